From an optimization exercise on the open Yosys and OpenROAD flow, aimed at small area and a short achievable clock period; shortcuts taken in it are not production practice.
At most, simulation tests tie the RTL to the original design; equivalence was not proved.
Order is by start time. A run may have started before the one above it ended, and the first run may already hold edits.
Some runs may be left out. An edit can pass the tests and still lose a function that they never use.
Function not checked in runs 6 to 12, 15, 16, 30, 34, 35 and 40: the RTL went through the layout flow alone.

File: design/flow/config.mk
export PLATFORM = sky130hd
export DESIGN_NAME = TIMER_TOP
export DESIGN_NICKNAME = TIMER_TOP
export VERILOG_FILES = /design/flow/design.v
export SDC_FILE = /design/flow/constraint.sdc
export NUM_CORES = 4
export LEC_CHECK = 0
export CAP_MARGIN = 20
export CORE_MARGIN = 2
export CORE_UTILIZATION = 40
export SLEW_MARGIN = 20
File: design/flow/constraint.sdc
create_clock -name core_clock -period 5.5 [get_ports {sys_clk}]
set_input_delay 1.1000 -clock core_clock [delete_from_list [all_inputs] [get_ports {sys_clk}]]
set_output_delay 1.1000 -clock core_clock [all_outputs]
set_load 0.01 [all_outputs]
File: design/flow/design.v
module THCSR_REG (
	input wire clk,
	input wire rst_n,
	input wire [11:0] addr,
	input wire wr_en,
	input wire [31:0] wr_data,
	input wire dbg_mode,
	output wire [31:0] rd_data	
);
	localparam THCSR_ADDR = 12'h1C;
	wire next_halt_req_mux_sel;
	wire next_halt_req_mux_out;
	wire halt_ack;
	reg halt_req;
	always @(posedge clk or negedge rst_n) begin
		if(~rst_n) begin
			halt_req <= 1'b0;
		end else begin
			halt_req <= next_halt_req_mux_out;
		end
	end
	assign halt_ack = halt_req && dbg_mode;
	assign next_halt_req_mux_sel = wr_en & (addr == THCSR_ADDR);
	assign next_halt_req_mux_out = next_halt_req_mux_sel ? wr_data[0] : halt_req;
	assign rd_data = {30'h0,halt_ack,halt_req};
endmodule
module TISR_REG (
	input wire clk,
	input wire rst_n,
	input wire [31:0] wr_data,
    input wire wr_en,
	input wire [11:0] addr,
	input wire cmp,	
	input wire int_en,
	output wire [31:0] rd_data
);
	localparam TISR_ADDR = 12'h18;
	wire int_mux_sel;
	wire clear_mux_sel;
	wire int_mux_out;
	wire clear_mux_out;
	reg int_st;
	always @(posedge clk or negedge rst_n) begin
		if(~rst_n) begin
			int_st <= 1'b0;	
		end else begin
			int_st <= clear_mux_out;
		end
	end
	assign clear_mux_out = clear_mux_sel ? 1'b0 : int_mux_out;
	assign int_mux_out = int_mux_sel ? 1'b1 : int_st;
	assign int_mux_sel = int_en && cmp;
	assign clear_mux_sel = wr_en & wr_data[0] & (addr == TISR_ADDR); 
	assign rd_data = {31'b0,int_st};
endmodule
module TIER_REG (
	input wire clk,
	input wire rst_n,	
	input wire [31:0] wr_data,
	input wire [11:0] addr,
	input wire wr_en,
	output wire [31:0] rd_data
);
	localparam TIER_ADDR = 12'h14;
	wire next_int_en_mux_sel;
	wire next_int_en;
	reg int_en;
	always @(posedge clk or negedge rst_n) begin
		if(~rst_n) begin
			int_en <= 1'b0;	
		end else begin
			int_en <= next_int_en;
		end
	end
	assign next_int_en = next_int_en_mux_sel ? wr_data[0] : int_en; 
	assign next_int_en_mux_sel = (addr == TIER_ADDR) & wr_en;
	assign rd_data = {31'h0,int_en};
endmodule
module TCR_REG (
	input wire  clk             ,
	input wire  rst_n           ,
	input wire  wr_en           ,
	input wire  [11:0] addr     ,
	input wire  [31:0] wr_data  ,
	output wire [31:0] rd_data  ,
	output wire        p_error  
);
	localparam TCR_ADDR = 12'h0;
	reg       timer_en ;
	reg       div_en   ;
	reg [3:0] div_val  ;
	wire       less_9           ;
	wire       addr_en          ;
	wire       timer_en_mux_sel ;
	wire       div_en_mux_sel   ;
	wire       div_val_mux_sel  ;
	wire       next_timer_en    ;
	wire       next_div_en      ;
	wire [3:0] next_div_val     ;
	wire       more_9_error     ;
	wire       write_error      ;
	always @(posedge clk or negedge rst_n) begin
		if(~rst_n) begin
			timer_en <= 1'b0;
		end else if (p_error) begin
			timer_en <= timer_en;
		end else begin
			timer_en <= next_timer_en;
		end
	end
	always @(posedge clk or negedge rst_n) begin
		if(~rst_n) begin
			div_en <= 1'b0;
		end else if (p_error) begin
			div_en <= div_en;
		end else begin
			div_en <= next_div_en;
		end
	end
	always @(posedge clk or negedge rst_n) begin
		if(~rst_n) begin
			div_val <= 4'b0001;
		end else if (p_error) begin
			div_val <= div_val;
		end else begin
			div_val <= next_div_val;
		end
	end
	assign p_error = write_error || more_9_error;
	assign write_error = timer_en_mux_sel && (wr_data[0] || timer_en) && ({wr_data[11:8],wr_data[1]} != {div_val,div_en});
	assign more_9_error = ~less_9 && div_en_mux_sel; 
	assign next_timer_en = timer_en_mux_sel ? wr_data[0] : timer_en;                   
	assign next_div_en = div_en_mux_sel ? wr_data[1] : div_en;
	assign next_div_val = div_val_mux_sel ? wr_data[11:8] : div_val;
	assign div_val_mux_sel = less_9 & div_en_mux_sel;
	assign div_en_mux_sel = (~(wr_data[0] || timer_en)) && timer_en_mux_sel;
	assign timer_en_mux_sel = addr_en & wr_en;
	assign addr_en = (addr == TCR_ADDR);
	assign less_9 = (~(|wr_data[10:8])) | (~wr_data[11]);
	assign rd_data = {20'h0,div_val,6'b0,div_en,timer_en};
endmodule
module TCMP0_REG (
	input wire clk,
	input wire rst_n,
	input wire [11:0] addr,
	input wire [31:0] wr_data,
	input wire wr_en,
	output wire [31:0] rd_data
);
	localparam TCMP0_ADDR = 12'h0c;
	reg [31:0] tcmp0_reg;
	wire next_tcmp0_mux_sel;
	wire [31:0] next_tcmp0;
	always @(posedge clk or negedge rst_n) begin
		if(~rst_n) begin
			tcmp0_reg <= 32'hFFFF_FFFF;
		end else begin
			tcmp0_reg <= next_tcmp0;
		end
	end
	assign next_tcmp0 = next_tcmp0_mux_sel ? wr_data : tcmp0_reg;
	assign next_tcmp0_mux_sel = wr_en & (addr == TCMP0_ADDR);
	assign rd_data = tcmp0_reg;
endmodule 
module TCMP1_REG (
	input wire clk,
	input wire rst_n,
	input wire [11:0] addr,
	input wire [31:0] wr_data,
	input wire wr_en,
	output wire [31:0] rd_data
);
	localparam TCMP1_ADDR = 12'h10;
	reg [31:0] tcmp1_reg;
	wire next_tcmp1_mux_sel;
	wire [31:0] next_tcmp1;
	always @(posedge clk or negedge rst_n) begin
		if(~rst_n) begin
			tcmp1_reg <= 32'hFFFF_FFFF;
		end else begin
			tcmp1_reg <= next_tcmp1;
		end
	end
	assign next_tcmp1 = next_tcmp1_mux_sel ? wr_data : tcmp1_reg;
	assign next_tcmp1_mux_sel = wr_en & (addr == TCMP1_ADDR);
	assign rd_data = tcmp1_reg;
endmodule 
module TDR0_REG (
	input wire wr_en,
	input wire [11:0] addr,
	input wire [31:0] wr_data,
	input wire [31:0] lsb_count,
	output wire [31:0] rd_data,
	output wire [31:0] wr_count,
	output wire tdr0_wr_en
);
	localparam TDR0_ADDR = 12'h4;
	wire addr_en;
	assign wr_count = wr_data;
	assign tdr0_wr_en = addr_en && wr_en;
	assign addr_en = (addr == TDR0_ADDR);
	assign rd_data = lsb_count;
endmodule
module TDR1_REG (
	input wire wr_en,
	input wire [11:0] addr,
	input wire [31:0] wr_data,
	input wire [31:0] msb_count,
	output wire [31:0] rd_data,
	output wire [31:0] wr_count,
	output wire tdr1_wr_en
);
	localparam TDR1_ADDR = 12'h8;
	wire addr_en;
	assign wr_count = wr_data;
	assign tdr1_wr_en = addr_en && wr_en;
	assign addr_en = (addr == TDR1_ADDR);
	assign rd_data = msb_count;
endmodule
module REGISTER (
	input wire clk            ,
	input wire rst_n          ,
	input wire [11:0] addr    ,
	input wire [31:0] wr_data ,
	input wire wr_en          ,
	input wire rd_en          ,
	input wire [63:0] counter ,
	input wire dbg_mode       ,
	output reg [31:0] rd_data,
	output wire interrupt     ,
	output wire div_en        ,
	output wire [3:0] div_val ,
	output wire halt_req      ,
	output wire timer_en      ,
	output wire tdr0_wr_en    ,
	output wire tdr1_wr_en    ,
	output wire [31:0] wr_count
);
	wire [31:0] rd_data_tcr;
	wire [31:0] rd_data_tdr0;
	wire [31:0] rd_data_tdr1;
	wire [31:0] rd_data_tcmp0;
	wire [31:0] rd_data_tcmp1;
	wire [31:0] rd_data_tier;
	wire [31:0] rd_data_tisr;
	wire [31:0] rd_data_thcsr; 
	wire        cmp;
	assign div_val  = rd_data_tcr[11:8];
	assign div_en   = rd_data_tcr[1];
	assign halt_req = rd_data_thcsr[1];
	assign timer_en = rd_data_tcr[0];
	always @(*) begin
		if(rd_en) begin
			case(addr)
				12'h00:
					rd_data = rd_data_tcr;
				12'h04:
					rd_data = rd_data_tdr0;
				12'h08:
					rd_data = rd_data_tdr1;
				12'h0c:
					rd_data = rd_data_tcmp0;
				12'h10:
					rd_data = rd_data_tcmp1;
				12'h14:
					rd_data = rd_data_tier;
				12'h18:
					rd_data = rd_data_tisr;
				12'h1c:
					rd_data = rd_data_thcsr;
				default:
					rd_data = 32'h0;
			endcase
		end else begin
			rd_data = 32'h0;
		end
	end 
	assign cmp = ({rd_data_tcmp1,rd_data_tcmp0} == counter);
	assign interrupt = rd_data_tisr[0] & rd_data_tier[0];
	TCR_REG M_TCR_REG (            
		.clk     (clk     ),
		.rst_n   (rst_n),
		.addr    (addr),
		.wr_data (wr_data),
		.wr_en   (wr_en),
		.rd_data (rd_data_tcr)
	);
	THCSR_REG M_THCSR_REG (      
		.clk(clk),
		.rst_n(rst_n),
		.addr(addr),
		.wr_data(wr_data),
		.rd_data(rd_data_thcsr),
		.wr_en(wr_en),
		.dbg_mode(dbg_mode)
	);
	TISR_REG M_TISR_REG (      
		.clk(clk),
		.rst_n(rst_n),
		.addr(addr),
		.wr_data(wr_data),
		.rd_data(rd_data_tisr),
		.wr_en(wr_en),
		.cmp(cmp),
		.int_en(rd_data_tier[0])
	);
	TIER_REG M_TIER_REG (     
		.clk(clk),
		.rst_n(rst_n),
		.addr(addr),
		.wr_data(wr_data),
		.wr_en(wr_en),
		.rd_data(rd_data_tier)
	);
	TCMP0_REG M_TCMP0_REG (    
		.clk(clk),
		.rst_n(rst_n),
		.addr(addr),
		.wr_data(wr_data),
		.wr_en(wr_en),
		.rd_data(rd_data_tcmp0)
	);
	TCMP1_REG M_TCMP1_REG (    
		.clk(clk),
		.rst_n(rst_n),
		.addr(addr),
		.wr_data(wr_data),
		.wr_en(wr_en),
		.rd_data(rd_data_tcmp1) 
	);
	TDR0_REG M_TDR0_REG (    
		.wr_en(wr_en),
		.addr(addr),
		.wr_data(wr_data),
		.lsb_count(counter[31:0]),
		.rd_data(rd_data_tdr0),
		.wr_count(wr_count),
		.tdr0_wr_en(tdr0_wr_en)
	);
	TDR1_REG M_TDR1_REG (     
		.wr_en(wr_en),
		.addr(addr),
		.wr_data(wr_data),
		.msb_count(counter[63:32]),
		.rd_data(rd_data_tdr1),
		.wr_count(),
		.tdr1_wr_en(tdr1_wr_en)
	);
endmodule
module rom (
	input  wire [3:0] div_val,
	output reg [7:0] val_overflow
);
	always @(*) begin
		case(div_val) 
			4'b0001:
				val_overflow = 8'b1        ;
			4'b0010:
				val_overflow = 8'b11       ;
			4'b0011:
				val_overflow = 8'b111      ;
			4'b0100:
				val_overflow = 8'b1111     ;
			4'b0101:
				val_overflow = 8'b1_1111   ;
			4'b0110:
				val_overflow = 8'b11_1111  ;
			4'b0111:
				val_overflow = 8'b111_1111 ;
			4'b1000:
				val_overflow = 8'b1111_1111;
			default:
				val_overflow = 8'b0;
		endcase
	end
endmodule 
module COUNTER (
	input wire clk	          ,
	input wire rst_n          ,
	input wire [3:0] div_val  ,   
	input wire div_en         ,	  
	input wire halt_req       ,   
	input wire timer_en       ,   
	input wire [31:0] wr_data ,
	input wire tdr1_wr_en     ,
	input wire tdr0_wr_en     ,
	output wire [63:0] counter
);
	reg        timer_en_reg_neg;
	wire        timer_en_neg;
	always @(posedge clk or negedge rst_n) begin
		if(~rst_n) begin
			timer_en_reg_neg <= 1'b0;
		end else begin
			timer_en_reg_neg <= timer_en;
		end
	end
	assign timer_en_neg = timer_en_reg_neg && (~timer_en);
	reg [7:0] counter_in;
	wire rst_counter_in_mux_sel;
	wire [7:0] next_counter_in;
	wire rst_counter_in;
	wire [7:0] halt_req_mux_out;
	always @(posedge clk or negedge rst_n) begin
		if(~rst_n) begin
			counter_in <= 8'b0;
		end else if (timer_en_neg) begin
			counter_in <= 8'h0;
		end else begin
			counter_in <= next_counter_in;
		end
	end
	assign halt_req_mux_out = halt_req ? counter_in : counter_in + 1'b1;
	assign next_counter_in = rst_counter_in_mux_sel ? 8'h0 : halt_req_mux_out;
	assign rst_counter_in_mux_sel = (~timer_en) | (rst_counter_in && ~halt_req);
	wire counter_en;
	wire counter_en_mux_sel;
	wire [7:0] val_overflow;
	rom ROM (
	.div_val(div_val),
	.val_overflow(val_overflow)
	);
	assign counter_en = halt_req ? 1'b0 : ~timer_en ? 1'b0 : counter_en_mux_sel ? 1'b1 : rst_counter_in;
	assign rst_counter_in = counter_in == val_overflow;
	assign counter_en_mux_sel = (~div_en) | ((div_val == 4'b0000) & div_en);
	wire [63:0] counter_plus;
	wire [31:0] next_counter_lsb;
	wire [31:0] next_counter_msb;
	reg [31:0] counter_lsb;
	reg [31:0] counter_msb;
	always @(posedge clk or negedge rst_n) begin
		if(~rst_n) begin
			counter_lsb <= 32'b0;
			counter_msb <= 32'b0;
		end else if(timer_en_neg) begin
			counter_lsb <= 32'b0;
			counter_msb <= 32'b0;
		end else begin
			counter_lsb <= next_counter_lsb;
			counter_msb <= next_counter_msb;
		end
	end
	assign counter_plus = {counter_msb,counter_lsb} + 1'b1; 
	assign next_counter_lsb = tdr0_wr_en ? wr_data : counter_en ? counter_plus[31: 0] : counter_lsb;
	assign next_counter_msb = tdr1_wr_en ? wr_data : counter_en ? counter_plus[63:32] : counter_msb;
	assign counter = {counter_msb, counter_lsb};
endmodule
module APB_SLAVE (  
	input wire clk,
	input wire rst_n,
	input wire psel,
	input wire penable,
	input wire pwrite,
	input wire [ 3:0] pstrb,
	input wire [31:0] apb_wr_data,
	output wire [31:0] reg_wr_data,
	output reg pready,
	output wire wr_en,
	output wire rd_en
);
	localparam IDLE     = 2'b00;
	localparam SETUP    = 2'b01;
	localparam ACCESS   = 2'b10;
	reg [31:0] data_strb ;
	reg [ 1:0] p_state   ;
	reg [ 1:0] n_state   ;
	reg [ 1:0] p_state_ff;
	always @(posedge clk or negedge rst_n) begin
		if(~rst_n) begin
			p_state_ff <= IDLE;
		end else begin
			p_state_ff <= p_state;
		end
	end
	always @(*) begin
		pready = (p_state_ff == SETUP) && (p_state == ACCESS);
	end
	assign wr_en = pready &&  pwrite;
	assign rd_en = pready && ~pwrite;
	always @(posedge clk or negedge rst_n) begin
		if(~rst_n) begin
			p_state <= IDLE    ;
		end else begin
			p_state <= n_state ;
		end
	end
	always @(*) begin
		case(p_state)
			IDLE: begin
				if(psel) begin
					n_state = SETUP;
				end else begin
					n_state = IDLE;
				end
			end
			SETUP: begin
				if(psel && penable) begin
					n_state = ACCESS;
				end else begin
					n_state = SETUP;
				end
			end
			ACCESS: begin
				if(psel && penable) begin
					n_state = ACCESS;
				end else if (psel && ~penable) begin
					n_state = SETUP;
				end else if (~psel && ~penable) begin
					n_state = IDLE;
				end else begin
					n_state = IDLE;
				end
			end
			default:
				n_state = IDLE;
		endcase
	end
	assign reg_wr_data = apb_wr_data & { {8{pstrb[3]}}, {8{pstrb[2]}}, {8{pstrb[1]}}, {8{pstrb[0]}} };
endmodule
module TIMER_TOP (
	input wire        sys_clk,
	input wire        sys_rst_n,
	input wire        tim_psel,
	input wire        tim_write,
	input wire        tim_penable,
	input wire [11:0] tim_paddr,
	input wire [31:0] tim_pwdata,
	output wire [31:0] tim_prdata,
	input  wire [3:0] tim_pstrb,
	output wire tim_pready,
	output wire tim_int,
	input wire dbg_mode 
);
	wire [31:0] reg_wr_data; 
	wire        wr_en, rd_en;
	wire div_en;
	wire [3:0] div_val;
	wire timer_en;
	wire tdr0_wr_en;
	wire tdr1_wr_en;
	wire [31:0] wr_count;
	wire [63:0] counter;
	wire halt_req;
	APB_SLAVE M_APB_SLAVE (
		.clk(sys_clk),
		.rst_n(sys_rst_n),
		.psel(tim_psel),
		.penable(tim_penable),
		.pwrite(tim_write),
		.pstrb(tim_pstrb),
		.apb_wr_data(tim_pwdata),
		.reg_wr_data(reg_wr_data),
		.pready(tim_pready),
		.wr_en(wr_en),
		.rd_en(rd_en)
	);
	REGISTER M_REGISTER (
		.clk     (sys_clk)     ,
		.rst_n   (sys_rst_n)   ,
		.addr    (tim_paddr)   ,
		.wr_data (reg_wr_data) ,
		.wr_en   (wr_en),
		.rd_en   (rd_en),
		.counter (counter),
		.dbg_mode (dbg_mode)    ,
		.rd_data (tim_prdata),
		.interrupt   (tim_int)  ,
		.div_en      (div_en)  ,
		.div_val (div_val),
		.halt_req   (halt_req)   ,
		.timer_en    (timer_en)  ,
		.tdr0_wr_en    (tdr0_wr_en),
		.tdr1_wr_en    (tdr1_wr_en),
		.wr_count	(wr_count)
	);
	COUNTER M_COUNTER (
		.clk  (sys_clk)	          ,
		.rst_n       (sys_rst_n)   ,
		.div_val  (div_val),   
		.div_en      (div_en)   ,	  
		.halt_req     (halt_req)  ,   
		.timer_en      (timer_en) ,   
		.wr_data (wr_count),
		.tdr1_wr_en     (tdr1_wr_en),
		.tdr0_wr_en   (tdr0_wr_en)  ,
		.counter(counter)
	);
endmodule
File: design/flow/run.sh
#!/bin/bash
# synth_recipe.tcl (not shown) runs the flow's synth.tcl, then flattens the netlist and writes it again
# the make line also repeats each setting of config.mk as NAME=value (left out here)
make -C /OpenROAD-flow-scripts/flow DESIGN_CONFIG=/design/flow/config.mk WORK_HOME=/design/flow/orfs CLKGATE_MAP_FILE= SYNTH_SCRIPT=/design/flow/synth_recipe.tcl finish
==> results of run 1 <==
final timing paths:
check / start / to / slack (ns)
max: tim_paddr[9] / tim_prdata[6] / 0.39
min reg2reg: M_APB_SLAVE.p_state[1]$_DFF_PN0_ / M_APB_SLAVE.p_state_ff[1]$_DFF_PN0_ / 0.47
max in group asynchronous: sys_rst_n / M_COUNTER.counter_lsb[18]$_DFFE_PN0P_ / 3.74
min in group asynchronous: sys_rst_n / M_COUNTER.counter_in[3]$_DFFE_PN0P_ / 0.67
min: M_APB_SLAVE.p_state[1]$_DFF_PN0_ / M_APB_SLAVE.p_state_ff[1]$_DFF_PN0_ / 0.47
max reg2reg: M_REGISTER.M_TCR_REG.div_val[0]$_DFFE_PN1P_ / M_COUNTER.counter_lsb[7]$_DFFE_PN0P_ / 1.63
Yosys cell counts, types with 5 or more instances:
cell	n
and2_1	11
o2bb2ai_1	5
nand2_1	136
nor2b_1	6
nand3_1	36
and4_1	6
buf_1	7
o21ai_0	95
o22ai_1	9
nor4_2	10
a211oi_1	27
mux2i_1	8
nor3_1	46
mux4_2	5
a21boi_0	24
nand4_1	31
dfrtp_1	85
a22oi_1	57
inv_1	31
a21oi_1	85
buf_2	7
nor4_1	19
a221oi_1	8
or2_2	5
and3_1	23
clkbuf_1	79
xnor2_1	83
xor2_1	19
dfstp_2	65
or3_1	10
nand2b_1	5
nor2_1	23
final cells by class:
| cell class | instances | area [um2] | share of cell area (%) |
|---|---|---|---|
| Inverter | 31 | 116.4 | 1.012 |
| Clock inverter | 12 | 126.4 | 1.099 |
| Tap cell | 324 | 405.4 | 3.527 |
| Timing Repair Buffer | 109 | 1062 | 9.242 |
| Clock buffer | 20 | 456.7 | 3.973 |
| Multi-Input combinational cell | 854 | 5492 | 47.78 |
| Sequential cell | 150 | 3835 | 33.37 |
metrics by stage:
step | setup slack, ns | util [%] | std cells
after global placement | 0.4133 | 45.22 | 1468
after detailed placement | 0.3953 | 45.26 | 1468
final | 0.3912 | 47.68 | 1500
after CTS | 0.3904 | 47.68 | 1500
after global routing | 0.2348 | 47.68 | 1500
after floorplan | 1.074 | - | 1130
per-layer routing:
layer	routed length [um]	share of wire, %	up-vias
li1	-	-	4203
met1	15150	44	4388
met2	15350	45	395
met3	2757	8.1	48
met4	899	2.6	0
met5	0	0	-
critical path: cells and delay by family:
kind	cells	cell delay (ns)
AO/OA/AOI/OAI	2	0.38
buffers and inverters	4	1.57
AND/OR/NAND/NOR	3	0.94
cells by family after synthesis:
group,after synthesis
simple gates,392
compound gates,342
flops,150
buf+inv,126
xor+xnor,102
mux,16
fa+ha+maj,2
==> results.json, run 1 <==
{
  "worst_path_max_delay_cell": "clkdlybuf4s50_1",
  "place_area_mm2": 0.01091,
  "synth_top_cell_by_area": "dfrtp_1",
  "start_util_pct": 40.44,
  "muxShareOfSynthArea_pct": 2.323,
  "worst_ep_arrival_time_ns": 4.01,
  "dominantRegCellSynth": "dfrtp_1",
  "cts_resized": 0,
  "cts_max_path_buffers": 2,
  "overflow": 0,
  "ctsHoldBuffers": 0,
  "dp_hpwl_mm": 23.50,
  "slowest_delay_ns": 0.58,
  "vias": 9034,
  "status": "timing/DRC/antenna clean",
  "post-route-min-period_ns": 5.109,
  "synth_edf_count": 0,
  "syn_nets": 1186,
  "avgViaCountPerCell": 6.023,
  "areaGrowthSynthToFinish_pct": 17.91,
  "syn-cell-area_mm2": 0.009748,
  "synth_compound_area_share_pct": 22.12,
  "cts_buffers": 17,
  "wl_mm": 34.16,
  "fmax_ghz": 0.1957,
  "die_y_um": 160.1,
  "slew_headroom_pct": 36.10,
  "antennaDiodeCount": 0,
  "clock_skew_ns": 0.01421,
  "synth.top_cells.by_area": "dfrtp_1 (22%), dfstp_2 (18%), xnor2_1 (7.5%)",
  "busiest_layer": "met2",
  "cts.clk_slew.worst_paths_ns": 0.06,
  "cts_sinks": 150,
  "wl_per_cell_um": 22.77,
  "whs_ns": 0.4681,
  "yosysSeqAreaShare_pct": 39.34,
  "critPathKind": "in -> out",
  "final_cell_mix": "nand2_1 (133), o21ai_0 (95), clkdlybuf4s50_1 (86)",
  "cts_setup_buffers": 0,
  "whs_path_depth": 0,
  "yosysUniqueCellTypes": 67,
  "fillers": 2396,
  "cp-start-kind": "input port",
  "worstMarginPinSlew_ns": 0.9505,
  "gr-usage-met1_pct": 37.53,
  "path_cells": "clkdlybuf4s50_1 -> or4_1 -> nor4_2 -> buf_4 -> and2_1 -> buf_4 -> a22oi_1 -> a21oi_1 -> clkdlybuf4s50_1",
  "die_w_um": 160.1,
  "drive_gt1_share_pct": 13.78,
  "period_share_pct": 92.89,
  "synth_top_area_share_pct": 21.82,
  "num-nets-final": 1219,
  "grt.met2_usage_pct": 41.11,
  "numPortBuffers": 87,
  "crit_fanout": 26,
  "rsz0062_at_grt": "no",
  "yosys.area_share.adder_pct": 0.2567,
  "gp_congestion": 0.9357,
  "synthCells": 1130,
  "antenna_found_initial": 0,
  "setup_viol": 0,
  "grt_max_degree": 74,
  "hold_viol": 0,
  "syn_area_per_cell_um2": 8.627,
  "maxCapViolations": 0,
  "maxSlewViolCount": 0,
  "clk-insertion-delay-late_ns": 0.43,
  "first_iter_violations": 860,
  "rr_worst_depth": 8,
  "async_flop_share_pct": 100.0,
  "cp-end-kind": "output pin",
  "cts_tree": "built",
  "track_usage_pct": 26.77,
  "synth-simple-area-share_pct": 21.78,
  "core_area_mm2": 0.02411,
  "yosys_warnings": 10,
  "die_area_mm2": 0.02564,
  "layout_commonest_cell": "nand2_1",
  "final_cell_area_mm2": 0.01149,
  "hp-class": "reg -> reg",
  "drtAntennaViolNets": 0,
  "grt_pass1_vias": 8801,
  "clock-root-buffer": "clkbuf_16",
  "io-pin-count": 88,
  "grt_use_met3_pct": 5.766,
  "synth_top_family_by_area": "compound AO/OA/AOI/OAI gates",
  "grt_pass1_wl_mm": 53.21,
  "rows": 57,
  "synth-seq-cells": 150,
  "dr.pass1.iters": 5,
  "drc": 0,
  "critPathRequiredTime_ns": 4.40,
  "synth_xor_area_share_pct": 9.164,
  "finalSetupTns_ns": 0,
  "cts_max_level": 4
}
Power of run 1 is not shown: the default activity estimate is doubtful for this run.
==> inputs of run 2 (changes only) <==
==> design/flow/design.v (replaced) <==
module TIMER_TOP (
	input  wire        sys_clk,
	input  wire        sys_rst_n,
	input  wire        tim_psel,
	input  wire        tim_write,
	input  wire        tim_penable,
	input  wire [11:0] tim_paddr,
	input  wire [31:0] tim_pwdata,
	output wire [31:0] tim_prdata,
	input  wire [3:0]  tim_pstrb,
	output wire        tim_pready,
	output wire        tim_int,
	input  wire        dbg_mode
);
	reg apb_wait;    
	reg rdy_rd;      
	reg rdy_wr;      
	always @(posedge sys_clk or negedge sys_rst_n) begin
		if (~sys_rst_n) begin
			apb_wait <= 1'b0;
			rdy_rd   <= 1'b0;
			rdy_wr   <= 1'b0;
		end else begin
			apb_wait <= tim_psel & ~tim_penable;
			rdy_rd   <= apb_wait & ~tim_write;
			rdy_wr   <= apb_wait &  tim_write;
		end
	end
	assign tim_pready = rdy_rd | rdy_wr;
	reg sel_tcr, sel_tdr0, sel_tdr1, sel_tcmp0, sel_tcmp1, sel_tier, sel_tisr, sel_thcsr;
	wire addr_hi0 = (tim_paddr[11:5] == 7'd0) & (tim_paddr[1:0] == 2'd0);
	always @(posedge sys_clk) begin
		sel_tcr   <= addr_hi0 & (tim_paddr[4:2] == 3'd0);
		sel_tdr0  <= addr_hi0 & (tim_paddr[4:2] == 3'd1);
		sel_tdr1  <= addr_hi0 & (tim_paddr[4:2] == 3'd2);
		sel_tcmp0 <= addr_hi0 & (tim_paddr[4:2] == 3'd3);
		sel_tcmp1 <= addr_hi0 & (tim_paddr[4:2] == 3'd4);
		sel_tier  <= addr_hi0 & (tim_paddr[4:2] == 3'd5);
		sel_tisr  <= addr_hi0 & (tim_paddr[4:2] == 3'd6);
		sel_thcsr <= addr_hi0 & (tim_paddr[4:2] == 3'd7);
	end
	wire [31:0] wdata = tim_pwdata & {{8{tim_pstrb[3]}}, {8{tim_pstrb[2]}}, {8{tim_pstrb[1]}}, {8{tim_pstrb[0]}}};
	wire we_tcr   = rdy_wr & sel_tcr;
	wire we_tdr0  = rdy_wr & sel_tdr0;
	wire we_tdr1  = rdy_wr & sel_tdr1;
	wire we_tcmp0 = rdy_wr & sel_tcmp0;
	wire we_tcmp1 = rdy_wr & sel_tcmp1;
	wire we_tier  = rdy_wr & sel_tier;
	wire we_tisr  = rdy_wr & sel_tisr;
	wire we_thcsr = rdy_wr & sel_thcsr;
	reg       timer_en;
	reg       div_en;
	reg [3:0] div_val;
	wire tcr_run  = wdata[0] | timer_en;
	wire tcr_diff = {wdata[11:8], wdata[1]} != {div_val, div_en};
	wire tcr_gt8  = wdata[11] & (|wdata[10:8]);
	wire tcr_ok   = tcr_run ? ~tcr_diff : ~tcr_gt8;
	always @(posedge sys_clk or negedge sys_rst_n) begin
		if (~sys_rst_n) begin
			timer_en <= 1'b0;
			div_en   <= 1'b0;
			div_val  <= 4'd1;
		end else if (we_tcr & tcr_ok) begin
			timer_en <= wdata[0];
			div_en   <= wdata[1];
			div_val  <= wdata[11:8];
		end
	end
	reg int_en, int_st, halt_req;
	wire halt_ack = halt_req & dbg_mode;
	always @(posedge sys_clk or negedge sys_rst_n) begin
		if (~sys_rst_n) begin
			int_en   <= 1'b0;
			halt_req <= 1'b0;
		end else begin
			if (we_tier)  int_en   <= wdata[0];
			if (we_thcsr) halt_req <= wdata[0];
		end
	end
	assign tim_int = int_st & int_en;
	reg [7:0] p;
	wire [7:0] p_ones;
	assign p_ones[0] = p[0];
	genvar gi;
	generate
		for (gi = 1; gi < 8; gi = gi + 1) begin : g_pones
			assign p_ones[gi] = p_ones[gi-1] & p[gi];
		end
	endgenerate
	reg p_tc;
	always @(*) begin
		case (div_val)
			4'd1: p_tc = p_ones[0];
			4'd2: p_tc = p_ones[1];
			4'd3: p_tc = p_ones[2];
			4'd4: p_tc = p_ones[3];
			4'd5: p_tc = p_ones[4];
			4'd6: p_tc = p_ones[5];
			4'd7: p_tc = p_ones[6];
			4'd8: p_tc = p_ones[7];
			default: p_tc = 1'b1;
		endcase
	end
	always @(posedge sys_clk or negedge sys_rst_n) begin
		if (~sys_rst_n) begin
			p <= 8'd0;
		end else if (~timer_en) begin
			p <= 8'd0;
		end else if (~halt_ack) begin
			p <= p_tc ? 8'd0 : p + 8'd1;
		end
	end
	wire cnt_en = timer_en & ~halt_ack & (~div_en | p_tc);
	reg timer_en_d;
	reg [31:0] cnt_lo, cnt_hi;
	wire clr = timer_en_d & ~timer_en;
	wire lo_ones = &cnt_lo;
	always @(posedge sys_clk or negedge sys_rst_n) begin
		if (~sys_rst_n) begin
			timer_en_d <= 1'b0;
		end else begin
			timer_en_d <= timer_en;
		end
	end
	always @(posedge sys_clk or negedge sys_rst_n) begin
		if (~sys_rst_n) begin
			cnt_lo <= 32'd0;
			cnt_hi <= 32'd0;
		end else if (clr) begin
			cnt_lo <= 32'd0;
			cnt_hi <= 32'd0;
		end else begin
			if (we_tdr0)
				cnt_lo <= wdata;
			else if (cnt_en)
				cnt_lo <= cnt_lo + 32'd1;
			if (we_tdr1)
				cnt_hi <= wdata;
			else if (cnt_en & lo_ones)
				cnt_hi <= cnt_hi + 32'd1;
		end
	end
	reg [31:0] tcmp0, tcmp1;
	always @(posedge sys_clk or negedge sys_rst_n) begin
		if (~sys_rst_n) begin
			tcmp0 <= 32'hFFFF_FFFF;
			tcmp1 <= 32'hFFFF_FFFF;
		end else begin
			if (we_tcmp0) tcmp0 <= wdata;
			if (we_tcmp1) tcmp1 <= wdata;
		end
	end
	wire cmp = ({tcmp1, tcmp0} == {cnt_hi, cnt_lo});
	always @(posedge sys_clk or negedge sys_rst_n) begin
		if (~sys_rst_n) begin
			int_st <= 1'b0;
		end else if (we_tisr & wdata[0]) begin
			int_st <= 1'b0;
		end else if (int_en & cmp) begin
			int_st <= 1'b1;
		end
	end
	assign tim_prdata =
		  ({32{sel_tcr}}   & {20'd0, div_val, 6'd0, div_en, timer_en})
		| ({32{sel_tdr0}}  & cnt_lo)
		| ({32{sel_tdr1}}  & cnt_hi)
		| ({32{sel_tcmp0}} & tcmp0)
		| ({32{sel_tcmp1}} & tcmp1)
		| ({32{sel_tier}}  & {31'd0, int_en})
		| ({32{sel_tisr}}  & {31'd0, int_st})
		| ({32{sel_thcsr}} & {30'd0, halt_ack, halt_req});
endmodule
==> results.json, run 2 <==
{
  "rows": 57,
  "worst_path_max_delay_cell": "dfxtp_1",
  "register_area_mm2": 0.003971,
  "synth-seq-cells": 157,
  "synth.top_cells.by_area": "dfrtp_1 (21%), dfstp_2 (17%), nand2_1 (9.5%)",
  "post-route-util_pct": 47.18,
  "cts_buffers": 17,
  "dp_hpwl_mm": 23.11,
  "die_w_um": 160.5,
  "hold_viol": 0,
  "synth_top_area_share_pct": 21.45,
  "hp-class": "reg -> reg",
  "numPortBuffers": 87,
  "io-pin-count": 88,
  "cts.clk_slew.worst_paths_ns": 0.07,
  "avgViaCountPerCell": 5.974,
  "syn_nets": 1214,
  "cp-start-kind": "flip-flop",
  "dr.pass1.iters": 5,
  "grt_pass1_wl_mm": 51.12,
  "status": "timing/DRC/antenna clean",
  "crit_fanout": 18,
  "yosysSeqAreaShare_pct": 40.52,
  "cts_setup_buffers": 0,
  "areaGrowthSynthToFinish_pct": 16.41,
  "maxCapViolations": 0,
  "critPathRequiredTime_ns": 4.40,
  "yosys_warnings": 1,
  "fillers": 2343,
  "muxShareOfSynthArea_pct": 0.8556,
  "overflow": 0,
  "dominantRegCellSynth": "dfrtp_1",
  "yosys.area_share.adder_pct": 0.5108,
  "path_delay_family": "flip-flops",
  "num-nets-final": 1241,
  "die_area_mm2": 0.02576,
  "start_util_pct": 40.53,
  "first_iter_violations": 917,
  "antenna_found_initial": 0,
  "yosysMostFrequentCell": "nand2_1",
  "ctsHoldBuffers": 0,
  "fmax_ghz": 0.2587,
  "cts_sinks": 157,
  "clk-insertion-delay-late_ns": 0.44,
  "drtAntennaViolNets": 0,
  "cts_tree": "built",
  "setup_viol": 0,
  "antennaDiodeCount": 0,
  "drive_gt1_share_pct": 12.12,
  "gp_congestion": 0.9383,
  "vias": 9080,
  "async_flop_share_pct": 94.90,
  "post-route-min-period_ns": 3.865,
  "path_cells": "buf_4 -> a22oi_1 -> nand2_1 -> clkdlybuf4s50_1",
  "slew_headroom_pct": 24.55,
  "grt_pass1_vias": 8705,
  "finalSetupTns_ns": 0,
  "final_cell_mix": "nand2_1 (247), clkdlybuf4s50_1 (86), dfrtp_1 (84)",
  "synth_xor_area_share_pct": 8.224,
  "rsz0062_at_grt": "no",
  "synth_top_family_by_area": "compound AO/OA/AOI/OAI gates",
  "grt_max_degree": 76,
  "clock_skew_ns": 0.008376,
  "clock-root-buffer": "clkbuf_16",
  "layout_commonest_cell": "nand2_1",
  "synth_compound_area_share_pct": 22.49,
  "worstMarginPinSlew_ns": 1.132,
  "syn_area_per_cell_um2": 8.476,
  "synth_top_cell_by_area": "dfrtp_1",
  "wl_mm": 33.22,
  "multiInputGateArea_mm2": 0.005318,
  "critPathBufInv": 2,
  "wl_per_cell_um": 21.86,
  "cts_max_level": 4,
  "synth_commonest_cells": "nand2_1 (249), dfrtp_1 (84), o21ai_0 (78)",
  "cp-end-kind": "output pin",
  "critPathKind": "reg -> out",
  "cts_resized": 0,
  "drc": 0,
  "core_area_mm2": 0.02418,
  "maxSlewViolCount": 0,
  "cts_max_path_buffers": 2,
  "yosysUniqueCellTypes": 71,
  "die_y_um": 160.5,
  "synth_edf_count": 0,
  "period_share_pct": 70.27,
  "slowest_delay_ns": 1.00,
  "synth-simple-area-share_pct": 21.93,
  "synthCells": 1156,
  "worst_ep_arrival_time_ns": 2.77,
  "syn-cell-area_mm2": 0.009798,
  "track_usage_pct": 25.82
}
-- run 2: cell types whose count changed after synthesis, moves of 11 or more --
| cell | change |
|---|---|
| a21boi_0 | -22 |
| nor3_1 | -28 |
| o21ai_0 | -17 |
| a21oi_1 | -22 |
| nand2_1 | +113 |
| xnor2_1 | -11 |
-- run 2: logic make-up after synthesis --
| family | after synthesis |
|---|---|
| buffers and inverters | 125 |
| AND/OR/NAND/NOR | 451 |
| flip-flops | 157 |
| adder cells (fa/ha/maj) | 4 |
| AO/OA/AOI/OAI | 319 |
| XOR/XNOR | 92 |
| multiplexers | 8 |
-- run 2: metal layers --
metal | vias up | global-route usage [%] | routed length [um]
li1 | 4196 | - | -
met1 | 4396 | 35.43 | 14400
met2 | 418 | 39.03 | 14830
met3 | 70 | 5.888 | 2770
met4 | 0 | 11.47 | 1226
met5 | - | 0 | 0
-- run 2: stage by stage --
stage	hold WS, ns	cell area (um2)	cells	setup WS, ns
final	0.4756	11410	1520	1.635
after global routing	0.5037	11410	1520	1.624
after CTS	0.4800	11410	1520	1.682
after detailed placement	0.4612	10810	1488	1.652
after global placement	0.4557	10810	1488	1.666
after floorplan	0.4448	9798	1156	2.584
-- run 2: worst paths after layout --
kind / start / to / slack, ns / depth (start not counted)
worst min register to register: apb_wait$_DFF_PN0_ / rdy_wr$_DFF_PN0_ / 0.48 / 1
worst min-delay path: apb_wait$_DFF_PN0_ / rdy_wr$_DFF_PN0_ / 0.48 / 1
worst max register to register: cnt_lo[1]$_DFFE_PN0P_ / cnt_hi[8]$_DFFE_PN0P_ / 2.21 / 7
max in group asynchronous: sys_rst_n / cnt_hi[27]$_DFFE_PN0P_ / 3.71 / 2
worst max-delay path: sel_tcmp0$_DFF_P_ / tim_prdata[3] / 1.63 / 4
min in group asynchronous: sys_rst_n / p[6]$_DFFE_PN0P_ / 0.72 / 1
-- run 2: final cells by class --
type	count	share of cell area, %
multi-input cells	874	46.62
flip-flops and latches	157	34.82
repair buffers	105	8.831
clock buffers	18	3.850
well taps	324	3.554
clock inverters	14	1.404
inverters	28	0.9215
Power of run 2 is not shown: the default activity estimate is doubtful for this run.
==> inputs of run 3 (changes only) <==
==> design/flow/flow/run.sh (new file) <==
#!/bin/bash
set -euo pipefail
export BUFFER_PORTS_ARGS="-buffer_cell sky130_fd_sc_hd__buf_1"
bash standard.sh "BUFFER_PORTS_ARGS=$BUFFER_PORTS_ARGS" finish > standard_flow.log 2>&1
==> design/flow/standard.sh (new file) <==
#!/bin/bash
# synth_recipe.tcl (not shown) runs the flow's synth.tcl, then flattens the netlist and writes it again
# the make line also repeats each setting of config.mk as NAME=value (left out here)
make -C /OpenROAD-flow-scripts/flow DESIGN_CONFIG=/design/flow/config.mk WORK_HOME=/design/flow/orfs CLKGATE_MAP_FILE= SYNTH_SCRIPT=/design/flow/synth_recipe.tcl "${@:-finish}"
removed: design/flow/run.sh
==> results.json, run 3 <==
{
  "dominantRegCellSynth": "dfrtp_1",
  "num-nets-final": 1241,
  "antennaDiodeCount": 0,
  "slowest_delay_ns": 0.89,
  "wl_mm": 32.90,
  "final_cell_mix": "nand2_1 (247), buf_1 (86), dfrtp_1 (84)",
  "syn_area_per_cell_um2": 8.476,
  "clk-insertion-delay-late_ns": 0.44,
  "hold_end": "rdy_wr$_DFF_PN0_",
  "path_cells": "ha_1 -> ha_1 -> a21boi_0 -> o221ai_1 -> a2bb2oi_4 -> a21oi_1 -> and4_1 -> o31a_1",
  "cts_buffers": 17,
  "dr_wl_met3_mm": 2.492,
  "crit_top_cell": "ha_1",
  "worst_ep_arrival_time_ns": 3.86,
  "maxCapViolations": 0,
  "finalSetupTns_ns": 0,
  "grt_pass1_vias": 8622,
  "critPathKind": "reg -> reg",
  "yosys_warnings": 1,
  "cts.clk_slew.worst_paths_ns": 0.07,
  "rsz0062_at_grt": "no",
  "hold_viol": 0,
  "dp_hpwl_mm": 22.77,
  "r2r_start": "p[0]$_DFFE_PN0P_",
  "avgViaCountPerCell": 5.942,
  "path_delay_family": "compound AO/OA/AOI/OAI gates",
  "die_area_mm2": 0.02576,
  "syn_nets": 1214,
  "numPortBuffers": 87,
  "antenna_found_initial": 0,
  "syn-cell-area_mm2": 0.009798,
  "yosysMostFrequentCell": "nand2_1",
  "layout_commonest_cell": "nand2_1",
  "synth_edf_count": 0,
  "whs_path_depth": 1,
  "drc": 0,
  "cts_resized": 0,
  "setup_viol": 0,
  "top_layer_used": "met4",
  "maxSlewViolCount": 0,
  "cts_setup_buffers": 0,
  "synthCells": 1156,
  "critPathRequiredTime_ns": 5.82,
  "slew_headroom_pct": 26.74,
  "die_y_um": 160.5,
  "cp-end-kind": "flip-flop",
  "clock_skew_ns": 0.01817,
  "hp-class": "reg -> reg",
  "critPathBufInv": 0,
  "yosysSeqAreaShare_pct": 40.52,
  "cts_max_level": 4,
  "overflow": 0,
  "rr_worst_depth": 8,
  "synth_top_area_share_pct": 21.45,
  "dr.pass1.iters": 5,
  "synth-seq-cells": 157,
  "reg2reg_to": "cnt_lo[31]$_DFFE_PN0P_",
  "grt_max_degree": 67,
  "grt_pass1_wl_mm": 51.71,
  "die_w_um": 160.5,
  "areaGrowthSynthToFinish_pct": 10.71,
  "wl_per_cell_um": 21.64,
  "yosysUniqueCellTypes": 71,
  "cts_tree": "built",
  "synth_commonest_cells": "nand2_1 (249), dfrtp_1 (84), o21ai_0 (78)",
  "synth.top_cells.by_area": "dfrtp_1 (21%), dfstp_2 (17%), nand2_1 (9.5%)",
  "vias": 9032,
  "post-route-min-period_ns": 3.537,
  "start_util_pct": 40.53,
  "io-pin-count": 88,
  "cp-start-kind": "flip-flop",
  "synth_top_cell_by_area": "dfrtp_1",
  "gp_congestion": 0.9949,
  "async_flop_share_pct": 94.90,
  "status": "timing/DRC/antenna clean",
  "worstMarginPinSlew_ns": 1.099,
  "fmax_ghz": 0.2827,
  "reg2reg_setup_slack_ns": 1.96,
  "worst_path_max_delay_cell": "a2bb2oi_4",
  "cts_max_path_buffers": 2,
  "core_area_mm2": 0.02418,
  "track_usage_pct": 25.99,
  "drive_gt1_share_pct": 11.87,
  "hold_start": "apb_wait$_DFF_PN0_",
  "rows": 57,
  "first_iter_violations": 1038,
  "ctsHoldBuffers": 0,
  "crit_fanout": 27,
  "drtAntennaViolNets": 0,
  "route.met2.wl_mm": 15.22,
  "clock-root-buffer": "clkbuf_16",
  "period_share_pct": 64.31,
  "cts_sinks": 157,
  "m1WireLength_mm": 14.68
}
==> run 3: cell families after synthesis <==
logic type	synth area share, %
AO/OA/AOI/OAI	22.49
adder cells (fa/ha/maj)	0.5108
buffers and inverters	5.478
XOR/XNOR	8.224
AND/OR/NAND/NOR	21.93
multiplexers	0.8556
flip-flops	40.52
==> run 3: layer usage <==
metal  track usage (%)  vias up
li1                  -     4196
met1             36.91     4414
met2             41.58      383
met3             4.623       39
met4             5.733        0
met5                 0        -
==> run 3: cell type report <==
cell class	count	area (um2)
clock buffers	20	446.7
clock inverters	12	137.6
fillers	2414	13330
inverters	28	105.1
multi-input cells	874	5318
flip-flops and latches	157	3970
well taps	324	405.4
repair buffers	105	465.4
==> run 3: stage by stage <==
| step | area [um2] | util, % | hold slack (ns) | setup WS [ns] | instances |
|---|---|---|---|---|---|
| 6_report | 10850 | 44.87 | 0.4803 | 1.963 | 1520 |
| 5_1_grt | 10850 | 44.87 | 0.4916 | 1.819 | 1520 |
| 4_1_cts | 10850 | 44.87 | 0.4849 | 2.000 | 1520 |
| 3_5_place_dp | 10260 | 42.45 | 0.4676 | 2.034 | 1488 |
| 3_3_place_gp | 10260 | 42.45 | 0.4580 | 2.092 | 1488 |
| 2_1_floorplan | 9798 | - | 0.4448 | 2.584 | 1156 |
==> run 3: worst max-delay path by stage <==
stage,cells past startpoint,to,startpoint,slack (ns)
5_1_grt,8,cnt_lo[29]$_DFFE_PN0P_,p[0]$_DFFE_PN0P_,1.82
6_report,8,cnt_lo[31]$_DFFE_PN0P_,p[0]$_DFFE_PN0P_,1.96
3_5_place_dp,8,cnt_lo[27]$_DFFE_PN0P_,p[0]$_DFFE_PN0P_,2.03
4_1_cts,8,cnt_lo[29]$_DFFE_PN0P_,p[0]$_DFFE_PN0P_,2.00
3_3_place_gp,8,cnt_hi[19]$_DFFE_PN0P_,dbg_mode,2.09
2_1_floorplan,6,div_en$_DFFE_PN0P_,tim_pstrb[0],2.58
Power of run 3 is not shown: the default activity estimate is doubtful for this run.
==> inputs of run 4 (changes only) <==
--- a/design/flow/config.mk
+++ b/design/flow/config.mk
@@ -9,3 +9,4 @@
 export CORE_MARGIN = 2
 export CORE_UTILIZATION = 40
+export SETUP_SLACK_MARGIN = 2.9
 export SLEW_MARGIN = 20
==> results.json, run 4 <==
{
  "yosysSeqAreaShare_pct": 40.52,
  "worstMarginPinSlew_ns": 0.8660,
  "yosysMostFrequentCell": "nand2_1",
  "start_util_pct": 40.53,
  "clk-insertion-delay-late_ns": 0.45,
  "path_cells": "buf_2 -> nand3_1 -> nand3_1 -> buf_2",
  "cts_max_level": 4,
  "areaGrowthSynthToFinish_pct": 20.90,
  "setup_viol": 0,
  "critical_path_depth": 4,
  "crit_fanout": 4,
  "overflow": 0,
  "die_y_um": 160.5,
  "gp_congestion": 0.9267,
  "cts_buffers": 17,
  "async_flop_share_pct": 94.90,
  "synthCells": 1156,
  "rows": 57,
  "layout_commonest_cell": "nand2_1",
  "syn_area_per_cell_um2": 8.476,
  "synth_commonest_cells": "nand2_1 (249), dfrtp_1 (84), o21ai_0 (78)",
  "critPathBufInv": 2,
  "clock-root-buffer": "clkbuf_16",
  "cts.clk_slew.worst_paths_ns": 0.06,
  "synth.top_cells.by_area": "dfrtp_1 (21%), dfstp_2 (17%), nand2_1 (9.5%)",
  "synth-seq-cells": 157,
  "synth_edf_count": 0,
  "num-nets-final": 1275,
  "cp-start-kind": "input port",
  "cp-end-kind": "output pin",
  "yosysUniqueCellTypes": 71,
  "avgViaCountPerCell": 6.077,
  "reg2reg_to": "cnt_lo[7]$_DFFE_PN0P_",
  "grt_pass1_wl_mm": 54.69,
  "clock_skew_ns": 0.01503,
  "dominantRegCellSynth": "dfrtp_1",
  "numPortBuffers": 87,
  "syn_nets": 1214,
  "worst_path_max_delay_cell": "buf_2",
  "critPathLaunch": "dbg_mode",
  "critPathRequiredTime_ns": 4.40,
  "hp-class": "reg -> reg",
  "critPathKind": "in -> out",
  "cts_sinks": 157,
  "drive_gt1_share_pct": 23.09,
  "period_share_pct": 48.79,
  "slew_headroom_pct": 42.26,
  "finalSetupTns_ns": 0,
  "dp_hpwl_mm": 22.67,
  "maxCapViolations": 0,
  "hold_viol": 0,
  "grt_max_degree": 92,
  "drtAntennaViolNets": 0,
  "syn-cell-area_mm2": 0.009798,
  "synth_top_cell_by_area": "dfrtp_1",
  "fin_ws_ns": 2.816,
  "die_w_um": 160.5,
  "yosys_warnings": 1,
  "ctsHoldBuffers": 0,
  "place_ws_ns": 1.844,
  "io-pin-count": 88,
  "post-route-min-period_ns": 2.684,
  "status": "timing/DRC/antenna clean",
  "final_cell_mix": "nand2_1 (245), o21ai_0 (78), dfrtp_1 (77)",
  "slowest_delay_ns": 0.14,
  "die_area_mm2": 0.02576,
  "setup.worst_path.end": "tim_prdata[1]",
  "reg2reg_setup_slack_ns": 2.94,
  "first_iter_violations": 985,
  "grt_pass1_vias": 9030,
  "dr.pass1.iters": 9,
  "synth_top_area_share_pct": 21.45,
  "r2r_start": "p[1]$_DFFE_PN0P_",
  "antenna_found_initial": 0,
  "path_delay_family": "buffers and inverters",
  "cts_tree": "built",
  "cts_max_path_buffers": 2,
  "antennaDiodeCount": 0,
  "worst_ep_arrival_time_ns": 1.58,
  "wl_per_cell_um": 22.99,
  "drc": 0,
  "rsz0062_at_grt": "yes",
  "maxSlewViolCount": 0,
  "fmax_ghz": 0.3726,
  "rr_worst_depth": 10,
  "track_usage_pct": 27.77,
  "core_area_mm2": 0.02418,
  "vias": 9443,
  "wl_mm": 35.72
}
run 4: cell types whose count changed in the layout (fill, tap and decap cells not counted), moves of 4 or more:
cell | before | now
a22oi_1 | 62 | 17
buf_1 | 86 | 56
buf_12 | 0 | 11
buf_6 | 0 | 4
dfrtp_1 | 84 | 77
a22oi_2 | 0 | 45
buf_4 | 18 | 29
clkbuf_2 | 0 | 11
buf_2 | 0 | 20
dfrtp_2 | 0 | 7
run 4: layer usage:
metal	part of all wire [%]	track usage, %
met1	41	38.04
met2	45	42.46
met3	9.4	5.940
met4	4.5	12.16
met5	0	0
run 4: metrics by stage:
step           std cells  hold slack, ns  util [%]  cell area, um2
2_1_floorplan       1156          0.4448         -            9823
5_1_grt             1554          0.5156     49.00           11850
4_1_cts             1551          0.4932     47.96           11600
3_3_place_gp        1487          0.4520     42.56           10290
3_5_place_dp        1487          0.4819     42.56           10290
6_report            1554          0.4927     49.00           11850
run 4: cell families after synthesis:
logic type | Yosys count | synth area share, %
AOI/OAI and AO/OA | 319 | 22.49
xor gates and xnor gates | 92 | 8.224
adders and majority gates | 4 | 0.5108
buffers and inverters | 125 | 5.478
DFF | 157 | 40.52
muxes | 8 | 0.8556
and+or+nand+nor | 451 | 21.93
run 4: layout make-up:
class | instances | area, um2
repair buffers | 138 | 1011
fillers | 2299 | 12330
clock inverters | 11 | 107.6
well taps | 324 | 405.4
clock buffers | 21 | 483.0
inverters | 28 | 105.1
flip-flops and latches | 157 | 3990
multi-input cells | 875 | 5744
run 4: what timing repair did:
item / in CTS / in global routing
endpoints found under the setup margin: 105 / 80
pin swaps: 31 / 19
gates resized for setup: 92 / 57
gates cloned: 5 / 1
setup buffers: 27 / 2
run 4: worst min-delay path by stage:
stage / startpoint / to / cells after the start
after floorplan: apb_wait$_DFF_PN0_ / rdy_wr$_DFF_PN0_ / 1
after global placement: apb_wait$_DFF_PN0_ / rdy_wr$_DFF_PN0_ / 1
after detailed placement: apb_wait$_DFF_PN0_ / rdy_rd$_DFF_PN0_ / 1
after CTS: tcmp0[27]$_DFFE_PN1P_ / tcmp0[27]$_DFFE_PN1P_ / 2
after global routing: tcmp0[24]$_DFFE_PN1P_ / tcmp0[24]$_DFFE_PN1P_ / 2
final: apb_wait$_DFF_PN0_ / rdy_rd$_DFF_PN0_ / 1
Power of run 4 is not shown: the default activity estimate is doubtful for this run.
==> inputs of run 5 (changes only) <==
--- a/design/flow/config.mk
+++ b/design/flow/config.mk
@@ -9,4 +9,4 @@
 export CORE_MARGIN = 2
 export CORE_UTILIZATION = 40
-export SETUP_SLACK_MARGIN = 2.9
+export SETUP_SLACK_MARGIN = 2.5
 export SLEW_MARGIN = 20
==> results.json, run 5 <==
{
  "maxSlewViolCount": 0,
  "period_share_pct": 52.74,
  "die_y_um": 160.5,
  "reg2reg_setup_slack_ns": 2.60,
  "cts_max_path_buffers": 2,
  "slew_headroom_pct": 30.74,
  "dr.pass1.iters": 5,
  "hold_start": "apb_wait$_DFF_PN0_",
  "rows": 57,
  "synth.top_cells.by_area": "dfrtp_1 (21%), dfstp_2 (17%), nand2_1 (9.5%)",
  "vias": 9042,
  "io-pin-count": 88,
  "overflow": 0,
  "synth-seq-cells": 157,
  "avgViaCountPerCell": 5.929,
  "layout_commonest_cell": "nand2_1",
  "synthCells": 1156,
  "hold_end": "rdy_wr$_DFF_PN0_",
  "antennaDiodeCount": 0,
  "antenna_found_initial": 0,
  "ctsHoldBuffers": 0,
  "yosysMostFrequentCell": "nand2_1",
  "fin_cells": 1525,
  "critPathKind": "reg -> reg",
  "dpl.cell_count": 1488,
  "cts_buffers": 17,
  "grt_pass1_wl_mm": 52.47,
  "grt_max_degree": 67,
  "syn_area_per_cell_um2": 8.476,
  "syn_nets": 1214,
  "clock-root-buffer": "clkbuf_16",
  "maxCapViolations": 0,
  "dominantRegCellSynth": "dfrtp_1",
  "gp_congestion": 0.9949,
  "yosys_warnings": 1,
  "yosysSeqAreaShare_pct": 40.52,
  "start_util_pct": 40.53,
  "cts.clk_slew.worst_paths_ns": 0.07,
  "die_w_um": 160.5,
  "cts_tree": "built",
  "hold_viol": 0,
  "rr_worst_depth": 7,
  "first_iter_violations": 1109,
  "syn-cell-area_mm2": 0.009798,
  "cts_sinks": 157,
  "hp-class": "reg -> reg",
  "clock_skew_ns": 0.01568,
  "drc": 0,
  "cp-start-kind": "flip-flop",
  "drive_gt1_share_pct": 12.74,
  "synth_edf_count": 0,
  "dp_hpwl_mm": 22.77,
  "track_usage_pct": 26.49,
  "numPortBuffers": 87,
  "async_flop_share_pct": 94.90,
  "synth_top_area_share_pct": 21.45,
  "areaGrowthSynthToFinish_pct": 11.75,
  "critPathRequiredTime_ns": 5.80,
  "whs_path_depth": 1,
  "r2r_start": "cnt_lo[1]$_DFFE_PN0P_",
  "worst_ep_arrival_time_ns": 3.20,
  "post-route-min-period_ns": 2.900,
  "rsz0062_at_grt": "no",
  "setup_viol": 0,
  "wl_mm": 33.72,
  "worstMarginPinSlew_ns": 1.036,
  "clk-insertion-delay-late_ns": 0.44,
  "fmax_ghz": 0.3448,
  "wl_per_cell_um": 22.11,
  "synth_top_cell_by_area": "dfrtp_1",
  "yosysUniqueCellTypes": 71,
  "reg2reg_to": "cnt_hi[19]$_DFFE_PN0P_",
  "num-nets-final": 1246,
  "crit_fanout": 21,
  "cp-end-kind": "flip-flop",
  "core_area_mm2": 0.02418,
  "synth_commonest_cells": "nand2_1 (249), dfrtp_1 (84), o21ai_0 (78)",
  "status": "timing/DRC/antenna clean",
  "final_cell_mix": "nand2_1 (247), dfrtp_1 (84), buf_1 (84)",
  "finalSetupTns_ns": 0,
  "die_area_mm2": 0.02576,
  "grt_pass1_vias": 8702,
  "cts_max_level": 4,
  "drtAntennaViolNets": 0
}
run 5: cell counts after synthesis:
Identical to the previous run, type by type.
run 5: worst max path at each step:
stage / from / to / slack, ns / cells after the start
6_report: cnt_lo[1]$_DFFE_PN0P_ / cnt_hi[19]$_DFFE_PN0P_ / 2.60 / 7
2_1_floorplan: tim_pstrb[0] / div_en$_DFFE_PN0P_ / 2.58 / 6
3_3_place_gp: dbg_mode / cnt_hi[19]$_DFFE_PN0P_ / 2.09 / 8
3_5_place_dp: p[0]$_DFFE_PN0P_ / cnt_lo[27]$_DFFE_PN0P_ / 2.03 / 8
4_1_cts: sel_tcmp1$_DFF_P_ / tim_prdata[5] / 2.51 / 4
5_1_grt: div_val[2]$_DFFE_PN0P_ / cnt_hi[24]$_DFFE_PN0P_ / 2.50 / 8
run 5: area by class of cell:
class	count	area, um2
clock buffers	20	446.7
clock inverters	12	137.6
fillers	2407	13230
inverters	28	105.1
multi-input cells	875	5370
flip-flops and latches	157	3974
well taps	324	405.4
repair buffers	109	510.5
run 5: per-stage QoR:
| stage | util (%) | cell area, um2 | worst slack, ns | hold WS, ns |
|---|---|---|---|---|
| CTS | 45.17 | 10920 | 2.513 | 0.4849 |
| detailed placement | 42.45 | 10260 | 2.034 | 0.4676 |
| global placement | 42.45 | 10260 | 2.092 | 0.4580 |
| floorplan | - | 9798 | 2.584 | 0.4448 |
| finish | 45.29 | 10950 | 2.600 | 0.4805 |
| global route | 45.29 | 10950 | 2.496 | 0.4916 |
run 5: what timing repair did:
item,4_1_cts,5_1_grt
setup endpoints to repair,76,54
gates resized for setup,4,6
gates cloned,1,0
pin swaps,1,0
setup buffers,4,0
run 5: worst max-delay path, cell delays in order (launching register included):
cell and delay [ns]:
dfrtp_1 0.51, ha_1 0.37, nand3_1 0.16, nor4_4 0.45, nand4_4 0.49, a2111oi_2 0.52
xnor2_1 0.16, a21oi_1 0.08
run 5: layer usage:
| layer | share of wire (%) | global-route usage [%] | wire, um | up-vias |
|---|---|---|---|---|
| met1 | 44 | 37.44 | 14950 | 4400 |
| met2 | 46 | 42.36 | 15380 | 386 |
| met3 | 8.0 | 4.778 | 2714 | 50 |
| li1 | - | - | - | 4206 |
| met5 | 0 | 0 | 0 | - |
| met4 | 2.0 | 6.265 | 675 | 0 |
run 5: kinds of logic (layout without fill, tap and decap cells):
| family | after synthesis | after routing | share of synthesized area, % |
|---|---|---|---|
| AO/OA/AOI/OAI | 319 | 320 | 22.49 |
| XOR/XNOR | 92 | 92 | 8.224 |
| adder cells (fa/ha/maj) | 4 | 4 | 0.5108 |
| buffers and inverters | 125 | 169 | 5.478 |
| flip-flops | 157 | 157 | 40.52 |
| multiplexers | 8 | 8 | 0.8556 |
| AND/OR/NAND/NOR | 451 | 451 | 21.93 |
Power of run 5 is not shown: the default activity estimate is doubtful for this run.
==> inputs of run 6 (changes only) <==
--- a/design/flow/design.v
+++ b/design/flow/design.v
@@ -123,4 +123,22 @@
 		end
 	end
+	wire [63:0] cnt = {cnt_hi, cnt_lo};
+	wire [63:0] ones_below;    
+	wire [7:0]  blk_ones;      
+	genvar bi, bk;
+	generate
+		for (bi = 0; bi < 8; bi = bi + 1) begin : g_blk
+			assign blk_ones[bi] = &cnt[8*bi+7:8*bi];
+			for (bk = 0; bk < 8; bk = bk + 1) begin : g_bit
+				if (bi == 0 && bk == 0)
+					assign ones_below[0] = 1'b1;
+				else if (bk == 0)
+					assign ones_below[8*bi] = &blk_ones[bi-1:0];
+				else
+					assign ones_below[8*bi+bk] = ones_below[8*bi] & (&cnt[8*bi+bk-1:8*bi]);
+			end
+		end
+	endgenerate
+	wire [63:0] cnt_inc = cnt ^ ({64{cnt_en}} & ones_below);
 	always @(posedge sys_clk or negedge sys_rst_n) begin
 		if (~sys_rst_n) begin
@@ -131,24 +149,19 @@
 			cnt_hi <= 32'd0;
 		end else begin
-			if (we_tdr0)
-				cnt_lo <= wdata;
-			else if (cnt_en)
-				cnt_lo <= cnt_lo + 32'd1;
-			if (we_tdr1)
-				cnt_hi <= wdata;
-			else if (cnt_en & lo_ones)
-				cnt_hi <= cnt_hi + 32'd1;
+			cnt_lo <= we_tdr0 ? wdata : cnt_inc[31:0];
+			cnt_hi <= we_tdr1 ? wdata : cnt_inc[63:32];
 		end
 	end
-	reg [31:0] tcmp0, tcmp1;
+	reg [31:0] tcmp0_n, tcmp1_n;
 	always @(posedge sys_clk or negedge sys_rst_n) begin
 		if (~sys_rst_n) begin
-			tcmp0 <= 32'hFFFF_FFFF;
-			tcmp1 <= 32'hFFFF_FFFF;
+			tcmp0_n <= 32'h0;
+			tcmp1_n <= 32'h0;
 		end else begin
-			if (we_tcmp0) tcmp0 <= wdata;
-			if (we_tcmp1) tcmp1 <= wdata;
+			if (we_tcmp0) tcmp0_n <= ~wdata;
+			if (we_tcmp1) tcmp1_n <= ~wdata;
 		end
 	end
+	wire [31:0] tcmp0 = ~tcmp0_n, tcmp1 = ~tcmp1_n;
 	wire cmp = ({tcmp1, tcmp0} == {cnt_hi, cnt_lo});
 	always @(posedge sys_clk or negedge sys_rst_n) begin
--- a/design/flow/config.mk
+++ b/design/flow/config.mk
@@ -9,4 +9,4 @@
 export CORE_MARGIN = 2
 export CORE_UTILIZATION = 40
-export SETUP_SLACK_MARGIN = 2.5
+export SETUP_SLACK_MARGIN = 2.7
 export SLEW_MARGIN = 20
==> results.json, run 6 <==
{
  "synth.top_cells.by_area": "dfrtp_1 (41%), xnor2_1 (6.0%), a21oi_1 (4.3%)",
  "async_flop_share_pct": 94.90,
  "hp-class": "reg -> reg",
  "die_y_um": 154.2,
  "whs_ns": 0.4552,
  "yosysUniqueCellTypes": 64,
  "setup_viol": 0,
  "grt.met2_usage_pct": 40.08,
  "yosysSeqAreaShare_pct": 43.12,
  "worst_path_max_delay_cell": "or4_1",
  "ctsHoldBuffers": 0,
  "clock_skew_ns": 0.008989,
  "syn_nets": 1059,
  "layout_commonest_cell": "dfrtp_1",
  "cts_tree": "built",
  "start_util_pct": 41.08,
  "cts.clk_slew.worst_paths_ns": 0.06,
  "worstMarginPinSlew_ns": 1.070,
  "path_cells": "ha_4 -> ha_4 -> mux2i_1 -> mux2_4 -> o32ai_4 -> o2111ai_4 -> or4_1 -> a311oi_1",
  "areaGrowthSynthToFinish_pct": 17.97,
  "numPortBuffers": 87,
  "yosys_warnings": 1,
  "clock-root-buffer": "clkbuf_16",
  "maxSlewViolCount": 0,
  "period_share_pct": 51.05,
  "vias": 8502,
  "avgViaCountPerCell": 6.256,
  "antenna_found_initial": 0,
  "dp_hpwl_mm": 19.54,
  "critPathBufInv": 0,
  "antennaDiodeCount": 0,
  "gr-usage-met1_pct": 36.78,
  "io-pin-count": 88,
  "synth-seq-cells": 157,
  "worst_ep_arrival_time_ns": 3.15,
  "rows": 54,
  "overflow": 0,
  "cp-end-kind": "flip-flop",
  "drc": 0,
  "synth_commonest_cells": "dfrtp_1 (148), nor2_1 (93), a21oi_1 (78)",
  "grt_max_degree": 150,
  "synth_top_area_share_pct": 41.05,
  "critPathKind": "reg -> reg",
  "final_cell_area_mm2": 0.01064,
  "clk-insertion-delay-late_ns": 0.43,
  "crit_fanout": 8,
  "syn_area_per_cell_um2": 9.003,
  "hold_viol": 0,
  "grt_pass1_vias": 7927,
  "final_cell_mix": "dfrtp_1 (143), nor2_1 (93), buf_1 (81)",
  "post-route-min-period_ns": 2.808,
  "slowest_delay_ns": 0.59,
  "cts_sinks": 157,
  "place_area_mm2": 0.009477,
  "wl_mm": 30.59,
  "rsz0062_at_grt": "yes",
  "syn-cell-area_mm2": 0.009021,
  "first_iter_violations": 1016,
  "path_delay_family": "compound AO/OA/AOI/OAI gates",
  "critPathRequiredTime_ns": 5.84,
  "wl_per_cell_um": 22.51,
  "finalSetupTns_ns": 0,
  "drive_gt1_share_pct": 13.16,
  "status": "timing/DRC/antenna clean",
  "num-nets-final": 1123,
  "slew_headroom_pct": 28.45,
  "cts_max_level": 4,
  "crit_top_cell": "ha_4",
  "drtAntennaViolNets": 0,
  "die_area_mm2": 0.02377,
  "yosysMostFrequentCell": "dfrtp_1",
  "maxCapViolations": 0,
  "synthCells": 1002,
  "track_usage_pct": 25.87,
  "synth_top_cell_by_area": "dfrtp_1",
  "synth_edf_count": 0,
  "fmax_ghz": 0.3562,
  "grt_use_met3_pct": 4.567,
  "dr.pass1.iters": 6,
  "busiest_layer": "met2",
  "grt_pass1_wl_mm": 47.66,
  "cts_buffers": 17,
  "core_area_mm2": 0.02196,
  "gp_congestion": 0.9013,
  "die_w_um": 154.2,
  "dominantRegCellSynth": "dfrtp_1",
  "cts_max_path_buffers": 2,
  "cp-start-kind": "flip-flop"
}
-- run 6: path summary, 6_finish.rpt --
path / start / to / slack, ns / cells after the start
worst max-delay path: p[1]$_DFFE_PN0P_ / cnt_hi[3]$_DFF_PN0_ / 2.69 / 8
max in group asynchronous: sys_rst_n / div_val[3]$_DFFE_PN0P_ / 4.01 / 2
worst min-delay path: sel_tisr$_DFF_P_ / int_st$_DFFE_PN0P_ / 0.46 / 1
min in group asynchronous: sys_rst_n / rdy_rd$_DFF_PN0_ / 0.84 / 2
worst min register to register: sel_tisr$_DFF_P_ / int_st$_DFFE_PN0P_ / 0.46 / 1
worst max register to register: p[1]$_DFFE_PN0P_ / cnt_hi[3]$_DFF_PN0_ / 2.69 / 8
-- run 6: layer usage --
metal / vias to the layer above / wire length [um]
li1: 3868 / -
met1: 4191 / 13470
met2: 389 / 14010
met3: 54 / 2296
met4: 0 / 808
met5: - / 0
-- run 6: final cells by class --
type | instances | area [um2]
fill | 2065 | 11320
inverter | 21 | 85.08
sequential | 157 | 3901
tap | 280 | 350.3
clock inverter | 8 | 95.09
multi-input combinational | 738 | 4980
clock buffer | 24 | 461.7
timing repair buffer | 131 | 769.5
-- run 6: worst reg2reg max path, cell delays in order, from the launching register on --
cell and delay, ns:
dfrtp_1 0.42, ha_4 0.17, ha_4 0.13, mux2i_1 0.06, mux2_4 0.29, o32ai_4 0.53
o2111ai_4 0.26, or4_1 0.59, a311oi_1 0.27
-- run 6: what timing repair did --
action	4_1_cts	5_1_grt
resized for setup	30	39
cloned	1	1
setup buffers	11	20
pin swaps	5	14
endpoints found under the setup margin	79	73
-- run 6: per-stage QoR --
step	utilization, %	worst slack (ns)	cells
finish	48.47	2.693	1359
global route	48.47	2.606	1359
CTS	46.92	2.577	1338
detailed placement	43.16	2.051	1294
global placement	43.16	2.051	1294
floorplan	-	2.830	1002
-- run 6: cell families after synthesis --
family	after synthesis	synth area share [%]
AOI/OAI and AO/OA	329	25.26
xor gates and xnor gates	88	8.544
adders and majority gates	3	0.4161
buffers and inverters	107	4.591
DFF	157	43.12
muxes	10	1.207
and+or+nand+nor	308	16.87
Power of run 6 is not shown: the default activity estimate is doubtful for this run.
==> inputs of run 7 (changes only) <==
--- a/design/flow/config.mk
+++ b/design/flow/config.mk
@@ -9,4 +9,4 @@
 export CORE_MARGIN = 2
 export CORE_UTILIZATION = 40
-export SETUP_SLACK_MARGIN = 2.7
+export SETUP_SLACK_MARGIN = 0
 export SLEW_MARGIN = 20
==> results.json, run 7 <==
{
  "cts.clk_slew.worst_paths_ns": 0.06,
  "vias": 8296,
  "yosysMostFrequentCell": "dfrtp_1",
  "dominantRegCellSynth": "dfrtp_1",
  "ctsHoldBuffers": 0,
  "drive_gt1_share_pct": 6.979,
  "track_usage_pct": 25.26,
  "die_y_um": 154.2,
  "grt_pass1_vias": 7803,
  "syn_area_per_cell_um2": 9.003,
  "cts_sinks": 157,
  "fmax_ghz": 0.3070,
  "grt_pass1_wl_mm": 46.59,
  "status": "timing/DRC/antenna clean",
  "cts_buffers": 17,
  "post-route-min-period_ns": 3.258,
  "overflow": 0,
  "syn-cell-area_mm2": 0.009021,
  "wl_per_cell_um": 22.28,
  "cts_resized": 0,
  "yosysSeqAreaShare_pct": 43.12,
  "wl_mm": 29.55,
  "critPathKind": "reg -> out",
  "clk-insertion-delay-late_ns": 0.44,
  "cp-end-kind": "output pin",
  "syn_nets": 1059,
  "final_cell_mix": "dfrtp_1 (148), nor2_1 (93), buf_1 (86)",
  "antennaDiodeCount": 0,
  "io-pin-count": 88,
  "worstMarginPinSlew_ns": 1.074,
  "period_share_pct": 59.23,
  "critPathRequiredTime_ns": 4.40,
  "synth_top_cell_by_area": "dfrtp_1",
  "worst_ep_arrival_time_ns": 2.16,
  "synth-seq-cells": 157,
  "avgViaCountPerCell": 6.256,
  "reg2reg_to": "cnt_hi[23]$_DFF_PN0_",
  "cts_max_level": 4,
  "synth.top_cells.by_area": "dfrtp_1 (41%), xnor2_1 (6.0%), a21oi_1 (4.3%)",
  "drtAntennaViolNets": 0,
  "num-nets-final": 1090,
  "setup_viol": 0,
  "antenna_found_initial": 0,
  "synth_edf_count": 0,
  "whs_path_depth": 1,
  "dp_hpwl_mm": 19.54,
  "clock_skew_ns": 0.01126,
  "rr_worst_depth": 9,
  "cts_max_path_buffers": 2,
  "synth_top_area_share_pct": 41.05,
  "rows": 54,
  "first_iter_violations": 956,
  "die_w_um": 154.2,
  "crit_fanout": 22,
  "hp-class": "reg -> reg",
  "grt_max_degree": 150,
  "r2r_start": "p[0]$_DFFE_PN0P_",
  "yosysUniqueCellTypes": 64,
  "dr.pass1.iters": 6,
  "hold_viol": 0,
  "clock-root-buffer": "clkbuf_16",
  "start_util_pct": 41.08,
  "numPortBuffers": 87,
  "cts_setup_buffers": 0,
  "cts_tree": "built",
  "rsz0062_at_grt": "no",
  "areaGrowthSynthToFinish_pct": 11.34,
  "yosys_warnings": 1,
  "hold_start": "sel_tisr$_DFF_P_",
  "drc": 0,
  "finalSetupTns_ns": 0,
  "core_area_mm2": 0.02196,
  "gp_congestion": 0.9013,
  "reg2reg_setup_slack_ns": 2.27,
  "async_flop_share_pct": 94.90,
  "maxCapViolations": 0,
  "cp-start-kind": "flip-flop",
  "synth_commonest_cells": "dfrtp_1 (148), nor2_1 (93), a21oi_1 (78)",
  "hold_end": "int_st$_DFFE_PN0P_",
  "maxSlewViolCount": 0,
  "layout_commonest_cell": "dfrtp_1",
  "synthCells": 1002,
  "slew_headroom_pct": 28.16,
  "die_area_mm2": 0.02377
}
run 7: cell counts after synthesis:
No cell type changed its count.
run 7: worst max path at each step:
stage	start	to	depth (start not counted)
6_report	sel_tcmp0$_DFF_P_	tim_prdata[10]	5
5_1_grt	cnt_lo[25]$_DFF_PN0_	cnt_hi[23]$_DFF_PN0_	7
4_1_cts	p[0]$_DFFE_PN0P_	cnt_hi[23]$_DFF_PN0_	9
3_5_place_dp	tim_pstrb[1]	div_val[2]$_DFFE_PN0P_	7
3_3_place_gp	tim_pstrb[1]	div_val[1]$_DFFE_PN0P_	7
2_1_floorplan	dbg_mode	cnt_hi[30]$_DFF_PN0_	8
run 7: logic make-up (layout without fill, tap and decap cells):
| logic type | after synthesis | count (layout) | share of synthesized area [%] |
|---|---|---|---|
| AOI/OAI and AO/OA | 329 | 329 | 25.26 |
| xor gates and xnor gates | 88 | 88 | 8.544 |
| adders and majority gates | 3 | 3 | 0.4161 |
| buffers and inverters | 107 | 151 | 4.591 |
| DFF | 157 | 157 | 43.12 |
| muxes | 10 | 10 | 1.207 |
| and+or+nand+nor | 308 | 308 | 16.87 |
run 7: per-layer routing:
metal	global-route usage, %	vias to the layer above	routed length [um]
met4	7.566	0	712
met3	4.287	51	1867
li1	-	3800	-
met1	36.39	4117	13390
met5	0	-	0
met2	39.14	328	13570
run 7: worst max-delay path, stage by stage (launching register included):
cell     delay [ns]
dfxtp_1        0.33
inv_1          0.32
buf_4          0.42
o22ai_1        0.20
a211o_1        0.32
buf_1          0.13
run 7: layout make-up:
cell class              instances  area, um2
fillers                      2140      11910
flip-flops and latches        157       3890
multi-input cells             738       4743
inverters                      21      78.83
clock inverters                 8      95.09
repair buffers                 98      425.4
well taps                     280      350.3
clock buffers                  24      461.7
run 7: metrics by stage:
step / worst slack (ns) / hold WS, ns / util, % / std cells / cell area, um2
3_5_place_dp: 2.051 / 0.4478 / 43.16 / 1294 / 9477
5_1_grt: 1.990 / 0.4620 / 45.74 / 1326 / 10040
6_report: 2.242 / 0.4548 / 45.74 / 1326 / 10040
3_3_place_gp: 2.051 / 0.4457 / 43.16 / 1294 / 9477
2_1_floorplan: 2.830 / 0.4208 / - / 1002 / 9021
4_1_cts: 2.296 / 0.4561 / 45.69 / 1326 / 10030
Power of run 7 is not shown: the default activity estimate is doubtful for this run.
==> inputs of run 8 (changes only) <==
--- a/design/flow/design.v
+++ b/design/flow/design.v
@@ -52,15 +52,20 @@
 	reg       div_en;
 	reg [3:0] div_val;
-	wire tcr_run  = wdata[0] | timer_en;
-	wire tcr_diff = {wdata[11:8], wdata[1]} != {div_val, div_en};
-	wire tcr_gt8  = wdata[11] & (|wdata[10:8]);
-	wire tcr_ok   = tcr_run ? ~tcr_diff : ~tcr_gt8;
+	wire tcr_same   = {wdata[11:8], wdata[1]} == {div_val, div_en};
+	wire tcr_gt8    = wdata[11] & (|wdata[10:8]);
+	wire tcr_en_we  = we_tcr & tcr_same;
+	wire tcr_div_we = we_tcr & ~wdata[0] & ~timer_en & ~tcr_gt8;
 	always @(posedge sys_clk or negedge sys_rst_n) begin
 		if (~sys_rst_n) begin
 			timer_en <= 1'b0;
+		end else if (tcr_en_we) begin
+			timer_en <= wdata[0];
+		end
+	end
+	always @(posedge sys_clk or negedge sys_rst_n) begin
+		if (~sys_rst_n) begin
 			div_en   <= 1'b0;
 			div_val  <= 4'd1;
-		end else if (we_tcr & tcr_ok) begin
-			timer_en <= wdata[0];
+		end else if (tcr_div_we) begin
 			div_en   <= wdata[1];
 			div_val  <= wdata[11:8];
@@ -80,33 +85,35 @@
 	assign tim_int = int_st & int_en;
 	reg [7:0] p;
-	wire [7:0] p_ones;
-	assign p_ones[0] = p[0];
+	reg       p_tc;
+	wire [7:1] p_ones;    
+	assign p_ones[1] = p[1];
 	genvar gi;
 	generate
-		for (gi = 1; gi < 8; gi = gi + 1) begin : g_pones
+		for (gi = 2; gi < 8; gi = gi + 1) begin : g_pones
 			assign p_ones[gi] = p_ones[gi-1] & p[gi];
 		end
 	endgenerate
-	reg p_tc;
+	reg p_before_tc;      
 	always @(*) begin
 		case (div_val)
-			4'd1: p_tc = p_ones[0];
-			4'd2: p_tc = p_ones[1];
-			4'd3: p_tc = p_ones[2];
-			4'd4: p_tc = p_ones[3];
-			4'd5: p_tc = p_ones[4];
-			4'd6: p_tc = p_ones[5];
-			4'd7: p_tc = p_ones[6];
-			4'd8: p_tc = p_ones[7];
-			default: p_tc = 1'b1;
+			4'd1: p_before_tc = ~p[0];
+			4'd2: p_before_tc = ~p[0] & p_ones[1];
+			4'd3: p_before_tc = ~p[0] & p_ones[2];
+			4'd4: p_before_tc = ~p[0] & p_ones[3];
+			4'd5: p_before_tc = ~p[0] & p_ones[4];
+			4'd6: p_before_tc = ~p[0] & p_ones[5];
+			4'd7: p_before_tc = ~p[0] & p_ones[6];
+			4'd8: p_before_tc = ~p[0] & p_ones[7];
+			default: p_before_tc = 1'b0;
 		endcase
 	end
-	always @(posedge sys_clk or negedge sys_rst_n) begin
-		if (~sys_rst_n) begin
-			p <= 8'd0;
-		end else if (~timer_en) begin
-			p <= 8'd0;
+	wire div_zero = (div_val == 4'd0);
+	always @(posedge sys_clk) begin
+		if (~timer_en) begin
+			p    <= 8'd0;
+			p_tc <= div_zero;
 		end else if (~halt_ack) begin
-			p <= p_tc ? 8'd0 : p + 8'd1;
+			p    <= p_tc ? 8'd0 : p + 8'd1;
+			p_tc <= p_tc ? div_zero : p_before_tc;
 		end
 	end
@@ -116,10 +123,6 @@
 	wire clr = timer_en_d & ~timer_en;
 	wire lo_ones = &cnt_lo;
-	always @(posedge sys_clk or negedge sys_rst_n) begin
-		if (~sys_rst_n) begin
-			timer_en_d <= 1'b0;
-		end else begin
-			timer_en_d <= timer_en;
-		end
+	always @(posedge sys_clk) begin
+		timer_en_d <= timer_en;
 	end
 	wire [63:0] cnt = {cnt_hi, cnt_lo};
==> results.json, run 8 <==
{
  "rsz0062_at_grt": "no",
  "dr.pass1.iters": 7,
  "multiInputGateArea_mm2": 0.004743,
  "finalSetupTns_ns": 0,
  "core_area_mm2": 0.02196,
  "syn_nets": 1048,
  "avgViaCountPerCell": 6.066,
  "yosys.area_share.adder_pct": 0.2775,
  "path_cells": "buf_4 -> a22oi_1 -> o221ai_1 -> buf_1",
  "yosysUniqueCellTypes": 57,
  "rows": 54,
  "critPathRequiredTime_ns": 4.40,
  "wl_per_cell_um": 21.88,
  "die_y_um": 154.1,
  "overflow": 0,
  "worstMarginPinSlew_ns": 0.9949,
  "first_iter_violations": 836,
  "synth_compound_area_share_pct": 22.58,
  "synthCells": 992,
  "maxCapViolations": 0,
  "cts_max_level": 4,
  "numPortBuffers": 87,
  "synth_top_family_by_area": "compound AO/OA/AOI/OAI gates",
  "dominantRegCellSynth": "dfrtp_1",
  "register_area_mm2": 0.003876,
  "die_area_mm2": 0.02376,
  "status": "timing/DRC/antenna clean",
  "slowest_delay_ns": 0.76,
  "grt_max_degree": 75,
  "async_flop_share_pct": 88.61,
  "antennaDiodeCount": 0,
  "synth_edf_count": 1,
  "antenna_found_initial": 0,
  "yosysMostFrequentCell": "dfrtp_1",
  "fillers": 2121,
  "route.met2.wl_mm": 13.17,
  "synth_commonest_cells": "dfrtp_1 (139), nor2_1 (83), a21oi_1 (76)",
  "whs_ns": 0.4746,
  "final_cell_mix": "dfrtp_1 (139), buf_1 (86), nor2_1 (83)",
  "cts_buffers": 17,
  "cp-start-kind": "flip-flop",
  "slew_headroom_pct": 33.67,
  "fmax_ghz": 0.3056,
  "crit_fanout": 22,
  "clk-insertion-delay-late_ns": 0.44,
  "ctsHoldBuffers": 0,
  "drive_gt1_share_pct": 7.239,
  "areaGrowthSynthToFinish_pct": 11.20,
  "cts.clk_slew.worst_paths_ns": 0.07,
  "num-nets-final": 1079,
  "clock_skew_ns": 0.01161,
  "hp-class": "reg -> reg",
  "io-pin-count": 88,
  "cp-end-kind": "output pin",
  "synth_top_cell_by_area": "dfrtp_1",
  "dr_wl_met3_mm": 1.869,
  "setup_viol": 0,
  "path_delay_family": "flip-flops",
  "drtAntennaViolNets": 0,
  "hold_viol": 0,
  "worst_ep_arrival_time_ns": 2.17,
  "dp_hpwl_mm": 19.73,
  "cts_sinks": 158,
  "synth-seq-cells": 158,
  "synth-simple-area-share_pct": 17.57,
  "die_w_um": 154.1,
  "critPathKind": "reg -> out",
  "yosysSeqAreaShare_pct": 42.97,
  "worst_path_max_delay_cell": "dfxtp_1",
  "track_usage_pct": 24.88,
  "m1WireLength_mm": 13.36,
  "syn-cell-area_mm2": 0.009017,
  "yosys_warnings": 1,
  "cts_setup_buffers": 0,
  "muxShareOfSynthArea_pct": 0.7493,
  "synth_top_area_share_pct": 38.57,
  "drc": 0,
  "vias": 7983,
  "maxSlewViolCount": 0,
  "top_layer_used": "met4",
  "gp_congestion": 0.9235,
  "grt_pass1_vias": 7616,
  "synth_xor_area_share_pct": 11.27,
  "cts_tree": "built",
  "post-route-min-period_ns": 3.272,
  "layout_commonest_cell": "dfrtp_1",
  "cts_resized": 0,
  "period_share_pct": 59.49,
  "synth.top_cells.by_area": "dfrtp_1 (39%), xnor2_1 (6.6%), xor2_1 (4.7%)",
  "syn_area_per_cell_um2": 9.090,
  "grt_pass1_wl_mm": 46.29,
  "critPathBufInv": 2,
  "cts_max_path_buffers": 2,
  "wl_mm": 28.80,
  "start_util_pct": 41.07,
  "clock-root-buffer": "clkbuf_16"
}
run 8: cell types whose count changed after synthesis, sizes merged, moves of 7 or more:
cell / delta
xor2: +22
a211oi: +20
nor2: -10
dfrtp: -9
dfxtp: +9
buf: +8
inv: -8
nor4: +8
a311oi: -7
nand3: -7
run 8: cell type report:
type,count,area share [%]
well taps,280,3.494
inverters,13,0.4866
multi-input cells,732,47.30
clock inverters,15,1.348
repair buffers,101,4.467
flip-flops and latches,158,38.66
clock buffers,17,4.243
run 8: path summary, 6_finish.rpt:
check                                startpoint  slack [ns]  cells past startpoint                     end
setup / recovery               sel_tdr0$_DFF_P_        2.23                      4          tim_prdata[31]
hold / removal               apb_wait$_DFF_PN0_        0.47                      1        rdy_wr$_DFF_PN0_
setup reg to reg           timer_en$_DFFE_PN0P_        2.68                      6    cnt_hi[11]$_DFF_PN0_
hold reg to reg              apb_wait$_DFF_PN0_        0.47                      1        rdy_wr$_DFF_PN0_
max in group asynchronous             sys_rst_n        3.64                      2  div_val[0]$_DFFE_PN1P_
min in group asynchronous             sys_rst_n        0.84                      1  tcmp0_n[6]$_DFFE_PN0P_
run 8: cell families after synthesis:
logic type               Yosys count
buffers and inverters            102
flip-flops                       158
adder cells (fa/ha/maj)            2
AO/OA/AOI/OAI                    306
XOR/XNOR                         116
AND/OR/NAND/NOR                  302
multiplexers                       6
run 8: layer usage:
metal  vias to the layer above  global-route usage (%)
li1                       3733                       -
met1                      3927                   36.40
met2                       294                   38.27
met4                         0                   5.429
met3                        29                   4.791
met5                         -                       0
run 8: per-stage QoR:
step	instances	util, %	setup WS, ns	area [um2]
after floorplan	992	-	2.281	9017
after global placement	1284	43.11	2.118	9467
after detailed placement	1284	43.11	2.081	9467
after CTS	1316	45.66	2.183	10030
after global routing	1316	45.66	2.064	10030
final	1316	45.66	2.228	10030
Power of run 8 is not shown: the default activity estimate is doubtful for this run.
==> inputs of run 9 (changes only) <==
--- a/design/flow/config.mk
+++ b/design/flow/config.mk
@@ -9,4 +9,4 @@
 export CORE_MARGIN = 2
 export CORE_UTILIZATION = 40
-export SETUP_SLACK_MARGIN = 0
+export SETUP_SLACK_MARGIN = 2.8
 export SLEW_MARGIN = 20
==> results.json, run 9 <==
{
  "synth_top_cell_by_area": "dfrtp_1",
  "clock-root-buffer": "clkbuf_16",
  "first_iter_violations": 870,
  "synth-seq-cells": 158,
  "synth.top_cells.by_area": "dfrtp_1 (39%), xnor2_1 (6.6%), xor2_1 (4.7%)",
  "synthCells": 992,
  "yosys_warnings": 1,
  "final_cell_mix": "dfrtp_1 (138), nor2_1 (83), a21oi_1 (76)",
  "cts_tree": "built",
  "setup_viol": 0,
  "post-route-min-period_ns": 2.956,
  "finalSetupTns_ns": 0,
  "clk-insertion-delay-late_ns": 0.45,
  "hold_viol": 0,
  "worst_ep_arrival_time_ns": 1.86,
  "cts_max_path_buffers": 2,
  "die_area_mm2": 0.02376,
  "rows": 54,
  "num-nets-final": 1109,
  "slew_headroom_pct": 46.56,
  "layout_commonest_cell": "dfrtp_1",
  "vias": 8363,
  "cts.clk_slew.worst_paths_ns": 0.06,
  "overflow": 0,
  "syn_nets": 1048,
  "cp-end-kind": "output pin",
  "gp_congestion": 0.8883,
  "period_share_pct": 53.75,
  "track_usage_pct": 25.62,
  "numPortBuffers": 87,
  "clock_skew_ns": 0.01496,
  "place_area_mm2": 0.009547,
  "grt_max_degree": 96,
  "hp-class": "reg -> reg",
  "die_w_um": 154.1,
  "fillers": 2078,
  "cts_max_level": 4,
  "cp-start-kind": "input port",
  "async_flop_share_pct": 88.61,
  "synth_edf_count": 1,
  "io-pin-count": 88,
  "drtAntennaViolNets": 0,
  "yosysSeqAreaShare_pct": 42.97,
  "rsz0062_at_grt": "yes",
  "dominantRegCellSynth": "dfrtp_1",
  "areaGrowthSynthToFinish_pct": 20.04,
  "cts_sinks": 158,
  "fmax_ghz": 0.3383,
  "start_util_pct": 41.07,
  "grt_pass1_vias": 7852,
  "maxCapViolations": 0,
  "wl_mm": 30.60,
  "die_y_um": 154.1,
  "dp_hpwl_mm": 19.37,
  "final_cell_area_mm2": 0.01082,
  "worstMarginPinSlew_ns": 0.7994,
  "critPathRequiredTime_ns": 4.40,
  "drive_gt1_share_pct": 14.82,
  "cts_buffers": 17,
  "antenna_found_initial": 0,
  "wl_per_cell_um": 22.73,
  "avgViaCountPerCell": 6.213,
  "dr.pass1.iters": 5,
  "status": "timing/DRC/antenna clean",
  "yosysUniqueCellTypes": 57,
  "antennaDiodeCount": 0,
  "crit_fanout": 3,
  "syn_area_per_cell_um2": 9.090,
  "grt_pass1_wl_mm": 46.75,
  "yosysMostFrequentCell": "dfrtp_1",
  "drc": 0,
  "syn-cell-area_mm2": 0.009017,
  "core_area_mm2": 0.02196,
  "maxSlewViolCount": 0,
  "synth_commonest_cells": "dfrtp_1 (139), nor2_1 (83), a21oi_1 (76)",
  "critPathKind": "in -> out",
  "synth_top_area_share_pct": 38.57
}
run 9: logic make-up (layout without fill, tap and decap cells):
logic type,Yosys count,in the layout,synth area share (%)
compound gates,306,306,22.58
buf+inv,102,173,4.593
xor+xnor,116,116,11.27
fa+ha+maj,2,2,0.2775
mux,6,6,0.7492
flops,158,158,42.97
simple gates,302,305,17.57
run 9: critical path, cell delays in order:
cell and delay [ns]:
buf_6 0.09, and2_4 0.13, a222oi_1 0.23, nand2_1 0.13, buf_2 0.16
run 9: metrics by stage:
stage	hold slack [ns]	instances	setup slack, ns	utilization [%]
6_report	0.4765	1346	2.544	49.29
3_3_place_gp	0.4524	1284	2.152	43.48
2_1_floorplan	0.4448	992	2.423	-
4_1_cts	0.4798	1332	2.544	47.87
5_1_grt	0.5149	1346	2.496	49.29
3_5_place_dp	0.4657	1284	2.134	43.48
run 9: layout make-up:
class	instances	area, um2	share of cell area (%)
well taps	280	350.3	3.237
multi-input cells	735	5080	46.93
clock buffers	21	483.0	4.462
inverters	13	58.81	0.5433
clock inverters	11	83.83	0.7745
flip-flops and latches	158	3891	35.95
repair buffers	128	877.1	8.103
run 9: metal layers:
| layer | part of all wire (%) | wire length (um) | track usage, % |
|---|---|---|---|
| met1 | 42 | 13000 | 34.54 |
| met2 | 46 | 14070 | 39.80 |
| met3 | 7.9 | 2429 | 6.201 |
| met4 | 3.6 | 1102 | 10.10 |
| met5 | 0 | 0 | 0 |
run 9: final timing paths:
check	slack [ns]	start	depth (start not counted)	end
setup reg to reg	2.87	cnt_lo[24]$_DFF_PN0_	6	cnt_hi[13]$_DFF_PN0_
min in group asynchronous	0.71	sys_rst_n	1	cnt_lo[5]$_DFF_PN0_
max in group asynchronous	3.81	sys_rst_n	2	cnt_lo[9]$_DFF_PN0_
hold reg to reg	0.48	apb_wait$_DFF_PN0_	1	rdy_wr$_DFF_PN0_
setup / recovery	2.54	dbg_mode	5	tim_prdata[1]
hold / removal	0.48	apb_wait$_DFF_PN0_	1	rdy_wr$_DFF_PN0_
run 9: timing repair:
action | 4_1_cts | 5_1_grt
gates resized for setup | 48 | 39
endpoints found under the setup margin | 54 | 65
setup buffers | 11 | 8
hold buffers | 0 | 0
pin swaps | 9 | 18
cloned | 5 | 6
Power of run 9 is not shown: the default activity estimate is doubtful for this run.
==> inputs of run 10 (changes only) <==
--- a/design/flow/config.mk
+++ b/design/flow/config.mk
@@ -9,4 +9,4 @@
 export CORE_MARGIN = 2
 export CORE_UTILIZATION = 40
-export SETUP_SLACK_MARGIN = 2.8
+export CTS_BUF_LIST = sky130_fd_sc_hd__clkbuf_8
 export SLEW_MARGIN = 20
==> results.json, run 10 <==
{
  "start_util_pct": 41.07,
  "synth.top_cells.by_area": "dfrtp_1 (39%), xnor2_1 (6.6%), xor2_1 (4.7%)",
  "setup_viol": 0,
  "cts_resized": 0,
  "dp_hpwl_mm": 19.73,
  "critPathKind": "reg -> out",
  "async_flop_share_pct": 88.61,
  "antennaDiodeCount": 0,
  "r2r_start": "timer_en$_DFFE_PN0P_",
  "worst_path_max_delay_cell": "buf_4",
  "multiInputGateArea_mm2": 0.004743,
  "synth_top_family_by_area": "compound AO/OA/AOI/OAI gates",
  "yosys.area_share.adder_pct": 0.2775,
  "die_w_um": 154.1,
  "path_cells": "inv_1 -> buf_4 -> o21ai_0 -> a221oi_1 -> nand2_1 -> buf_1",
  "clock-root-buffer": "clkbuf_8",
  "wl_per_cell_um": 21.80,
  "gp_congestion": 0.9235,
  "worst_ep_arrival_time_ns": 2.22,
  "cts_tree": "built",
  "track_usage_pct": 24.80,
  "grt_max_degree": 75,
  "drive_gt1_share_pct": 7.239,
  "slowest_delay_ns": 0.39,
  "overflow": 0,
  "num-nets-final": 1079,
  "synth_commonest_cells": "dfrtp_1 (139), nor2_1 (83), a21oi_1 (76)",
  "vias": 7941,
  "synth_xor_area_share_pct": 11.27,
  "period_share_pct": 60.37,
  "worstMarginPinSlew_ns": 0.9963,
  "register_area_mm2": 0.003876,
  "critPathLaunch": "sel_tcmp0$_DFF_P_",
  "antenna_found_initial": 0,
  "clock_skew_ns": 0.01423,
  "ctsHoldBuffers": 0,
  "drc": 0,
  "hold_start": "apb_wait$_DFF_PN0_",
  "die_y_um": 154.1,
  "synth_compound_area_share_pct": 22.58,
  "grt_pass1_vias": 7582,
  "syn-cell-area_mm2": 0.009017,
  "synth-simple-area-share_pct": 17.57,
  "cts.clk_slew.worst_paths_ns": 0.10,
  "hold_viol": 0,
  "finalSetupTns_ns": 0,
  "rows": 54,
  "synthCells": 992,
  "yosysSeqAreaShare_pct": 42.97,
  "synth-seq-cells": 158,
  "maxCapViolations": 0,
  "cts_max_level": 4,
  "dr.pass1.iters": 5,
  "syn_nets": 1048,
  "fmax_ghz": 0.3011,
  "critPathRequiredTime_ns": 4.40,
  "avgViaCountPerCell": 6.034,
  "wl_mm": 28.68,
  "numPortBuffers": 87,
  "yosys_warnings": 1,
  "layout_commonest_cell": "dfrtp_1",
  "yosysMostFrequentCell": "dfrtp_1",
  "cts_sinks": 158,
  "grt_pass1_wl_mm": 45.86,
  "syn_area_per_cell_um2": 9.090,
  "synth_top_area_share_pct": 38.57,
  "cts_setup_buffers": 0,
  "synth_edf_count": 1,
  "dominantRegCellSynth": "dfrtp_1",
  "die_area_mm2": 0.02376,
  "yosysUniqueCellTypes": 57,
  "final_cell_mix": "dfrtp_1 (139), buf_1 (86), nor2_1 (83)",
  "rsz0062_at_grt": "no",
  "muxShareOfSynthArea_pct": 0.7493,
  "cp-start-kind": "flip-flop",
  "cp-end-kind": "output pin",
  "cts_buffers": 17,
  "hp-class": "reg -> reg",
  "io-pin-count": 88,
  "maxSlewViolCount": 0,
  "post-route-min-period_ns": 3.321,
  "fillers": 2145,
  "areaGrowthSynthToFinish_pct": 9.074,
  "status": "timing/DRC/antenna clean",
  "clk-insertion-delay-late_ns": 0.47,
  "crit_fanout": 21,
  "drtAntennaViolNets": 0,
  "core_area_mm2": 0.02196,
  "slew_headroom_pct": 33.58,
  "first_iter_violations": 780,
  "cts_max_path_buffers": 2,
  "synth_top_cell_by_area": "dfrtp_1"
}
-- run 10: changes by cell type in the layout (fill, tap and decap cells not counted), sizes merged, moves of 3 or more --
cell / previous run / this run
inv: 14 / 18
or3: 10 / 7
clkbuf: 27 / 18
clkinv: 3 / 7
clkinvlp: 7 / 2
bufbuf: 3 / 0
buf: 119 / 100
-- run 10: layer usage --
layer,track usage (%),part of all wire [%],vias to the layer above
met5,0,0,-
met4,6.943,2.2,0
met3,5.158,6.5,36
met2,37.11,45,275
met1,36.27,46,3898
li1,-,-,3732
-- run 10: logic make-up after synthesis --
logic type / after synthesis
buffers and inverters: 102
multiplexers: 6
AO/OA/AOI/OAI: 306
flip-flops: 158
AND/OR/NAND/NOR: 302
adder cells (fa/ha/maj): 2
XOR/XNOR: 116
-- run 10: layout make-up --
cell class / count / share of cell area, %
Multi-Input combinational cell: 732 / 48.23
Sequential cell: 158 / 39.41
Timing Repair Buffer: 101 / 4.554
Tap cell: 280 / 3.562
Clock buffer: 17 / 2.379
Clock inverter: 15 / 1.374
Inverter: 13 / 0.4961
-- run 10: critical path: cells and delay by family, from the launching register on --
kind                   cells  cell delay, ns
and+or+nand+nor            1            0.11
buffers and inverters      3            0.90
AOI/OAI and AO/OA          2            0.37
DFF                        1            0.36
-- run 10: final timing paths --
check / end / slack, ns / cells after the start
min in group asynchronous: tcmp0_n[6]$_DFFE_PN0P_ / 0.80 / 1
worst max-delay path: tim_prdata[0] / 2.18 / 6
max in group asynchronous: div_val[0]$_DFFE_PN1P_ / 3.71 / 2
worst min register to register: rdy_wr$_DFF_PN0_ / 0.48 / 1
worst min-delay path: rdy_wr$_DFF_PN0_ / 0.48 / 1
worst max register to register: cnt_hi[11]$_DFF_PN0_ / 2.65 / 6
-- run 10: per-stage QoR --
stage	util [%]	setup slack, ns	std cells	hold slack [ns]	area (um2)
after floorplan	-	2.281	992	0.4448	9017
after global placement	43.11	2.118	1284	0.4540	9467
after detailed placement	43.11	2.081	1284	0.4588	9467
after CTS	44.79	2.128	1316	0.4831	9836
after global routing	44.79	2.006	1316	0.4922	9836
final	44.79	2.179	1316	0.4812	9836
Power of run 10 is not shown: the default activity estimate is doubtful for this run.
==> inputs of run 11 (changes only) <==
--- a/design/flow/design.v
+++ b/design/flow/design.v
@@ -177,12 +177,34 @@
 		end
 	end
-	assign tim_prdata =
-		  ({32{sel_tcr}}   & {20'd0, div_val, 6'd0, div_en, timer_en})
-		| ({32{sel_tdr0}}  & cnt_lo)
-		| ({32{sel_tdr1}}  & cnt_hi)
-		| ({32{sel_tcmp0}} & tcmp0)
-		| ({32{sel_tcmp1}} & tcmp1)
-		| ({32{sel_tier}}  & {31'd0, int_en})
-		| ({32{sel_tisr}}  & {31'd0, int_st})
-		| ({32{sel_thcsr}} & {30'd0, halt_ack, halt_req});
+	wire [3:0] addr_sel_d;    
+	assign addr_sel_d[0] = addr_hi0 & (tim_paddr[4:2] == 3'd0);
+	assign addr_sel_d[1] = addr_hi0 & (tim_paddr[4:2] == 3'd1);
+	assign addr_sel_d[2] = addr_hi0 & (tim_paddr[4:2] == 3'd2);
+	assign addr_sel_d[3] = addr_hi0 & (tim_paddr[4:2] == 3'd7);
+	wire sel_tcmp0_d = addr_hi0 & (tim_paddr[4:2] == 3'd3);
+	wire sel_tcmp1_d = addr_hi0 & (tim_paddr[4:2] == 3'd4);
+	wire cnt1_nw  = ~clr & cnt_inc[1];
+	wire cnt33_nw = ~clr & cnt_inc[33];
+	reg rd1_q, rd1_halt_q;
+	always @(posedge sys_clk) begin
+		rd1_q <= (addr_sel_d[0] & div_en) | (addr_sel_d[1] & cnt1_nw) | (addr_sel_d[2] & cnt33_nw)
+		       | (sel_tcmp0_d & ~tcmp0_n[1]) | (sel_tcmp1_d & ~tcmp1_n[1]);
+		rd1_halt_q <= addr_sel_d[3] & halt_req;
+	end
+	assign tim_prdata[31:2] =
+		  ({30{sel_tcr}}   & {20'd0, div_val, 6'd0})
+		| ({30{sel_tdr0}}  & cnt_lo[31:2])
+		| ({30{sel_tdr1}}  & cnt_hi[31:2])
+		| ({30{sel_tcmp0}} & tcmp0[31:2])
+		| ({30{sel_tcmp1}} & tcmp1[31:2]);
+	assign tim_prdata[1] = rd1_q | (rd1_halt_q & dbg_mode);
+	assign tim_prdata[0] =
+		  (sel_tcr   & timer_en)
+		| (sel_tdr0  & cnt_lo[0])
+		| (sel_tdr1  & cnt_hi[0])
+		| (sel_tcmp0 & tcmp0[0])
+		| (sel_tcmp1 & tcmp1[0])
+		| (sel_tier  & int_en)
+		| (sel_tisr  & int_st)
+		| (sel_thcsr & halt_req);
 endmodule
--- a/design/flow/config.mk
+++ b/design/flow/config.mk
@@ -10,3 +10,4 @@
 export CORE_UTILIZATION = 40
 export CTS_BUF_LIST = sky130_fd_sc_hd__clkbuf_8
+export SETUP_SLACK_MARGIN = 0
 export SLEW_MARGIN = 20
==> results.json, run 11 <==
{
  "cts_max_level": 4,
  "cts_sinks": 160,
  "cts_resized": 0,
  "die_w_um": 154.7,
  "overflow": 0,
  "post-route-min-period_ns": 3.480,
  "drc": 0,
  "grt_max_degree": 66,
  "avgViaCountPerCell": 6.011,
  "track_usage_pct": 25.13,
  "synth_top_cell_by_area": "dfrtp_1",
  "clock_skew_ns": 0.01858,
  "grt_pass1_wl_mm": 46.28,
  "core_area_mm2": 0.02243,
  "die_y_um": 154.7,
  "die_area_mm2": 0.02393,
  "clock-root-buffer": "clkbuf_8",
  "syn_nets": 1067,
  "synth_commonest_cells": "dfrtp_1 (139), nor2_1 (95), a21oi_1 (80)",
  "wl_per_cell_um": 21.83,
  "io-pin-count": 88,
  "rows": 55,
  "yosysUniqueCellTypes": 63,
  "antenna_found_initial": 0,
  "clk-insertion-delay-late_ns": 0.48,
  "cts_tree": "built",
  "dominantRegCellSynth": "dfrtp_1",
  "cp-end-kind": "output pin",
  "drtAntennaViolNets": 0,
  "hold_viol": 0,
  "layout_commonest_cell": "dfrtp_1",
  "cts_max_path_buffers": 2,
  "antennaDiodeCount": 0,
  "yosys_warnings": 1,
  "synthCells": 1011,
  "hp-class": "reg -> reg",
  "gp_congestion": 0.9576,
  "finalSetupTns_ns": 0,
  "cts_buffers": 17,
  "async_flop_share_pct": 87.50,
  "drive_gt1_share_pct": 6.723,
  "synth.top_cells.by_area": "dfrtp_1 (38%), xnor2_1 (6.8%), a21oi_1 (4.4%)",
  "grt_pass1_vias": 7882,
  "yosysMostFrequentCell": "dfrtp_1",
  "syn_area_per_cell_um2": 8.985,
  "synth_edf_count": 1,
  "start_util_pct": 40.49,
  "maxCapViolations": 0,
  "period_share_pct": 63.28,
  "cts_setup_buffers": 0,
  "synth-seq-cells": 160,
  "critPathRequiredTime_ns": 4.40,
  "maxSlewViolCount": 0,
  "fmax_ghz": 0.2873,
  "slew_headroom_pct": 38.11,
  "crit_fanout": 16,
  "dr.pass1.iters": 5,
  "whs_path_depth": 1,
  "dp_hpwl_mm": 20.25,
  "yosysSeqAreaShare_pct": 43.10,
  "status": "timing/DRC/antenna clean",
  "synth_top_area_share_pct": 38.29,
  "ctsHoldBuffers": 0,
  "rsz0062_at_grt": "no",
  "numPortBuffers": 87,
  "areaGrowthSynthToFinish_pct": 9.311,
  "first_iter_violations": 629,
  "worst_ep_arrival_time_ns": 2.38,
  "critPathKind": "reg -> out",
  "cp-start-kind": "flip-flop",
  "wl_mm": 29.27,
  "worstMarginPinSlew_ns": 0.9284,
  "vias": 8061,
  "setup_viol": 0,
  "num-nets-final": 1099,
  "cts.clk_slew.worst_paths_ns": 0.09,
  "rr_worst_depth": 7,
  "final_cell_mix": "dfrtp_1 (139), nor2_1 (95), buf_1 (86)",
  "syn-cell-area_mm2": 0.009084
}
==> run 11: changes by cell type after synthesis, moves of 5 or more <==
cell / change
nor2_1: +12
clkbuf_1: -9
inv_1: +8
buf_2: +6
nor4_1: +6
xor2_1: -6
nand4_1: -5
==> run 11: cells by family (layout without fill, tap and decap cells) <==
kind of cell	after synthesis	after routing	synth area share [%]
AOI/OAI and AO/OA	310	310	22.51
and+or+nand+nor	310	310	17.56
DFF	160	160	43.10
xor gates and xnor gates	113	113	10.90
buffers and inverters	109	154	4.807
muxes	7	7	0.8539
adders and majority gates	2	2	0.2754
==> run 11: critical path: stages (launching register included) <==
cell and delay, ns:
dfxtp_1 0.34, inv_1 0.54, buf_4 0.38, o22ai_1 0.15
a211o_1 0.34, buf_1 0.14
==> run 11: path summary, 6_finish.rpt <==
path / start / to / slack, ns
max: sel_tcmp0$_DFF_P_ / tim_prdata[10] / 2.02
min: apb_wait$_DFF_PN0_ / rdy_wr$_DFF_PN0_ / 0.49
max reg2reg: cnt_lo[2]$_DFF_PN0_ / cnt_hi[25]$_DFF_PN0_ / 2.57
min reg2reg: apb_wait$_DFF_PN0_ / rdy_wr$_DFF_PN0_ / 0.49
max in group asynchronous: sys_rst_n / tcmp0_n[2]$_DFFE_PN0P_ / 3.57
min in group asynchronous: sys_rst_n / tcmp0_n[5]$_DFFE_PN0P_ / 0.77
==> run 11: final cells by class <==
type / instances / area [um2]
Clock buffer: 18 / 247.7
Clock inverter: 14 / 135.1
Fill cell: 2260 / 12500
Inverter: 21 / 78.83
Multi-Input combinational cell: 742 / 4747
Sequential cell: 160 / 3918
Tap cell: 285 / 356.6
Timing Repair Buffer: 101 / 446.7
==> run 11: layer usage <==
| layer | routed length, um | up-vias | global-route usage (%) |
|---|---|---|---|
| li1 | - | 3785 | - |
| met1 | 13010 | 3946 | 34.23 |
| met2 | 13440 | 284 | 39.60 |
| met3 | 2047 | 46 | 5.912 |
| met4 | 782 | 0 | 8.289 |
| met5 | 0 | - | 0 |
==> run 11: metrics by stage <==
step / hold WS, ns / util [%] / std cells / cell area, um2 / setup slack [ns]
final: 0.4871 / 44.26 / 1341 / 9930 / 2.020
after global routing: 0.4966 / 44.26 / 1341 / 9930 / 1.942
after CTS: 0.4934 / 44.19 / 1340 / 9915 / 2.020
after detailed placement: 0.4740 / 42.49 / 1308 / 9532 / 2.102
after global placement: 0.4603 / 42.44 / 1307 / 9520 / 1.765
after floorplan: 0.4448 / - / 1011 / 9084 / 2.883
Power of run 11 is not shown: the default activity estimate is doubtful for this run.
==> inputs of run 12 (changes only) <==
--- a/design/flow/config.mk
+++ b/design/flow/config.mk
@@ -10,4 +10,4 @@
 export CORE_UTILIZATION = 40
 export CTS_BUF_LIST = sky130_fd_sc_hd__clkbuf_8
-export SETUP_SLACK_MARGIN = 0
+export SETUP_SLACK_MARGIN = 2.9
 export SLEW_MARGIN = 20
==> results.json, run 12 <==
{
  "reg2reg_setup_slack_ns": 2.94,
  "dominantRegCellSynth": "dfrtp_1",
  "cp-start-kind": "flip-flop",
  "clock_skew_ns": 0.02468,
  "synth-simple-area-share_pct": 17.56,
  "setup_viol": 0,
  "top_layer_used": "met4",
  "crit_fanout": 7,
  "core_area_mm2": 0.02243,
  "syn-cell-area_mm2": 0.009084,
  "hold_viol": 0,
  "cts.clk_slew.worst_paths_ns": 0.09,
  "overflow": 0,
  "yosysSeqAreaShare_pct": 43.10,
  "synth_top_cell_by_area": "dfrtp_1",
  "grt_pass1_wl_mm": 49.50,
  "grt_pass1_vias": 8082,
  "vias": 8601,
  "cts_sinks": 160,
  "drc": 0,
  "drtAntennaViolNets": 0,
  "yosysMostFrequentCell": "dfrtp_1",
  "hold_start": "apb_wait$_DFF_PN0_",
  "syn_nets": 1067,
  "synth-seq-cells": 160,
  "wl_per_cell_um": 23.07,
  "first_iter_violations": 780,
  "layout_commonest_cell": "dfrtp_1",
  "antennaDiodeCount": 0,
  "io-pin-count": 88,
  "areaGrowthSynthToFinish_pct": 22.96,
  "rows": 55,
  "finalSetupTns_ns": 0,
  "syn_area_per_cell_um2": 8.985,
  "die_area_mm2": 0.02393,
  "synth_top_area_share_pct": 38.29,
  "slew_headroom_pct": 41.90,
  "die_y_um": 154.7,
  "synth_xor_area_share_pct": 10.90,
  "crit_top_cell": "buf_12",
  "cts_tree": "built",
  "whs_path_depth": 1,
  "track_usage_pct": 27.04,
  "final_cell_mix": "dfrtp_1 (130), nor2_1 (95), a21oi_1 (80)",
  "hp-class": "reg -> reg",
  "synth_commonest_cells": "dfrtp_1 (139), nor2_1 (95), a21oi_1 (80)",
  "worst_path_max_delay_cell": "dfxtp_2",
  "antenna_found_initial": 0,
  "numPortBuffers": 87,
  "num-nets-final": 1141,
  "worstMarginPinSlew_ns": 0.8716,
  "path_cells": "clkinvlp_4 -> buf_12 -> buf_12 -> buf_12 -> o22ai_2 -> a211o_1 -> buf_2",
  "synth_compound_area_share_pct": 22.51,
  "clock-root-buffer": "clkbuf_8",
  "yosys_warnings": 1,
  "r2r_start": "cnt_lo[16]$_DFF_PN0_",
  "cp-end-kind": "output pin",
  "period_share_pct": 52.61,
  "avgViaCountPerCell": 6.219,
  "maxSlewViolCount": 0,
  "die_w_um": 154.7,
  "rr_worst_depth": 6,
  "worst_ep_arrival_time_ns": 1.79,
  "cts_buffers": 17,
  "m1WireLength_mm": 13.84,
  "cts_max_level": 4,
  "fin_cells": 1383,
  "place_area_mm2": 0.009535,
  "slowest_delay_ns": 0.37,
  "synthCells": 1011,
  "wl_mm": 31.91,
  "dpl.cell_count": 1308,
  "dr_wl_met3_mm": 2.398,
  "critPathRequiredTime_ns": 4.40,
  "reg2reg_to": "cnt_hi[18]$_DFF_PN0_",
  "post-route-min-period_ns": 2.893,
  "critPathKind": "reg -> out",
  "clk-insertion-delay-late_ns": 0.48,
  "synth.top_cells.by_area": "dfrtp_1 (38%), xnor2_1 (6.8%), a21oi_1 (4.4%)",
  "maxCapViolations": 0,
  "synth_top_family_by_area": "compound AO/OA/AOI/OAI gates",
  "dr.pass1.iters": 6,
  "status": "timing/DRC/antenna clean",
  "async_flop_share_pct": 87.50,
  "drive_gt1_share_pct": 20.13,
  "final_cell_area_mm2": 0.01117,
  "route.met2.wl_mm": 14.94,
  "fmax_ghz": 0.3456,
  "grt_max_degree": 63,
  "dp_hpwl_mm": 20.62,
  "ctsHoldBuffers": 0,
  "muxShareOfSynthArea_pct": 0.8540,
  "yosys.area_share.adder_pct": 0.2755,
  "rsz0062_at_grt": "yes",
  "cts_max_path_buffers": 2,
  "hold_end": "rdy_wr$_DFF_PN0_",
  "synth_edf_count": 1,
  "start_util_pct": 40.49,
  "yosysUniqueCellTypes": 63,
  "gp_congestion": 0.9535
}
## run 12: metal layers
| layer | track usage [%] | vias to the layer above |
|---|---|---|
| li1 | - | 3899 |
| met3 | 4.819 | 46 |
| met2 | 43.05 | 416 |
| met5 | 0 | - |
| met4 | 8.377 | 0 |
| met1 | 37.66 | 4240 |
## run 12: final cells by class
class                      count  area (um2)
timing repair buffer         143        1162
clock inverter                12       122.6
sequential                   160        3936
inverter                      21       85.08
tap                          285       356.6
multi-input combinational    742        5231
clock buffer                  20       275.3
fill                        2089       11260
## run 12: worst max-delay path: cells and delay by family, from the launching register on
family	cells	cell delay, ns
compound gates	2	0.28
buf+inv	5	0.66
flops	1	0.37
## run 12: repair_timing
item	CTS	global route
pin swaps	30	18
resized for setup	112	51
cloned	5	0
buffers inserted	35	3
endpoints found under the setup margin	61	61
## run 12: metrics by stage
step	setup WS (ns)	hold slack [ns]	util [%]
global placement	1.760	0.4596	42.44
global route	2.581	0.5106	49.79
detailed placement	2.006	0.4679	42.50
floorplan	2.935	0.4448	-
CTS	2.618	0.4881	48.39
finish	2.607	0.4923	49.79
## run 12: logic make-up after synthesis
group,after synthesis
buffers and inverters,109
AOI/OAI and AO/OA,310
DFF,160
adders and majority gates,2
muxes,7
xor gates and xnor gates,113
and+or+nand+nor,310
## run 12: worst max path at each step
stage	from	end	slack, ns	depth (start not counted)
floorplan	dbg_mode	cnt_lo[8]$_DFF_PN0_	2.93	7
global placement	dbg_mode	cnt_hi[4]$_DFF_PN0_	1.76	7
detailed placement	dbg_mode	cnt_hi[23]$_DFF_PN0_	2.01	8
CTS	sel_tcmp0$_DFF_P_	tim_prdata[8]	2.62	6
global route	sel_tcmp0$_DFF_P_	tim_prdata[9]	2.58	7
finish	sel_tcmp0$_DFF_P_	tim_prdata[9]	2.61	7
Power of run 12 is not shown: the default activity estimate is doubtful for this run.
==> inputs of run 13 (changes only) <==
--- a/design/flow/design.v
+++ b/design/flow/design.v
@@ -30,14 +30,4 @@
 	reg sel_tcr, sel_tdr0, sel_tdr1, sel_tcmp0, sel_tcmp1, sel_tier, sel_tisr, sel_thcsr;
 	wire addr_hi0 = (tim_paddr[11:5] == 7'd0) & (tim_paddr[1:0] == 2'd0);
-	always @(posedge sys_clk) begin
-		sel_tcr   <= addr_hi0 & (tim_paddr[4:2] == 3'd0);
-		sel_tdr0  <= addr_hi0 & (tim_paddr[4:2] == 3'd1);
-		sel_tdr1  <= addr_hi0 & (tim_paddr[4:2] == 3'd2);
-		sel_tcmp0 <= addr_hi0 & (tim_paddr[4:2] == 3'd3);
-		sel_tcmp1 <= addr_hi0 & (tim_paddr[4:2] == 3'd4);
-		sel_tier  <= addr_hi0 & (tim_paddr[4:2] == 3'd5);
-		sel_tisr  <= addr_hi0 & (tim_paddr[4:2] == 3'd6);
-		sel_thcsr <= addr_hi0 & (tim_paddr[4:2] == 3'd7);
-	end
 	wire [31:0] wdata = tim_pwdata & {{8{tim_pstrb[3]}}, {8{tim_pstrb[2]}}, {8{tim_pstrb[1]}}, {8{tim_pstrb[0]}}};
 	wire we_tcr   = rdy_wr & sel_tcr;
@@ -119,4 +109,14 @@
 	end
 	wire cnt_en = timer_en & ~halt_ack & (~div_en | p_tc);
+	always @(posedge sys_clk) begin
+		sel_tcr   <= sel_tcr_d;
+		sel_tdr0  <= sel_tdr0_d;
+		sel_tdr1  <= sel_tdr1_d;
+		sel_tcmp0 <= sel_tcmp0_d;
+		sel_tcmp1 <= sel_tcmp1_d;
+		sel_tier  <= sel_tier_d;
+		sel_tisr  <= sel_tisr_d;
+		sel_thcsr <= sel_thcsr_d;
+	end
 	reg timer_en_d;
 	reg [31:0] cnt_lo, cnt_hi;
@@ -177,34 +177,27 @@
 		end
 	end
-	wire [3:0] addr_sel_d;    
-	assign addr_sel_d[0] = addr_hi0 & (tim_paddr[4:2] == 3'd0);
-	assign addr_sel_d[1] = addr_hi0 & (tim_paddr[4:2] == 3'd1);
-	assign addr_sel_d[2] = addr_hi0 & (tim_paddr[4:2] == 3'd2);
-	assign addr_sel_d[3] = addr_hi0 & (tim_paddr[4:2] == 3'd7);
+	wire sel_tcr_d   = addr_hi0 & (tim_paddr[4:2] == 3'd0);
+	wire sel_tdr0_d  = addr_hi0 & (tim_paddr[4:2] == 3'd1);
+	wire sel_tdr1_d  = addr_hi0 & (tim_paddr[4:2] == 3'd2);
 	wire sel_tcmp0_d = addr_hi0 & (tim_paddr[4:2] == 3'd3);
 	wire sel_tcmp1_d = addr_hi0 & (tim_paddr[4:2] == 3'd4);
-	wire cnt1_nw  = ~clr & cnt_inc[1];
-	wire cnt33_nw = ~clr & cnt_inc[33];
-	reg rd1_q, rd1_halt_q;
-	always @(posedge sys_clk) begin
-		rd1_q <= (addr_sel_d[0] & div_en) | (addr_sel_d[1] & cnt1_nw) | (addr_sel_d[2] & cnt33_nw)
-		       | (sel_tcmp0_d & ~tcmp0_n[1]) | (sel_tcmp1_d & ~tcmp1_n[1]);
-		rd1_halt_q <= addr_sel_d[3] & halt_req;
-	end
-	assign tim_prdata[31:2] =
-		  ({30{sel_tcr}}   & {20'd0, div_val, 6'd0})
-		| ({30{sel_tdr0}}  & cnt_lo[31:2])
-		| ({30{sel_tdr1}}  & cnt_hi[31:2])
-		| ({30{sel_tcmp0}} & tcmp0[31:2])
-		| ({30{sel_tcmp1}} & tcmp1[31:2]);
-	assign tim_prdata[1] = rd1_q | (rd1_halt_q & dbg_mode);
-	assign tim_prdata[0] =
-		  (sel_tcr   & timer_en)
-		| (sel_tdr0  & cnt_lo[0])
-		| (sel_tdr1  & cnt_hi[0])
-		| (sel_tcmp0 & tcmp0[0])
-		| (sel_tcmp1 & tcmp1[0])
-		| (sel_tier  & int_en)
-		| (sel_tisr  & int_st)
-		| (sel_thcsr & halt_req);
+	wire sel_tier_d  = addr_hi0 & (tim_paddr[4:2] == 3'd5);
+	wire sel_tisr_d  = addr_hi0 & (tim_paddr[4:2] == 3'd6);
+	wire sel_thcsr_d = addr_hi0 & (tim_paddr[4:2] == 3'd7);
+	wire int_st_nw   = int_st | (int_en & cmp);
+	reg [31:0] rd_q;
+	reg        rd_halt_q;
+	always @(posedge sys_clk) begin
+		rd_q <=
+			  ({32{sel_tcr_d}}   & {20'd0, div_val, 6'd0, div_en, timer_en})
+			| ({32{sel_tdr0_d}}  & cnt_inc[31:0])
+			| ({32{sel_tdr1_d}}  & cnt_inc[63:32])
+			| ({32{sel_tcmp0_d}} & ~tcmp0_n)
+			| ({32{sel_tcmp1_d}} & ~tcmp1_n)
+			| ({32{sel_tier_d}}  & {31'd0, int_en})
+			| ({32{sel_tisr_d}}  & {31'd0, int_st_nw})
+			| ({32{sel_thcsr_d}} & {31'd0, halt_req});
+		rd_halt_q <= sel_thcsr_d & halt_req;
+	end
+	assign tim_prdata = {rd_q[31:2], rd_q[1] | (rd_halt_q & dbg_mode), rd_q[0]};
 endmodule
--- a/design/flow/config.mk
+++ b/design/flow/config.mk
@@ -10,4 +10,4 @@
 export CORE_UTILIZATION = 40
 export CTS_BUF_LIST = sky130_fd_sc_hd__clkbuf_8
-export SETUP_SLACK_MARGIN = 2.9
+export SETUP_SLACK_MARGIN = 0
 export SLEW_MARGIN = 20
==> results.json, run 13 <==
{
  "status": "timing/DRC/antenna clean",
  "grt_pass1_vias": 8059,
  "grt_pass1_wl_mm": 47.83,
  "drc": 0,
  "worst_path_max_delay_cell": "or4b_1",
  "numPortBuffers": 87,
  "worstMarginPinSlew_ns": 0.9750,
  "cts_tree": "built",
  "synthCells": 1094,
  "synth_edf_count": 1,
  "rows": 58,
  "maxCapViolations": 0,
  "die_w_um": 162.8,
  "hp-class": "reg -> reg",
  "rsz0062_at_grt": "no",
  "syn-cell-area_mm2": 0.01008,
  "cts_sinks": 191,
  "clk-insertion-delay-late_ns": 0.49,
  "antennaDiodeCount": 0,
  "cts_setup_buffers": 0,
  "synth_top_cell_by_area": "dfrtp_1",
  "cts_max_level": 4,
  "reg2reg_setup_slack_ns": 2.53,
  "cp-end-kind": "flip-flop",
  "drtAntennaViolNets": 0,
  "final_cell_mix": "dfrtp_1 (139), nor2_1 (95), buf_1 (86)",
  "whs_path_depth": 1,
  "ctsHoldBuffers": 0,
  "synth_top_area_share_pct": 34.50,
  "final_cell_area_mm2": 0.01083,
  "avgViaCountPerCell": 5.965,
  "whs_ns": 0.4909,
  "critPathRequiredTime_ns": 5.89,
  "cp-start-kind": "input port",
  "cts_max_path_buffers": 2,
  "slew_headroom_pct": 35.00,
  "areaGrowthSynthToFinish_pct": 7.410,
  "gp_congestion": 0.8954,
  "synth.top_cells.by_area": "dfrtp_1 (35%), dfxtp_1 (9.9%), xor2_1 (6.2%)",
  "fmax_ghz": 0.3193,
  "path_cells": "buf_1 -> nand2_2 -> nand4_1 -> or4b_1 -> nor4_1 -> xnor2_1 -> a211oi_1",
  "track_usage_pct": 23.62,
  "syn_area_per_cell_um2": 9.215,
  "period_share_pct": 56.94,
  "yosys_warnings": 1,
  "antenna_found_initial": 0,
  "fillers": 2500,
  "layout_commonest_cell": "dfrtp_1",
  "yosysMostFrequentCell": "dfrtp_1",
  "grt_max_degree": 78,
  "die_y_um": 162.8,
  "slowest_delay_ns": 0.93,
  "clock-root-buffer": "clkbuf_8",
  "post-route-min-period_ns": 3.132,
  "dominantRegCellSynth": "dfrtp_1",
  "finalSetupTns_ns": 0,
  "synth-seq-cells": 191,
  "yosysSeqAreaShare_pct": 44.99,
  "cts.clk_slew.worst_paths_ns": 0.10,
  "setup_viol": 0,
  "clock_skew_ns": 0.02022,
  "crit_fanout": 13,
  "dr.pass1.iters": 5,
  "overflow": 0,
  "cts_buffers": 17,
  "hold_viol": 0,
  "place_ws_ns": 1.963,
  "maxSlewViolCount": 0,
  "num-nets-final": 1158,
  "yosysUniqueCellTypes": 67,
  "die_area_mm2": 0.02649,
  "cts_resized": 0,
  "core_area_mm2": 0.02496,
  "worst_ep_arrival_time_ns": 3.52,
  "io-pin-count": 88,
  "async_flop_share_pct": 73.30,
  "fin_ws_ns": 2.368,
  "start_util_pct": 40.38,
  "rr_worst_depth": 5,
  "vias": 8619,
  "dp_hpwl_mm": 21.08,
  "synth_commonest_cells": "dfrtp_1 (139), nor2_1 (95), a21oi_1 (76)",
  "syn_nets": 1150,
  "place_area_mm2": 0.01039,
  "wl_per_cell_um": 21.55,
  "first_iter_violations": 916,
  "wl_mm": 31.14,
  "drive_gt1_share_pct": 6.637,
  "critPathKind": "in -> reg"
}
run 13: cell count changes after synthesis, moves of 8 or more:
cell | previous run | this run
buf_4 | 3 | 31
nor4_1 | 26 | 16
xnor2_1 | 71 | 51
and3_1 | 10 | 20
nand4_1 | 23 | 41
dfxtp_1 | 19 | 50
o22a_1 | 1 | 13
buf_1 | 15 | 7
o22ai_1 | 5 | 21
nand2_1 | 53 | 69
a22oi_1 | 31 | 3
xor2_1 | 42 | 71
run 13: layout make-up:
| type | count | area (um2) | area share [%] |
|---|---|---|---|
| inverters | 17 | 63.81 | 0.5893 |
| flip-flops and latches | 191 | 4536 | 41.89 |
| well taps | 330 | 412.9 | 3.813 |
| clock buffers | 17 | 234.0 | 2.161 |
| multi-input cells | 773 | 4921 | 45.45 |
| repair buffers | 102 | 455.4 | 4.206 |
| clock inverters | 15 | 205.2 | 1.895 |
run 13: path summary, 6_finish.rpt:
| check | startpoint | to |
|---|---|---|
| setup / recovery | dbg_mode | cnt_hi[26]$_DFF_PN0_ |
| max in group asynchronous | sys_rst_n | cnt_lo[11]$_DFF_PN0_ |
| hold reg to reg | apb_wait$_DFF_PN0_ | rdy_wr$_DFF_PN0_ |
| min in group asynchronous | sys_rst_n | tcmp0_n[27]$_DFFE_PN0P_ |
| hold / removal | apb_wait$_DFF_PN0_ | rdy_wr$_DFF_PN0_ |
| setup reg to reg | timer_en$_DFFE_PN0P_ | cnt_hi[26]$_DFF_PN0_ |
run 13: through the flow:
stage | cells | util, %
after floorplan | 1094 | -
after global placement | 1413 | 41.61
after detailed placement | 1413 | 41.61
after CTS | 1445 | 43.37
after global routing | 1445 | 43.37
final | 1445 | 43.37
run 13: worst max-delay path, delay by kind of cell:
family / cells / cell delay, ns
and+or+nand+nor: 4 / 1.89
buffers and inverters: 1 / 0.10
xor gates and xnor gates: 1 / 0.15
AOI/OAI and AO/OA: 1 / 0.26
run 13: metal layers:
metal | track usage (%) | routed length (um)
met4 | 6.637 | 606
met5 | 0 | 0
met3 | 4.762 | 2292
met2 | 35.42 | 13600
met1 | 34.61 | 14640
run 13: cells by family after synthesis:
kind of cell    Yosys count  synth area share [%]
simple gates            345                 17.79
buf+inv                 130                 6.466
fa+ha+maj                 2                0.2482
flops                   191                 44.99
xor+xnor                122                 10.60
compound gates          300                 19.46
mux                       4                0.4468
Power of run 13 is not shown: the default activity estimate is doubtful for this run.
==> inputs of run 14 (changes only) <==
--- a/design/flow/config.mk
+++ b/design/flow/config.mk
@@ -10,4 +10,4 @@
 export CORE_UTILIZATION = 40
 export CTS_BUF_LIST = sky130_fd_sc_hd__clkbuf_8
-export SETUP_SLACK_MARGIN = 0
+export SETUP_SLACK_MARGIN = 2.9
 export SLEW_MARGIN = 20
==> results.json, run 14 <==
{
  "status": "timing/DRC/antenna clean",
  "track_usage_pct": 24.45,
  "cts_max_level": 4,
  "fmax_ghz": 0.3844,
  "ctsHoldBuffers": 0,
  "critPathBufInv": 0,
  "yosysMostFrequentCell": "dfrtp_1",
  "clock_skew_ns": 0.02798,
  "worstMarginPinSlew_ns": 0.9871,
  "synth_top_area_share_pct": 34.50,
  "numPortBuffers": 87,
  "avgViaCountPerCell": 5.961,
  "synthCells": 1094,
  "synth-seq-cells": 191,
  "synth_commonest_cells": "dfrtp_1 (139), nor2_1 (95), a21oi_1 (76)",
  "crit_fanout": 6,
  "cp-start-kind": "flip-flop",
  "muxShareOfSynthArea_pct": 0.4468,
  "period_share_pct": 47.30,
  "setup_viol": 0,
  "slew_headroom_pct": 33.59,
  "areaGrowthSynthToFinish_pct": 10.28,
  "place_ws_ns": 1.936,
  "synth_edf_count": 1,
  "overflow": 0,
  "cts_buffers": 17,
  "register_area_mm2": 0.004548,
  "reg2reg_setup_slack_ns": 2.90,
  "die_y_um": 162.8,
  "async_flop_share_pct": 73.30,
  "antennaDiodeCount": 0,
  "grt_max_degree": 66,
  "yosys.area_share.adder_pct": 0.2482,
  "clk-insertion-delay-late_ns": 0.49,
  "vias": 8739,
  "cts_tree": "built",
  "drive_gt1_share_pct": 10.92,
  "dp_hpwl_mm": 22.01,
  "hold_viol": 0,
  "cts.clk_slew.worst_paths_ns": 0.10,
  "slowest_delay_ns": 0.64,
  "drtAntennaViolNets": 0,
  "fin_ws_ns": 2.899,
  "synth_xor_area_share_pct": 10.60,
  "yosys_warnings": 1,
  "hp-class": "reg -> reg",
  "grt_pass1_vias": 8081,
  "synth-simple-area-share_pct": 17.79,
  "gp_congestion": 0.8797,
  "critPathKind": "reg -> reg",
  "core_area_mm2": 0.02496,
  "layout_commonest_cell": "dfrtp_1",
  "synth.top_cells.by_area": "dfrtp_1 (35%), dfxtp_1 (9.9%), xor2_1 (6.2%)",
  "final_cell_mix": "dfrtp_1 (129), nor2_1 (95), buf_1 (83)",
  "syn_nets": 1150,
  "wl_mm": 32.10,
  "path_delay_family": "simple AND/OR/NAND/NOR gates",
  "cp-end-kind": "flip-flop",
  "wl_per_cell_um": 21.90,
  "num-nets-final": 1179,
  "maxSlewViolCount": 0,
  "final_cell_area_mm2": 0.01112,
  "multiInputGateArea_mm2": 0.005059,
  "synth_top_cell_by_area": "dfrtp_1",
  "crit_top_cell": "or4_4",
  "critPathRequiredTime_ns": 5.88,
  "dr.pass1.iters": 5,
  "drc": 0,
  "place_area_mm2": 0.01043,
  "yosysSeqAreaShare_pct": 44.99,
  "io-pin-count": 88,
  "post-route-min-period_ns": 2.601,
  "antenna_found_initial": 0,
  "syn_area_per_cell_um2": 9.215,
  "dominantRegCellSynth": "dfrtp_1",
  "cts_sinks": 191,
  "first_iter_violations": 1103,
  "die_w_um": 162.8,
  "path_cells": "nand4_1 -> or4_4 -> or4_4 -> xor2_1 -> nor2_1 -> a2111o_1",
  "worst_ep_arrival_time_ns": 2.98,
  "maxCapViolations": 0,
  "synth_top_family_by_area": "compound AO/OA/AOI/OAI gates",
  "syn-cell-area_mm2": 0.01008,
  "start_util_pct": 40.38,
  "fillers": 2488,
  "yosysUniqueCellTypes": 67,
  "rows": 58,
  "finalSetupTns_ns": 0,
  "worst_path_max_delay_cell": "or4_4",
  "synth_compound_area_share_pct": 19.46,
  "rsz0062_at_grt": "yes",
  "grt_pass1_wl_mm": 49.54,
  "clock-root-buffer": "clkbuf_8",
  "die_area_mm2": 0.02649,
  "cts_max_path_buffers": 2
}
==> run 14: final timing paths <==
kind                                           end                 start  cells after the start
min                               rdy_wr$_DFF_PN0_    apb_wait$_DFF_PN0_                      1
min reg2reg                       rdy_wr$_DFF_PN0_    apb_wait$_DFF_PN0_                      1
max reg2reg                        rd_q[0]$_DFF_P_  cnt_lo[14]$_DFF_PN0_                      6
max                                rd_q[0]$_DFF_P_  cnt_lo[14]$_DFF_PN0_                      6
min in group asynchronous  tcmp1_n[29]$_DFFE_PN0P_             sys_rst_n                      1
max in group asynchronous     cnt_lo[11]$_DFF_PN0_             sys_rst_n                      2
==> run 14: logic make-up (layout without fill, tap and decap cells) <==
logic type	Yosys count	count (layout)
buffers and inverters	130	172
AND/OR/NAND/NOR	345	345
AO/OA/AOI/OAI	300	300
XOR/XNOR	122	122
adder cells (fa/ha/maj)	2	2
multiplexers	4	4
flip-flops	191	191
==> run 14: worst reg2reg max path: stages (launching register included) <==
cell and delay [ns]:
dfrtp_1 0.43, nand4_1 0.21, or4_4 0.50, or4_4 0.64, xor2_1 0.25, nor2_1 0.08, a2111o_1 0.39
==> run 14: routing by layer <==
metal  track usage (%)  vias to the layer above  share of wire, %
met4             6.074                        0               2.1
met5                 0                        -                 0
met3             4.813                       50               8.7
met2             36.27                      417                44
li1                  -                     4016                 -
met1             36.53                     4256                46
==> run 14: layout make-up <==
class	instances	share of cell area [%]
inverter	17	0.6078
timing repair buffer	123	5.639
clock buffer	22	2.724
sequential	191	40.91
tap	330	3.714
clock inverter	10	0.9004
multi-input combinational	773	45.50
==> run 14: timing repair <==
item | in CTS | in global routing
pin swaps | 6 | 4
endpoints found under the setup margin | 75 | 41
setup buffers | 13 | 8
gates resized for setup | 18 | 14
==> run 14: metrics by stage <==
stage,hold slack [ns],instances,utilization [%]
floorplan,0.4306,1094,-
global placement,0.4497,1413,41.79
detailed placement,0.4581,1413,41.79
CTS,0.4845,1458,44.06
global route,0.5030,1466,44.53
finish,0.4800,1466,44.53
Power of run 14 is not shown: the default activity estimate is doubtful for this run.
==> inputs of run 15 (changes only) <==
--- a/design/flow/design.v
+++ b/design/flow/design.v
@@ -28,15 +28,22 @@
 	end
 	assign tim_pready = rdy_rd | rdy_wr;
-	reg sel_tcr, sel_tdr0, sel_tdr1, sel_tcmp0, sel_tcmp1, sel_tier, sel_tisr, sel_thcsr;
 	wire addr_hi0 = (tim_paddr[11:5] == 7'd0) & (tim_paddr[1:0] == 2'd0);
+	wire sel_tcr_d   = addr_hi0 & (tim_paddr[4:2] == 3'd0);
+	wire sel_tdr0_d  = addr_hi0 & (tim_paddr[4:2] == 3'd1);
+	wire sel_tdr1_d  = addr_hi0 & (tim_paddr[4:2] == 3'd2);
+	wire sel_tcmp0_d = addr_hi0 & (tim_paddr[4:2] == 3'd3);
+	wire sel_tcmp1_d = addr_hi0 & (tim_paddr[4:2] == 3'd4);
+	wire sel_tier_d  = addr_hi0 & (tim_paddr[4:2] == 3'd5);
+	wire sel_tisr_d  = addr_hi0 & (tim_paddr[4:2] == 3'd6);
+	wire sel_thcsr_d = addr_hi0 & (tim_paddr[4:2] == 3'd7);
 	wire [31:0] wdata = tim_pwdata & {{8{tim_pstrb[3]}}, {8{tim_pstrb[2]}}, {8{tim_pstrb[1]}}, {8{tim_pstrb[0]}}};
-	wire we_tcr   = rdy_wr & sel_tcr;
-	wire we_tdr0  = rdy_wr & sel_tdr0;
-	wire we_tdr1  = rdy_wr & sel_tdr1;
-	wire we_tcmp0 = rdy_wr & sel_tcmp0;
-	wire we_tcmp1 = rdy_wr & sel_tcmp1;
-	wire we_tier  = rdy_wr & sel_tier;
-	wire we_tisr  = rdy_wr & sel_tisr;
-	wire we_thcsr = rdy_wr & sel_thcsr;
+	wire we_tcr   = rdy_wr & sel_tcr_d;
+	wire we_tdr0  = rdy_wr & sel_tdr0_d;
+	wire we_tdr1  = rdy_wr & sel_tdr1_d;
+	wire we_tcmp0 = rdy_wr & sel_tcmp0_d;
+	wire we_tcmp1 = rdy_wr & sel_tcmp1_d;
+	wire we_tier  = rdy_wr & sel_tier_d;
+	wire we_tisr  = rdy_wr & sel_tisr_d;
+	wire we_thcsr = rdy_wr & sel_thcsr_d;
 	reg       timer_en;
 	reg       div_en;
@@ -109,14 +116,4 @@
 	end
 	wire cnt_en = timer_en & ~halt_ack & (~div_en | p_tc);
-	always @(posedge sys_clk) begin
-		sel_tcr   <= sel_tcr_d;
-		sel_tdr0  <= sel_tdr0_d;
-		sel_tdr1  <= sel_tdr1_d;
-		sel_tcmp0 <= sel_tcmp0_d;
-		sel_tcmp1 <= sel_tcmp1_d;
-		sel_tier  <= sel_tier_d;
-		sel_tisr  <= sel_tisr_d;
-		sel_thcsr <= sel_thcsr_d;
-	end
 	reg timer_en_d;
 	reg [31:0] cnt_lo, cnt_hi;
@@ -177,12 +174,4 @@
 		end
 	end
-	wire sel_tcr_d   = addr_hi0 & (tim_paddr[4:2] == 3'd0);
-	wire sel_tdr0_d  = addr_hi0 & (tim_paddr[4:2] == 3'd1);
-	wire sel_tdr1_d  = addr_hi0 & (tim_paddr[4:2] == 3'd2);
-	wire sel_tcmp0_d = addr_hi0 & (tim_paddr[4:2] == 3'd3);
-	wire sel_tcmp1_d = addr_hi0 & (tim_paddr[4:2] == 3'd4);
-	wire sel_tier_d  = addr_hi0 & (tim_paddr[4:2] == 3'd5);
-	wire sel_tisr_d  = addr_hi0 & (tim_paddr[4:2] == 3'd6);
-	wire sel_thcsr_d = addr_hi0 & (tim_paddr[4:2] == 3'd7);
 	wire int_st_nw   = int_st | (int_en & cmp);
 	reg [31:0] rd_q;
--- a/design/flow/config.mk
+++ b/design/flow/config.mk
@@ -10,4 +10,4 @@
 export CORE_UTILIZATION = 40
 export CTS_BUF_LIST = sky130_fd_sc_hd__clkbuf_8
-export SETUP_SLACK_MARGIN = 2.9
+export SETUP_SLACK_MARGIN = 3.0
 export SLEW_MARGIN = 20
==> results.json, run 15 <==
{
  "layout_commonest_cell": "dfrtp_1",
  "grt_pass1_vias": 8238,
  "io-pin-count": 88,
  "clock_skew_ns": 0.01267,
  "cts_max_path_buffers": 2,
  "core_area_mm2": 0.02432,
  "yosysSeqAreaShare_pct": 44.17,
  "numPortBuffers": 87,
  "wl_per_cell_um": 22.80,
  "dp_hpwl_mm": 20.16,
  "first_iter_violations": 979,
  "hold_end": "rdy_wr$_DFF_PN0_",
  "start_util_pct": 40.73,
  "syn-cell-area_mm2": 0.009906,
  "die_w_um": 161.4,
  "cp-start-kind": "input port",
  "final_cell_mix": "dfrtp_1 (137), nand2_1 (109), xnor2_1 (91)",
  "synth_commonest_cells": "dfrtp_1 (139), nand2_1 (113), o21ai_0 (109)",
  "overflow": 0,
  "cts_sinks": 183,
  "wl_mm": 34.11,
  "worst_path_max_delay_cell": "or4_4",
  "rsz0062_at_grt": "yes",
  "cts_max_level": 4,
  "avgViaCountPerCell": 5.936,
  "yosysUniqueCellTypes": 65,
  "critPathKind": "in -> reg",
  "yosys_warnings": 1,
  "drc": 0,
  "maxSlewViolCount": 0,
  "areaGrowthSynthToFinish_pct": 19.20,
  "critPathRequiredTime_ns": 5.90,
  "synthCells": 1093,
  "period_share_pct": 49.34,
  "rows": 57,
  "antennaDiodeCount": 0,
  "cts_tree": "built",
  "r2r_start": "cnt_hi[29]$_DFF_PN0_",
  "antenna_found_initial": 0,
  "finalSetupTns_ns": 0,
  "drive_gt1_share_pct": 16.89,
  "fillers": 2305,
  "yosysMostFrequentCell": "dfrtp_1",
  "cp-end-kind": "flip-flop",
  "num-nets-final": 1215,
  "cts_buffers": 17,
  "fmax_ghz": 0.3685,
  "hold_start": "apb_wait$_DFF_PN0_",
  "async_flop_share_pct": 76.50,
  "dominantRegCellSynth": "dfrtp_1",
  "synth-seq-cells": 183,
  "slew_headroom_pct": 35.19,
  "synth_top_area_share_pct": 35.11,
  "die_y_um": 161.4,
  "hold_viol": 0,
  "syn_area_per_cell_um2": 9.063,
  "clock-root-buffer": "clkbuf_8",
  "hp-class": "reg -> reg",
  "dr.pass1.iters": 8,
  "die_area_mm2": 0.02604,
  "path_cells": "buf_1 -> or4_4 -> or3_4 -> nor4_4 -> buf_6 -> and2_4 -> nor2_1 -> nor3_1",
  "post-route-min-period_ns": 2.714,
  "track_usage_pct": 24.21,
  "whs_path_depth": 1,
  "status": "timing/DRC/antenna clean",
  "cts.clk_slew.worst_paths_ns": 0.10,
  "synth.top_cells.by_area": "dfrtp_1 (35%), dfxtp_1 (8.5%), xnor2_1 (8.0%)",
  "synth_edf_count": 1,
  "critPathLaunch": "tim_paddr[0]",
  "worst_ep_arrival_time_ns": 3.11,
  "reg2reg_to": "int_st$_DFFE_PN0P_",
  "crit_fanout": 6,
  "synth_top_cell_by_area": "dfrtp_1",
  "worstMarginPinSlew_ns": 0.9702,
  "syn_nets": 1149,
  "gp_congestion": 0.8854,
  "vias": 8881,
  "grt_max_degree": 141,
  "slowest_delay_ns": 0.55,
  "grt_pass1_wl_mm": 48.12,
  "drtAntennaViolNets": 0,
  "clk-insertion-delay-late_ns": 0.48,
  "setup_viol": 0,
  "rr_worst_depth": 6,
  "maxCapViolations": 0,
  "reg2reg_setup_slack_ns": 2.96
}
-- run 15: worst max-delay path by stage --
stage	endpoint	slack (ns)	depth (start not counted)
final	cnt_lo[28]$_DFF_PN0_	2.79	8
after global routing	cnt_lo[0]$_DFF_PN0_	2.74	8
after CTS	cnt_lo[28]$_DFF_PN0_	2.77	8
after detailed placement	rd_q[5]$_DFF_P_	1.49	8
after global placement	rd_q[5]$_DFF_P_	1.50	8
after floorplan	div_en$_DFFE_PN0P_	2.55	6
-- run 15: per-layer routing --
layer | global-route usage (%) | vias up | part of all wire [%] | routed length (um)
li1 | - | 4027 | - | -
met1 | 34.01 | 4287 | 42 | 14470
met2 | 37.47 | 483 | 45 | 15250
met3 | 4.648 | 84 | 9.2 | 3126
met4 | 8.442 | 0 | 3.7 | 1258
met5 | 0 | - | 0 | 0
-- run 15: logic make-up after synthesis --
| kind of cell | after synthesis | synth area share (%) |
|---|---|---|
| muxes | 11 | 1.213 |
| AOI/OAI and AO/OA | 262 | 16.55 |
| xor gates and xnor gates | 124 | 10.96 |
| and+or+nand+nor | 394 | 21.02 |
| buffers and inverters | 117 | 5.835 |
| adders and majority gates | 2 | 0.2526 |
| DFF | 183 | 44.17 |
-- run 15: critical path: cells and delay by family --
kind	cells	cell delay (ns)
buffers and inverters	2	0.31
AND/OR/NAND/NOR	6	1.69
-- run 15: stage by stage --
step / hold slack (ns) / cells / utilization (%) / area [um2] / worst slack [ns]
2_1_floorplan: 0.3422 / 1093 / - / 10160 / 2.552
3_5_place_dp: 0.4613 / 1416 / 42.49 / 10330 / 1.491
5_1_grt: 0.5316 / 1496 / 48.55 / 11810 / 2.739
6_report: 0.4903 / 1496 / 48.55 / 11810 / 2.786
4_1_cts: 0.4942 / 1465 / 45.24 / 11000 / 2.769
3_3_place_gp: 0.4590 / 1416 / 42.49 / 10330 / 1.498
-- run 15: area by class of cell --
cell class                 count  area, um2  area share, %
multi-input combinational    800       5578          47.24
timing repair buffer         139      998.5          8.456
sequential                   183       4380          37.10
clock inverter                14      126.4          1.070
tap                          324      405.4          3.433
clock buffer                  18      247.7          2.098
inverter                      18      71.32         0.6040
-- run 15: repair_timing --
item / 4_1_cts / 5_1_grt
hold buffers: 0 / 0
pin swaps: 17 / 44
resized for setup: 40 / 103
endpoints found under the setup margin: 168 / 167
cloned: 4 / 12
setup buffers: 13 / 19
Power of run 15 is not shown: the default activity estimate is doubtful for this run.
==> inputs of run 16 (changes only) <==
--- a/design/flow/config.mk
+++ b/design/flow/config.mk
@@ -10,4 +10,4 @@
 export CORE_UTILIZATION = 40
 export CTS_BUF_LIST = sky130_fd_sc_hd__clkbuf_8
-export SETUP_SLACK_MARGIN = 3.0
+export SETUP_SLACK_MARGIN = 2.9
 export SLEW_MARGIN = 20
==> results.json, run 16 <==
{
  "maxSlewViolCount": 0,
  "start_util_pct": 40.73,
  "yosysUniqueCellTypes": 65,
  "rows": 57,
  "worstMarginPinSlew_ns": 1.031,
  "dp_hpwl_mm": 20.31,
  "period_share_pct": 49.79,
  "cts_max_level": 4,
  "hp-class": "reg -> reg",
  "fillers": 2282,
  "track_usage_pct": 25.07,
  "synth.top_cells.by_area": "dfrtp_1 (35%), dfxtp_1 (8.5%), xnor2_1 (8.0%)",
  "layout_commonest_cell": "dfrtp_1",
  "synthCells": 1093,
  "cts_buffers": 17,
  "first_iter_violations": 1068,
  "worst_ep_arrival_time_ns": 3.10,
  "antenna_found_initial": 0,
  "grt_max_degree": 141,
  "synth_top_cell_by_area": "dfrtp_1",
  "grt_pass1_vias": 8235,
  "setup_viol": 0,
  "synth-seq-cells": 183,
  "avgViaCountPerCell": 6.040,
  "syn-cell-area_mm2": 0.009906,
  "antennaDiodeCount": 0,
  "fmax_ghz": 0.3652,
  "grt_pass1_wl_mm": 49.34,
  "yosysMostFrequentCell": "dfrtp_1",
  "hold_viol": 0,
  "synth_commonest_cells": "dfrtp_1 (139), nand2_1 (113), o21ai_0 (109)",
  "async_flop_share_pct": 76.50,
  "dpl.cell_count": 1416,
  "die_area_mm2": 0.02604,
  "cts_tree": "built",
  "post-route-min-period_ns": 2.738,
  "io-pin-count": 88,
  "maxCapViolations": 0,
  "drtAntennaViolNets": 0,
  "num-nets-final": 1211,
  "die_y_um": 161.4,
  "clock_skew_ns": 0.01700,
  "wl_mm": 35.49,
  "cp-end-kind": "flip-flop",
  "syn_area_per_cell_um2": 9.063,
  "areaGrowthSynthToFinish_pct": 18.09,
  "fin_cells": 1492,
  "clk-insertion-delay-late_ns": 0.49,
  "critPathKind": "in -> reg",
  "clock-root-buffer": "clkbuf_8",
  "slew_headroom_pct": 31.26,
  "numPortBuffers": 87,
  "final_cell_mix": "dfrtp_1 (136), nand2_1 (97), xnor2_1 (91)",
  "die_w_um": 161.4,
  "synth_top_area_share_pct": 35.11,
  "dominantRegCellSynth": "dfrtp_1",
  "cts_max_path_buffers": 2,
  "cp-start-kind": "input port",
  "status": "timing/DRC/antenna clean",
  "cts_sinks": 183,
  "dr.pass1.iters": 7,
  "yosys_warnings": 1,
  "critPathRequiredTime_ns": 5.87,
  "rsz0062_at_grt": "yes",
  "crit_fanout": 8,
  "drive_gt1_share_pct": 17.55,
  "finalSetupTns_ns": 0,
  "synth_edf_count": 1,
  "vias": 9012,
  "ctsHoldBuffers": 0,
  "yosysSeqAreaShare_pct": 44.17,
  "cts.clk_slew.worst_paths_ns": 0.09,
  "wl_per_cell_um": 23.78,
  "core_area_mm2": 0.02432,
  "overflow": 0,
  "gp_congestion": 0.8937,
  "syn_nets": 1149,
  "drc": 0
}
==> run 16: cell counts after synthesis <==
No cell type changed its count.
==> run 16: worst paths after layout <==
check / start / endpoint / slack (ns) / cells after the start
max in group asynchronous: sys_rst_n / cnt_lo[24]$_DFF_PN0_ / 3.95 / 2
worst min register to register: apb_wait$_DFF_PN0_ / rdy_wr$_DFF_PN0_ / 0.48 / 1
worst min-delay path: apb_wait$_DFF_PN0_ / rdy_wr$_DFF_PN0_ / 0.48 / 1
worst max-delay path: tim_paddr[0] / tcmp1_n[20]$_DFFE_PN0P_ / 2.76 / 10
min in group asynchronous: sys_rst_n / tcmp1_n[12]$_DFFE_PN0P_ / 0.64 / 2
worst max register to register: cnt_lo[8]$_DFF_PN0_ / rd_q[2]$_DFF_P_ / 2.92 / 6
==> run 16: critical path: stages <==
cell and delay [ns]:
buf_1 0.07, or4_4 0.56, or3_4 0.46, buf_6 0.15, nor3_4 0.13, nand2_2 0.12
buf_12 0.19, clkbuf_16 0.19, nand2_1 0.07, o21ai_1 0.06
==> run 16: layer usage <==
metal	up-vias	wire, um	global-route usage (%)
li1	4017	-	-
met2	523	15630	38.03
met3	105	3907	6.805
met1	4367	14620	34.75
met4	0	1332	8.360
met5	-	0	0
==> run 16: through the flow <==
step	util (%)	hold WS (ns)	worst slack, ns	area [um2]
global route	48.10	0.5257	2.725	11700
global placement	42.49	0.4589	1.514	10330
finish	48.10	0.4823	2.762	11700
floorplan	-	0.3422	2.552	10160
detailed placement	42.49	0.4618	1.545	10330
CTS	45.22	0.4869	2.778	11000
==> run 16: final cells by class <==
cell class / instances / area (um2) / area share [%]
multi-input combinational: 799 / 5494 / 46.97
sequential: 183 / 4382 / 37.46
timing repair buffer: 136 / 980.9 / 8.386
tap: 324 / 405.4 / 3.466
clock buffer: 17 / 234.0 / 2.000
clock inverter: 15 / 130.1 / 1.112
inverter: 18 / 71.32 / 0.6097
==> run 16: what timing repair did <==
item | in CTS | in global routing
pin swaps | 14 | 29
gates cloned | 6 | 12
resized for setup | 30 | 125
setup buffers | 12 | 14
setup endpoints to repair | 135 | 162
==> run 16: cell families after synthesis <==
group	Yosys count	share of synthesized area, %
compound gates	262	16.55
xor+xnor	124	10.96
fa+ha+maj	2	0.2526
buf+inv	117	5.835
flops	183	44.17
mux	11	1.213
simple gates	394	21.02
Power of run 16 is not shown: the default activity estimate is doubtful for this run.
==> inputs of run 17 (changes only) <==
--- a/design/flow/design.v
+++ b/design/flow/design.v
@@ -28,22 +28,15 @@
 	end
 	assign tim_pready = rdy_rd | rdy_wr;
+	reg sel_tcr, sel_tdr0, sel_tdr1, sel_tcmp0, sel_tcmp1, sel_tier, sel_tisr, sel_thcsr;
 	wire addr_hi0 = (tim_paddr[11:5] == 7'd0) & (tim_paddr[1:0] == 2'd0);
-	wire sel_tcr_d   = addr_hi0 & (tim_paddr[4:2] == 3'd0);
-	wire sel_tdr0_d  = addr_hi0 & (tim_paddr[4:2] == 3'd1);
-	wire sel_tdr1_d  = addr_hi0 & (tim_paddr[4:2] == 3'd2);
-	wire sel_tcmp0_d = addr_hi0 & (tim_paddr[4:2] == 3'd3);
-	wire sel_tcmp1_d = addr_hi0 & (tim_paddr[4:2] == 3'd4);
-	wire sel_tier_d  = addr_hi0 & (tim_paddr[4:2] == 3'd5);
-	wire sel_tisr_d  = addr_hi0 & (tim_paddr[4:2] == 3'd6);
-	wire sel_thcsr_d = addr_hi0 & (tim_paddr[4:2] == 3'd7);
 	wire [31:0] wdata = tim_pwdata & {{8{tim_pstrb[3]}}, {8{tim_pstrb[2]}}, {8{tim_pstrb[1]}}, {8{tim_pstrb[0]}}};
-	wire we_tcr   = rdy_wr & sel_tcr_d;
-	wire we_tdr0  = rdy_wr & sel_tdr0_d;
-	wire we_tdr1  = rdy_wr & sel_tdr1_d;
-	wire we_tcmp0 = rdy_wr & sel_tcmp0_d;
-	wire we_tcmp1 = rdy_wr & sel_tcmp1_d;
-	wire we_tier  = rdy_wr & sel_tier_d;
-	wire we_tisr  = rdy_wr & sel_tisr_d;
-	wire we_thcsr = rdy_wr & sel_thcsr_d;
+	wire we_tcr   = rdy_wr & sel_tcr;
+	wire we_tdr0  = rdy_wr & sel_tdr0;
+	wire we_tdr1  = rdy_wr & sel_tdr1;
+	wire we_tcmp0 = rdy_wr & sel_tcmp0;
+	wire we_tcmp1 = rdy_wr & sel_tcmp1;
+	wire we_tier  = rdy_wr & sel_tier;
+	wire we_tisr  = rdy_wr & sel_tisr;
+	wire we_thcsr = rdy_wr & sel_thcsr;
 	reg       timer_en;
 	reg       div_en;
@@ -116,4 +109,14 @@
 	end
 	wire cnt_en = timer_en & ~halt_ack & (~div_en | p_tc);
+	always @(posedge sys_clk) begin
+		sel_tcr   <= sel_tcr_d;
+		sel_tdr0  <= sel_tdr0_d;
+		sel_tdr1  <= sel_tdr1_d;
+		sel_tcmp0 <= sel_tcmp0_d;
+		sel_tcmp1 <= sel_tcmp1_d;
+		sel_tier  <= sel_tier_d;
+		sel_tisr  <= sel_tisr_d;
+		sel_thcsr <= sel_thcsr_d;
+	end
 	reg timer_en_d;
 	reg [31:0] cnt_lo, cnt_hi;
@@ -174,4 +177,12 @@
 		end
 	end
+	wire sel_tcr_d   = addr_hi0 & (tim_paddr[4:2] == 3'd0);
+	wire sel_tdr0_d  = addr_hi0 & (tim_paddr[4:2] == 3'd1);
+	wire sel_tdr1_d  = addr_hi0 & (tim_paddr[4:2] == 3'd2);
+	wire sel_tcmp0_d = addr_hi0 & (tim_paddr[4:2] == 3'd3);
+	wire sel_tcmp1_d = addr_hi0 & (tim_paddr[4:2] == 3'd4);
+	wire sel_tier_d  = addr_hi0 & (tim_paddr[4:2] == 3'd5);
+	wire sel_tisr_d  = addr_hi0 & (tim_paddr[4:2] == 3'd6);
+	wire sel_thcsr_d = addr_hi0 & (tim_paddr[4:2] == 3'd7);
 	wire int_st_nw   = int_st | (int_en & cmp);
 	reg [31:0] rd_q;
==> design/flow/flow/run.sh (replaced) <==
#!/bin/bash
set -euo pipefail
WD=$PWD
export BUFFER_PORTS_ARGS="-buffer_cell sky130_fd_sc_hd__buf_1"
if [[ -f flow/abc.script ]]; then
  rm -rf "$WD/scripts_abc"
  cp -r "$FLOW_HOME/scripts" "$WD/scripts_abc"
  cp flow/abc.script "$WD/scripts_abc/abc_speed.script"
  bash standard.sh "SCRIPTS_DIR=$WD/scripts_abc" synth > synth_flow.log 2>&1
fi
bash standard.sh "BUFFER_PORTS_ARGS=$BUFFER_PORTS_ARGS" finish > standard_flow.log 2>&1
==> design/flow/flow/abc.script (new file) <==
strash
dch
amap
topo
==> results.json, run 17 <==
{
  "gr-usage-met1_pct": 36.47,
  "overflow": 0,
  "layout_commonest_cell": "o22ai_1",
  "synthCells": 1021,
  "track_usage_pct": 28.55,
  "grt_max_degree": 64,
  "cts_sinks": 191,
  "clock-root-buffer": "clkbuf_8",
  "cts.clk_slew.worst_paths_ns": 0.09,
  "maxSlewViolCount": 0,
  "drtAntennaViolNets": 0,
  "drive_gt1_share_pct": 23.73,
  "clk-insertion-delay-late_ns": 0.48,
  "post-route-min-period_ns": 3.446,
  "synth_top_family_by_area": "compound AO/OA/AOI/OAI gates",
  "synth_xor_area_share_pct": 0.09643,
  "ctsHoldBuffers": 0,
  "cts_max_path_buffers": 2,
  "fmax_ghz": 0.2902,
  "status": "timing/DRC/antenna clean",
  "worst_ep_arrival_time_ns": 3.81,
  "areaGrowthSynthToFinish_pct": 28.65,
  "core_area_mm2": 0.02243,
  "critPathKind": "in -> reg",
  "yosysSeqAreaShare_pct": 49.94,
  "io-pin-count": 88,
  "synth_top_area_share_pct": 38.30,
  "start_util_pct": 40.49,
  "drc": 0,
  "critPathRequiredTime_ns": 5.87,
  "cp-start-kind": "input port",
  "hp-class": "reg -> reg",
  "grt_use_met3_pct": 7.425,
  "cts_max_level": 4,
  "dp_hpwl_mm": 22.21,
  "numPortBuffers": 87,
  "yosysUniqueCellTypes": 43,
  "dpl.cell_count": 1375,
  "synth_compound_area_share_pct": 26.26,
  "cts_buffers": 17,
  "wl_mm": 34.39,
  "synth_top_cell_by_area": "dfrtp_1",
  "busiest_layer": "met2",
  "syn_area_per_cell_um2": 8.896,
  "antennaDiodeCount": 0,
  "synth_commonest_cells": "clkinv_1 (148), o22ai_1 (148), dfrtp_1 (139)",
  "synth-seq-cells": 191,
  "die_area_mm2": 0.02393,
  "first_iter_violations": 1043,
  "die_y_um": 154.7,
  "async_flop_share_pct": 73.30,
  "slew_headroom_pct": 38.62,
  "syn-cell-area_mm2": 0.009082,
  "finalSetupTns_ns": 0,
  "cp-end-kind": "flip-flop",
  "synth.top_cells.by_area": "dfrtp_1 (38%), dfxtp_1 (11%), o22ai_1 (10%)",
  "maxCapViolations": 0,
  "wl_per_cell_um": 23.14,
  "final_cell_mix": "o22ai_1 (138), dfrtp_1 (137), clkinv_1 (119)",
  "vias": 9278,
  "grt_pass1_vias": 8868,
  "antenna_found_initial": 0,
  "fin_cells": 1486,
  "num-nets-final": 1244,
  "rsz0062_at_grt": "yes",
  "post-route-util_pct": 52.09,
  "avgViaCountPerCell": 6.244,
  "worstMarginPinSlew_ns": 0.8975,
  "syn_nets": 1077,
  "crit_fanout": 2,
  "dominantRegCellSynth": "dfrtp_1",
  "cts_tree": "built",
  "dr.pass1.iters": 8,
  "period_share_pct": 62.66,
  "gp_congestion": 1.005,
  "hold_viol": 0,
  "yosys.area_share.adder_pct": 0.2755,
  "setup_viol": 0,
  "muxShareOfSynthArea_pct": 0,
  "synth_edf_count": 1,
  "die_w_um": 154.7,
  "grt.met2_usage_pct": 45.81,
  "yosys_warnings": 1,
  "clock_skew_ns": 0.01176,
  "synth-simple-area-share_pct": 14.75,
  "rows": 55,
  "grt_pass1_wl_mm": 51.49
}
[run 17: cell count changes after synthesis, moves of 25 or more]
cell,previous run,this run
clkbuf_1,52,0
clkinv_1,1,148
a221oi_1,2,27
and2_1,37,0
o22ai_1,6,148
o21ai_0,109,53
nand2_1,113,56
nor2_1,60,128
xor2_1,33,0
xnor2_1,91,1
[run 17: path summary, 6_finish.rpt]
kind,start,end,slack [ns],cells past startpoint
worst max-delay path,dbg_mode,rd_q[21]$_DFF_P_,2.05,23
worst min-delay path,sel_tisr$_DFF_P_,int_st$_DFFE_PN0P_,0.41,1
worst max register to register,cnt_lo[9]$_DFF_PN0_,rd_q[21]$_DFF_P_,2.10,21
worst min register to register,sel_tisr$_DFF_P_,int_st$_DFFE_PN0P_,0.41,1
max in group asynchronous,sys_rst_n,tcmp0_n[11]$_DFFE_PN0P_,3.66,2
min in group asynchronous,sys_rst_n,cnt_hi[25]$_DFF_PN0_,0.69,1
[run 17: worst max-delay path, stage by stage]
cell and delay, ns:
buf_12 0.12, clkinv_16 0.04, nor2_4 0.03, nor3_4 0.21
nand3_2 0.16, buf_6 0.15, buf_6 0.10, buf_6 0.10
buf_6 0.10, buf_6 0.11, buf_6 0.10, buf_6 0.10
buf_6 0.11, nor2_4 0.14, nand2_4 0.09, nor2_4 0.14
nand2_2 0.11, nor2_4 0.14, nand2_2 0.09, nor2_4 0.12
buf_6 0.11, a21oi_2 0.03, a221o_1 0.31
[run 17: per-layer routing]
metal  wire length [um]  up-vias  share of wire (%)
met1              13670     4492                 40
li1                   -     4127                  -
met3               3108      117                9.0
met4               1617        0                4.7
met5                  0        -                  0
met2              16000      542                 47
[run 17: repair_timing]
action                                  CTS  global route
resized for setup                       126           112
pin swaps                                46            56
endpoints found under the setup margin  101            87
setup buffers                            51            28
[run 17: logic make-up (layout without fill, tap and decap cells)]
kind of cell             Yosys count  count (layout)
AO/OA/AOI/OAI                    356             356
flip-flops                       191             191
XOR/XNOR                           1               1
AND/OR/NAND/NOR                  292             292
buffers and inverters            179             359
adder cells (fa/ha/maj)            2               2
[run 17: cell type report]
class                      instances  area, um2
multi-input combinational        651       4586
timing repair buffer             179       1197
fill                            2105      10750
sequential                       191       4538
clock inverter                    12      98.84
inverter                         148      633.1
tap                              285      356.6
clock buffer                      20      275.3
[run 17: through the flow]
stage	hold slack, ns	worst slack [ns]	cell area, um2
2_1_floorplan	0.3908	1.724	9303
3_3_place_gp	0.3957	1.091	9854
3_5_place_dp	0.4027	0.9514	9854
4_1_cts	0.4153	2.148	11040
5_1_grt	0.4297	1.984	11690
6_report	0.4139	2.054	11690
Power of run 17 is not shown: the default activity estimate is doubtful for this run.
==> inputs of run 18 (changes only) <==
==> design/flow/flow/abc.script (replaced) <==
&get -n
&st
&dch
&nf
&put
==> results.json, run 18 <==
{
  "dr.pass1.iters": 5,
  "die_area_mm2": 0.02477,
  "slew_headroom_pct": 30.19,
  "worstMarginPinSlew_ns": 1.038,
  "areaGrowthSynthToFinish_pct": 13.69,
  "hp-class": "reg -> reg",
  "final_cell_area_mm2": 0.01070,
  "cts_max_level": 4,
  "rows": 56,
  "worst_ep_arrival_time_ns": 1.48,
  "avgViaCountPerCell": 5.827,
  "synth-seq-cells": 191,
  "fillers": 2346,
  "yosysMostFrequentCell": "dfrtp_1",
  "antennaDiodeCount": 0,
  "path_delay_family": "buffers and inverters",
  "start_util_pct": 40.46,
  "yosysUniqueCellTypes": 44,
  "dr_wl_met3_mm": 1.581,
  "first_iter_violations": 606,
  "critPathBufInv": 2,
  "drive_gt1_share_pct": 8.056,
  "top_layer_used": "met5",
  "path_cells": "buf_6 -> a21o_1 -> buf_2",
  "synth_edf_count": 1,
  "cts_sinks": 191,
  "core_area_mm2": 0.02326,
  "async_flop_share_pct": 73.30,
  "cts_tree": "built",
  "wl_mm": 30.20,
  "rsz0062_at_grt": "yes",
  "drtAntennaViolNets": 0,
  "fmax_ghz": 0.3878,
  "yosys_warnings": 1,
  "io-pin-count": 88,
  "die_y_um": 157.4,
  "synth.top_cells.by_area": "dfrtp_1 (37%), dfxtp_1 (11%), a21oi_1 (6.0%)",
  "numPortBuffers": 87,
  "syn-cell-area_mm2": 0.009413,
  "synthCells": 1027,
  "maxCapViolations": 0,
  "crit_fanout": 4,
  "dpl.cell_count": 1415,
  "clock_skew_ns": 0.02548,
  "critPathRequiredTime_ns": 4.40,
  "syn_nets": 1083,
  "cp-start-kind": "input port",
  "track_usage_pct": 24.95,
  "fin_cells": 1461,
  "dp_hpwl_mm": 19.92,
  "gp_congestion": 0.8891,
  "layout_commonest_cell": "dfrtp_1",
  "critPathKind": "in -> out",
  "overflow": 0,
  "clock-root-buffer": "clkbuf_8",
  "drc": 0,
  "finalSetupTns_ns": 0,
  "post-route-min-period_ns": 2.579,
  "num-nets-final": 1185,
  "m1WireLength_mm": 13.58,
  "cts_buffers": 17,
  "synth_top_cell_by_area": "dfrtp_1",
  "synth_commonest_cells": "dfrtp_1 (139), nor2_1 (137), a21oi_1 (112)",
  "antenna_found_initial": 1,
  "worst_path_max_delay_cell": "a21o_1",
  "place_area_mm2": 0.01008,
  "place_ws_ns": 2.263,
  "die_w_um": 157.4,
  "period_share_pct": 46.89,
  "clk-insertion-delay-late_ns": 0.48,
  "hold_viol": 0,
  "multiInputGateArea_mm2": 0.004792,
  "maxSlewViolCount": 0,
  "register_area_mm2": 0.004538,
  "slowest_delay_ns": 0.14,
  "yosysSeqAreaShare_pct": 48.19,
  "grt_pass1_wl_mm": 47.33,
  "vias": 8513,
  "cts.clk_slew.worst_paths_ns": 0.10,
  "route.met2.wl_mm": 14.07,
  "final_cell_mix": "dfrtp_1 (137), nor2_1 (136), a21oi_1 (112)",
  "grt_pass1_vias": 8320,
  "status": "timing/DRC/antenna clean",
  "syn_area_per_cell_um2": 9.165,
  "grt_max_degree": 67,
  "dominantRegCellSynth": "dfrtp_1",
  "cp-end-kind": "output pin",
  "wl_per_cell_um": 20.67,
  "synth_top_area_share_pct": 36.95,
  "fin_ws_ns": 2.921,
  "setup_viol": 0,
  "cts_max_path_buffers": 2
}
-- run 18: final cells by class --
cell class	count	share of cell area [%]
Clock buffer	19	2.444
Clock inverter	13	0.8418
Inverter	15	0.6898
Multi-Input combinational cell	791	44.78
Sequential cell	191	42.41
Tap cell	319	3.730
Timing Repair Buffer	113	5.109
-- run 18: routing by layer --
layer / track usage [%] / up-vias
met1: 33.40 / 4154
met4: 9.610 / 2
met3: 4.460 / 61
li1: - / 4012
met2: 40.24 / 284
met5: 0 / -
-- run 18: final timing paths --
path / from / end / slack [ns] / cells after the start
hold reg to reg: sel_tisr$_DFF_P_ / int_st$_DFFE_PN0P_ / 0.43 / 1
max in group asynchronous: sys_rst_n / cnt_lo[10]$_DFF_PN0_ / 3.96 / 2
setup / recovery: dbg_mode / tim_prdata[1] / 2.92 / 3
setup reg to reg: cnt_lo[1]$_DFF_PN0_ / rd_q[11]$_DFF_P_ / 2.95 / 7
min in group asynchronous: sys_rst_n / tcmp0_n[16]$_DFFE_PN0P_ / 0.60 / 1
hold / removal: sel_tisr$_DFF_P_ / int_st$_DFFE_PN0P_ / 0.43 / 1
-- run 18: timing repair --
action | 4_1_cts | 5_1_grt
buffers inserted | 4 | 8
endpoints found under the setup margin | 52 | 35
gates cloned | 1 | 0
hold buffers | 0 | 0
gates resized for setup | 16 | 12
pin swaps | 3 | 9
-- run 18: through the flow --
| stage | utilization, % | hold WS [ns] |
|---|---|---|
| after CTS | 45.37 | 0.4296 |
| after floorplan | - | 0.4018 |
| after global routing | 46.00 | 0.4567 |
| final | 46.00 | 0.4270 |
| after global placement | 43.35 | 0.4164 |
| after detailed placement | 43.35 | 0.4155 |
-- run 18: cells by family (layout without fill, tap and decap cells) --
family          after synthesis  after routing  synth area share [%]
fa+ha+maj                     2              2                0.2658
compound gates              347            347                 22.25
buf+inv                      46            160                 3.071
flops                       191            191                 48.19
xor+xnor                     91             91                 8.467
mux                           2              2                0.2392
simple gates                348            349                 17.52
Power of run 18 is not shown: the default activity estimate is doubtful for this run.
==> inputs of run 19 (changes only) <==
==> design/flow/flow/run.sh (replaced) <==
#!/bin/bash
set -euo pipefail
WD=$PWD
CLUSTER=$(cat flow/cts_cluster_size 2>/dev/null || echo 30)
export BUFFER_PORTS_ARGS="-buffer_cell sky130_fd_sc_hd__buf_1"
export CTS_ARGS="-sink_clustering_enable -repair_clock_nets -buf_list sky130_fd_sc_hd__clkbuf_8 -dont_use_dummy_load -sink_clustering_size $CLUSTER"
if [[ -f flow/abc.script ]]; then
  rm -rf "$WD/scripts_abc"
  cp -r "$FLOW_HOME/scripts" "$WD/scripts_abc"
  cp flow/abc.script "$WD/scripts_abc/abc_speed.script"
  bash standard.sh "SCRIPTS_DIR=$WD/scripts_abc" synth > synth_flow.log 2>&1
fi
bash standard.sh "BUFFER_PORTS_ARGS=$BUFFER_PORTS_ARGS" "CTS_ARGS=$CTS_ARGS" finish > standard_flow.log 2>&1
==> design/flow/flow/cts_cluster_size (new file) <==
45
--- a/design/flow/config.mk
+++ b/design/flow/config.mk
@@ -9,5 +9,4 @@
 export CORE_MARGIN = 2
 export CORE_UTILIZATION = 40
-export CTS_BUF_LIST = sky130_fd_sc_hd__clkbuf_8
 export SETUP_SLACK_MARGIN = 2.9
 export SLEW_MARGIN = 20
==> results.json, run 19 <==
{
  "grt_pass1_wl_mm": 47.15,
  "path_cells": "buf_6 -> a21o_1 -> buf_2",
  "areaGrowthSynthToFinish_pct": 12.77,
  "vias": 8409,
  "grt_max_degree": 67,
  "period_share_pct": 46.89,
  "ctsHoldBuffers": 0,
  "worst_ep_arrival_time_ns": 1.48,
  "synth_top_cell_by_area": "dfrtp_1",
  "place_area_mm2": 0.01008,
  "dr.pass1.iters": 6,
  "clock_skew_ns": 0.03879,
  "yosysMostFrequentCell": "dfrtp_1",
  "antennaDiodeCount": 0,
  "status": "timing/DRC/antenna clean",
  "cp-start-kind": "input port",
  "num-nets-final": 1185,
  "yosysUniqueCellTypes": 44,
  "critPathBufInv": 2,
  "critPathRequiredTime_ns": 4.40,
  "gp_congestion": 0.8891,
  "hp-class": "reg -> reg",
  "first_iter_violations": 717,
  "track_usage_pct": 24.90,
  "antenna_found_initial": 1,
  "syn_area_per_cell_um2": 9.165,
  "rr_worst_depth": 8,
  "final_cell_mix": "nor2_1 (136), dfrtp_1 (136), a21oi_1 (112)",
  "whs_ns": 0.4305,
  "path_delay_family": "buffers and inverters",
  "post-route-util_pct": 45.63,
  "cts_sinks": 191,
  "slowest_delay_ns": 0.14,
  "overflow": 0,
  "avgViaCountPerCell": 5.815,
  "die_y_um": 157.4,
  "worst_path_max_delay_cell": "a21o_1",
  "fmax_ghz": 0.3878,
  "slew_headroom_pct": 30.46,
  "numPortBuffers": 87,
  "reg2reg_to": "cnt_hi[21]$_DFF_PN0_",
  "yosys_warnings": 1,
  "cp-end-kind": "output pin",
  "syn_nets": 1083,
  "synth_edf_count": 1,
  "synth.top_cells.by_area": "dfrtp_1 (37%), dfxtp_1 (11%), a21oi_1 (6.0%)",
  "start_util_pct": 40.46,
  "die_area_mm2": 0.02477,
  "yosysSeqAreaShare_pct": 48.19,
  "clock-root-buffer": "clkbuf_8",
  "post-route-min-period_ns": 2.579,
  "reg2reg_setup_slack_ns": 3.01,
  "setup.worst_path.end": "tim_prdata[1]",
  "dp_hpwl_mm": 19.92,
  "wl_mm": 30.11,
  "drtAntennaViolNets": 0,
  "grt_pass1_vias": 8288,
  "synth-seq-cells": 191,
  "synthCells": 1027,
  "critPathKind": "in -> out",
  "maxSlewViolCount": 0,
  "finalSetupTns_ns": 0,
  "drive_gt1_share_pct": 7.098,
  "core_area_mm2": 0.02326,
  "die_w_um": 157.4,
  "async_flop_share_pct": 73.30,
  "synth_commonest_cells": "dfrtp_1 (139), nor2_1 (137), a21oi_1 (112)",
  "setup_viol": 0,
  "critPathLaunch": "dbg_mode",
  "crit_fanout": 4,
  "r2r_start": "cnt_lo[1]$_DFF_PN0_",
  "cts_buffers": 17,
  "cts_max_level": 4,
  "cts_tree": "built",
  "maxCapViolations": 0,
  "final_cell_area_mm2": 0.01062,
  "wl_per_cell_um": 20.82,
  "clk-insertion-delay-late_ns": 0.48,
  "synth_top_area_share_pct": 36.95,
  "critical_path_depth": 3,
  "dominantRegCellSynth": "dfrtp_1",
  "syn-cell-area_mm2": 0.009413,
  "rows": 56,
  "cts_max_path_buffers": 2,
  "rsz0062_at_grt": "yes",
  "drc": 0,
  "cts.clk_slew.worst_paths_ns": 0.09,
  "io-pin-count": 88,
  "hold_viol": 0,
  "worstMarginPinSlew_ns": 1.034
}
[run 19: cell counts after synthesis]
No cell type changed its count.
[run 19: per-layer routing]
layer	part of all wire [%]	wire [um]	vias to the layer above	global-route usage [%]
li1	-	-	3992	-
met5	0.043	13	-	0
met4	3.1	940	2	9.134
met2	47	14100	333	40.42
met3	6.3	1890	57	4.598
met1	44	13170	4025	33.19
[run 19: area by class of cell]
class                   instances  area (um2)
multi-input cells             791        4822
flip-flops and latches        191        4539
repair buffers                113       546.8
fillers                      2352       12650
well taps                     319       399.1
clock buffers                  17       234.0
inverters                      15       73.82
[run 19: cells by family after synthesis]
kind of cell	Yosys count	share of synthesized area, %
muxes	2	0.2392
xor gates and xnor gates	91	8.467
and+or+nand+nor	348	17.52
adders and majority gates	2	0.2658
buffers and inverters	46	3.071
DFF	191	48.19
AOI/OAI and AO/OA	347	22.25
[run 19: worst min path at each step]
stage,cells after the start,endpoint,start
global route,1,int_st$_DFFE_PN0P_,sel_tisr$_DFF_P_
CTS,1,int_st$_DFFE_PN0P_,sel_tisr$_DFF_P_
finish,1,int_st$_DFFE_PN0P_,sel_tisr$_DFF_P_
detailed placement,1,int_st$_DFFE_PN0P_,sel_tisr$_DFF_P_
global placement,1,int_st$_DFFE_PN0P_,sel_tisr$_DFF_P_
floorplan,1,int_st$_DFFE_PN0P_,sel_tisr$_DFF_P_
[run 19: timing repair]
action | 4_1_cts | 5_1_grt
gates resized for setup | 16 | 17
endpoints found under the setup margin | 56 | 38
pin swaps | 3 | 10
cloned | 1 | 0
setup buffers | 4 | 8
[run 19: stage by stage]
stage | setup WS (ns) | cells
2_1_floorplan | 2.901 | 1027
3_3_place_gp | 2.285 | 1415
3_5_place_dp | 2.263 | 1415
4_1_cts | 2.891 | 1437
5_1_grt | 2.804 | 1446
6_report | 2.921 | 1446
Power of run 19 is not shown: the default activity estimate is doubtful for this run.
==> inputs of run 20 (changes only) <==
==> design/flow/flow/cts_cluster_size (replaced) <==
30
==> results.json, run 20 <==
{
  "antenna_found_initial": 1,
  "critPathKind": "in -> out",
  "wl_per_cell_um": 20.82,
  "syn_nets": 1083,
  "rows": 56,
  "drive_gt1_share_pct": 7.098,
  "r2r_start": "cnt_lo[1]$_DFF_PN0_",
  "overflow": 0,
  "cts_sinks": 191,
  "dominantRegCellSynth": "dfrtp_1",
  "io-pin-count": 88,
  "cp-end-kind": "output pin",
  "first_iter_violations": 717,
  "die_w_um": 157.4,
  "start_util_pct": 40.46,
  "setup_viol": 0,
  "yosysSeqAreaShare_pct": 48.19,
  "status": "timing/DRC/antenna clean",
  "hold_viol": 0,
  "grt_max_degree": 67,
  "synth_top_area_share_pct": 36.95,
  "avgViaCountPerCell": 5.815,
  "clk-insertion-delay-late_ns": 0.48,
  "dp_hpwl_mm": 19.92,
  "yosysMostFrequentCell": "dfrtp_1",
  "path_cells": "buf_6 -> a21o_1 -> buf_2",
  "worstMarginPinSlew_ns": 1.034,
  "die_area_mm2": 0.02477,
  "cts_buffers": 17,
  "antennaDiodeCount": 0,
  "numPortBuffers": 87,
  "core_area_mm2": 0.02326,
  "syn_area_per_cell_um2": 9.165,
  "critPathRequiredTime_ns": 4.40,
  "post-route-min-period_ns": 2.579,
  "clock_skew_ns": 0.03879,
  "slowest_delay_ns": 0.14,
  "ctsHoldBuffers": 0,
  "drc": 0,
  "finalSetupTns_ns": 0,
  "cts_tree": "built",
  "worst_ep_arrival_time_ns": 1.48,
  "track_usage_pct": 24.90,
  "grt_pass1_wl_mm": 47.15,
  "async_flop_share_pct": 73.30,
  "hp-class": "reg -> reg",
  "cts_max_level": 4,
  "worst_path_max_delay_cell": "a21o_1",
  "hold_start": "sel_tisr$_DFF_P_",
  "synth.top_cells.by_area": "dfrtp_1 (37%), dfxtp_1 (11%), a21oi_1 (6.0%)",
  "critPathLaunch": "dbg_mode",
  "final_cell_mix": "nor2_1 (136), dfrtp_1 (136), a21oi_1 (112)",
  "synth_commonest_cells": "dfrtp_1 (139), nor2_1 (137), a21oi_1 (112)",
  "gp_congestion": 0.8891,
  "period_share_pct": 46.89,
  "synthCells": 1027,
  "clock-root-buffer": "clkbuf_8",
  "num-nets-final": 1185,
  "yosysUniqueCellTypes": 44,
  "maxSlewViolCount": 0,
  "drtAntennaViolNets": 0,
  "slew_headroom_pct": 30.46,
  "fmax_ghz": 0.3878,
  "synth_top_cell_by_area": "dfrtp_1",
  "synth_edf_count": 1,
  "areaGrowthSynthToFinish_pct": 12.77,
  "syn-cell-area_mm2": 0.009413,
  "maxCapViolations": 0,
  "crit_fanout": 4,
  "cts_max_path_buffers": 2,
  "vias": 8409,
  "cp-start-kind": "input port",
  "yosys_warnings": 1,
  "synth-seq-cells": 191,
  "dr.pass1.iters": 6,
  "die_y_um": 157.4,
  "wl_mm": 30.11,
  "rsz0062_at_grt": "yes",
  "grt_pass1_vias": 8288,
  "cts.clk_slew.worst_paths_ns": 0.09
}
-- run 20: cell families (layout without fill, tap and decap cells) --
family,Yosys count,after routing,share of synthesized area (%)
buffers and inverters,46,145,3.071
xor gates and xnor gates,91,91,8.467
and+or+nand+nor,348,349,17.52
DFF,191,191,48.19
AOI/OAI and AO/OA,347,347,22.25
muxes,2,2,0.2392
adders and majority gates,2,2,0.2658
-- run 20: stage by stage --
| stage | setup slack [ns] | hold slack [ns] | utilization, % | area, um2 | cells |
|---|---|---|---|---|---|
| 5_1_grt | 2.804 | 0.4559 | 45.63 | 10620 | 1446 |
| 2_1_floorplan | 2.901 | 0.4018 | - | 9482 | 1027 |
| 4_1_cts | 2.891 | 0.4291 | 44.87 | 10440 | 1437 |
| 3_3_place_gp | 2.285 | 0.4164 | 43.35 | 10080 | 1415 |
| 6_report | 2.921 | 0.4305 | 45.63 | 10620 | 1446 |
| 3_5_place_dp | 2.263 | 0.4155 | 43.35 | 10080 | 1415 |
-- run 20: final timing paths --
| check | slack [ns] | endpoint | cells after the start |
|---|---|---|---|
| setup / recovery | 2.92 | tim_prdata[1] | 3 |
| hold / removal | 0.43 | int_st$_DFFE_PN0P_ | 1 |
| setup reg to reg | 3.01 | cnt_hi[21]$_DFF_PN0_ | 8 |
| hold reg to reg | 0.43 | int_st$_DFFE_PN0P_ | 1 |
| max in group asynchronous | 3.94 | cnt_lo[10]$_DFF_PN0_ | 2 |
| min in group asynchronous | 0.61 | tcmp0_n[16]$_DFFE_PN0P_ | 1 |
-- run 20: final cells by class --
class,count,area (um2)
fillers,2352,12650
multi-input cells,791,4822
flip-flops and latches,191,4539
repair buffers,113,546.8
well taps,319,399.1
clock buffers,17,234.0
inverters,15,73.82
-- run 20: worst max-delay path, delay by kind of cell --
family          cells  cell delay, ns
compound gates      1            0.14
buf+inv             2            0.23
-- run 20: timing repair --
item                                    4_1_cts  5_1_grt
setup buffers                                 4        8
resized for setup                            16       17
endpoints found under the setup margin       56       38
hold endpoints to repair                      0        0
gates cloned                                  1        0
pin swaps                                     3       10
-- run 20: routing by layer --
| layer | track usage [%] | vias up | part of all wire, % |
|---|---|---|---|
| met5 | 0 | - | 0.043 |
| met4 | 9.134 | 2 | 3.1 |
| met3 | 4.598 | 57 | 6.3 |
| met2 | 40.42 | 333 | 47 |
| met1 | 33.19 | 4025 | 44 |
| li1 | - | 3992 | - |
Power of run 20 is not shown: the default activity estimate is doubtful for this run.
==> inputs of run 21 (changes only) <==
--- a/design/flow/flow/run.sh
+++ b/design/flow/flow/run.sh
@@ -3,6 +3,7 @@
 WD=$PWD
 CLUSTER=$(cat flow/cts_cluster_size 2>/dev/null || echo 30)
+CTS_EXTRA=$(cat flow/cts_extra 2>/dev/null || true)
 export BUFFER_PORTS_ARGS="-buffer_cell sky130_fd_sc_hd__buf_1"
-export CTS_ARGS="-sink_clustering_enable -repair_clock_nets -buf_list sky130_fd_sc_hd__clkbuf_8 -dont_use_dummy_load -sink_clustering_size $CLUSTER"
+export CTS_ARGS="-sink_clustering_enable -repair_clock_nets -buf_list sky130_fd_sc_hd__clkbuf_8 -dont_use_dummy_load -sink_clustering_size $CLUSTER $CTS_EXTRA"
 if [[ -f flow/abc.script ]]; then
   rm -rf "$WD/scripts_abc"
==> design/flow/flow/cts_extra (new file) <==
-sink_buffer_max_cap_derate 0.2
==> results.json, run 21 <==
{
  "status": "timing/DRC/antenna clean",
  "register_area_mm2": 0.004539,
  "vias": 8409,
  "async_flop_share_pct": 73.30,
  "track_usage_pct": 24.90,
  "fmax_ghz": 0.3878,
  "cts_sinks": 191,
  "period_share_pct": 46.89,
  "cts_buffers": 17,
  "maxCapViolations": 0,
  "slowest_delay_ns": 0.14,
  "areaGrowthSynthToFinish_pct": 12.77,
  "post-route-min-period_ns": 2.579,
  "whs_path_depth": 1,
  "dp_hpwl_mm": 19.92,
  "hp-class": "reg -> reg",
  "place_ws_ns": 2.263,
  "worst_path_max_delay_cell": "a21o_1",
  "whs_ns": 0.4305,
  "ctsHoldBuffers": 0,
  "grt_pass1_vias": 8288,
  "drive_gt1_share_pct": 7.098,
  "synth_top_area_share_pct": 36.95,
  "die_w_um": 157.4,
  "syn_nets": 1083,
  "numPortBuffers": 87,
  "start_util_pct": 40.46,
  "grt_pass1_wl_mm": 47.15,
  "grt_max_degree": 67,
  "cts_tree": "built",
  "drc": 0,
  "clock-root-buffer": "clkbuf_8",
  "cts.clk_slew.worst_paths_ns": 0.09,
  "cts_max_level": 4,
  "avgViaCountPerCell": 5.815,
  "synth_commonest_cells": "dfrtp_1 (139), nor2_1 (137), a21oi_1 (112)",
  "r2r_start": "cnt_lo[1]$_DFF_PN0_",
  "crit_fanout": 4,
  "finalSetupTns_ns": 0,
  "wl_mm": 30.11,
  "critPathRequiredTime_ns": 4.40,
  "core_area_mm2": 0.02326,
  "worstMarginPinSlew_ns": 1.034,
  "dominantRegCellSynth": "dfrtp_1",
  "path_cells": "buf_6 -> a21o_1 -> buf_2",
  "gp_congestion": 0.8891,
  "yosysUniqueCellTypes": 44,
  "multiInputGateArea_mm2": 0.004822,
  "rsz0062_at_grt": "yes",
  "post-route-util_pct": 45.63,
  "rr_worst_depth": 8,
  "yosys_warnings": 1,
  "drtAntennaViolNets": 0,
  "fin_ws_ns": 2.921,
  "setup_viol": 0,
  "clk-insertion-delay-late_ns": 0.48,
  "fillers": 2352,
  "overflow": 0,
  "yosysMostFrequentCell": "dfrtp_1",
  "syn-cell-area_mm2": 0.009413,
  "clock_skew_ns": 0.03879,
  "slew_headroom_pct": 30.46,
  "synth_top_cell_by_area": "dfrtp_1",
  "wl_per_cell_um": 20.82,
  "first_iter_violations": 717,
  "cp-end-kind": "output pin",
  "num-nets-final": 1185,
  "antenna_found_initial": 1,
  "io-pin-count": 88,
  "yosysSeqAreaShare_pct": 48.19,
  "rows": 56,
  "maxSlewViolCount": 0,
  "antennaDiodeCount": 0,
  "reg2reg_to": "cnt_hi[21]$_DFF_PN0_",
  "die_area_mm2": 0.02477,
  "synth_edf_count": 1,
  "worst_ep_arrival_time_ns": 1.48,
  "cts_max_path_buffers": 2,
  "reg2reg_setup_slack_ns": 3.01,
  "critPathKind": "in -> out",
  "cp-start-kind": "input port",
  "dr.pass1.iters": 6,
  "die_y_um": 157.4,
  "critPathLaunch": "dbg_mode",
  "synth-seq-cells": 191,
  "synthCells": 1027,
  "final_cell_mix": "nor2_1 (136), dfrtp_1 (136), a21oi_1 (112)",
  "syn_area_per_cell_um2": 9.165,
  "synth.top_cells.by_area": "dfrtp_1 (37%), dfxtp_1 (11%), a21oi_1 (6.0%)",
  "setup.worst_path.end": "tim_prdata[1]",
  "hold_viol": 0
}
## run 21: cells by family (layout without fill, tap and decap cells)
logic type | Yosys count | in the layout | share of synthesized area (%)
AND/OR/NAND/NOR | 348 | 349 | 17.52
AO/OA/AOI/OAI | 347 | 347 | 22.25
flip-flops | 191 | 191 | 48.19
XOR/XNOR | 91 | 91 | 8.467
buffers and inverters | 46 | 145 | 3.071
adder cells (fa/ha/maj) | 2 | 2 | 0.2658
multiplexers | 2 | 2 | 0.2392
## run 21: stage by stage
| step | instances | cell area (um2) |
|---|---|---|
| 4_1_cts | 1437 | 10440 |
| 3_3_place_gp | 1415 | 10080 |
| 2_1_floorplan | 1027 | 9482 |
| 5_1_grt | 1446 | 10620 |
| 6_report | 1446 | 10620 |
| 3_5_place_dp | 1415 | 10080 |
## run 21: cell type report
cell class | instances | share of cell area, %
Timing Repair Buffer | 113 | 5.151
Clock buffer | 17 | 2.204
Multi-Input combinational cell | 791 | 45.43
Inverter | 15 | 0.6954
Tap cell | 319 | 3.760
Sequential cell | 191 | 42.76
## run 21: metal layers
metal  global-route usage [%]  vias up  wire [um]
met3                    4.598       57       1890
li1                         -     3992          -
met1                    33.19     4025      13170
met2                    40.42      333      14100
met4                    9.134        2        940
met5                        0        -         13
## run 21: repair_timing
action                     in CTS  in global routing
setup buffers                   4                  8
gates cloned                    1                  0
pin swaps                       3                 10
resized for setup              16                 17
setup endpoints to repair      56                 38
## run 21: worst max-delay path: cells and delay by family
kind / cells / cell delay, ns
buffers and inverters: 2 / 0.23
AOI/OAI and AO/OA: 1 / 0.14
## run 21: worst min path at each step
stage / slack, ns / endpoint / startpoint
6_report: 0.43 / int_st$_DFFE_PN0P_ / sel_tisr$_DFF_P_
5_1_grt: 0.46 / int_st$_DFFE_PN0P_ / sel_tisr$_DFF_P_
4_1_cts: 0.43 / int_st$_DFFE_PN0P_ / sel_tisr$_DFF_P_
3_5_place_dp: 0.42 / int_st$_DFFE_PN0P_ / sel_tisr$_DFF_P_
3_3_place_gp: 0.42 / int_st$_DFFE_PN0P_ / sel_tisr$_DFF_P_
2_1_floorplan: 0.40 / int_st$_DFFE_PN0P_ / sel_tisr$_DFF_P_
Power of run 21 is not shown: the default activity estimate is doubtful for this run.
==> inputs of run 22 (changes only) <==
==> design/flow/flow/cts_extra (replaced) <==
-sink_buffer_max_cap_derate 0.05
==> results.json, run 22 <==
{
  "status": "timing/DRC/antenna clean",
  "dominantRegCellSynth": "dfrtp_1",
  "drtAntennaViolNets": 0,
  "dr.pass1.iters": 6,
  "place_area_mm2": 0.01008,
  "syn-cell-area_mm2": 0.009413,
  "cts.clk_slew.worst_paths_ns": 0.09,
  "crit_fanout": 4,
  "drc": 0,
  "synth-seq-cells": 191,
  "cp-end-kind": "output pin",
  "start_util_pct": 40.46,
  "track_usage_pct": 24.90,
  "critPathKind": "in -> out",
  "fillers": 2352,
  "die_y_um": 157.4,
  "critPathRequiredTime_ns": 4.40,
  "die_w_um": 157.4,
  "avgViaCountPerCell": 5.815,
  "async_flop_share_pct": 73.30,
  "busiest_layer": "met2",
  "vias": 8409,
  "gr-usage-met1_pct": 33.19,
  "rsz0062_at_grt": "yes",
  "maxSlewViolCount": 0,
  "core_area_mm2": 0.02326,
  "overflow": 0,
  "grt_max_degree": 67,
  "rows": 56,
  "synth_top_area_share_pct": 36.95,
  "num-nets-final": 1185,
  "register_area_mm2": 0.004539,
  "reg2reg_setup_slack_ns": 3.01,
  "areaGrowthSynthToFinish_pct": 12.77,
  "fin_cells": 1446,
  "cts_buffers": 17,
  "antenna_found_initial": 1,
  "syn_area_per_cell_um2": 9.165,
  "yosys_warnings": 1,
  "post-route-min-period_ns": 2.579,
  "synth_edf_count": 1,
  "yosysMostFrequentCell": "dfrtp_1",
  "gp_congestion": 0.8891,
  "yosysUniqueCellTypes": 44,
  "cts_tree": "built",
  "grt_pass1_vias": 8288,
  "critPathBufInv": 2,
  "first_iter_violations": 717,
  "clock_skew_ns": 0.03879,
  "period_share_pct": 46.89,
  "setup_viol": 0,
  "io-pin-count": 88,
  "slew_headroom_pct": 30.46,
  "finalSetupTns_ns": 0,
  "maxCapViolations": 0,
  "worst_path_max_delay_cell": "a21o_1",
  "clock-root-buffer": "clkbuf_8",
  "final_cell_area_mm2": 0.01062,
  "cp-start-kind": "input port",
  "cts_max_level": 4,
  "synth.top_cells.by_area": "dfrtp_1 (37%), dfxtp_1 (11%), a21oi_1 (6.0%)",
  "cts_max_path_buffers": 2,
  "hp-class": "reg -> reg",
  "worst_ep_arrival_time_ns": 1.48,
  "dp_hpwl_mm": 19.92,
  "path_cells": "buf_6 -> a21o_1 -> buf_2",
  "grt_pass1_wl_mm": 47.15,
  "path_delay_family": "buffers and inverters",
  "yosysSeqAreaShare_pct": 48.19,
  "wl_mm": 30.11,
  "synth_commonest_cells": "dfrtp_1 (139), nor2_1 (137), a21oi_1 (112)",
  "clk-insertion-delay-late_ns": 0.48,
  "synth_top_cell_by_area": "dfrtp_1",
  "hold_viol": 0,
  "numPortBuffers": 87,
  "dpl.cell_count": 1415,
  "antennaDiodeCount": 0,
  "drive_gt1_share_pct": 7.098,
  "multiInputGateArea_mm2": 0.004822,
  "syn_nets": 1083,
  "grt.met2_usage_pct": 40.42,
  "slowest_delay_ns": 0.14,
  "synthCells": 1027,
  "grt_use_met3_pct": 4.598,
  "final_cell_mix": "nor2_1 (136), dfrtp_1 (136), a21oi_1 (112)",
  "worstMarginPinSlew_ns": 1.034,
  "fmax_ghz": 0.3878,
  "die_area_mm2": 0.02477,
  "wl_per_cell_um": 20.82,
  "cts_sinks": 191
}
-- run 22: worst reg2reg max path, delay by kind of cell, from the launching register on --
| family | cells | cell delay, ns |
|---|---|---|
| AO/OA/AOI/OAI | 1 | 0.12 |
| XOR/XNOR | 1 | 0.26 |
| buffers and inverters | 1 | 0.26 |
| flip-flops | 1 | 0.48 |
| AND/OR/NAND/NOR | 5 | 1.31 |
-- run 22: what timing repair did --
item	in CTS	in global routing
gates resized for setup	16	17
cloned	1	0
hold endpoints to repair	0	0
buffers inserted	4	8
hold buffers	0	0
pin swaps	3	10
setup endpoints to repair	56	38
-- run 22: final cells by class --
| cell class | count | area share (%) |
|---|---|---|
| Multi-Input combinational cell | 791 | 45.43 |
| Sequential cell | 191 | 42.76 |
| Timing Repair Buffer | 113 | 5.151 |
| Tap cell | 319 | 3.760 |
| Clock buffer | 17 | 2.204 |
| Inverter | 15 | 0.6954 |
-- run 22: path summary, 6_finish.rpt --
path                       depth (start not counted)                       to                 from
max                                                3            tim_prdata[1]             dbg_mode
min                                                1       int_st$_DFFE_PN0P_     sel_tisr$_DFF_P_
max reg2reg                                        8     cnt_hi[21]$_DFF_PN0_  cnt_lo[1]$_DFF_PN0_
min reg2reg                                        1       int_st$_DFFE_PN0P_     sel_tisr$_DFF_P_
max in group asynchronous                          2     cnt_lo[10]$_DFF_PN0_            sys_rst_n
min in group asynchronous                          1  tcmp0_n[16]$_DFFE_PN0P_            sys_rst_n
-- run 22: through the flow --
step,hold WS (ns),worst slack (ns),utilization [%]
2_1_floorplan,0.4018,2.901,-
3_3_place_gp,0.4164,2.285,43.35
3_5_place_dp,0.4155,2.263,43.35
4_1_cts,0.4291,2.891,44.87
5_1_grt,0.4559,2.804,45.63
6_report,0.4305,2.921,45.63
-- run 22: cell families (layout without fill, tap and decap cells) --
group	count (synthesis)	after routing	synth area share, %
AND/OR/NAND/NOR	348	349	17.52
multiplexers	2	2	0.2392
flip-flops	191	191	48.19
AO/OA/AOI/OAI	347	347	22.25
XOR/XNOR	91	91	8.467
adder cells (fa/ha/maj)	2	2	0.2658
buffers and inverters	46	145	3.071
-- run 22: layer usage --
metal / vias up / routed length, um
met5: - / 13
met4: 2 / 940
met3: 57 / 1890
met2: 333 / 14100
met1: 4025 / 13170
li1: 3992 / -
Power of run 22 is not shown: the default activity estimate is doubtful for this run.
==> inputs of run 23 (changes only) <==
removed: design/flow/flow/cts_cluster_size
removed: design/flow/flow/cts_extra
==> results.json, run 23 <==
{
  "status": "timing/DRC/antenna clean",
  "cts_max_level": 4,
  "dp_hpwl_mm": 19.92,
  "yosysUniqueCellTypes": 44,
  "rows": 56,
  "period_share_pct": 46.89,
  "clock_skew_ns": 0.03879,
  "synth_top_cell_by_area": "dfrtp_1",
  "m1WireLength_mm": 13.17,
  "route.met2.wl_mm": 14.10,
  "yosysSeqAreaShare_pct": 48.19,
  "hp-class": "reg -> reg",
  "die_area_mm2": 0.02477,
  "worst_ep_arrival_time_ns": 1.48,
  "rsz0062_at_grt": "yes",
  "fin_ws_ns": 2.921,
  "critPathBufInv": 2,
  "start_util_pct": 40.46,
  "cts_sinks": 191,
  "avgViaCountPerCell": 5.815,
  "dr_wl_met3_mm": 1.890,
  "drc": 0,
  "slowest_delay_ns": 0.14,
  "clk-insertion-delay-late_ns": 0.48,
  "final_cell_mix": "nor2_1 (136), dfrtp_1 (136), a21oi_1 (112)",
  "post-route-min-period_ns": 2.579,
  "wl_per_cell_um": 20.82,
  "gp_congestion": 0.8891,
  "critPathRequiredTime_ns": 4.40,
  "io-pin-count": 88,
  "antennaDiodeCount": 0,
  "cts_max_path_buffers": 2,
  "path_delay_family": "buffers and inverters",
  "path_cells": "buf_6 -> a21o_1 -> buf_2",
  "place_ws_ns": 2.263,
  "track_usage_pct": 24.90,
  "cts_buffers": 17,
  "synth-seq-cells": 191,
  "synthCells": 1027,
  "num-nets-final": 1185,
  "yosys_warnings": 1,
  "wl_mm": 30.11,
  "antenna_found_initial": 1,
  "cts.clk_slew.worst_paths_ns": 0.09,
  "cp-start-kind": "input port",
  "yosysMostFrequentCell": "dfrtp_1",
  "syn_nets": 1083,
  "top_layer_used": "met5",
  "overflow": 0,
  "worstMarginPinSlew_ns": 1.034,
  "first_iter_violations": 717,
  "fmax_ghz": 0.3878,
  "slew_headroom_pct": 30.46,
  "grt_pass1_wl_mm": 47.15,
  "setup_viol": 0,
  "numPortBuffers": 87,
  "dominantRegCellSynth": "dfrtp_1",
  "async_flop_share_pct": 73.30,
  "synth_commonest_cells": "dfrtp_1 (139), nor2_1 (137), a21oi_1 (112)",
  "syn-cell-area_mm2": 0.009413,
  "maxSlewViolCount": 0,
  "grt_pass1_vias": 8288,
  "drtAntennaViolNets": 0,
  "grt_max_degree": 67,
  "drive_gt1_share_pct": 7.098,
  "vias": 8409,
  "die_w_um": 157.4,
  "cts_tree": "built",
  "worst_path_max_delay_cell": "a21o_1",
  "critPathKind": "in -> out",
  "core_area_mm2": 0.02326,
  "hold_viol": 0,
  "synth.top_cells.by_area": "dfrtp_1 (37%), dfxtp_1 (11%), a21oi_1 (6.0%)",
  "cp-end-kind": "output pin",
  "areaGrowthSynthToFinish_pct": 12.77,
  "synth_top_area_share_pct": 36.95,
  "finalSetupTns_ns": 0,
  "dr.pass1.iters": 6,
  "die_y_um": 157.4,
  "synth_edf_count": 1,
  "syn_area_per_cell_um2": 9.165,
  "crit_fanout": 4,
  "clock-root-buffer": "clkbuf_8",
  "maxCapViolations": 0
}
run 23: cell families (layout without fill, tap and decap cells):
logic type      after synthesis  in the layout  synth area share, %
xor+xnor                     91             91                8.467
buf+inv                      46            145                3.071
compound gates              347            347                22.25
simple gates                348            349                17.52
mux                           2              2               0.2392
fa+ha+maj                     2              2               0.2658
flops                       191            191                48.19
run 23: per-layer routing:
layer | GRT usage (%) | up-vias
met5 | 0 | -
met4 | 9.134 | 2
met3 | 4.598 | 57
met2 | 40.42 | 333
met1 | 33.19 | 4025
li1 | - | 3992
run 23: cell type report:
type	count	area, um2
Fill cell	2352	12650
Clock buffer	17	234.0
Tap cell	319	399.1
Multi-Input combinational cell	791	4822
Sequential cell	191	4539
Inverter	15	73.82
Timing Repair Buffer	113	546.8
run 23: timing repair:
item	4_1_cts	5_1_grt
endpoints found under the setup margin	56	38
hold buffers	0	0
resized for setup	16	17
cloned	1	0
pin swaps	3	10
buffers inserted	4	8
run 23: worst paths after layout:
kind | cells after the start | slack, ns | start | to
worst max-delay path | 3 | 2.92 | dbg_mode | tim_prdata[1]
worst max register to register | 8 | 3.01 | cnt_lo[1]$_DFF_PN0_ | cnt_hi[21]$_DFF_PN0_
worst min-delay path | 1 | 0.43 | sel_tisr$_DFF_P_ | int_st$_DFFE_PN0P_
max in group asynchronous | 2 | 3.94 | sys_rst_n | cnt_lo[10]$_DFF_PN0_
worst min register to register | 1 | 0.43 | sel_tisr$_DFF_P_ | int_st$_DFFE_PN0P_
min in group asynchronous | 1 | 0.61 | sys_rst_n | tcmp0_n[16]$_DFFE_PN0P_
run 23: per-stage QoR:
stage / util [%] / hold WS [ns] / std cells / instance area (um2)
finish: 45.63 / 0.4305 / 1446 / 10620
global route: 45.63 / 0.4559 / 1446 / 10620
CTS: 44.87 / 0.4291 / 1437 / 10440
detailed placement: 43.35 / 0.4155 / 1415 / 10080
global placement: 43.35 / 0.4164 / 1415 / 10080
floorplan: - / 0.4018 / 1027 / 9482
run 23: worst register-to-register path: stages (launching register included):
cell,delay [ns]
dfrtp_1,0.48
nand4_1,0.29
nor4_4,0.43
buf_4,0.26
nand4_1,0.18
nor4_1,0.29
xor2_1,0.26
o21ai_0,0.12
nor2_1,0.12
Power of run 23 is not shown: the default activity estimate is doubtful for this run.
==> inputs of run 24 (changes only) <==
==> design/flow/flow/abc.script (replaced) <==
&get -n
&st
&syn2
&dch
&nf
&put
==> results.json, run 24 <==
{
  "dominantRegCellSynth": "dfrtp_1",
  "vias": 7868,
  "cp-end-kind": "output pin",
  "drive_gt1_share_pct": 8.278,
  "slew_headroom_pct": 47.01,
  "overflow": 0,
  "maxSlewViolCount": 0,
  "start_util_pct": 40.90,
  "yosys_warnings": 1,
  "rsz0062_at_grt": "yes",
  "hold_viol": 0,
  "syn_area_per_cell_um2": 9.857,
  "io-pin-count": 88,
  "setup_viol": 0,
  "grt_pass1_vias": 7500,
  "synth_top_cell_by_area": "dfrtp_1",
  "clock_skew_ns": 0.03183,
  "path_delay_family": "buffers and inverters",
  "grt_pass1_wl_mm": 43.73,
  "worstMarginPinSlew_ns": 0.7949,
  "synth.top_cells.by_area": "dfrtp_1 (37%), dfxtp_1 (11%), xnor2_1 (6.8%)",
  "critPathRequiredTime_ns": 4.40,
  "ctsHoldBuffers": 0,
  "numPortBuffers": 87,
  "cts_max_level": 4,
  "syn_nets": 1001,
  "fmax_ghz": 0.3837,
  "dr.pass1.iters": 5,
  "maxCapViolations": 0,
  "worst_path_max_delay_cell": "a21o_1",
  "cts_max_path_buffers": 2,
  "async_flop_share_pct": 73.30,
  "syn-cell-area_mm2": 0.009315,
  "crit_fanout": 4,
  "dp_hpwl_mm": 17.92,
  "slowest_delay_ns": 0.16,
  "cts_sinks": 191,
  "layout_commonest_cell": "dfrtp_1",
  "critPathBufInv": 2,
  "synth-seq-cells": 191,
  "cts.clk_slew.worst_paths_ns": 0.10,
  "synth_top_area_share_pct": 37.34,
  "yosysUniqueCellTypes": 39,
  "status": "timing/DRC/antenna clean",
  "clock-root-buffer": "clkbuf_8",
  "gp_congestion": 0.8394,
  "track_usage_pct": 23.51,
  "avgViaCountPerCell": 5.768,
  "num-nets-final": 1109,
  "grt_max_degree": 141,
  "first_iter_violations": 613,
  "finalSetupTns_ns": 0,
  "die_w_um": 156.6,
  "die_area_mm2": 0.02453,
  "cts_tree": "built",
  "die_y_um": 156.6,
  "cts_buffers": 17,
  "synth_edf_count": 1,
  "wl_per_cell_um": 21.03,
  "path_cells": "buf_8 -> a21o_1 -> buf_2",
  "antenna_found_initial": 0,
  "drc": 0,
  "wl_mm": 28.68,
  "areaGrowthSynthToFinish_pct": 13.34,
  "period_share_pct": 47.39,
  "antennaDiodeCount": 0,
  "final_cell_mix": "dfrtp_1 (136), nor2_1 (92), a21oi_1 (90)",
  "yosysMostFrequentCell": "dfrtp_1",
  "synthCells": 945,
  "core_area_mm2": 0.02278,
  "yosysSeqAreaShare_pct": 48.69,
  "clk-insertion-delay-late_ns": 0.48,
  "fillers": 2224,
  "synth_commonest_cells": "dfrtp_1 (139), nor2_1 (94), a21oi_1 (90)",
  "cp-start-kind": "input port",
  "hp-class": "reg -> reg",
  "worst_ep_arrival_time_ns": 1.51,
  "post-route-min-period_ns": 2.606,
  "rows": 55,
  "critPathKind": "in -> out",
  "drtAntennaViolNets": 0
}
[run 24: worst paths after layout]
| kind | from | end | slack [ns] | cells past startpoint |
|---|---|---|---|---|
| hold reg to reg | sel_tier$_DFF_P_ | int_en$_DFFE_PN0P_ | 0.44 | 1 |
| setup / recovery | dbg_mode | tim_prdata[1] | 2.89 | 3 |
| setup reg to reg | cnt_hi[9]$_DFF_PN0_ | rd_q[29]$_DFF_P_ | 3.06 | 8 |
| min in group asynchronous | sys_rst_n | cnt_hi[31]$_DFF_PN0_ | 0.76 | 2 |
| max in group asynchronous | sys_rst_n | rdy_wr$_DFF_PN0_ | 4.05 | 2 |
| hold / removal | sel_tier$_DFF_P_ | int_en$_DFFE_PN0P_ | 0.44 | 1 |
[run 24: what timing repair did]
action,CTS,global route
cloned,1,2
setup buffers,7,13
setup endpoints to repair,68,52
pin swaps,5,10
resized for setup,21,18
[run 24: through the flow]
step           utilization (%)  setup slack [ns]  hold WS [ns]  area (um2)  std cells
2_1_floorplan                -             2.768        0.4002        9389        945
3_3_place_gp             43.82             2.140        0.4173        9981       1324
3_5_place_dp             43.82             2.095        0.4222        9981       1324
4_1_cts                  45.46             2.867        0.4453       10350       1349
5_1_grt                  46.35             2.870        0.4789       10560       1364
6_report                 46.35             2.894        0.4441       10560       1364
[run 24: cell type report]
class / count / area [um2] / share of cell area [%]
clock buffers: 17 / 234.0 / 2.216
repair buffers: 117 / 615.6 / 5.831
flip-flops and latches: 191 / 4539 / 43.00
multi-input cells: 708 / 4710 / 44.61
inverters: 18 / 67.56 / 0.6400
well taps: 313 / 391.6 / 3.709
[run 24: worst reg2reg max path, cell delays in order, from the launching register on]
cell and delay [ns]:
dfrtp_1 0.45, nand4_1 0.28, nor3_1 0.39, nand4_1 0.31, nor4_4 0.31, buf_4 0.17
nand2_1 0.05, xor2_1 0.19, o221ai_1 0.15
[run 24: per-layer routing]
layer / track usage, % / share of wire [%]
met1: 32.16 / 45
met2: 38.26 / 48
met3: 3.988 / 5.8
met4: 7.121 / 1.6
met5: 0 / 0
[run 24: logic make-up (layout without fill, tap and decap cells)]
kind of cell / Yosys count / after routing / share of synthesized area (%)
compound gates: 300 / 300 / 21.16
simple gates: 270 / 273 / 14.08
flops: 191 / 191 / 48.69
xor+xnor: 130 / 130 / 12.22
buf+inv: 49 / 152 / 3.224
mux: 3 / 3 / 0.3626
fa+ha+maj: 2 / 2 / 0.2686
Power of run 24 is not shown: the default activity estimate is doubtful for this run.
==> inputs of run 25 (changes only) <==
==> design/flow/flow/abc.script (replaced) <==
&get -n
&st
&dch
&nf -R 1000
&put
==> results.json, run 25 <==
{
  "synth_compound_area_share_pct": 23.90,
  "first_iter_violations": 752,
  "hold_viol": 0,
  "rr_worst_depth": 10,
  "yosys.area_share.adder_pct": 0.2711,
  "wl_per_cell_um": 21.69,
  "grt_pass1_wl_mm": 48.15,
  "slew_headroom_pct": 34.75,
  "die_w_um": 155.9,
  "fmax_ghz": 0.3611,
  "dp_hpwl_mm": 20.49,
  "syn_area_per_cell_um2": 9.113,
  "cts.clk_slew.worst_paths_ns": 0.09,
  "worstMarginPinSlew_ns": 0.9788,
  "synth_commonest_cells": "nor2_1 (148), dfrtp_1 (139), a21oi_1 (109)",
  "final_cell_mix": "nor2_1 (139), dfrtp_1 (135), a21oi_1 (107)",
  "period_share_pct": 50.35,
  "yosysSeqAreaShare_pct": 49.13,
  "areaGrowthSynthToFinish_pct": 16.05,
  "yosysUniqueCellTypes": 45,
  "maxCapViolations": 0,
  "clk-insertion-delay-late_ns": 0.48,
  "grt_use_met3_pct": 4.528,
  "worst_ep_arrival_time_ns": 3.10,
  "post-route-min-period_ns": 2.769,
  "syn-cell-area_mm2": 0.009231,
  "dominantRegCellSynth": "dfrtp_1",
  "synth_xor_area_share_pct": 6.452,
  "crit_fanout": 4,
  "maxSlewViolCount": 0,
  "cts_buffers": 17,
  "busiest_layer": "met2",
  "grt.met2_usage_pct": 41.15,
  "rsz0062_at_grt": "yes",
  "rows": 55,
  "yosys_warnings": 1,
  "dr.pass1.iters": 5,
  "status": "timing/DRC/antenna clean",
  "overflow": 0,
  "vias": 8550,
  "cp-start-kind": "input port",
  "syn_nets": 1069,
  "synth.top_cells.by_area": "dfrtp_1 (38%), dfxtp_1 (11%), nor2_1 (6.0%)",
  "r2r_start": "cnt_lo[7]$_DFF_PN0_",
  "setup_viol": 0,
  "drc": 0,
  "synth_top_family_by_area": "compound AO/OA/AOI/OAI gates",
  "synthCells": 1013,
  "reg2reg_setup_slack_ns": 2.90,
  "synth-seq-cells": 191,
  "yosysMostFrequentCell": "nor2_1",
  "muxShareOfSynthArea_pct": 0,
  "async_flop_share_pct": 73.30,
  "hold_start": "sel_tisr$_DFF_P_",
  "clock_skew_ns": 0.04039,
  "antenna_found_initial": 0,
  "cts_max_path_buffers": 2,
  "cts_tree": "built",
  "worst_path_max_delay_cell": "a221o_1",
  "gp_congestion": 0.9467,
  "cts_max_level": 4,
  "reg2reg_to": "rd_q[22]$_DFF_P_",
  "path_cells": "buf_8 -> nand2_8 -> nand2_4 -> a21oi_4 -> buf_4 -> buf_6 -> and2_4 -> and3_4 -> and2_4 -> nor2b_4 -> and2_4 -> nand2_2 -> xnor2_2 -> a221o_1",
  "numPortBuffers": 87,
  "drtAntennaViolNets": 0,
  "die_y_um": 155.9,
  "track_usage_pct": 25.82,
  "core_area_mm2": 0.02264,
  "cts_sinks": 191,
  "whs_path_depth": 1,
  "layout_commonest_cell": "nor2_1",
  "synth_edf_count": 1,
  "hp-class": "reg -> reg",
  "antennaDiodeCount": 0,
  "grt_pass1_vias": 8222,
  "grt_max_degree": 73,
  "avgViaCountPerCell": 6.038,
  "gr-usage-met1_pct": 36.47,
  "start_util_pct": 40.77,
  "io-pin-count": 88,
  "die_area_mm2": 0.02431,
  "synth-simple-area-share_pct": 17.20,
  "slowest_delay_ns": 0.33,
  "synth_top_cell_by_area": "dfrtp_1",
  "finalSetupTns_ns": 0,
  "synth_top_area_share_pct": 37.68,
  "cp-end-kind": "flip-flop",
  "num-nets-final": 1189,
  "crit_top_cell": "and2_4",
  "clock-root-buffer": "clkbuf_8",
  "critPathKind": "in -> reg",
  "critPathRequiredTime_ns": 5.83,
  "wl_mm": 30.71,
  "hold_end": "int_st$_DFFE_PN0P_",
  "drive_gt1_share_pct": 12.47
}
[run 25: cell count changes after synthesis, moves of 19 or more]
cell and delta:
a211oi_1 -27, o21ai_0 +45, xnor2_1 -47, o221ai_1 -19
o22ai_1 +31, o22a_1 -22, a21oi_1 +19, nand2_1 +26
nor2_1 +54
[run 25: how the worst max path moves through the flow]
stage / start / to / slack [ns]
after global routing: dbg_mode / cnt_hi[31]$_DFF_PN0_ / 2.69
after global placement: dbg_mode / cnt_hi[31]$_DFF_PN0_ / 1.95
after detailed placement: dbg_mode / cnt_hi[31]$_DFF_PN0_ / 1.89
final: dbg_mode / rd_q[22]$_DFF_P_ / 2.73
after CTS: dbg_mode / rd_q[22]$_DFF_P_ / 2.85
after floorplan: dbg_mode / cnt_hi[31]$_DFF_PN0_ / 2.49
[run 25: per-stage QoR]
stage / instances / area (um2) / utilization [%] / hold slack [ns] / setup slack [ns]
final: 1416 / 10710 / 47.32 / 0.4415 / 2.731
after global routing: 1416 / 10710 / 47.32 / 0.4583 / 2.688
after CTS: 1404 / 10370 / 45.81 / 0.4377 / 2.854
after detailed placement: 1367 / 9906 / 43.75 / 0.4235 / 1.892
after global placement: 1367 / 9906 / 43.75 / 0.4208 / 1.946
after floorplan: 1013 / 9334 / - / 0.4002 / 2.494
[run 25: kinds of logic after synthesis]
group | count (synthesis)
compound gates | 363
simple gates | 345
flops | 191
xor+xnor | 68
buf+inv | 44
fa+ha+maj | 2
[run 25: layer usage]
layer	wire length, um	up-vias
met5	0	-
met4	569	0
met3	2117	37
met2	14400	352
met1	13620	4190
li1	-	3971
[run 25: repair_timing]
action,in CTS,in global routing
gates resized for setup,24,53
setup endpoints to repair,54,59
setup buffers,20,12
hold buffers,0,0
pin swaps,14,19
[run 25: cell type report]
type                            count  area, um2
Multi-Input combinational cell    778       4806
Sequential cell                   191       4541
Clock buffer                       17      234.0
Tap cell                          285      356.6
Fill cell                        2209      11930
Inverter                           13      55.05
Timing Repair Buffer              132      720.7
[run 25: critical path, delay by kind of cell]
kind,cells,cell delay [ns]
buffers and inverters,3,0.36
AND/OR/NAND/NOR,8,0.94
AO/OA/AOI/OAI,2,0.53
XOR/XNOR,1,0.16
Power of run 25 is not shown: the default activity estimate is doubtful for this run.
==> inputs of run 26 (changes only) <==
==> design/flow/flow/abc.script (replaced) <==
&get -n
&st
&dch
&nf
&put
--- a/design/flow/config.mk
+++ b/design/flow/config.mk
@@ -8,5 +8,6 @@
 export CAP_MARGIN = 20
 export CORE_MARGIN = 2
-export CORE_UTILIZATION = 40
+export CORE_UTILIZATION = 70
+export PLACE_DENSITY = 0.85
 export SETUP_SLACK_MARGIN = 2.9
 export SLEW_MARGIN = 20
==> results.json, run 26 <==
{
  "synth_top_area_share_pct": 36.95,
  "gp_congestion": 0.9870,
  "hold_viol": 0,
  "numPortBuffers": 87,
  "wl_per_cell_um": 21.06,
  "yosysUniqueCellTypes": 44,
  "syn-cell-area_mm2": 0.009413,
  "synth_top_cell_by_area": "dfrtp_1",
  "cts_buffers": 17,
  "synth.top_cells.by_area": "dfrtp_1 (37%), dfxtp_1 (11%), a21oi_1 (6.0%)",
  "cp-start-kind": "input port",
  "maxCapViolations": 0,
  "yosysSeqAreaShare_pct": 48.19,
  "start_util_pct": 71.36,
  "die_area_mm2": 0.01439,
  "critPathRequiredTime_ns": 4.40,
  "wl_mm": 27.36,
  "post-route-min-period_ns": 2.582,
  "dp_hpwl_mm": 17.75,
  "period_share_pct": 46.95,
  "grt_pass1_wl_mm": 43.13,
  "cts_tree": "built",
  "synthCells": 1027,
  "dominantRegCellSynth": "dfrtp_1",
  "setup_viol": 0,
  "maxSlewViolCount": 0,
  "core_area_mm2": 0.01319,
  "grt_max_degree": 65,
  "die_y_um": 120.0,
  "crit_fanout": 4,
  "synth-seq-cells": 191,
  "final_cell_mix": "nor2_1 (137), dfrtp_1 (137), a21oi_1 (112)",
  "yosys_warnings": 1,
  "whs_ns": 0.4516,
  "yosysMostFrequentCell": "dfrtp_1",
  "fillers": 961,
  "syn_nets": 1083,
  "cts_max_path_buffers": 2,
  "drive_gt1_share_pct": 6.679,
  "clock-root-buffer": "clkbuf_8",
  "avgViaCountPerCell": 6.894,
  "overflow": 0,
  "track_usage_pct": 38.57,
  "areaGrowthSynthToFinish_pct": 9.929,
  "grt_pass1_vias": 8246,
  "dr.pass1.iters": 9,
  "cts_sinks": 191,
  "ctsHoldBuffers": 0,
  "critPathKind": "in -> out",
  "clock_skew_ns": 0.02823,
  "drtAntennaViolNets": 0,
  "rsz0062_at_grt": "no",
  "vias": 8955,
  "fmax_ghz": 0.3873,
  "cts_max_level": 4,
  "antenna_found_initial": 0,
  "io-pin-count": 88,
  "slew_headroom_pct": 39.99,
  "synth_edf_count": 1,
  "hp-class": "reg -> reg",
  "clk-insertion-delay-late_ns": 0.48,
  "worstMarginPinSlew_ns": 0.8933,
  "drc": 0,
  "async_flop_share_pct": 73.30,
  "die_w_um": 120.0,
  "worst_ep_arrival_time_ns": 1.48,
  "finalSetupTns_ns": 0,
  "cp-end-kind": "output pin",
  "first_iter_violations": 1333,
  "synth_commonest_cells": "dfrtp_1 (139), nor2_1 (137), a21oi_1 (112)",
  "syn_area_per_cell_um2": 9.165,
  "rows": 42,
  "cts.clk_slew.worst_paths_ns": 0.09,
  "num-nets-final": 1181,
  "status": "timing/DRC/antenna clean",
  "antennaDiodeCount": 0
}
## run 26: critical path, cell delays in order
cell and delay [ns]:
buf_8 0.11, a21o_1 0.14, buf_2 0.13
## run 26: path summary, 6_finish.rpt
kind	startpoint	end	slack, ns	cells past startpoint
max	dbg_mode	tim_prdata[1]	2.92	3
min	sel_tier$_DFF_P_	int_en$_DFFE_PN0P_	0.45	1
max reg2reg	cnt_lo[14]$_DFF_PN0_	cnt_hi[19]$_DFF_PN0_	2.97	8
min reg2reg	sel_tier$_DFF_P_	int_en$_DFFE_PN0P_	0.45	1
max in group asynchronous	sys_rst_n	cnt_lo[4]$_DFF_PN0_	3.68	2
min in group asynchronous	sys_rst_n	cnt_hi[19]$_DFF_PN0_	0.75	1
## run 26: cells by family after synthesis
family	Yosys count	synth area share (%)
and+or+nand+nor	348	17.52
AOI/OAI and AO/OA	347	22.25
DFF	191	48.19
xor gates and xnor gates	91	8.467
buffers and inverters	46	3.071
muxes	2	0.2392
adders and majority gates	2	0.2658
## run 26: area by class of cell
class                   count  area [um2]  share of cell area [%]
inverters                  15       63.81                  0.6167
multi-input cells         791        4771                   46.11
flip-flops and latches    191        4538                   43.86
repair buffers            109       520.5                   5.030
clock buffers              17       234.0                   2.261
well taps                 176       220.2                   2.128
## run 26: timing repair
item | CTS | global route
pin swaps | 3 | 7
resized for setup | 13 | 11
gates cloned | 0 | 1
setup buffers | 3 | 7
endpoints found under the setup margin | 50 | 51
## run 26: stage by stage
step	area (um2)	cells	util, %	setup slack, ns
floorplan	9482	1027	-	2.901
global placement	9889	1270	74.98	2.476
detailed placement	9889	1270	74.98	2.346
CTS	10210	1290	77.41	2.894
global route	10350	1299	78.45	2.895
finish	10350	1299	78.45	2.918
## run 26: per-layer routing
layer  vias to the layer above  global-route usage (%)  share of wire [%]
met5                         -                       0                  0
met4                         0                   19.49                5.1
met3                       129                   8.603                 11
met2                       622                   60.01                 46
met1                      4210                   51.05                 38
li1                       3994                       -                  -
Power of run 26 is not shown: the default activity estimate is doubtful for this run.
==> inputs of run 27 (changes only) <==
--- a/design/flow/config.mk
+++ b/design/flow/config.mk
@@ -8,6 +8,6 @@
 export CAP_MARGIN = 20
 export CORE_MARGIN = 2
-export CORE_UTILIZATION = 70
-export PLACE_DENSITY = 0.85
+export CORE_UTILIZATION = 55
+export PLACE_DENSITY = 0.7
 export SETUP_SLACK_MARGIN = 2.9
 export SLEW_MARGIN = 20
==> results.json, run 27 <==
{
  "grt_max_degree": 65,
  "synth_top_area_share_pct": 36.95,
  "dp_hpwl_mm": 18.48,
  "synth_edf_count": 1,
  "syn_area_per_cell_um2": 9.165,
  "die_y_um": 134.8,
  "maxSlewViolCount": 0,
  "first_iter_violations": 1039,
  "cts_buffers": 17,
  "critPathKind": "in -> out",
  "hold_viol": 0,
  "grt_pass1_wl_mm": 44.27,
  "cp-start-kind": "input port",
  "fillers": 1491,
  "yosysUniqueCellTypes": 44,
  "clk-insertion-delay-late_ns": 0.47,
  "rows": 47,
  "layout_commonest_cell": "dfrtp_1",
  "finalSetupTns_ns": 0,
  "period_share_pct": 47.06,
  "rsz0062_at_grt": "yes",
  "cts.clk_slew.worst_paths_ns": 0.09,
  "cp-end-kind": "output pin",
  "avgViaCountPerCell": 6.447,
  "ctsHoldBuffers": 0,
  "cts_tree": "built",
  "maxCapViolations": 0,
  "drtAntennaViolNets": 0,
  "setup_viol": 0,
  "overflow": 0,
  "async_flop_share_pct": 73.30,
  "reg2reg_setup_slack_ns": 3.01,
  "slew_headroom_pct": 40.54,
  "die_area_mm2": 0.01818,
  "num-nets-final": 1186,
  "critPathRequiredTime_ns": 4.40,
  "syn-cell-area_mm2": 0.009413,
  "io-pin-count": 88,
  "dominantRegCellSynth": "dfrtp_1",
  "wl_per_cell_um": 20.92,
  "final_cell_mix": "dfrtp_1 (138), nor2_1 (137), a21oi_1 (112)",
  "synth.top_cells.by_area": "dfrtp_1 (37%), dfxtp_1 (11%), a21oi_1 (6.0%)",
  "drive_gt1_share_pct": 6.915,
  "dr.pass1.iters": 6,
  "worstMarginPinSlew_ns": 0.8851,
  "status": "timing/DRC/antenna clean",
  "synth_top_cell_by_area": "dfrtp_1",
  "core_area_mm2": 0.01664,
  "track_usage_pct": 31.54,
  "post-route-util_pct": 62.75,
  "die_w_um": 134.8,
  "drc": 0,
  "yosysSeqAreaShare_pct": 48.19,
  "antenna_found_initial": 0,
  "cts_max_path_buffers": 2,
  "synth_commonest_cells": "dfrtp_1 (139), nor2_1 (137), a21oi_1 (112)",
  "crit_fanout": 3,
  "synth-seq-cells": 191,
  "vias": 8691,
  "cts_max_level": 4,
  "worst_ep_arrival_time_ns": 1.49,
  "yosysMostFrequentCell": "dfrtp_1",
  "numPortBuffers": 87,
  "clock-root-buffer": "clkbuf_8",
  "synthCells": 1027,
  "grt_pass1_vias": 8223,
  "clock_skew_ns": 0.02665,
  "cts_sinks": 191,
  "yosys_warnings": 1,
  "areaGrowthSynthToFinish_pct": 10.94,
  "wl_mm": 28.20,
  "start_util_pct": 56.56,
  "post-route-min-period_ns": 2.588,
  "syn_nets": 1083,
  "gp_congestion": 1.011,
  "antennaDiodeCount": 0,
  "hp-class": "reg -> reg",
  "fmax_ghz": 0.3863
}
[run 27: cell families (layout without fill, tap and decap cells)]
kind of cell    Yosys count  after routing  share of synthesized area (%)
simple gates            348            349                          17.52
compound gates          347            347                          22.25
fa+ha+maj                 2              2                         0.2658
buf+inv                  46            146                          3.071
xor+xnor                 91             91                          8.467
mux                       2              2                         0.2392
flops                   191            191                          48.19
[run 27: final timing paths]
check	from	endpoint	cells past startpoint
max in group asynchronous	sys_rst_n	cnt_hi[15]$_DFF_PN0_	2
min in group asynchronous	sys_rst_n	tcmp0_n[13]$_DFFE_PN0P_	1
worst max-delay path	dbg_mode	tim_prdata[1]	3
worst min register to register	sel_tisr$_DFF_P_	int_st$_DFFE_PN0P_	1
worst min-delay path	sel_tisr$_DFF_P_	int_st$_DFFE_PN0P_	1
worst max register to register	cnt_hi[8]$_DFF_PN0_	cnt_hi[31]$_DFF_PN0_	7
[run 27: through the flow]
step	worst slack, ns	instance area (um2)	instances	hold WS [ns]
4_1_cts	2.866	10260	1335	0.4251
2_1_floorplan	2.901	9482	1027	0.4018
6_report	2.912	10440	1348	0.4215
3_5_place_dp	2.333	9947	1314	0.4122
5_1_grt	2.774	10440	1348	0.4464
3_3_place_gp	2.452	9945	1314	0.4088
[run 27: timing repair]
action,in CTS,in global routing
setup buffers,4,11
cloned,0,1
setup endpoints to repair,43,55
pin swaps,3,7
resized for setup,10,11
[run 27: critical path, stage by stage]
cell and delay (ns):
buf_8 0.10, a21o_1 0.15, buf_2 0.13
[run 27: area by class of cell]
type | instances | area [um2] | share of cell area, %
flip-flops and latches | 191 | 4537 | 43.45
inverters | 15 | 63.81 | 0.6111
well taps | 220 | 275.3 | 2.636
multi-input cells | 791 | 4767 | 45.65
clock buffers | 17 | 234.0 | 2.241
repair buffers | 114 | 565.5 | 5.416
[run 27: per-layer routing]
layer	vias up	GRT usage [%]	part of all wire [%]
li1	4003	-	-
met1	4204	43.25	43
met2	406	49.32	47
met3	78	6.719	7.4
met4	0	12.11	3.2
met5	-	0	0
Power of run 27 is not shown: the default activity estimate is doubtful for this run.
==> inputs of run 28 (changes only) <==
--- a/design/flow/design.v
+++ b/design/flow/design.v
@@ -119,8 +119,14 @@
 		sel_thcsr <= sel_thcsr_d;
 	end
+	reg out_of_reset;
+	always @(posedge sys_clk or negedge sys_rst_n) begin
+		if (~sys_rst_n)
+			out_of_reset <= 1'b0;
+		else
+			out_of_reset <= 1'b1;
+	end
 	reg timer_en_d;
 	reg [31:0] cnt_lo, cnt_hi;
-	wire clr = timer_en_d & ~timer_en;
-	wire lo_ones = &cnt_lo;
+	wire clr = (timer_en_d & ~timer_en) | ~out_of_reset;
 	always @(posedge sys_clk) begin
 		timer_en_d <= timer_en;
@@ -144,11 +150,8 @@
 	endgenerate
 	wire [63:0] cnt_inc = cnt ^ ({64{cnt_en}} & ones_below);
-	always @(posedge sys_clk or negedge sys_rst_n) begin
-		if (~sys_rst_n) begin
+	always @(posedge sys_clk) begin
+		if (clr) begin
 			cnt_lo <= 32'd0;
 			cnt_hi <= 32'd0;
-		end else if (clr) begin
-			cnt_lo <= 32'd0;
-			cnt_hi <= 32'd0;
 		end else begin
 			cnt_lo <= we_tdr0 ? wdata : cnt_inc[31:0];
@@ -157,6 +160,6 @@
 	end
 	reg [31:0] tcmp0_n, tcmp1_n;
-	always @(posedge sys_clk or negedge sys_rst_n) begin
-		if (~sys_rst_n) begin
+	always @(posedge sys_clk) begin
+		if (~out_of_reset) begin
 			tcmp0_n <= 32'h0;
 			tcmp1_n <= 32'h0;
--- a/design/flow/config.mk
+++ b/design/flow/config.mk
@@ -8,6 +8,6 @@
 export CAP_MARGIN = 20
 export CORE_MARGIN = 2
-export CORE_UTILIZATION = 55
-export PLACE_DENSITY = 0.7
+export CORE_UTILIZATION = 70
+export PLACE_DENSITY = 0.85
 export SETUP_SLACK_MARGIN = 2.9
 export SLEW_MARGIN = 20
==> results.json, run 28 <==
{
  "die_w_um": 116.2,
  "synthCells": 1000,
  "io-pin-count": 88,
  "hold_viol": 0,
  "hp-class": "reg -> reg",
  "antennaDiodeCount": 0,
  "ctsHoldBuffers": 0,
  "synth-simple-area-share_pct": 15.59,
  "yosysMostFrequentCell": "dfxtp_1",
  "reg2reg_to": "rd_q[13]$_DFF_P_",
  "cts.clk_slew.worst_paths_ns": 0.08,
  "synth_top_cell_by_area": "dfxtp_1",
  "final_cell_mix": "dfxtp_1 (172), a21oi_1 (144), o21ai_0 (140)",
  "clk-insertion-delay-late_ns": 0.47,
  "numPortBuffers": 87,
  "maxSlewViolCount": 0,
  "status": "timing/DRC/antenna clean",
  "cts_sinks": 192,
  "synth_edf_count": 1,
  "reg2reg_setup_slack_ns": 2.97,
  "dominantRegCellSynth": "dfxtp_1",
  "clock_skew_ns": 0.01807,
  "yosys_warnings": 1,
  "slew_headroom_pct": 46.04,
  "setup_viol": 0,
  "whs_path_depth": 1,
  "cts_max_path_buffers": 2,
  "worst_ep_arrival_time_ns": 1.51,
  "cp-end-kind": "output pin",
  "muxShareOfSynthArea_pct": 0.3689,
  "first_iter_violations": 1203,
  "finalSetupTns_ns": 0,
  "drc": 0,
  "cp-start-kind": "input port",
  "wl_mm": 28.37,
  "synth_compound_area_share_pct": 28.48,
  "synth-seq-cells": 192,
  "fillers": 906,
  "syn_nets": 1056,
  "synth_commonest_cells": "dfxtp_1 (178), a21oi_1 (144), o21ai_0 (140)",
  "dr.pass1.iters": 6,
  "antenna_found_initial": 0,
  "yosysUniqueCellTypes": 53,
  "worstMarginPinSlew_ns": 0.8094,
  "rsz0062_at_grt": "yes",
  "synth_xor_area_share_pct": 7.250,
  "async_flop_share_pct": 6.771,
  "areaGrowthSynthToFinish_pct": 11.12,
  "cts_buffers": 17,
  "start_util_pct": 70.74,
  "die_y_um": 116.2,
  "track_usage_pct": 41.70,
  "post-route-min-period_ns": 2.615,
  "grt_max_degree": 66,
  "synth_top_family_by_area": "compound AO/OA/AOI/OAI gates",
  "crit_fanout": 3,
  "yosysSeqAreaShare_pct": 44.45,
  "syn-cell-area_mm2": 0.008818,
  "drive_gt1_share_pct": 7.208,
  "hold_start": "sel_tisr$_DFF_P_",
  "cts_max_level": 4,
  "dp_hpwl_mm": 18.17,
  "period_share_pct": 47.55,
  "gp_congestion": 1.016,
  "cts_tree": "built",
  "rr_worst_depth": 8,
  "wl_per_cell_um": 22.37,
  "die_area_mm2": 0.01351,
  "overflow": 0,
  "avgViaCountPerCell": 6.958,
  "rows": 41,
  "critPathKind": "in -> out",
  "grt_pass1_vias": 7916,
  "grt_pass1_wl_mm": 43.15,
  "synth.top_cells.by_area": "dfxtp_1 (40%), a21oi_1 (8.2%), o21ai_0 (7.9%)",
  "fmax_ghz": 0.3824,
  "num-nets-final": 1154,
  "maxCapViolations": 0,
  "syn_area_per_cell_um2": 8.818,
  "hold_end": "int_st$_DFFE_PN0P_",
  "vias": 8823,
  "synth_top_area_share_pct": 40.41,
  "core_area_mm2": 0.01247,
  "r2r_start": "cnt_lo[17]$_SDFF_PP0_",
  "layout_commonest_cell": "dfxtp_1",
  "clock-root-buffer": "clkbuf_8",
  "drtAntennaViolNets": 0,
  "critPathRequiredTime_ns": 4.40,
  "yosys.area_share.adder_pct": 0.2838
}
run 28: timing repair:
| action | 4_1_cts | 5_1_grt |
|---|---|---|
| setup buffers | 10 | 3 |
| gates resized for setup | 16 | 21 |
| cloned | 1 | 0 |
| pin swaps | 6 | 6 |
| setup endpoints to repair | 63 | 51 |
| hold endpoints to repair | 0 | 0 |
run 28: final cells by class:
class                           instances  area (um2)  share of cell area [%]
Tap cell                              172       215.2                   2.196
Sequential cell                       192        3929                   40.09
Timing Repair Buffer                  109       510.5                   5.209
Multi-Input combinational cell        757        4820                   49.18
Clock buffer                           17       234.0                   2.388
Inverter                               21       91.34                  0.9321
run 28: kinds of logic (layout without fill, tap and decap cells):
logic type / count (synthesis) / count (layout)
multiplexers: 3 / 3
other: 1 / 1
buffers and inverters: 52 / 147
AO/OA/AOI/OAI: 417 / 417
AND/OR/NAND/NOR: 260 / 261
flip-flops: 192 / 192
adder cells (fa/ha/maj): 2 / 2
XOR/XNOR: 73 / 73
run 28: worst max path at each step:
stage	startpoint	end	cells past startpoint
final	dbg_mode	tim_prdata[1]	3
after global routing	dbg_mode	rd_q[13]$_DFF_P_	9
after global placement	tim_paddr[11]	rd_q[8]$_DFF_P_	7
after floorplan	tim_paddr[11]	rd_q[0]$_DFF_P_	7
after CTS	dbg_mode	tim_prdata[1]	3
after detailed placement	dbg_mode	rd_q[23]$_DFF_P_	9
run 28: per-stage QoR:
step | instance area, um2 | setup WS, ns | hold slack [ns] | cells | util, %
after floorplan | 8891 | 2.688 | 0.4017 | 1000 | -
after global placement | 9283 | 2.283 | 0.4102 | 1237 | 74.47
after detailed placement | 9283 | 2.205 | 0.4163 | 1237 | 74.47
after CTS | 9687 | 2.884 | 0.4210 | 1265 | 77.71
after global routing | 9799 | 2.860 | 0.4335 | 1268 | 78.61
final | 9799 | 2.885 | 0.4177 | 1268 | 78.61
run 28: per-layer routing:
layer | global-route usage, % | up-vias | routed length, um
li1 | - | 3952 | -
met1 | 58.50 | 4103 | 11500
met2 | 62.60 | 653 | 12450
met3 | 9.081 | 115 | 3205
met4 | 17.30 | 0 | 1212
met5 | 0 | - | 0
run 28: critical path, stage by stage:
cell and delay (ns):
buf_8 0.10, a21o_1 0.18, buf_6 0.13
Power of run 28 is not shown: the default activity estimate is doubtful for this run.
==> inputs of run 29 (changes only) <==
--- a/design/flow/config.mk
+++ b/design/flow/config.mk
@@ -8,6 +8,5 @@
 export CAP_MARGIN = 20
 export CORE_MARGIN = 2
-export CORE_UTILIZATION = 70
-export PLACE_DENSITY = 0.85
+export CORE_UTILIZATION = 40
 export SETUP_SLACK_MARGIN = 2.9
 export SLEW_MARGIN = 20
==> results.json, run 29 <==
{
  "drc": 0,
  "r2r_start": "cnt_lo[16]$_SDFF_PP0_",
  "yosysSeqAreaShare_pct": 44.45,
  "maxSlewViolCount": 0,
  "critPathKind": "in -> out",
  "critPathRequiredTime_ns": 4.40,
  "numPortBuffers": 87,
  "hold_start": "sel_tisr$_DFF_P_",
  "fmax_ghz": 0.3843,
  "areaGrowthSynthToFinish_pct": 12.90,
  "die_area_mm2": 0.02325,
  "hold_viol": 0,
  "synthCells": 1000,
  "synth_top_cell_by_area": "dfxtp_1",
  "synth.top_cells.by_area": "dfxtp_1 (40%), a21oi_1 (8.2%), o21ai_0 (7.9%)",
  "cts.clk_slew.worst_paths_ns": 0.09,
  "syn-cell-area_mm2": 0.008818,
  "crit_fanout": 3,
  "dominantRegCellSynth": "dfxtp_1",
  "synth_commonest_cells": "dfxtp_1 (178), a21oi_1 (144), o21ai_0 (140)",
  "cts_max_level": 4,
  "avgViaCountPerCell": 6.119,
  "slew_headroom_pct": 42.58,
  "cp-start-kind": "input port",
  "async_flop_share_pct": 6.771,
  "dp_hpwl_mm": 20.28,
  "cts_max_path_buffers": 2,
  "drtAntennaViolNets": 0,
  "yosys_warnings": 1,
  "post-route-min-period_ns": 2.602,
  "wl_mm": 29.88,
  "num-nets-final": 1156,
  "whs_path_depth": 1,
  "antenna_found_initial": 1,
  "clock-root-buffer": "clkbuf_8",
  "dr.pass1.iters": 5,
  "drive_gt1_share_pct": 7.559,
  "period_share_pct": 47.31,
  "synth-seq-cells": 192,
  "rr_worst_depth": 8,
  "synth_edf_count": 1,
  "track_usage_pct": 25.60,
  "cp-end-kind": "output pin",
  "hp-class": "reg -> reg",
  "io-pin-count": 88,
  "rows": 54,
  "wl_per_cell_um": 21.69,
  "whs_ns": 0.4405,
  "grt_max_degree": 66,
  "reg2reg_setup_slack_ns": 2.98,
  "synth_top_area_share_pct": 40.41,
  "antennaDiodeCount": 0,
  "setup_viol": 0,
  "rsz0062_at_grt": "yes",
  "overflow": 0,
  "vias": 8432,
  "clock_skew_ns": 0.02305,
  "die_y_um": 152.5,
  "grt_pass1_wl_mm": 47.15,
  "worst_ep_arrival_time_ns": 1.50,
  "syn_nets": 1056,
  "status": "timing/DRC/antenna clean",
  "start_util_pct": 40.53,
  "final_cell_mix": "dfxtp_1 (171), a21oi_1 (144), o21ai_0 (140)",
  "first_iter_violations": 804,
  "gp_congestion": 0.9636,
  "cts_buffers": 17,
  "cts_tree": "built",
  "syn_area_per_cell_um2": 8.818,
  "hold_end": "int_st$_DFFE_PN0P_",
  "maxCapViolations": 0,
  "yosysUniqueCellTypes": 53,
  "cts_sinks": 192,
  "yosysMostFrequentCell": "dfxtp_1",
  "clk-insertion-delay-late_ns": 0.47,
  "core_area_mm2": 0.02176,
  "die_w_um": 152.5,
  "reg2reg_to": "rd_q[19]$_DFF_P_",
  "layout_commonest_cell": "dfxtp_1",
  "worstMarginPinSlew_ns": 0.8613,
  "finalSetupTns_ns": 0,
  "grt_pass1_vias": 8098
}
-- run 29: cell counts after synthesis --
Identical to the previous run, type by type.
-- run 29: worst max path at each step --
stage	start	to	cells after the start
global placement	tim_paddr[11]	rd_q[2]$_DFF_P_	8
detailed placement	tim_paddr[11]	rd_q[9]$_DFF_P_	7
finish	dbg_mode	tim_prdata[1]	3
floorplan	tim_paddr[11]	rd_q[0]$_DFF_P_	7
CTS	dbg_mode	tim_prdata[1]	3
global route	cnt_lo[16]$_SDFF_PP0_	rd_q[19]$_DFF_P_	8
-- run 29: area by class of cell --
type | count | area [um2]
Fill cell | 2210 | 11800
Sequential cell | 192 | 3930
Inverter | 21 | 91.34
Tap cell | 280 | 350.3
Timing Repair Buffer | 111 | 523.0
Clock buffer | 17 | 234.0
Multi-Input combinational cell | 757 | 4827
-- run 29: timing repair --
item,CTS,global route
gates cloned,1,0
pin swaps,6,6
gates resized for setup,18,19
hold endpoints to repair,0,0
setup buffers,10,5
setup endpoints to repair,64,32
hold buffers,0,0
-- run 29: per-layer routing --
metal | up-vias | track usage, % | wire length, um
met5 | - | 0 | 0
met4 | 0 | 8.818 | 806
met3 | 58 | 5.148 | 2341
met2 | 374 | 38.22 | 12810
met1 | 4037 | 36.94 | 13920
li1 | 3963 | - | -
-- run 29: kinds of logic (layout without fill, tap and decap cells) --
kind of cell | Yosys count | after routing | share of synthesized area (%)
mux | 3 | 3 | 0.3689
flops | 192 | 192 | 44.45
buf+inv | 52 | 149 | 3.533
other cells | 1 | 1 | 0.04252
simple gates | 260 | 261 | 15.59
fa+ha+maj | 2 | 2 | 0.2837
xor+xnor | 73 | 73 | 7.250
compound gates | 417 | 417 | 28.48
-- run 29: worst max-delay path, cell delays in order --
cell    delay [ns]
buf_8         0.10
a21o_1        0.16
buf_2         0.14
-- run 29: stage by stage --
| step | instances | setup slack [ns] | area (um2) | utilization, % |
|---|---|---|---|---|
| final | 1378 | 2.898 | 9956 | 45.76 |
| after CTS | 1373 | 2.876 | 9848 | 45.27 |
| after floorplan | 1000 | 2.688 | 8891 | - |
| after global routing | 1378 | 2.841 | 9956 | 45.76 |
| after detailed placement | 1345 | 2.173 | 9430 | 43.35 |
| after global placement | 1344 | 2.002 | 9418 | 43.29 |
Power of run 29 is not shown: the default activity estimate is doubtful for this run.
==> inputs of run 30 (changes only) <==
--- a/design/flow/design.v
+++ b/design/flow/design.v
@@ -28,15 +28,23 @@
 	end
 	assign tim_pready = rdy_rd | rdy_wr;
-	reg sel_tcr, sel_tdr0, sel_tdr1, sel_tcmp0, sel_tcmp1, sel_tier, sel_tisr, sel_thcsr;
 	wire addr_hi0 = (tim_paddr[11:5] == 7'd0) & (tim_paddr[1:0] == 2'd0);
+	wire sel_tcr_d   = addr_hi0 & (tim_paddr[4:2] == 3'd0);
+	wire sel_tdr0_d  = addr_hi0 & (tim_paddr[4:2] == 3'd1);
+	wire sel_tdr1_d  = addr_hi0 & (tim_paddr[4:2] == 3'd2);
+	wire sel_tcmp0_d = addr_hi0 & (tim_paddr[4:2] == 3'd3);
+	wire sel_tcmp1_d = addr_hi0 & (tim_paddr[4:2] == 3'd4);
+	wire sel_tier_d  = addr_hi0 & (tim_paddr[4:2] == 3'd5);
+	wire sel_tisr_d  = addr_hi0 & (tim_paddr[4:2] == 3'd6);
+	wire sel_thcsr_d = addr_hi0 & (tim_paddr[4:2] == 3'd7);
+	reg [31:0] rd_q;
 	wire [31:0] wdata = tim_pwdata & {{8{tim_pstrb[3]}}, {8{tim_pstrb[2]}}, {8{tim_pstrb[1]}}, {8{tim_pstrb[0]}}};
-	wire we_tcr   = rdy_wr & sel_tcr;
-	wire we_tdr0  = rdy_wr & sel_tdr0;
-	wire we_tdr1  = rdy_wr & sel_tdr1;
-	wire we_tcmp0 = rdy_wr & sel_tcmp0;
-	wire we_tcmp1 = rdy_wr & sel_tcmp1;
-	wire we_tier  = rdy_wr & sel_tier;
-	wire we_tisr  = rdy_wr & sel_tisr;
-	wire we_thcsr = rdy_wr & sel_thcsr;
+	wire we_tcr   = rdy_wr & rd_q[0];
+	wire we_tdr0  = rdy_wr & rd_q[1];
+	wire we_tdr1  = rdy_wr & rd_q[2];
+	wire we_tcmp0 = rdy_wr & rd_q[3];
+	wire we_tcmp1 = rdy_wr & rd_q[4];
+	wire we_tier  = rdy_wr & rd_q[5];
+	wire we_tisr  = rdy_wr & rd_q[6];
+	wire we_thcsr = rdy_wr & rd_q[7];
 	reg       timer_en;
 	reg       div_en;
@@ -109,14 +117,4 @@
 	end
 	wire cnt_en = timer_en & ~halt_ack & (~div_en | p_tc);
-	always @(posedge sys_clk) begin
-		sel_tcr   <= sel_tcr_d;
-		sel_tdr0  <= sel_tdr0_d;
-		sel_tdr1  <= sel_tdr1_d;
-		sel_tcmp0 <= sel_tcmp0_d;
-		sel_tcmp1 <= sel_tcmp1_d;
-		sel_tier  <= sel_tier_d;
-		sel_tisr  <= sel_tisr_d;
-		sel_thcsr <= sel_thcsr_d;
-	end
 	reg out_of_reset;
 	always @(posedge sys_clk or negedge sys_rst_n) begin
@@ -180,17 +178,6 @@
 		end
 	end
-	wire sel_tcr_d   = addr_hi0 & (tim_paddr[4:2] == 3'd0);
-	wire sel_tdr0_d  = addr_hi0 & (tim_paddr[4:2] == 3'd1);
-	wire sel_tdr1_d  = addr_hi0 & (tim_paddr[4:2] == 3'd2);
-	wire sel_tcmp0_d = addr_hi0 & (tim_paddr[4:2] == 3'd3);
-	wire sel_tcmp1_d = addr_hi0 & (tim_paddr[4:2] == 3'd4);
-	wire sel_tier_d  = addr_hi0 & (tim_paddr[4:2] == 3'd5);
-	wire sel_tisr_d  = addr_hi0 & (tim_paddr[4:2] == 3'd6);
-	wire sel_thcsr_d = addr_hi0 & (tim_paddr[4:2] == 3'd7);
 	wire int_st_nw   = int_st | (int_en & cmp);
-	reg [31:0] rd_q;
-	reg        rd_halt_q;
-	always @(posedge sys_clk) begin
-		rd_q <=
+	wire [31:0] rd_d =
 			  ({32{sel_tcr_d}}   & {20'd0, div_val, 6'd0, div_en, timer_en})
 			| ({32{sel_tdr0_d}}  & cnt_inc[31:0])
@@ -201,4 +188,9 @@
 			| ({32{sel_tisr_d}}  & {31'd0, int_st_nw})
 			| ({32{sel_thcsr_d}} & {31'd0, halt_req});
+	wire [7:0] wr_sel_d = {sel_thcsr_d, sel_tisr_d, sel_tier_d, sel_tcmp1_d,
+	                       sel_tcmp0_d, sel_tdr1_d, sel_tdr0_d, sel_tcr_d};
+	reg rd_halt_q;
+	always @(posedge sys_clk) begin
+		rd_q <= {rd_d[31:8], tim_write ? wr_sel_d : rd_d[7:0]};
 		rd_halt_q <= sel_thcsr_d & halt_req;
 	end
==> results.json, run 30 <==
{
  "yosysSeqAreaShare_pct": 43.26,
  "status": "timing/DRC/antenna clean",
  "synth_xor_area_share_pct": 7.356,
  "start_util_pct": 41.09,
  "reg2reg_setup_slack_ns": 2.95,
  "syn_nets": 1048,
  "cts.clk_slew.worst_paths_ns": 0.10,
  "core_area_mm2": 0.02115,
  "yosysMostFrequentCell": "dfxtp_1",
  "reg2reg_to": "rd_q[24]$_DFF_P_",
  "cts_max_path_buffers": 2,
  "critPathRequiredTime_ns": 5.87,
  "cts_buffers": 17,
  "finalSetupTns_ns": 0,
  "maxSlewViolCount": 0,
  "wl_per_cell_um": 21.75,
  "busiest_layer": "met2",
  "synth_top_family_by_area": "compound AO/OA/AOI/OAI gates",
  "yosys_warnings": 1,
  "rsz0062_at_grt": "yes",
  "muxShareOfSynthArea_pct": 0.6334,
  "die_y_um": 151.4,
  "hold_start": "p[4]$_SDFFE_PN0N_",
  "wl_mm": 29.75,
  "grt_max_degree": 66,
  "synth_top_area_share_pct": 39.15,
  "clock-root-buffer": "clkbuf_8",
  "gp_congestion": 0.9794,
  "hold_end": "p[4]$_SDFFE_PN0N_",
  "slew_headroom_pct": 45.17,
  "synth_commonest_cells": "dfxtp_1 (170), o21ai_0 (138), a21oi_1 (135)",
  "worst_ep_arrival_time_ns": 3.02,
  "clk-insertion-delay-late_ns": 0.48,
  "ctsHoldBuffers": 0,
  "period_share_pct": 48.29,
  "overflow": 0,
  "cp-end-kind": "flip-flop",
  "rr_worst_depth": 8,
  "drc": 0,
  "drive_gt1_share_pct": 9.332,
  "worstMarginPinSlew_ns": 0.8224,
  "rows": 53,
  "dr.pass1.iters": 6,
  "synth.top_cells.by_area": "dfxtp_1 (39%), o21ai_0 (7.9%), a21oi_1 (7.8%)",
  "antennaDiodeCount": 0,
  "critPathKind": "in -> reg",
  "clock_skew_ns": 0.03111,
  "layout_commonest_cell": "dfxtp_1",
  "hp-class": "reg -> reg",
  "synth_edf_count": 1,
  "grt.met2_usage_pct": 39.25,
  "avgViaCountPerCell": 6.180,
  "fmax_ghz": 0.3765,
  "die_w_um": 151.4,
  "maxCapViolations": 0,
  "yosysUniqueCellTypes": 54,
  "cts_tree": "built",
  "drtAntennaViolNets": 0,
  "num-nets-final": 1151,
  "final_cell_mix": "dfxtp_1 (151), o21ai_0 (136), a21oi_1 (135)",
  "cp-start-kind": "input port",
  "grt_pass1_vias": 7865,
  "synth-simple-area-share_pct": 16.31,
  "grt_pass1_wl_mm": 46.09,
  "setup_viol": 0,
  "vias": 8454,
  "first_iter_violations": 702,
  "synth_top_cell_by_area": "dfxtp_1",
  "cts_sinks": 184,
  "hold_viol": 0,
  "areaGrowthSynthToFinish_pct": 14.25,
  "syn-cell-area_mm2": 0.008692,
  "async_flop_share_pct": 7.065,
  "synth_compound_area_share_pct": 29.01,
  "grt_use_met3_pct": 5.151,
  "yosys.area_share.adder_pct": 0.2879,
  "dominantRegCellSynth": "dfxtp_1",
  "dp_hpwl_mm": 20.02,
  "r2r_start": "cnt_lo[2]$_SDFF_PP0_",
  "gr-usage-met1_pct": 37.88,
  "die_area_mm2": 0.02293,
  "track_usage_pct": 26.31,
  "crit_fanout": 16,
  "whs_path_depth": 2,
  "io-pin-count": 88,
  "syn_area_per_cell_um2": 8.762,
  "synthCells": 992,
  "antenna_found_initial": 0,
  "cts_max_level": 4,
  "synth-seq-cells": 184,
  "numPortBuffers": 87,
  "post-route-min-period_ns": 2.656
}
## run 30: what timing repair did
item / CTS / global route
gates resized for setup: 23 / 33
pin swaps: 5 / 15
endpoints found under the setup margin: 63 / 47
gates cloned: 0 / 1
setup buffers: 8 / 13
## run 30: through the flow
stage	area (um2)	instances	util, %	worst slack (ns)	hold slack, ns
floorplan	8828	992	-	2.643	0.4256
global placement	9319	1328	44.05	2.092	0.4558
detailed placement	9339	1329	44.15	2.053	0.4623
CTS	9707	1354	45.89	2.879	0.4751
global route	9931	1368	46.95	2.810	0.5103
finish	9931	1368	46.95	2.844	0.4753
## run 30: worst max-delay path by stage
stage,slack [ns],depth (start not counted),from,endpoint
after floorplan,2.64,7,dbg_mode,rd_q[7]$_DFF_P_
after global placement,2.09,8,dbg_mode,rd_q[13]$_DFF_P_
after detailed placement,2.05,8,dbg_mode,rd_q[7]$_DFF_P_
after CTS,2.88,3,dbg_mode,tim_prdata[1]
after global routing,2.81,6,tim_paddr[11],rd_q[13]$_DFF_P_
final,2.84,6,tim_paddr[11],rd_q[13]$_DFF_P_
## run 30: cell type report
type,count,area (um2)
multi-input combinational,768,4935
clock buffer,17,234.0
inverter,10,37.54
timing repair buffer,114,568.0
fill,2071,11220
sequential,184,3812
tap,275,344.1
## run 30: logic make-up (layout without fill, tap and decap cells)
family / after synthesis / count (layout)
xor+xnor: 73 / 73
flops: 184 / 184
other cells: 1 / 1
mux: 5 / 5
compound gates: 415 / 415
simple gates: 271 / 272
fa+ha+maj: 2 / 2
buf+inv: 41 / 141
## run 30: worst max-delay path, stage by stage
cell and delay (ns):
buf_1 0.08, nor4_2 0.28, and3_1 0.48, nand3_2 0.57, o22a_1 0.44, o221ai_1 0.07
## run 30: metal layers
| layer | up-vias | wire length [um] |
|---|---|---|
| met2 | 398 | 12930 |
| li1 | 3963 | - |
| met4 | 0 | 795 |
| met5 | - | 0 |
| met1 | 4042 | 13570 |
| met3 | 51 | 2456 |
Power of run 30 is not shown: the default activity estimate is doubtful for this run.
==> inputs of run 31 (changes only) <==
==> design/flow/design.v: back to that of run 28 <==
--- a/design/flow/flow/run.sh
+++ b/design/flow/flow/run.sh
@@ -5,5 +5,5 @@
 CTS_EXTRA=$(cat flow/cts_extra 2>/dev/null || true)
 export BUFFER_PORTS_ARGS="-buffer_cell sky130_fd_sc_hd__buf_1"
-export CTS_ARGS="-sink_clustering_enable -repair_clock_nets -buf_list sky130_fd_sc_hd__clkbuf_8 -dont_use_dummy_load -sink_clustering_size $CLUSTER $CTS_EXTRA"
+export CTS_ARGS="-sink_clustering_enable -repair_clock_nets -buf_list $(cat flow/cts_bufs 2>/dev/null || echo sky130_fd_sc_hd__clkbuf_8) -dont_use_dummy_load -sink_clustering_size $CLUSTER $CTS_EXTRA"
 if [[ -f flow/abc.script ]]; then
   rm -rf "$WD/scripts_abc"
==> design/flow/flow/cts_bufs (new file) <==
sky130_fd_sc_hd__clkbuf_4 sky130_fd_sc_hd__clkbuf_8
==> results.json, run 31 <==
{
  "synthCells": 1000,
  "syn-cell-area_mm2": 0.008818,
  "numPortBuffers": 87,
  "dp_hpwl_mm": 20.28,
  "gp_congestion": 0.9636,
  "die_y_um": 152.5,
  "io-pin-count": 88,
  "yosys_warnings": 1,
  "yosysSeqAreaShare_pct": 44.45,
  "syn_nets": 1056,
  "synth_commonest_cells": "dfxtp_1 (178), a21oi_1 (144), o21ai_0 (140)",
  "yosysUniqueCellTypes": 53,
  "status": "did not finish",
  "synth.top_cells.by_area": "dfxtp_1 (40%), a21oi_1 (8.2%), o21ai_0 (7.9%)",
  "dominantRegCellSynth": "dfxtp_1",
  "yosysMostFrequentCell": "dfxtp_1",
  "synth_edf_count": 1,
  "rows": 54,
  "start_util_pct": 40.53,
  "syn_area_per_cell_um2": 8.818,
  "synth-seq-cells": 192,
  "synth_top_area_share_pct": 40.41,
  "async_flop_share_pct": 6.771,
  "synth_top_cell_by_area": "dfxtp_1",
  "lastStage": "4_1_cts",
  "error_line": "[ERROR STA-0564] clock_tree_synthesis positional arguments not supported.",
  "die_w_um": 152.5
}
## run 31: cell count changes after synthesis, sizes merged, moves of 9 or more
cell and delta:
a21oi +9, nor4 +11, o2bb2ai -11, nor2 -10
clkinv +11
## run 31: cell families after synthesis
logic type	after synthesis	synth area share, %
simple gates	260	15.59
buf+inv	52	3.533
fa+ha+maj	2	0.2837
other cells	1	0.04252
compound gates	417	28.48
xor+xnor	73	7.250
flops	192	44.45
mux	3	0.3689
## run 31: worst max path at each step
stage	slack [ns]	depth (start not counted)	from	to
3_5_place_dp	2.17	7	tim_paddr[11]	rd_q[9]$_DFF_P_
3_3_place_gp	2.00	8	tim_paddr[11]	rd_q[2]$_DFF_P_
2_1_floorplan	2.69	7	tim_paddr[11]	rd_q[0]$_DFF_P_
## run 31: stage by stage
| step | hold WS [ns] | setup slack, ns | cell area [um2] | cells |
|---|---|---|---|---|
| floorplan | 0.4017 | 2.688 | 8891 | 1000 |
| global placement | 0.4101 | 2.002 | 9418 | 1344 |
| detailed placement | 0.4236 | 2.173 | 9430 | 1345 |
==> inputs of run 32 (changes only) <==
==> design/flow/flow/cts_bufs (replaced) <==
{sky130_fd_sc_hd__clkbuf_2 sky130_fd_sc_hd__clkbuf_4 sky130_fd_sc_hd__clkbuf_8 sky130_fd_sc_hd__clkbuf_16}
==> results.json, run 32 <==
{
  "busiest_layer": "met2",
  "worstMarginPinSlew_ns": 0.8362,
  "synth_commonest_cells": "dfxtp_1 (178), a21oi_1 (144), o21ai_0 (140)",
  "yosysMostFrequentCell": "dfxtp_1",
  "drtAntennaViolNets": 0,
  "antenna_found_initial": 1,
  "fillers": 2169,
  "die_area_mm2": 0.02325,
  "critPathKind": "in -> out",
  "cts.clk_slew.worst_paths_ns": 0.07,
  "gr-usage-met1_pct": 37.51,
  "cts_max_path_buffers": 2,
  "synth_edf_count": 1,
  "wl_per_cell_um": 21.59,
  "final_cell_mix": "dfxtp_1 (171), a21oi_1 (144), o21ai_0 (140)",
  "fmax_ghz": 0.3843,
  "yosysUniqueCellTypes": 53,
  "cts_tree": "built",
  "dominantRegCellSynth": "dfxtp_1",
  "cts_buffers": 17,
  "track_usage_pct": 25.66,
  "maxCapViolations": 0,
  "core_area_mm2": 0.02176,
  "areaGrowthSynthToFinish_pct": 15.73,
  "cts_max_level": 4,
  "die_y_um": 152.5,
  "clock_skew_ns": 0.01731,
  "avgViaCountPerCell": 6.079,
  "cp-end-kind": "output pin",
  "maxSlewViolCount": 0,
  "rsz0062_at_grt": "yes",
  "antennaDiodeCount": 0,
  "layout_commonest_cell": "dfxtp_1",
  "critPathRequiredTime_ns": 4.40,
  "synth_top_area_share_pct": 40.41,
  "syn_area_per_cell_um2": 8.818,
  "synth.top_cells.by_area": "dfxtp_1 (40%), a21oi_1 (8.2%), o21ai_0 (7.9%)",
  "die_w_um": 152.5,
  "synth_top_cell_by_area": "dfxtp_1",
  "io-pin-count": 88,
  "num-nets-final": 1165,
  "drive_gt1_share_pct": 8.130,
  "setup_viol": 0,
  "finalSetupTns_ns": 0,
  "first_iter_violations": 785,
  "clock-root-buffer": "clkbuf_16",
  "grt_use_met3_pct": 4.238,
  "grt_pass1_vias": 8145,
  "cts_sinks": 192,
  "syn_nets": 1056,
  "ctsHoldBuffers": 0,
  "crit_fanout": 3,
  "numPortBuffers": 87,
  "slew_headroom_pct": 44.25,
  "vias": 8431,
  "worst_ep_arrival_time_ns": 1.50,
  "start_util_pct": 40.53,
  "hold_viol": 0,
  "yosysSeqAreaShare_pct": 44.45,
  "hp-class": "reg -> reg",
  "grt.met2_usage_pct": 38.42,
  "grt_max_degree": 66,
  "syn-cell-area_mm2": 0.008818,
  "status": "timing/DRC/antenna clean",
  "gp_congestion": 0.9636,
  "clk-insertion-delay-late_ns": 0.43,
  "dp_hpwl_mm": 20.28,
  "synthCells": 1000,
  "overflow": 0,
  "period_share_pct": 47.31,
  "wl_mm": 29.94,
  "synth-seq-cells": 192,
  "grt_pass1_wl_mm": 47.35,
  "drc": 0,
  "dr.pass1.iters": 5,
  "post-route-min-period_ns": 2.602,
  "cp-start-kind": "input port",
  "rows": 54,
  "yosys_warnings": 1,
  "async_flop_share_pct": 6.771
}
==> run 32: repair_timing <==
action	CTS	global route
endpoints found under the setup margin	64	42
setup buffers	14	10
gates resized for setup	17	18
gates cloned	1	0
pin swaps	7	8
hold endpoints to repair	0	0
==> run 32: layout make-up <==
cell class	count	area, um2	area share (%)
Clock buffer	17	425.4	4.168
Tap cell	280	350.3	3.433
Sequential cell	192	3929	38.49
Multi-Input combinational cell	757	4816	47.19
Inverter	21	91.34	0.8949
Timing Repair Buffer	120	594.3	5.823
==> run 32: final timing paths <==
| check | from | end | slack, ns | cells past startpoint |
|---|---|---|---|---|
| hold / removal | sel_tisr$_DFF_P_ | int_st$_DFFE_PN0P_ | 0.43 | 1 |
| setup reg to reg | cnt_lo[16]$_SDFF_PP0_ | rd_q[21]$_DFF_P_ | 2.95 | 8 |
| hold reg to reg | sel_tisr$_DFF_P_ | int_st$_DFFE_PN0P_ | 0.43 | 1 |
| min in group asynchronous | sys_rst_n | timer_en$_DFFE_PN0P_ | 0.74 | 1 |
| max in group asynchronous | sys_rst_n | div_val[2]$_DFFE_PN0P_ | 4.24 | 1 |
| setup / recovery | dbg_mode | tim_prdata[1] | 2.90 | 3 |
==> run 32: cell families (layout without fill, tap and decap cells) <==
group                    Yosys count  count (layout)  synth area share [%]
multiplexers                       3               3                0.3689
AND/OR/NAND/NOR                  260             261                 15.59
other                              1               1               0.04252
AO/OA/AOI/OAI                    417             417                 28.48
XOR/XNOR                          73              73                 7.250
flip-flops                       192             192                 44.45
buffers and inverters             52             158                 3.533
adder cells (fa/ha/maj)            2               2                0.2837
==> run 32: layer usage <==
layer  part of all wire [%]  vias up
met1                     47     4035
li1                       -     3993
met3                    6.8       48
met2                     44      355
met5                      0        -
met4                    2.5        0
==> run 32: worst max-delay path: stages <==
cell and delay [ns]:
buf_8 0.10, a21o_1 0.16, buf_2 0.14
==> run 32: per-stage QoR <==
step	area (um2)	util, %	setup slack (ns)	cells	hold slack (ns)
global route	10210	46.91	2.830	1387	0.4603
CTS	10060	46.26	2.876	1377	0.4328
global placement	9418	43.29	2.002	1344	0.4101
detailed placement	9430	43.35	2.173	1345	0.4236
floorplan	8891	-	2.688	1000	0.4017
finish	10210	46.91	2.898	1387	0.4295
Power of run 32 is not shown: the default activity estimate is doubtful for this run.
==> inputs of run 33 (changes only) <==
==> design/flow/flow/cts_bufs (replaced) <==
{sky130_fd_sc_hd__clkbuf_4 sky130_fd_sc_hd__clkbuf_8}
==> results.json, run 33 <==
{
  "first_iter_violations": 804,
  "dp_hpwl_mm": 20.28,
  "grt_max_degree": 66,
  "grt.met2_usage_pct": 38.22,
  "post-route-min-period_ns": 2.602,
  "cts_max_path_buffers": 2,
  "overflow": 0,
  "synth_top_area_share_pct": 40.41,
  "setup_viol": 0,
  "gr-usage-met1_pct": 36.94,
  "syn_nets": 1056,
  "rows": 54,
  "cts_buffers": 17,
  "antennaDiodeCount": 0,
  "areaGrowthSynthToFinish_pct": 12.90,
  "yosysUniqueCellTypes": 53,
  "syn-cell-area_mm2": 0.008818,
  "slew_headroom_pct": 42.58,
  "synth_edf_count": 1,
  "synth_commonest_cells": "dfxtp_1 (178), a21oi_1 (144), o21ai_0 (140)",
  "die_w_um": 152.5,
  "yosysSeqAreaShare_pct": 44.45,
  "num-nets-final": 1156,
  "antenna_found_initial": 1,
  "whs_path_depth": 1,
  "dominantRegCellSynth": "dfxtp_1",
  "die_y_um": 152.5,
  "drive_gt1_share_pct": 7.559,
  "cts_sinks": 192,
  "maxSlewViolCount": 0,
  "numPortBuffers": 87,
  "wl_mm": 29.88,
  "hold_viol": 0,
  "gp_congestion": 0.9636,
  "yosys_warnings": 1,
  "fin_ws_ns": 2.898,
  "grt_pass1_vias": 8098,
  "grt_pass1_wl_mm": 47.15,
  "worst_ep_arrival_time_ns": 1.50,
  "drc": 0,
  "clock-root-buffer": "clkbuf_8",
  "synth-seq-cells": 192,
  "core_area_mm2": 0.02176,
  "rsz0062_at_grt": "yes",
  "clk-insertion-delay-late_ns": 0.47,
  "synth_top_cell_by_area": "dfxtp_1",
  "wl_per_cell_um": 21.69,
  "fmax_ghz": 0.3843,
  "period_share_pct": 47.31,
  "busiest_layer": "met2",
  "final_cell_mix": "dfxtp_1 (171), a21oi_1 (144), o21ai_0 (140)",
  "yosysMostFrequentCell": "dfxtp_1",
  "avgViaCountPerCell": 6.119,
  "cts_max_level": 4,
  "worstMarginPinSlew_ns": 0.8613,
  "die_area_mm2": 0.02325,
  "cts_tree": "built",
  "clock_skew_ns": 0.02305,
  "critPathRequiredTime_ns": 4.40,
  "maxCapViolations": 0,
  "drtAntennaViolNets": 0,
  "io-pin-count": 88,
  "hp-class": "reg -> reg",
  "grt_use_met3_pct": 5.148,
  "syn_area_per_cell_um2": 8.818,
  "dr.pass1.iters": 5,
  "layout_commonest_cell": "dfxtp_1",
  "track_usage_pct": 25.60,
  "vias": 8432,
  "async_flop_share_pct": 6.771,
  "cts.clk_slew.worst_paths_ns": 0.09,
  "rr_worst_depth": 8,
  "ctsHoldBuffers": 0,
  "cp-start-kind": "input port",
  "crit_fanout": 3,
  "status": "timing/DRC/antenna clean",
  "cp-end-kind": "output pin",
  "synth.top_cells.by_area": "dfxtp_1 (40%), a21oi_1 (8.2%), o21ai_0 (7.9%)",
  "synthCells": 1000,
  "critPathKind": "in -> out",
  "finalSetupTns_ns": 0,
  "start_util_pct": 40.53,
  "place_ws_ns": 2.173
}
==> run 33: cell types whose count changed in the layout (fill, tap and decap cells not counted), sizes merged <==
cell,before,now
buf,120,111
==> run 33: critical path: stages <==
cell and delay [ns]:
buf_8 0.10, a21o_1 0.16, buf_2 0.14
==> run 33: logic make-up (layout without fill, tap and decap cells) <==
group	count (synthesis)	in the layout	synth area share (%)
buf+inv	52	149	3.533
mux	3	3	0.3689
other cells	1	1	0.04252
simple gates	260	261	15.59
compound gates	417	417	28.48
fa+ha+maj	2	2	0.2837
flops	192	192	44.45
xor+xnor	73	73	7.250
==> run 33: timing repair <==
action | 4_1_cts | 5_1_grt
cloned | 1 | 0
gates resized for setup | 18 | 19
buffers inserted | 10 | 5
setup endpoints to repair | 64 | 32
pin swaps | 6 | 6
==> run 33: final timing paths <==
check	endpoint	start	slack, ns
worst max-delay path	tim_prdata[1]	dbg_mode	2.90
worst min-delay path	int_st$_DFFE_PN0P_	sel_tisr$_DFF_P_	0.44
worst max register to register	rd_q[19]$_DFF_P_	cnt_lo[16]$_SDFF_PP0_	2.98
worst min register to register	int_st$_DFFE_PN0P_	sel_tisr$_DFF_P_	0.44
max in group asynchronous	rdy_wr$_DFF_PN0_	sys_rst_n	4.21
min in group asynchronous	halt_req$_DFFE_PN0P_	sys_rst_n	0.71
==> run 33: final cells by class <==
type,instances,area (um2)
fillers,2210,11800
multi-input cells,757,4827
flip-flops and latches,192,3930
repair buffers,111,523.0
well taps,280,350.3
clock buffers,17,234.0
inverters,21,91.34
==> run 33: stage by stage <==
stage	hold slack, ns	utilization, %	area (um2)	cells
final	0.4405	45.76	9956	1378
after global routing	0.4529	45.76	9956	1378
after CTS	0.4366	45.27	9848	1373
after detailed placement	0.4236	43.35	9430	1345
after global placement	0.4101	43.29	9418	1344
after floorplan	0.4017	-	8891	1000
==> run 33: per-layer routing <==
layer	wire length, um	part of all wire [%]
met5	0	0
met4	806	2.7
met3	2341	7.8
met2	12810	43
met1	13920	47
Power of run 33 is not shown: the default activity estimate is doubtful for this run.
==> inputs of run 34 (changes only) <==
--- a/design/flow/design.v
+++ b/design/flow/design.v
@@ -30,4 +30,12 @@
 	reg sel_tcr, sel_tdr0, sel_tdr1, sel_tcmp0, sel_tcmp1, sel_tier, sel_tisr, sel_thcsr;
 	wire addr_hi0 = (tim_paddr[11:5] == 7'd0) & (tim_paddr[1:0] == 2'd0);
+	wire sel_tcr_d   = addr_hi0 & (tim_paddr[4:2] == 3'd0);
+	wire sel_tdr0_d  = addr_hi0 & (tim_paddr[4:2] == 3'd1);
+	wire sel_tdr1_d  = addr_hi0 & (tim_paddr[4:2] == 3'd2);
+	wire sel_tcmp0_d = addr_hi0 & (tim_paddr[4:2] == 3'd3);
+	wire sel_tcmp1_d = addr_hi0 & (tim_paddr[4:2] == 3'd4);
+	wire sel_tier_d  = addr_hi0 & (tim_paddr[4:2] == 3'd5);
+	wire sel_tisr_d  = addr_hi0 & (tim_paddr[4:2] == 3'd6);
+	wire sel_thcsr_d = addr_hi0 & (tim_paddr[4:2] == 3'd7);
 	wire [31:0] wdata = tim_pwdata & {{8{tim_pstrb[3]}}, {8{tim_pstrb[2]}}, {8{tim_pstrb[1]}}, {8{tim_pstrb[0]}}};
 	wire we_tcr   = rdy_wr & sel_tcr;
@@ -180,27 +188,25 @@
 		end
 	end
-	wire sel_tcr_d   = addr_hi0 & (tim_paddr[4:2] == 3'd0);
-	wire sel_tdr0_d  = addr_hi0 & (tim_paddr[4:2] == 3'd1);
-	wire sel_tdr1_d  = addr_hi0 & (tim_paddr[4:2] == 3'd2);
-	wire sel_tcmp0_d = addr_hi0 & (tim_paddr[4:2] == 3'd3);
-	wire sel_tcmp1_d = addr_hi0 & (tim_paddr[4:2] == 3'd4);
-	wire sel_tier_d  = addr_hi0 & (tim_paddr[4:2] == 3'd5);
-	wire sel_tisr_d  = addr_hi0 & (tim_paddr[4:2] == 3'd6);
-	wire sel_thcsr_d = addr_hi0 & (tim_paddr[4:2] == 3'd7);
-	wire int_st_nw   = int_st | (int_en & cmp);
-	reg [31:0] rd_q;
-	reg        rd_halt_q;
-	always @(posedge sys_clk) begin
-		rd_q <=
-			  ({32{sel_tcr_d}}   & {20'd0, div_val, 6'd0, div_en, timer_en})
-			| ({32{sel_tdr0_d}}  & cnt_inc[31:0])
-			| ({32{sel_tdr1_d}}  & cnt_inc[63:32])
-			| ({32{sel_tcmp0_d}} & ~tcmp0_n)
-			| ({32{sel_tcmp1_d}} & ~tcmp1_n)
-			| ({32{sel_tier_d}}  & {31'd0, int_en})
-			| ({32{sel_tisr_d}}  & {31'd0, int_st_nw})
-			| ({32{sel_thcsr_d}} & {31'd0, halt_req});
-		rd_halt_q <= sel_thcsr_d & halt_req;
-	end
-	assign tim_prdata = {rd_q[31:2], rd_q[1] | (rd_halt_q & dbg_mode), rd_q[0]};
+	reg rd1_q, rd1_halt_q;
+	always @(posedge sys_clk) begin
+		rd1_q <= (sel_tcr_d & div_en) | (sel_tdr0_d & cnt_inc[1]) | (sel_tdr1_d & cnt_inc[33])
+		       | (sel_tcmp0_d & ~tcmp0_n[1]) | (sel_tcmp1_d & ~tcmp1_n[1]);
+		rd1_halt_q <= sel_thcsr_d & halt_req;
+	end
+	assign tim_prdata[31:2] =
+		  ({30{sel_tcr}}   & {20'd0, div_val, 6'd0})
+		| ({30{sel_tdr0}}  & cnt_lo[31:2])
+		| ({30{sel_tdr1}}  & cnt_hi[31:2])
+		| ({30{sel_tcmp0}} & tcmp0[31:2])
+		| ({30{sel_tcmp1}} & tcmp1[31:2]);
+	assign tim_prdata[1] = rd1_q | (rd1_halt_q & dbg_mode);
+	assign tim_prdata[0] =
+		  (sel_tcr   & timer_en)
+		| (sel_tdr0  & cnt_lo[0])
+		| (sel_tdr1  & cnt_hi[0])
+		| (sel_tcmp0 & tcmp0[0])
+		| (sel_tcmp1 & tcmp1[0])
+		| (sel_tier  & int_en)
+		| (sel_tisr  & int_st)
+		| (sel_thcsr & halt_req);
 endmodule
--- a/design/flow/flow/run.sh
+++ b/design/flow/flow/run.sh
@@ -5,5 +5,5 @@
 CTS_EXTRA=$(cat flow/cts_extra 2>/dev/null || true)
 export BUFFER_PORTS_ARGS="-buffer_cell sky130_fd_sc_hd__buf_1"
-export CTS_ARGS="-sink_clustering_enable -repair_clock_nets -buf_list $(cat flow/cts_bufs 2>/dev/null || echo sky130_fd_sc_hd__clkbuf_8) -dont_use_dummy_load -sink_clustering_size $CLUSTER $CTS_EXTRA"
+export CTS_ARGS="-sink_clustering_enable -repair_clock_nets -buf_list sky130_fd_sc_hd__clkbuf_8 -dont_use_dummy_load -sink_clustering_size $CLUSTER $CTS_EXTRA"
 if [[ -f flow/abc.script ]]; then
   rm -rf "$WD/scripts_abc"
removed: design/flow/flow/cts_bufs
==> results.json, run 34 <==
{
  "hold_viol": 0,
  "numPortBuffers": 87,
  "post-route-util_pct": 48.51,
  "yosysSeqAreaShare_pct": 41.33,
  "place_area_mm2": 0.008800,
  "antenna_found_initial": 0,
  "num-nets-final": 1112,
  "rows": 51,
  "cts_max_level": 4,
  "synth_top_cell_by_area": "dfxtp_1",
  "die_w_um": 145.3,
  "slowest_delay_ns": 0.35,
  "synth.top_cells.by_area": "dfxtp_1 (37%), o21ai_0 (7.0%), xnor2_1 (6.0%)",
  "drc": 0,
  "clock_skew_ns": 0.02839,
  "status": "timing/DRC/antenna clean",
  "yosys_warnings": 1,
  "synth_edf_count": 1,
  "path_delay_family": "compound AO/OA/AOI/OAI gates",
  "critPathKind": "reg -> out",
  "final_cell_mix": "dfxtp_1 (144), o21ai_0 (102), a21oi_1 (84)",
  "synth_top_area_share_pct": 36.86,
  "cts.clk_slew.worst_paths_ns": 0.07,
  "crit_fanout": 5,
  "finalSetupTns_ns": 0,
  "grt_pass1_wl_mm": 41.65,
  "cts_tree": "built",
  "areaGrowthSynthToFinish_pct": 18.65,
  "post-route-min-period_ns": 3.026,
  "die_y_um": 145.3,
  "path_cells": "buf_12 -> a222oi_1 -> o221ai_1 -> a221oi_1 -> nand2_1 -> buf_2",
  "cts_buffers": 17,
  "synth-seq-cells": 161,
  "grt_max_degree": 66,
  "final_cell_area_mm2": 0.009473,
  "critPathRequiredTime_ns": 4.40,
  "hp-class": "reg -> reg",
  "grt_pass1_vias": 7418,
  "start_util_pct": 40.89,
  "maxSlewViolCount": 0,
  "layout_commonest_cell": "dfxtp_1",
  "slew_headroom_pct": 29.52,
  "period_share_pct": 55.01,
  "clock-root-buffer": "clkbuf_8",
  "rsz0062_at_grt": "yes",
  "synth_commonest_cells": "dfxtp_1 (147), o21ai_0 (112), a21oi_1 (84)",
  "core_area_mm2": 0.01953,
  "cts_sinks": 161,
  "syn-cell-area_mm2": 0.007984,
  "fin_ws_ns": 2.474,
  "synthCells": 928,
  "maxCapViolations": 0,
  "first_iter_violations": 539,
  "drive_gt1_share_pct": 11.57,
  "worst_ep_arrival_time_ns": 1.93,
  "critPathBufInv": 2,
  "yosysUniqueCellTypes": 49,
  "syn_area_per_cell_um2": 8.603,
  "dr.pass1.iters": 5,
  "dp_hpwl_mm": 17.06,
  "gp_congestion": 0.8793,
  "place_ws_ns": 2.134,
  "die_area_mm2": 0.02111,
  "drtAntennaViolNets": 0,
  "cp-start-kind": "flip-flop",
  "async_flop_share_pct": 8.075,
  "worst_path_max_delay_cell": "dfxtp_4",
  "yosysMostFrequentCell": "dfxtp_1",
  "cp-end-kind": "output pin",
  "setup_viol": 0,
  "fmax_ghz": 0.3305,
  "syn_nets": 984,
  "wl_mm": 26.14,
  "dominantRegCellSynth": "dfxtp_1",
  "clk-insertion-delay-late_ns": 0.47,
  "antennaDiodeCount": 0,
  "io-pin-count": 88,
  "wl_per_cell_um": 19.82,
  "track_usage_pct": 24.59,
  "vias": 7992,
  "worstMarginPinSlew_ns": 1.057,
  "avgViaCountPerCell": 6.059,
  "overflow": 0,
  "cts_max_path_buffers": 2
}
[run 34: changes by cell type after synthesis, sizes merged, moves of 14 or more]
| cell | delta |
|---|---|
| a211oi | +36 |
| a21oi | -60 |
| a22oi | +23 |
| a31oi | +52 |
| and2 | -23 |
| buf | -31 |
| dfxtp | -31 |
| o21ai | -28 |
| o22a | -27 |
| o22ai | -16 |
| xor2 | +14 |
[run 34: worst paths after layout]
kind / from / endpoint / slack [ns] / cells after the start
min in group asynchronous: sys_rst_n / rdy_rd$_DFF_PN0_ / 0.68 / 1
min: sel_tisr$_DFF_P_ / int_st$_DFFE_PN0P_ / 0.47 / 1
max: sel_tdr0$_DFF_P_ / tim_prdata[0] / 2.47 / 6
max in group asynchronous: sys_rst_n / rdy_wr$_DFF_PN0_ / 4.28 / 1
max reg2reg: cnt_lo[17]$_SDFF_PP0_ / cnt_hi[14]$_SDFF_PP0_ / 3.01 / 7
min reg2reg: sel_tisr$_DFF_P_ / int_st$_DFFE_PN0P_ / 0.47 / 1
[run 34: cell families after synthesis]
logic type      count (synthesis)  synth area share, %
fa+ha+maj                       2               0.3134
buf+inv                        26                1.222
flops                         161                41.33
other cells                     1              0.04697
simple gates                  256                16.36
compound gates                388                30.32
xor+xnor                       91                9.983
mux                             3               0.4231
[run 34: timing repair]
action / 4_1_cts / 5_1_grt
buffers inserted: 8 / 2
pin swaps: 11 / 12
endpoints found under the setup margin: 46 / 37
resized for setup: 69 / 32
gates cloned: 3 / 0
hold buffers: 0 / 0
[run 34: area by class of cell]
class	count	area, um2
tap	265	331.6
sequential	161	3316
timing repair inverter	1	8.758
fill	1964	10050
clock buffer	17	234.0
timing repair buffer	108	609.3
multi-input combinational	741	4845
inverter	26	128.9
[run 34: per-layer routing]
layer  wire length (um)  vias to the layer above  global-route usage [%]
met5                  0                        -                       0
met4                671                        0                   8.431
met3               1483                       41                   4.654
met2              12420                      266                   39.69
met1              11560                     3799                   33.01
li1                   -                     3886                       -
[run 34: through the flow]
step | hold slack (ns) | std cells
floorplan | 0.4204 | 928
global placement | 0.4590 | 1289
detailed placement | 0.4621 | 1289
CTS | 0.4735 | 1317
global route | 0.4994 | 1319
finish | 0.4690 | 1319
Power of run 34 is not shown: the default activity estimate is doubtful for this run.
==> inputs of run 35 (changes only) <==
--- a/design/flow/config.mk
+++ b/design/flow/config.mk
@@ -9,4 +9,4 @@
 export CORE_MARGIN = 2
 export CORE_UTILIZATION = 40
-export SETUP_SLACK_MARGIN = 2.9
+export SETUP_SLACK_MARGIN = 2.8
 export SLEW_MARGIN = 20
==> results.json, run 35 <==
{
  "status": "timing/DRC/antenna clean",
  "avgViaCountPerCell": 6.032,
  "die_area_mm2": 0.02111,
  "hold_end": "int_st$_DFFE_PN0P_",
  "fin_ws_ns": 2.491,
  "reg2reg_to": "cnt_hi[29]$_SDFF_PP0_",
  "finalSetupTns_ns": 0,
  "clock_skew_ns": 0.02943,
  "syn_area_per_cell_um2": 8.603,
  "hp-class": "reg -> reg",
  "yosysMostFrequentCell": "dfxtp_1",
  "overflow": 0,
  "worstMarginPinSlew_ns": 0.9879,
  "numPortBuffers": 87,
  "vias": 7962,
  "slowest_delay_ns": 0.36,
  "cts.clk_slew.worst_paths_ns": 0.09,
  "register_area_mm2": 0.003316,
  "crit_fanout": 3,
  "critPathRequiredTime_ns": 4.40,
  "critPathKind": "reg -> out",
  "fmax_ghz": 0.3323,
  "path_cells": "buf_12 -> a222oi_1 -> o221ai_1 -> a221oi_1 -> nand2_1 -> buf_2",
  "rows": 51,
  "core_area_mm2": 0.01953,
  "die_y_um": 145.3,
  "cts_max_level": 4,
  "yosysUniqueCellTypes": 49,
  "drc": 0,
  "cts_buffers": 17,
  "synthCells": 928,
  "multiInputGateArea_mm2": 0.004871,
  "cp-start-kind": "flip-flop",
  "first_iter_violations": 585,
  "syn-cell-area_mm2": 0.007984,
  "layout_commonest_cell": "dfxtp_1",
  "reg2reg_setup_slack_ns": 3.01,
  "slew_headroom_pct": 34.10,
  "synth_top_area_share_pct": 36.86,
  "synth-seq-cells": 161,
  "grt_pass1_wl_mm": 41.29,
  "clk-insertion-delay-late_ns": 0.46,
  "cp-end-kind": "output pin",
  "async_flop_share_pct": 8.075,
  "wl_mm": 25.93,
  "track_usage_pct": 24.20,
  "worst_ep_arrival_time_ns": 1.91,
  "dpl.cell_count": 1287,
  "dr.pass1.iters": 8,
  "grt_pass1_vias": 7340,
  "yosysSeqAreaShare_pct": 41.33,
  "period_share_pct": 54.72,
  "cts_tree": "built",
  "final_cell_mix": "dfxtp_1 (144), o21ai_0 (102), a21oi_1 (84)",
  "maxCapViolations": 0,
  "worst_path_max_delay_cell": "dfxtp_4",
  "maxSlewViolCount": 0,
  "synth_edf_count": 1,
  "synth_commonest_cells": "dfxtp_1 (147), o21ai_0 (112), a21oi_1 (84)",
  "whs_path_depth": 1,
  "fin_cells": 1320,
  "gp_congestion": 0.8252,
  "place_ws_ns": 2.118,
  "antennaDiodeCount": 0,
  "hold_viol": 0,
  "hold_start": "sel_tisr$_DFF_P_",
  "rsz0062_at_grt": "yes",
  "start_util_pct": 40.89,
  "synth_top_cell_by_area": "dfxtp_1",
  "dominantRegCellSynth": "dfxtp_1",
  "areaGrowthSynthToFinish_pct": 19.04,
  "yosys_warnings": 1,
  "drtAntennaViolNets": 0,
  "fillers": 1981,
  "die_w_um": 145.3,
  "path_delay_family": "compound AO/OA/AOI/OAI gates",
  "rr_worst_depth": 8,
  "syn_nets": 984,
  "post-route-min-period_ns": 3.009,
  "dp_hpwl_mm": 16.84,
  "drive_gt1_share_pct": 12.32,
  "num-nets-final": 1113,
  "wl_per_cell_um": 19.65,
  "grt_max_degree": 67,
  "r2r_start": "cnt_lo[16]$_SDFF_PP0_",
  "clock-root-buffer": "clkbuf_8",
  "critPathBufInv": 2,
  "setup_viol": 0,
  "cts_max_path_buffers": 2,
  "io-pin-count": 88,
  "place_area_mm2": 0.008752,
  "final_cell_area_mm2": 0.009504,
  "synth.top_cells.by_area": "dfxtp_1 (37%), o21ai_0 (7.0%), xnor2_1 (6.0%)",
  "cts_sinks": 161,
  "antenna_found_initial": 0
}
run 35: worst max path at each step:
stage / endpoint / from / slack, ns / cells past startpoint
finish: tim_prdata[0] / sel_tdr0$_DFF_P_ / 2.49 / 6
global route: tim_prdata[0] / sel_tdr0$_DFF_P_ / 2.35 / 6
CTS: tim_prdata[0] / sel_tdr0$_DFF_P_ / 2.45 / 6
detailed placement: tim_prdata[0] / sel_tcmp0$_DFF_P_ / 2.12 / 5
global placement: tim_prdata[0] / sel_tcmp0$_DFF_P_ / 2.17 / 5
floorplan: cnt_hi[18]$_SDFF_PP0_ / dbg_mode / 2.79 / 8
run 35: per-stage QoR:
step | utilization (%) | hold slack (ns)
4_1_cts | 47.86 | 0.4591
2_1_floorplan | - | 0.4204
3_5_place_dp | 44.82 | 0.4487
6_report | 48.67 | 0.4619
5_1_grt | 48.67 | 0.5044
3_3_place_gp | 44.82 | 0.4455
run 35: final cells by class:
cell class | count | share of cell area, %
sequential | 161 | 34.89
timing repair inverter | 1 | 0.09215
tap | 265 | 3.489
inverter | 26 | 1.316
multi-input combinational | 741 | 51.25
timing repair buffer | 109 | 6.503
clock buffer | 17 | 2.462
run 35: timing repair:
action | in CTS | in global routing
gates cloned | 3 | 0
endpoints found under the setup margin | 56 | 50
setup buffers | 9 | 4
endpoints found under the hold margin | 0 | 0
hold buffers | 0 | 0
resized for setup | 79 | 32
pin swaps | 10 | 10
run 35: cell families (layout without fill, tap and decap cells):
group	after synthesis	in the layout	share of synthesized area, %
flops	161	161	41.33
simple gates	256	256	16.36
compound gates	388	388	30.32
mux	3	3	0.4231
xor+xnor	91	91	9.983
fa+ha+maj	2	2	0.3134
buf+inv	26	153	1.222
other cells	1	1	0.04697
run 35: per-layer routing:
metal  track usage (%)  up-vias  wire length [um]
met2             38.98      263             12230
met4             7.157        0               443
met1             32.71     3773             11720
met3             5.063       29              1545
met5                 0        -                 0
li1                  -     3897                 -
run 35: worst reg2reg max path, stage by stage, from the launching register on:
cell      delay, ns
dfxtp_1        0.46
nand3_1        0.23
nor3_2         0.40
nand4_1        0.31
nor4_4         0.32
buf_4          0.20
nand3_1        0.11
xor2_1         0.17
a211oi_1       0.23
Power of run 35 is not shown: the default activity estimate is doubtful for this run.
==> inputs of run 36 (changes only) <==
==> design/flow/design.v: back to that of run 28 <==
--- a/design/flow/config.mk
+++ b/design/flow/config.mk
@@ -9,4 +9,4 @@
 export CORE_MARGIN = 2
 export CORE_UTILIZATION = 40
-export SETUP_SLACK_MARGIN = 2.8
+export SETUP_SLACK_MARGIN = 2.95
 export SLEW_MARGIN = 20
==> results.json, run 36 <==
{
  "status": "timing/DRC/antenna clean",
  "numPortBuffers": 87,
  "dpl.cell_count": 1345,
  "grt_pass1_wl_mm": 46.51,
  "fin_ws_ns": 2.921,
  "crit_fanout": 2,
  "synth_top_cell_by_area": "dfxtp_1",
  "yosysMostFrequentCell": "dfxtp_1",
  "finalSetupTns_ns": 0,
  "yosysSeqAreaShare_pct": 44.45,
  "track_usage_pct": 25.46,
  "rsz0062_at_grt": "yes",
  "avgViaCountPerCell": 6.128,
  "post-route-min-period_ns": 2.579,
  "cts_tree": "built",
  "synth_top_area_share_pct": 40.41,
  "wl_per_cell_um": 22.01,
  "die_w_um": 152.5,
  "worst_path_max_delay_cell": "a21o_1",
  "wl_mm": 30.53,
  "whs_path_depth": 1,
  "die_area_mm2": 0.02325,
  "hold_end": "int_st$_DFFE_PN0P_",
  "dr.pass1.iters": 6,
  "synth_xor_area_share_pct": 7.250,
  "multiInputGateArea_mm2": 0.004865,
  "io-pin-count": 88,
  "num-nets-final": 1165,
  "clock_skew_ns": 0.04228,
  "core_area_mm2": 0.02176,
  "post-route-util_pct": 46.47,
  "synth.top_cells.by_area": "dfxtp_1 (40%), a21oi_1 (8.2%), o21ai_0 (7.9%)",
  "hp-class": "reg -> reg",
  "dominantRegCellSynth": "dfxtp_1",
  "cts_sinks": 192,
  "drtAntennaViolNets": 0,
  "cts.clk_slew.worst_paths_ns": 0.10,
  "syn_nets": 1056,
  "slowest_delay_ns": 0.16,
  "ctsHoldBuffers": 0,
  "synth-simple-area-share_pct": 15.59,
  "maxCapViolations": 0,
  "hold_start": "sel_tisr$_DFF_P_",
  "synth_top_family_by_area": "compound AO/OA/AOI/OAI gates",
  "drc": 0,
  "maxSlewViolCount": 0,
  "fin_cells": 1387,
  "r2r_start": "cnt_lo[5]$_SDFF_PP0_",
  "first_iter_violations": 995,
  "cts_buffers": 17,
  "synthCells": 1000,
  "cts_max_path_buffers": 2,
  "drive_gt1_share_pct": 9.214,
  "critPathRequiredTime_ns": 4.40,
  "synth_commonest_cells": "dfxtp_1 (178), a21oi_1 (144), o21ai_0 (140)",
  "synth-seq-cells": 192,
  "path_cells": "buf_8 -> a21o_1 -> buf_6",
  "register_area_mm2": 0.003934,
  "critPathKind": "in -> out",
  "syn-cell-area_mm2": 0.008818,
  "gp_congestion": 0.9632,
  "place_ws_ns": 2.183,
  "yosysUniqueCellTypes": 53,
  "rr_worst_depth": 8,
  "areaGrowthSynthToFinish_pct": 14.64,
  "antenna_found_initial": 1,
  "final_cell_mix": "dfxtp_1 (168), a21oi_1 (144), o21ai_0 (139)",
  "hold_viol": 0,
  "clk-insertion-delay-late_ns": 0.49,
  "setup_viol": 0,
  "antennaDiodeCount": 0,
  "clock-root-buffer": "clkbuf_8",
  "cts_max_level": 4,
  "period_share_pct": 46.89,
  "overflow": 0,
  "fmax_ghz": 0.3877,
  "die_y_um": 152.5,
  "reg2reg_to": "rd_q[12]$_DFF_P_",
  "syn_area_per_cell_um2": 8.818,
  "rows": 54,
  "cp-start-kind": "input port",
  "layout_commonest_cell": "dfxtp_1",
  "yosys_warnings": 1,
  "async_flop_share_pct": 6.771,
  "grt_pass1_vias": 7954,
  "reg2reg_setup_slack_ns": 2.97,
  "yosys.area_share.adder_pct": 0.2838,
  "muxShareOfSynthArea_pct": 0.3689,
  "slew_headroom_pct": 46.23,
  "worst_ep_arrival_time_ns": 1.48,
  "worstMarginPinSlew_ns": 0.8065,
  "grt_max_degree": 66,
  "vias": 8500,
  "cp-end-kind": "output pin",
  "dp_hpwl_mm": 20.03,
  "fillers": 2189,
  "synth_edf_count": 1,
  "start_util_pct": 40.53,
  "synth_compound_area_share_pct": 28.48
}
[run 36: cell count changes after synthesis, sizes merged, moves of 16 or more]
cell	before	now
buf	0	31
a211oi	44	8
o22ai	2	18
a31oi	60	8
a22oi	24	1
and2	16	39
dfxtp	147	178
o21ai	112	140
o22a	0	27
a21oi	84	144
[run 36: what timing repair did]
action,4_1_cts,5_1_grt
cloned,1,1
pin swaps,8,12
endpoints found under the setup margin,66,55
setup buffers,13,10
gates resized for setup,23,30
[run 36: cells by family (layout without fill, tap and decap cells)]
| logic type | count (synthesis) | after routing |
|---|---|---|
| mux | 3 | 3 |
| buf+inv | 52 | 157 |
| other cells | 1 | 1 |
| fa+ha+maj | 2 | 2 |
| simple gates | 260 | 262 |
| flops | 192 | 192 |
| xor+xnor | 73 | 73 |
| compound gates | 417 | 417 |
[run 36: critical path: cells and delay by family]
kind,cells,cell delay [ns]
buffers and inverters,2,0.22
AOI/OAI and AO/OA,1,0.16
[run 36: final cells by class]
type	count	area share, %
sequential	192	38.91
clock buffer	17	2.314
tap	280	3.465
inverter	21	0.9035
multi-input combinational	758	48.12
timing repair buffer	119	6.287
[run 36: through the flow]
stage / instance area (um2) / hold WS [ns]
after floorplan: 8899 / 0.4017
after global placement: 9433 / 0.4169
after detailed placement: 9433 / 0.4139
after CTS: 9901 / 0.4288
after global routing: 10110 / 0.4481
final: 10110 / 0.4285
[run 36: worst max path at each step]
| stage | cells past startpoint | end | start | slack, ns |
|---|---|---|---|---|
| finish | 3 | tim_prdata[1] | dbg_mode | 2.92 |
| global route | 6 | rd_q[6]$_DFF_P_ | tim_paddr[11] | 2.88 |
| floorplan | 7 | rd_q[0]$_DFF_P_ | tim_paddr[11] | 2.69 |
| CTS | 3 | tim_prdata[1] | dbg_mode | 2.90 |
| global placement | 7 | rd_q[11]$_DFF_P_ | tim_paddr[11] | 2.24 |
| detailed placement | 7 | rd_q[9]$_DFF_P_ | tim_paddr[11] | 2.18 |
[run 36: per-layer routing]
layer	vias up	wire length (um)	global-route usage [%]	part of all wire, %
met4	0	721	7.584	2.4
met3	53	2712	4.608	8.9
met5	-	0	0	0
met2	435	13100	38.31	43
li1	3979	-	-	-
met1	4033	13990	37.28	46
Power of run 36 is not shown: the default activity estimate is doubtful for this run.
==> inputs of run 37 (changes only) <==
==> design/flow/flow/abc.script (replaced) <==
&get -n
&st
&syn2
&dch
&nf
&put
--- a/design/flow/config.mk
+++ b/design/flow/config.mk
@@ -9,4 +9,4 @@
 export CORE_MARGIN = 2
 export CORE_UTILIZATION = 40
-export SETUP_SLACK_MARGIN = 2.95
+export SETUP_SLACK_MARGIN = 2.9
 export SLEW_MARGIN = 20
==> results.json, run 37 <==
{
  "fin_ws_ns": 2.736,
  "cts.clk_slew.worst_paths_ns": 0.10,
  "maxCapViolations": 0,
  "drc": 0,
  "worst_ep_arrival_time_ns": 3.18,
  "synth_top_area_share_pct": 39.73,
  "cts_tree": "built",
  "async_flop_share_pct": 6.771,
  "cts_max_level": 4,
  "synth_top_cell_by_area": "dfxtp_1",
  "place_ws_ns": 2.154,
  "m1WireLength_mm": 13.14,
  "rows": 54,
  "critPathKind": "reg -> reg",
  "synth_commonest_cells": "dfxtp_1 (178), nor2_1 (150), o21ai_0 (137)",
  "clock-root-buffer": "clkbuf_8",
  "syn-cell-area_mm2": 0.008970,
  "cts_buffers": 17,
  "cp-end-kind": "flip-flop",
  "core_area_mm2": 0.02189,
  "synth_edf_count": 1,
  "gp_congestion": 0.8720,
  "hp-class": "reg -> reg",
  "synthCells": 1052,
  "die_area_mm2": 0.02364,
  "clock_skew_ns": 0.02702,
  "post-route-min-period_ns": 2.764,
  "die_w_um": 153.8,
  "yosysUniqueCellTypes": 47,
  "maxSlewViolCount": 0,
  "slew_headroom_pct": 38.50,
  "post-route-util_pct": 47.27,
  "fmax_ghz": 0.3618,
  "register_area_mm2": 0.003951,
  "top_layer_used": "met4",
  "fillers": 2152,
  "worstMarginPinSlew_ns": 0.9225,
  "yosys_warnings": 1,
  "critPathRequiredTime_ns": 5.91,
  "synth-seq-cells": 192,
  "synth.top_cells.by_area": "dfxtp_1 (40%), o21ai_0 (7.6%), xor2_1 (6.6%)",
  "antenna_found_initial": 0,
  "syn_area_per_cell_um2": 8.526,
  "overflow": 0,
  "setup_viol": 0,
  "final_cell_mix": "dfxtp_1 (162), nor2_1 (145), o21ai_0 (136)",
  "syn_nets": 1108,
  "wl_mm": 27.85,
  "drtAntennaViolNets": 0,
  "route.met2.wl_mm": 12.87,
  "drive_gt1_share_pct": 10.53,
  "hold_viol": 0,
  "wl_per_cell_um": 19.36,
  "rsz0062_at_grt": "yes",
  "multiInputGateArea_mm2": 0.005165,
  "yosysSeqAreaShare_pct": 43.70,
  "grt_max_degree": 66,
  "ctsHoldBuffers": 0,
  "areaGrowthSynthToFinish_pct": 15.37,
  "die_y_um": 153.8,
  "cts_max_path_buffers": 2,
  "first_iter_violations": 544,
  "period_share_pct": 50.25,
  "status": "timing/DRC/antenna clean",
  "vias": 8078,
  "num-nets-final": 1217,
  "cts_sinks": 192,
  "layout_commonest_cell": "dfxtp_1",
  "dominantRegCellSynth": "dfxtp_1",
  "finalSetupTns_ns": 0,
  "clk-insertion-delay-late_ns": 0.49,
  "dr.pass1.iters": 5,
  "dp_hpwl_mm": 18.40,
  "avgViaCountPerCell": 5.614,
  "numPortBuffers": 87,
  "yosysMostFrequentCell": "dfxtp_1",
  "start_util_pct": 40.98,
  "antennaDiodeCount": 0,
  "track_usage_pct": 23.51,
  "dr_wl_met3_mm": 1.318,
  "grt_pass1_wl_mm": 43.51,
  "crit_fanout": 6,
  "cp-start-kind": "flip-flop",
  "grt_pass1_vias": 7738,
  "io-pin-count": 88
}
## run 37: changes by cell type after synthesis, moves of 7 or more
cell and delta:
a211oi_1 -7, a21oi_1 -68, clkinv_1 -12, nand2_1 +25, nor2_1 +112, o22ai_1 -15, xor2_1 +46
## run 37: worst paths after layout
kind,start,end,slack [ns],cells after the start
max,cnt_lo[8]$_SDFF_PP0_,rd_q[10]$_DFF_P_,2.74,9
min,sel_thcsr$_DFF_P_,halt_req$_DFFE_PN0P_,0.45,1
max reg2reg,cnt_lo[8]$_SDFF_PP0_,rd_q[10]$_DFF_P_,2.74,9
min reg2reg,sel_thcsr$_DFF_P_,halt_req$_DFFE_PN0P_,0.45,1
max in group asynchronous,sys_rst_n,rdy_wr$_DFF_PN0_,4.34,1
min in group asynchronous,sys_rst_n,rdy_rd$_DFF_PN0_,0.65,1
## run 37: cell type report
class	count	area share [%]
multi-input cells	820	49.91
flip-flops and latches	192	38.18
repair buffers	121	5.936
well taps	280	3.385
clock buffers	17	2.261
inverters	9	0.3264
## run 37: kinds of logic (layout without fill, tap and decap cells)
family,after synthesis,count (layout),share of synthesized area [%]
fa+ha+maj,2,2,0.2789
simple gates,386,386,20.11
other cells,1,1,0.04181
flops,192,192,43.70
mux,1,1,0.1116
buf+inv,40,147,2.971
compound gates,305,305,20.58
xor+xnor,125,125,12.21
## run 37: critical path, cell delays in order (launching register included)
cell,delay (ns)
dfxtp_2,0.40
nand4_1,0.17
or4_4,0.57
or4_4,0.59
buf_6,0.15
nor3_4,0.21
buf_6,0.15
nand3_4,0.09
xor2_4,0.21
o221ai_2,0.16
## run 37: metrics by stage
step,hold slack (ns),cells,cell area (um2)
floorplan,0.4204,1052,9086
global route,0.4703,1439,10350
global placement,0.4285,1396,9608
CTS,0.4443,1430,10080
detailed placement,0.4321,1396,9608
finish,0.4537,1439,10350
## run 37: repair_timing
| action | in CTS | in global routing |
|---|---|---|
| pin swaps | 14 | 14 |
| resized for setup | 32 | 40 |
| hold endpoints to repair | 0 | 0 |
| buffers inserted | 17 | 9 |
| setup endpoints to repair | 62 | 60 |
## run 37: layer usage
metal | GRT usage [%] | vias to the layer above
met3 | 4.087 | 39
met2 | 38.10 | 223
met4 | 6.422 | 0
li1 | - | 3958
met5 | 0 | -
met1 | 32.44 | 3858
Power of run 37 is not shown: the default activity estimate is doubtful for this run.
==> inputs of run 38 (changes only) <==
==> design/flow/flow/abc.script (replaced) <==
&get -n
&st
&dch
&nf
&put
--- a/design/flow/config.mk
+++ b/design/flow/config.mk
@@ -9,4 +9,4 @@
 export CORE_MARGIN = 2
 export CORE_UTILIZATION = 40
-export SETUP_SLACK_MARGIN = 2.9
+export SETUP_SLACK_MARGIN = 2.8
 export SLEW_MARGIN = 20
==> results.json, run 38 <==
{
  "final_cell_mix": "dfxtp_1 (174), a21oi_1 (144), o21ai_0 (140)",
  "syn-cell-area_mm2": 0.008818,
  "cts_max_level": 4,
  "ctsHoldBuffers": 0,
  "grt_pass1_wl_mm": 45.53,
  "grt_max_degree": 66,
  "cts_sinks": 192,
  "synthCells": 1000,
  "vias": 8284,
  "antennaDiodeCount": 0,
  "core_area_mm2": 0.02176,
  "drive_gt1_share_pct": 6.044,
  "dr.pass1.iters": 7,
  "clock_skew_ns": 0.03806,
  "synth_top_cell_by_area": "dfxtp_1",
  "wl_mm": 29.16,
  "maxSlewViolCount": 0,
  "cts_max_path_buffers": 2,
  "cp-end-kind": "flip-flop",
  "avgViaCountPerCell": 6.038,
  "syn_nets": 1056,
  "cp-start-kind": "input port",
  "slowest_delay_ns": 0.49,
  "worstMarginPinSlew_ns": 0.7719,
  "worst_ep_arrival_time_ns": 2.97,
  "gp_congestion": 0.9394,
  "start_util_pct": 40.53,
  "cts_tree": "built",
  "path_cells": "clkbuf_2 -> a21boi_4 -> nand2_8 -> inv_8 -> nand4_1 -> nor4_4 -> nand4_1 -> xor2_1 -> o221ai_1",
  "rows": 54,
  "whs_path_depth": 1,
  "maxCapViolations": 0,
  "status": "timing/DRC/antenna clean",
  "synth_top_area_share_pct": 40.41,
  "yosysSeqAreaShare_pct": 44.45,
  "layout_commonest_cell": "dfxtp_1",
  "setup_viol": 0,
  "rsz0062_at_grt": "no",
  "async_flop_share_pct": 6.771,
  "grt_pass1_vias": 7649,
  "die_area_mm2": 0.02325,
  "yosysUniqueCellTypes": 53,
  "num-nets-final": 1150,
  "critPathRequiredTime_ns": 5.83,
  "hold_viol": 0,
  "worst_path_max_delay_cell": "nor4_4",
  "die_w_um": 152.5,
  "slew_headroom_pct": 48.54,
  "die_y_um": 152.5,
  "drc": 0,
  "clk-insertion-delay-late_ns": 0.48,
  "finalSetupTns_ns": 0,
  "rr_worst_depth": 8,
  "cts_buffers": 17,
  "hold_start": "sel_tisr$_DFF_P_",
  "critPathKind": "in -> reg",
  "dominantRegCellSynth": "dfxtp_1",
  "crit_fanout": 15,
  "synth_edf_count": 1,
  "syn_area_per_cell_um2": 8.818,
  "synth.top_cells.by_area": "dfxtp_1 (40%), a21oi_1 (8.2%), o21ai_0 (7.9%)",
  "clock-root-buffer": "clkbuf_8",
  "antenna_found_initial": 1,
  "yosys_warnings": 1,
  "cts.clk_slew.worst_paths_ns": 0.09,
  "first_iter_violations": 962,
  "areaGrowthSynthToFinish_pct": 11.58,
  "drtAntennaViolNets": 0,
  "hp-class": "reg -> reg",
  "dp_hpwl_mm": 19.71,
  "wl_per_cell_um": 21.25,
  "reg2reg_to": "rd_q[21]$_DFF_P_",
  "r2r_start": "cnt_lo[17]$_SDFF_PP0_",
  "numPortBuffers": 87,
  "yosysMostFrequentCell": "dfxtp_1",
  "period_share_pct": 48.04,
  "post-route-min-period_ns": 2.642,
  "crit_top_cell": "nand4_1",
  "overflow": 0,
  "synth-seq-cells": 192,
  "fmax_ghz": 0.3785,
  "io-pin-count": 88,
  "synth_commonest_cells": "dfxtp_1 (178), a21oi_1 (144), o21ai_0 (140)",
  "hold_end": "int_st$_DFFE_PN0P_",
  "track_usage_pct": 24.60,
  "reg2reg_setup_slack_ns": 2.90
}
==> run 38: cell types whose count changed after synthesis, moves of 12 or more <==
cell      previous run  this run
a21oi_1             76       144
clkinv_1             9        21
nand2_1             82        57
nor2_1             150        38
o22ai_1              3        18
xor2_1              68        22
==> run 38: through the flow <==
step                      cells  util, %  worst slack [ns]  hold slack (ns)  instance area [um2]
after floorplan            1000        -             2.686           0.4017                 8899
after global placement     1345    43.33             2.179           0.4151                 9427
after detailed placement   1345    43.33             2.092           0.4195                 9427
after CTS                  1365    44.67             2.799           0.4325                 9718
after global routing       1372    45.23             2.746           0.4486                 9839
final                      1372    45.23             2.858           0.4332                 9839
==> run 38: cell families (layout without fill, tap and decap cells) <==
kind of cell,count (synthesis),count (layout),synth area share (%)
flops,192,192,44.45
compound gates,417,417,28.48
xor+xnor,73,73,7.250
simple gates,260,261,15.59
other cells,1,1,0.04252
buf+inv,52,143,3.533
fa+ha+maj,2,2,0.2837
mux,3,3,0.3689
==> run 38: worst max-delay path, delay by kind of cell <==
family	cells	cell delay, ns
AOI/OAI and AO/OA	2	0.44
xor gates and xnor gates	1	0.20
buffers and inverters	2	0.26
and+or+nand+nor	4	0.98
==> run 38: what timing repair did <==
action,in CTS,in global routing
gates cloned,0,1
endpoints found under the setup margin,59,48
pin swaps,2,5
setup buffers,3,6
gates resized for setup,5,16
hold endpoints to repair,0,0
==> run 38: cell type report <==
| class | instances | area (um2) |
|---|---|---|
| flip-flops and latches | 192 | 3925 |
| inverters | 21 | 86.33 |
| multi-input cells | 757 | 4781 |
| fillers | 2212 | 11920 |
| well taps | 280 | 350.3 |
| repair buffers | 105 | 462.9 |
| clock buffers | 17 | 234.0 |
==> run 38: per-layer routing <==
layer | wire [um] | part of all wire (%) | GRT usage (%)
met5 | 0 | 0 | 0
met4 | 566 | 1.9 | 6.393
met3 | 2191 | 7.5 | 4.266
met2 | 12780 | 44 | 37.24
met1 | 13620 | 47 | 36.31
==> run 38: worst max path at each step <==
stage               cells after the start                   from               end  slack (ns)
detailed placement                      9          tim_paddr[11]   rd_q[0]$_DFF_P_        2.09
global route                            8  cnt_lo[21]$_SDFF_PP0_  rd_q[22]$_DFF_P_        2.75
floorplan                               7          tim_paddr[11]   rd_q[0]$_DFF_P_        2.69
CTS                                     7   cnt_hi[5]$_SDFF_PP0_  rd_q[31]$_DFF_P_        2.80
finish                                  9               dbg_mode  rd_q[23]$_DFF_P_        2.86
global placement                        9          tim_paddr[11]   rd_q[0]$_DFF_P_        2.18
Power of run 38 is not shown: the default activity estimate is doubtful for this run.
==> inputs of run 39 (changes only) <==
--- a/design/flow/config.mk
+++ b/design/flow/config.mk
@@ -9,4 +9,4 @@
 export CORE_MARGIN = 2
 export CORE_UTILIZATION = 40
-export SETUP_SLACK_MARGIN = 2.8
+export SETUP_SLACK_MARGIN = 2.85
 export SLEW_MARGIN = 20
==> results.json, run 39 <==
{
  "slew_headroom_pct": 44.76,
  "slowest_delay_ns": 0.31,
  "cts_buffers": 17,
  "cts_max_level": 4,
  "final_cell_mix": "dfxtp_1 (174), a21oi_1 (144), o21ai_0 (140)",
  "gp_congestion": 0.9644,
  "path_cells": "buf_2 -> a21boi_4 -> nand2_8 -> clkinv_8 -> and3_1 -> and4_1 -> nand4_1 -> xor2_1 -> o221ai_1",
  "fin_cells": 1377,
  "reg2reg_setup_slack_ns": 2.92,
  "post-route-min-period_ns": 2.647,
  "synth_commonest_cells": "dfxtp_1 (178), a21oi_1 (144), o21ai_0 (140)",
  "cp-end-kind": "flip-flop",
  "whs_ns": 0.4411,
  "status": "timing/DRC/antenna clean",
  "synth.top_cells.by_area": "dfxtp_1 (40%), a21oi_1 (8.2%), o21ai_0 (7.9%)",
  "crit_fanout": 15,
  "async_flop_share_pct": 6.771,
  "drive_gt1_share_pct": 6.472,
  "synthCells": 1000,
  "die_y_um": 152.5,
  "critPathBufInv": 2,
  "path_delay_family": "simple AND/OR/NAND/NOR gates",
  "setup_viol": 0,
  "grt_max_degree": 66,
  "yosysUniqueCellTypes": 53,
  "die_w_um": 152.5,
  "yosys_warnings": 1,
  "cts_max_path_buffers": 2,
  "clock_skew_ns": 0.03933,
  "drtAntennaViolNets": 0,
  "dominantRegCellSynth": "dfxtp_1",
  "worst_path_max_delay_cell": "a21boi_4",
  "post-route-util_pct": 45.51,
  "synth-seq-cells": 192,
  "cts_sinks": 192,
  "grt_pass1_vias": 7670,
  "start_util_pct": 40.53,
  "io-pin-count": 88,
  "antenna_found_initial": 1,
  "period_share_pct": 48.13,
  "maxCapViolations": 0,
  "avgViaCountPerCell": 6.007,
  "cp-start-kind": "input port",
  "cts_tree": "built",
  "wl_per_cell_um": 21.34,
  "dp_hpwl_mm": 19.90,
  "synth_edf_count": 1,
  "vias": 8271,
  "track_usage_pct": 24.80,
  "yosysSeqAreaShare_pct": 44.45,
  "clk-insertion-delay-late_ns": 0.48,
  "rows": 54,
  "syn_area_per_cell_um2": 8.818,
  "synth_top_area_share_pct": 40.41,
  "core_area_mm2": 0.02176,
  "areaGrowthSynthToFinish_pct": 12.27,
  "layout_commonest_cell": "dfxtp_1",
  "drc": 0,
  "synth_top_cell_by_area": "dfxtp_1",
  "clock-root-buffer": "clkbuf_8",
  "rsz0062_at_grt": "yes",
  "hp-class": "reg -> reg",
  "cts.clk_slew.worst_paths_ns": 0.09,
  "numPortBuffers": 87,
  "critPathRequiredTime_ns": 5.82,
  "fmax_ghz": 0.3778,
  "hold_viol": 0,
  "wl_mm": 29.39,
  "num-nets-final": 1155,
  "syn-cell-area_mm2": 0.008818,
  "grt_pass1_wl_mm": 45.47,
  "antennaDiodeCount": 0,
  "overflow": 0,
  "worst_ep_arrival_time_ns": 2.96,
  "syn_nets": 1056,
  "first_iter_violations": 784,
  "yosysMostFrequentCell": "dfxtp_1",
  "worstMarginPinSlew_ns": 0.8285,
  "dr.pass1.iters": 5,
  "dpl.cell_count": 1345,
  "critPathKind": "in -> reg",
  "finalSetupTns_ns": 0,
  "die_area_mm2": 0.02325,
  "maxSlewViolCount": 0
}
## run 39: cell counts after synthesis
Identical to the previous run, type by type.
## run 39: worst paths after layout
check                                           from                endpoint  cells after the start
worst max-delay path                        dbg_mode        rd_q[29]$_DFF_P_                      9
max in group asynchronous                  sys_rst_n        rdy_wr$_DFF_PN0_                      1
worst min-delay path                sel_tisr$_DFF_P_      int_st$_DFFE_PN0P_                      1
min in group asynchronous                  sys_rst_n  out_of_reset$_DFF_PN0_                      1
worst max register to register  cnt_lo[1]$_SDFF_PP0_        rd_q[22]$_DFF_P_                      8
worst min register to register      sel_tisr$_DFF_P_      int_st$_DFFE_PN0P_                      1
## run 39: kinds of logic (layout without fill, tap and decap cells)
logic type / count (synthesis) / count (layout) / share of synthesized area, %
compound gates: 417 / 417 / 28.48
xor+xnor: 73 / 73 / 7.250
fa+ha+maj: 2 / 2 / 0.2837
buf+inv: 52 / 148 / 3.533
flops: 192 / 192 / 44.45
mux: 3 / 3 / 0.3689
other cells: 1 / 1 / 0.04252
simple gates: 260 / 261 / 15.59
## run 39: layout make-up
cell class / instances / area, um2
fill: 2208 / 11860
multi-input combinational: 757 / 4791
sequential: 192 / 3926
clock buffer: 17 / 234.0
tap: 280 / 350.3
inverter: 21 / 91.34
timing repair buffer: 110 / 508.0
## run 39: repair_timing
action	CTS	global route
buffers inserted	9	5
setup endpoints to repair	61	33
hold buffers	0	0
pin swaps	3	3
cloned	0	1
gates resized for setup	9	14
## run 39: routing by layer
layer	part of all wire, %	up-vias	global-route usage, %	routed length, um
met2	44	349	38.03	12790
met3	7.5	45	5.262	2205
met1	47	3920	35.59	13730
met5	0.048	-	0	14
met4	2.2	2	6.481	656
li1	-	3955	-	-
## run 39: per-stage QoR
step	setup slack [ns]	cell area, um2
finish	2.853	9901
global route	2.808	9901
CTS	2.888	9801
detailed placement	2.120	9440
global placement	1.990	9425
floorplan	2.688	8899
Power of run 39 is not shown: the default activity estimate is doubtful for this run.
==> inputs of run 40 (changes only) <==
--- a/design/flow/design.v
+++ b/design/flow/design.v
@@ -132,4 +132,5 @@
 		timer_en_d <= timer_en;
 	end
+	reg lo_full_q;    
 	wire [63:0] cnt = {cnt_hi, cnt_lo};
 	wire [63:0] ones_below;    
@@ -142,4 +143,8 @@
 				if (bi == 0 && bk == 0)
 					assign ones_below[0] = 1'b1;
+				else if (bk == 0 && bi == 4)
+					assign ones_below[32] = lo_full_q;
+				else if (bk == 0 && bi > 4)
+					assign ones_below[8*bi] = lo_full_q & (&blk_ones[bi-1:4]);
 				else if (bk == 0)
 					assign ones_below[8*bi] = &blk_ones[bi-1:0];
@@ -149,4 +154,12 @@
 		end
 	endgenerate
+	always @(posedge sys_clk) begin
+		if (clr)
+			lo_full_q <= 1'b0;
+		else if (we_tdr0)
+			lo_full_q <= &wdata;
+		else if (cnt_en)
+			lo_full_q <= ~cnt_lo[0] & (&cnt_lo[31:1]);
+	end
 	wire [63:0] cnt_inc = cnt ^ ({64{cnt_en}} & ones_below);
 	always @(posedge sys_clk) begin
--- a/design/flow/config.mk
+++ b/design/flow/config.mk
@@ -9,4 +9,4 @@
 export CORE_MARGIN = 2
 export CORE_UTILIZATION = 40
-export SETUP_SLACK_MARGIN = 2.85
+export SETUP_SLACK_MARGIN = 2.9
 export SLEW_MARGIN = 20
==> results.json, run 40 <==
{
  "cp-end-kind": "flip-flop",
  "syn_area_per_cell_um2": 9.006,
  "async_flop_share_pct": 6.736,
  "grt_pass1_wl_mm": 41.89,
  "num-nets-final": 1137,
  "overflow": 0,
  "drtAntennaViolNets": 0,
  "worstMarginPinSlew_ns": 0.7699,
  "place_ws_ns": 2.189,
  "die_y_um": 153.0,
  "synth_edf_count": 1,
  "drc": 0,
  "drive_gt1_share_pct": 7.414,
  "yosysSeqAreaShare_pct": 44.37,
  "post-route-min-period_ns": 2.644,
  "cts_tree": "built",
  "critPathKind": "in -> reg",
  "die_area_mm2": 0.02341,
  "wl_mm": 26.46,
  "clock_skew_ns": 0.02927,
  "track_usage_pct": 22.50,
  "die_w_um": 153.0,
  "finalSetupTns_ns": 0,
  "avgViaCountPerCell": 5.799,
  "worst_path_max_delay_cell": "or4_4",
  "synth_commonest_cells": "dfxtp_1 (179), a21oi_1 (136), o21ai_0 (131)",
  "cts_max_path_buffers": 2,
  "dr.pass1.iters": 6,
  "grt_pass1_vias": 7467,
  "yosys_warnings": 1,
  "clock-root-buffer": "clkbuf_8",
  "synth-seq-cells": 193,
  "yosysUniqueCellTypes": 52,
  "setup.worst_path.end": "cnt_lo[30]$_SDFF_PP0_",
  "layout_commonest_cell": "dfxtp_1",
  "dp_hpwl_mm": 17.38,
  "cp-start-kind": "input port",
  "status": "timing/DRC/antenna clean",
  "critPathLaunch": "dbg_mode",
  "fin_cells": 1360,
  "synthCells": 986,
  "vias": 7886,
  "syn_nets": 1042,
  "crit_fanout": 6,
  "rr_worst_depth": 7,
  "fmax_ghz": 0.3782,
  "whs_ns": 0.4183,
  "slowest_delay_ns": 0.57,
  "gr-usage-met1_pct": 31.46,
  "r2r_start": "cnt_lo[11]$_SDFF_PP0_",
  "dpl.cell_count": 1329,
  "path_cells": "buf_6 -> a21bo_4 -> or2_4 -> nor4_4 -> nand4_1 -> or4_4 -> xor2_2 -> a211oi_2",
  "synth.top_cells.by_area": "dfxtp_1 (40%), a21oi_1 (7.7%), o21ai_0 (7.4%)",
  "slew_headroom_pct": 48.67,
  "numPortBuffers": 87,
  "maxCapViolations": 0,
  "antenna_found_initial": 1,
  "yosysMostFrequentCell": "dfxtp_1",
  "grt_max_degree": 65,
  "synth_top_area_share_pct": 40.36,
  "hold_viol": 0,
  "cts_buffers": 17,
  "critical_path_depth": 8,
  "critPathBufInv": 1,
  "critPathRequiredTime_ns": 5.89,
  "areaGrowthSynthToFinish_pct": 11.53,
  "final_cell_mix": "dfxtp_1 (168), a21oi_1 (136), o21ai_0 (131)",
  "first_iter_violations": 741,
  "clk-insertion-delay-late_ns": 0.47,
  "cts.clk_slew.worst_paths_ns": 0.09,
  "fin_ws_ns": 2.856,
  "dominantRegCellSynth": "dfxtp_1",
  "grt.met2_usage_pct": 35.72,
  "cts_sinks": 193,
  "io-pin-count": 88,
  "path_delay_family": "simple AND/OR/NAND/NOR gates",
  "rows": 54,
  "grt_use_met3_pct": 4.763,
  "busiest_layer": "met2",
  "gp_congestion": 0.8547,
  "cts_max_level": 4,
  "start_util_pct": 40.69,
  "hp-class": "reg -> reg",
  "reg2reg_to": "cnt_lo[30]$_SDFF_PP0_",
  "syn-cell-area_mm2": 0.008880,
  "period_share_pct": 48.08,
  "reg2reg_setup_slack_ns": 2.87,
  "maxSlewViolCount": 0,
  "wl_per_cell_um": 19.46,
  "core_area_mm2": 0.02182,
  "rsz0062_at_grt": "yes",
  "synth_top_cell_by_area": "dfxtp_1",
  "setup_viol": 0,
  "worst_ep_arrival_time_ns": 3.03
}
==> run 40: cell types whose count changed after synthesis, sizes merged, moves of 9 or more <==
| cell | delta |
|---|---|
| nand4 | +11 |
| nor2 | -10 |
| xor2 | +38 |
| o22ai | -13 |
| o21ai | -9 |
| nand2 | -9 |
==> run 40: cells by family (layout without fill, tap and decap cells) <==
family	after synthesis	after routing	share of synthesized area, %
AO/OA/AOI/OAI	368	368	24.60
XOR/XNOR	116	116	11.44
adder cells (fa/ha/maj)	2	2	0.2818
buffers and inverters	49	142	3.382
flip-flops	193	193	44.37
multiplexers	4	4	0.5072
other	1	2	0.04223
AND/OR/NAND/NOR	253	253	15.37
==> run 40: cell type report <==
type	count	area, um2
inverter	18	72.57
antenna	1	2.502
sequential	193	3958
fill	2193	11920
multi-input combinational	744	4805
tap	280	350.3
timing repair buffer	107	481.7
clock buffer	17	234.0
==> run 40: metrics by stage <==
step,utilization [%],instance area (um2)
3_3_place_gp,43.43,9478
3_5_place_dp,43.43,9478
6_report,45.38,9903
5_1_grt,45.37,9901
4_1_cts,44.91,9801
2_1_floorplan,-,8966
==> run 40: how the worst min path moves through the flow <==
stage | start | to | slack, ns | cells after the start
after floorplan | sel_tisr$_DFF_P_ | int_st$_DFFE_PN0P_ | 0.40 | 1
after global placement | sel_tisr$_DFF_P_ | int_st$_DFFE_PN0P_ | 0.40 | 1
after detailed placement | sel_tisr$_DFF_P_ | int_st$_DFFE_PN0P_ | 0.41 | 1
after CTS | sel_tisr$_DFF_P_ | int_st$_DFFE_PN0P_ | 0.42 | 1
after global routing | sel_tisr$_DFF_P_ | int_st$_DFFE_PN0P_ | 0.42 | 1
final | sel_tisr$_DFF_P_ | int_st$_DFFE_PN0P_ | 0.42 | 1
==> run 40: worst reg2reg max path, stage by stage (launching register included) <==
cell and delay (ns):
dfxtp_2 0.40, nand4_1 0.26, or4_4 0.52, nor4_4 0.25
nand4_1 0.18, or4_4 0.57, xor2_2 0.17, a211oi_2 0.22
==> run 40: routing by layer <==
metal | vias to the layer above | share of wire [%]
met4 | 0 | 1.4
li1 | 3824 | -
met2 | 272 | 45
met3 | 26 | 6.4
met5 | - | 0
met1 | 3764 | 47
==> run 40: repair_timing <==
item                       CTS  global route
gates resized for setup      8            24
hold buffers                 0             0
setup endpoints to repair   27            26
hold endpoints to repair     0             0
buffers inserted             8             4
pin swaps                    9             9
Power of run 40 is not shown: the default activity estimate is doubtful for this run.
==> inputs of run 41 (changes only) <==
--- a/design/flow/design.v
+++ b/design/flow/design.v
@@ -30,4 +30,22 @@
 	reg sel_tcr, sel_tdr0, sel_tdr1, sel_tcmp0, sel_tcmp1, sel_tier, sel_tisr, sel_thcsr;
 	wire addr_hi0 = (tim_paddr[11:5] == 7'd0) & (tim_paddr[1:0] == 2'd0);
+	wire sel_tcr_d   = addr_hi0 & (tim_paddr[4:2] == 3'd0);
+	wire sel_tdr0_d  = addr_hi0 & (tim_paddr[4:2] == 3'd1);
+	wire sel_tdr1_d  = addr_hi0 & (tim_paddr[4:2] == 3'd2);
+	wire sel_tcmp0_d = addr_hi0 & (tim_paddr[4:2] == 3'd3);
+	wire sel_tcmp1_d = addr_hi0 & (tim_paddr[4:2] == 3'd4);
+	wire sel_tier_d  = addr_hi0 & (tim_paddr[4:2] == 3'd5);
+	wire sel_tisr_d  = addr_hi0 & (tim_paddr[4:2] == 3'd6);
+	wire sel_thcsr_d = addr_hi0 & (tim_paddr[4:2] == 3'd7);
+	always @(posedge sys_clk) begin
+		sel_tcr   <= sel_tcr_d;
+		sel_tdr0  <= sel_tdr0_d;
+		sel_tdr1  <= sel_tdr1_d;
+		sel_tcmp0 <= sel_tcmp0_d;
+		sel_tcmp1 <= sel_tcmp1_d;
+		sel_tier  <= sel_tier_d;
+		sel_tisr  <= sel_tisr_d;
+		sel_thcsr <= sel_thcsr_d;
+	end
 	wire [31:0] wdata = tim_pwdata & {{8{tim_pstrb[3]}}, {8{tim_pstrb[2]}}, {8{tim_pstrb[1]}}, {8{tim_pstrb[0]}}};
 	wire we_tcr   = rdy_wr & sel_tcr;
@@ -109,14 +127,4 @@
 	end
 	wire cnt_en = timer_en & ~halt_ack & (~div_en | p_tc);
-	always @(posedge sys_clk) begin
-		sel_tcr   <= sel_tcr_d;
-		sel_tdr0  <= sel_tdr0_d;
-		sel_tdr1  <= sel_tdr1_d;
-		sel_tcmp0 <= sel_tcmp0_d;
-		sel_tcmp1 <= sel_tcmp1_d;
-		sel_tier  <= sel_tier_d;
-		sel_tisr  <= sel_tisr_d;
-		sel_thcsr <= sel_thcsr_d;
-	end
 	reg out_of_reset;
 	always @(posedge sys_clk or negedge sys_rst_n) begin
@@ -132,5 +140,4 @@
 		timer_en_d <= timer_en;
 	end
-	reg lo_full_q;    
 	wire [63:0] cnt = {cnt_hi, cnt_lo};
 	wire [63:0] ones_below;    
@@ -143,8 +150,4 @@
 				if (bi == 0 && bk == 0)
 					assign ones_below[0] = 1'b1;
-				else if (bk == 0 && bi == 4)
-					assign ones_below[32] = lo_full_q;
-				else if (bk == 0 && bi > 4)
-					assign ones_below[8*bi] = lo_full_q & (&blk_ones[bi-1:4]);
 				else if (bk == 0)
 					assign ones_below[8*bi] = &blk_ones[bi-1:0];
@@ -154,12 +157,4 @@
 		end
 	endgenerate
-	always @(posedge sys_clk) begin
-		if (clr)
-			lo_full_q <= 1'b0;
-		else if (we_tdr0)
-			lo_full_q <= &wdata;
-		else if (cnt_en)
-			lo_full_q <= ~cnt_lo[0] & (&cnt_lo[31:1]);
-	end
 	wire [63:0] cnt_inc = cnt ^ ({64{cnt_en}} & ones_below);
 	always @(posedge sys_clk) begin
@@ -193,12 +188,4 @@
 		end
 	end
-	wire sel_tcr_d   = addr_hi0 & (tim_paddr[4:2] == 3'd0);
-	wire sel_tdr0_d  = addr_hi0 & (tim_paddr[4:2] == 3'd1);
-	wire sel_tdr1_d  = addr_hi0 & (tim_paddr[4:2] == 3'd2);
-	wire sel_tcmp0_d = addr_hi0 & (tim_paddr[4:2] == 3'd3);
-	wire sel_tcmp1_d = addr_hi0 & (tim_paddr[4:2] == 3'd4);
-	wire sel_tier_d  = addr_hi0 & (tim_paddr[4:2] == 3'd5);
-	wire sel_tisr_d  = addr_hi0 & (tim_paddr[4:2] == 3'd6);
-	wire sel_thcsr_d = addr_hi0 & (tim_paddr[4:2] == 3'd7);
 	wire int_st_nw   = int_st | (int_en & cmp);
 	reg [31:0] rd_q;
==> results.json, run 41 <==
{
  "synthCells": 1020,
  "grt.met2_usage_pct": 34.91,
  "dr.pass1.iters": 6,
  "vias": 8200,
  "worst_ep_arrival_time_ns": 1.49,
  "synth_top_area_share_pct": 40.14,
  "status": "timing/DRC/antenna clean",
  "critPathKind": "in -> out",
  "synth_edf_count": 1,
  "io-pin-count": 88,
  "cp-start-kind": "input port",
  "overflow": 0,
  "cts_max_path_buffers": 2,
  "crit_fanout": 3,
  "fmax_ghz": 0.3862,
  "post-route-util_pct": 45.79,
  "syn_nets": 1076,
  "grt_pass1_vias": 7584,
  "grt_use_met3_pct": 4.253,
  "core_area_mm2": 0.02182,
  "die_area_mm2": 0.02340,
  "synth-seq-cells": 192,
  "final_cell_mix": "dfxtp_1 (178), o21ai_0 (156), a21oi_1 (146)",
  "cts_tree": "built",
  "synth.top_cells.by_area": "dfxtp_1 (40%), o21ai_0 (8.8%), a21oi_1 (8.2%)",
  "yosysUniqueCellTypes": 48,
  "die_y_um": 153.0,
  "clock_skew_ns": 0.03036,
  "fin_ws_ns": 2.910,
  "async_flop_share_pct": 6.771,
  "layout_commonest_cell": "dfxtp_1",
  "drive_gt1_share_pct": 6.816,
  "setup_viol": 0,
  "critPathRequiredTime_ns": 4.40,
  "busiest_layer": "met2",
  "track_usage_pct": 22.51,
  "dp_hpwl_mm": 17.38,
  "synth_top_cell_by_area": "dfxtp_1",
  "cp-end-kind": "output pin",
  "clk-insertion-delay-late_ns": 0.47,
  "num-nets-final": 1173,
  "cts_sinks": 192,
  "rsz0062_at_grt": "yes",
  "hold_viol": 0,
  "synth_commonest_cells": "dfxtp_1 (178), o21ai_0 (156), a21oi_1 (146)",
  "yosysMostFrequentCell": "dfxtp_1",
  "drtAntennaViolNets": 0,
  "slowest_delay_ns": 0.15,
  "syn_area_per_cell_um2": 8.703,
  "clock-root-buffer": "clkbuf_8",
  "grt_pass1_wl_mm": 42.30,
  "gp_congestion": 0.8201,
  "start_util_pct": 40.68,
  "grt_max_degree": 66,
  "numPortBuffers": 87,
  "whs_ns": 0.4405,
  "place_ws_ns": 2.221,
  "areaGrowthSynthToFinish_pct": 12.57,
  "hp-class": "reg -> reg",
  "period_share_pct": 47.08,
  "path_cells": "buf_8 -> a21o_1 -> buf_2",
  "gr-usage-met1_pct": 32.56,
  "rows": 54,
  "antennaDiodeCount": 0,
  "avgViaCountPerCell": 5.878,
  "finalSetupTns_ns": 0,
  "cts_max_level": 4,
  "wl_per_cell_um": 19.53,
  "first_iter_violations": 575,
  "yosys_warnings": 1,
  "slew_headroom_pct": 47.33,
  "wl_mm": 27.25,
  "cts.clk_slew.worst_paths_ns": 0.09,
  "cts_buffers": 17,
  "yosysSeqAreaShare_pct": 44.16,
  "post-route-min-period_ns": 2.590,
  "worst_path_max_delay_cell": "a21o_1",
  "worstMarginPinSlew_ns": 0.7901,
  "maxCapViolations": 0,
  "syn-cell-area_mm2": 0.008877,
  "drc": 0,
  "die_w_um": 153.0,
  "maxSlewViolCount": 0,
  "dominantRegCellSynth": "dfxtp_1",
  "antenna_found_initial": 0
}
[run 41: through the flow]
| stage | instances | cell area, um2 |
|---|---|---|
| after floorplan | 1020 | 8965 |
| final | 1395 | 9993 |
| after global placement | 1362 | 9469 |
| after detailed placement | 1362 | 9470 |
| after global routing | 1395 | 9993 |
| after CTS | 1387 | 9837 |
[run 41: what timing repair did]
action,4_1_cts,5_1_grt
endpoints found under the setup margin,60,48
resized for setup,14,18
hold buffers,0,0
gates cloned,1,1
pin swaps,4,6
setup buffers,7,7
[run 41: path summary, 6_finish.rpt]
kind,startpoint,to,slack [ns],depth (start not counted)
hold / removal,sel_tisr$_DFF_P_,int_st$_DFFE_PN0P_,0.44,1
min in group asynchronous,sys_rst_n,timer_en$_DFFE_PN0P_,0.68,1
setup reg to reg,cnt_lo[17]$_SDFF_PP0_,rd_q[31]$_DFF_P_,3.01,8
max in group asynchronous,sys_rst_n,rdy_wr$_DFF_PN0_,4.29,1
hold reg to reg,sel_tisr$_DFF_P_,int_st$_DFFE_PN0P_,0.44,1
setup / recovery,dbg_mode,tim_prdata[1],2.91,3
[run 41: cell type report]
class | instances | area, um2
timing repair buffer | 107 | 489.2
fill | 2212 | 11830
clock buffer | 17 | 234.0
sequential | 192 | 3921
inverter | 19 | 83.83
tap | 280 | 350.3
multi-input combinational | 780 | 4915
[run 41: layer usage]
| layer | vias to the layer above | share of wire (%) |
|---|---|---|
| li1 | 3964 | - |
| met1 | 3920 | 48 |
| met2 | 286 | 45 |
| met3 | 30 | 6.0 |
| met4 | 0 | 1.1 |
| met5 | - | 0 |
[run 41: critical path: cells and delay by family]
family / cells / cell delay [ns]
AOI/OAI and AO/OA: 1 / 0.15
buffers and inverters: 2 / 0.23
[run 41: cells by family after synthesis]
logic type	Yosys count	share of synthesized area (%)
AO/OA/AOI/OAI	400	26.22
AND/OR/NAND/NOR	283	16.73
flip-flops	192	44.16
XOR/XNOR	89	8.781
buffers and inverters	50	3.425
multiplexers	3	0.3664
adder cells (fa/ha/maj)	2	0.2818
other	1	0.04224
Power of run 41 is not shown: the default activity estimate is doubtful for this run.
==> inputs of run 42 (changes only) <==
--- a/design/flow/config.mk
+++ b/design/flow/config.mk
@@ -11,2 +11,3 @@
 export SETUP_SLACK_MARGIN = 2.9
 export SLEW_MARGIN = 20
+export TNS_END_PERCENT = 0
==> results.json, run 42 <==
{
  "synth-seq-cells": 192,
  "worst_ep_arrival_time_ns": 1.50,
  "yosysUniqueCellTypes": 48,
  "die_area_mm2": 0.02340,
  "io-pin-count": 88,
  "whs_path_depth": 1,
  "hp-class": "reg -> reg",
  "finalSetupTns_ns": 0,
  "syn_nets": 1076,
  "start_util_pct": 40.68,
  "syn_area_per_cell_um2": 8.703,
  "cts.clk_slew.worst_paths_ns": 0.09,
  "slowest_delay_ns": 0.16,
  "rsz0062_at_grt": "yes",
  "grt_pass1_vias": 7781,
  "vias": 8134,
  "path_cells": "buf_2 -> a21o_1 -> buf_1",
  "synthCells": 1020,
  "grt_max_degree": 66,
  "post-route-min-period_ns": 2.604,
  "dominantRegCellSynth": "dfxtp_1",
  "layout_commonest_cell": "dfxtp_1",
  "clock_skew_ns": 0.02667,
  "die_w_um": 153.0,
  "hold_viol": 0,
  "setup_viol": 0,
  "core_area_mm2": 0.02182,
  "clock-root-buffer": "clkbuf_8",
  "grt_pass1_wl_mm": 43.35,
  "post-route-util_pct": 45.29,
  "cts_max_level": 4,
  "cp-start-kind": "input port",
  "drtAntennaViolNets": 0,
  "clk-insertion-delay-late_ns": 0.48,
  "critPathRequiredTime_ns": 4.40,
  "critPathKind": "in -> out",
  "place_ws_ns": 1.451,
  "wl_mm": 26.94,
  "overflow": 0,
  "yosys_warnings": 1,
  "gp_congestion": 0.8743,
  "cts_sinks": 192,
  "synth_edf_count": 1,
  "maxSlewViolCount": 0,
  "yosysSeqAreaShare_pct": 44.16,
  "status": "timing/DRC/antenna clean",
  "cp-end-kind": "output pin",
  "drive_gt1_share_pct": 5.410,
  "num-nets-final": 1167,
  "numPortBuffers": 87,
  "die_y_um": 153.0,
  "ctsHoldBuffers": 0,
  "avgViaCountPerCell": 5.856,
  "synth.top_cells.by_area": "dfxtp_1 (40%), o21ai_0 (8.8%), a21oi_1 (8.2%)",
  "whs_ns": 0.4280,
  "yosysMostFrequentCell": "dfxtp_1",
  "worst_path_max_delay_cell": "a21o_1",
  "dp_hpwl_mm": 17.66,
  "drc": 0,
  "fin_ws_ns": 2.896,
  "syn-cell-area_mm2": 0.008877,
  "maxCapViolations": 0,
  "areaGrowthSynthToFinish_pct": 11.35,
  "antennaDiodeCount": 0,
  "cts_buffers": 17,
  "fillers": 2245,
  "fmax_ghz": 0.3840,
  "first_iter_violations": 580,
  "period_share_pct": 47.35,
  "wl_per_cell_um": 19.40,
  "slew_headroom_pct": 47.11,
  "synth_commonest_cells": "dfxtp_1 (178), o21ai_0 (156), a21oi_1 (146)",
  "track_usage_pct": 23.06,
  "rr_worst_depth": 8,
  "synth_top_area_share_pct": 40.14,
  "async_flop_share_pct": 6.771,
  "cts_max_path_buffers": 2,
  "crit_fanout": 3,
  "antenna_found_initial": 0,
  "final_cell_mix": "dfxtp_1 (177), o21ai_0 (156), a21oi_1 (146)",
  "cts_tree": "built",
  "worstMarginPinSlew_ns": 0.7933,
  "synth_top_cell_by_area": "dfxtp_1",
  "rows": 54,
  "dr.pass1.iters": 5
}
-- run 42: cell counts after synthesis --
Identical to the previous run, type by type.
-- run 42: through the flow --
stage,instances,instance area [um2]
after floorplan,1020,8896
after global placement,1365,9423
after detailed placement,1366,9444
after CTS,1387,9804
after global routing,1389,9884
final,1389,9884
-- run 42: final cells by class --
type	count	area (um2)	share of cell area (%)
flip-flops and latches	192	3923	39.68
multi-input cells	779	4841	48.97
clock buffers	17	234.0	2.367
well taps	280	350.3	3.544
repair buffers	102	452.9	4.582
inverters	19	83.83	0.8481
-- run 42: final timing paths --
path	endpoint	start	slack, ns
hold / removal	int_st$_DFFE_PN0P_	sel_tisr$_DFF_P_	0.43
setup reg to reg	rd_q[22]$_DFF_P_	cnt_lo[18]$_SDFF_PP0_	2.94
min in group asynchronous	out_of_reset$_DFF_PN0_	sys_rst_n	0.67
hold reg to reg	int_st$_DFFE_PN0P_	sel_tisr$_DFF_P_	0.43
max in group asynchronous	rdy_wr$_DFF_PN0_	sys_rst_n	4.29
setup / recovery	tim_prdata[1]	dbg_mode	2.90
-- run 42: critical path: cells and delay by family --
family | cells | cell delay (ns)
buf+inv | 2 | 0.25
compound gates | 1 | 0.16
-- run 42: kinds of logic after synthesis --
| family | Yosys count | share of synthesized area [%] |
|---|---|---|
| fa+ha+maj | 2 | 0.2818 |
| simple gates | 283 | 16.73 |
| compound gates | 400 | 26.22 |
| other cells | 1 | 0.04224 |
| flops | 192 | 44.16 |
| buf+inv | 50 | 3.425 |
| mux | 3 | 0.3664 |
| xor+xnor | 89 | 8.781 |
-- run 42: repair_timing --
action | 4_1_cts | 5_1_grt
setup endpoints to repair | 84 | 46
setup buffers | 3 | 2
pin swaps | 4 | 2
cloned | 1 | 0
gates resized for setup | 18 | 12
-- run 42: layer usage --
layer  track usage (%)  routed length (um)
met5                 0                   0
met4             7.848                 542
met3             3.828                1426
met2             35.83               12020
met1             32.60               12950
Power of run 42 is not shown: the default activity estimate is doubtful for this run.
==> inputs of run 43 (changes only) <==
--- a/design/flow/config.mk
+++ b/design/flow/config.mk
@@ -11,3 +11,3 @@
 export SETUP_SLACK_MARGIN = 2.9
 export SLEW_MARGIN = 20
-export TNS_END_PERCENT = 0
+export TNS_END_PERCENT = 30
==> results.json, run 43 <==
{
  "cts_tree": "built",
  "num-nets-final": 1169,
  "worst_ep_arrival_time_ns": 1.49,
  "worst_path_max_delay_cell": "a21o_1",
  "die_area_mm2": 0.02340,
  "finalSetupTns_ns": 0,
  "cts_sinks": 192,
  "grt_max_degree": 66,
  "period_share_pct": 47.15,
  "dp_hpwl_mm": 17.48,
  "crit_fanout": 3,
  "synth_commonest_cells": "dfxtp_1 (178), o21ai_0 (156), a21oi_1 (146)",
  "yosys_warnings": 1,
  "wl_per_cell_um": 19.22,
  "slew_headroom_pct": 45.32,
  "syn_area_per_cell_um2": 8.703,
  "gp_congestion": 0.8244,
  "avgViaCountPerCell": 5.830,
  "post-route-util_pct": 45.42,
  "worstMarginPinSlew_ns": 0.8202,
  "clock-root-buffer": "clkbuf_8",
  "cts_max_path_buffers": 2,
  "drtAntennaViolNets": 0,
  "grt_pass1_vias": 7564,
  "drc": 0,
  "areaGrowthSynthToFinish_pct": 11.66,
  "numPortBuffers": 87,
  "rows": 54,
  "synth_compound_area_share_pct": 26.22,
  "cts_buffers": 17,
  "die_w_um": 153.0,
  "whs_ns": 0.4217,
  "die_y_um": 153.0,
  "syn-cell-area_mm2": 0.008877,
  "synth_top_area_share_pct": 40.14,
  "dr.pass1.iters": 5,
  "cp-start-kind": "input port",
  "yosys.area_share.adder_pct": 0.2819,
  "synthCells": 1020,
  "clk-insertion-delay-late_ns": 0.48,
  "track_usage_pct": 22.69,
  "critPathRequiredTime_ns": 4.40,
  "maxSlewViolCount": 0,
  "slowest_delay_ns": 0.16,
  "first_iter_violations": 625,
  "synth_xor_area_share_pct": 8.781,
  "syn_nets": 1076,
  "cp-end-kind": "output pin",
  "dominantRegCellSynth": "dfxtp_1",
  "fmax_ghz": 0.3856,
  "ctsHoldBuffers": 0,
  "vias": 8109,
  "cts.clk_slew.worst_paths_ns": 0.09,
  "async_flop_share_pct": 6.771,
  "setup_viol": 0,
  "synth-simple-area-share_pct": 16.73,
  "synth_top_family_by_area": "compound AO/OA/AOI/OAI gates",
  "clock_skew_ns": 0.02935,
  "hp-class": "reg -> reg",
  "critPathKind": "in -> out",
  "antennaDiodeCount": 0,
  "post-route-min-period_ns": 2.593,
  "path_cells": "clkbuf_2 -> a21o_1 -> buf_1",
  "rsz0062_at_grt": "yes",
  "yosysMostFrequentCell": "dfxtp_1",
  "fillers": 2214,
  "layout_commonest_cell": "dfxtp_1",
  "synth.top_cells.by_area": "dfxtp_1 (40%), o21ai_0 (8.8%), a21oi_1 (8.2%)",
  "muxShareOfSynthArea_pct": 0.3665,
  "core_area_mm2": 0.02182,
  "grt_pass1_wl_mm": 42.46,
  "overflow": 0,
  "cts_max_level": 4,
  "wl_mm": 26.73,
  "synth-seq-cells": 192,
  "synth_edf_count": 1,
  "hold_viol": 0,
  "final_cell_mix": "dfxtp_1 (174), o21ai_0 (156), a21oi_1 (146)",
  "status": "timing/DRC/antenna clean",
  "antenna_found_initial": 0,
  "start_util_pct": 40.68,
  "io-pin-count": 88,
  "yosysUniqueCellTypes": 48,
  "yosysSeqAreaShare_pct": 44.16,
  "maxCapViolations": 0,
  "synth_top_cell_by_area": "dfxtp_1",
  "drive_gt1_share_pct": 6.031
}
-- run 43: layout make-up --
type / instances / area (um2) / share of cell area (%)
sequential: 192 / 3926 / 39.61
timing repair buffer: 104 / 467.9 / 4.721
multi-input combinational: 779 / 4850 / 48.93
clock buffer: 17 / 234.0 / 2.361
inverter: 19 / 83.83 / 0.8457
tap: 280 / 350.3 / 3.534
-- run 43: per-stage QoR --
step	area (um2)	instances	worst slack (ns)
global placement	9433	1363	2.012
detailed placement	9453	1364	1.974
floorplan	8920	1020	2.395
global route	9912	1391	2.823
CTS	9798	1386	2.836
finish	9912	1391	2.907
-- run 43: layer usage --
| metal | vias to the layer above | share of wire [%] | global-route usage [%] |
|---|---|---|---|
| met5 | - | 0 | 0 |
| met4 | 0 | 1.9 | 7.011 |
| met3 | 40 | 5.2 | 3.998 |
| met2 | 257 | 45 | 34.55 |
| met1 | 3850 | 48 | 32.79 |
| li1 | 3962 | - | - |
-- run 43: kinds of logic after synthesis --
logic type	after synthesis
compound gates	400
xor+xnor	89
fa+ha+maj	2
buf+inv	50
flops	192
mux	3
other cells	1
simple gates	283
-- run 43: final timing paths --
| kind | start | end | slack, ns | depth (start not counted) |
|---|---|---|---|---|
| hold / removal | sel_tisr$_DFF_P_ | int_st$_DFFE_PN0P_ | 0.42 | 1 |
| setup reg to reg | cnt_lo[18]$_SDFF_PP0_ | rd_q[30]$_DFF_P_ | 2.97 | 8 |
| min in group asynchronous | sys_rst_n | rdy_rd$_DFF_PN0_ | 0.69 | 1 |
| hold reg to reg | sel_tisr$_DFF_P_ | int_st$_DFFE_PN0P_ | 0.42 | 1 |
| setup / recovery | dbg_mode | tim_prdata[1] | 2.91 | 3 |
| max in group asynchronous | sys_rst_n | rdy_wr$_DFF_PN0_ | 4.25 | 1 |
-- run 43: repair_timing --
| action | CTS | global route |
|---|---|---|
| buffers inserted | 4 | 5 |
| gates cloned | 1 | 0 |
| pin swaps | 3 | 4 |
| gates resized for setup | 12 | 18 |
| setup endpoints to repair | 67 | 57 |
-- run 43: worst max-delay path, delay by kind of cell --
kind                   cells  cell delay (ns)
AOI/OAI and AO/OA          1             0.16
buffers and inverters      2             0.24
Power of run 43 is not shown: the default activity estimate is doubtful for this run.

## afterwards: timing with drivers on the ports
Ports are ideal in the flow. The routed layouts listed here were re-timed in OpenROAD. Step 1, drivers: a clkbuf_16 drives sys_clk and a buf_2 each remaining input, both assumed. Step 2 also shifts input and output timing later by t, the mid clock arrival at the registers, as if the neighbouring blocks saw the same clock. Three values: ideal ports, drivers, drivers and shift; two values: the first two.
run | t (ns) | slack for setup (ns) | hold slack, ns
run 1 | 0.470 | 0.391 / 0.362 / 0.362 | 0.468 / 0.468 / 0.468
run 2 | 0.478 | 1.635 / 1.591 / 1.559 | 0.476 / 0.476 / 0.476
run 3 | 0.480 | 1.963 / 1.963 / 1.884 | 0.480 / 0.480 / 0.480
run 4 | 0.497 | 2.816 / 2.783 / 2.503 | 0.493 / 0.493 / 0.493
run 5 | 0.481 | 2.600 / 2.600 / 2.269 | 0.481 / 0.481 / 0.481
run 6 | 0.474 | 2.692 / 2.655 / 2.406 | 0.455 / 0.455 / 0.455
run 7 | 0.484 | 2.242 / 2.191 / 1.929 | 0.455 / 0.455 / 0.455
run 8 | 0.481 | 2.228 / 2.179 / 2.053 | 0.475 / 0.475 / 0.475
run 9 | 0.491 | 2.544 / 2.512 / 2.319 | 0.477 / 0.477 / 0.477
run 10 | 0.512 | 2.179 / 2.133 / 2.067 | 0.481 / 0.481 / 0.481
run 11 | 0.512 | 2.020 / 1.977 / 2.060 | 0.487 / 0.487 / 0.487
run 12 | 0.516 | 2.607 / 2.560 / 2.535 | 0.492 / 0.492 / 0.492
run 13 | 0.521 | 2.368 / 2.388 / 1.867 | 0.491 / 0.491 / 0.491
run 14 | 0.521 | 2.899 / 2.891 / 2.428 | 0.480 / 0.480 / 0.480
run 15 | 0.518 | 2.786 / 2.810 / 2.292 | 0.490 / 0.490 / 0.490
run 16 | 0.524 | 2.762 / 2.787 / 2.263 | 0.482 / 0.482 / 0.482
run 17 | 0.518 | 2.054 / 2.050 / 1.532 | 0.414 / 0.414 / 0.414
run 18 | 0.514 | 2.921 / 2.883 / 2.420 | 0.427 / 0.427 / 0.427
run 19 | 0.504 | 2.921 / 2.883 / 2.494 | 0.430 / 0.430 / 0.430
run 20 | 0.504 | 2.921 / 2.883 / 2.494 | 0.430 / 0.430 / 0.430
run 21 | 0.504 | 2.921 / 2.883 / 2.494 | 0.430 / 0.430 / 0.430
run 22 | 0.504 | 2.921 / 2.883 / 2.494 | 0.430 / 0.430 / 0.430
run 23 | 0.504 | 2.921 / 2.883 / 2.494 | 0.430 / 0.430 / 0.430
run 24 | 0.506 | 2.894 / 2.850 / 2.469 | 0.444 / 0.444 / 0.444
run 25 | 0.507 | 2.731 / 2.737 / 2.230 | 0.442 / 0.442 / 0.442
run 26 | 0.500 | 2.918 / 2.878 / 2.447 | 0.452 / 0.452 / 0.452
run 27 | 0.499 | 2.912 / 2.864 / 2.445 | 0.422 / 0.422 / 0.422
run 28 | 0.499 | 2.885 / 2.843 / 2.410 | 0.418 / 0.418 / 0.418
run 29 | 0.502 | 2.898 / 2.857 / 2.510 | 0.441 / 0.441 / 0.441
run 30 | 0.506 | 2.844 / 2.853 / 2.363 | 0.475 / 0.475 / 0.475
run 32 | 0.475 | 2.898 / 2.857 / 2.520 | 0.430 / 0.430 / 0.430
run 33 | 0.502 | 2.898 / 2.857 / 2.510 | 0.441 / 0.441 / 0.441
run 34 | 0.499 | 2.474 / 2.429 / 2.518 | 0.469 / 0.469 / 0.469
run 35 | 0.491 | 2.491 / 2.450 / 2.464 | 0.462 / 0.462 / 0.462
run 36 | 0.509 | 2.921 / 2.882 / 2.447 | 0.428 / 0.428 / 0.428
run 37 | 0.514 | 2.736 / 2.736 / 2.441 | 0.454 / 0.454 / 0.454
run 38 | 0.504 | 2.858 / 2.865 / 2.377 | 0.433 / 0.433 / 0.433
run 39 | 0.504 | 2.853 / 2.869 / 2.372 | 0.441 / 0.441 / 0.441
run 40 | 0.498 | 2.856 / 2.865 / 2.367 | 0.418 / 0.418 / 0.418
run 41 | 0.503 | 2.910 / 2.861 / 2.476 | 0.440 / 0.440 / 0.440
run 42 | 0.512 | 2.896 / 2.876 / 2.456 | 0.428 / 0.428 / 0.428
run 43 | 0.510 | 2.907 / 2.885 / 2.511 | 0.422 / 0.422 / 0.422
After both steps every run listed still meets setup and hold. For run 17, which loses most, drivers alone change the setup slack by -0.004 ns; drivers and shift together by -0.522 ns.
